Source: an optimization exercise on an open RTL-to-GDS flow (aim: small area, a short achievable clock period and few clock cycles). Production flows keep margins and buffers that such runs may drop.
Where RTL was checked, it was by simulation tests only, not by an equivalence proof against the original.
The runs stand in the order in which they began. Some may have run side by side, so a run need not build on the results above it, and the first need not be the original design.
Some runs may be left out. An edit can pass the tests and still lose a function that they never use.
For runs 2 to 4, only the layout was checked, not whether the RTL still works.
Power figures rest on the tool's default switching activity, not on a simulated workload.

File: flow/design.v
module multiplier ( input  wire clk, start, is_signed,
                    input  wire [31:0] a, b, 
                    output wire [63:0] s,
                    output wire done
                   );
reg  is_signed_reg;
reg  [31:0] a_reg;
reg  enable;					
reg  [ 4:0] count ;
reg  [66:0] accumulator ;  
wire IsZero, IsDouble, IsNegative ;
wire [33:0] a_0, a_1, a_2 ;  
wire [33:0] Sum ;
always@(posedge clk)
   if( start )
	 begin
	  a_reg         <=  a;
	  enable        <=  1;
	  is_signed_reg <= is_signed;
	  if( is_signed )
	   count <= 15;  
	  else
	   count <= 16;  
	 end 
	else if ( count != 5'b0 )
	 begin
	  count  <= (count  - 1);  
	  enable <= (count != 0); 
	 end
	else
	  enable <= 0;
always@(posedge clk)
   if( start )        
    accumulator <= { 32'b0, 2'b0,  b, 1'b0};
   else if ( enable ) 
    accumulator <= { Sum[33:0], accumulator[34:2]};  
 assign a_0[33:0] = (IsDouble)? {{(is_signed_reg)? a_reg[31] : 1'b0}, a_reg[31:0], 1'b0} : { {2{(is_signed_reg)? a_reg[31] : 1'b0}}, a_reg[31:0]};
 assign a_1[33:0] = a_0 ^ {34{IsNegative}};
 assign a_2[33:0] = a_1 & {34{~IsZero   }};
 assign   s[63:0] = is_signed_reg? accumulator[66:3] : accumulator[64:1] ;
 assign   done     = ~enable & (count == 5'b0);
 FullAdder    module0( a_2[33:0], { {2{accumulator[66]} }, accumulator[66:35]}, (IsNegative)&(~IsZero), Sum);
 BoothEncoder module1( accumulator[2:0], IsZero, IsDouble, IsNegative);
endmodule 
module BoothEncoder( input wire [2:0] in, output wire IsZero, IsDouble, IsNegative);
  assign IsZero     = (in == 3'b000)|(in == 3'b111);
  assign IsDouble   = (in == 3'b011)|(in == 3'b100);  
  assign IsNegative =  in[2]; 
endmodule
module FullAdder   ( input wire [33:0] In1,In2, input wire Cin, output wire [33:0] Sum);  
  assign Sum[33:0] = In1[33:0] + In2[33:0] + { 33'b0 , Cin } ;						
endmodule
File: flow/run.sh
#!/bin/bash
# synth_recipe.tcl (not shown) runs the flow's synth.tcl, then flattens the netlist and writes it again
# the make line also repeats each setting of config.mk as NAME=value (left out here)
make -C /OpenROAD-flow-scripts/flow DESIGN_CONFIG=/design/flow/config.mk WORK_HOME=/design/flow/orfs CLKGATE_MAP_FILE= SYNTH_SCRIPT=/design/flow/synth_recipe.tcl finish
File: flow/config.mk
export PLATFORM = sky130hd
export DESIGN_NAME = multiplier
export DESIGN_NICKNAME = multiplier
export VERILOG_FILES = /design/flow/design.v
export SDC_FILE = /design/flow/constraint.sdc
export NUM_CORES = 4
export LEC_CHECK = 0
export CAP_MARGIN = 20
export CORE_MARGIN = 2
export CORE_UTILIZATION = 40
export SLEW_MARGIN = 20
File: flow/constraint.sdc
create_clock -name core_clock -period 6.0 [get_ports {clk}]
set_input_delay 1.2000 -clock core_clock [delete_from_list [all_inputs] [get_ports {clk}]]
set_output_delay 1.2000 -clock core_clock [all_outputs]
set_load 0.01 [all_outputs]
==> impl_metrics.csv, run 1 <==
group,metric,value,unit
setup_path,cp_num_buf_inv,1,
routing,vias_per_cell,5.621,
setup_path,crit_arrival,4.65,ns
floorplan,die-area,18920,sq um
cts,insertion_delay,0.36,ns
layout,final_cell_mix,"clkdlybuf4s50_1, edfxtp_1, o21ai_0, mux2_2, nor2_1",
run,maxCapViolations,0,
grt,grtUsageMet1,26.92,%
place,post-place-ws,1.718,ns
setup_path,worstPathMaxFanout,16,
layout,final_common_cell,"clkdlybuf4s50_1",
cts,numCtsBuffers,9,
logic_synthesis,ys_seq_elements,106,
routing,drc,0,
layout,n_antenna_cell,0,
layout,largest_reg_flops,67,
timing,worst_pin_slew,0.9413,ns
place,port_buffers,131,
grt,gr-total-overflow,0,
outcome,outcome,"no timing/DRC/antenna violations",
logic_synthesis,synthesis.area,7136,sq um
timing,rsz0062_at_grt,"no",
layout,syn_to_final_growth,25.32,%
logic_synthesis,ys_types,62,
timing,drv_slew,0,
timing,finalSetupTns,0,ns
timing,holdWs,0.5009,ns
logic_synthesis,seq_area_frac_synth,39.56,%
grt,use_met2,34.16,%
routing,drtIter0Drc,394,
routing,drtPass1Iterations,6,
logic_synthesis,ys_warn_count,1,
routing,finalWirelength,19090,microns
logic_synthesis,yosysTopAreaCellShare,29.46,%
timing,max_freq,0.2294,GHz
floorplan,dieWidth,137.6,microns
cts,cts_tree,"yes",
layout,final_nets,938,
setup_path,path_common_cell,"and3_1",
logic_synthesis,syn_area_per_cell,9.842,sq um
routing,wl_per_cell,17.92,microns
cts,clk_pin_slew,0.07,ns
setup_path,start_kind,"flop",
floorplan,rows,48,
setup_path,path_delay_family,"simple AND/OR/NAND/NOR gates",
floorplan,initial_core_util,41.11,%
pwr,power_density,384.7,nW/um^2
floorplan,ios,132,
pwr,p_leak,3.590,nW
setup_path,crit_slowest_cell,"and3_1",
cts,cts-root-buf,"clkbuf_16",
hold_path,hold_class,"reg2reg",
setup_path,r2r_slack,1.64,ns
grt,top_usage_layer,"met2",
logic_synthesis,ys_dominant_reg_cell,"edfxtp_1",
cts,ctsResizeCount,0,
grt,antenna_found_initial,0,
pwr,ir_worst_vdd,0.1815,mV
logic_synthesis,async_flop_share,0,%
logic_synthesis,synthCells,725,
logic_synthesis,synth_top_area_cell,"edfxtp_1",
routing,vias,5986,
place,dp_hpwl,13370,microns
place,gp_congestion,0.8872,
cts,htree_num_levels,3,
floorplan,coreArea,17360,sq um
logic_synthesis,synth_edf_count,70,
grt,grt_pass1_wl,30490,microns
timing,min_period,4.359,ns
setup_path,r2r_start,"accumulator[1]",
timing,finalClockSkew,0.005172,ns
setup_path,end_kind,"flop",
timing,setup_viol,0,
grt,grtUsageTotal,20.53,%
cts,holdBufCountCts,0,
cts,cts.sinks,106,
hold_path,worstHoldStart,"accumulator[62]",
setup_path,worst-setup-path-type,"reg2reg",
cts,clockBufferDepth,2,
timing,maxSlewHeadroom,37.24,%
layout,layout-drive-gt1-share,12.14,%
setup_path,worstPathRequired,6.29,ns
floorplan,die_h,137.6,microns
timing,finalHoldViolCount,0,
pwr,design_power_total,3.441,mW
grt,grt_max_degree,53,
grt,grt_use_met3,3.937,%
setup_path,crit_path_start,"accumulator[1]",
timing,fin_crit_sh,72.64,%
setup_path,max_stage_delay,0.72,ns
setup_path,crit_chain,"and3_1 > buf_4 > a221oi_1 > fa_1 > nand2b_1 > a211oi_2 > o21ai_1 > and3_1 > o311a_1 > nor3_1 > mux2_1 > a21oi_1",
grt,grt_pass1_vias,6022,
routing,ant_nets,0,
cts,cts_setup_buffers,0,
timing,layout_setup_ws,1.641,ns
logic_synthesis,ys_top_cells_by_area,"edfxtp_1, dfxtp_1, mux2_2",
worst min-delay path: cells and delay by family (launching register included):
family | cells | cell delay, ns
and+or+nand+nor | 1 | 0.06
DFF | 1 | 0.35
AOI/OAI and AO/OA | 1 | 0.05
cells by family (layout without fill, tap and decap cells):
| logic type | after synthesis | count (layout) | share of synthesized area, % |
|---|---|---|---|
| XOR/XNOR | 62 | 62 | 7.610 |
| AND/OR/NAND/NOR | 148 | 148 | 9.662 |
| AO/OA/AOI/OAI | 233 | 233 | 21.41 |
| buffers and inverters | 65 | 180 | 3.612 |
| flip-flops | 106 | 106 | 39.56 |
| multiplexers | 75 | 75 | 11.63 |
| adder cells (fa/ha/maj) | 36 | 36 | 6.523 |
path summary, 6_finish.rpt:
check / to / cells past startpoint
hold / removal: accumulator[62] / 2
setup / recovery: accumulator[63] / 12
setup reg to reg: accumulator[63] / 12
hold reg to reg: accumulator[62] / 2
stage by stage:
| stage | cell area [sq um] | utilization [%] | cells |
|---|---|---|---|
| 2_1_floorplan | 7136 | - | 725 |
| 3_3_place_gp | 8640 | 49.78 | 1049 |
| 3_5_place_dp | 8640 | 49.78 | 1049 |
| 4_1_cts | 8942 | 51.52 | 1065 |
| 5_1_grt | 8942 | 51.52 | 1065 |
| 6_report | 8942 | 51.52 | 1065 |
cells in the mapped netlist (3+ instances only):
library cell / instances
buf_1: 4
a22o_1: 31
o21ai_0: 63
a22oi_1: 31
dfxtp_1: 36
o211ai_1: 4
a21oi_1: 49
o21bai_1: 6
xnor2_1: 17
xor2_1: 45
nor3_1: 9
nand3_1: 5
a221oi_1: 3
ha_1: 34
nand2_1: 48
nor2_1: 54
o21ai_1: 7
nand4_1: 11
and3_1: 3
a211oi_1: 4
a21o_1: 13
clkbuf_1: 34
mux2i_1: 12
inv_1: 22
edfxtp_1: 70
mux2_2: 62
layer usage:
layer / part of all wire [%] / routed length [microns]
met1: 45 / 8657
met2: 46 / 8775
met3: 6.9 / 1311
met4: 1.8 / 342
met5: 0 / 0
where the power goes:
part	internal (mW)	switching [mW]
registers	0.940	0.173
logic	0.834	0.876
clock network	0.328	0.289
total	2.10	1.34
layout make-up:
type / count / area, sq um
repair buffers: 141 / 1384
flip-flops and latches: 106 / 2823
inverters: 23 / 86.33
multi-input cells: 554 / 4065
well taps: 225 / 281.5
fillers: 1551 / 8414
clock inverters: 7 / 77.57
clock buffers: 9 / 225.2
Testbench counts, summed over its fixed seeds: cycles 27,997.
--- run 2: outline of the changes from run 1 ---
flow/design.v: 52 -> 1675 lines; modules unchanged: 0
  multiplier: edited, 44 -> 1675 lines, shown in part
  removed: BoothEncoder, FullAdder
==> module multiplier, changes in run 2, first 53 of 1718 lines <==
@@ -1,44 +1,1675 @@
 module multiplier ( input  wire clk, start, is_signed,
-                    input  wire [31:0] a, b, 
-                    output wire [63:0] s,
-                    output wire done
+                    input  wire [31:0] a, b,
+                    output reg  [63:0] s,
+                    output reg  done
                    );
-reg  is_signed_reg;
-reg  [31:0] a_reg;
-reg  enable;					
-reg  [ 4:0] count ;
-reg  [66:0] accumulator ;  
-wire IsZero, IsDouble, IsNegative ;
-wire [33:0] a_0, a_1, a_2 ;  
-wire [33:0] Sum ;
-always@(posedge clk)
-   if( start )
-	 begin
-	  a_reg         <=  a;
-	  enable        <=  1;
-	  is_signed_reg <= is_signed;
-	  if( is_signed )
-	   count <= 15;  
-	  else
-	   count <= 16;  
-	 end 
-	else if ( count != 5'b0 )
-	 begin
-	  count  <= (count  - 1);  
-	  enable <= (count != 0); 
-	 end
-	else
-	  enable <= 0;
-always@(posedge clk)
-   if( start )        
-    accumulator <= { 32'b0, 2'b0,  b, 1'b0};
-   else if ( enable ) 
-    accumulator <= { Sum[33:0], accumulator[34:2]};  
- assign a_0[33:0] = (IsDouble)? {{(is_signed_reg)? a_reg[31] : 1'b0}, a_reg[31:0], 1'b0} : { {2{(is_signed_reg)? a_reg[31] : 1'b0}}, a_reg[31:0]};
- assign a_1[33:0] = a_0 ^ {34{IsNegative}};
- assign a_2[33:0] = a_1 & {34{~IsZero   }};
- assign   s[63:0] = is_signed_reg? accumulator[66:3] : accumulator[64:1] ;
- assign   done     = ~enable & (count == 5'b0);
- FullAdder    module0( a_2[33:0], { {2{accumulator[66]} }, accumulator[66:35]}, (IsNegative)&(~IsZero), Sum);
- BoothEncoder module1( accumulator[2:0], IsZero, IsDouble, IsNegative);
-endmodule 
+  wire a32 = is_signed & a[31];
+  wire one0 = b[0];
+  wire two1 = b[1] & ~b[0];
+  wire neg2 = b[1];
+  wire pp3 = ((one0 & a[0])) ^ neg2;
==> run 2 against run 1 <==
Against the previous run: now fails the layout checks on setup timing; die area increased to 4.9 times the previous value; utilization increased by 5.7 points; setup slack got worse by 2.8 ns; cell area increased to 5.8 times the previous value; routed wire length increased to 8.9 times the previous value; non-clock buffer count increased by 1255; fmax decreased by 39%.
==> impl_metrics.csv, run 2 <==
group,metric,value,unit
floorplan,ios,132,
logic_synthesis,ys_types,77,
floorplan,rows,110,
logic_synthesis,synthesis.area,36360,sq um
grt,grt_pass1_wl,250800,microns
logic_synthesis,synth_top_area_cell,"fa_1",
place,place_area,46270,sq um
setup_path,worstPathMaxFanout,19,
place,placedCellCount,6961,
layout,final_common_cell,"buf_4",
timing,holdWs,1.457,ns
layout,design_area,51550,sq um
timing,fin_crit_sh,120.1,%
place,port_buffers,130,
floorplan,dieWidth,305.5,microns
floorplan,die_h,305.5,microns
routing,drtPass1Iterations,8,
cts,cts_tree,"yes",
grt,grt_max_degree,65,
layout,largest_reg_flops,64,
timing,drv_slew,0,
setup_path,worstPathRequired,6.09,ns
setup_path,worst-setup-path-type,"in2reg",
cts,numCtsBuffers,9,
timing,max_freq,0.1388,GHz
layout,largest-register,"s",
grt,grtUsageTotal,34.95,%
logic_synthesis,async_flop_share,0,%
cts,cts.sinks,64,
outcome,check.faults,"setup timing",
cts,clk_pin_slew,0.06,ns
routing,drtIter0Drc,5617,
place,post-place-ws,-2.262,ns
floorplan,initial_core_util,40.40,%
routing,finalWirelength,170100,microns
cts,htree_num_levels,3,
logic_synthesis,ys_seq_elements,64,
cts,clockBufferDepth,2,
logic_synthesis,synth_edf_count,64,
layout,regArea,1922,sq um
hold_path,hold_class,"in2reg",
floorplan,die-area,93330,sq um
grt,antenna_found_initial,4,
place,dp_hpwl,135500,microns
routing,wl_per_cell,23.93,microns
timing,finalHoldViolCount,0,
logic_synthesis,synthCells,5183,
timing,layout_setup_ws,-1.204,ns
cts,cts-root-buf,"clkbuf_16",
layout,layout-drive-gt1-share,35.17,%
setup_path,crit_path_start,"b[13]",
cts,holdBufCountCts,0,
logic_synthesis,seq_area_frac_synth,5.285,%
timing,rsz0062_at_grt,"yes",
routing,vias_per_cell,6.080,
logic_synthesis,ys_warn_count,1,
place,gp_congestion,0.9866,
routing,drc,0,
logic_synthesis,yosysTopAreaCellShare,26.32,%
logic_synthesis,ys_dominant_reg_cell,"edfxtp_1",
layout,final_cell_mix,"buf_4, nand2_1, a21oi_1, inv_1, fa_1",
hold_path,worstHoldStart,"b[1]",
setup_path,crit_arrival,7.30,ns
layout,multi_input_area,33290,sq um
layout,finalNonFillerCells,7111,
grt,grt_pass1_vias,39780,
grt,gr-total-overflow,0,
setup_path,start_kind,"input port",
timing,setup_viol,44,
logic_synthesis,yosys.cell_count.top_type,"nand2_1",
logic_synthesis,ys_top_cells_by_area,"fa_1, a21oi_1, nand2_1",
timing,min_period,7.204,ns
logic_synthesis,yosys-top-cells-count,"nand2_1, inv_1, a21oi_1",
run,maxCapViolations,0,
layout,final_nets,6565,
outcome,outcome,"complete, but fails checks",
timing,maxSlewHeadroom,38.79,%
routing,ant_nets,0,
floorplan,coreArea,90010,sq um
layout,nFillCells,8260,
logic_synthesis,syn_area_per_cell,7.015,sq um
layout,syn_to_final_growth,41.77,%
timing,worst_pin_slew,0.9182,ns
setup_path,end_kind,"flop",
routing,vias,43240,
==> run 2: cell count changes in the layout (fill, tap and decap cells not counted), sizes merged, moves of 69 or more <==
cell / delta
a22oi: +234
a221oi: +118
fa: +476
a211oi: +92
nor2: +294
o21ai: +315
nor2b: +69
o22ai: +167
inv: +545
maj3: +110
buf: +1308
nand2: +621
a21oi: +507
==> run 2: area by class of cell <==
class | instances | area share, %
Clock inverter | 5 | 0.1408
Multi-Input combinational cell | 3881 | 64.59
Clock buffer | 10 | 0.4442
Antenna cell | 4 | 0.01942
Inverter | 575 | 4.236
Tap cell | 1176 | 2.854
Timing Repair Buffer | 1396 | 23.99
Sequential cell | 64 | 3.728
==> run 2: critical path: stages <==
cell,delay [ns]
buf_8,0.14
buf_4,0.21
buf_4,0.34
nor2_1,0.11
a221oi_2,0.29
fa_1,0.48
inv_1,0.12
fa_2,0.22
inv_2,0.04
fa_2,0.52
inv_2,0.04
fa_2,0.57
inv_2,0.04
fa_2,0.59
ha_4,0.23
ha_4,0.26
a2111oi_4,0.35
o21ai_1,0.13
o22a_1,0.27
a41o_1,0.24
a211oi_4,0.23
a21oi_4,0.13
o21ai_4,0.24
nor4b_4,0.22
a211oi_1,0.07
==> run 2: repair_timing <==
item | 4_1_cts | 5_1_grt
setup buffers | 81 | 58
gates resized for setup | 693 | 349
gates cloned | 5 | 3
pin swaps | 240 | 177
setup endpoints to repair | 51 | 50
endpoints found under the hold margin | 0 | 0
==> run 2: routing by layer <==
layer | up-vias | share of wire [%] | GRT usage, %
met1 | 20940 | 42 | 50.96
met2 | 2729 | 42 | 51.09
met4 | 2 | 4.4 | 12.05
met5 | - | 0.0076 | 0
met3 | 345 | 12 | 7.065
li1 | 19220 | - | -
==> run 2: path summary, 6_finish.rpt <==
check	slack (ns)	end	depth (start not counted)
hold / removal	1.46	s[0]	3
setup / recovery	-1.20	s[57]	25
==> run 2: logic make-up after synthesis <==
| kind of cell | synth area share, % |
|---|---|
| AO/OA/AOI/OAI | 31.95 |
| XOR/XNOR | 2.963 |
| adder cells (fa/ha/maj) | 32.55 |
| buffers and inverters | 12.83 |
| flip-flops | 5.285 |
| multiplexers | 0.02753 |
| other | 0.01031 |
| AND/OR/NAND/NOR | 14.39 |
==> run 2: per-stage QoR <==
| stage | util (%) | setup TNS (ns) |
|---|---|---|
| 2_1_floorplan | - | -28.09 |
| 3_3_place_gp | 51.40 | -83.62 |
| 3_5_place_dp | 51.40 | -86.49 |
| 4_1_cts | 55.23 | -33.73 |
| 5_1_grt | 57.27 | -41.20 |
| 6_report | 57.27 | -35.00 |
Power of run 2 is left out: the tool's default activity adds up to more than one toggle a clock period on the data nets, which glitch-free logic cannot reach.
--- run 3: outline of the changes from run 2 ---
flow/design.v: 1675 -> 2198 lines; modules unchanged: 0
  multiplier: edited, 1675 -> 2187 lines, shown in part
  FA: new, 4 lines
  PP: new, 3 lines
  HA: new, 4 lines
==> module multiplier as of run 3, first 57 of 2187 lines <==
module multiplier ( input  wire clk, start, is_signed,
                    input  wire [31:0] a, b,
                    output reg  [63:0] s,
                    output reg  done
                   );
  wire a32 = is_signed & a[31];
  wire one0 = b[0];
  wire two1 = b[1] & ~b[0];
  wire neg2 = b[1];
  wire pp3 = ((one0 & a[0])) ^ neg2;
  wire pp4;
  PP pm4 (one0, two1, neg2, a[1], a[0], pp4);
  wire pp5;
  PP pm5 (one0, two1, neg2, a[2], a[1], pp5);
  wire pp6;
  PP pm6 (one0, two1, neg2, a[3], a[2], pp6);
  wire pp7;
  PP pm7 (one0, two1, neg2, a[4], a[3], pp7);
  wire pp8;
  PP pm8 (one0, two1, neg2, a[5], a[4], pp8);
  wire pp9;
  PP pm9 (one0, two1, neg2, a[6], a[5], pp9);
  wire pp10;
  PP pm10 (one0, two1, neg2, a[7], a[6], pp10);
  wire pp11;
  PP pm11 (one0, two1, neg2, a[8], a[7], pp11);
  wire pp12;
  PP pm12 (one0, two1, neg2, a[9], a[8], pp12);
  wire pp13;
  PP pm13 (one0, two1, neg2, a[10], a[9], pp13);
  wire pp14;
  PP pm14 (one0, two1, neg2, a[11], a[10], pp14);
  wire pp15;
  PP pm15 (one0, two1, neg2, a[12], a[11], pp15);
  wire pp16;
  PP pm16 (one0, two1, neg2, a[13], a[12], pp16);
  wire pp17;
  PP pm17 (one0, two1, neg2, a[14], a[13], pp17);
  wire pp18;
  PP pm18 (one0, two1, neg2, a[15], a[14], pp18);
  wire pp19;
  PP pm19 (one0, two1, neg2, a[16], a[15], pp19);
  wire pp20;
  PP pm20 (one0, two1, neg2, a[17], a[16], pp20);
  wire pp21;
  PP pm21 (one0, two1, neg2, a[18], a[17], pp21);
  wire pp22;
  PP pm22 (one0, two1, neg2, a[19], a[18], pp22);
  wire pp23;
  PP pm23 (one0, two1, neg2, a[20], a[19], pp23);
  wire pp24;
  PP pm24 (one0, two1, neg2, a[21], a[20], pp24);
  wire pp25;
  PP pm25 (one0, two1, neg2, a[22], a[21], pp25);
  wire pp26;
  PP pm26 (one0, two1, neg2, a[23], a[22], pp26);
  wire pp27;
==> module FA as of run 3 <==
module FA (input wire x, y, z, output wire s, c);
  assign s = x ^ y ^ z;
  assign c = (x & y) | (x & z) | (y & z);
endmodule
==> module PP as of run 3 <==
module PP (input wire one, two, neg, x, y, output wire p);
  assign p = ((one & x) | (two & y)) ^ neg;
endmodule
==> module HA as of run 3 <==
module HA (input wire x, y, output wire s, c);
  assign s = x ^ y;
  assign c = x & y;
endmodule
--- a/flow/config.mk
+++ b/flow/config.mk
@@ -10,2 +10,3 @@
 export CORE_UTILIZATION = 40
 export SLEW_MARGIN = 20
+export SYNTH_HIERARCHICAL = 1
==> run 3 against run 2 <==
Against the previous run: global-route usage is 4.6 points lower; setup slack worse by 0.11 ns; hold slack better by 0.10 ns; largest cell class unchanged; fmax is 1.5% lower; the layout still fails its checks (setup timing); sequential share of layout area is 1.0 points higher; synthesized cell count is 53% lower; clock-buffer cell count is 1 higher; first-iteration DRC count is 64% lower; critical path depth stayed put; non-clock buffer count is 490 lower.
==> impl_metrics.csv, run 3 <==
group,metric,value,unit
outcome,outcome,"complete, but fails checks",
outcome,check.faults,"setup timing",
routing,finalWirelength,109500,microns
routing,ant_nets,0,
layout,final_cell_mix,"buf_4, a22oi_2, xnor2_1, fa_1, fa_2",
floorplan,coreArea,68830,sq um
timing,setup_viol,48,
logic_synthesis,ys_dominant_reg_cell,"edfxtp_1",
logic_synthesis,synth_edf_count,64,
routing,vias,24640,
cts,htree_num_levels,3,
logic_synthesis,yosys-top-cells-count,"xnor2_1, a22oi_2, fa_1",
hold_path,hold_class,"in2reg",
layout,layout-drive-gt1-share,55.10,%
logic_synthesis,syn_area_per_cell,11.53,sq um
grt,grt_pass1_wl,163900,microns
grt,grtUsageTotal,30.37,%
routing,drtPass1Iterations,5,
timing,worst_pin_slew,0.8701,ns
floorplan,ios,132,
setup_path,worstPathMaxFanout,5,
layout,final_nets,3926,
layout,largest_reg_flops,64,
floorplan,initial_core_util,40.56,%
setup_path,worstPathRequired,6.07,ns
layout,finalNonFillerCells,4223,
logic_synthesis,synth_top_area_cell,"fa_1",
grt,grt_max_degree,65,
timing,maxSlewHeadroom,41.99,%
place,placedCellCount,4139,
setup_path,end_kind,"flop",
timing,layout_setup_ws,-1.313,ns
timing,max_freq,0.1367,GHz
timing,fin_crit_sh,121.9,%
routing,drtIter0Drc,2022,
layout,syn_to_final_growth,45.69,%
cts,clk_pin_slew,0.05,ns
logic_synthesis,ys_seq_elements,64,
run,maxCapViolations,0,
cts,cts-root-buf,"clkbuf_16",
grt,gr-total-overflow,0,
logic_synthesis,ys_warn_count,7,
hold_path,min_to,"s[1]",
routing,vias_per_cell,5.834,
timing,rsz0062_at_grt,"yes",
floorplan,rows,96,
setup_path,start_kind,"input port",
layout,final_core_util,59.09,%
floorplan,die-area,71920,sq um
routing,wl_per_cell,25.92,microns
logic_synthesis,yosys.cell_count.top_type,"xnor2_1",
logic_synthesis,ys_top_cells_by_area,"fa_1, a22oi_2, xnor2_1",
setup_path,crit_arrival,7.38,ns
layout,final_common_cell,"buf_4",
setup_path,worst-setup-path-type,"in2reg",
timing,finalHoldViolCount,0,
place,gp_congestion,0.9887,
grt,grt_pass1_vias,26030,
layout,n_antenna_cell,0,
cts,cts.sinks,64,
logic_synthesis,seq_area_frac_synth,6.884,%
layout,design_area,40670,sq um
layout,largest-register,"s",
logic_synthesis,yosysTopAreaCellShare,34.35,%
place,port_buffers,130,
hold_path,whs_path_depth,2,
floorplan,die_h,268.2,microns
logic_synthesis,ys_types,67,
routing,drc,0,
place,place_area,37500,sq um
place,dp_hpwl,88780,microns
cts,cts_tree,"yes",
timing,drv_slew,0,
floorplan,dieWidth,268.2,microns
logic_synthesis,synthesis.area,27920,sq um
logic_synthesis,async_flop_share,0,%
cts,numCtsBuffers,9,
cts,clockBufferDepth,2,
timing,min_period,7.313,ns
hold_path,worstHoldStart,"start",
logic_synthesis,synthCells,2422,
grt,antenna_found_initial,1,
==> run 3: worst max-delay path: stages <==
cell,delay (ns)
clkbuf_4,0.22
buf_6,0.19
nand2_2,0.08
o21ai_4,0.08
buf_12,0.14
buf_16,0.13
a22oi_2,0.18
xnor2_2,0.15
fa_1,0.48
fa_2,0.41
fa_2,0.42
fa_2,0.37
fa_1,0.52
fa_2,0.43
fa_2,0.50
ha_4,0.19
a21oi_4,0.17
buf_6,0.12
o21a_1,0.15
nand2_1,0.09
or4b_4,0.50
nand2_4,0.10
o211ai_1,0.16
a21boi_1,0.23
xnor2_1,0.14
==> run 3: how the worst max path moves through the flow <==
stage,cells past startpoint,to,from
CTS,23,s[52],b[4]
detailed placement,23,s[63],b[16]
global route,25,s[52],b[8]
global placement,23,s[63],b[16]
finish,25,s[52],b[17]
floorplan,21,s[60],b[9]
==> run 3: layout make-up <==
cell class | count | area (sq um)
Inverter | 34 | 127.6
Sequential cell | 64 | 1922
Clock buffer | 11 | 232.7
Tap cell | 931 | 1165
Multi-Input combinational cell | 2272 | 28510
Clock inverter | 5 | 71.32
Fill cell | 5606 | 28160
Timing Repair Buffer | 906 | 8637
==> run 3: cell families (layout without fill, tap and decap cells) <==
group	count (synthesis)	in the layout	share of synthesized area, %
XOR/XNOR	603	603	18.92
AND/OR/NAND/NOR	317	317	5.585
multiplexers	2	2	0.07172
flip-flops	64	64	6.884
buffers and inverters	86	956	1.201
other	1	1	0.01343
AO/OA/AOI/OAI	777	777	28.81
adder cells (fa/ha/maj)	572	572	38.52
==> run 3: layer usage <==
metal	vias up	global-route usage, %	wire length [microns]
li1	10580	-	-
met1	12700	41.59	45920
met2	1108	48.43	50140
met3	244	5.058	8294
met4	2	10.98	5096
met5	-	0	12
==> run 3: Yosys stat by module, one instance, submodules excluded <==
module      flip-flops and latches  cells  cell area [sq um]  times used
HA                               0      1              12.51          30
PP                               0      2              21.27         512
multiplier                      64    889               7061           1
FA                               0      1              20.02         479
==> run 3: metrics by stage <==
step	worst slack [ns]	setup TNS, ns	hold WS (ns)
finish	-1.313	-43.69	1.561
global route	-1.443	-51.17	1.621
CTS	-1.445	-50.87	1.593
detailed placement	-2.369	-97.31	1.950
global placement	-2.333	-95.19	1.941
floorplan	-1.467	-43.46	1.313
==> run 3: timing repair <==
action                                  4_1_cts  5_1_grt
endpoints found under the setup margin       54       53
hold buffers                                  0        0
cloned                                        2        2
setup buffers                                40       29
pin swaps                                   114      205
gates resized for setup                     207      263
Power of run 3 is left out for the same reason.
## Run 4: large edit since run 3, in outline
flow/design.v: 2198 -> 3097 lines; modules unchanged: 3
  multiplier: edited, 2187 -> 3052 lines, shown in part
  ENC: new, 4 lines
  PGN: new, 4 lines
  FX: new, 6 lines
  X2: new, 3 lines
  MAJ: new, 3 lines
  NODE: new, 3 lines
  NODEP: new, 4 lines
  NODEI: new, 3 lines
  NODEIP: new, 4 lines
==> module multiplier, changes in run 4, first 55 of 4994 lines <==
@@ -5,2179 +5,3044 @@
                    );
   wire a32 = is_signed & a[31];
-  wire one0 = b[0];
-  wire two1 = b[1] & ~b[0];
-  wire neg2 = b[1];
-  wire pp3 = ((one0 & a[0])) ^ neg2;
-  wire pp4;
-  PP pm4 (one0, two1, neg2, a[1], a[0], pp4);
-  wire pp5;
-  PP pm5 (one0, two1, neg2, a[2], a[1], pp5);
+  wire one1 = b[0];
+  wire two2 = b[1] & ~b[0];
+  wire one3 = b[0];
+  wire two4 = b[1] & ~b[0];
+  wire pp5 = (one1 & a[0]) ^ b[1];
   wire pp6;
-  PP pm6 (one0, two1, neg2, a[3], a[2], pp6);
-  wire pp7;
-  PP pm7 (one0, two1, neg2, a[4], a[3], pp7);
+  PP u7 (one1, two2, b[1], a[1], a[0], pp6);
   wire pp8;
-  PP pm8 (one0, two1, neg2, a[5], a[4], pp8);
-  wire pp9;
-  PP pm9 (one0, two1, neg2, a[6], a[5], pp9);
+  PP u9 (one1, two2, b[1], a[2], a[1], pp8);
   wire pp10;
-  PP pm10 (one0, two1, neg2, a[7], a[6], pp10);
-  wire pp11;
-  PP pm11 (one0, two1, neg2, a[8], a[7], pp11);
+  PP u11 (one1, two2, b[1], a[3], a[2], pp10);
   wire pp12;
-  PP pm12 (one0, two1, neg2, a[9], a[8], pp12);
-  wire pp13;
-  PP pm13 (one0, two1, neg2, a[10], a[9], pp13);
+  PP u13 (one1, two2, b[1], a[4], a[3], pp12);
   wire pp14;
-  PP pm14 (one0, two1, neg2, a[11], a[10], pp14);
-  wire pp15;
-  PP pm15 (one0, two1, neg2, a[12], a[11], pp15);
+  PP u15 (one1, two2, b[1], a[5], a[4], pp14);
   wire pp16;
-  PP pm16 (one0, two1, neg2, a[13], a[12], pp16);
-  wire pp17;
-  PP pm17 (one0, two1, neg2, a[14], a[13], pp17);
+  PP u17 (one1, two2, b[1], a[6], a[5], pp16);
   wire pp18;
-  PP pm18 (one0, two1, neg2, a[15], a[14], pp18);
-  wire pp19;
-  PP pm19 (one0, two1, neg2, a[16], a[15], pp19);
+  PP u19 (one1, two2, b[1], a[7], a[6], pp18);
   wire pp20;
-  PP pm20 (one0, two1, neg2, a[17], a[16], pp20);
-  wire pp21;
-  PP pm21 (one0, two1, neg2, a[18], a[17], pp21);
==> module ENC as of run 4 <==
module ENC (input wire b2, b1, b0, output wire one, two);
  assign one = b1 ^ b0;
  assign two = (b2 & ~b1 & ~b0) | (~b2 & b1 & b0);
endmodule
==> module PGN as of run 4 <==
module PGN (input wire x, y, output wire pn, gn);
  assign pn = ~(x ^ y);
  assign gn = ~(x & y);
endmodule
==> module FX as of run 4 <==
module FX (input wire x, y, z, output wire s, c);
  wire t;
  X2 x1 (x, y, t);
  X2 x2 (t, z, s);
  MAJ m (x, y, z, c);
endmodule
==> module X2 as of run 4 <==
module X2 (input wire x, y, output wire s);
  assign s = x ^ y;
endmodule
==> module MAJ as of run 4 <==
module MAJ (input wire x, y, z, output wire c);
  assign c = (x & y) | (x & z) | (y & z);
endmodule
==> module NODE as of run 4 <==
module NODE (input wire gh, ph, gl, output wire gn);
  assign gn = ~(gh | (ph & gl));
endmodule
==> module NODEP as of run 4 <==
module NODEP (input wire gh, ph, gl, pl, output wire gn, pn);
  assign gn = ~(gh | (ph & gl));
  assign pn = ~(ph & pl);
endmodule
==> module NODEI as of run 4 <==
module NODEI (input wire ghn, phn, gln, output wire g);
  assign g = ~(ghn & (phn | gln));
endmodule
==> module NODEIP as of run 4 <==
module NODEIP (input wire ghn, phn, gln, pln, output wire g, p);
  assign g = ~(ghn & (phn | gln));
  assign p = ~(phn | pln);
endmodule
--- a/flow/config.mk
+++ b/flow/config.mk
@@ -9,4 +9,5 @@
 export CORE_MARGIN = 2
 export CORE_UTILIZATION = 40
+export GPL_TIMING_DRIVEN = 0
 export SLEW_MARGIN = 20
 export SYNTH_HIERARCHICAL = 1
==> run 4 against run 3 <==
Against the previous run: the layout still fails its checks (setup timing); via count rose by 32%; sequential cell count stayed put; clock-buffer cell count down 2; highest routed layer is now met4.
==> impl_metrics.csv, run 4 <==
group,metric,value,unit
floorplan,coreArea,84880,sq um
timing,worst_pin_slew,0.8314,ns
cts,htree_num_levels,3,
layout,syn_to_final_growth,41.96,%
grt,grt_pass1_vias,31450,
layout,n_antenna_cell,0,
floorplan,initial_core_util,40.29,%
setup_path,crit_arrival,6.47,ns
routing,drtPass1Iterations,5,
timing,max_freq,0.1565,GHz
layout,final_cell_mix,"xor2_1, a22oi_2, maj3_2, buf_4, xnor2_1",
layout,largest_reg_flops,64,
setup_path,worstPathRequired,6.08,ns
routing,vias_per_cell,5.914,
floorplan,die_h,296.4,microns
timing,maxSlewHeadroom,44.57,%
setup_path,worstPathMaxFanout,33,
outcome,check.faults,"setup timing",
grt,grt_pass1_wl,198000,microns
timing,layout_setup_ws,-0.3880,ns
timing,finalHoldViolCount,0,
logic_synthesis,synthCells,3636,
place,place_area,38570,sq um
layout,final_nets,4521,
cts,clk_pin_slew,0.06,ns
timing,holdWs,1.160,ns
floorplan,ios,132,
setup_path,worst-setup-path-type,"in2reg",
cts,cts-root-buf,"clkbuf_16",
logic_synthesis,syn_area_per_cell,9.405,sq um
grt,gr-total-overflow,0,
setup_path,end_kind,"flop",
routing,wl_per_cell,25.29,microns
timing,rsz0062_at_grt,"yes",
grt,grtUsageTotal,29.66,%
floorplan,die-area,87840,sq um
timing,setup_viol,39,
routing,ant_nets,0,
layout,design_area,48540,sq um
timing,fin_crit_sh,106.5,%
layout,layout-drive-gt1-share,57.50,%
outcome,outcome,"complete, but fails checks",
cts,cts_tree,"yes",
grt,grt_max_degree,57,
routing,finalWirelength,139300,microns
layout,largest-register,"s",
routing,drc,0,
hold_path,hold_class,"in2reg",
floorplan,dieWidth,296.4,microns
logic_synthesis,ys_warn_count,7,
timing,min_period,6.388,ns
setup_path,start_kind,"input port",
layout,final_common_cell,"xor2_1",
run,maxCapViolations,0,
routing,vias,32580,
floorplan,rows,107,
place,gp_congestion,0.9442,
routing,drtIter0Drc,2770,
logic_synthesis,synthesis.area,34200,sq um
cts,clockBufferDepth,2,
cts,numCtsBuffers,9,
layout,nFillCells,7140,
place,dp_hpwl,88740,microns
grt,antenna_found_initial,0,
timing,drv_slew,0,
cts,cts.sinks,64,
place,port_buffers,130,
==> run 4: layer usage <==
| metal | global-route usage (%) | up-vias | wire length (microns) |
|---|---|---|---|
| li1 | - | 14310 | - |
| met1 | 38.37 | 16110 | 55950 |
| met2 | 48.86 | 1655 | 64100 |
| met3 | 4.588 | 500 | 11520 |
| met4 | 12.61 | 0 | 7735 |
| met5 | 0 | - | 0 |
==> run 4: worst paths after layout <==
check / startpoint / endpoint / depth (start not counted) / slack, ns
min: start / s[62] / 1 / 1.16
max: a[11] / s[49] / 23 / -0.39
==> run 4: cell type report <==
| class | count | area [sq um] | share of cell area (%) |
|---|---|---|---|
| Clock inverter | 7 | 118.9 | 0.2449 |
| Multi-Input combinational cell | 3406 | 36050 | 74.27 |
| Tap cell | 1144 | 1431 | 2.949 |
| Clock buffer | 9 | 225.2 | 0.4640 |
| Inverter | 158 | 670.6 | 1.382 |
| Timing Repair Buffer | 713 | 8038 | 16.56 |
| Sequential cell | 64 | 1922 | 3.959 |
| Buffer | 8 | 82.58 | 0.1701 |
==> run 4: stage by stage <==
stage	instances	worst slack, ns	TNS, ns	util, %
after global routing	5509	-0.4786	-13.67	57.19
final	5509	-0.3880	-9.694	57.19
after detailed placement	4949	-1.944	-78.43	45.45
after floorplan	3636	-0.04490	-0.5974	-
after CTS	5361	-0.07293	-0.6910	53.39
after global placement	4910	-4.850	-255.36	44.07
==> run 4: critical path: stages <==
cell and delay [ns]:
buf_4 0.64, a22oi_2 0.18, xnor2_1 0.37, xor2_1 0.36
xor2_1 0.30, maj3_2 0.32, xor2_1 0.18, xor2_1 0.30
xor2_1 0.20, xor2_1 0.26, xor2_1 0.20, xor2_1 0.17
ha_1 0.28, ha_4 0.29, inv_4 0.06, nor2_4 0.22
nand2_4 0.12, o21ai_4 0.21, a21oi_2 0.07, buf_4 0.15
o21ai_2 0.12, a21oi_2 0.08, xor2_2 0.18
==> run 4: what timing repair did <==
item | 4_1_cts | 5_1_grt
cloned | 26 | 3
hold buffers | 0 | 0
gates resized for setup | 512 | 356
pin swaps | 225 | 237
endpoints found under the setup margin | 50 | 47
buffers inserted | 371 | 146
Power of run 4 is left out for the same reason.
==> inputs of run 5 (changes only) <==
--- a/flow/design.v
+++ b/flow/design.v
@@ -1175,15 +1175,15 @@
   wire cf1199 = ~pp1182;
   wire h1200, h1201;
-  HA u1202 (b[3], pp77, h1200, h1201);
+  HX u1202 (b[3], pp77, h1200, h1201);
   wire h1203, h1204;
-  HA u1205 (pp10, pp78, h1203, h1204);
+  HX u1205 (pp10, pp78, h1203, h1204);
   wire f1206, f1207;
   FX u1208 (b[5], pp12, pp149, f1206, f1207);
   wire h1209, h1210;
-  HA u1211 (pp80, h1204, h1209, h1210);
+  HX u1211 (pp80, h1204, h1209, h1210);
   wire f1212, f1213;
   FX u1214 (pp14, pp150, pp82, f1212, f1213);
   wire h1215, h1216;
-  HA u1217 (f1207, f1212, h1215, h1216);
+  HX u1217 (f1207, f1212, h1215, h1216);
   wire f1218, f1219;
   FX u1220 (b[7], pp152, pp16, f1218, f1219);
@@ -1191,5 +1191,5 @@
   FX u1223 (pp221, pp84, f1213, f1221, f1222);
   wire h1224, h1225;
-  HA u1226 (f1218, f1221, h1224, h1225);
+  HX u1226 (f1218, f1221, h1224, h1225);
   wire f1227, f1228;
   FX u1229 (pp154, pp18, pp222, f1227, f1228);
@@ -1197,5 +1197,5 @@
   FX u1232 (pp86, f1219, f1227, f1230, f1231);
   wire h1233, h1234;
-  HA u1235 (f1222, f1230, h1233, h1234);
+  HX u1235 (f1222, f1230, h1233, h1234);
   wire f1236, f1237;
   FX u1238 (b[9], pp156, pp20, f1236, f1237);
@@ -1205,5 +1205,5 @@
   FX u1244 (f1228, f1236, f1239, f1242, f1243);
   wire h1245, h1246;
-  HA u1247 (f1231, f1242, h1245, h1246);
+  HX u1247 (f1231, f1242, h1245, h1246);
   wire f1248, f1249;
   FX u1250 (pp158, pp22, pp226, f1248, f1249);
@@ -1213,5 +1213,5 @@
   FX u1256 (f1240, f1248, f1251, f1254, f1255);
   wire h1257, h1258;
-  HA u1259 (f1243, f1254, h1257, h1258);
+  HX u1259 (f1243, f1254, h1257, h1258);
   wire f1260, f1261;
   FX u1262 (b[11], pp160, pp228, f1260, f1261);
@@ -1223,5 +1223,5 @@
   FX u1271 (f1263, f1252, f1266, f1269, f1270);
   wire h1272, h1273;
-  HA u1274 (f1255, f1269, h1272, h1273);
+  HX u1274 (f1255, h1258, h1272, h1273);
   wire f1275, f1276;
   FX u1277 (pp162, pp230, pp26, f1275, f1276);
@@ -1233,5 +1233,5 @@
   FX u1286 (f1278, f1267, f1281, f1284, f1285);
   wire h1287, h1288;
-  HA u1289 (f1270, f1284, h1287, h1288);
+  HX u1289 (f1270, f1284, h1287, h1288);
   wire f1290, f1291;
   FX u1292 (b[13], pp164, pp232, f1290, f1291);
@@ -1245,5 +1245,5 @@
   FX u1304 (f1296, f1282, f1299, f1302, f1303);
   wire h1305, h1306;
-  HA u1307 (f1285, f1302, h1305, h1306);
+  HX u1307 (f1285, f1302, h1305, h1306);
   wire f1308, f1309;
   FX u1310 (pp166, pp234, pp30, f1308, f1309);
@@ -1257,5 +1257,5 @@
   FX u1322 (f1300, f1314, f1317, f1320, f1321);
   wire h1323, h1324;
-  HA u1325 (f1303, f1320, h1323, h1324);
+  HX u1325 (f1303, f1320, h1323, h1324);
   wire f1326, f1327;
   FX u1328 (b[15], pp100, pp168, f1326, f1327);
@@ -1271,5 +1271,5 @@
   FX u1343 (f1335, f1338, f1318, f1341, f1342);
   wire h1344, h1345;
-  HA u1346 (f1321, f1341, h1344, h1345);
+  HX u1346 (f1321, f1341, h1344, h1345);
   wire f1347, f1348;
   FX u1349 (pp102, pp170, pp238, f1347, f1348);
@@ -1285,5 +1285,5 @@
   FX u1364 (f1356, f1359, f1339, f1362, f1363);
   wire h1365, h1366;
-  HA u1367 (f1342, f1362, h1365, h1366);
+  HX u1367 (f1342, f1362, h1365, h1366);
   wire f1368, f1369;
   FX u1370 (b[17], pp104, pp172, f1368, f1369);
@@ -1301,5 +1301,5 @@
   FX u1388 (f1380, f1360, f1383, f1386, f1387);
   wire h1389, h1390;
-  HA u1391 (f1363, f1386, h1389, h1390);
+  HX u1391 (f1363, f1386, h1389, h1390);
   wire f1392, f1393;
   FX u1394 (pp106, pp174, pp242, f1392, f1393);
@@ -1317,5 +1317,5 @@
   FX u1412 (f1404, f1384, f1407, f1410, f1411);
   wire h1413, h1414;
-  HA u1415 (f1387, f1410, h1413, h1414);
+  HX u1415 (f1387, f1410, h1413, h1414);
   wire f1416, f1417;
   FX u1418 (b[19], pp108, pp176, f1416, f1417);
@@ -1335,5 +1335,5 @@
   FX u1439 (f1431, f1408, f1434, f1437, f1438);
   wire h1440, h1441;
-  HA u1442 (f1411, f1437, h1440, h1441);
+  HX u1442 (f1411, f1437, h1440, h1441);
   wire f1443, f1444;
   FX u1445 (pp110, pp178, pp246, f1443, f1444);
@@ -1353,5 +1353,5 @@
   FX u1466 (f1458, f1435, f1461, f1464, f1465);
   wire h1467, h1468;
-  HA u1469 (f1438, f1464, h1467, h1468);
+  HX u1469 (f1438, f1464, h1467, h1468);
   wire f1470, f1471;
   FX u1472 (b[21], pp112, pp180, f1470, f1471);
@@ -1373,5 +1373,5 @@
   FX u1496 (f1459, f1462, f1491, f1494, f1495);
   wire h1497, h1498;
-  HA u1499 (f1465, f1494, h1497, h1498);
+  HX u1499 (f1465, f1494, h1497, h1498);
   wire f1500, f1501;
   FX u1502 (pp114, pp182, pp250, f1500, f1501);
@@ -1393,5 +1393,5 @@
   FX u1526 (f1489, f1521, f1492, f1524, f1525);
   wire h1527, h1528;
-  HA u1529 (f1495, f1524, h1527, h1528);
+  HX u1529 (f1495, f1524, h1527, h1528);
   wire f1530, f1531;
   FX u1532 (b[23], pp116, pp184, f1530, f1531);
@@ -1415,5 +1415,5 @@
   FX u1559 (f1551, f1554, f1522, f1557, f1558);
   wire h1560, h1561;
-  HA u1562 (f1557, f1525, h1560, h1561);
+  HX u1562 (f1557, f1525, h1560, h1561);
   wire f1563, f1564;
   FX u1565 (pp118, pp186, pp254, f1563, f1564);
@@ -1437,5 +1437,5 @@
   FX u1592 (f1584, f1587, f1555, f1590, f1591);
   wire h1593, h1594;
-  HA u1595 (f1558, f1590, h1593, h1594);
+  HX u1595 (f1558, f1590, h1593, h1594);
   wire f1596, f1597;
   FX u1598 (b[25], pp120, pp188, f1596, f1597);
@@ -1461,5 +1461,5 @@
   FX u1628 (f1620, f1623, f1588, f1626, f1627);
   wire h1629, h1630;
-  HA u1631 (f1591, f1626, h1629, h1630);
+  HX u1631 (f1591, f1626, h1629, h1630);
   wire f1632, f1633;
   FX u1634 (pp122, pp190, pp258, f1632, f1633);
@@ -1485,5 +1485,5 @@
   FX u1664 (f1656, f1659, f1624, f1662, f1663);
   wire h1665, h1666;
-  HA u1667 (f1627, f1662, h1665, h1666);
+  HX u1667 (f1627, f1662, h1665, h1666);
   wire f1668, f1669;
   FX u1670 (b[27], pp124, pp192, f1668, f1669);
@@ -1511,5 +1511,5 @@
   FX u1703 (f1695, f1660, f1698, f1701, f1702);
   wire h1704, h1705;
-  HA u1706 (f1663, f1701, h1704, h1705);
+  HX u1706 (f1663, f1701, h1704, h1705);
   wire f1707, f1708;
   FX u1709 (pp126, pp194, pp262, f1707, f1708);
@@ -1537,5 +1537,5 @@
   FX u1742 (f1734, f1699, f1737, f1740, f1741);
   wire h1743, h1744;
-  HA u1745 (f1702, f1740, h1743, h1744);
+  HX u1745 (f1702, f1740, h1743, h1744);
   wire f1746, f1747;
   FX u1748 (b[29], pp1013, pp128, f1746, f1747);
@@ -1565,5 +1565,5 @@
   FX u1784 (f1776, f1738, f1779, f1782, f1783);
   wire h1785, h1786;
-  HA u1787 (f1741, f1782, h1785, h1786);
+  HX u1787 (f1741, f1782, h1785, h1786);
   wire f1788, f1789;
   FX u1790 (pp1014, pp130, pp198, f1788, f1789);
@@ -1593,5 +1593,5 @@
   FX u1826 (f1818, f1780, f1821, f1824, f1825);
   wire h1827, h1828;
-  HA u1829 (f1783, f1824, h1827, h1828);
+  HX u1829 (f1783, f1824, h1827, h1828);
   wire f1830, f1831;
   FX u1832 (b[31], pp1016, pp1085, f1830, f1831);
@@ -1623,5 +1623,5 @@
   FX u1871 (f1863, f1866, f1822, f1869, f1870);
   wire h1872, h1873;
-  HA u1874 (f1825, f1869, h1872, h1873);
+  HX u1874 (f1825, f1869, h1872, h1873);
   wire f1875, f1876;
   FX u1877 (pp1018, pp1086, pp134, f1875, f1876);
@@ -1653,5 +1653,5 @@
   FX u1916 (f1908, f1911, f1867, f1914, f1915);
   wire h1917, h1918;
-  HA u1919 (f1914, f1870, h1917, h1918);
+  HX u1919 (f1914, f1870, h1917, h1918);
   wire f1920, f1921;
   FX u1922 (pp1152, pp1020, pp1088, f1920, f1921);
@@ -2212,5 +2212,5 @@
   PGN u2754 (h1246, h1257, g2752, g2753);
   wire g2755, g2756;
-  PGN u2757 (h1258, h1272, g2755, g2756);
+  PGN u2757 (f1269, h1272, g2755, g2756);
   wire g2758, g2759;
   PGN u2760 (h1273, h1287, g2758, g2759);
@@ -3063,6 +3063,19 @@
 endmodule
 module PGN (input wire x, y, output wire pn, gn);
-  assign pn = ~(x ^ y);
-  assign gn = ~(x & y);
+  XN2 p (x, y, pn);
+  ND2 g (x, y, gn);
+endmodule
+module XN2 (input wire x, y, output wire s);
+  assign s = ~(x ^ y);
+endmodule
+module ND2 (input wire x, y, output wire s);
+  assign s = ~(x & y);
+endmodule
+module HX (input wire x, y, output wire s, c);
+  X2 u1 (x, y, s);
+  AN2 u2 (x, y, c);
+endmodule
+module AN2 (input wire x, y, output wire s);
+  assign s = x & y;
 endmodule
 module FX (input wire x, y, z, output wire s, c);
--- a/flow/config.mk
+++ b/flow/config.mk
@@ -10,4 +10,5 @@
 export CORE_UTILIZATION = 40
 export GPL_TIMING_DRIVEN = 0
+export SETUP_SLACK_MARGIN = 0.7
 export SLEW_MARGIN = 20
 export SYNTH_HIERARCHICAL = 1
==> run 5 against run 4 <==
Against the previous run: the layout still fails its checks (setup timing); sequential cell count did not move; final cell count rose by 1.5%; critical path depth rose by 4; setup slack improved by 0.085 ns; routed wire length rose by 4.3%; synthesized cell count fell by 0.91%; first-iteration DRC count fell by 4.2%; via count rose by 1.9%; critical path type unchanged; largest cell class unchanged; fmax rose by 1.4%; global-route usage rose by 1.3 points.
==> impl_metrics.csv, run 5 <==
group,metric,value,unit
hold_path,hold_class,"in2reg",
timing,min_period,6.303,ns
layout,syn_to_final_growth,49.87,%
routing,vias,33190,
grt,gr-total-overflow,0,
cts,numCtsBuffers,9,
layout,final_common_cell,"xor2_1",
setup_path,worst-setup-path-type,"in2reg",
timing,rsz0062_at_grt,"yes",
layout,final_cell_mix,"xor2_1, buf_4, a22oi_2, maj3_2, xnor2_1",
floorplan,rows,106,
place,port_buffers,130,
layout,final_nets,4521,
routing,drtIter0Drc,2655,
floorplan,dieWidth,294.7,microns
logic_synthesis,synthesis.area,33800,sq um
cts,clockBufferDepth,2,
cts,clk_pin_slew,0.06,ns
run,maxCapViolations,0,
layout,finalNonFillerCells,5593,
grt,grt_pass1_vias,32300,
timing,layout_setup_ws,-0.3026,ns
setup_path,worstPathRequired,6.15,ns
cts,cts.sinks,64,
setup_path,worstPathMaxFanout,6,
grt,antenna_found_initial,3,
place,placedCellCount,4895,
cts,cts_tree,"yes",
routing,ant_nets,0,
timing,setup_viol,35,
floorplan,die-area,86830,sq um
cts,cts-root-buf,"clkbuf_16",
setup_path,crit_slowest_cell,"maj3_2",
routing,drc,0,
timing,finalHoldViolCount,0,
grt,grtUsageTotal,30.97,%
timing,maxSlewHeadroom,43.69,%
setup_path,path_delay_family,"XOR/XNOR gates",
setup_path,start_kind,"input port",
floorplan,initial_core_util,40.39,%
place,dp_hpwl,87390,microns
timing,max_freq,0.1587,GHz
setup_path,crit_arrival,6.45,ns
outcome,outcome,"complete, but fails checks",
timing,drv_slew,0,
timing,worst_pin_slew,0.8447,ns
floorplan,ios,132,
setup_path,max_stage_delay,0.37,ns
floorplan,die_h,294.7,microns
floorplan,coreArea,83690,sq um
place,gp_congestion,0.9569,
layout,layout-drive-gt1-share,60.57,%
setup_path,cp_num_buf_inv,8,
grt,grt_max_degree,48,
layout,largest_reg_flops,64,
routing,wl_per_cell,25.98,microns
setup_path,end_kind,"flop",
cts,htree_num_levels,3,
timing,fin_crit_sh,105.0,%
timing,holdWs,1.241,ns
outcome,check.faults,"setup timing",
routing,drtPass1Iterations,5,
grt,grt_pass1_wl,203800,microns
routing,vias_per_cell,5.935,
layout,largest-register,"s",
timing,finalSetupTns,-6.526,ns
routing,finalWirelength,145300,microns
logic_synthesis,syn_area_per_cell,9.380,sq um
logic_synthesis,synthCells,3603,
logic_synthesis,ys_warn_count,7,
==> run 5: what timing repair did <==
action,4_1_cts,5_1_grt
gates cloned,30,3
endpoints found under the setup margin,56,55
hold buffers,0,0
pin swaps,274,271
setup buffers,508,140
resized for setup,529,421
endpoints found under the hold margin,0,0
==> run 5: layer usage <==
metal  part of all wire, %  GRT usage, %  vias up
li1                      -             -    14470
met2                    46         52.03     1754
met5                 0.021             0        -
met1                    39         38.77    16340
met3                   8.1         4.570      624
met4                   6.3         14.73        4
==> run 5: worst paths after layout <==
check	start	endpoint	slack, ns	cells after the start
worst max-delay path	b[9]	s[45]	-0.30	27
worst min-delay path	start	s[61]	1.24	1
==> run 5: area by class of cell <==
type | instances | area, sq um
sequential | 64 | 1922
antenna | 1 | 2.502
timing repair buffer | 839 | 9580
clock inverter | 7 | 102.6
inverter | 33 | 123.9
tap | 1134 | 1419
multi-input combinational | 3498 | 37190
fill | 6526 | 33040
buffer | 8 | 81.33
clock buffer | 9 | 225.2
==> run 5: through the flow <==
stage | cell area [sq um] | setup WS [ns] | utilization, %
2_1_floorplan | 34900 | 0.1192 | -
3_3_place_gp | 37620 | -5.143 | 44.95
3_5_place_dp | 38310 | -2.155 | 45.78
4_1_cts | 46990 | 0.003789 | 56.15
5_1_grt | 50650 | -0.4250 | 60.52
6_report | 50650 | -0.3026 | 60.52
Testbench counts for the RTL of run 5, summed over its fixed seeds: cycles 1,600.
Power of run 5 is left out for the same reason.
==> inputs of run 6 (changes only) <==
==> flow/design.v (replaced) <==
module multiplier ( input  wire clk, start, is_signed,
                    input  wire [31:0] a, b,
                    output wire [63:0] s,
                    output reg  done
                   );
  reg  [32:0] ar;       
  reg  [65:0] r;        
  reg         bp;       
  reg         corr;     
  reg  [1:0] step;
  wire [33:0] h = r[65:32];
  wire [31:0] l = r[31:0];
  wire last = (step == 2'd3);
  wire cl = corr & last;
  wire hs1 = ~h[33];
  wire one2 = l[0] ^ bp;
  wire two3 = (l[1] & ~l[0] & ~bp) | (~l[1] & l[0] & bp);
  wire pp4 = (one2 & ar[0]) ^ l[1];
  wire pp5;
  PP u6 (one2, two3, l[1], ar[1], ar[0], pp5);
  wire pp7;
  PP u8 (one2, two3, l[1], ar[2], ar[1], pp7);
  wire pp9;
  PP u10 (one2, two3, l[1], ar[3], ar[2], pp9);
  wire pp11;
  PP u12 (one2, two3, l[1], ar[4], ar[3], pp11);
  wire pp13;
  PP u14 (one2, two3, l[1], ar[5], ar[4], pp13);
  wire pp15;
  PP u16 (one2, two3, l[1], ar[6], ar[5], pp15);
  wire pp17;
  PP u18 (one2, two3, l[1], ar[7], ar[6], pp17);
  wire pp19;
  PP u20 (one2, two3, l[1], ar[8], ar[7], pp19);
  wire pp21;
  PP u22 (one2, two3, l[1], ar[9], ar[8], pp21);
  wire pp23;
  PP u24 (one2, two3, l[1], ar[10], ar[9], pp23);
  wire pp25;
  PP u26 (one2, two3, l[1], ar[11], ar[10], pp25);
  wire pp27;
  PP u28 (one2, two3, l[1], ar[12], ar[11], pp27);
  wire pp29;
  PP u30 (one2, two3, l[1], ar[13], ar[12], pp29);
  wire pp31;
  PP u32 (one2, two3, l[1], ar[14], ar[13], pp31);
  wire pp33;
  PP u34 (one2, two3, l[1], ar[15], ar[14], pp33);
  wire pp35;
  PP u36 (one2, two3, l[1], ar[16], ar[15], pp35);
  wire pp37;
  PP u38 (one2, two3, l[1], ar[17], ar[16], pp37);
  wire pp39;
  PP u40 (one2, two3, l[1], ar[18], ar[17], pp39);
  wire pp41;
  PP u42 (one2, two3, l[1], ar[19], ar[18], pp41);
  wire pp43;
  PP u44 (one2, two3, l[1], ar[20], ar[19], pp43);
  wire pp45;
  PP u46 (one2, two3, l[1], ar[21], ar[20], pp45);
  wire pp47;
  PP u48 (one2, two3, l[1], ar[22], ar[21], pp47);
  wire pp49;
  PP u50 (one2, two3, l[1], ar[23], ar[22], pp49);
  wire pp51;
  PP u52 (one2, two3, l[1], ar[24], ar[23], pp51);
  wire pp53;
  PP u54 (one2, two3, l[1], ar[25], ar[24], pp53);
  wire pp55;
  PP u56 (one2, two3, l[1], ar[26], ar[25], pp55);
  wire pp57;
  PP u58 (one2, two3, l[1], ar[27], ar[26], pp57);
  wire pp59;
  PP u60 (one2, two3, l[1], ar[28], ar[27], pp59);
  wire pp61;
  PP u62 (one2, two3, l[1], ar[29], ar[28], pp61);
  wire pp63;
  PP u64 (one2, two3, l[1], ar[30], ar[29], pp63);
  wire pp65;
  PP u66 (one2, two3, l[1], ar[31], ar[30], pp65);
  wire pp67;
  PP u68 (one2, two3, l[1], ar[32], ar[31], pp67);
  wire pp69 = ~(((one2 | two3) & ar[32]) ^ l[1]);
  wire one70 = l[2] ^ l[1];
  wire two71 = (l[3] & ~l[2] & ~l[1]) | (~l[3] & l[2] & l[1]);
  wire pp72 = (one70 & ar[0]) ^ l[3];
  wire pp73;
  PP u74 (one70, two71, l[3], ar[1], ar[0], pp73);
  wire pp75;
  PP u76 (one70, two71, l[3], ar[2], ar[1], pp75);
  wire pp77;
  PP u78 (one70, two71, l[3], ar[3], ar[2], pp77);
  wire pp79;
  PP u80 (one70, two71, l[3], ar[4], ar[3], pp79);
  wire pp81;
  PP u82 (one70, two71, l[3], ar[5], ar[4], pp81);
  wire pp83;
  PP u84 (one70, two71, l[3], ar[6], ar[5], pp83);
  wire pp85;
  PP u86 (one70, two71, l[3], ar[7], ar[6], pp85);
  wire pp87;
  PP u88 (one70, two71, l[3], ar[8], ar[7], pp87);
  wire pp89;
  PP u90 (one70, two71, l[3], ar[9], ar[8], pp89);
  wire pp91;
  PP u92 (one70, two71, l[3], ar[10], ar[9], pp91);
  wire pp93;
  PP u94 (one70, two71, l[3], ar[11], ar[10], pp93);
  wire pp95;
  PP u96 (one70, two71, l[3], ar[12], ar[11], pp95);
  wire pp97;
  PP u98 (one70, two71, l[3], ar[13], ar[12], pp97);
  wire pp99;
  PP u100 (one70, two71, l[3], ar[14], ar[13], pp99);
  wire pp101;
  PP u102 (one70, two71, l[3], ar[15], ar[14], pp101);
  wire pp103;
  PP u104 (one70, two71, l[3], ar[16], ar[15], pp103);
  wire pp105;
  PP u106 (one70, two71, l[3], ar[17], ar[16], pp105);
  wire pp107;
  PP u108 (one70, two71, l[3], ar[18], ar[17], pp107);
  wire pp109;
  PP u110 (one70, two71, l[3], ar[19], ar[18], pp109);
  wire pp111;
  PP u112 (one70, two71, l[3], ar[20], ar[19], pp111);
  wire pp113;
  PP u114 (one70, two71, l[3], ar[21], ar[20], pp113);
  wire pp115;
  PP u116 (one70, two71, l[3], ar[22], ar[21], pp115);
  wire pp117;
  PP u118 (one70, two71, l[3], ar[23], ar[22], pp117);
  wire pp119;
  PP u120 (one70, two71, l[3], ar[24], ar[23], pp119);
  wire pp121;
  PP u122 (one70, two71, l[3], ar[25], ar[24], pp121);
  wire pp123;
  PP u124 (one70, two71, l[3], ar[26], ar[25], pp123);
  wire pp125;
  PP u126 (one70, two71, l[3], ar[27], ar[26], pp125);
  wire pp127;
  PP u128 (one70, two71, l[3], ar[28], ar[27], pp127);
  wire pp129;
  PP u130 (one70, two71, l[3], ar[29], ar[28], pp129);
  wire pp131;
  PP u132 (one70, two71, l[3], ar[30], ar[29], pp131);
  wire pp133;
  PP u134 (one70, two71, l[3], ar[31], ar[30], pp133);
  wire pp135;
  PP u136 (one70, two71, l[3], ar[32], ar[31], pp135);
  wire pp137 = ~(((one70 | two71) & ar[32]) ^ l[3]);
  wire one138 = l[4] ^ l[3];
  wire two139 = (l[5] & ~l[4] & ~l[3]) | (~l[5] & l[4] & l[3]);
  wire pp140 = (one138 & ar[0]) ^ l[5];
  wire pp141;
  PP u142 (one138, two139, l[5], ar[1], ar[0], pp141);
  wire pp143;
  PP u144 (one138, two139, l[5], ar[2], ar[1], pp143);
  wire pp145;
  PP u146 (one138, two139, l[5], ar[3], ar[2], pp145);
  wire pp147;
  PP u148 (one138, two139, l[5], ar[4], ar[3], pp147);
  wire pp149;
  PP u150 (one138, two139, l[5], ar[5], ar[4], pp149);
  wire pp151;
  PP u152 (one138, two139, l[5], ar[6], ar[5], pp151);
  wire pp153;
  PP u154 (one138, two139, l[5], ar[7], ar[6], pp153);
  wire pp155;
  PP u156 (one138, two139, l[5], ar[8], ar[7], pp155);
  wire pp157;
  PP u158 (one138, two139, l[5], ar[9], ar[8], pp157);
  wire pp159;
  PP u160 (one138, two139, l[5], ar[10], ar[9], pp159);
  wire pp161;
  PP u162 (one138, two139, l[5], ar[11], ar[10], pp161);
  wire pp163;
  PP u164 (one138, two139, l[5], ar[12], ar[11], pp163);
  wire pp165;
  PP u166 (one138, two139, l[5], ar[13], ar[12], pp165);
  wire pp167;
  PP u168 (one138, two139, l[5], ar[14], ar[13], pp167);
  wire pp169;
  PP u170 (one138, two139, l[5], ar[15], ar[14], pp169);
  wire pp171;
  PP u172 (one138, two139, l[5], ar[16], ar[15], pp171);
  wire pp173;
  PP u174 (one138, two139, l[5], ar[17], ar[16], pp173);
  wire pp175;
  PP u176 (one138, two139, l[5], ar[18], ar[17], pp175);
  wire pp177;
  PP u178 (one138, two139, l[5], ar[19], ar[18], pp177);
  wire pp179;
  PP u180 (one138, two139, l[5], ar[20], ar[19], pp179);
  wire pp181;
  PP u182 (one138, two139, l[5], ar[21], ar[20], pp181);
  wire pp183;
  PP u184 (one138, two139, l[5], ar[22], ar[21], pp183);
  wire pp185;
  PP u186 (one138, two139, l[5], ar[23], ar[22], pp185);
  wire pp187;
  PP u188 (one138, two139, l[5], ar[24], ar[23], pp187);
  wire pp189;
  PP u190 (one138, two139, l[5], ar[25], ar[24], pp189);
  wire pp191;
  PP u192 (one138, two139, l[5], ar[26], ar[25], pp191);
  wire pp193;
  PP u194 (one138, two139, l[5], ar[27], ar[26], pp193);
  wire pp195;
  PP u196 (one138, two139, l[5], ar[28], ar[27], pp195);
  wire pp197;
  PP u198 (one138, two139, l[5], ar[29], ar[28], pp197);
  wire pp199;
  PP u200 (one138, two139, l[5], ar[30], ar[29], pp199);
  wire pp201;
  PP u202 (one138, two139, l[5], ar[31], ar[30], pp201);
  wire pp203;
  PP u204 (one138, two139, l[5], ar[32], ar[31], pp203);
  wire pp205 = ~(((one138 | two139) & ar[32]) ^ l[5]);
  wire one206 = l[6] ^ l[5];
  wire two207 = (l[7] & ~l[6] & ~l[5]) | (~l[7] & l[6] & l[5]);
  wire pp208 = (one206 & ar[0]) ^ l[7];
  wire pp209;
  PP u210 (one206, two207, l[7], ar[1], ar[0], pp209);
  wire pp211;
  PP u212 (one206, two207, l[7], ar[2], ar[1], pp211);
  wire pp213;
  PP u214 (one206, two207, l[7], ar[3], ar[2], pp213);
  wire pp215;
  PP u216 (one206, two207, l[7], ar[4], ar[3], pp215);
  wire pp217;
  PP u218 (one206, two207, l[7], ar[5], ar[4], pp217);
  wire pp219;
  PP u220 (one206, two207, l[7], ar[6], ar[5], pp219);
  wire pp221;
  PP u222 (one206, two207, l[7], ar[7], ar[6], pp221);
  wire pp223;
  PP u224 (one206, two207, l[7], ar[8], ar[7], pp223);
  wire pp225;
  PP u226 (one206, two207, l[7], ar[9], ar[8], pp225);
  wire pp227;
  PP u228 (one206, two207, l[7], ar[10], ar[9], pp227);
  wire pp229;
  PP u230 (one206, two207, l[7], ar[11], ar[10], pp229);
  wire pp231;
  PP u232 (one206, two207, l[7], ar[12], ar[11], pp231);
  wire pp233;
  PP u234 (one206, two207, l[7], ar[13], ar[12], pp233);
  wire pp235;
  PP u236 (one206, two207, l[7], ar[14], ar[13], pp235);
  wire pp237;
  PP u238 (one206, two207, l[7], ar[15], ar[14], pp237);
  wire pp239;
  PP u240 (one206, two207, l[7], ar[16], ar[15], pp239);
  wire pp241;
  PP u242 (one206, two207, l[7], ar[17], ar[16], pp241);
  wire pp243;
  PP u244 (one206, two207, l[7], ar[18], ar[17], pp243);
  wire pp245;
  PP u246 (one206, two207, l[7], ar[19], ar[18], pp245);
  wire pp247;
  PP u248 (one206, two207, l[7], ar[20], ar[19], pp247);
  wire pp249;
  PP u250 (one206, two207, l[7], ar[21], ar[20], pp249);
  wire pp251;
  PP u252 (one206, two207, l[7], ar[22], ar[21], pp251);
  wire pp253;
  PP u254 (one206, two207, l[7], ar[23], ar[22], pp253);
  wire pp255;
  PP u256 (one206, two207, l[7], ar[24], ar[23], pp255);
  wire pp257;
  PP u258 (one206, two207, l[7], ar[25], ar[24], pp257);
  wire pp259;
  PP u260 (one206, two207, l[7], ar[26], ar[25], pp259);
  wire pp261;
  PP u262 (one206, two207, l[7], ar[27], ar[26], pp261);
  wire pp263;
  PP u264 (one206, two207, l[7], ar[28], ar[27], pp263);
  wire pp265;
  PP u266 (one206, two207, l[7], ar[29], ar[28], pp265);
  wire pp267;
  PP u268 (one206, two207, l[7], ar[30], ar[29], pp267);
  wire pp269;
  PP u270 (one206, two207, l[7], ar[31], ar[30], pp269);
  wire pp271;
  PP u272 (one206, two207, l[7], ar[32], ar[31], pp271);
  wire pp273 = ~(((one206 | two207) & ar[32]) ^ l[7]);
  wire pc274 = cl & ar[0];
  wire pc275 = cl & ar[1];
  wire pc276 = cl & ar[2];
  wire pc277 = cl & ar[3];
  wire pc278 = cl & ar[4];
  wire pc279 = cl & ar[5];
  wire pc280 = cl & ar[6];
  wire pc281 = cl & ar[7];
  wire pc282 = cl & ar[8];
  wire pc283 = cl & ar[9];
  wire pc284 = cl & ar[10];
  wire pc285 = cl & ar[11];
  wire pc286 = cl & ar[12];
  wire pc287 = cl & ar[13];
  wire pc288 = cl & ar[14];
  wire pc289 = cl & ar[15];
  wire pc290 = cl & ar[16];
  wire pc291 = cl & ar[17];
  wire pc292 = cl & ar[18];
  wire pc293 = cl & ar[19];
  wire pc294 = cl & ar[20];
  wire pc295 = cl & ar[21];
  wire pc296 = cl & ar[22];
  wire pc297 = cl & ar[23];
  wire pc298 = cl & ar[24];
  wire pc299 = cl & ar[25];
  wire pc300 = cl & ar[26];
  wire pc301 = cl & ar[27];
  wire pc302 = cl & ar[28];
  wire pc303 = cl & ar[29];
  wire pc304 = cl & ar[30];
  wire pc305 = cl & ar[31];
  wire cf306 = ~pc300;
  wire cf307 = ~pc302;
  wire cf308 = ~pc304;
  wire h309, h310;
  HA u311 (h[0], l[1], h309, h310);
  wire h312, h313;
  HA u314 (h[1], h310, h312, h313);
  wire f315, f316;
  FA u317 (pp7, h[2], l[3], f315, f316);
  wire h318, h319;
  HA u320 (pp72, h313, h318, h319);
  wire f321, f322;
  FA u323 (pp9, h[3], pp73, f321, f322);
  wire h324, h325;
  HA u326 (h319, f316, h324, h325);
  wire f327, f328;
  FA u329 (pp11, h[4], l[5], f327, f328);
  wire f330, f331;
  FA u332 (f322, pp140, pp75, f330, f331);
  wire h333, h334;
  HA u335 (f327, h325, h333, h334);
  wire f336, f337;
  FA u338 (pp141, h[5], pp13, f336, f337);
  wire f339, f340;
  FA u341 (f336, pp77, f328, f339, f340);
  wire h342, h343;
  HA u344 (f331, h334, h342, h343);
  wire f345, f346;
  FA u347 (pp143, h[6], l[7], f345, f346);
  wire f348, f349;
  FA u350 (pp79, pp15, pp208, f348, f349);
  wire f351, f352;
  FA u353 (f348, f337, f345, f351, f352);
  wire h354, h355;
  HA u356 (f340, f351, h354, h355);
  wire f357, f358;
  FA u359 (pp17, h[7], pp145, f357, f358);
  wire f360, f361;
  FA u362 (f346, pp209, pp81, f360, f361);
  wire f363, f364;
  FA u365 (f360, f349, f357, f363, f364);
  wire h366, h367;
  HA u368 (f352, h355, h366, h367);
  wire f369, f370;
  FA u371 (pp147, h[8], pc274, f369, f370);
  wire f372, f373;
  FA u374 (pp83, pp19, pp211, f372, f373);
  wire f375, f376;
  FA u377 (f372, f358, f369, f375, f376);
  wire f378, f379;
  FA u380 (f364, f361, f375, f378, f379);
  wire f381, f382;
  FA u383 (pp149, h[9], pc275, f381, f382);
  wire f384, f385;
  FA u386 (pp85, pp21, pp213, f384, f385);
  wire f387, f388;
  FA u389 (f381, f370, f373, f387, f388);
  wire f390, f391;
  FA u392 (f387, f384, f376, f390, f391);
  wire f393, f394;
  FA u395 (pp151, h[10], pc276, f393, f394);
  wire f396, f397;
  FA u398 (pp87, pp215, pp23, f396, f397);
  wire f399, f400;
  FA u401 (f393, f382, f385, f399, f400);
  wire f402, f403;
  FA u404 (f399, f396, f388, f402, f403);
  wire f405, f406;
  FA u407 (pp153, h[11], pc277, f405, f406);
  wire f408, f409;
  FA u410 (pp89, pp217, pp25, f408, f409);
  wire f411, f412;
  FA u413 (f405, f394, f397, f411, f412);
  wire f414, f415;
  FA u416 (f411, f408, f400, f414, f415);
  wire f417, f418;
  FA u419 (pp155, h[12], pc278, f417, f418);
  wire f420, f421;
  FA u422 (pp91, pp219, pp27, f420, f421);
  wire f423, f424;
  FA u425 (f417, f406, f409, f423, f424);
  wire f426, f427;
  FA u428 (f423, f420, f412, f426, f427);
  wire f429, f430;
  FA u431 (pp157, h[13], pc279, f429, f430);
  wire f432, f433;
  FA u434 (pp93, pp221, pp29, f432, f433);
  wire f435, f436;
  FA u437 (f429, f418, f421, f435, f436);
  wire f438, f439;
  FA u440 (f435, f432, f424, f438, f439);
  wire f441, f442;
  FA u443 (pp159, h[14], pc280, f441, f442);
  wire f444, f445;
  FA u446 (pp95, pp223, pp31, f444, f445);
  wire f447, f448;
  FA u449 (f441, f430, f433, f447, f448);
  wire f450, f451;
  FA u452 (f447, f444, f436, f450, f451);
  wire f453, f454;
  FA u455 (pp161, h[15], pc281, f453, f454);
  wire f456, f457;
  FA u458 (pp97, pp225, pp33, f456, f457);
  wire f459, f460;
  FA u461 (f453, f442, f445, f459, f460);
  wire f462, f463;
  FA u464 (f459, f456, f448, f462, f463);
  wire f465, f466;
  FA u467 (pp163, h[16], pc282, f465, f466);
  wire f468, f469;
  FA u470 (pp99, pp227, pp35, f468, f469);
  wire f471, f472;
  FA u473 (f465, f454, f457, f471, f472);
  wire f474, f475;
  FA u476 (f471, f468, f460, f474, f475);
  wire f477, f478;
  FA u479 (pp101, h[17], pc283, f477, f478);
  wire f480, f481;
  FA u482 (pp37, pp165, pp229, f480, f481);
  wire f483, f484;
  FA u485 (f477, f466, f469, f483, f484);
  wire f486, f487;
  FA u488 (f483, f480, f472, f486, f487);
  wire f489, f490;
  FA u491 (pp103, h[18], pc284, f489, f490);
  wire f492, f493;
  FA u494 (pp39, pp167, pp231, f492, f493);
  wire f495, f496;
  FA u497 (f489, f478, f481, f495, f496);
  wire f498, f499;
  FA u500 (f495, f492, f484, f498, f499);
  wire f501, f502;
  FA u503 (pp105, h[19], pc285, f501, f502);
  wire f504, f505;
  FA u506 (pp41, pp169, pp233, f504, f505);
  wire f507, f508;
  FA u509 (f501, f490, f493, f507, f508);
  wire f510, f511;
  FA u512 (f507, f504, f496, f510, f511);
  wire f513, f514;
  FA u515 (pp107, h[20], pc286, f513, f514);
  wire f516, f517;
  FA u518 (pp43, pp171, pp235, f516, f517);
  wire f519, f520;
  FA u521 (f513, f502, f505, f519, f520);
  wire f522, f523;
  FA u524 (f519, f516, f508, f522, f523);
  wire f525, f526;
  FA u527 (pp109, h[21], pc287, f525, f526);
  wire f528, f529;
  FA u530 (pp45, pp173, pp237, f528, f529);
  wire f531, f532;
  FA u533 (f525, f514, f517, f531, f532);
  wire f534, f535;
  FA u536 (f531, f528, f520, f534, f535);
  wire f537, f538;
  FA u539 (pp111, h[22], pc288, f537, f538);
  wire f540, f541;
  FA u542 (pp47, pp175, pp239, f540, f541);
  wire f543, f544;
  FA u545 (f537, f526, f529, f543, f544);
  wire f546, f547;
  FA u548 (f543, f540, f532, f546, f547);
  wire f549, f550;
  FA u551 (pp113, h[23], pc289, f549, f550);
  wire f552, f553;
  FA u554 (pp49, pp177, pp241, f552, f553);
  wire f555, f556;
  FA u557 (f549, f538, f541, f555, f556);
  wire f558, f559;
  FA u560 (f555, f552, f544, f558, f559);
  wire f561, f562;
  FA u563 (pp115, h[24], pc290, f561, f562);
  wire f564, f565;
  FA u566 (pp51, pp179, pp243, f564, f565);
  wire f567, f568;
  FA u569 (f561, f550, f553, f567, f568);
  wire f570, f571;
  FA u572 (f567, f564, f556, f570, f571);
  wire f573, f574;
  FA u575 (pp117, h[25], pc291, f573, f574);
  wire f576, f577;
  FA u578 (pp53, pp181, pp245, f576, f577);
  wire f579, f580;
  FA u581 (f573, f562, f565, f579, f580);
  wire f582, f583;
  FA u584 (f579, f576, f568, f582, f583);
  wire f585, f586;
  FA u587 (pp119, h[26], pc292, f585, f586);
  wire f588, f589;
  FA u590 (pp55, pp183, pp247, f588, f589);
  wire f591, f592;
  FA u593 (f585, f574, f577, f591, f592);
  wire f594, f595;
  FA u596 (f591, f588, f580, f594, f595);
  wire f597, f598;
  FA u599 (pp121, h[27], pc293, f597, f598);
  wire f600, f601;
  FA u602 (pp57, pp185, pp249, f600, f601);
  wire f603, f604;
  FA u605 (f597, f586, f589, f603, f604);
  wire f606, f607;
  FA u608 (f603, f600, f592, f606, f607);
  wire f609, f610;
  FA u611 (pp123, h[28], pc294, f609, f610);
  wire f612, f613;
  FA u614 (pp59, pp187, pp251, f612, f613);
  wire f615, f616;
  FA u617 (f609, f598, f601, f615, f616);
  wire f618, f619;
  FA u620 (f615, f612, f604, f618, f619);
  wire f621, f622;
  FA u623 (pp125, h[29], pc295, f621, f622);
  wire f624, f625;
  FA u626 (pp61, pp189, pp253, f624, f625);
  wire f627, f628;
  FA u629 (f621, f610, f613, f627, f628);
  wire f630, f631;
  FA u632 (f627, f624, f616, f630, f631);
  wire f633, f634;
  FA u635 (pp127, h[30], pc296, f633, f634);
  wire f636, f637;
  FA u638 (pp63, pp191, pp255, f636, f637);
  wire f639, f640;
  FA u641 (f633, f622, f625, f639, f640);
  wire f642, f643;
  FA u644 (f639, f636, f628, f642, f643);
  wire f645, f646;
  FA u647 (pp129, h[31], pc297, f645, f646);
  wire f648, f649;
  FA u650 (pp65, pp193, pp257, f648, f649);
  wire f651, f652;
  FA u653 (f645, f634, f637, f651, f652);
  wire f654, f655;
  FA u656 (f651, f648, f640, f654, f655);
  wire f657, f658;
  FA u659 (pp131, h[32], pc298, f657, f658);
  wire f660, f661;
  FA u662 (pp67, pp195, pp259, f660, f661);
  wire f663, f664;
  FA u665 (f657, f646, f649, f663, f664);
  wire f666, f667;
  FA u668 (f663, f660, f652, f666, f667);
  wire f669, f670;
  FA u671 (pp133, hs1, pc299, f669, f670);
  wire f672, f673;
  FA u674 (pp69, pp197, pp261, f672, f673);
  wire f675, f676;
  FA u677 (f669, f658, f661, f675, f676);
  wire f678, f679;
  FA u680 (f675, f672, f664, f678, f679);
  wire f681, f682;
  FA u683 (pp199, cf306, pp135, f681, f682);
  wire f684, f685;
  FA u686 (f673, pp263, f670, f684, f685);
  wire f687, f688;
  FA u689 (f676, f681, f684, f687, f688);
  wire f690, f691;
  FA u692 (pp137, pc300, pc301, f690, f691);
  wire f693, f694;
  FA u695 (f682, pp201, pp265, f693, f694);
  wire f696, f697;
  FA u698 (f693, f690, f685, f696, f697);
  wire f699, f700;
  FA u701 (pp267, cf307, pp203, f699, f700);
  wire f702, f703;
  FA u704 (f694, f691, f699, f702, f703);
  wire f705, f706;
  FA u707 (pp205, pc302, pc303, f705, f706);
  wire f708, f709;
  FA u710 (f705, pp269, f700, f708, f709);
  wire f711, f712;
  FA u713 (f706, cf308, pp271, f711, f712);
  wire f714, f715;
  FA u716 (pp273, pc304, pc305, f714, f715);
  wire g717, g718;
  PGN u719 (pp4, h309, g717, g718);
  wire g720, g721;
  PGN u722 (pp5, h312, g720, g721);
  wire g723, g724;
  PGN u725 (f315, h318, g723, g724);
  wire g726, g727;
  PGN u728 (f321, h324, g726, g727);
  wire g729, g730;
  PGN u731 (f330, h333, g729, g730);
  wire g732, g733;
  PGN u734 (f339, h342, g732, g733);
  wire g735, g736;
  PGN u737 (h343, h354, g735, g736);
  wire g738, g739;
  PGN u740 (f363, h366, g738, g739);
  wire g741, g742;
  PGN u743 (h367, f378, g741, g742);
  wire g744, g745;
  PGN u746 (f379, f390, g744, g745);
  wire g747, g748;
  PGN u749 (f391, f402, g747, g748);
  wire g750, g751;
  PGN u752 (f403, f414, g750, g751);
  wire g753, g754;
  PGN u755 (f415, f426, g753, g754);
  wire g756, g757;
  PGN u758 (f427, f438, g756, g757);
  wire g759, g760;
  PGN u761 (f439, f450, g759, g760);
  wire g762, g763;
  PGN u764 (f451, f462, g762, g763);
  wire g765, g766;
  PGN u767 (f463, f474, g765, g766);
  wire g768, g769;
  PGN u770 (f475, f486, g768, g769);
  wire g771, g772;
  PGN u773 (f487, f498, g771, g772);
  wire g774, g775;
  PGN u776 (f499, f510, g774, g775);
  wire g777, g778;
  PGN u779 (f511, f522, g777, g778);
  wire g780, g781;
  PGN u782 (f523, f534, g780, g781);
  wire g783, g784;
  PGN u785 (f535, f546, g783, g784);
  wire g786, g787;
  PGN u788 (f547, f558, g786, g787);
  wire g789, g790;
  PGN u791 (f559, f570, g789, g790);
  wire g792, g793;
  PGN u794 (f571, f582, g792, g793);
  wire g795, g796;
  PGN u797 (f583, f594, g795, g796);
  wire g798, g799;
  PGN u800 (f595, f606, g798, g799);
  wire g801, g802;
  PGN u803 (f607, f618, g801, g802);
  wire g804, g805;
  PGN u806 (f619, f630, g804, g805);
  wire g807, g808;
  PGN u809 (f631, f642, g807, g808);
  wire g810, g811;
  PGN u812 (f643, f654, g810, g811);
  wire g813, g814;
  PGN u815 (f655, f666, g813, g814);
  wire g816, g817;
  PGN u818 (f667, f678, g816, g817);
  wire g819, g820;
  PGN u821 (f679, f687, g819, g820);
  wire g822, g823;
  PGN u824 (f688, f696, g822, g823);
  wire g825, g826;
  PGN u827 (f697, f702, g825, g826);
  wire g828, g829;
  PGN u830 (f703, f708, g828, g829);
  wire g831, g832;
  PGN u833 (f709, f711, g831, g832);
  wire g834, g835;
  PGN u836 (f712, f714, g834, g835);
  wire g837, g838;
  PGN u839 (1'b1, f715, g837, g838);
  wire n840 = ~1'b1;
  wire k841;
  NODEI u842 (g721, g720, g718, k841);
  wire k843, k844;
  NODEIP u845 (g724, g723, g721, g720, k843, k844);
  wire k846, k847;
  NODEIP u848 (g727, g726, g724, g723, k846, k847);
  wire k849, k850;
  NODEIP u851 (g730, g729, g727, g726, k849, k850);
  wire k852, k853;
  NODEIP u854 (g733, g732, g730, g729, k852, k853);
  wire k855, k856;
  NODEIP u857 (g736, g735, g733, g732, k855, k856);
  wire k858, k859;
  NODEIP u860 (g739, g738, g736, g735, k858, k859);
  wire k861, k862;
  NODEIP u863 (g742, g741, g739, g738, k861, k862);
  wire k864, k865;
  NODEIP u866 (g745, g744, g742, g741, k864, k865);
  wire k867, k868;
  NODEIP u869 (g748, g747, g745, g744, k867, k868);
  wire k870, k871;
  NODEIP u872 (g751, g750, g748, g747, k870, k871);
  wire k873, k874;
  NODEIP u875 (g754, g753, g751, g750, k873, k874);
  wire k876, k877;
  NODEIP u878 (g757, g756, g754, g753, k876, k877);
  wire k879, k880;
  NODEIP u881 (g760, g759, g757, g756, k879, k880);
  wire k882, k883;
  NODEIP u884 (g763, g762, g760, g759, k882, k883);
  wire k885, k886;
  NODEIP u887 (g766, g765, g763, g762, k885, k886);
  wire k888, k889;
  NODEIP u890 (g769, g768, g766, g765, k888, k889);
  wire k891, k892;
  NODEIP u893 (g772, g771, g769, g768, k891, k892);
  wire k894, k895;
  NODEIP u896 (g775, g774, g772, g771, k894, k895);
  wire k897, k898;
  NODEIP u899 (g778, g777, g775, g774, k897, k898);
  wire k900, k901;
  NODEIP u902 (g781, g780, g778, g777, k900, k901);
  wire k903, k904;
  NODEIP u905 (g784, g783, g781, g780, k903, k904);
  wire k906, k907;
  NODEIP u908 (g787, g786, g784, g783, k906, k907);
  wire k909, k910;
  NODEIP u911 (g790, g789, g787, g786, k909, k910);
  wire k912, k913;
  NODEIP u914 (g793, g792, g790, g789, k912, k913);
  wire k915, k916;
  NODEIP u917 (g796, g795, g793, g792, k915, k916);
  wire k918, k919;
  NODEIP u920 (g799, g798, g796, g795, k918, k919);
  wire k921, k922;
  NODEIP u923 (g802, g801, g799, g798, k921, k922);
  wire k924, k925;
  NODEIP u926 (g805, g804, g802, g801, k924, k925);
  wire k927, k928;
  NODEIP u929 (g808, g807, g805, g804, k927, k928);
  wire k930, k931;
  NODEIP u932 (g811, g810, g808, g807, k930, k931);
  wire k933, k934;
  NODEIP u935 (g814, g813, g811, g810, k933, k934);
  wire k936, k937;
  NODEIP u938 (g817, g816, g814, g813, k936, k937);
  wire k939, k940;
  NODEIP u941 (g820, g819, g817, g816, k939, k940);
  wire k942, k943;
  NODEIP u944 (g823, g822, g820, g819, k942, k943);
  wire k945, k946;
  NODEIP u947 (g826, g825, g823, g822, k945, k946);
  wire k948, k949;
  NODEIP u950 (g829, g828, g826, g825, k948, k949);
  wire k951, k952;
  NODEIP u953 (g832, g831, g829, g828, k951, k952);
  wire k954, k955;
  NODEIP u956 (g835, g834, g832, g831, k954, k955);
  wire k957, k958;
  NODEIP u959 (g838, g837, g835, g834, k957, k958);
  wire n960 = ~n840;
  wire n961 = ~g838;
  wire q962 = n960 & n961;
  wire n963 = ~g837;
  wire q964 = n960 & n963;
  wire n965 = ~g718;
  wire k966;
  NODE u967 (k843, k844, n965, k966);
  wire k968;
  NODE u969 (k846, k847, k841, k968);
  wire k970, k971;
  NODEP u972 (k849, k850, k843, k844, k970, k971);
  wire k973, k974;
  NODEP u975 (k852, k853, k846, k847, k973, k974);
  wire k976, k977;
  NODEP u978 (k855, k856, k849, k850, k976, k977);
  wire k979, k980;
  NODEP u981 (k858, k859, k852, k853, k979, k980);
  wire k982, k983;
  NODEP u984 (k861, k862, k855, k856, k982, k983);
  wire k985, k986;
  NODEP u987 (k864, k865, k858, k859, k985, k986);
  wire k988, k989;
  NODEP u990 (k867, k868, k861, k862, k988, k989);
  wire k991, k992;
  NODEP u993 (k870, k871, k864, k865, k991, k992);
  wire k994, k995;
  NODEP u996 (k873, k874, k867, k868, k994, k995);
  wire k997, k998;
  NODEP u999 (k876, k877, k870, k871, k997, k998);
  wire k1000, k1001;
  NODEP u1002 (k879, k880, k873, k874, k1000, k1001);
  wire k1003, k1004;
  NODEP u1005 (k882, k883, k876, k877, k1003, k1004);
  wire k1006, k1007;
  NODEP u1008 (k885, k886, k879, k880, k1006, k1007);
  wire k1009, k1010;
  NODEP u1011 (k888, k889, k882, k883, k1009, k1010);
  wire k1012, k1013;
  NODEP u1014 (k891, k892, k885, k886, k1012, k1013);
  wire k1015, k1016;
  NODEP u1017 (k894, k895, k888, k889, k1015, k1016);
  wire k1018, k1019;
  NODEP u1020 (k897, k898, k891, k892, k1018, k1019);
  wire k1021, k1022;
  NODEP u1023 (k900, k901, k894, k895, k1021, k1022);
  wire k1024, k1025;
  NODEP u1026 (k903, k904, k897, k898, k1024, k1025);
  wire k1027, k1028;
  NODEP u1029 (k906, k907, k900, k901, k1027, k1028);
  wire k1030, k1031;
  NODEP u1032 (k909, k910, k903, k904, k1030, k1031);
  wire k1033, k1034;
  NODEP u1035 (k912, k913, k906, k907, k1033, k1034);
  wire k1036, k1037;
  NODEP u1038 (k915, k916, k909, k910, k1036, k1037);
  wire k1039, k1040;
  NODEP u1041 (k918, k919, k912, k913, k1039, k1040);
  wire k1042, k1043;
  NODEP u1044 (k921, k922, k915, k916, k1042, k1043);
  wire k1045, k1046;
  NODEP u1047 (k924, k925, k918, k919, k1045, k1046);
  wire k1048, k1049;
  NODEP u1050 (k927, k928, k921, k922, k1048, k1049);
  wire k1051, k1052;
  NODEP u1053 (k930, k931, k924, k925, k1051, k1052);
  wire k1054, k1055;
  NODEP u1056 (k933, k934, k927, k928, k1054, k1055);
  wire k1057, k1058;
  NODEP u1059 (k936, k937, k930, k931, k1057, k1058);
  wire k1060, k1061;
  NODEP u1062 (k939, k940, k933, k934, k1060, k1061);
  wire k1063, k1064;
  NODEP u1065 (k942, k943, k936, k937, k1063, k1064);
  wire k1066, k1067;
  NODEP u1068 (k945, k946, k939, k940, k1066, k1067);
  wire k1069, k1070;
  NODEP u1071 (k948, k949, k942, k943, k1069, k1070);
  wire k1072, k1073;
  NODEP u1074 (k951, k952, k945, k946, k1072, k1073);
  wire k1075, k1076;
  NODEP u1077 (k954, k955, k948, k949, k1075, k1076);
  wire k1078, k1079;
  NODEP u1080 (k957, k958, k951, k952, k1078, k1079);
  wire k1081, k1082;
  NODEP u1083 (q962, q964, k954, k955, k1081, k1082);
  wire k1084;
  NODEI u1085 (k970, k971, g718, k1084);
  wire n1086 = ~k841;
  wire k1087;
  NODEI u1088 (k973, k974, n1086, k1087);
  wire k1089;
  NODEI u1090 (k976, k977, k966, k1089);
  wire k1091;
  NODEI u1092 (k979, k980, k968, k1091);
  wire k1093, k1094;
  NODEIP u1095 (k982, k983, k970, k971, k1093, k1094);
  wire k1096, k1097;
  NODEIP u1098 (k985, k986, k973, k974, k1096, k1097);
  wire k1099, k1100;
  NODEIP u1101 (k988, k989, k976, k977, k1099, k1100);
  wire k1102, k1103;
  NODEIP u1104 (k991, k992, k979, k980, k1102, k1103);
  wire k1105, k1106;
  NODEIP u1107 (k994, k995, k982, k983, k1105, k1106);
  wire k1108, k1109;
  NODEIP u1110 (k997, k998, k985, k986, k1108, k1109);
  wire k1111, k1112;
  NODEIP u1113 (k1000, k1001, k988, k989, k1111, k1112);
  wire k1114, k1115;
  NODEIP u1116 (k1003, k1004, k991, k992, k1114, k1115);
  wire k1117, k1118;
  NODEIP u1119 (k1006, k1007, k994, k995, k1117, k1118);
  wire k1120, k1121;
  NODEIP u1122 (k1009, k1010, k997, k998, k1120, k1121);
  wire k1123, k1124;
  NODEIP u1125 (k1012, k1013, k1000, k1001, k1123, k1124);
  wire k1126, k1127;
  NODEIP u1128 (k1015, k1016, k1003, k1004, k1126, k1127);
  wire k1129, k1130;
  NODEIP u1131 (k1018, k1019, k1006, k1007, k1129, k1130);
  wire k1132, k1133;
  NODEIP u1134 (k1021, k1022, k1009, k1010, k1132, k1133);
  wire k1135, k1136;
  NODEIP u1137 (k1024, k1025, k1012, k1013, k1135, k1136);
  wire k1138, k1139;
  NODEIP u1140 (k1027, k1028, k1015, k1016, k1138, k1139);
  wire k1141, k1142;
  NODEIP u1143 (k1030, k1031, k1018, k1019, k1141, k1142);
  wire k1144, k1145;
  NODEIP u1146 (k1033, k1034, k1021, k1022, k1144, k1145);
  wire k1147, k1148;
  NODEIP u1149 (k1036, k1037, k1024, k1025, k1147, k1148);
  wire k1150, k1151;
  NODEIP u1152 (k1039, k1040, k1027, k1028, k1150, k1151);
  wire k1153, k1154;
  NODEIP u1155 (k1042, k1043, k1030, k1031, k1153, k1154);
  wire k1156, k1157;
  NODEIP u1158 (k1045, k1046, k1033, k1034, k1156, k1157);
  wire k1159, k1160;
  NODEIP u1161 (k1048, k1049, k1036, k1037, k1159, k1160);
  wire k1162, k1163;
  NODEIP u1164 (k1051, k1052, k1039, k1040, k1162, k1163);
  wire k1165, k1166;
  NODEIP u1167 (k1054, k1055, k1042, k1043, k1165, k1166);
  wire k1168, k1169;
  NODEIP u1170 (k1057, k1058, k1045, k1046, k1168, k1169);
  wire k1171, k1172;
  NODEIP u1173 (k1060, k1061, k1048, k1049, k1171, k1172);
  wire k1174, k1175;
  NODEIP u1176 (k1063, k1064, k1051, k1052, k1174, k1175);
  wire k1177, k1178;
  NODEIP u1179 (k1066, k1067, k1054, k1055, k1177, k1178);
  wire k1180, k1181;
  NODEIP u1182 (k1069, k1070, k1057, k1058, k1180, k1181);
  wire k1183, k1184;
  NODEIP u1185 (k1072, k1073, k1060, k1061, k1183, k1184);
  wire k1186, k1187;
  NODEIP u1188 (k1075, k1076, k1063, k1064, k1186, k1187);
  wire k1189, k1190;
  NODEIP u1191 (k1078, k1079, k1066, k1067, k1189, k1190);
  wire k1192, k1193;
  NODEIP u1194 (k1081, k1082, k1069, k1070, k1192, k1193);
  wire k1195;
  NODE u1196 (k1093, k1094, n965, k1195);
  wire k1197;
  NODE u1198 (k1096, k1097, k841, k1197);
  wire n1199 = ~k966;
  wire k1200;
  NODE u1201 (k1099, k1100, n1199, k1200);
  wire n1202 = ~k968;
  wire k1203;
  NODE u1204 (k1102, k1103, n1202, k1203);
  wire k1205;
  NODE u1206 (k1105, k1106, k1084, k1205);
  wire k1207;
  NODE u1208 (k1108, k1109, k1087, k1207);
  wire k1209;
  NODE u1210 (k1111, k1112, k1089, k1209);
  wire k1211;
  NODE u1212 (k1114, k1115, k1091, k1211);
  wire k1213, k1214;
  NODEP u1215 (k1117, k1118, k1093, k1094, k1213, k1214);
  wire k1216, k1217;
  NODEP u1218 (k1120, k1121, k1096, k1097, k1216, k1217);
  wire k1219, k1220;
  NODEP u1221 (k1123, k1124, k1099, k1100, k1219, k1220);
  wire k1222, k1223;
  NODEP u1224 (k1126, k1127, k1102, k1103, k1222, k1223);
  wire k1225, k1226;
  NODEP u1227 (k1129, k1130, k1105, k1106, k1225, k1226);
  wire k1228, k1229;
  NODEP u1230 (k1132, k1133, k1108, k1109, k1228, k1229);
  wire k1231, k1232;
  NODEP u1233 (k1135, k1136, k1111, k1112, k1231, k1232);
  wire k1234, k1235;
  NODEP u1236 (k1138, k1139, k1114, k1115, k1234, k1235);
  wire k1237, k1238;
  NODEP u1239 (k1141, k1142, k1117, k1118, k1237, k1238);
  wire k1240, k1241;
  NODEP u1242 (k1144, k1145, k1120, k1121, k1240, k1241);
  wire k1243, k1244;
  NODEP u1245 (k1147, k1148, k1123, k1124, k1243, k1244);
  wire k1246, k1247;
  NODEP u1248 (k1150, k1151, k1126, k1127, k1246, k1247);
  wire k1249, k1250;
  NODEP u1251 (k1153, k1154, k1129, k1130, k1249, k1250);
  wire k1252, k1253;
  NODEP u1254 (k1156, k1157, k1132, k1133, k1252, k1253);
  wire k1255, k1256;
  NODEP u1257 (k1159, k1160, k1135, k1136, k1255, k1256);
  wire k1258, k1259;
  NODEP u1260 (k1162, k1163, k1138, k1139, k1258, k1259);
  wire k1261, k1262;
  NODEP u1263 (k1165, k1166, k1141, k1142, k1261, k1262);
  wire k1264, k1265;
  NODEP u1266 (k1168, k1169, k1144, k1145, k1264, k1265);
  wire k1267, k1268;
  NODEP u1269 (k1171, k1172, k1147, k1148, k1267, k1268);
  wire k1270, k1271;
  NODEP u1272 (k1174, k1175, k1150, k1151, k1270, k1271);
  wire k1273, k1274;
  NODEP u1275 (k1177, k1178, k1153, k1154, k1273, k1274);
  wire k1276, k1277;
  NODEP u1278 (k1180, k1181, k1156, k1157, k1276, k1277);
  wire k1279, k1280;
  NODEP u1281 (k1183, k1184, k1159, k1160, k1279, k1280);
  wire k1282, k1283;
  NODEP u1284 (k1186, k1187, k1162, k1163, k1282, k1283);
  wire k1285, k1286;
  NODEP u1287 (k1189, k1190, k1165, k1166, k1285, k1286);
  wire k1288, k1289;
  NODEP u1290 (k1192, k1193, k1168, k1169, k1288, k1289);
  wire k1291;
  NODEI u1292 (k1213, k1214, g718, k1291);
  wire k1293;
  NODEI u1294 (k1216, k1217, n1086, k1293);
  wire k1295;
  NODEI u1296 (k1219, k1220, k966, k1295);
  wire k1297;
  NODEI u1298 (k1222, k1223, k968, k1297);
  wire n1299 = ~k1084;
  wire k1300;
  NODEI u1301 (k1225, k1226, n1299, k1300);
  wire n1302 = ~k1087;
  wire k1303;
  NODEI u1304 (k1228, k1229, n1302, k1303);
  wire n1305 = ~k1089;
  wire k1306;
  NODEI u1307 (k1231, k1232, n1305, k1306);
  wire n1308 = ~k1091;
  wire k1309;
  NODEI u1310 (k1234, k1235, n1308, k1309);
  wire k1311;
  NODEI u1312 (k1237, k1238, k1195, k1311);
  wire k1313;
  NODEI u1314 (k1240, k1241, k1197, k1313);
  wire k1315;
  NODEI u1316 (k1243, k1244, k1200, k1315);
  wire k1317;
  NODEI u1318 (k1246, k1247, k1203, k1317);
  wire k1319;
  NODEI u1320 (k1249, k1250, k1205, k1319);
  wire k1321;
  NODEI u1322 (k1252, k1253, k1207, k1321);
  wire k1323;
  NODEI u1324 (k1255, k1256, k1209, k1323);
  wire k1325;
  NODEI u1326 (k1258, k1259, k1211, k1325);
  wire k1327, k1328;
  NODEIP u1329 (k1261, k1262, k1213, k1214, k1327, k1328);
  wire k1330, k1331;
  NODEIP u1332 (k1264, k1265, k1216, k1217, k1330, k1331);
  wire k1333, k1334;
  NODEIP u1335 (k1267, k1268, k1219, k1220, k1333, k1334);
  wire k1336, k1337;
  NODEIP u1338 (k1270, k1271, k1222, k1223, k1336, k1337);
  wire k1339, k1340;
  NODEIP u1341 (k1273, k1274, k1225, k1226, k1339, k1340);
  wire k1342, k1343;
  NODEIP u1344 (k1276, k1277, k1228, k1229, k1342, k1343);
  wire k1345, k1346;
  NODEIP u1347 (k1279, k1280, k1231, k1232, k1345, k1346);
  wire k1348, k1349;
  NODEIP u1350 (k1282, k1283, k1234, k1235, k1348, k1349);
  wire k1351, k1352;
  NODEIP u1353 (k1285, k1286, k1237, k1238, k1351, k1352);
  wire k1354, k1355;
  NODEIP u1356 (k1288, k1289, k1240, k1241, k1354, k1355);
  wire k1357;
  NODE u1358 (k1327, k1328, n965, k1357);
  wire k1359;
  NODE u1360 (k1330, k1331, k841, k1359);
  wire k1361;
  NODE u1362 (k1333, k1334, n1199, k1361);
  wire k1363;
  NODE u1364 (k1336, k1337, n1202, k1363);
  wire k1365;
  NODE u1366 (k1339, k1340, k1084, k1365);
  wire k1367;
  NODE u1368 (k1342, k1343, k1087, k1367);
  wire k1369;
  NODE u1370 (k1345, k1346, k1089, k1369);
  wire k1371;
  NODE u1372 (k1348, k1349, k1091, k1371);
  wire n1373 = ~k1195;
  wire k1374;
  NODE u1375 (k1351, k1352, n1373, k1374);
  wire n1376 = ~k1197;
  wire k1377;
  NODE u1378 (k1354, k1355, n1376, k1377);
  wire r1379 = ~g717;
  wire r1380 = g720 ^ g718;
  wire r1381 = ~(g723 ^ k841);
  wire r1382 = g726 ^ k966;
  wire r1383 = g729 ^ k968;
  wire r1384 = ~(g732 ^ k1084);
  wire r1385 = ~(g735 ^ k1087);
  wire r1386 = ~(g738 ^ k1089);
  wire r1387 = ~(g741 ^ k1091);
  wire r1388 = g744 ^ k1195;
  wire r1389 = g747 ^ k1197;
  wire r1390 = g750 ^ k1200;
  wire r1391 = g753 ^ k1203;
  wire r1392 = g756 ^ k1205;
  wire r1393 = g759 ^ k1207;
  wire r1394 = g762 ^ k1209;
  wire r1395 = g765 ^ k1211;
  wire r1396 = ~(g768 ^ k1291);
  wire r1397 = ~(g771 ^ k1293);
  wire r1398 = ~(g774 ^ k1295);
  wire r1399 = ~(g777 ^ k1297);
  wire r1400 = ~(g780 ^ k1300);
  wire r1401 = ~(g783 ^ k1303);
  wire r1402 = ~(g786 ^ k1306);
  wire r1403 = ~(g789 ^ k1309);
  wire r1404 = ~(g792 ^ k1311);
  wire r1405 = ~(g795 ^ k1313);
  wire r1406 = ~(g798 ^ k1315);
  wire r1407 = ~(g801 ^ k1317);
  wire r1408 = ~(g804 ^ k1319);
  wire r1409 = ~(g807 ^ k1321);
  wire r1410 = ~(g810 ^ k1323);
  wire r1411 = ~(g813 ^ k1325);
  wire r1412 = g816 ^ k1357;
  wire r1413 = g819 ^ k1359;
  wire r1414 = g822 ^ k1361;
  wire r1415 = g825 ^ k1363;
  wire r1416 = g828 ^ k1365;
  wire r1417 = g831 ^ k1367;
  wire r1418 = g834 ^ k1369;
  wire r1419 = g837 ^ k1371;
  wire r1420 = ~(1'b1 ^ k1374);
  wire [41:0] v = {r1420, r1419, r1418, r1417, r1416, r1415, r1414, r1413, r1412, r1411, r1410, r1409, r1408, r1407, r1406, r1405, r1404, r1403, r1402, r1401, r1400, r1399, r1398, r1397, r1396, r1395, r1394, r1393, r1392, r1391, r1390, r1389, r1388, r1387, r1386, r1385, r1384, r1383, r1382, r1381, r1380, r1379};
  assign s = r[63:0];
  always @(posedge clk)
    if (start) begin
      ar   <= {is_signed & a[31], a};
      r    <= {34'd0, b};
      bp   <= 1'b0;
      corr <= b[31] & ~is_signed;
      step <= 2'd0;
      done <= 1'b0;
    end else if (!done) begin
      r    <= {v, l[31:8]};
      bp   <= l[7];
      step <= step + 2'd1;
      done <= last;
    end
endmodule
module PP (input wire one, two, neg, x, y, output wire p);
  assign p = ((one & x) | (two & y)) ^ neg;
endmodule
module FA (input wire x, y, z, output wire s, c);
  assign s = x ^ y ^ z;
  assign c = (x & y) | (x & z) | (y & z);
endmodule
module FX (input wire x, y, z, output wire s, c);
  wire t;
  X2 x1 (x, y, t);
  X2 x2 (t, z, s);
  MAJ m (x, y, z, c);
endmodule
module X2 (input wire x, y, output wire s);
  assign s = x ^ y;
endmodule
module MAJ (input wire x, y, z, output wire c);
  assign c = (x & y) | (x & z) | (y & z);
endmodule
module HA (input wire x, y, output wire s, c);
  assign s = x ^ y;
  assign c = x & y;
endmodule
module PGN (input wire x, y, output wire pn, gn);
  assign pn = ~(x ^ y);
  assign gn = ~(x & y);
endmodule
module NODE (input wire gh, ph, gl, output wire gn);
  assign gn = ~(gh | (ph & gl));
endmodule
module NODEP (input wire gh, ph, gl, pl, output wire gn, pn);
  assign gn = ~(gh | (ph & gl));
  assign pn = ~(ph & pl);
endmodule
module NODEI (input wire ghn, phn, gln, output wire g);
  assign g = ~(ghn & (phn | gln));
endmodule
module NODEIP (input wire ghn, phn, gln, pln, output wire g, p);
  assign g = ~(ghn & (phn | gln));
  assign p = ~(phn | pln);
endmodule
--- a/flow/config.mk
+++ b/flow/config.mk
@@ -9,6 +9,5 @@
 export CORE_MARGIN = 2
 export CORE_UTILIZATION = 40
-export GPL_TIMING_DRIVEN = 0
-export SETUP_SLACK_MARGIN = 0.7
+export SETUP_SLACK_MARGIN = 2.0
 export SLEW_MARGIN = 20
 export SYNTH_HIERARCHICAL = 1
==> run 6 against run 5 <==
Against the previous run: the run now finishes clean; clock-buffer cell count did not move; cell area shrank 66%; via count is 70% lower; final cell count shrank 67%; sequential cell count grew 40; utilization down 6.8 points; sequential share of layout area is 12 points higher; die area down 60%; critical path depth down 7; setup slack improved by 1.5 ns; synthesized cell count fell by 65%; non-clock buffer count is 630 lower; critical path type is now reg2reg; critical endpoint is now r[50]; highest routed layer is now met4.
==> impl_metrics.csv, run 6 <==
group,metric,value,unit
outcome,outcome,"no timing/DRC/antenna violations",
floorplan,dieWidth,185.5,microns
grt,antenna_found_initial,0,
cts,htree_num_levels,3,
logic_synthesis,yosys.cell_count.top_type,"xnor2_1",
cts,clockBufferDepth,2,
floorplan,coreArea,32450,sq um
grt,grt_pass1_vias,10490,
place,gp_congestion,0.9498,
logic_synthesis,synth_top_area_cell,"fa_1",
timing,fin_crit_sh,80.84,%
layout,n_antenna_cell,0,
grt,grtUsageTotal,24.48,%
place,port_buffers,131,
place,dp_hpwl,30410,microns
logic_synthesis,synthCells,1247,
routing,ant_nets,0,
logic_synthesis,ys_dominant_reg_cell,"edfxtp_1",
floorplan,rows,66,
timing,setup_viol,0,
floorplan,ios,132,
timing,maxSlewHeadroom,44.30,%
routing,drtPass1Iterations,6,
cts,insertion_delay,0.39,ns
setup_path,worstPathRequired,6.32,ns
layout,finalNonFillerCells,1866,
logic_synthesis,ys_seq_elements,104,
timing,finalHoldViolCount,0,
setup_path,worst-setup-path-type,"reg2reg",
routing,vias_per_cell,5.401,
routing,vias,10080,
layout,layout-drive-gt1-share,45.86,%
layout,final_common_cell,"clkdlybuf4s50_1",
grt,grt_pass1_wl,62670,microns
logic_synthesis,synth_edf_count,66,
place,post-place-ws,0.7211,ns
grt,gr-total-overflow,0,
timing,layout_setup_ws,1.150,ns
grt,grt_max_degree,86,
cts,cts.sinks,104,
cts,holdBufCountCts,0,
cts,numCtsBuffers,9,
layout,largest-register,"r",
routing,finalWirelength,41730,microns
logic_synthesis,seq_area_frac_synth,20.81,%
logic_synthesis,ys_top_cells_by_area,"fa_1, edfxtp_1, a22oi_2",
logic_synthesis,yosysTopAreaCellShare,19.44,%
setup_path,start_kind,"flop",
timing,worst_pin_slew,0.8355,ns
timing,max_freq,0.2062,GHz
logic_synthesis,synthesis.area,13180,sq um
setup_path,crit_arrival,5.17,ns
layout,largest_reg_flops,66,
setup_path,end_kind,"flop",
layout,final_nets,1664,
cts,cts_tree,"yes",
cts,clk_pin_slew,0.08,ns
logic_synthesis,async_flop_share,0,%
timing,min_period,4.850,ns
setup_path,worstPathMaxFanout,6,
logic_synthesis,ys_types,32,
timing,drv_slew,0,
floorplan,die-area,34420,sq um
hold_path,hold_class,"reg2reg",
routing,drc,0,
routing,wl_per_cell,22.36,microns
layout,final_cell_mix,"clkdlybuf4s50_1, a22oi_2, xnor2_1, fa_1, o21ai_2",
timing,finalClockSkew,0.01544,ns
floorplan,initial_core_util,40.61,%
routing,drtIter0Drc,525,
layout,syn_to_final_growth,32.39,%
floorplan,die_h,185.5,microns
logic_synthesis,syn_area_per_cell,10.57,sq um
logic_synthesis,ys_warn_count,7,
logic_synthesis,yosys-top-cells-count,"xnor2_1, a22oi_2, fa_1",
place,placedCellCount,1790,
cts,cts-root-buf,"clkbuf_16",
timing,rsz0062_at_grt,"yes",
run,maxCapViolations,0,
run 6: Yosys stat by module, one instance, submodules excluded:
module,flip-flops and latches,area [sq um],cells,times used
NODEI,0,5.005,1,21
NODE,0,8.758,1,19
HA,0,12.51,1,8
FA,0,20.02,1,128
NODEIP,0,12.51,2,81
PGN,0,20.02,3,41
multiplier,104,4912,406,1
NODEP,0,12.51,2,62
PP,0,21.27,2,128
run 6: routing by layer:
| metal | vias up | part of all wire [%] | GRT usage [%] |
|---|---|---|---|
| met5 | - | 0 | 0 |
| met4 | 0 | 2.4 | 5.683 |
| met3 | 55 | 4.7 | 4.735 |
| met2 | 266 | 49 | 41.33 |
| met1 | 5096 | 44 | 32.45 |
| li1 | 4661 | - | - |
run 6: final cells by class:
cell class	instances	area (sq um)
fill	2875	15010
multi-input combinational	992	11160
sequential	104	2744
timing repair buffer	217	2290
tap	442	553.0
inverter	95	406.6
clock buffer	9	225.2
clock inverter	7	70.07
run 6: worst paths after layout:
kind | endpoint | slack (ns) | cells after the start | from
setup / recovery | r[50] | 1.15 | 20 | r[1]
hold reg to reg | step[1] | 0.51 | 2 | step[1]
hold / removal | step[1] | 0.51 | 2 | step[1]
setup reg to reg | r[50] | 1.15 | 20 | r[1]
run 6: metrics by stage:
step | hold WS, ns | cell area (sq um) | setup TNS (ns) | util (%)
global placement | 0.4787 | 15290 | 0 | 47.12
detailed placement | 0.5034 | 15290 | 0 | 47.12
finish | 0.5138 | 17450 | 0 | 53.76
CTS | 0.5229 | 16460 | 0 | 50.73
global route | 0.5548 | 17450 | 0 | 53.76
floorplan | 0.4637 | 13550 | -64.74 | -
run 6: logic make-up (layout without fill, tap and decap cells):
logic type	count (synthesis)	count (layout)	synth area share (%)
compound gates	329	329	24.44
simple gates	245	245	7.766
fa+ha+maj	178	178	24.19
xor+xnor	177	177	11.93
buf+inv	151	328	5.896
flops	104	104	20.81
mux	62	62	4.937
other cells	1	1	0.02845
run 6: timing repair:
action,4_1_cts,5_1_grt
pin swaps,38,56
gates resized for setup,118,144
hold endpoints to repair,0,0
buffers inserted,35,20
gates cloned,1,3
setup endpoints to repair,37,36
run 6: worst max-delay path, cell delays in order, from the launching register on:
cell	delay [ns]
edfxtp_1	0.47
buf_6	0.18
buf_12	0.12
xor2_4	0.18
buf_6	0.16
buf_12	0.15
a22oi_2	0.20
xnor2_2	0.12
fa_2	0.60
fa_2	0.44
fa_2	0.57
ha_4	0.22
inv_6	0.09
nor2_4	0.07
a21oi_4	0.23
o21ai_4	0.10
a21oi_2	0.25
o21ai_2	0.12
xnor2_2	0.26
mux2i_1	0.11
nor2_1	0.13
Testbench counts for the RTL of run 6, summed over its fixed seeds: cycles 8,000.
Power of run 6 is left out for the same reason.
==> inputs of run 7 (changes only) <==
==> flow/design.v (replaced) <==
module multiplier ( input  wire clk, start, is_signed,
                    input  wire [31:0] a, b,
                    output wire [63:0] s,
                    output reg  done
                   );
  reg  [32:0] ar;             
  wire [32:0] ar_d;
  reg  [34:0] sr, cr;         
  reg  [31:0] l;              
  reg         ci;             
  reg  [7:0] plx, ply;      
  reg  [3:0] e1, e2, en;     
  reg         corr;           
  reg  [2:0] st;
  reg         cl;             
  reg         f0;             
  reg  [31:0] hr;             
  wire fin = (st == 3'd4);
  wire sq1 = sr[0] & ~f0;
  wire cq2 = cr[0] & ~f0;
  wire sq3 = sr[1] & ~f0;
  wire cq4 = cr[1] & ~f0;
  wire sq5 = sr[2] & ~f0;
  wire cq6 = cr[2] & ~f0;
  wire sq7 = sr[3] & ~f0;
  wire cq8 = cr[3] & ~f0;
  wire sq9 = sr[4] & ~f0;
  wire cq10 = cr[4] & ~f0;
  wire sq11 = sr[5] & ~f0;
  wire cq12 = cr[5] & ~f0;
  wire sq13 = sr[6] & ~f0;
  wire cq14 = cr[6] & ~f0;
  wire sq15 = sr[7] & ~f0;
  wire cq16 = cr[7] & ~f0;
  wire sq17 = sr[8] & ~f0;
  wire cq18 = cr[8] & ~f0;
  wire sq19 = sr[9] & ~f0;
  wire cq20 = cr[9] & ~f0;
  wire sq21 = sr[10] & ~f0;
  wire cq22 = cr[10] & ~f0;
  wire sq23 = sr[11] & ~f0;
  wire cq24 = cr[11] & ~f0;
  wire sq25 = sr[12] & ~f0;
  wire cq26 = cr[12] & ~f0;
  wire sq27 = sr[13] & ~f0;
  wire cq28 = cr[13] & ~f0;
  wire sq29 = sr[14] & ~f0;
  wire cq30 = cr[14] & ~f0;
  wire sq31 = sr[15] & ~f0;
  wire cq32 = cr[15] & ~f0;
  wire sq33 = sr[16] & ~f0;
  wire cq34 = cr[16] & ~f0;
  wire sq35 = sr[17] & ~f0;
  wire cq36 = cr[17] & ~f0;
  wire sq37 = sr[18] & ~f0;
  wire cq38 = cr[18] & ~f0;
  wire sq39 = sr[19] & ~f0;
  wire cq40 = cr[19] & ~f0;
  wire sq41 = sr[20] & ~f0;
  wire cq42 = cr[20] & ~f0;
  wire sq43 = sr[21] & ~f0;
  wire cq44 = cr[21] & ~f0;
  wire sq45 = sr[22] & ~f0;
  wire cq46 = cr[22] & ~f0;
  wire sq47 = sr[23] & ~f0;
  wire cq48 = cr[23] & ~f0;
  wire sq49 = sr[24] & ~f0;
  wire cq50 = cr[24] & ~f0;
  wire sq51 = sr[25] & ~f0;
  wire cq52 = cr[25] & ~f0;
  wire sq53 = sr[26] & ~f0;
  wire cq54 = cr[26] & ~f0;
  wire sq55 = sr[27] & ~f0;
  wire cq56 = cr[27] & ~f0;
  wire sq57 = sr[28] & ~f0;
  wire cq58 = cr[28] & ~f0;
  wire sq59 = sr[29] & ~f0;
  wire cq60 = cr[29] & ~f0;
  wire sq61 = sr[30] & ~f0;
  wire cq62 = cr[30] & ~f0;
  wire sq63 = sr[31] & ~f0;
  wire cq64 = cr[31] & ~f0;
  wire sq65 = sr[32] & ~f0;
  wire cq66 = cr[32] & ~f0;
  wire sq67 = sr[33] & ~f0;
  wire cq68 = cr[33] & ~f0;
  wire sq69 = sr[34] & ~f0;
  wire cq70 = cr[34] & ~f0;
  wire pp71 = (e1[0] & ar[0]) ^ en[0];
  wire pp72;
  PP u73 (e1[0], e2[0], en[0], ar[1], ar[0], pp72);
  wire pp74;
  PP u75 (e1[0], e2[0], en[0], ar[2], ar[1], pp74);
  wire pp76;
  PP u77 (e1[0], e2[0], en[0], ar[3], ar[2], pp76);
  wire pp78;
  PP u79 (e1[0], e2[0], en[0], ar[4], ar[3], pp78);
  wire pp80;
  PP u81 (e1[0], e2[0], en[0], ar[5], ar[4], pp80);
  wire pp82;
  PP u83 (e1[0], e2[0], en[0], ar[6], ar[5], pp82);
  wire pp84;
  PP u85 (e1[0], e2[0], en[0], ar[7], ar[6], pp84);
  wire pp86;
  PP u87 (e1[0], e2[0], en[0], ar[8], ar[7], pp86);
  wire pp88;
  PP u89 (e1[0], e2[0], en[0], ar[9], ar[8], pp88);
  wire pp90;
  PP u91 (e1[0], e2[0], en[0], ar[10], ar[9], pp90);
  wire pp92;
  PP u93 (e1[0], e2[0], en[0], ar[11], ar[10], pp92);
  wire pp94;
  PP u95 (e1[0], e2[0], en[0], ar[12], ar[11], pp94);
  wire pp96;
  PP u97 (e1[0], e2[0], en[0], ar[13], ar[12], pp96);
  wire pp98;
  PP u99 (e1[0], e2[0], en[0], ar[14], ar[13], pp98);
  wire pp100;
  PP u101 (e1[0], e2[0], en[0], ar[15], ar[14], pp100);
  wire pp102;
  PP u103 (e1[0], e2[0], en[0], ar[16], ar[15], pp102);
  wire pp104;
  PP u105 (e1[0], e2[0], en[0], ar[17], ar[16], pp104);
  wire pp106;
  PP u107 (e1[0], e2[0], en[0], ar[18], ar[17], pp106);
  wire pp108;
  PP u109 (e1[0], e2[0], en[0], ar[19], ar[18], pp108);
  wire pp110;
  PP u111 (e1[0], e2[0], en[0], ar[20], ar[19], pp110);
  wire pp112;
  PP u113 (e1[0], e2[0], en[0], ar[21], ar[20], pp112);
  wire pp114;
  PP u115 (e1[0], e2[0], en[0], ar[22], ar[21], pp114);
  wire pp116;
  PP u117 (e1[0], e2[0], en[0], ar[23], ar[22], pp116);
  wire pp118;
  PP u119 (e1[0], e2[0], en[0], ar[24], ar[23], pp118);
  wire pp120;
  PP u121 (e1[0], e2[0], en[0], ar[25], ar[24], pp120);
  wire pp122;
  PP u123 (e1[0], e2[0], en[0], ar[26], ar[25], pp122);
  wire pp124;
  PP u125 (e1[0], e2[0], en[0], ar[27], ar[26], pp124);
  wire pp126;
  PP u127 (e1[0], e2[0], en[0], ar[28], ar[27], pp126);
  wire pp128;
  PP u129 (e1[0], e2[0], en[0], ar[29], ar[28], pp128);
  wire pp130;
  PP u131 (e1[0], e2[0], en[0], ar[30], ar[29], pp130);
  wire pp132;
  PP u133 (e1[0], e2[0], en[0], ar[31], ar[30], pp132);
  wire pp134;
  PP u135 (e1[0], e2[0], en[0], ar[32], ar[31], pp134);
  wire sg136 = ~(((e1[0] | e2[0]) & ar[32]) ^ en[0]);
  wire pp137 = (e1[1] & ar[0]) ^ en[1];
  wire pp138;
  PP u139 (e1[1], e2[1], en[1], ar[1], ar[0], pp138);
  wire pp140;
  PP u141 (e1[1], e2[1], en[1], ar[2], ar[1], pp140);
  wire pp142;
  PP u143 (e1[1], e2[1], en[1], ar[3], ar[2], pp142);
  wire pp144;
  PP u145 (e1[1], e2[1], en[1], ar[4], ar[3], pp144);
  wire pp146;
  PP u147 (e1[1], e2[1], en[1], ar[5], ar[4], pp146);
  wire pp148;
  PP u149 (e1[1], e2[1], en[1], ar[6], ar[5], pp148);
  wire pp150;
  PP u151 (e1[1], e2[1], en[1], ar[7], ar[6], pp150);
  wire pp152;
  PP u153 (e1[1], e2[1], en[1], ar[8], ar[7], pp152);
  wire pp154;
  PP u155 (e1[1], e2[1], en[1], ar[9], ar[8], pp154);
  wire pp156;
  PP u157 (e1[1], e2[1], en[1], ar[10], ar[9], pp156);
  wire pp158;
  PP u159 (e1[1], e2[1], en[1], ar[11], ar[10], pp158);
  wire pp160;
  PP u161 (e1[1], e2[1], en[1], ar[12], ar[11], pp160);
  wire pp162;
  PP u163 (e1[1], e2[1], en[1], ar[13], ar[12], pp162);
  wire pp164;
  PP u165 (e1[1], e2[1], en[1], ar[14], ar[13], pp164);
  wire pp166;
  PP u167 (e1[1], e2[1], en[1], ar[15], ar[14], pp166);
  wire pp168;
  PP u169 (e1[1], e2[1], en[1], ar[16], ar[15], pp168);
  wire pp170;
  PP u171 (e1[1], e2[1], en[1], ar[17], ar[16], pp170);
  wire pp172;
  PP u173 (e1[1], e2[1], en[1], ar[18], ar[17], pp172);
  wire pp174;
  PP u175 (e1[1], e2[1], en[1], ar[19], ar[18], pp174);
  wire pp176;
  PP u177 (e1[1], e2[1], en[1], ar[20], ar[19], pp176);
  wire pp178;
  PP u179 (e1[1], e2[1], en[1], ar[21], ar[20], pp178);
  wire pp180;
  PP u181 (e1[1], e2[1], en[1], ar[22], ar[21], pp180);
  wire pp182;
  PP u183 (e1[1], e2[1], en[1], ar[23], ar[22], pp182);
  wire pp184;
  PP u185 (e1[1], e2[1], en[1], ar[24], ar[23], pp184);
  wire pp186;
  PP u187 (e1[1], e2[1], en[1], ar[25], ar[24], pp186);
  wire pp188;
  PP u189 (e1[1], e2[1], en[1], ar[26], ar[25], pp188);
  wire pp190;
  PP u191 (e1[1], e2[1], en[1], ar[27], ar[26], pp190);
  wire pp192;
  PP u193 (e1[1], e2[1], en[1], ar[28], ar[27], pp192);
  wire pp194;
  PP u195 (e1[1], e2[1], en[1], ar[29], ar[28], pp194);
  wire pp196;
  PP u197 (e1[1], e2[1], en[1], ar[30], ar[29], pp196);
  wire pp198;
  PP u199 (e1[1], e2[1], en[1], ar[31], ar[30], pp198);
  wire pp200;
  PP u201 (e1[1], e2[1], en[1], ar[32], ar[31], pp200);
  wire sg202 = ~(((e1[1] | e2[1]) & ar[32]) ^ en[1]);
  wire pp203 = (e1[2] & ar[0]) ^ en[2];
  wire pp204;
  PP u205 (e1[2], e2[2], en[2], ar[1], ar[0], pp204);
  wire pp206;
  PP u207 (e1[2], e2[2], en[2], ar[2], ar[1], pp206);
  wire pp208;
  PP u209 (e1[2], e2[2], en[2], ar[3], ar[2], pp208);
  wire pp210;
  PP u211 (e1[2], e2[2], en[2], ar[4], ar[3], pp210);
  wire pp212;
  PP u213 (e1[2], e2[2], en[2], ar[5], ar[4], pp212);
  wire pp214;
  PP u215 (e1[2], e2[2], en[2], ar[6], ar[5], pp214);
  wire pp216;
  PP u217 (e1[2], e2[2], en[2], ar[7], ar[6], pp216);
  wire pp218;
  PP u219 (e1[2], e2[2], en[2], ar[8], ar[7], pp218);
  wire pp220;
  PP u221 (e1[2], e2[2], en[2], ar[9], ar[8], pp220);
  wire pp222;
  PP u223 (e1[2], e2[2], en[2], ar[10], ar[9], pp222);
  wire pp224;
  PP u225 (e1[2], e2[2], en[2], ar[11], ar[10], pp224);
  wire pp226;
  PP u227 (e1[2], e2[2], en[2], ar[12], ar[11], pp226);
  wire pp228;
  PP u229 (e1[2], e2[2], en[2], ar[13], ar[12], pp228);
  wire pp230;
  PP u231 (e1[2], e2[2], en[2], ar[14], ar[13], pp230);
  wire pp232;
  PP u233 (e1[2], e2[2], en[2], ar[15], ar[14], pp232);
  wire pp234;
  PP u235 (e1[2], e2[2], en[2], ar[16], ar[15], pp234);
  wire pp236;
  PP u237 (e1[2], e2[2], en[2], ar[17], ar[16], pp236);
  wire pp238;
  PP u239 (e1[2], e2[2], en[2], ar[18], ar[17], pp238);
  wire pp240;
  PP u241 (e1[2], e2[2], en[2], ar[19], ar[18], pp240);
  wire pp242;
  PP u243 (e1[2], e2[2], en[2], ar[20], ar[19], pp242);
  wire pp244;
  PP u245 (e1[2], e2[2], en[2], ar[21], ar[20], pp244);
  wire pp246;
  PP u247 (e1[2], e2[2], en[2], ar[22], ar[21], pp246);
  wire pp248;
  PP u249 (e1[2], e2[2], en[2], ar[23], ar[22], pp248);
  wire pp250;
  PP u251 (e1[2], e2[2], en[2], ar[24], ar[23], pp250);
  wire pp252;
  PP u253 (e1[2], e2[2], en[2], ar[25], ar[24], pp252);
  wire pp254;
  PP u255 (e1[2], e2[2], en[2], ar[26], ar[25], pp254);
  wire pp256;
  PP u257 (e1[2], e2[2], en[2], ar[27], ar[26], pp256);
  wire pp258;
  PP u259 (e1[2], e2[2], en[2], ar[28], ar[27], pp258);
  wire pp260;
  PP u261 (e1[2], e2[2], en[2], ar[29], ar[28], pp260);
  wire pp262;
  PP u263 (e1[2], e2[2], en[2], ar[30], ar[29], pp262);
  wire pp264;
  PP u265 (e1[2], e2[2], en[2], ar[31], ar[30], pp264);
  wire pp266;
  PP u267 (e1[2], e2[2], en[2], ar[32], ar[31], pp266);
  wire sg268 = ~(((e1[2] | e2[2]) & ar[32]) ^ en[2]);
  wire pp269 = (e1[3] & ar[0]) ^ en[3];
  wire pp270;
  PP u271 (e1[3], e2[3], en[3], ar[1], ar[0], pp270);
  wire pp272;
  PP u273 (e1[3], e2[3], en[3], ar[2], ar[1], pp272);
  wire pp274;
  PP u275 (e1[3], e2[3], en[3], ar[3], ar[2], pp274);
  wire pp276;
  PP u277 (e1[3], e2[3], en[3], ar[4], ar[3], pp276);
  wire pp278;
  PP u279 (e1[3], e2[3], en[3], ar[5], ar[4], pp278);
  wire pp280;
  PP u281 (e1[3], e2[3], en[3], ar[6], ar[5], pp280);
  wire pp282;
  PP u283 (e1[3], e2[3], en[3], ar[7], ar[6], pp282);
  wire pp284;
  PP u285 (e1[3], e2[3], en[3], ar[8], ar[7], pp284);
  wire pp286;
  PP u287 (e1[3], e2[3], en[3], ar[9], ar[8], pp286);
  wire pp288;
  PP u289 (e1[3], e2[3], en[3], ar[10], ar[9], pp288);
  wire pp290;
  PP u291 (e1[3], e2[3], en[3], ar[11], ar[10], pp290);
  wire pp292;
  PP u293 (e1[3], e2[3], en[3], ar[12], ar[11], pp292);
  wire pp294;
  PP u295 (e1[3], e2[3], en[3], ar[13], ar[12], pp294);
  wire pp296;
  PP u297 (e1[3], e2[3], en[3], ar[14], ar[13], pp296);
  wire pp298;
  PP u299 (e1[3], e2[3], en[3], ar[15], ar[14], pp298);
  wire pp300;
  PP u301 (e1[3], e2[3], en[3], ar[16], ar[15], pp300);
  wire pp302;
  PP u303 (e1[3], e2[3], en[3], ar[17], ar[16], pp302);
  wire pp304;
  PP u305 (e1[3], e2[3], en[3], ar[18], ar[17], pp304);
  wire pp306;
  PP u307 (e1[3], e2[3], en[3], ar[19], ar[18], pp306);
  wire pp308;
  PP u309 (e1[3], e2[3], en[3], ar[20], ar[19], pp308);
  wire pp310;
  PP u311 (e1[3], e2[3], en[3], ar[21], ar[20], pp310);
  wire pp312;
  PP u313 (e1[3], e2[3], en[3], ar[22], ar[21], pp312);
  wire pp314;
  PP u315 (e1[3], e2[3], en[3], ar[23], ar[22], pp314);
  wire pp316;
  PP u317 (e1[3], e2[3], en[3], ar[24], ar[23], pp316);
  wire pp318;
  PP u319 (e1[3], e2[3], en[3], ar[25], ar[24], pp318);
  wire pp320;
  PP u321 (e1[3], e2[3], en[3], ar[26], ar[25], pp320);
  wire pp322;
  PP u323 (e1[3], e2[3], en[3], ar[27], ar[26], pp322);
  wire pp324;
  PP u325 (e1[3], e2[3], en[3], ar[28], ar[27], pp324);
  wire pp326;
  PP u327 (e1[3], e2[3], en[3], ar[29], ar[28], pp326);
  wire pp328;
  PP u329 (e1[3], e2[3], en[3], ar[30], ar[29], pp328);
  wire pp330;
  PP u331 (e1[3], e2[3], en[3], ar[31], ar[30], pp330);
  wire pp332;
  PP u333 (e1[3], e2[3], en[3], ar[32], ar[31], pp332);
  wire sg334 = ~(((e1[3] | e2[3]) & ar[32]) ^ en[3]);
  wire pc335 = cl & ar[0];
  wire pc336 = cl & ar[1];
  wire pc337 = cl & ar[2];
  wire pc338 = cl & ar[3];
  wire pc339 = cl & ar[4];
  wire pc340 = cl & ar[5];
  wire pc341 = cl & ar[6];
  wire pc342 = cl & ar[7];
  wire pc343 = cl & ar[8];
  wire pc344 = cl & ar[9];
  wire pc345 = cl & ar[10];
  wire pc346 = cl & ar[11];
  wire pc347 = cl & ar[12];
  wire pc348 = cl & ar[13];
  wire pc349 = cl & ar[14];
  wire pc350 = cl & ar[15];
  wire pc351 = cl & ar[16];
  wire pc352 = cl & ar[17];
  wire pc353 = cl & ar[18];
  wire pc354 = cl & ar[19];
  wire pc355 = cl & ar[20];
  wire pc356 = cl & ar[21];
  wire pc357 = cl & ar[22];
  wire pc358 = cl & ar[23];
  wire pc359 = cl & ar[24];
  wire pc360 = cl & ar[25];
  wire pc361 = cl & ar[26];
  wire pc362 = cl & ar[27];
  wire pc363 = cl & ar[28];
  wire pc364 = cl & ar[29];
  wire pc365 = cl & ar[30];
  wire pc366 = cl & ar[31];
  wire cf367 = ~cq70;
  wire cf368 = ~pp266;
  wire cf369 = ~pp332;
  wire _w1, _w2;
  FX u370 (en[0], cq2, sq1, _w1, _w2);
  wire _w3, _w4;
  FX u371 (cq4, sq3, pp72, _w3, _w4);
  wire _w5, _w6;
  FX u372 (en[1], cq6, sq5, _w5, _w6);
  wire _w7, _w8;
  FX u373 (pp137, pp74, _w5, _w7, _w8);
  wire _w9, _w10;
  FX u374 (cq8, sq7, pp138, _w9, _w10);
  wire _w11, _w12;
  FX u375 (pp76, _w6, _w9, _w11, _w12);
  wire _w13, _w14;
  FX u376 (en[2], cq10, sq9, _w13, _w14);
  wire _w15, _w16;
  FX u377 (pp140, pp203, pp78, _w15, _w16);
  wire _w17, _w18;
  FX u378 (_w13, _w10, _w15, _w17, _w18);
  wire _w19, _w20;
  FX u379 (cq12, sq11, pp142, _w19, _w20);
  wire _w21, _w22;
  FX u380 (pp204, pp80, _w14, _w21, _w22);
  wire _w23, _w24;
  FX u381 (_w19, _w16, _w21, _w23, _w24);
  wire _w25, _w26;
  FX u382 (en[3], cq14, sq13, _w25, _w26);
  wire _w27, _w28;
  FX u383 (pp144, pp206, pp269, _w27, _w28);
  wire _w29, _w30;
  FX u384 (pp82, _w25, _w20, _w29, _w30);
  wire _w31, _w32;
  FX u385 (_w27, _w22, _w29, _w31, _w32);
  wire _w33, _w34;
  FX u386 (cq16, sq15, pp146, _w33, _w34);
  wire _w35, _w36;
  FX u387 (pp208, pp270, pp84, _w35, _w36);
  wire _w37, _w38;
  FX u388 (_w26, _w33, _w28, _w37, _w38);
  wire _w39, _w40;
  FX u389 (_w35, _w30, _w37, _w39, _w40);
  wire _w41, _w42;
  FX u390 (cq18, sq17, pp148, _w41, _w42);
  wire _w43, _w44;
  FX u391 (pp210, pp272, pp86, _w43, _w44);
  wire _w45, _w46;
  FX u392 (pc335, _w41, _w34, _w45, _w46);
  wire _w47, _w48;
  FX u393 (_w36, _w43, _w38, _w47, _w48);
  wire _w49, _w50;
  HX u394 (_w45, _w47, _w49, _w50);
  wire _w51, _w52;
  FX u395 (cq20, sq19, pp150, _w51, _w52);
  wire _w53, _w54;
  FX u396 (pp212, pp274, pp88, _w53, _w54);
  wire _w55, _w56;
  FX u397 (pc336, _w51, _w42, _w55, _w56);
  wire _w57, _w58;
  FX u398 (_w44, _w53, _w46, _w57, _w58);
  wire _w59, _w60;
  FX u399 (_w55, _w57, _w48, _w59, _w60);
  wire _w61, _w62;
  FX u400 (cq22, sq21, pp152, _w61, _w62);
  wire _w63, _w64;
  FX u401 (pp214, pp276, pp90, _w63, _w64);
  wire _w65, _w66;
  FX u402 (pc337, _w61, _w52, _w65, _w66);
  wire _w67, _w68;
  FX u403 (_w54, _w63, _w56, _w67, _w68);
  wire _w69, _w70;
  FX u404 (_w65, _w67, _w58, _w69, _w70);
  wire _w71, _w72;
  FX u405 (cq24, sq23, pp154, _w71, _w72);
  wire _w73, _w74;
  FX u406 (pp216, pp278, pp92, _w73, _w74);
  wire _w75, _w76;
  FX u407 (pc338, _w71, _w62, _w75, _w76);
  wire _w77, _w78;
  FX u408 (_w64, _w73, _w66, _w77, _w78);
  wire _w79, _w80;
  FX u409 (_w75, _w77, _w68, _w79, _w80);
  wire _w81, _w82;
  FX u410 (cq26, sq25, pp156, _w81, _w82);
  wire _w83, _w84;
  FX u411 (pp218, pp280, pp94, _w83, _w84);
  wire _w85, _w86;
  FX u412 (pc339, _w81, _w72, _w85, _w86);
  wire _w87, _w88;
  FX u413 (_w74, _w83, _w76, _w87, _w88);
  wire _w89, _w90;
  FX u414 (_w85, _w87, _w78, _w89, _w90);
  wire _w91, _w92;
  FX u415 (cq28, sq27, pp158, _w91, _w92);
  wire _w93, _w94;
  FX u416 (pp220, pp282, pp96, _w93, _w94);
  wire _w95, _w96;
  FX u417 (pc340, _w91, _w82, _w95, _w96);
  wire _w97, _w98;
  FX u418 (_w84, _w93, _w86, _w97, _w98);
  wire _w99, _w100;
  FX u419 (_w95, _w97, _w88, _w99, _w100);
  wire _w101, _w102;
  FX u420 (cq30, sq29, pp160, _w101, _w102);
  wire _w103, _w104;
  FX u421 (pp222, pp284, pp98, _w103, _w104);
  wire _w105, _w106;
  FX u422 (pc341, _w101, _w92, _w105, _w106);
  wire _w107, _w108;
  FX u423 (_w94, _w103, _w96, _w107, _w108);
  wire _w109, _w110;
  FX u424 (_w105, _w107, _w98, _w109, _w110);
  wire _w111, _w112;
  FX u425 (cq32, sq31, pp100, _w111, _w112);
  wire _w113, _w114;
  FX u426 (pp162, pp224, pp286, _w113, _w114);
  wire _w115, _w116;
  FX u427 (pc342, _w111, _w102, _w115, _w116);
  wire _w117, _w118;
  FX u428 (_w104, _w113, _w106, _w117, _w118);
  wire _w119, _w120;
  FX u429 (_w115, _w117, _w108, _w119, _w120);
  wire _w121, _w122;
  FX u430 (cq34, sq33, pp102, _w121, _w122);
  wire _w123, _w124;
  FX u431 (pp164, pp226, pp288, _w123, _w124);
  wire _w125, _w126;
  FX u432 (pc343, _w121, _w112, _w125, _w126);
  wire _w127, _w128;
  FX u433 (_w114, _w123, _w116, _w127, _w128);
  wire _w129, _w130;
  FX u434 (_w125, _w127, _w118, _w129, _w130);
  wire _w131, _w132;
  FX u435 (cq36, sq35, pp104, _w131, _w132);
  wire _w133, _w134;
  FX u436 (pp166, pp228, pp290, _w133, _w134);
  wire _w135, _w136;
  FX u437 (pc344, _w131, _w122, _w135, _w136);
  wire _w137, _w138;
  FX u438 (_w124, _w133, _w126, _w137, _w138);
  wire _w139, _w140;
  FX u439 (_w135, _w137, _w128, _w139, _w140);
  wire _w141, _w142;
  FX u440 (cq38, sq37, pp106, _w141, _w142);
  wire _w143, _w144;
  FX u441 (pp168, pp230, pp292, _w143, _w144);
  wire _w145, _w146;
  FX u442 (pc345, _w141, _w132, _w145, _w146);
  wire _w147, _w148;
  FX u443 (_w134, _w143, _w136, _w147, _w148);
  wire _w149, _w150;
  FX u444 (_w145, _w147, _w138, _w149, _w150);
  wire _w151, _w152;
  FX u445 (cq40, sq39, pp108, _w151, _w152);
  wire _w153, _w154;
  FX u446 (pp170, pp232, pp294, _w153, _w154);
  wire _w155, _w156;
  FX u447 (pc346, _w151, _w142, _w155, _w156);
  wire _w157, _w158;
  FX u448 (_w144, _w153, _w146, _w157, _w158);
  wire _w159, _w160;
  FX u449 (_w155, _w157, _w148, _w159, _w160);
  wire _w161, _w162;
  FX u450 (cq42, sq41, pp110, _w161, _w162);
  wire _w163, _w164;
  FX u451 (pp172, pp234, pp296, _w163, _w164);
  wire _w165, _w166;
  FX u452 (pc347, _w161, _w152, _w165, _w166);
  wire _w167, _w168;
  FX u453 (_w154, _w163, _w156, _w167, _w168);
  wire _w169, _w170;
  FX u454 (_w165, _w167, _w158, _w169, _w170);
  wire _w171, _w172;
  FX u455 (cq44, sq43, pp112, _w171, _w172);
  wire _w173, _w174;
  FX u456 (pp174, pp236, pp298, _w173, _w174);
  wire _w175, _w176;
  FX u457 (pc348, _w171, _w162, _w175, _w176);
  wire _w177, _w178;
  FX u458 (_w164, _w173, _w166, _w177, _w178);
  wire _w179, _w180;
  FX u459 (_w175, _w177, _w168, _w179, _w180);
  wire _w181, _w182;
  FX u460 (cq46, sq45, pp114, _w181, _w182);
  wire _w183, _w184;
  FX u461 (pp176, pp238, pp300, _w183, _w184);
  wire _w185, _w186;
  FX u462 (pc349, _w181, _w172, _w185, _w186);
  wire _w187, _w188;
  FX u463 (_w174, _w183, _w176, _w187, _w188);
  wire _w189, _w190;
  FX u464 (_w185, _w187, _w178, _w189, _w190);
  wire _w191, _w192;
  FX u465 (cq48, sq47, pp116, _w191, _w192);
  wire _w193, _w194;
  FX u466 (pp178, pp240, pp302, _w193, _w194);
  wire _w195, _w196;
  FX u467 (pc350, _w191, _w182, _w195, _w196);
  wire _w197, _w198;
  FX u468 (_w184, _w193, _w186, _w197, _w198);
  wire _w199, _w200;
  FX u469 (_w195, _w197, _w188, _w199, _w200);
  wire _w201, _w202;
  FX u470 (cq50, sq49, pp118, _w201, _w202);
  wire _w203, _w204;
  FX u471 (pp180, pp242, pp304, _w203, _w204);
  wire _w205, _w206;
  FX u472 (pc351, _w201, _w192, _w205, _w206);
  wire _w207, _w208;
  FX u473 (_w194, _w203, _w196, _w207, _w208);
  wire _w209, _w210;
  FX u474 (_w205, _w207, _w198, _w209, _w210);
  wire _w211, _w212;
  FX u475 (cq52, sq51, pp120, _w211, _w212);
  wire _w213, _w214;
  FX u476 (pp182, pp244, pp306, _w213, _w214);
  wire _w215, _w216;
  FX u477 (pc352, _w211, _w202, _w215, _w216);
  wire _w217, _w218;
  FX u478 (_w204, _w213, _w206, _w217, _w218);
  wire _w219, _w220;
  FX u479 (_w215, _w217, _w208, _w219, _w220);
  wire _w221, _w222;
  FX u480 (cq54, sq53, pp122, _w221, _w222);
  wire _w223, _w224;
  FX u481 (pp184, pp246, pp308, _w223, _w224);
  wire _w225, _w226;
  FX u482 (pc353, _w221, _w212, _w225, _w226);
  wire _w227, _w228;
  FX u483 (_w214, _w223, _w216, _w227, _w228);
  wire _w229, _w230;
  FX u484 (_w225, _w227, _w218, _w229, _w230);
  wire _w231, _w232;
  FX u485 (cq56, sq55, pp124, _w231, _w232);
  wire _w233, _w234;
  FX u486 (pp186, pp248, pp310, _w233, _w234);
  wire _w235, _w236;
  FX u487 (pc354, _w231, _w222, _w235, _w236);
  wire _w237, _w238;
  FX u488 (_w224, _w233, _w226, _w237, _w238);
  wire _w239, _w240;
  FX u489 (_w235, _w237, _w228, _w239, _w240);
  wire _w241, _w242;
  FX u490 (cq58, sq57, pp126, _w241, _w242);
  wire _w243, _w244;
  FX u491 (pp188, pp250, pp312, _w243, _w244);
  wire _w245, _w246;
  FX u492 (pc355, _w241, _w232, _w245, _w246);
  wire _w247, _w248;
  FX u493 (_w234, _w243, _w236, _w247, _w248);
  wire _w249, _w250;
  FX u494 (_w245, _w247, _w238, _w249, _w250);
  wire _w251, _w252;
  FX u495 (cq60, sq59, pp128, _w251, _w252);
  wire _w253, _w254;
  FX u496 (pp190, pp252, pp314, _w253, _w254);
  wire _w255, _w256;
  FX u497 (pc356, _w251, _w242, _w255, _w256);
  wire _w257, _w258;
  FX u498 (_w244, _w253, _w246, _w257, _w258);
  wire _w259, _w260;
  FX u499 (_w255, _w257, _w248, _w259, _w260);
  wire _w261, _w262;
  FX u500 (cq62, sq61, pp130, _w261, _w262);
  wire _w263, _w264;
  FX u501 (pp192, pp254, pp316, _w263, _w264);
  wire _w265, _w266;
  FX u502 (pc357, _w261, _w252, _w265, _w266);
  wire _w267, _w268;
  FX u503 (_w254, _w263, _w256, _w267, _w268);
  wire _w269, _w270;
  FX u504 (_w265, _w267, _w258, _w269, _w270);
  wire _w271, _w272;
  FX u505 (cq64, sq63, pp132, _w271, _w272);
  wire _w273, _w274;
  FX u506 (pp194, pp256, pp318, _w273, _w274);
  wire _w275, _w276;
  FX u507 (pc358, _w271, _w262, _w275, _w276);
  wire _w277, _w278;
  FX u508 (_w264, _w273, _w266, _w277, _w278);
  wire _w279, _w280;
  FX u509 (_w275, _w277, _w268, _w279, _w280);
  wire _w281, _w282;
  FX u510 (cq66, sq65, pp134, _w281, _w282);
  wire _w283, _w284;
  FX u511 (pp196, pp258, pp320, _w283, _w284);
  wire _w285, _w286;
  FX u512 (pc359, _w281, _w272, _w285, _w286);
  wire _w287, _w288;
  FX u513 (_w274, _w283, _w276, _w287, _w288);
  wire _w289, _w290;
  FX u514 (_w285, _w287, _w278, _w289, _w290);
  wire _w291, _w292;
  FX u515 (f0, cq68, sq67, _w291, _w292);
  wire _w293, _w294;
  FX u516 (pp198, pp260, pp322, _w293, _w294);
  wire _w295, _w296;
  FX u517 (sg136, pc360, _w291, _w295, _w296);
  wire _w297, _w298;
  FX u518 (_w282, _w284, _w293, _w297, _w298);
  wire _w299, _w300;
  FX u519 (_w295, _w286, _w297, _w299, _w300);
  wire _w301, _w302;
  HX u520 (_w288, _w299, _w301, _w302);
  wire _w303, _w304;
  FX u521 (cf367, sq69, pp200, _w303, _w304);
  wire _w305, _w306;
  FX u522 (pp262, pp324, pc361, _w305, _w306);
  wire _w307, _w308;
  FX u523 (_w292, _w303, _w294, _w307, _w308);
  wire _w309, _w310;
  FX u524 (_w305, _w296, _w307, _w309, _w310);
  wire _w311, _w312;
  FX u525 (_w298, _w309, _w300, _w311, _w312);
  wire _w313, _w314;
  FX u526 (cq70, pp264, pp326, _w313, _w314);
  wire _w315, _w316;
  FX u527 (sg202, pc362, _w304, _w315, _w316);
  wire _w317, _w318;
  FX u528 (_w306, _w313, _w315, _w317, _w318);
  wire _w319, _w320;
  FX u529 (_w308, _w317, _w310, _w319, _w320);
  wire _w321, _w322;
  FX u530 (cf368, pp328, pc363, _w321, _w322);
  wire _w323, _w324;
  FX u531 (_w314, _w321, _w316, _w323, _w324);
  wire _w325, _w326;
  HX u532 (_w318, _w323, _w325, _w326);
  wire _w327, _w328;
  FX u533 (pp266, pp330, sg268, _w327, _w328);
  wire _w329, _w330;
  FX u534 (pc364, _w322, _w327, _w329, _w330);
  wire _w331, _w332;
  HX u535 (_w329, _w324, _w331, _w332);
  wire _w333, _w334;
  FX u536 (cf369, pc365, _w328, _w333, _w334);
  wire _w335, _w336;
  HX u537 (_w333, _w330, _w335, _w336);
  wire _w337, _w338;
  FX u538 (pp332, sg334, pc366, _w337, _w338);
  wire _w339, _w340;
  HX u539 (_w337, _w334, _w339, _w340);
  wire _w341, _w342;
  HX u540 (1'b1, _w338, _w341, _w342);
  wire [42:0] tx = {1'b0, _w342, _w340, _w336, _w332, _w326, _w320, _w312, _w302, _w290, _w280, _w270, _w260, _w250, _w240, _w230, _w220, _w210, _w200, _w190, _w180, _w170, _w160, _w150, _w140, _w130, _w120, _w110, _w100, _w90, _w80, _w70, _w60, _w50, _w40, _w32, _w24, _w18, _w12, _w8, _w4, _w2, pp71};
  wire [42:0] ty = {1'b0, 1'b0, _w341, _w339, _w335, _w331, _w325, _w319, _w311, _w301, _w289, _w279, _w269, _w259, _w249, _w239, _w229, _w219, _w209, _w199, _w189, _w179, _w169, _w159, _w149, _w139, _w129, _w119, _w109, _w99, _w89, _w79, _w69, _w59, _w49, _w39, _w31, _w23, _w17, _w11, _w7, _w3, _w1};
  wire [8:0] lo = f0 ? 9'd0 : plx + ply + ci;
  wire g541, g542;
  PGN u543 (fx[0], fy[0], g541, g542);
  wire g544, g545;
  PGN u546 (fx[1], fy[1], g544, g545);
  wire g547, g548;
  PGN u549 (fx[2], fy[2], g547, g548);
  wire g550, g551;
  PGN u552 (fx[3], fy[3], g550, g551);
  wire g553, g554;
  PGN u555 (fx[4], fy[4], g553, g554);
  wire g556, g557;
  PGN u558 (fx[5], fy[5], g556, g557);
  wire g559, g560;
  PGN u561 (fx[6], fy[6], g559, g560);
  wire g562, g563;
  PGN u564 (fx[7], fy[7], g562, g563);
  wire g565, g566;
  PGN u567 (fx[8], fy[8], g565, g566);
  wire g568, g569;
  PGN u570 (fx[9], fy[9], g568, g569);
  wire g571, g572;
  PGN u573 (fx[10], fy[10], g571, g572);
  wire g574, g575;
  PGN u576 (fx[11], fy[11], g574, g575);
  wire g577, g578;
  PGN u579 (fx[12], fy[12], g577, g578);
  wire g580, g581;
  PGN u582 (fx[13], fy[13], g580, g581);
  wire g583, g584;
  PGN u585 (fx[14], fy[14], g583, g584);
  wire g586, g587;
  PGN u588 (fx[15], fy[15], g586, g587);
  wire g589, g590;
  PGN u591 (fx[16], fy[16], g589, g590);
  wire g592, g593;
  PGN u594 (fx[17], fy[17], g592, g593);
  wire g595, g596;
  PGN u597 (fx[18], fy[18], g595, g596);
  wire g598, g599;
  PGN u600 (fx[19], fy[19], g598, g599);
  wire g601, g602;
  PGN u603 (fx[20], fy[20], g601, g602);
  wire g604, g605;
  PGN u606 (fx[21], fy[21], g604, g605);
  wire g607, g608;
  PGN u609 (fx[22], fy[22], g607, g608);
  wire g610, g611;
  PGN u612 (fx[23], fy[23], g610, g611);
  wire g613, g614;
  PGN u615 (fx[24], fy[24], g613, g614);
  wire g616, g617;
  PGN u618 (fx[25], fy[25], g616, g617);
  wire g619, g620;
  PGN u621 (fx[26], fy[26], g619, g620);
  wire g622, g623;
  PGN u624 (fx[27], fy[27], g622, g623);
  wire g625, g626;
  PGN u627 (fx[28], fy[28], g625, g626);
  wire g628, g629;
  PGN u630 (fx[29], fy[29], g628, g629);
  wire g631, g632;
  PGN u633 (fx[30], fy[30], g631, g632);
  wire g634, g635;
  PGN u636 (fx[31], fy[31], g634, g635);
  wire g637, g638;
  PGN u639 (fx[32], fy[32], g637, g638);
  wire g640, g641;
  PGN u642 (fx[33], fy[33], g640, g641);
  wire g643, g644;
  PGN u645 (fx[34], fy[34], g643, g644);
  wire g646, g647;
  PGN u648 (fx[35], fy[35], g646, g647);
  wire g649, g650;
  PGN u651 (fx[36], fy[36], g649, g650);
  wire g652, g653;
  PGN u654 (fx[37], fy[37], g652, g653);
  wire g655, g656;
  PGN u657 (fx[38], fy[38], g655, g656);
  wire g658, g659;
  PGN u660 (fx[39], fy[39], g658, g659);
  wire n661 = ~ci;
  wire k662;
  NODEI u663 (g542, g541, n661, k662);
  wire k664, k665;
  NODEIP u666 (g545, g544, g542, g541, k664, k665);
  wire k667, k668;
  NODEIP u669 (g548, g547, g545, g544, k667, k668);
  wire k670, k671;
  NODEIP u672 (g551, g550, g548, g547, k670, k671);
  wire k673, k674;
  NODEIP u675 (g554, g553, g551, g550, k673, k674);
  wire k676, k677;
  NODEIP u678 (g557, g556, g554, g553, k676, k677);
  wire k679, k680;
  NODEIP u681 (g560, g559, g557, g556, k679, k680);
  wire k682, k683;
  NODEIP u684 (g563, g562, g560, g559, k682, k683);
  wire k685, k686;
  NODEIP u687 (g566, g565, g563, g562, k685, k686);
  wire k688, k689;
  NODEIP u690 (g569, g568, g566, g565, k688, k689);
  wire k691, k692;
  NODEIP u693 (g572, g571, g569, g568, k691, k692);
  wire k694, k695;
  NODEIP u696 (g575, g574, g572, g571, k694, k695);
  wire k697, k698;
  NODEIP u699 (g578, g577, g575, g574, k697, k698);
  wire k700, k701;
  NODEIP u702 (g581, g580, g578, g577, k700, k701);
  wire k703, k704;
  NODEIP u705 (g584, g583, g581, g580, k703, k704);
  wire k706, k707;
  NODEIP u708 (g587, g586, g584, g583, k706, k707);
  wire k709, k710;
  NODEIP u711 (g590, g589, g587, g586, k709, k710);
  wire k712, k713;
  NODEIP u714 (g593, g592, g590, g589, k712, k713);
  wire k715, k716;
  NODEIP u717 (g596, g595, g593, g592, k715, k716);
  wire k718, k719;
  NODEIP u720 (g599, g598, g596, g595, k718, k719);
  wire k721, k722;
  NODEIP u723 (g602, g601, g599, g598, k721, k722);
  wire k724, k725;
  NODEIP u726 (g605, g604, g602, g601, k724, k725);
  wire k727, k728;
  NODEIP u729 (g608, g607, g605, g604, k727, k728);
  wire k730, k731;
  NODEIP u732 (g611, g610, g608, g607, k730, k731);
  wire k733, k734;
  NODEIP u735 (g614, g613, g611, g610, k733, k734);
  wire k736, k737;
  NODEIP u738 (g617, g616, g614, g613, k736, k737);
  wire k739, k740;
  NODEIP u741 (g620, g619, g617, g616, k739, k740);
  wire k742, k743;
  NODEIP u744 (g623, g622, g620, g619, k742, k743);
  wire k745, k746;
  NODEIP u747 (g626, g625, g623, g622, k745, k746);
  wire k748, k749;
  NODEIP u750 (g629, g628, g626, g625, k748, k749);
  wire k751, k752;
  NODEIP u753 (g632, g631, g629, g628, k751, k752);
  wire k754, k755;
  NODEIP u756 (g635, g634, g632, g631, k754, k755);
  wire k757, k758;
  NODEIP u759 (g638, g637, g635, g634, k757, k758);
  wire k760, k761;
  NODEIP u762 (g641, g640, g638, g637, k760, k761);
  wire k763, k764;
  NODEIP u765 (g644, g643, g641, g640, k763, k764);
  wire k766, k767;
  NODEIP u768 (g647, g646, g644, g643, k766, k767);
  wire k769, k770;
  NODEIP u771 (g650, g649, g647, g646, k769, k770);
  wire k772, k773;
  NODEIP u774 (g653, g652, g650, g649, k772, k773);
  wire k775, k776;
  NODEIP u777 (g656, g655, g653, g652, k775, k776);
  wire k778, k779;
  NODEIP u780 (g659, g658, g656, g655, k778, k779);
  wire k781;
  NODE u782 (k664, k665, ci, k781);
  wire k783;
  NODE u784 (k667, k668, k662, k783);
  wire k785, k786;
  NODEP u787 (k670, k671, k664, k665, k785, k786);
  wire k788, k789;
  NODEP u790 (k673, k674, k667, k668, k788, k789);
  wire k791, k792;
  NODEP u793 (k676, k677, k670, k671, k791, k792);
  wire k794, k795;
  NODEP u796 (k679, k680, k673, k674, k794, k795);
  wire k797, k798;
  NODEP u799 (k682, k683, k676, k677, k797, k798);
  wire k800, k801;
  NODEP u802 (k685, k686, k679, k680, k800, k801);
  wire k803, k804;
  NODEP u805 (k688, k689, k682, k683, k803, k804);
  wire k806, k807;
  NODEP u808 (k691, k692, k685, k686, k806, k807);
  wire k809, k810;
  NODEP u811 (k694, k695, k688, k689, k809, k810);
  wire k812, k813;
  NODEP u814 (k697, k698, k691, k692, k812, k813);
  wire k815, k816;
  NODEP u817 (k700, k701, k694, k695, k815, k816);
  wire k818, k819;
  NODEP u820 (k703, k704, k697, k698, k818, k819);
  wire k821, k822;
  NODEP u823 (k706, k707, k700, k701, k821, k822);
  wire k824, k825;
  NODEP u826 (k709, k710, k703, k704, k824, k825);
  wire k827, k828;
  NODEP u829 (k712, k713, k706, k707, k827, k828);
  wire k830, k831;
  NODEP u832 (k715, k716, k709, k710, k830, k831);
  wire k833, k834;
  NODEP u835 (k718, k719, k712, k713, k833, k834);
  wire k836, k837;
  NODEP u838 (k721, k722, k715, k716, k836, k837);
  wire k839, k840;
  NODEP u841 (k724, k725, k718, k719, k839, k840);
  wire k842, k843;
  NODEP u844 (k727, k728, k721, k722, k842, k843);
  wire k845, k846;
  NODEP u847 (k730, k731, k724, k725, k845, k846);
  wire k848, k849;
  NODEP u850 (k733, k734, k727, k728, k848, k849);
  wire k851, k852;
  NODEP u853 (k736, k737, k730, k731, k851, k852);
  wire k854, k855;
  NODEP u856 (k739, k740, k733, k734, k854, k855);
  wire k857, k858;
  NODEP u859 (k742, k743, k736, k737, k857, k858);
  wire k860, k861;
  NODEP u862 (k745, k746, k739, k740, k860, k861);
  wire k863, k864;
  NODEP u865 (k748, k749, k742, k743, k863, k864);
  wire k866, k867;
  NODEP u868 (k751, k752, k745, k746, k866, k867);
  wire k869, k870;
  NODEP u871 (k754, k755, k748, k749, k869, k870);
  wire k872, k873;
  NODEP u874 (k757, k758, k751, k752, k872, k873);
  wire k875, k876;
  NODEP u877 (k760, k761, k754, k755, k875, k876);
  wire k878, k879;
  NODEP u880 (k763, k764, k757, k758, k878, k879);
  wire k881, k882;
  NODEP u883 (k766, k767, k760, k761, k881, k882);
  wire k884, k885;
  NODEP u886 (k769, k770, k763, k764, k884, k885);
  wire k887, k888;
  NODEP u889 (k772, k773, k766, k767, k887, k888);
  wire k890, k891;
  NODEP u892 (k775, k776, k769, k770, k890, k891);
  wire k893, k894;
  NODEP u895 (k778, k779, k772, k773, k893, k894);
  wire k896;
  NODEI u897 (k785, k786, n661, k896);
  wire n898 = ~k662;
  wire k899;
  NODEI u900 (k788, k789, n898, k899);
  wire k901;
  NODEI u902 (k791, k792, k781, k901);
  wire k903;
  NODEI u904 (k794, k795, k783, k903);
  wire k905, k906;
  NODEIP u907 (k797, k798, k785, k786, k905, k906);
  wire k908, k909;
  NODEIP u910 (k800, k801, k788, k789, k908, k909);
  wire k911, k912;
  NODEIP u913 (k803, k804, k791, k792, k911, k912);
  wire k914, k915;
  NODEIP u916 (k806, k807, k794, k795, k914, k915);
  wire k917, k918;
  NODEIP u919 (k809, k810, k797, k798, k917, k918);
  wire k920, k921;
  NODEIP u922 (k812, k813, k800, k801, k920, k921);
  wire k923, k924;
  NODEIP u925 (k815, k816, k803, k804, k923, k924);
  wire k926, k927;
  NODEIP u928 (k818, k819, k806, k807, k926, k927);
  wire k929, k930;
  NODEIP u931 (k821, k822, k809, k810, k929, k930);
  wire k932, k933;
  NODEIP u934 (k824, k825, k812, k813, k932, k933);
  wire k935, k936;
  NODEIP u937 (k827, k828, k815, k816, k935, k936);
  wire k938, k939;
  NODEIP u940 (k830, k831, k818, k819, k938, k939);
  wire k941, k942;
  NODEIP u943 (k833, k834, k821, k822, k941, k942);
  wire k944, k945;
  NODEIP u946 (k836, k837, k824, k825, k944, k945);
  wire k947, k948;
  NODEIP u949 (k839, k840, k827, k828, k947, k948);
  wire k950, k951;
  NODEIP u952 (k842, k843, k830, k831, k950, k951);
  wire k953, k954;
  NODEIP u955 (k845, k846, k833, k834, k953, k954);
  wire k956, k957;
  NODEIP u958 (k848, k849, k836, k837, k956, k957);
  wire k959, k960;
  NODEIP u961 (k851, k852, k839, k840, k959, k960);
  wire k962, k963;
  NODEIP u964 (k854, k855, k842, k843, k962, k963);
  wire k965, k966;
  NODEIP u967 (k857, k858, k845, k846, k965, k966);
  wire k968, k969;
  NODEIP u970 (k860, k861, k848, k849, k968, k969);
  wire k971, k972;
  NODEIP u973 (k863, k864, k851, k852, k971, k972);
  wire k974, k975;
  NODEIP u976 (k866, k867, k854, k855, k974, k975);
  wire k977, k978;
  NODEIP u979 (k869, k870, k857, k858, k977, k978);
  wire k980, k981;
  NODEIP u982 (k872, k873, k860, k861, k980, k981);
  wire k983, k984;
  NODEIP u985 (k875, k876, k863, k864, k983, k984);
  wire k986, k987;
  NODEIP u988 (k878, k879, k866, k867, k986, k987);
  wire k989, k990;
  NODEIP u991 (k881, k882, k869, k870, k989, k990);
  wire k992, k993;
  NODEIP u994 (k884, k885, k872, k873, k992, k993);
  wire k995, k996;
  NODEIP u997 (k887, k888, k875, k876, k995, k996);
  wire k998, k999;
  NODEIP u1000 (k890, k891, k878, k879, k998, k999);
  wire k1001, k1002;
  NODEIP u1003 (k893, k894, k881, k882, k1001, k1002);
  wire k1004;
  NODE u1005 (k905, k906, ci, k1004);
  wire k1006;
  NODE u1007 (k908, k909, k662, k1006);
  wire n1008 = ~k781;
  wire k1009;
  NODE u1010 (k911, k912, n1008, k1009);
  wire n1011 = ~k783;
  wire k1012;
  NODE u1013 (k914, k915, n1011, k1012);
  wire k1014;
  NODE u1015 (k917, k918, k896, k1014);
  wire k1016;
  NODE u1017 (k920, k921, k899, k1016);
  wire k1018;
  NODE u1019 (k923, k924, k901, k1018);
  wire k1020;
  NODE u1021 (k926, k927, k903, k1020);
  wire k1022, k1023;
  NODEP u1024 (k929, k930, k905, k906, k1022, k1023);
  wire k1025, k1026;
  NODEP u1027 (k932, k933, k908, k909, k1025, k1026);
  wire k1028, k1029;
  NODEP u1030 (k935, k936, k911, k912, k1028, k1029);
  wire k1031, k1032;
  NODEP u1033 (k938, k939, k914, k915, k1031, k1032);
  wire k1034, k1035;
  NODEP u1036 (k941, k942, k917, k918, k1034, k1035);
  wire k1037, k1038;
  NODEP u1039 (k944, k945, k920, k921, k1037, k1038);
  wire k1040, k1041;
  NODEP u1042 (k947, k948, k923, k924, k1040, k1041);
  wire k1043, k1044;
  NODEP u1045 (k950, k951, k926, k927, k1043, k1044);
  wire k1046, k1047;
  NODEP u1048 (k953, k954, k929, k930, k1046, k1047);
  wire k1049, k1050;
  NODEP u1051 (k956, k957, k932, k933, k1049, k1050);
  wire k1052, k1053;
  NODEP u1054 (k959, k960, k935, k936, k1052, k1053);
  wire k1055, k1056;
  NODEP u1057 (k962, k963, k938, k939, k1055, k1056);
  wire k1058, k1059;
  NODEP u1060 (k965, k966, k941, k942, k1058, k1059);
  wire k1061, k1062;
  NODEP u1063 (k968, k969, k944, k945, k1061, k1062);
  wire k1064, k1065;
  NODEP u1066 (k971, k972, k947, k948, k1064, k1065);
  wire k1067, k1068;
  NODEP u1069 (k974, k975, k950, k951, k1067, k1068);
  wire k1070, k1071;
  NODEP u1072 (k977, k978, k953, k954, k1070, k1071);
  wire k1073, k1074;
  NODEP u1075 (k980, k981, k956, k957, k1073, k1074);
  wire k1076, k1077;
  NODEP u1078 (k983, k984, k959, k960, k1076, k1077);
  wire k1079, k1080;
  NODEP u1081 (k986, k987, k962, k963, k1079, k1080);
  wire k1082, k1083;
  NODEP u1084 (k989, k990, k965, k966, k1082, k1083);
  wire k1085, k1086;
  NODEP u1087 (k992, k993, k968, k969, k1085, k1086);
  wire k1088, k1089;
  NODEP u1090 (k995, k996, k971, k972, k1088, k1089);
  wire k1091, k1092;
  NODEP u1093 (k998, k999, k974, k975, k1091, k1092);
  wire k1094, k1095;
  NODEP u1096 (k1001, k1002, k977, k978, k1094, k1095);
  wire k1097;
  NODEI u1098 (k1022, k1023, n661, k1097);
  wire k1099;
  NODEI u1100 (k1025, k1026, n898, k1099);
  wire k1101;
  NODEI u1102 (k1028, k1029, k781, k1101);
  wire k1103;
  NODEI u1104 (k1031, k1032, k783, k1103);
  wire n1105 = ~k896;
  wire k1106;
  NODEI u1107 (k1034, k1035, n1105, k1106);
  wire n1108 = ~k899;
  wire k1109;
  NODEI u1110 (k1037, k1038, n1108, k1109);
  wire n1111 = ~k901;
  wire k1112;
  NODEI u1113 (k1040, k1041, n1111, k1112);
  wire n1114 = ~k903;
  wire k1115;
  NODEI u1116 (k1043, k1044, n1114, k1115);
  wire k1117;
  NODEI u1118 (k1046, k1047, k1004, k1117);
  wire k1119;
  NODEI u1120 (k1049, k1050, k1006, k1119);
  wire k1121;
  NODEI u1122 (k1052, k1053, k1009, k1121);
  wire k1123;
  NODEI u1124 (k1055, k1056, k1012, k1123);
  wire k1125;
  NODEI u1126 (k1058, k1059, k1014, k1125);
  wire k1127;
  NODEI u1128 (k1061, k1062, k1016, k1127);
  wire k1129;
  NODEI u1130 (k1064, k1065, k1018, k1129);
  wire k1131;
  NODEI u1132 (k1067, k1068, k1020, k1131);
  wire k1133, k1134;
  NODEIP u1135 (k1070, k1071, k1022, k1023, k1133, k1134);
  wire k1136, k1137;
  NODEIP u1138 (k1073, k1074, k1025, k1026, k1136, k1137);
  wire k1139, k1140;
  NODEIP u1141 (k1076, k1077, k1028, k1029, k1139, k1140);
  wire k1142, k1143;
  NODEIP u1144 (k1079, k1080, k1031, k1032, k1142, k1143);
  wire k1145, k1146;
  NODEIP u1147 (k1082, k1083, k1034, k1035, k1145, k1146);
  wire k1148, k1149;
  NODEIP u1150 (k1085, k1086, k1037, k1038, k1148, k1149);
  wire k1151, k1152;
  NODEIP u1153 (k1088, k1089, k1040, k1041, k1151, k1152);
  wire k1154, k1155;
  NODEIP u1156 (k1091, k1092, k1043, k1044, k1154, k1155);
  wire k1157, k1158;
  NODEIP u1159 (k1094, k1095, k1046, k1047, k1157, k1158);
  wire k1160;
  NODE u1161 (k1133, k1134, ci, k1160);
  wire k1162;
  NODE u1163 (k1136, k1137, k662, k1162);
  wire k1164;
  NODE u1165 (k1139, k1140, n1008, k1164);
  wire k1166;
  NODE u1167 (k1142, k1143, n1011, k1166);
  wire k1168;
  NODE u1169 (k1145, k1146, k896, k1168);
  wire k1170;
  NODE u1171 (k1148, k1149, k899, k1170);
  wire k1172;
  NODE u1173 (k1151, k1152, k901, k1172);
  wire k1174;
  NODE u1175 (k1154, k1155, k903, k1174);
  wire n1176 = ~k1004;
  wire k1177;
  NODE u1178 (k1157, k1158, n1176, k1177);
  wire r1179 = ~(g541 ^ ci);
  wire r1180 = ~(g544 ^ k662);
  wire r1181 = g547 ^ k781;
  wire r1182 = g550 ^ k783;
  wire r1183 = ~(g553 ^ k896);
  wire r1184 = ~(g556 ^ k899);
  wire r1185 = ~(g559 ^ k901);
  wire r1186 = ~(g562 ^ k903);
  wire r1187 = g565 ^ k1004;
  wire r1188 = g568 ^ k1006;
  wire r1189 = g571 ^ k1009;
  wire r1190 = g574 ^ k1012;
  wire r1191 = g577 ^ k1014;
  wire r1192 = g580 ^ k1016;
  wire r1193 = g583 ^ k1018;
  wire r1194 = g586 ^ k1020;
  wire r1195 = ~(g589 ^ k1097);
  wire r1196 = ~(g592 ^ k1099);
  wire r1197 = ~(g595 ^ k1101);
  wire r1198 = ~(g598 ^ k1103);
  wire r1199 = ~(g601 ^ k1106);
  wire r1200 = ~(g604 ^ k1109);
  wire r1201 = ~(g607 ^ k1112);
  wire r1202 = ~(g610 ^ k1115);
  wire r1203 = ~(g613 ^ k1117);
  wire r1204 = ~(g616 ^ k1119);
  wire r1205 = ~(g619 ^ k1121);
  wire r1206 = ~(g622 ^ k1123);
  wire r1207 = ~(g625 ^ k1125);
  wire r1208 = ~(g628 ^ k1127);
  wire r1209 = ~(g631 ^ k1129);
  wire r1210 = ~(g634 ^ k1131);
  wire r1211 = g637 ^ k1160;
  wire r1212 = g640 ^ k1162;
  wire r1213 = g643 ^ k1164;
  wire r1214 = g646 ^ k1166;
  wire r1215 = g649 ^ k1168;
  wire r1216 = g652 ^ k1170;
  wire r1217 = g655 ^ k1172;
  wire r1218 = g658 ^ k1174;
  wire [39:0] fx = {sr[31:0], plx};
  wire [39:0] fy = {cr[31:0], ply};
  wire [39:0] fsum = {r1218, r1217, r1216, r1215, r1214, r1213, r1212, r1211, r1210, r1209, r1208, r1207, r1206, r1205, r1204, r1203, r1202, r1201, r1200, r1199, r1198, r1197, r1196, r1195, r1194, r1193, r1192, r1191, r1190, r1189, r1188, r1187, r1186, r1185, r1184, r1183, r1182, r1181, r1180, r1179};
  wire [8:0] bw = {b[7:0], 1'b0};
  wire [8:0] lw = l[15:7];
  wire [3:0] b1, b2, bn, l1, l2, ln;
  genvar g;
  generate
    for (g = 0; g < 4; g = g + 1) begin : enc
      ENC eb (bw[2*g+2], bw[2*g+1], bw[2*g], b1[g], b2[g], bn[g]);
      ENC el (lw[2*g+2], lw[2*g+1], lw[2*g], l1[g], l2[g], ln[g]);
    end
  endgenerate
  assign s = {hr, l};
  always @(posedge clk) begin
    sr  <= tx[42:8];
    cr  <= ty[42:8];
    plx <= tx[7:0];
    ply <= ty[7:0];
    ci  <= lo[8];
    f0  <= start;
  end
  always @(posedge clk)
    if (fin && !done)
      hr <= fsum[39:8];
  always @(posedge clk)
    if (start) begin
      l    <= b;
      corr <= b[31] & ~is_signed;
      cl   <= 1'b0;
      st   <= 3'd0;
      done <= 1'b0;
    end else if (!done) begin
      st <= st + 3'd1;
      cl <= corr & (st == 3'd2);
      if (fin) begin
        l    <= {fsum[7:0], l[31:8]};
        done <= 1'b1;
      end else begin
        l   <= {lo[7:0], l[31:8]};
      end
    end
  wire [32:0] a_in = {is_signed & a[31], a};
  generate
    for (g = 0; g < 33; g = g + 1) begin : hold_a
      MX ma (start, a_in[g], ar[g], ar_d[g]);
    end
  endgenerate
  always @(posedge clk) ar <= ar_d;
  always @(posedge clk)
    if (start) begin
      e1 <= b1;
      e2 <= b2;
      en <= bn;
    end else begin
      e1 <= l1;
      e2 <= l2;
      en <= ln;
    end
endmodule
module ENC (input wire b2, b1, b0, output wire one, two, neg);
  assign one = b1 ^ b0;
  assign two = (b2 & ~b1 & ~b0) | (~b2 & b1 & b0);
  assign neg = b2 & ~(b1 & b0);
endmodule
module MX (input wire s, a, b, output wire y);
  assign y = s ? a : b;
endmodule
module PP (input wire one, two, neg, x, y, output wire p);
  assign p = ((one & x) | (two & y)) ^ neg;
endmodule
module FA (input wire x, y, z, output wire s, c);
  assign s = x ^ y ^ z;
  assign c = (x & y) | (x & z) | (y & z);
endmodule
module FX (input wire x, y, z, output wire s, c);
  wire t;
  X2 x1 (x, y, t);
  X2 x2 (t, z, s);
  MAJ m (x, y, z, c);
endmodule
module X2 (input wire x, y, output wire s);
  assign s = x ^ y;
endmodule
module MAJ (input wire x, y, z, output wire c);
  assign c = (x & y) | (x & z) | (y & z);
endmodule
module HA (input wire x, y, output wire s, c);
  assign s = x ^ y;
  assign c = x & y;
endmodule
module HX (input wire x, y, output wire s, c);
  X2 u1 (x, y, s);
  AN2 u2 (x, y, c);
endmodule
module AN2 (input wire x, y, output wire s);
  assign s = x & y;
endmodule
module PGN (input wire x, y, output wire pn, gn);
  XN2 p (x, y, pn);
  ND2 g (x, y, gn);
endmodule
module XN2 (input wire x, y, output wire s);
  assign s = ~(x ^ y);
endmodule
module ND2 (input wire x, y, output wire s);
  assign s = ~(x & y);
endmodule
module NODE (input wire gh, ph, gl, output wire gn);
  assign gn = ~(gh | (ph & gl));
endmodule
module NODEP (input wire gh, ph, gl, pl, output wire gn, pn);
  assign gn = ~(gh | (ph & gl));
  assign pn = ~(ph & pl);
endmodule
module NODEI (input wire ghn, phn, gln, output wire g);
  assign g = ~(ghn & (phn | gln));
endmodule
module NODEIP (input wire ghn, phn, gln, pln, output wire g, p);
  assign g = ~(ghn & (phn | gln));
  assign p = ~(phn | pln);
endmodule
==> flow/flow/run.sh (new file) <==
#!/bin/bash
# The standard layout, with faster port buffers (buf_2 instead of the
# default delay-cell buffer) so register-to-port paths are not limited by them.
set -euo pipefail
bash standard.sh "BUFFER_PORTS_ARGS=-buffer_cell sky130_fd_sc_hd__buf_2" finish > standard_flow.log 2>&1
==> flow/standard.sh (new file) <==
#!/bin/bash
# synth_recipe.tcl (not shown) runs the flow's synth.tcl, then flattens the netlist and writes it again
# the make line also repeats each setting of config.mk as NAME=value (left out here)
make -C /OpenROAD-flow-scripts/flow DESIGN_CONFIG=/design/flow/config.mk WORK_HOME=/design/flow/orfs CLKGATE_MAP_FILE= SYNTH_SCRIPT=/design/flow/synth_recipe.tcl "${@:-finish}"
--- a/flow/config.mk
+++ b/flow/config.mk
@@ -9,5 +9,5 @@
 export CORE_MARGIN = 2
 export CORE_UTILIZATION = 40
-export SETUP_SLACK_MARGIN = 2.0
+export SETUP_SLACK_MARGIN = 4.2
 export SLEW_MARGIN = 20
 export SYNTH_HIERARCHICAL = 1
removed: flow/run.sh
==> run 7 against run 6 <==
Against the previous run: still clean; final cell count is 49% higher; cell area grew 50%; fmax increased by 96%; routed wire length is 60% higher; synthesized area grew 35%; clock skew increased by 0.0027 ns; sequential cell count increased by 96.
==> impl_metrics.csv, run 7 <==
group,metric,value,unit
outcome,outcome,"no timing/DRC/antenna violations",
floorplan,dieWidth,214.8,microns
cts,cts_tree,"yes",
timing,fin_crit_sh,41.17,%
timing,finalSetupTns,0,ns
cts,htree_num_levels,4,
setup_path,crit_arrival,2.85,ns
hold_path,hold_class,"reg2reg",
setup_path,worstPathRequired,6.38,ns
floorplan,die-area,46120,sq um
setup_path,worstPathMaxFanout,7,
timing,max_freq,0.4049,GHz
place,placedCellCount,2458,
logic_synthesis,synthCells,1740,
routing,vias,15200,
layout,largest-register,"sr",
floorplan,ios,132,
timing,setup_viol,0,
floorplan,initial_core_util,40.36,%
setup_path,worst-setup-path-type,"reg2reg",
layout,syn_to_final_growth,47.22,%
routing,drtIter0Drc,1039,
layout,n_antenna_cell,0,
cts,holdBufCountCts,0,
logic_synthesis,synthesis.area,17770,sq um
grt,grt_pass1_wl,92000,microns
grt,antenna_found_initial,0,
layout,layout-drive-gt1-share,65.71,%
cts,clk_pin_slew,0.09,ns
cts,clockBufferDepth,2,
routing,ant_nets,0,
routing,wl_per_cell,23.98,microns
routing,drtPass1Iterations,5,
routing,vias_per_cell,5.469,
routing,finalWirelength,66630,microns
place,gp_congestion,0.8799,
layout,final_nets,2261,
setup_path,end_kind,"flop",
layout,final_common_cell,"xor2_1",
cts,cts-root-buf,"clkbuf_16",
layout,finalNonFillerCells,2779,
logic_synthesis,ys_warn_count,7,
cts,numCtsBuffers,17,
cts,insertion_delay,0.49,ns
layout,multi_input_area,16070,sq um
place,dp_hpwl,37090,microns
grt,gr-total-overflow,0,
floorplan,die_h,214.8,microns
setup_path,start_kind,"flop",
layout,nFillCells,3488,
grt,grt_pass1_vias,15090,
floorplan,rows,77,
grt,grt_max_degree,33,
cts,cts.sinks,200,
grt,grtUsageTotal,26.49,%
logic_synthesis,syn_area_per_cell,10.21,sq um
floorplan,coreArea,44030,sq um
run,maxCapViolations,0,
timing,finalClockSkew,0.01819,ns
timing,drv_slew,0,
place,port_buffers,131,
layout,regArea,4892,sq um
layout,largest_reg_flops,34,
timing,finalHoldViolCount,0,
timing,min_period,2.470,ns
routing,drc,0,
layout,final_cell_mix,"xor2_1, buf_4, maj3_2, a22oi_2, buf_2",
timing,rsz0062_at_grt,"yes",
## run 7: changes by cell type in the layout (fill, tap and decap cells not counted), sizes merged, moves of 41 or more
| cell | change |
|---|---|
| fa | -126 |
| maj3 | +164 |
| nor2b | +75 |
| xnor2 | +41 |
| inv | -81 |
| dfxtp | +97 |
| buf | +332 |
| xor2 | +337 |
| clkdlybuf4s50 | -130 |
| mux2 | +47 |
## run 7: cell type report
| class | count | share of cell area [%] |
|---|---|---|
| well taps | 592 | 2.832 |
| flip-flops and latches | 200 | 18.70 |
| multi-input cells | 1521 | 61.44 |
| clock inverters | 13 | 0.5836 |
| repair buffers | 421 | 14.49 |
| inverters | 13 | 0.2583 |
| clock buffers | 19 | 1.693 |
## run 7: repair_timing
item,CTS,global route
buffers inserted,168,112
resized for setup,472,183
pin swaps,251,281
endpoints found under the setup margin,318,180
cloned,6,3
## run 7: per-stage QoR
stage	hold slack, ns	setup WS [ns]	util, %	instance area (sq um)
after floorplan	0.4862	3.667	-	18340
after global placement	0.5130	2.892	44.41	19550
after detailed placement	0.5297	2.866	44.41	19550
after CTS	0.5569	3.641	55.15	24280
after global routing	0.5963	3.443	59.41	26160
final	0.5942	3.530	59.41	26160
## run 7: path summary, 6_finish.rpt
kind,from,end,slack [ns],cells after the start
max,e1[0],sr[22],3.53,7
min,l[25],l[17],0.59,1
max reg2reg,e1[0],sr[22],3.53,7
min reg2reg,l[25],l[17],0.59,1
## run 7: routing by layer
layer	wire length (microns)	global-route usage, %	vias to the layer above
li1	-	-	6964
met1	27290	32.87	7579
met2	32160	44.05	477
met3	3458	4.006	179
met4	3723	14.79	0
met5	0	0	-
## run 7: worst max-delay path: stages, from the launching register on
cell       delay [ns]
dfxtp_4          0.49
clkbuf_16        0.21
a22oi_2          0.09
xnor2_2          0.19
maj3_2           0.35
maj3_2           0.36
maj3_2           0.35
maj3_2           0.31
Testbench counts for the RTL of run 7, summed over its fixed seeds: cycles 9,600.
Power of run 7 is not shown: the default activity estimate is doubtful for this run.
==> inputs of run 8 (changes only) <==
==> flow/flow/run.sh (replaced) <==
#!/bin/bash
# The standard layout, with faster port buffers (buf_2 instead of the
# default delay-cell buffer) and power recovery (downsizing of gates with
# slack) after global routing.
set -euo pipefail
bash standard.sh "BUFFER_PORTS_ARGS=-buffer_cell sky130_fd_sc_hd__buf_2" RECOVER_POWER=100 finish > standard_flow.log 2>&1
==> run 8 against run 7 <==
Against the previous run: now fails the layout checks on capacitance limit, slew limit; utilization decreased by 2.4 points; final cell count increased by 0.11%; critical path depth decreased by 4; register-to-register slack got worse by 1.1 ns; sequential share of layout area increased by 0.74 points; clock-buffer cell count unchanged; highest routed layer unchanged; critical path type is now in2reg.
==> impl_metrics.csv, run 8 <==
group,metric,value,unit
routing,ant_nets,0,
grt,gr-total-overflow,0,
setup_path,end_kind,"flop",
floorplan,rows,77,
layout,layout-drive-gt1-share,54.64,%
routing,drtPass1Iterations,5,
place,place_area,19550,sq um
logic_synthesis,ys_warn_count,7,
timing,finalHoldViolCount,0,
setup_path,worstPathRequired,6.10,ns
routing,drc,0,
place,port_buffers,131,
setup_path,worstSetupEndpoint,"l[27]",
place,dp_hpwl,37090,microns
setup_path,start_kind,"input port",
setup_path,crit_chain,"clkbuf_1 > inv_8 > nand2_1",
timing,maxSlewHeadroom,-55.75,%
setup_path,r2r_slack,2.42,ns
timing,drv_slew,56,
place,post-place-ws,2.866,ns
timing,worst_pin_slew,2.336,ns
floorplan,die-area,46120,sq um
timing,setup_viol,0,
timing,finalClockSkew,0.01821,ns
cts,clk_pin_slew,0.08,ns
setup_path,ff2ff_path_depth,7,
run,maxCapViolations,2,
layout,largest-register,"sr",
floorplan,ios,132,
cts,cts.sinks,200,
floorplan,coreArea,44030,sq um
layout,nFillCells,3736,
grt,grt_pass1_wl,92000,microns
cts,cts_tree,"yes",
cts,cts-root-buf,"clkbuf_16",
layout,design_area,25080,sq um
timing,min_period,3.963,ns
setup_path,r2r-end,"sr[2]",
setup_path,worst-setup-path-type,"in2reg",
place,gp_congestion,0.8799,
layout,final_cell_mix,"xor2_1, buf_4, maj3_2, a22oi_2, xnor2_2",
setup_path,worstPathMaxFanout,32,
timing,finalSetupTns,0,ns
cts,htree_num_levels,4,
cts,holdBufCountCts,0,
cts,insertion_delay,0.49,ns
logic_synthesis,synthCells,1740,
grt,grtUsageTotal,26.49,%
routing,vias,15140,
grt,antenna_found_initial,1,
logic_synthesis,syn_area_per_cell,10.21,sq um
cts,numCtsBuffers,17,
setup_path,crit_path_start,"start",
routing,vias_per_cell,5.442,
floorplan,die_h,214.8,microns
timing,rsz0062_at_grt,"yes",
routing,finalWirelength,66630,microns
hold_path,hold_class,"reg2reg",
floorplan,dieWidth,214.8,microns
layout,final_nets,2261,
floorplan,initial_core_util,40.36,%
layout,final_common_cell,"xor2_1",
grt,grt_max_degree,33,
setup_path,path_delay_family,"buffers and inverters",
setup_path,crit_slowest_cell,"clkbuf_1",
routing,wl_per_cell,23.95,microns
cts,clockBufferDepth,2,
logic_synthesis,synthesis.area,17770,sq um
outcome,outcome,"complete, but fails checks",
layout,largest_reg_flops,34,
setup_path,cp_num_buf_inv,2,
timing,max_freq,0.2524,GHz
timing,fin_crit_sh,66.05,%
timing,layout_setup_ws,2.037,ns
setup_path,crit_arrival,4.06,ns
setup_path,path_depth,3,
outcome,check.faults,"capacitance limit, slew limit",
grt,grt_pass1_vias,15090,
routing,drtIter0Drc,1070,
layout,syn_to_final_growth,41.15,%
setup_path,r2r_start,"e1[0]",
setup_path,max_stage_delay,1.58,ns
-- run 8: layout make-up --
type | instances | area [sq um] | area share, %
Sequential cell | 200 | 4877 | 19.45
Inverter | 13 | 67.56 | 0.2694
Clock buffer | 19 | 442.9 | 1.766
Multi-Input combinational cell | 1521 | 15440 | 61.55
Timing Repair Buffer | 421 | 3354 | 13.37
Tap cell | 592 | 740.7 | 2.953
Antenna cell | 3 | 7.507 | 0.02993
Clock inverter | 13 | 152.6 | 0.6086
-- run 8: per-layer routing --
metal / global-route usage [%] / vias up / share of wire, %
li1: - / 6965 / -
met5: 0 / - / 0
met1: 32.87 / 7495 / 40
met4: 14.79 / 0 / 6.3
met3: 4.006 / 186 / 5.9
met2: 44.05 / 493 / 48
-- run 8: metrics by stage --
step	std cells	hold slack (ns)	utilization, %
finish	2782	0.5741	56.96
global route	2780	0.5873	56.95
CTS	2664	0.5569	55.15
detailed placement	2458	0.5297	44.41
global placement	2458	0.5130	44.41
floorplan	1751	0.4862	-
-- run 8: how the worst min path moves through the flow --
stage	endpoint	depth (start not counted)	slack [ns]	startpoint
3_5_place_dp	cl	2	0.53	corr
6_report	l[17]	1	0.57	l[25]
4_1_cts	cl	2	0.56	corr
3_3_place_gp	cl	2	0.51	corr
2_1_floorplan	cl	2	0.49	corr
5_1_grt	l[17]	1	0.59	l[25]
-- run 8: repair_timing --
action / CTS / global route
hold endpoints to repair: 0 / 0
buffers inserted: 168 / 112
gates cloned: 6 / 3
endpoints found under the setup margin: 318 / 180
pin swaps: 251 / 281
resized for setup: 472 / 183
Power of run 8 is not shown: the default activity estimate is doubtful for this run.
==> inputs of run 9 (changes only) <==
==> flow/flow/run.sh (replaced) <==
#!/bin/bash
# The standard layout, with faster port buffers (buf_2 instead of the
# default delay-cell buffer) so register-to-port paths are not limited by them.
set -euo pipefail
bash standard.sh "BUFFER_PORTS_ARGS=-buffer_cell sky130_fd_sc_hd__buf_2" finish > standard_flow.log 2>&1
--- a/flow/config.mk
+++ b/flow/config.mk
@@ -9,5 +9,5 @@
 export CORE_MARGIN = 2
 export CORE_UTILIZATION = 40
-export SETUP_SLACK_MARGIN = 4.2
+export SETUP_SLACK_MARGIN = 3.6
 export SLEW_MARGIN = 20
 export SYNTH_HIERARCHICAL = 1
==> run 9 against run 8 <==
Against the previous run: now clean on timing, DRC and antenna; synthesized cell count unchanged; fmax up 60%; die area unchanged; clock skew down 0.0053 ns; sequential share of layout area up 2.1 points.
==> impl_metrics.csv, run 9 <==
group,metric,value,unit
outcome,outcome,"no timing/DRC/antenna violations",
layout,final_cell_mix,"xor2_1, maj3_2, buf_2, a22oi_2",
cts,clk_pin_slew,0.09,ns
logic_synthesis,ys_warn_count,7,
grt,grt_pass1_vias,13750,
setup_path,worst-setup-path-type,"reg2reg",
setup_path,start_kind,"flop",
timing,layout_setup_ws,3.517,ns
layout,n_antenna_cell,0,
setup_path,ff2ff_path_depth,8,
layout,final_common_cell,"xor2_1",
floorplan,dieWidth,214.8,microns
setup_path,r2r_start,"e1[1]",
grt,grtUsageTotal,23.83,%
layout,nFillCells,4061,
floorplan,initial_core_util,40.36,%
run,maxCapViolations,0,
grt,antenna_found_initial,0,
cts,htree_num_levels,4,
routing,drtIter0Drc,923,
floorplan,ios,132,
timing,finalClockSkew,0.01287,ns
timing,max_freq,0.4027,GHz
floorplan,rows,77,
setup_path,crit_chain,"buf_6 > a22oi_2 > xnor2_2 > maj3_2 > xor2_1 > xor2_1 > maj3_2 > maj3_2",
place,gp_congestion,0.8827,
timing,maxSlewHeadroom,53.85,%
routing,finalWirelength,58100,microns
place,port_buffers,131,
timing,worst_pin_slew,0.6873,ns
cts,holdBufCountCts,0,
layout,largest-register,"sr",
routing,wl_per_cell,22.24,microns
setup_path,worstSetupEndpoint,"sr[27]",
grt,grt_max_degree,41,
hold_path,hold_class,"reg2reg",
floorplan,die_h,214.8,microns
routing,vias_per_cell,5.339,
cts,clockBufferDepth,2,
routing,vias,13950,
cts,cts_tree,"yes",
place,dp_hpwl,37280,microns
setup_path,r2r-end,"sr[27]",
timing,min_period,2.483,ns
timing,setup_viol,0,
setup_path,worstPathMaxFanout,5,
cts,numCtsBuffers,17,
layout,syn_to_final_growth,24.41,%
layout,largest_reg_flops,34,
setup_path,crit_arrival,2.86,ns
layout,layout-drive-gt1-share,48.79,%
setup_path,max_stage_delay,0.50,ns
grt,grt_pass1_wl,83670,microns
timing,drv_slew,0,
setup_path,worstPathRequired,6.37,ns
setup_path,r2r_slack,3.52,ns
layout,final_nets,2095,
timing,rsz0062_at_grt,"yes",
cts,insertion_delay,0.48,ns
routing,ant_nets,0,
layout,final_core_util,50.21,%
floorplan,die-area,46120,sq um
setup_path,path_common_cell,"maj3_2",
cts,cts-root-buf,"clkbuf_16",
cts,cts.sinks,200,
hold_path,worstHoldStart,"cl",
routing,drc,0,
place,post-place-ws,3.009,ns
routing,drtPass1Iterations,6,
logic_synthesis,synthesis.area,17770,sq um
grt,gr-total-overflow,0,
setup_path,end_kind,"flop",
timing,finalHoldViolCount,0,
timing,finalSetupTns,0,ns
logic_synthesis,syn_area_per_cell,10.21,sq um
floorplan,coreArea,44030,sq um
setup_path,crit_slowest_cell,"dfxtp_4",
setup_path,crit_path_start,"e1[1]",
timing,fin_crit_sh,41.39,%
logic_synthesis,synthCells,1740,
==> run 9: cell type report <==
class / count / area (sq um) / share of cell area [%]
Sequential cell: 200 / 4757 / 21.52
Tap cell: 592 / 740.7 / 3.351
Timing Repair Buffer: 256 / 2111 / 9.548
Clock inverter: 13 / 171.4 / 0.7754
Inverter: 13 / 48.80 / 0.2207
Multi-Input combinational cell: 1520 / 13820 / 62.53
Clock buffer: 19 / 454.2 / 2.055
==> run 9: how the worst min path moves through the flow <==
stage                     endpoint  cells after the start
final                           cl                      2
after global routing            cl                      2
after CTS                       cl                      2
after detailed placement        cl                      2
after global placement          cl                      2
after floorplan                 cl                      2
==> run 9: what timing repair did <==
action,in CTS,in global routing
setup endpoints to repair,84,68
buffers inserted,45,69
pin swaps,1,212
resized for setup,55,113
endpoints found under the hold margin,0,0
cloned,0,5
==> run 9: worst max-delay path: cells and delay by family (launching register included) <==
family / cells / cell delay, ns
compound gates: 1 / 0.10
flops: 1 / 0.50
fa+ha+maj: 3 / 1.00
buf+inv: 1 / 0.19
xor+xnor: 3 / 0.56
==> run 9: through the flow <==
step                instance area [sq um]  std cells  hold slack (ns)
floorplan                           17870       1751           0.4862
global placement                    19230       2461           0.4727
finish                              22110       2613           0.5204
global route                        22110       2613           0.5554
detailed placement                  19260       2462           0.5032
CTS                                 20720       2539           0.5238
==> run 9: layer usage <==
| layer | GRT usage [%] | share of wire (%) |
|---|---|---|
| met5 | 0 | 0 |
| met4 | 9.005 | 2.9 |
| met3 | 3.298 | 4.0 |
| met2 | 39.90 | 49 |
| met1 | 31.13 | 44 |
Power of run 9 is not shown: the default activity estimate is doubtful for this run.
==> inputs of run 10 (changes only) <==
--- a/flow/config.mk
+++ b/flow/config.mk
@@ -8,5 +8,6 @@
 export CAP_MARGIN = 20
 export CORE_MARGIN = 2
-export CORE_UTILIZATION = 40
+export CORE_UTILIZATION = 60
+export PLACE_DENSITY = 0.75
 export SETUP_SLACK_MARGIN = 3.6
 export SLEW_MARGIN = 20
==> run 10 against run 9 <==
Against the previous run: still clean; via count rose by 3.7%; sequential share of layout area rose by 0.42 points; clock-buffer cell count fell by 1; cell area fell by 1.8%; first-iteration DRC count rose by 20%; register-to-register slack got worse by 0.05 ns; critical path type unchanged.
==> impl_metrics.csv, run 10 <==
group,metric,value,unit
outcome,outcome,"no timing/DRC/antenna violations",
grt,top_usage_layer,"met2",
timing,holdWs,0.5527,ns
layout,layout-drive-gt1-share,49.18,%
cts,clk_pin_slew,0.08,ns
cts,insertion_delay,0.46,ns
hold_path,hold_class,"reg2reg",
grt,grt_pass1_wl,79890,microns
layout,largest_reg_flops,34,
setup_path,crit_chain,"buf_12 > buf_4 > a22oi_2 > xnor2_2 > xor2_1 > xor2_1 > xor2_1 > xor2_2 > xor2_1 > xor2_1",
grt,grt_pass1_vias,13910,
floorplan,rows,63,
setup_path,crit_arrival,2.90,ns
layout,largest-register,"sr",
layout,syn_to_final_growth,22.18,%
layout,n_antenna_cell,0,
grt,grt_max_degree,54,
setup_path,max_stage_delay,0.37,ns
setup_path,crit_slowest_cell,"dfxtp_4",
place,gp_congestion,0.9304,
setup_path,path_common_cell,"xor2_1",
timing,maxSlewHeadroom,30.18,%
cts,htree_num_levels,4,
layout,final_cell_mix,"xor2_1, maj3_2, buf_2, a22oi_2, nand2_1",
grt,grtUsageMet1,44.70,%
timing,finalClockSkew,0.01988,ns
cts,cts.sinks,200,
cts,cts_tree,"yes",
floorplan,initial_core_util,60.43,%
timing,finalSetupTns,0,ns
setup_path,worstPathMaxFanout,12,
setup_path,start_kind,"flop",
routing,drtIter0Drc,1109,
logic_synthesis,synthesis.area,17770,sq um
timing,max_freq,0.3955,GHz
grt,gr-total-overflow,0,
layout,final_nets,2081,
logic_synthesis,syn_area_per_cell,10.21,sq um
routing,ant_nets,0,
place,dp_hpwl,34210,microns
routing,drtPass1Iterations,5,
cts,clockBufferDepth,2,
timing,setup_viol,0,
grt,grt_use_met3,4.414,%
routing,wl_per_cell,23.37,microns
routing,vias_per_cell,6.035,
run,maxCapViolations,0,
layout,finalNonFillerCells,2397,
floorplan,dieWidth,176.1,microns
timing,worst_pin_slew,1.045,ns
routing,drc,0,
setup_path,worst-setup-path-type,"reg2reg",
logic_synthesis,ys_warn_count,7,
timing,fin_crit_sh,42.14,%
place,port_buffers,131,
floorplan,die_h,176.1,microns
timing,min_period,2.529,ns
grt,antenna_found_initial,1,
grt,use_met2,54.43,%
timing,finalHoldViolCount,0,
grt,grtUsageTotal,33.68,%
cts,cts-root-buf,"clkbuf_16",
timing,rsz0062_at_grt,"yes",
setup_path,end_kind,"flop",
routing,finalWirelength,56010,microns
floorplan,ios,132,
floorplan,coreArea,29400,sq um
logic_synthesis,synthCells,1740,
floorplan,die-area,31010,sq um
routing,vias,14470,
cts,numCtsBuffers,17,
layout,final_common_cell,"xor2_1",
setup_path,worstPathRequired,6.38,ns
timing,drv_slew,0,
place,placedCellCount,2258,
-- run 10: final timing paths --
kind,from,to,slack (ns),cells past startpoint
setup / recovery,e1[2],cr[5],3.47,10
hold / removal,corr,cl,0.55,2
setup reg to reg,e1[2],cr[5],3.47,10
hold reg to reg,corr,cl,0.55,2
-- run 10: worst max-delay path: cells and delay by family, from the launching register on --
family | cells | cell delay, ns
compound gates | 1 | 0.19
flops | 1 | 0.37
buf+inv | 2 | 0.31
xor+xnor | 7 | 1.57
-- run 10: what timing repair did --
action / 4_1_cts / 5_1_grt
buffers inserted: 37 / 67
pin swaps: 0 / 159
resized for setup: 47 / 143
hold buffers: 0 / 0
setup endpoints to repair: 140 / 87
gates cloned: 1 / 2
-- run 10: layout make-up --
type | instances | area [sq um]
Multi-Input combinational cell | 1520 | 13920
Clock buffer | 18 | 429.2
Timing Repair Buffer | 242 | 1934
Sequential cell | 200 | 4763
Fill cell | 2064 | 7692
Inverter | 13 | 48.80
Clock inverter | 14 | 130.1
Tap cell | 390 | 488.0
-- run 10: per-stage QoR --
| stage | setup WS (ns) | cell area [sq um] | utilization (%) |
|---|---|---|---|
| 6_report | 3.471 | 21710 | 73.84 |
| 5_1_grt | 3.401 | 21710 | 73.84 |
| 4_1_cts | 3.569 | 20200 | 68.72 |
| 3_5_place_dp | 2.950 | 18970 | 64.53 |
| 3_3_place_gp | 2.976 | 18970 | 64.53 |
| 2_1_floorplan | 3.484 | 17870 | - |
-- run 10: layer usage --
| metal | part of all wire (%) | routed length, microns | vias up |
|---|---|---|---|
| li1 | - | - | 6597 |
| met1 | 41 | 23230 | 7207 |
| met2 | 48 | 26810 | 552 |
| met5 | 0 | 0 | - |
| met3 | 6.4 | 3604 | 109 |
| met4 | 4.2 | 2369 | 0 |
Power of run 10 is not shown: the default activity estimate is doubtful for this run.
==> run 11: too many edits to list; what changed since run 10 <==
flow/design.v: 1349 -> 3207 lines; modules unchanged: 16
  multiplier: edited, 1287 -> 3148 lines, shown in part
  removed: MX
==> module multiplier as of run 11, first 59 of 3148 lines <==
module multiplier ( input  wire clk, start, is_signed,
                    input  wire [31:0] a, b,
                    output reg  [63:0] s,
                    output reg  done
                   );
  wire a32 = is_signed & a[31];
  wire as1;
  AN2 u2 (is_signed, a[31], as1);
  wire one3 = b[0];
  wire two4 = b[1] & ~b[0];
  wire one5 = b[0];
  wire two6 = b[1] & ~b[0];
  wire one7 = b[0];
  wire two8 = b[1] & ~b[0];
  wire one9 = b[0];
  wire two10 = b[1] & ~b[0];
  wire pp11 = (one3 & a[0]) ^ b[1];
  wire pp12;
  PP u13 (one3, two4, b[1], a[1], a[0], pp12);
  wire pp14;
  PP u15 (one3, two4, b[1], a[2], a[1], pp14);
  wire pp16;
  PP u17 (one3, two4, b[1], a[3], a[2], pp16);
  wire pp18;
  PP u19 (one3, two4, b[1], a[4], a[3], pp18);
  wire pp20;
  PP u21 (one3, two4, b[1], a[5], a[4], pp20);
  wire pp22;
  PP u23 (one3, two4, b[1], a[6], a[5], pp22);
  wire pp24;
  PP u25 (one3, two4, b[1], a[7], a[6], pp24);
  wire pp26;
  PP u27 (one3, two4, b[1], a[8], a[7], pp26);
  wire pp28;
  PP u29 (one5, two6, b[1], a[9], a[8], pp28);
  wire pp30;
  PP u31 (one5, two6, b[1], a[10], a[9], pp30);
  wire pp32;
  PP u33 (one5, two6, b[1], a[11], a[10], pp32);
  wire pp34;
  PP u35 (one5, two6, b[1], a[12], a[11], pp34);
  wire pp36;
  PP u37 (one5, two6, b[1], a[13], a[12], pp36);
  wire pp38;
  PP u39 (one5, two6, b[1], a[14], a[13], pp38);
  wire pp40;
  PP u41 (one5, two6, b[1], a[15], a[14], pp40);
  wire pp42;
  PP u43 (one5, two6, b[1], a[16], a[15], pp42);
  wire pp44;
  PP u45 (one7, two8, b[1], a[17], a[16], pp44);
  wire pp46;
  PP u47 (one7, two8, b[1], a[18], a[17], pp46);
  wire pp48;
  PP u49 (one7, two8, b[1], a[19], a[18], pp48);
  wire pp50;
  PP u51 (one7, two8, b[1], a[20], a[19], pp50);
  wire pp52;
  PP u53 (one7, two8, b[1], a[21], a[20], pp52);
removed: flow/flow/run.sh
removed: flow/standard.sh
==> flow/run.sh (new file) <==
#!/bin/bash
# synth_recipe.tcl (not shown) runs the flow's synth.tcl, then flattens the netlist and writes it again
# the make line also repeats each setting of config.mk as NAME=value (left out here)
make -C /OpenROAD-flow-scripts/flow DESIGN_CONFIG=/design/flow/config.mk WORK_HOME=/design/flow/orfs CLKGATE_MAP_FILE= SYNTH_SCRIPT=/design/flow/synth_recipe.tcl finish
--- a/flow/config.mk
+++ b/flow/config.mk
@@ -9,6 +9,7 @@
 export CORE_MARGIN = 2
 export CORE_UTILIZATION = 60
+export GPL_TIMING_DRIVEN = 0
 export PLACE_DENSITY = 0.75
-export SETUP_SLACK_MARGIN = 3.6
+export SETUP_SLACK_MARGIN = 0.8
 export SLEW_MARGIN = 20
 export SYNTH_HIERARCHICAL = 1
==> run 11 against run 10 <==
Against the previous run: the layout now fails its checks (setup timing); routed wire length increased to 2.7 times the previous value; fmax decreased by 66%; critical endpoint is now s[41]; clock-buffer cell count decreased by 8; critical path type is now in2reg.
==> impl_metrics.csv, run 11 <==
group,metric,value,unit
outcome,outcome,"complete, but fails checks",
outcome,check.faults,"setup timing",
run,maxCapViolations,0,
cts,clockBufferDepth,2,
cts,holdBufCountCts,0,
grt,antenna_found_initial,3,
cts,htree_num_levels,3,
cts,cts_tree,"yes",
timing,drv_slew,0,
setup_path,start_kind,"input port",
timing,fin_crit_sh,122.3,%
routing,finalWirelength,149800,microns
floorplan,coreArea,58690,sq um
setup_path,worstPathMaxFanout,17,
cts,clk_pin_slew,0.06,ns
routing,vias_per_cell,7.013,
setup_path,end_kind,"flop",
hold_path,whs_path_depth,1,
setup_path,crit_arrival,7.48,ns
place,port_buffers,130,
grt,grt_pass1_vias,32100,
hold_path,hold_class,"in2reg",
layout,largest_reg_flops,64,
cts,cts-root-buf,"clkbuf_16",
place,gp_congestion,0.9934,
floorplan,die_h,246.9,microns
layout,syn_to_final_growth,33.86,%
cts,cts.sinks,64,
logic_synthesis,syn_area_per_cell,9.326,sq um
timing,maxSlewHeadroom,27.32,%
routing,drtIter0Drc,4098,
timing,max_freq,0.1363,GHz
timing,rsz0062_at_grt,"yes",
layout,layout-drive-gt1-share,56.15,%
timing,holdWs,1.475,ns
place,dp_hpwl,87550,microns
timing,min_period,7.336,ns
cts,numCtsBuffers,9,
routing,wl_per_cell,29.29,microns
routing,drtPass1Iterations,6,
routing,drc,0,
logic_synthesis,synthCells,3795,
floorplan,die-area,60950,sq um
grt,grt_pass1_wl,183100,microns
layout,largest-register,"s",
setup_path,worstPathRequired,6.14,ns
timing,setup_viol,45,
timing,finalHoldViolCount,0,
logic_synthesis,ys_warn_count,7,
grt,gr-total-overflow,0,
layout,nFillCells,3134,
logic_synthesis,synthesis.area,35390,sq um
hold_path,worstHoldStart,"start",
timing,worst_pin_slew,1.088,ns
timing,finalSetupTns,-41.81,ns
floorplan,initial_core_util,60.31,%
grt,grtUsageTotal,38.07,%
floorplan,dieWidth,246.9,microns
floorplan,ios,132,
routing,vias,35870,
floorplan,rows,89,
routing,ant_nets,0,
timing,layout_setup_ws,-1.336,ns
setup_path,worst-setup-path-type,"in2reg",
layout,final_common_cell,"xor2_1",
grt,grt_max_degree,65,
hold_path,min_to,"s[43]",
layout,final_cell_mix,"xor2_1, a22oi_2, maj3_2, xnor2_1, buf_4",
layout,final_nets,4463,
-- run 11: per-stage QoR --
stage	util (%)	instance area, sq um	instances	worst slack, ns
2_1_floorplan	-	35750	3795	0.1465
3_3_place_gp	64.79	38020	4698	-4.261
3_5_place_dp	65.45	38410	4728	-2.264
4_1_cts	73.21	42960	4931	0.1015
5_1_grt	80.73	47370	5113	-1.430
6_report	80.73	47380	5114	-1.336
-- run 11: worst max-delay path by stage --
stage	endpoint	from	slack, ns
floorplan	s[40]	b[1]	0.15
detailed placement	s[41]	b[27]	-2.26
global route	s[39]	a[0]	-1.43
global placement	s[41]	b[1]	-4.26
finish	s[41]	a[0]	-1.34
CTS	s[43]	b[1]	0.10
-- run 11: layer usage --
layer | global-route usage (%) | wire length [microns] | up-vias
met5 | 0 | 67 | -
met4 | 16.30 | 14710 | 6
met3 | 5.709 | 17150 | 1229
met2 | 62.04 | 64490 | 2992
met1 | 49.76 | 53340 | 17080
li1 | - | - | 14560
-- run 11: worst max-delay path, stage by stage --
cell	delay [ns]
buf_8	0.23
buf_6	0.21
buf_6	0.23
nand2_1	0.14
xnor2_1	0.33
xor2_1	0.31
xor2_1	0.43
buf_4	0.22
xor2_2	0.11
maj3_2	0.37
maj3_2	0.36
xor2_2	0.16
xor2_1	0.25
xor2_1	0.71
xor2_2	0.50
buf_4	0.25
xnor2_4	0.13
buf_6	0.15
nor2_4	0.06
a21oi_4	0.17
o21ai_2	0.10
a21oi_2	0.24
o21ai_2	0.09
a21oi_2	0.22
xor2_2	0.26
-- run 11: cell type report --
type / count / area, sq um / area share (%)
diodes: 1 / 2.502 / 0.005282
clock buffers: 10 / 229.0 / 0.4833
well taps: 773 / 967.2 / 2.041
repair buffers: 529 / 5573 / 11.76
multi-input cells: 3692 / 38390 / 81.04
flip-flops and latches: 64 / 1922 / 4.057
inverters: 33 / 123.9 / 0.2615
clock inverters: 6 / 107.6 / 0.2271
plain buffers: 6 / 60.06 / 0.1268
-- run 11: what timing repair did --
action	CTS	global route
cloned	5	8
gates resized for setup	569	461
endpoints found under the setup margin	57	53
setup buffers	182	174
pin swaps	149	251
Testbench counts for the RTL of run 11, summed over its fixed seeds: cycles 1,600.
Power of run 11 is left out: the tool's default activity adds up to more than one toggle a clock period on the data nets, which glitch-free logic cannot reach.
==> inputs of run 12 (changes only) <==
==> flow/design.v (replaced) <==
module multiplier ( input  wire clk, start, is_signed,
                    input  wire [31:0] a, b,
                    output wire [63:0] s,
                    output reg  done
                   );
  reg  [32:0] ar;             
  wire [32:0] ar_d;
  reg  [33:0] sr, cr;         
  reg  [31:0] l;              
  reg         ci;             
  reg  [7:0] plx, ply;      
  reg  [3:0] e1, e2, en;     
  reg         corr;           
  reg  [2:0] st;
  reg         cl;             
  reg         f0;             
  reg  [31:0] hr;             
  wire fin = (st == 3'd4);
  wire sq1 = sr[0] & ~f0;
  wire cq2 = cr[0] & ~f0;
  wire sq3 = sr[1] & ~f0;
  wire cq4 = cr[1] & ~f0;
  wire sq5 = sr[2] & ~f0;
  wire cq6 = cr[2] & ~f0;
  wire sq7 = sr[3] & ~f0;
  wire cq8 = cr[3] & ~f0;
  wire sq9 = sr[4] & ~f0;
  wire cq10 = cr[4] & ~f0;
  wire sq11 = sr[5] & ~f0;
  wire cq12 = cr[5] & ~f0;
  wire sq13 = sr[6] & ~f0;
  wire cq14 = cr[6] & ~f0;
  wire sq15 = sr[7] & ~f0;
  wire cq16 = cr[7] & ~f0;
  wire sq17 = sr[8] & ~f0;
  wire cq18 = cr[8] & ~f0;
  wire sq19 = sr[9] & ~f0;
  wire cq20 = cr[9] & ~f0;
  wire sq21 = sr[10] & ~f0;
  wire cq22 = cr[10] & ~f0;
  wire sq23 = sr[11] & ~f0;
  wire cq24 = cr[11] & ~f0;
  wire sq25 = sr[12] & ~f0;
  wire cq26 = cr[12] & ~f0;
  wire sq27 = sr[13] & ~f0;
  wire cq28 = cr[13] & ~f0;
  wire sq29 = sr[14] & ~f0;
  wire cq30 = cr[14] & ~f0;
  wire sq31 = sr[15] & ~f0;
  wire cq32 = cr[15] & ~f0;
  wire sq33 = sr[16] & ~f0;
  wire cq34 = cr[16] & ~f0;
  wire sq35 = sr[17] & ~f0;
  wire cq36 = cr[17] & ~f0;
  wire sq37 = sr[18] & ~f0;
  wire cq38 = cr[18] & ~f0;
  wire sq39 = sr[19] & ~f0;
  wire cq40 = cr[19] & ~f0;
  wire sq41 = sr[20] & ~f0;
  wire cq42 = cr[20] & ~f0;
  wire sq43 = sr[21] & ~f0;
  wire cq44 = cr[21] & ~f0;
  wire sq45 = sr[22] & ~f0;
  wire cq46 = cr[22] & ~f0;
  wire sq47 = sr[23] & ~f0;
  wire cq48 = cr[23] & ~f0;
  wire sq49 = sr[24] & ~f0;
  wire cq50 = cr[24] & ~f0;
  wire sq51 = sr[25] & ~f0;
  wire cq52 = cr[25] & ~f0;
  wire sq53 = sr[26] & ~f0;
  wire cq54 = cr[26] & ~f0;
  wire sq55 = sr[27] & ~f0;
  wire cq56 = cr[27] & ~f0;
  wire sq57 = sr[28] & ~f0;
  wire cq58 = cr[28] & ~f0;
  wire sq59 = sr[29] & ~f0;
  wire cq60 = cr[29] & ~f0;
  wire sq61 = sr[30] & ~f0;
  wire cq62 = cr[30] & ~f0;
  wire sq63 = sr[31] & ~f0;
  wire cq64 = cr[31] & ~f0;
  wire sq65 = sr[32] & ~f0;
  wire cq66 = cr[32] & ~f0;
  wire sq67 = sr[33] & ~f0;
  wire cq68 = cr[33] & ~f0;
  wire pp69 = (e1[0] & ar[0]) ^ en[0];
  wire pp70;
  PP u71 (e1[0], e2[0], en[0], ar[1], ar[0], pp70);
  wire pp72;
  PP u73 (e1[0], e2[0], en[0], ar[2], ar[1], pp72);
  wire pp74;
  PP u75 (e1[0], e2[0], en[0], ar[3], ar[2], pp74);
  wire pp76;
  PP u77 (e1[0], e2[0], en[0], ar[4], ar[3], pp76);
  wire pp78;
  PP u79 (e1[0], e2[0], en[0], ar[5], ar[4], pp78);
  wire pp80;
  PP u81 (e1[0], e2[0], en[0], ar[6], ar[5], pp80);
  wire pp82;
  PP u83 (e1[0], e2[0], en[0], ar[7], ar[6], pp82);
  wire pp84;
  PP u85 (e1[0], e2[0], en[0], ar[8], ar[7], pp84);
  wire pp86;
  PP u87 (e1[0], e2[0], en[0], ar[9], ar[8], pp86);
  wire pp88;
  PP u89 (e1[0], e2[0], en[0], ar[10], ar[9], pp88);
  wire pp90;
  PP u91 (e1[0], e2[0], en[0], ar[11], ar[10], pp90);
  wire pp92;
  PP u93 (e1[0], e2[0], en[0], ar[12], ar[11], pp92);
  wire pp94;
  PP u95 (e1[0], e2[0], en[0], ar[13], ar[12], pp94);
  wire pp96;
  PP u97 (e1[0], e2[0], en[0], ar[14], ar[13], pp96);
  wire pp98;
  PP u99 (e1[0], e2[0], en[0], ar[15], ar[14], pp98);
  wire pp100;
  PP u101 (e1[0], e2[0], en[0], ar[16], ar[15], pp100);
  wire pp102;
  PP u103 (e1[0], e2[0], en[0], ar[17], ar[16], pp102);
  wire pp104;
  PP u105 (e1[0], e2[0], en[0], ar[18], ar[17], pp104);
  wire pp106;
  PP u107 (e1[0], e2[0], en[0], ar[19], ar[18], pp106);
  wire pp108;
  PP u109 (e1[0], e2[0], en[0], ar[20], ar[19], pp108);
  wire pp110;
  PP u111 (e1[0], e2[0], en[0], ar[21], ar[20], pp110);
  wire pp112;
  PP u113 (e1[0], e2[0], en[0], ar[22], ar[21], pp112);
  wire pp114;
  PP u115 (e1[0], e2[0], en[0], ar[23], ar[22], pp114);
  wire pp116;
  PP u117 (e1[0], e2[0], en[0], ar[24], ar[23], pp116);
  wire pp118;
  PP u119 (e1[0], e2[0], en[0], ar[25], ar[24], pp118);
  wire pp120;
  PP u121 (e1[0], e2[0], en[0], ar[26], ar[25], pp120);
  wire pp122;
  PP u123 (e1[0], e2[0], en[0], ar[27], ar[26], pp122);
  wire pp124;
  PP u125 (e1[0], e2[0], en[0], ar[28], ar[27], pp124);
  wire pp126;
  PP u127 (e1[0], e2[0], en[0], ar[29], ar[28], pp126);
  wire pp128;
  PP u129 (e1[0], e2[0], en[0], ar[30], ar[29], pp128);
  wire pp130;
  PP u131 (e1[0], e2[0], en[0], ar[31], ar[30], pp130);
  wire pp132;
  PP u133 (e1[0], e2[0], en[0], ar[32], ar[31], pp132);
  wire sg134 = ~(((e1[0] | e2[0]) & ar[32]) ^ en[0]);
  wire pp135 = (e1[1] & ar[0]) ^ en[1];
  wire pp136;
  PP u137 (e1[1], e2[1], en[1], ar[1], ar[0], pp136);
  wire pp138;
  PP u139 (e1[1], e2[1], en[1], ar[2], ar[1], pp138);
  wire pp140;
  PP u141 (e1[1], e2[1], en[1], ar[3], ar[2], pp140);
  wire pp142;
  PP u143 (e1[1], e2[1], en[1], ar[4], ar[3], pp142);
  wire pp144;
  PP u145 (e1[1], e2[1], en[1], ar[5], ar[4], pp144);
  wire pp146;
  PP u147 (e1[1], e2[1], en[1], ar[6], ar[5], pp146);
  wire pp148;
  PP u149 (e1[1], e2[1], en[1], ar[7], ar[6], pp148);
  wire pp150;
  PP u151 (e1[1], e2[1], en[1], ar[8], ar[7], pp150);
  wire pp152;
  PP u153 (e1[1], e2[1], en[1], ar[9], ar[8], pp152);
  wire pp154;
  PP u155 (e1[1], e2[1], en[1], ar[10], ar[9], pp154);
  wire pp156;
  PP u157 (e1[1], e2[1], en[1], ar[11], ar[10], pp156);
  wire pp158;
  PP u159 (e1[1], e2[1], en[1], ar[12], ar[11], pp158);
  wire pp160;
  PP u161 (e1[1], e2[1], en[1], ar[13], ar[12], pp160);
  wire pp162;
  PP u163 (e1[1], e2[1], en[1], ar[14], ar[13], pp162);
  wire pp164;
  PP u165 (e1[1], e2[1], en[1], ar[15], ar[14], pp164);
  wire pp166;
  PP u167 (e1[1], e2[1], en[1], ar[16], ar[15], pp166);
  wire pp168;
  PP u169 (e1[1], e2[1], en[1], ar[17], ar[16], pp168);
  wire pp170;
  PP u171 (e1[1], e2[1], en[1], ar[18], ar[17], pp170);
  wire pp172;
  PP u173 (e1[1], e2[1], en[1], ar[19], ar[18], pp172);
  wire pp174;
  PP u175 (e1[1], e2[1], en[1], ar[20], ar[19], pp174);
  wire pp176;
  PP u177 (e1[1], e2[1], en[1], ar[21], ar[20], pp176);
  wire pp178;
  PP u179 (e1[1], e2[1], en[1], ar[22], ar[21], pp178);
  wire pp180;
  PP u181 (e1[1], e2[1], en[1], ar[23], ar[22], pp180);
  wire pp182;
  PP u183 (e1[1], e2[1], en[1], ar[24], ar[23], pp182);
  wire pp184;
  PP u185 (e1[1], e2[1], en[1], ar[25], ar[24], pp184);
  wire pp186;
  PP u187 (e1[1], e2[1], en[1], ar[26], ar[25], pp186);
  wire pp188;
  PP u189 (e1[1], e2[1], en[1], ar[27], ar[26], pp188);
  wire pp190;
  PP u191 (e1[1], e2[1], en[1], ar[28], ar[27], pp190);
  wire pp192;
  PP u193 (e1[1], e2[1], en[1], ar[29], ar[28], pp192);
  wire pp194;
  PP u195 (e1[1], e2[1], en[1], ar[30], ar[29], pp194);
  wire pp196;
  PP u197 (e1[1], e2[1], en[1], ar[31], ar[30], pp196);
  wire pp198;
  PP u199 (e1[1], e2[1], en[1], ar[32], ar[31], pp198);
  wire sg200 = ~(((e1[1] | e2[1]) & ar[32]) ^ en[1]);
  wire pp201 = (e1[2] & ar[0]) ^ en[2];
  wire pp202;
  PP u203 (e1[2], e2[2], en[2], ar[1], ar[0], pp202);
  wire pp204;
  PP u205 (e1[2], e2[2], en[2], ar[2], ar[1], pp204);
  wire pp206;
  PP u207 (e1[2], e2[2], en[2], ar[3], ar[2], pp206);
  wire pp208;
  PP u209 (e1[2], e2[2], en[2], ar[4], ar[3], pp208);
  wire pp210;
  PP u211 (e1[2], e2[2], en[2], ar[5], ar[4], pp210);
  wire pp212;
  PP u213 (e1[2], e2[2], en[2], ar[6], ar[5], pp212);
  wire pp214;
  PP u215 (e1[2], e2[2], en[2], ar[7], ar[6], pp214);
  wire pp216;
  PP u217 (e1[2], e2[2], en[2], ar[8], ar[7], pp216);
  wire pp218;
  PP u219 (e1[2], e2[2], en[2], ar[9], ar[8], pp218);
  wire pp220;
  PP u221 (e1[2], e2[2], en[2], ar[10], ar[9], pp220);
  wire pp222;
  PP u223 (e1[2], e2[2], en[2], ar[11], ar[10], pp222);
  wire pp224;
  PP u225 (e1[2], e2[2], en[2], ar[12], ar[11], pp224);
  wire pp226;
  PP u227 (e1[2], e2[2], en[2], ar[13], ar[12], pp226);
  wire pp228;
  PP u229 (e1[2], e2[2], en[2], ar[14], ar[13], pp228);
  wire pp230;
  PP u231 (e1[2], e2[2], en[2], ar[15], ar[14], pp230);
  wire pp232;
  PP u233 (e1[2], e2[2], en[2], ar[16], ar[15], pp232);
  wire pp234;
  PP u235 (e1[2], e2[2], en[2], ar[17], ar[16], pp234);
  wire pp236;
  PP u237 (e1[2], e2[2], en[2], ar[18], ar[17], pp236);
  wire pp238;
  PP u239 (e1[2], e2[2], en[2], ar[19], ar[18], pp238);
  wire pp240;
  PP u241 (e1[2], e2[2], en[2], ar[20], ar[19], pp240);
  wire pp242;
  PP u243 (e1[2], e2[2], en[2], ar[21], ar[20], pp242);
  wire pp244;
  PP u245 (e1[2], e2[2], en[2], ar[22], ar[21], pp244);
  wire pp246;
  PP u247 (e1[2], e2[2], en[2], ar[23], ar[22], pp246);
  wire pp248;
  PP u249 (e1[2], e2[2], en[2], ar[24], ar[23], pp248);
  wire pp250;
  PP u251 (e1[2], e2[2], en[2], ar[25], ar[24], pp250);
  wire pp252;
  PP u253 (e1[2], e2[2], en[2], ar[26], ar[25], pp252);
  wire pp254;
  PP u255 (e1[2], e2[2], en[2], ar[27], ar[26], pp254);
  wire pp256;
  PP u257 (e1[2], e2[2], en[2], ar[28], ar[27], pp256);
  wire pp258;
  PP u259 (e1[2], e2[2], en[2], ar[29], ar[28], pp258);
  wire pp260;
  PP u261 (e1[2], e2[2], en[2], ar[30], ar[29], pp260);
  wire pp262;
  PP u263 (e1[2], e2[2], en[2], ar[31], ar[30], pp262);
  wire pp264;
  PP u265 (e1[2], e2[2], en[2], ar[32], ar[31], pp264);
  wire sg266 = ~(((e1[2] | e2[2]) & ar[32]) ^ en[2]);
  wire pp267 = (e1[3] & ar[0]) ^ en[3];
  wire pp268;
  PP u269 (e1[3], e2[3], en[3], ar[1], ar[0], pp268);
  wire pp270;
  PP u271 (e1[3], e2[3], en[3], ar[2], ar[1], pp270);
  wire pp272;
  PP u273 (e1[3], e2[3], en[3], ar[3], ar[2], pp272);
  wire pp274;
  PP u275 (e1[3], e2[3], en[3], ar[4], ar[3], pp274);
  wire pp276;
  PP u277 (e1[3], e2[3], en[3], ar[5], ar[4], pp276);
  wire pp278;
  PP u279 (e1[3], e2[3], en[3], ar[6], ar[5], pp278);
  wire pp280;
  PP u281 (e1[3], e2[3], en[3], ar[7], ar[6], pp280);
  wire pp282;
  PP u283 (e1[3], e2[3], en[3], ar[8], ar[7], pp282);
  wire pp284;
  PP u285 (e1[3], e2[3], en[3], ar[9], ar[8], pp284);
  wire pp286;
  PP u287 (e1[3], e2[3], en[3], ar[10], ar[9], pp286);
  wire pp288;
  PP u289 (e1[3], e2[3], en[3], ar[11], ar[10], pp288);
  wire pp290;
  PP u291 (e1[3], e2[3], en[3], ar[12], ar[11], pp290);
  wire pp292;
  PP u293 (e1[3], e2[3], en[3], ar[13], ar[12], pp292);
  wire pp294;
  PP u295 (e1[3], e2[3], en[3], ar[14], ar[13], pp294);
  wire pp296;
  PP u297 (e1[3], e2[3], en[3], ar[15], ar[14], pp296);
  wire pp298;
  PP u299 (e1[3], e2[3], en[3], ar[16], ar[15], pp298);
  wire pp300;
  PP u301 (e1[3], e2[3], en[3], ar[17], ar[16], pp300);
  wire pp302;
  PP u303 (e1[3], e2[3], en[3], ar[18], ar[17], pp302);
  wire pp304;
  PP u305 (e1[3], e2[3], en[3], ar[19], ar[18], pp304);
  wire pp306;
  PP u307 (e1[3], e2[3], en[3], ar[20], ar[19], pp306);
  wire pp308;
  PP u309 (e1[3], e2[3], en[3], ar[21], ar[20], pp308);
  wire pp310;
  PP u311 (e1[3], e2[3], en[3], ar[22], ar[21], pp310);
  wire pp312;
  PP u313 (e1[3], e2[3], en[3], ar[23], ar[22], pp312);
  wire pp314;
  PP u315 (e1[3], e2[3], en[3], ar[24], ar[23], pp314);
  wire pp316;
  PP u317 (e1[3], e2[3], en[3], ar[25], ar[24], pp316);
  wire pp318;
  PP u319 (e1[3], e2[3], en[3], ar[26], ar[25], pp318);
  wire pp320;
  PP u321 (e1[3], e2[3], en[3], ar[27], ar[26], pp320);
  wire pp322;
  PP u323 (e1[3], e2[3], en[3], ar[28], ar[27], pp322);
  wire pp324;
  PP u325 (e1[3], e2[3], en[3], ar[29], ar[28], pp324);
  wire pp326;
  PP u327 (e1[3], e2[3], en[3], ar[30], ar[29], pp326);
  wire pp328;
  PP u329 (e1[3], e2[3], en[3], ar[31], ar[30], pp328);
  wire pp330;
  PP u331 (e1[3], e2[3], en[3], ar[32], ar[31], pp330);
  wire sg332 = ~(((e1[3] | e2[3]) & ar[32]) ^ en[3]);
  wire pc333 = cl & ar[0];
  wire pc334 = cl & ar[1];
  wire pc335 = cl & ar[2];
  wire pc336 = cl & ar[3];
  wire pc337 = cl & ar[4];
  wire pc338 = cl & ar[5];
  wire pc339 = cl & ar[6];
  wire pc340 = cl & ar[7];
  wire pc341 = cl & ar[8];
  wire pc342 = cl & ar[9];
  wire pc343 = cl & ar[10];
  wire pc344 = cl & ar[11];
  wire pc345 = cl & ar[12];
  wire pc346 = cl & ar[13];
  wire pc347 = cl & ar[14];
  wire pc348 = cl & ar[15];
  wire pc349 = cl & ar[16];
  wire pc350 = cl & ar[17];
  wire pc351 = cl & ar[18];
  wire pc352 = cl & ar[19];
  wire pc353 = cl & ar[20];
  wire pc354 = cl & ar[21];
  wire pc355 = cl & ar[22];
  wire pc356 = cl & ar[23];
  wire pc357 = cl & ar[24];
  wire pc358 = cl & ar[25];
  wire pc359 = cl & ar[26];
  wire pc360 = cl & ar[27];
  wire pc361 = cl & ar[28];
  wire pc362 = cl & ar[29];
  wire pc363 = cl & ar[30];
  wire pc364 = cl & ar[31];
  wire cf365 = ~pp198;
  wire cf366 = ~pp264;
  wire cf367 = ~pp330;
  wire _w1, _w2;
  FX u368 (en[0], cq2, sq1, _w1, _w2);
  wire _w3, _w4;
  FX u369 (cq4, sq3, pp70, _w3, _w4);
  wire _w5, _w6;
  FX u370 (en[1], cq6, sq5, _w5, _w6);
  wire _w7, _w8;
  FX u371 (pp135, pp72, _w5, _w7, _w8);
  wire _w9, _w10;
  FX u372 (cq8, sq7, pp136, _w9, _w10);
  wire _w11, _w12;
  FX u373 (pp74, _w6, _w9, _w11, _w12);
  wire _w13, _w14;
  FX u374 (en[2], cq10, sq9, _w13, _w14);
  wire _w15, _w16;
  FX u375 (pp138, pp201, pp76, _w15, _w16);
  wire _w17, _w18;
  FX u376 (_w13, _w10, _w15, _w17, _w18);
  wire _w19, _w20;
  FX u377 (cq12, sq11, pp140, _w19, _w20);
  wire _w21, _w22;
  FX u378 (pp202, pp78, _w14, _w21, _w22);
  wire _w23, _w24;
  FX u379 (_w19, _w16, _w21, _w23, _w24);
  wire _w25, _w26;
  FX u380 (en[3], cq14, sq13, _w25, _w26);
  wire _w27, _w28;
  FX u381 (pp142, pp204, pp267, _w27, _w28);
  wire _w29, _w30;
  FX u382 (pp80, _w25, _w20, _w29, _w30);
  wire _w31, _w32;
  FX u383 (_w27, _w22, _w29, _w31, _w32);
  wire _w33, _w34;
  FX u384 (cq16, sq15, pp144, _w33, _w34);
  wire _w35, _w36;
  FX u385 (pp206, pp268, pp82, _w35, _w36);
  wire _w37, _w38;
  FX u386 (_w26, _w33, _w28, _w37, _w38);
  wire _w39, _w40;
  FX u387 (_w35, _w30, _w37, _w39, _w40);
  wire _w41, _w42;
  FX u388 (cq18, sq17, pp146, _w41, _w42);
  wire _w43, _w44;
  FX u389 (pp208, pp270, pp84, _w43, _w44);
  wire _w45, _w46;
  FX u390 (pc333, _w41, _w34, _w45, _w46);
  wire _w47, _w48;
  FX u391 (_w36, _w43, _w38, _w47, _w48);
  wire _w49, _w50;
  HX u392 (_w45, _w47, _w49, _w50);
  wire _w51, _w52;
  FX u393 (cq20, sq19, pp148, _w51, _w52);
  wire _w53, _w54;
  FX u394 (pp210, pp272, pp86, _w53, _w54);
  wire _w55, _w56;
  FX u395 (pc334, _w51, _w42, _w55, _w56);
  wire _w57, _w58;
  FX u396 (_w44, _w53, _w46, _w57, _w58);
  wire _w59, _w60;
  FX u397 (_w55, _w57, _w48, _w59, _w60);
  wire _w61, _w62;
  FX u398 (cq22, sq21, pp150, _w61, _w62);
  wire _w63, _w64;
  FX u399 (pp212, pp274, pp88, _w63, _w64);
  wire _w65, _w66;
  FX u400 (pc335, _w61, _w52, _w65, _w66);
  wire _w67, _w68;
  FX u401 (_w54, _w63, _w56, _w67, _w68);
  wire _w69, _w70;
  FX u402 (_w65, _w67, _w58, _w69, _w70);
  wire _w71, _w72;
  FX u403 (cq24, sq23, pp152, _w71, _w72);
  wire _w73, _w74;
  FX u404 (pp214, pp276, pp90, _w73, _w74);
  wire _w75, _w76;
  FX u405 (pc336, _w71, _w62, _w75, _w76);
  wire _w77, _w78;
  FX u406 (_w64, _w73, _w66, _w77, _w78);
  wire _w79, _w80;
  FX u407 (_w75, _w77, _w68, _w79, _w80);
  wire _w81, _w82;
  FX u408 (cq26, sq25, pp154, _w81, _w82);
  wire _w83, _w84;
  FX u409 (pp216, pp278, pp92, _w83, _w84);
  wire _w85, _w86;
  FX u410 (pc337, _w81, _w72, _w85, _w86);
  wire _w87, _w88;
  FX u411 (_w74, _w83, _w76, _w87, _w88);
  wire _w89, _w90;
  FX u412 (_w85, _w87, _w78, _w89, _w90);
  wire _w91, _w92;
  FX u413 (cq28, sq27, pp156, _w91, _w92);
  wire _w93, _w94;
  FX u414 (pp218, pp280, pp94, _w93, _w94);
  wire _w95, _w96;
  FX u415 (pc338, _w91, _w82, _w95, _w96);
  wire _w97, _w98;
  FX u416 (_w84, _w93, _w86, _w97, _w98);
  wire _w99, _w100;
  FX u417 (_w95, _w97, _w88, _w99, _w100);
  wire _w101, _w102;
  FX u418 (cq30, sq29, pp158, _w101, _w102);
  wire _w103, _w104;
  FX u419 (pp220, pp282, pp96, _w103, _w104);
  wire _w105, _w106;
  FX u420 (pc339, _w101, _w92, _w105, _w106);
  wire _w107, _w108;
  FX u421 (_w94, _w103, _w96, _w107, _w108);
  wire _w109, _w110;
  FX u422 (_w105, _w107, _w98, _w109, _w110);
  wire _w111, _w112;
  FX u423 (cq32, sq31, pp160, _w111, _w112);
  wire _w113, _w114;
  FX u424 (pp222, pp284, pp98, _w113, _w114);
  wire _w115, _w116;
  FX u425 (pc340, _w111, _w102, _w115, _w116);
  wire _w117, _w118;
  FX u426 (_w104, _w113, _w106, _w117, _w118);
  wire _w119, _w120;
  FX u427 (_w115, _w117, _w108, _w119, _w120);
  wire _w121, _w122;
  FX u428 (cq34, sq33, pp100, _w121, _w122);
  wire _w123, _w124;
  FX u429 (pp162, pp224, pp286, _w123, _w124);
  wire _w125, _w126;
  FX u430 (pc341, _w121, _w112, _w125, _w126);
  wire _w127, _w128;
  FX u431 (_w114, _w123, _w116, _w127, _w128);
  wire _w129, _w130;
  FX u432 (_w125, _w127, _w118, _w129, _w130);
  wire _w131, _w132;
  FX u433 (cq36, sq35, pp102, _w131, _w132);
  wire _w133, _w134;
  FX u434 (pp164, pp226, pp288, _w133, _w134);
  wire _w135, _w136;
  FX u435 (pc342, _w131, _w122, _w135, _w136);
  wire _w137, _w138;
  FX u436 (_w124, _w133, _w126, _w137, _w138);
  wire _w139, _w140;
  FX u437 (_w135, _w137, _w128, _w139, _w140);
  wire _w141, _w142;
  FX u438 (cq38, sq37, pp104, _w141, _w142);
  wire _w143, _w144;
  FX u439 (pp166, pp228, pp290, _w143, _w144);
  wire _w145, _w146;
  FX u440 (pc343, _w141, _w132, _w145, _w146);
  wire _w147, _w148;
  FX u441 (_w134, _w143, _w136, _w147, _w148);
  wire _w149, _w150;
  FX u442 (_w145, _w147, _w138, _w149, _w150);
  wire _w151, _w152;
  FX u443 (cq40, sq39, pp106, _w151, _w152);
  wire _w153, _w154;
  FX u444 (pp168, pp230, pp292, _w153, _w154);
  wire _w155, _w156;
  FX u445 (pc344, _w151, _w142, _w155, _w156);
  wire _w157, _w158;
  FX u446 (_w144, _w153, _w146, _w157, _w158);
  wire _w159, _w160;
  FX u447 (_w155, _w157, _w148, _w159, _w160);
  wire _w161, _w162;
  FX u448 (cq42, sq41, pp108, _w161, _w162);
  wire _w163, _w164;
  FX u449 (pp170, pp232, pp294, _w163, _w164);
  wire _w165, _w166;
  FX u450 (pc345, _w161, _w152, _w165, _w166);
  wire _w167, _w168;
  FX u451 (_w154, _w163, _w156, _w167, _w168);
  wire _w169, _w170;
  FX u452 (_w165, _w167, _w158, _w169, _w170);
  wire _w171, _w172;
  FX u453 (cq44, sq43, pp110, _w171, _w172);
  wire _w173, _w174;
  FX u454 (pp172, pp234, pp296, _w173, _w174);
  wire _w175, _w176;
  FX u455 (pc346, _w171, _w162, _w175, _w176);
  wire _w177, _w178;
  FX u456 (_w164, _w173, _w166, _w177, _w178);
  wire _w179, _w180;
  FX u457 (_w175, _w177, _w168, _w179, _w180);
  wire _w181, _w182;
  FX u458 (cq46, sq45, pp112, _w181, _w182);
  wire _w183, _w184;
  FX u459 (pp174, pp236, pp298, _w183, _w184);
  wire _w185, _w186;
  FX u460 (pc347, _w181, _w172, _w185, _w186);
  wire _w187, _w188;
  FX u461 (_w174, _w183, _w176, _w187, _w188);
  wire _w189, _w190;
  FX u462 (_w185, _w187, _w178, _w189, _w190);
  wire _w191, _w192;
  FX u463 (cq48, sq47, pp114, _w191, _w192);
  wire _w193, _w194;
  FX u464 (pp176, pp238, pp300, _w193, _w194);
  wire _w195, _w196;
  FX u465 (pc348, _w191, _w182, _w195, _w196);
  wire _w197, _w198;
  FX u466 (_w184, _w193, _w186, _w197, _w198);
  wire _w199, _w200;
  FX u467 (_w195, _w197, _w188, _w199, _w200);
  wire _w201, _w202;
  FX u468 (cq50, sq49, pp116, _w201, _w202);
  wire _w203, _w204;
  FX u469 (pp178, pp240, pp302, _w203, _w204);
  wire _w205, _w206;
  FX u470 (pc349, _w201, _w192, _w205, _w206);
  wire _w207, _w208;
  FX u471 (_w194, _w203, _w196, _w207, _w208);
  wire _w209, _w210;
  FX u472 (_w205, _w207, _w198, _w209, _w210);
  wire _w211, _w212;
  FX u473 (cq52, sq51, pp118, _w211, _w212);
  wire _w213, _w214;
  FX u474 (pp180, pp242, pp304, _w213, _w214);
  wire _w215, _w216;
  FX u475 (pc350, _w211, _w202, _w215, _w216);
  wire _w217, _w218;
  FX u476 (_w204, _w213, _w206, _w217, _w218);
  wire _w219, _w220;
  FX u477 (_w215, _w217, _w208, _w219, _w220);
  wire _w221, _w222;
  FX u478 (cq54, sq53, pp120, _w221, _w222);
  wire _w223, _w224;
  FX u479 (pp182, pp244, pp306, _w223, _w224);
  wire _w225, _w226;
  FX u480 (pc351, _w221, _w212, _w225, _w226);
  wire _w227, _w228;
  FX u481 (_w214, _w223, _w216, _w227, _w228);
  wire _w229, _w230;
  FX u482 (_w225, _w227, _w218, _w229, _w230);
  wire _w231, _w232;
  FX u483 (cq56, sq55, pp122, _w231, _w232);
  wire _w233, _w234;
  FX u484 (pp184, pp246, pp308, _w233, _w234);
  wire _w235, _w236;
  FX u485 (pc352, _w231, _w222, _w235, _w236);
  wire _w237, _w238;
  FX u486 (_w224, _w233, _w226, _w237, _w238);
  wire _w239, _w240;
  FX u487 (_w235, _w237, _w228, _w239, _w240);
  wire _w241, _w242;
  FX u488 (cq58, sq57, pp124, _w241, _w242);
  wire _w243, _w244;
  FX u489 (pp186, pp248, pp310, _w243, _w244);
  wire _w245, _w246;
  FX u490 (pc353, _w241, _w232, _w245, _w246);
  wire _w247, _w248;
  FX u491 (_w234, _w243, _w236, _w247, _w248);
  wire _w249, _w250;
  FX u492 (_w245, _w247, _w238, _w249, _w250);
  wire _w251, _w252;
  FX u493 (cq60, sq59, pp126, _w251, _w252);
  wire _w253, _w254;
  FX u494 (pp188, pp250, pp312, _w253, _w254);
  wire _w255, _w256;
  FX u495 (pc354, _w251, _w242, _w255, _w256);
  wire _w257, _w258;
  FX u496 (_w244, _w253, _w246, _w257, _w258);
  wire _w259, _w260;
  FX u497 (_w255, _w257, _w248, _w259, _w260);
  wire _w261, _w262;
  FX u498 (cq62, sq61, pp128, _w261, _w262);
  wire _w263, _w264;
  FX u499 (pp190, pp252, pp314, _w263, _w264);
  wire _w265, _w266;
  FX u500 (pc355, _w261, _w252, _w265, _w266);
  wire _w267, _w268;
  FX u501 (_w254, _w263, _w256, _w267, _w268);
  wire _w269, _w270;
  FX u502 (_w265, _w267, _w258, _w269, _w270);
  wire _w271, _w272;
  FX u503 (cq64, sq63, pp130, _w271, _w272);
  wire _w273, _w274;
  FX u504 (pp192, pp254, pp316, _w273, _w274);
  wire _w275, _w276;
  FX u505 (pc356, _w271, _w262, _w275, _w276);
  wire _w277, _w278;
  FX u506 (_w264, _w273, _w266, _w277, _w278);
  wire _w279, _w280;
  FX u507 (_w275, _w277, _w268, _w279, _w280);
  wire _w281, _w282;
  FX u508 (cq66, sq65, pp132, _w281, _w282);
  wire _w283, _w284;
  FX u509 (pp194, pp256, pp318, _w283, _w284);
  wire _w285, _w286;
  FX u510 (pc357, _w281, _w272, _w285, _w286);
  wire _w287, _w288;
  FX u511 (_w274, _w283, _w276, _w287, _w288);
  wire _w289, _w290;
  FX u512 (_w285, _w287, _w278, _w289, _w290);
  wire _w291, _w292;
  FX u513 (f0, cq68, sq67, _w291, _w292);
  wire _w293, _w294;
  FX u514 (pp196, pp258, pp320, _w293, _w294);
  wire _w295, _w296;
  FX u515 (sg134, pc358, _w291, _w295, _w296);
  wire _w297, _w298;
  FX u516 (_w282, _w284, _w293, _w297, _w298);
  wire _w299, _w300;
  FX u517 (_w295, _w286, _w297, _w299, _w300);
  wire _w301, _w302;
  HX u518 (_w288, _w299, _w301, _w302);
  wire _w303, _w304;
  FX u519 (cf365, pp260, pp322, _w303, _w304);
  wire _w305, _w306;
  FX u520 (pc359, _w292, _w294, _w305, _w306);
  wire _w307, _w308;
  FX u521 (_w303, _w296, _w305, _w307, _w308);
  wire _w309, _w310;
  FX u522 (_w298, _w307, _w300, _w309, _w310);
  wire _w311, _w312;
  FX u523 (pp198, pp262, pp324, _w311, _w312);
  wire _w313, _w314;
  FX u524 (sg200, pc360, _w304, _w313, _w314);
  wire _w315, _w316;
  FX u525 (_w311, _w313, _w306, _w315, _w316);
  wire _w317, _w318;
  HX u526 (_w315, _w308, _w317, _w318);
  wire _w319, _w320;
  FX u527 (cf366, pp326, pc361, _w319, _w320);
  wire _w321, _w322;
  FX u528 (_w312, _w319, _w314, _w321, _w322);
  wire _w323, _w324;
  HX u529 (_w321, _w316, _w323, _w324);
  wire _w325, _w326;
  FX u530 (pp264, pp328, sg266, _w325, _w326);
  wire _w327, _w328;
  FX u531 (pc362, _w320, _w325, _w327, _w328);
  wire _w329, _w330;
  HX u532 (_w327, _w322, _w329, _w330);
  wire _w331, _w332;
  FX u533 (cf367, pc363, _w326, _w331, _w332);
  wire _w333, _w334;
  HX u534 (_w331, _w328, _w333, _w334);
  wire _w335, _w336;
  FX u535 (pp330, sg332, pc364, _w335, _w336);
  wire _w337, _w338;
  HX u536 (_w335, _w332, _w337, _w338);
  wire _w339, _w340;
  HX u537 (1'b1, _w336, _w339, _w340);
  wire [41:0] tx = {_w340, _w338, _w334, _w330, _w324, _w318, _w310, _w302, _w290, _w280, _w270, _w260, _w250, _w240, _w230, _w220, _w210, _w200, _w190, _w180, _w170, _w160, _w150, _w140, _w130, _w120, _w110, _w100, _w90, _w80, _w70, _w60, _w50, _w40, _w32, _w24, _w18, _w12, _w8, _w4, _w2, pp69};
  wire [41:0] ty = {1'b0, _w339, _w337, _w333, _w329, _w323, _w317, _w309, _w301, _w289, _w279, _w269, _w259, _w249, _w239, _w229, _w219, _w209, _w199, _w189, _w179, _w169, _w159, _w149, _w139, _w129, _w119, _w109, _w99, _w89, _w79, _w69, _w59, _w49, _w39, _w31, _w23, _w17, _w11, _w7, _w3, _w1};
  wire [8:0] lo = f0 ? 9'd0 : plx + ply + ci;
  wire g538, g539;
  PGN u540 (fx[0], fy[0], g538, g539);
  wire g541, g542;
  PGN u543 (fx[1], fy[1], g541, g542);
  wire g544, g545;
  PGN u546 (fx[2], fy[2], g544, g545);
  wire g547, g548;
  PGN u549 (fx[3], fy[3], g547, g548);
  wire g550, g551;
  PGN u552 (fx[4], fy[4], g550, g551);
  wire g553, g554;
  PGN u555 (fx[5], fy[5], g553, g554);
  wire g556, g557;
  PGN u558 (fx[6], fy[6], g556, g557);
  wire g559, g560;
  PGN u561 (fx[7], fy[7], g559, g560);
  wire g562, g563;
  PGN u564 (fx[8], fy[8], g562, g563);
  wire g565, g566;
  PGN u567 (fx[9], fy[9], g565, g566);
  wire g568, g569;
  PGN u570 (fx[10], fy[10], g568, g569);
  wire g571, g572;
  PGN u573 (fx[11], fy[11], g571, g572);
  wire g574, g575;
  PGN u576 (fx[12], fy[12], g574, g575);
  wire g577, g578;
  PGN u579 (fx[13], fy[13], g577, g578);
  wire g580, g581;
  PGN u582 (fx[14], fy[14], g580, g581);
  wire g583, g584;
  PGN u585 (fx[15], fy[15], g583, g584);
  wire g586, g587;
  PGN u588 (fx[16], fy[16], g586, g587);
  wire g589, g590;
  PGN u591 (fx[17], fy[17], g589, g590);
  wire g592, g593;
  PGN u594 (fx[18], fy[18], g592, g593);
  wire g595, g596;
  PGN u597 (fx[19], fy[19], g595, g596);
  wire g598, g599;
  PGN u600 (fx[20], fy[20], g598, g599);
  wire g601, g602;
  PGN u603 (fx[21], fy[21], g601, g602);
  wire g604, g605;
  PGN u606 (fx[22], fy[22], g604, g605);
  wire g607, g608;
  PGN u609 (fx[23], fy[23], g607, g608);
  wire g610, g611;
  PGN u612 (fx[24], fy[24], g610, g611);
  wire g613, g614;
  PGN u615 (fx[25], fy[25], g613, g614);
  wire g616, g617;
  PGN u618 (fx[26], fy[26], g616, g617);
  wire g619, g620;
  PGN u621 (fx[27], fy[27], g619, g620);
  wire g622, g623;
  PGN u624 (fx[28], fy[28], g622, g623);
  wire g625, g626;
  PGN u627 (fx[29], fy[29], g625, g626);
  wire g628, g629;
  PGN u630 (fx[30], fy[30], g628, g629);
  wire g631, g632;
  PGN u633 (fx[31], fy[31], g631, g632);
  wire g634, g635;
  PGN u636 (fx[32], fy[32], g634, g635);
  wire g637, g638;
  PGN u639 (fx[33], fy[33], g637, g638);
  wire g640, g641;
  PGN u642 (fx[34], fy[34], g640, g641);
  wire g643, g644;
  PGN u645 (fx[35], fy[35], g643, g644);
  wire g646, g647;
  PGN u648 (fx[36], fy[36], g646, g647);
  wire g649, g650;
  PGN u651 (fx[37], fy[37], g649, g650);
  wire g652, g653;
  PGN u654 (fx[38], fy[38], g652, g653);
  wire g655, g656;
  PGN u657 (fx[39], fy[39], g655, g656);
  wire n658 = ~ci;
  wire k659;
  NODEI u660 (g539, g538, n658, k659);
  wire k661, k662;
  NODEIP u663 (g545, g544, g542, g541, k661, k662);
  wire k664, k665;
  NODEIP u666 (g551, g550, g548, g547, k664, k665);
  wire k667, k668;
  NODEIP u669 (g557, g556, g554, g553, k667, k668);
  wire k670, k671;
  NODEIP u672 (g563, g562, g560, g559, k670, k671);
  wire k673, k674;
  NODEIP u675 (g569, g568, g566, g565, k673, k674);
  wire k676, k677;
  NODEIP u678 (g575, g574, g572, g571, k676, k677);
  wire k679, k680;
  NODEIP u681 (g581, g580, g578, g577, k679, k680);
  wire k682, k683;
  NODEIP u684 (g587, g586, g584, g583, k682, k683);
  wire k685, k686;
  NODEIP u687 (g593, g592, g590, g589, k685, k686);
  wire k688, k689;
  NODEIP u690 (g599, g598, g596, g595, k688, k689);
  wire k691, k692;
  NODEIP u693 (g605, g604, g602, g601, k691, k692);
  wire k694, k695;
  NODEIP u696 (g611, g610, g608, g607, k694, k695);
  wire k697, k698;
  NODEIP u699 (g617, g616, g614, g613, k697, k698);
  wire k700, k701;
  NODEIP u702 (g623, g622, g620, g619, k700, k701);
  wire k703, k704;
  NODEIP u705 (g629, g628, g626, g625, k703, k704);
  wire k706, k707;
  NODEIP u708 (g635, g634, g632, g631, k706, k707);
  wire k709, k710;
  NODEIP u711 (g641, g640, g638, g637, k709, k710);
  wire k712, k713;
  NODEIP u714 (g647, g646, g644, g643, k712, k713);
  wire k715, k716;
  NODEIP u717 (g653, g652, g650, g649, k715, k716);
  wire n718 = ~k659;
  wire k719;
  NODEI u720 (g542, g541, n718, k719);
  wire k721;
  NODE u722 (k661, k662, k659, k721);
  wire n723 = ~k664;
  wire n724 = ~k665;
  wire k725, k726;
  NODEIP u727 (g554, g553, n723, n724, k725, k726);
  wire k728, k729;
  NODEP u730 (k667, k668, k664, k665, k728, k729);
  wire n731 = ~k670;
  wire n732 = ~k671;
  wire k733, k734;
  NODEIP u735 (g566, g565, n731, n732, k733, k734);
  wire k736, k737;
  NODEP u738 (k673, k674, k670, k671, k736, k737);
  wire n739 = ~k676;
  wire n740 = ~k677;
  wire k741, k742;
  NODEIP u743 (g578, g577, n739, n740, k741, k742);
  wire k744, k745;
  NODEP u746 (k679, k680, k676, k677, k744, k745);
  wire n747 = ~k682;
  wire n748 = ~k683;
  wire k749, k750;
  NODEIP u751 (g590, g589, n747, n748, k749, k750);
  wire k752, k753;
  NODEP u754 (k685, k686, k682, k683, k752, k753);
  wire n755 = ~k688;
  wire n756 = ~k689;
  wire k757, k758;
  NODEIP u759 (g602, g601, n755, n756, k757, k758);
  wire k760, k761;
  NODEP u762 (k691, k692, k688, k689, k760, k761);
  wire n763 = ~k694;
  wire n764 = ~k695;
  wire k765, k766;
  NODEIP u767 (g614, g613, n763, n764, k765, k766);
  wire k768, k769;
  NODEP u770 (k697, k698, k694, k695, k768, k769);
  wire n771 = ~k700;
  wire n772 = ~k701;
  wire k773, k774;
  NODEIP u775 (g626, g625, n771, n772, k773, k774);
  wire k776, k777;
  NODEP u778 (k703, k704, k700, k701, k776, k777);
  wire n779 = ~k706;
  wire n780 = ~k707;
  wire k781, k782;
  NODEIP u783 (g638, g637, n779, n780, k781, k782);
  wire k784, k785;
  NODEP u786 (k709, k710, k706, k707, k784, k785);
  wire n787 = ~k712;
  wire n788 = ~k713;
  wire k789, k790;
  NODEIP u791 (g650, g649, n787, n788, k789, k790);
  wire k792, k793;
  NODEP u794 (k715, k716, k712, k713, k792, k793);
  wire k795;
  NODEI u796 (g548, g547, k721, k795);
  wire n797 = ~k721;
  wire k798;
  NODE u799 (k664, k665, n797, k798);
  wire k800;
  NODE u801 (k725, k726, n797, k800);
  wire k802;
  NODEI u803 (k728, k729, k721, k802);
  wire k804, k805;
  NODEIP u806 (g572, g571, k736, k737, k804, k805);
  wire n807 = ~k736;
  wire n808 = ~k737;
  wire k809, k810;
  NODEP u811 (k676, k677, n807, n808, k809, k810);
  wire k812, k813;
  NODEP u814 (k741, k742, n807, n808, k812, k813);
  wire k815, k816;
  NODEIP u817 (k744, k745, k736, k737, k815, k816);
  wire k818, k819;
  NODEIP u820 (g596, g595, k752, k753, k818, k819);
  wire n821 = ~k752;
  wire n822 = ~k753;
  wire k823, k824;
  NODEP u825 (k688, k689, n821, n822, k823, k824);
  wire k826, k827;
  NODEP u828 (k757, k758, n821, n822, k826, k827);
  wire k829, k830;
  NODEIP u831 (k760, k761, k752, k753, k829, k830);
  wire k832, k833;
  NODEIP u834 (g620, g619, k768, k769, k832, k833);
  wire n835 = ~k768;
  wire n836 = ~k769;
  wire k837, k838;
  NODEP u839 (k700, k701, n835, n836, k837, k838);
  wire k840, k841;
  NODEP u842 (k773, k774, n835, n836, k840, k841);
  wire k843, k844;
  NODEIP u845 (k776, k777, k768, k769, k843, k844);
  wire k846, k847;
  NODEIP u848 (g644, g643, k784, k785, k846, k847);
  wire n849 = ~k784;
  wire n850 = ~k785;
  wire k851, k852;
  NODEP u853 (k712, k713, n849, n850, k851, k852);
  wire k854, k855;
  NODEP u856 (k789, k790, n849, n850, k854, k855);
  wire k857, k858;
  NODEIP u859 (k792, k793, k784, k785, k857, k858);
  wire n860 = ~k802;
  wire k861;
  NODEI u862 (g560, g559, n860, k861);
  wire k863;
  NODE u864 (k670, k671, k802, k863);
  wire k865;
  NODE u866 (k733, k734, k802, k865);
  wire k867;
  NODEI u868 (k736, k737, n860, k867);
  wire k869;
  NODE u870 (k804, k805, k802, k869);
  wire k871;
  NODEI u872 (k809, k810, n860, k871);
  wire k873;
  NODEI u874 (k812, k813, n860, k873);
  wire k875;
  NODE u876 (k815, k816, k802, k875);
  wire n877 = ~k829;
  wire n878 = ~k830;
  wire k879, k880;
  NODEIP u881 (g608, g607, n877, n878, k879, k880);
  wire k882, k883;
  NODEP u884 (k694, k695, k829, k830, k882, k883);
  wire k885, k886;
  NODEP u887 (k765, k766, k829, k830, k885, k886);
  wire k888, k889;
  NODEIP u890 (k768, k769, n877, n878, k888, k889);
  wire k891, k892;
  NODEP u893 (k832, k833, k829, k830, k891, k892);
  wire k894, k895;
  NODEIP u896 (k837, k838, n877, n878, k894, k895);
  wire k897, k898;
  NODEIP u899 (k840, k841, n877, n878, k897, k898);
  wire k900, k901;
  NODEP u902 (k843, k844, k829, k830, k900, k901);
  wire n903 = ~k857;
  wire n904 = ~k858;
  wire k905, k906;
  NODEIP u907 (g656, g655, n903, n904, k905, k906);
  wire k908;
  NODEI u909 (g584, g583, k875, k908);
  wire n910 = ~k875;
  wire k911;
  NODE u912 (k682, k683, n910, k911);
  wire k913;
  NODE u914 (k749, k750, n910, k913);
  wire k915;
  NODEI u916 (k752, k753, k875, k915);
  wire k917;
  NODE u918 (k818, k819, n910, k917);
  wire k919;
  NODEI u920 (k823, k824, k875, k919);
  wire k921;
  NODEI u922 (k826, k827, k875, k921);
  wire k923;
  NODE u924 (k829, k830, n910, k923);
  wire k925;
  NODE u926 (k879, k880, n910, k925);
  wire k927;
  NODEI u928 (k882, k883, k875, k927);
  wire k929;
  NODEI u930 (k885, k886, k875, k929);
  wire k931;
  NODE u932 (k888, k889, n910, k931);
  wire k933;
  NODEI u934 (k891, k892, k875, k933);
  wire k935;
  NODE u936 (k894, k895, n910, k935);
  wire k937;
  NODE u938 (k897, k898, n910, k937);
  wire k939;
  NODEI u940 (k900, k901, k875, k939);
  wire n941 = ~k939;
  wire k942;
  NODEI u943 (g632, g631, n941, k942);
  wire k944;
  NODE u945 (k706, k707, k939, k944);
  wire k946;
  NODE u947 (k781, k782, k939, k946);
  wire k948;
  NODEI u949 (k784, k785, n941, k948);
  wire k950;
  NODE u951 (k846, k847, k939, k950);
  wire k952;
  NODEI u953 (k851, k852, n941, k952);
  wire k954;
  NODEI u955 (k854, k855, n941, k954);
  wire k956;
  NODE u957 (k857, k858, k939, k956);
  wire k958;
  NODE u959 (k905, k906, k939, k958);
  wire r960 = ~(g538 ^ ci);
  wire r961 = ~(g541 ^ k659);
  wire r962 = ~(g544 ^ k719);
  wire r963 = g547 ^ k721;
  wire r964 = ~(g550 ^ k795);
  wire r965 = g553 ^ k798;
  wire r966 = g556 ^ k800;
  wire r967 = ~(g559 ^ k802);
  wire r968 = ~(g562 ^ k861);
  wire r969 = g565 ^ k863;
  wire r970 = g568 ^ k865;
  wire r971 = ~(g571 ^ k867);
  wire r972 = g574 ^ k869;
  wire r973 = ~(g577 ^ k871);
  wire r974 = ~(g580 ^ k873);
  wire r975 = g583 ^ k875;
  wire r976 = ~(g586 ^ k908);
  wire r977 = g589 ^ k911;
  wire r978 = g592 ^ k913;
  wire r979 = ~(g595 ^ k915);
  wire r980 = g598 ^ k917;
  wire r981 = ~(g601 ^ k919);
  wire r982 = ~(g604 ^ k921);
  wire r983 = g607 ^ k923;
  wire r984 = g610 ^ k925;
  wire r985 = ~(g613 ^ k927);
  wire r986 = ~(g616 ^ k929);
  wire r987 = g619 ^ k931;
  wire r988 = ~(g622 ^ k933);
  wire r989 = g625 ^ k935;
  wire r990 = g628 ^ k937;
  wire r991 = ~(g631 ^ k939);
  wire r992 = ~(g634 ^ k942);
  wire r993 = g637 ^ k944;
  wire r994 = g640 ^ k946;
  wire r995 = ~(g643 ^ k948);
  wire r996 = g646 ^ k950;
  wire r997 = ~(g649 ^ k952);
  wire r998 = ~(g652 ^ k954);
  wire r999 = g655 ^ k956;
  wire [39:0] fx = {sr[31:0], plx};
  wire [39:0] fy = {cr[31:0], ply};
  wire [39:0] fsum = {r999, r998, r997, r996, r995, r994, r993, r992, r991, r990, r989, r988, r987, r986, r985, r984, r983, r982, r981, r980, r979, r978, r977, r976, r975, r974, r973, r972, r971, r970, r969, r968, r967, r966, r965, r964, r963, r962, r961, r960};
  wire [8:0] bw = {b[7:0], 1'b0};
  wire [8:0] lw = l[15:7];
  wire [3:0] b1, b2, bn, l1, l2, ln;
  genvar g;
  generate
    for (g = 0; g < 4; g = g + 1) begin : enc
      ENC eb (bw[2*g+2], bw[2*g+1], bw[2*g], b1[g], b2[g], bn[g]);
      ENC el (lw[2*g+2], lw[2*g+1], lw[2*g], l1[g], l2[g], ln[g]);
    end
  endgenerate
  assign s = {hr, l};
  always @(posedge clk) begin
    sr  <= tx[41:8];
    cr  <= ty[41:8];
    plx <= tx[7:0];
    ply <= ty[7:0];
    ci  <= lo[8];
    f0  <= start;
  end
  always @(posedge clk)
    if (fin && !done)
      hr <= fsum[39:8];
  always @(posedge clk)
    if (start) begin
      l    <= b;
      corr <= b[31] & ~is_signed;
      cl   <= 1'b0;
      st   <= 3'd0;
      done <= 1'b0;
    end else if (!done) begin
      st <= st + 3'd1;
      cl <= corr & (st == 3'd2);
      if (fin) begin
        l    <= {fsum[7:0], l[31:8]};
        done <= 1'b1;
      end else begin
        l   <= {lo[7:0], l[31:8]};
      end
    end
  wire [32:0] a_in = {is_signed & a[31], a};
  generate
    for (g = 0; g < 33; g = g + 1) begin : hold_a
      MX ma (start, a_in[g], ar[g], ar_d[g]);
    end
  endgenerate
  always @(posedge clk) ar <= ar_d;
  always @(posedge clk)
    if (start) begin
      e1 <= b1;
      e2 <= b2;
      en <= bn;
    end else begin
      e1 <= l1;
      e2 <= l2;
      en <= ln;
    end
endmodule
module ENC (input wire b2, b1, b0, output wire one, two, neg);
  assign one = b1 ^ b0;
  assign two = (b2 & ~b1 & ~b0) | (~b2 & b1 & b0);
  assign neg = b2 & ~(b1 & b0);
endmodule
module MX (input wire s, a, b, output wire y);
  assign y = s ? a : b;
endmodule
module PP (input wire one, two, neg, x, y, output wire p);
  assign p = ((one & x) | (two & y)) ^ neg;
endmodule
module FA (input wire x, y, z, output wire s, c);
  assign s = x ^ y ^ z;
  assign c = (x & y) | (x & z) | (y & z);
endmodule
module FX (input wire x, y, z, output wire s, c);
  wire t;
  X2 x1 (x, y, t);
  X2 x2 (t, z, s);
  MAJ m (x, y, z, c);
endmodule
module X2 (input wire x, y, output wire s);
  assign s = x ^ y;
endmodule
module MAJ (input wire x, y, z, output wire c);
  assign c = (x & y) | (x & z) | (y & z);
endmodule
module HA (input wire x, y, output wire s, c);
  assign s = x ^ y;
  assign c = x & y;
endmodule
module HX (input wire x, y, output wire s, c);
  X2 u1 (x, y, s);
  AN2 u2 (x, y, c);
endmodule
module AN2 (input wire x, y, output wire s);
  assign s = x & y;
endmodule
module PGN (input wire x, y, output wire pn, gn);
  XN2 p (x, y, pn);
  ND2 g (x, y, gn);
endmodule
module XN2 (input wire x, y, output wire s);
  assign s = ~(x ^ y);
endmodule
module ND2 (input wire x, y, output wire s);
  assign s = ~(x & y);
endmodule
module NODE (input wire gh, ph, gl, output wire gn);
  assign gn = ~(gh | (ph & gl));
endmodule
module NODEP (input wire gh, ph, gl, pl, output wire gn, pn);
  assign gn = ~(gh | (ph & gl));
  assign pn = ~(ph & pl);
endmodule
module NODEI (input wire ghn, phn, gln, output wire g);
  assign g = ~(ghn & (phn | gln));
endmodule
module NODEIP (input wire ghn, phn, gln, pln, output wire g, p);
  assign g = ~(ghn & (phn | gln));
  assign p = ~(phn | pln);
endmodule
==> flow/flow/run.sh (new file) <==
#!/bin/bash
# The standard layout, with faster port buffers (buf_2 instead of the
# default delay-cell buffer) so register-to-port paths are not limited by them.
set -euo pipefail
bash standard.sh "BUFFER_PORTS_ARGS=-buffer_cell sky130_fd_sc_hd__buf_2" finish > standard_flow.log 2>&1
==> flow/standard.sh (new file) <==
#!/bin/bash
# synth_recipe.tcl (not shown) runs the flow's synth.tcl, then flattens the netlist and writes it again
# the make line also repeats each setting of config.mk as NAME=value (left out here)
make -C /OpenROAD-flow-scripts/flow DESIGN_CONFIG=/design/flow/config.mk WORK_HOME=/design/flow/orfs CLKGATE_MAP_FILE= SYNTH_SCRIPT=/design/flow/synth_recipe.tcl "${@:-finish}"
--- a/flow/config.mk
+++ b/flow/config.mk
@@ -8,8 +8,6 @@
 export CAP_MARGIN = 20
 export CORE_MARGIN = 2
-export CORE_UTILIZATION = 60
-export GPL_TIMING_DRIVEN = 0
-export PLACE_DENSITY = 0.75
-export SETUP_SLACK_MARGIN = 0.8
+export CORE_UTILIZATION = 40
+export SETUP_SLACK_MARGIN = 3.6
 export SLEW_MARGIN = 20
 export SYNTH_HIERARCHICAL = 1
removed: flow/run.sh
==> run 12 against run 11 <==
Against the previous run: the run now finishes clean; clock-buffer cell count increased by 8; hold slack got worse by 0.93 ns; synthesized cell count decreased by 58%; via count decreased by 64%; final cell count decreased by 52%.
==> impl_metrics.csv, run 12 <==
group,metric,value,unit
setup_path,path_common_cell,"xor2_1",
place,place_area,18260,sq um
layout,largest_reg_flops,34,
setup_path,r2r_start,"ar[22]",
timing,drv_slew,0,
timing,min_period,2.524,ns
grt,antenna_found_initial,1,
hold_path,hold_class,"reg2reg",
layout,multi_input_area,12720,sq um
layout,final_cell_mix,"xor2_1, maj3_2, xnor2_1, buf_2, a22oi_2",
setup_path,worstSetupEndpoint,"cr[19]",
logic_synthesis,synthesis.area,16890,sq um
grt,grt_pass1_wl,74720,microns
setup_path,worstPathMaxFanout,10,
routing,finalWirelength,48180,microns
timing,fin_crit_sh,42.06,%
grt,grtUsageTotal,22.07,%
floorplan,coreArea,41850,sq um
routing,ant_nets,0,
timing,worst_pin_slew,0.5696,ns
floorplan,rows,75,
outcome,outcome,"no timing/DRC/antenna violations",
cts,cts.sinks,200,
routing,drc,0,
setup_path,crit_chain,"a22oi_2 > xnor2_1 > xor2_1 > xor2_1 > xor2_1 > xor2_1 > xor2_1 > xor2_1",
run,maxCapViolations,0,
setup_path,path_delay_family,"XOR/XNOR gates",
floorplan,dieWidth,209.5,microns
setup_path,r2r_slack,3.48,ns
layout,largest-register,"sr",
setup_path,worst-setup-path-type,"reg2reg",
timing,setup_viol,0,
routing,vias,12790,
routing,vias_per_cell,5.212,
cts,cts-root-buf,"clkbuf_16",
cts,htree_num_levels,4,
cts,numCtsBuffers,17,
logic_synthesis,ys_warn_count,7,
timing,finalHoldViolCount,0,
setup_path,worstPathRequired,6.36,ns
cts,cts_tree,"yes",
layout,final_nets,1988,
setup_path,start_kind,"flop",
setup_path,r2r-end,"cr[19]",
grt,grt_pass1_vias,13130,
setup_path,path_depth,8,
place,port_buffers,131,
setup_path,ff2ff_path_depth,8,
timing,finalClockSkew,0.009549,ns
layout,regArea,4775,sq um
setup_path,max_stage_delay,0.55,ns
layout,nFillCells,3835,
floorplan,initial_core_util,40.36,%
setup_path,cp_num_buf_inv,0,
setup_path,end_kind,"flop",
logic_synthesis,syn_area_per_cell,10.48,sq um
floorplan,die-area,43890,sq um
place,gp_congestion,0.8115,
setup_path,crit_arrival,2.88,ns
setup_path,crit_slowest_cell,"dfxtp_2",
timing,maxSlewHeadroom,61.75,%
cts,clockBufferDepth,2,
setup_path,crit_path_start,"ar[22]",
timing,finalSetupTns,0,ns
routing,wl_per_cell,19.63,microns
layout,layout-drive-gt1-share,47.81,%
layout,final_common_cell,"xor2_1",
cts,insertion_delay,0.48,ns
logic_synthesis,synthCells,1612,
routing,drtPass1Iterations,5,
timing,rsz0062_at_grt,"yes",
cts,clk_pin_slew,0.08,ns
layout,design_area,21170,sq um
layout,syn_to_final_growth,25.31,%
cts,holdBufCountCts,0,
floorplan,ios,132,
grt,gr-total-overflow,0,
grt,grt_max_degree,43,
routing,drtIter0Drc,635,
place,dp_hpwl,30910,microns
floorplan,die_h,209.5,microns
timing,max_freq,0.3962,GHz
==> run 12: worst min-delay path by stage <==
stage / end / start / cells past startpoint / slack (ns)
after floorplan: cl / corr / 2 / 0.49
after global placement: st[0] / st[0] / 2 / 0.53
after detailed placement: st[0] / st[0] / 2 / 0.54
after CTS: cl / corr / 2 / 0.56
after global routing: st[0] / st[0] / 2 / 0.59
final: cl / corr / 2 / 0.54
==> run 12: worst register-to-register path: stages (launching register included) <==
cell	delay, ns
dfxtp_2	0.55
a22oi_2	0.10
xnor2_1	0.27
xor2_1	0.22
xor2_1	0.29
xor2_1	0.21
xor2_1	0.23
xor2_1	0.20
xor2_1	0.31
==> run 12: metrics by stage <==
stage / worst slack [ns] / util (%) / cells / hold WS, ns
5_1_grt: 3.339 / 50.57 / 2454 / 0.5860
3_3_place_gp: 2.977 / 43.63 / 2273 / 0.5285
4_1_cts: 3.476 / 48.68 / 2412 / 0.5591
6_report: 3.476 / 50.57 / 2454 / 0.5419
3_5_place_dp: 2.906 / 43.63 / 2273 / 0.5412
2_1_floorplan: 3.484 / - / 1617 / 0.4862
==> run 12: timing repair <==
action | CTS | global route
buffers inserted | 107 | 40
cloned | 0 | 1
gates resized for setup | 90 | 74
setup endpoints to repair | 157 | 76
pin swaps | 84 | 89
==> run 12: final cells by class <==
| type | count | share of cell area [%] |
|---|---|---|
| Timing Repair Buffer | 283 | 10.67 |
| Clock inverter | 14 | 0.6384 |
| Clock buffer | 18 | 2.128 |
| Tap cell | 539 | 3.186 |
| Sequential cell | 200 | 22.56 |
| Multi-Input combinational cell | 1359 | 60.08 |
| Inverter | 40 | 0.7271 |
| Antenna cell | 1 | 0.01182 |
==> run 12: metal layers <==
layer / up-vias / track usage, % / share of wire [%]
li1: 6180 / - / -
met1: 6320 / 29.22 / 45
met2: 237 / 37.72 / 49
met3: 53 / 3.023 / 4.0
met4: 0 / 6.065 / 1.9
met5: - / 0 / 0
Testbench counts for the RTL of run 12, summed over its fixed seeds: cycles 9,600.
Power of run 12 is not shown: the default activity estimate is doubtful for this run.
==> inputs of run 13 (changes only) <==
--- a/flow/config.mk
+++ b/flow/config.mk
@@ -9,5 +9,5 @@
 export CORE_MARGIN = 2
 export CORE_UTILIZATION = 40
-export SETUP_SLACK_MARGIN = 3.6
+export SETUP_SLACK_MARGIN = 3.8
 export SLEW_MARGIN = 20
 export SYNTH_HIERARCHICAL = 1
==> run 13 against run 12 <==
Against the previous run: routed wire length is 9.6% higher; final cell count is 4.8% higher; die area stayed put; sequential cell count stayed put; register-to-register slack worse by 0.02 ns; cell area is 8.6% higher; fmax is 0.97% lower; setup slack worse by 0.025 ns; non-clock buffer count is 120 higher; first-iteration DRC count is 45% higher; sequential share of layout area is 1.6 points lower; critical path depth is 2 higher.
==> impl_metrics.csv, run 13 <==
group,metric,value,unit
outcome,outcome,"no timing/DRC/antenna violations",
cts,htree_num_levels,4,
setup_path,crit_chain,"buf_8 > buf_12 > a22oi_2 > xnor2_2 > xor2_1 > xor2_1 > xor2_1 > xor2_1 > xor2_1 > xor2_1",
routing,vias,13630,
grt,antenna_found_initial,0,
cts,insertion_delay,0.47,ns
grt,grt_pass1_vias,13610,
setup_path,start_kind,"flop",
layout,design_area,22980,sq um
setup_path,worstPathRequired,6.37,ns
layout,syn_to_final_growth,36.03,%
hold_path,hold_class,"reg2reg",
cts,cts-root-buf,"clkbuf_16",
floorplan,initial_core_util,40.36,%
setup_path,path_common_cell,"xor2_1",
logic_synthesis,syn_area_per_cell,10.48,sq um
floorplan,dieWidth,209.5,microns
timing,setup_viol,0,
timing,finalHoldViolCount,0,
layout,largest-register,"sr",
setup_path,cp_num_buf_inv,2,
logic_synthesis,synthCells,1612,
floorplan,coreArea,41850,sq um
timing,finalClockSkew,0.01794,ns
logic_synthesis,ys_warn_count,7,
grt,gr-total-overflow,0,
routing,drc,0,
cts,clockBufferDepth,2,
setup_path,end_kind,"flop",
cts,numCtsBuffers,17,
timing,drv_slew,0,
routing,wl_per_cell,20.53,microns
timing,worst_pin_slew,0.5130,ns
layout,final_nets,2108,
grt,grt_max_degree,47,
place,dp_hpwl,30790,microns
layout,layout-drive-gt1-share,55.41,%
timing,finalSetupTns,0,ns
layout,final_common_cell,"xor2_1",
routing,ant_nets,0,
floorplan,die_h,209.5,microns
place,gp_congestion,0.8142,
routing,vias_per_cell,5.298,
floorplan,rows,75,
place,port_buffers,131,
run,maxCapViolations,0,
grt,grt_pass1_wl,77680,microns
layout,largest_reg_flops,34,
timing,maxSlewHeadroom,65.55,%
setup_path,crit_arrival,2.92,ns
logic_synthesis,synthesis.area,16890,sq um
grt,grtUsageTotal,23.04,%
routing,drtIter0Drc,922,
routing,finalWirelength,52830,microns
routing,drtPass1Iterations,5,
layout,final_cell_mix,"xor2_1, buf_4, maj3_2, buf_2, a22oi_2",
setup_path,path_delay_family,"XOR/XNOR gates",
cts,cts_tree,"yes",
setup_path,worst-setup-path-type,"reg2reg",
timing,rsz0062_at_grt,"yes",
timing,max_freq,0.3924,GHz
floorplan,ios,132,
floorplan,die-area,43890,sq um
setup_path,crit_slowest_cell,"dfxtp_4",
setup_path,max_stage_delay,0.40,ns
layout,n_antenna_cell,0,
place,place_area,18510,sq um
timing,fin_crit_sh,42.47,%
setup_path,worstPathMaxFanout,5,
cts,clk_pin_slew,0.09,ns
timing,min_period,2.548,ns
cts,cts.sinks,200,
run 13: tightest hold or removal path: stages (launching register included):
cell	delay, ns
dfxtp_1	0.37
xor2_1	0.08
nor2_1	0.08
run 13: cell type report:
type	count	area, sq um
clock inverter	15	198.9
multi-input combinational	1359	13330
tap	539	674.4
sequential	200	4811
clock buffer	17	425.4
inverter	40	162.7
fill	3553	18880
timing repair buffer	403	3376
run 13: layer usage:
metal,part of all wire (%),global-route usage (%)
met1,44,30.67
met5,0,0
met4,2.0,5.967
met3,4.8,2.529
met2,49,39.84
run 13: worst paths after layout:
kind / start / endpoint / slack (ns) / depth (start not counted)
worst max-delay path: e1[2] / cr[18] / 3.45 / 10
worst min-delay path: st[0] / st[0] / 0.57 / 2
worst max register to register: e1[2] / cr[18] / 3.45 / 10
worst min register to register: st[0] / st[0] / 0.57 / 2
run 13: repair_timing:
action	CTS	global route
buffers inserted	181	81
endpoints found under the hold margin	0	0
pin swaps	176	183
gates resized for setup	175	101
endpoints found under the setup margin	214	186
gates cloned	1	5
hold buffers	0	0
run 13: per-stage QoR:
step | hold WS [ns] | instances | util [%] | worst slack (ns)
floorplan | 0.4862 | 1617 | - | 3.631
global placement | 0.5354 | 2273 | 44.23 | 2.532
detailed placement | 0.5548 | 2273 | 44.23 | 2.500
CTS | 0.5706 | 2487 | 51.73 | 3.535
global route | 0.5895 | 2573 | 54.90 | 3.311
finish | 0.5676 | 2573 | 54.90 | 3.452
Power of run 13 is not shown: the default activity estimate is doubtful for this run.
==> inputs of run 14 (changes only) <==
--- a/flow/config.mk
+++ b/flow/config.mk
@@ -8,6 +8,6 @@
 export CAP_MARGIN = 20
 export CORE_MARGIN = 2
-export CORE_UTILIZATION = 40
-export SETUP_SLACK_MARGIN = 3.8
+export CORE_UTILIZATION = 50
+export SETUP_SLACK_MARGIN = 3.5
 export SLEW_MARGIN = 20
 export SYNTH_HIERARCHICAL = 1
==> run 14 against run 13 <==
Against the previous run: still clean on timing, DRC and antenna; sequential share of layout area up 2.4 points; register-to-register slack better by 0.04 ns; synthesized cell count unchanged; routed wire length decreased by 14%; global-route usage grew 2.7 points; critical endpoint is now cr[21]; largest cell class unchanged; highest routed layer unchanged.
==> impl_metrics.csv, run 14 <==
group,metric,value,unit
setup_path,worstPathMaxFanout,8,
timing,max_freq,0.3990,GHz
routing,vias,12340,
setup_path,crit_path_start,"e1[1]",
setup_path,ff2ff_path_depth,9,
grt,grt_max_degree,55,
timing,min_period,2.506,ns
floorplan,dieWidth,187.8,microns
place,placedCellCount,2184,
run,maxCapViolations,0,
hold_path,whs_path_depth,2,
timing,holdWs,0.5412,ns
floorplan,die_h,187.8,microns
setup_path,r2r_slack,3.49,ns
floorplan,rows,67,
floorplan,die-area,35270,sq um
layout,largest-register,"sr",
hold_path,hold_class,"reg2reg",
routing,finalWirelength,45550,microns
routing,vias_per_cell,5.374,
timing,finalHoldViolCount,0,
setup_path,worst-setup-path-type,"reg2reg",
cts,clockBufferDepth,2,
setup_path,crit_chain,"buf_4 > a22oi_2 > xnor2_2 > xor2_1 > xor2_1 > xor2_1 > xor2_1 > xor2_1 > xor2_1",
grt,antenna_found_initial,1,
setup_path,r2r_start,"e1[1]",
layout,final_nets,1922,
setup_path,r2r-end,"cr[21]",
setup_path,path_depth,9,
layout,largest_reg_flops,34,
timing,finalSetupTns,0,ns
routing,drtPass1Iterations,5,
setup_path,end_kind,"flop",
setup_path,path_common_cell,"xor2_1",
floorplan,coreArea,33360,sq um
cts,numCtsBuffers,17,
timing,worst_pin_slew,0.5942,ns
place,post-place-ws,2.869,ns
grt,grt_pass1_wl,70320,microns
logic_synthesis,syn_area_per_cell,10.48,sq um
layout,finalNonFillerCells,2297,
logic_synthesis,synthesis.area,16890,sq um
setup_path,crit_arrival,2.86,ns
cts,cts_tree,"yes",
cts,cts-root-buf,"clkbuf_16",
timing,drv_slew,0,
timing,finalClockSkew,0.01415,ns
cts,holdBufCountCts,0,
cts,clk_pin_slew,0.08,ns
timing,fin_crit_sh,41.77,%
floorplan,initial_core_util,50.63,%
setup_path,path_delay_family,"XOR/XNOR gates",
floorplan,ios,132,
cts,htree_num_levels,4,
cts,insertion_delay,0.46,ns
layout,layout-drive-gt1-share,44.86,%
routing,ant_nets,0,
routing,drtIter0Drc,624,
cts,cts.sinks,200,
timing,rsz0062_at_grt,"yes",
layout,final_cell_mix,"xor2_1, maj3_2, xnor2_1, buf_2, a22oi_2",
layout,final_common_cell,"xor2_1",
routing,wl_per_cell,19.83,microns
setup_path,start_kind,"flop",
timing,maxSlewHeadroom,60.29,%
layout,syn_to_final_growth,20.95,%
setup_path,worstSetupEndpoint,"cr[21]",
routing,drc,0,
outcome,outcome,"no timing/DRC/antenna violations",
grt,grtUsageTotal,25.76,%
setup_path,worstPathRequired,6.35,ns
setup_path,cp_num_buf_inv,1,
grt,grt_pass1_vias,12470,
grt,gr-total-overflow,0,
logic_synthesis,ys_warn_count,7,
logic_synthesis,synthCells,1612,
setup_path,crit_slowest_cell,"dfxtp_4",
timing,layout_setup_ws,3.494,ns
place,dp_hpwl,30310,microns
place,gp_congestion,0.8210,
place,port_buffers,131,
setup_path,max_stage_delay,0.42,ns
timing,setup_viol,0,
run 14: cell types whose count changed in the layout (fill, tap and decap cells not counted), moves of 6 or more:
cell and change:
nor2_2 -6, nor2_1 +9, dfxtp_4 -7, dfxtp_2 -17, xnor2_4 -8, buf_6 -24, dfxtp_1 +24, xnor2_1 +53
buf_4 -147, xnor2_2 -45, buf_12 -8
run 14: per-layer routing:
metal / up-vias / routed length [microns] / global-route usage, %
li1: 6028 / - / -
met1: 6035 / 20880 / 33.89
met2: 225 / 22050 / 43.72
met3: 55 / 1805 / 4.211
met4: 0 / 815 / 7.087
met5: - / 0 / 0
run 14: worst min-delay path by stage:
stage | from | endpoint
floorplan | corr | cl
global placement | corr | cl
detailed placement | corr | cl
CTS | corr | cl
global route | corr | cl
finish | corr | cl
run 14: tightest hold or removal path, cell delays in order, from the launching register on:
cell      delay [ns]
edfxtp_1        0.33
a32oi_1         0.09
nor2_1          0.09
run 14: cell type report:
cell class	count	area [sq um]
clock inverters	13	187.7
clock buffers	19	432.9
repair buffers	217	1699
flip-flops and latches	200	4763
fillers	2929	12930
diodes	1	2.502
well taps	448	560.5
inverters	40	153.9
multi-input cells	1359	12630
run 14: timing repair:
action / CTS / global route
setup endpoints to repair: 124 / 58
endpoints found under the hold margin: 0 / 0
resized for setup: 47 / 87
pin swaps: 1 / 43
gates cloned: 0 / 0
setup buffers: 40 / 40
run 14: metrics by stage:
step / area, sq um / util, %
after floorplan: 16960 / -
after global placement: 18150 / 54.41
after detailed placement: 18150 / 54.41
after CTS: 19480 / 58.38
after global routing: 20430 / 61.23
final: 20430 / 61.23
Power of run 14 is not shown: the default activity estimate is doubtful for this run.
==> inputs of run 15 (changes only) <==
--- a/flow/config.mk
+++ b/flow/config.mk
@@ -8,6 +8,6 @@
 export CAP_MARGIN = 20
 export CORE_MARGIN = 2
-export CORE_UTILIZATION = 50
-export SETUP_SLACK_MARGIN = 3.5
+export CORE_UTILIZATION = 40
+export SETUP_SLACK_MARGIN = 3.7
 export SLEW_MARGIN = 20
 export SYNTH_HIERARCHICAL = 1
==> run 15 against run 14 <==
Against the previous run: still clean; cell area rose by 8.8%; routed wire length is 12% higher; register-to-register slack worse by 0.08 ns; synthesized area unchanged; sequential cell count stayed put; die area increased by 24%; via count is 6.6% higher; global-route usage is 2.5 points lower; synthesized cell count is the same; final cell count rose by 9.2%; largest cell class unchanged.
==> impl_metrics.csv, run 15 <==
group,metric,value,unit
floorplan,initial_core_util,40.36,%
grt,grt_pass1_vias,13150,
floorplan,die_h,209.5,microns
logic_synthesis,synthesis.area,16890,sq um
floorplan,rows,75,
logic_synthesis,synthCells,1612,
cts,numCtsBuffers,17,
timing,worst_pin_slew,0.5610,ns
timing,finalHoldViolCount,0,
setup_path,worstPathRequired,6.36,ns
grt,antenna_found_initial,0,
cts,htree_num_levels,4,
routing,ant_nets,0,
routing,vias_per_cell,5.243,
cts,cts_tree,"yes",
layout,design_area,22220,sq um
timing,fin_crit_sh,43.14,%
timing,finalSetupTns,0,ns
timing,drv_slew,0,
cts,holdBufCountCts,0,
layout,layout-drive-gt1-share,52.59,%
timing,rsz0062_at_grt,"yes",
place,gp_congestion,0.8036,
grt,grt_max_degree,47,
outcome,outcome,"no timing/DRC/antenna violations",
routing,wl_per_cell,20.38,microns
setup_path,max_stage_delay,0.43,ns
timing,setup_viol,0,
setup_path,worst-setup-path-type,"reg2reg",
routing,drc,0,
layout,final_common_cell,"xor2_1",
logic_synthesis,ys_warn_count,7,
layout,n_antenna_cell,0,
layout,largest-register,"sr",
cts,clk_pin_slew,0.08,ns
timing,holdWs,0.5042,ns
logic_synthesis,syn_area_per_cell,10.48,sq um
routing,drtIter0Drc,628,
setup_path,path_common_cell,"maj3_2",
layout,final_cell_mix,"xor2_1, maj3_2, buf_4, buf_2, a22oi_2",
setup_path,end_kind,"flop",
hold_path,hold_class,"reg2reg",
setup_path,start_kind,"flop",
timing,max_freq,0.3863,GHz
layout,largest_reg_flops,34,
routing,vias,13150,
floorplan,die-area,43890,sq um
routing,drtPass1Iterations,5,
layout,final_nets,2044,
timing,maxSlewHeadroom,62.60,%
layout,syn_to_final_growth,31.56,%
hold_path,whs_path_depth,2,
place,place_area,18460,sq um
floorplan,ios,132,
floorplan,dieWidth,209.5,microns
grt,gr-total-overflow,0,
cts,insertion_delay,0.48,ns
place,port_buffers,131,
place,dp_hpwl,30560,microns
setup_path,crit_slowest_cell,"dfxtp_4",
floorplan,coreArea,41850,sq um
cts,cts.sinks,200,
setup_path,crit_chain,"buf_12 > buf_16 > buf_12 > a22oi_2 > xnor2_2 > maj3_2 > maj3_2 > maj3_2 > maj3_2",
cts,cts-root-buf,"clkbuf_16",
timing,min_period,2.588,ns
setup_path,worstPathMaxFanout,8,
setup_path,crit_arrival,2.95,ns
routing,finalWirelength,51140,microns
timing,finalClockSkew,0.01348,ns
setup_path,ff2ff_path_depth,9,
grt,grt_pass1_wl,76940,microns
run,maxCapViolations,0,
grt,grtUsageTotal,23.22,%
cts,clockBufferDepth,2,
-- run 15: layout make-up --
type,count,area (sq um)
clock buffer,17,425.4
inverter,40,156.4
multi-input combinational,1359,13040
tap,539,674.4
clock inverter,15,172.7
sequential,200,4797
timing repair buffer,339,2957
fill,3664,19630
-- run 15: layer usage --
layer / GRT usage, % / part of all wire, % / vias to the layer above
met2: 38.49 / 48 / 275
met4: 8.242 / 3.0 / 0
li1: - / - / 6298
met1: 29.96 / 44 / 6505
met3: 4.863 / 4.9 / 76
met5: 0 / 0 / -
-- run 15: worst paths after layout --
path / from / endpoint / slack, ns
max: e1[1] / sr[8] / 3.41
min: cl / cl / 0.50
max reg2reg: e1[1] / sr[8] / 3.41
min reg2reg: cl / cl / 0.50
-- run 15: repair_timing --
item,in CTS,in global routing
resized for setup,141,94
buffers inserted,128,67
hold endpoints to repair,0,0
gates cloned,8,0
pin swaps,152,159
setup endpoints to repair,127,120
-- run 15: worst max-delay path, delay by kind of cell, from the launching register on --
family                   cells  cell delay [ns]
buffers and inverters        3             0.40
flip-flops                   1             0.43
AO/OA/AOI/OAI                1             0.21
adder cells (fa/ha/maj)      4             1.30
XOR/XNOR                     1             0.10
-- run 15: through the flow --
step                setup slack (ns)  utilization, %  std cells
floorplan                      3.638               -       1617
global placement               3.015           44.10       2274
detailed placement             2.979           44.10       2274
CTS                            3.525           50.85       2442
global route                   3.341           53.09       2509
finish                         3.412           53.09       2509
Power of run 15 is not shown: the default activity estimate is doubtful for this run.
==> inputs of run 16 (changes only) <==
--- a/flow/config.mk
+++ b/flow/config.mk
@@ -8,6 +8,6 @@
 export CAP_MARGIN = 20
 export CORE_MARGIN = 2
-export CORE_UTILIZATION = 40
-export SETUP_SLACK_MARGIN = 3.7
+export CORE_UTILIZATION = 50
+export SETUP_SLACK_MARGIN = 3.3
 export SLEW_MARGIN = 20
 export SYNTH_HIERARCHICAL = 1
==> run 16 against run 15 <==
Against the previous run: cell area down 13%; utilization up 4.6 points; synthesized area unchanged; first-iteration DRC count down 12%; hold slack better by 0.067 ns; still clean; critical path depth down 1; via count down 8.4%; largest cell class unchanged; critical path type unchanged; final cell count down 11%.
==> impl_metrics.csv, run 16 <==
group,metric,value,unit
setup_path,crit_arrival,2.96,ns
timing,finalSetupTns,0,ns
layout,final_nets,1865,
grt,grtUsageTotal,24.48,%
cts,clockBufferDepth,2,
routing,highest_layer,"met4",
cts,clk_pin_slew,0.09,ns
setup_path,path_common_cell,"xor2_1",
layout,final_common_cell,"xor2_1",
run,maxCapViolations,0,
setup_path,worst-setup-path-type,"reg2reg",
routing,vias_per_cell,5.379,
logic_synthesis,synthesis.area,16890,sq um
grt,grt_pass1_vias,12110,
layout,n_antenna_cell,0,
place,port_buffers,131,
grt,grt_pass1_wl,67250,microns
cts,numCtsBuffers,17,
layout,final_cell_mix,"xor2_1, xnor2_1, maj3_2, buf_2, a22oi_2",
outcome,outcome,"no timing/DRC/antenna violations",
setup_path,max_stage_delay,0.35,ns
place,dp_hpwl,29880,microns
routing,finalWirelength,42900,microns
setup_path,r2r_slack,3.40,ns
routing,ant_nets,0,
routing,drtPass1Iterations,4,
timing,layout_setup_ws,3.402,ns
floorplan,die-area,35270,sq um
place,post-place-ws,2.605,ns
routing,drtIter0Drc,553,
timing,worst_pin_slew,0.6755,ns
timing,finalHoldViolCount,0,
layout,largest_reg_flops,34,
cts,cts_tree,"yes",
routing,dr_wl_met3,1527,microns
cts,htree_num_levels,4,
timing,rsz0062_at_grt,"yes",
layout,layout-drive-gt1-share,38.97,%
setup_path,start_kind,"flop",
timing,min_period,2.598,ns
timing,fin_crit_sh,43.30,%
routing,wl_met1,20270,microns
grt,gr-total-overflow,0,
setup_path,crit_chain,"buf_6 > a22oi_2 > xnor2_1 > maj3_2 > maj3_2 > xor2_1 > xor2_1 > xor2_1",
layout,largest-register,"sr",
cts,cts-root-buf,"clkbuf_16",
timing,drv_slew,0,
routing,vias,12040,
floorplan,die_h,187.8,microns
routing,drc,0,
floorplan,dieWidth,187.8,microns
logic_synthesis,synthCells,1612,
floorplan,coreArea,33360,sq um
setup_path,ff2ff_path_depth,8,
grt,antenna_found_initial,0,
routing,wl_met2,20190,microns
floorplan,ios,132,
logic_synthesis,ys_warn_count,7,
layout,syn_to_final_growth,13.87,%
routing,wl_per_cell,19.16,microns
timing,max_freq,0.3849,GHz
setup_path,end_kind,"flop",
cts,cts.sinks,200,
setup_path,worstPathRequired,6.37,ns
cts,insertion_delay,0.47,ns
cts,holdBufCountCts,0,
floorplan,initial_core_util,50.63,%
logic_synthesis,syn_area_per_cell,10.48,sq um
grt,grt_max_degree,46,
timing,maxSlewHeadroom,54.97,%
hold_path,whs_path_depth,2,
timing,finalClockSkew,0.01492,ns
setup_path,crit_slowest_cell,"maj3_2",
setup_path,worstPathMaxFanout,33,
floorplan,rows,67,
hold_path,hold_class,"reg2reg",
place,gp_congestion,0.8108,
timing,setup_viol,0,
==> run 16: layout make-up <==
class | count | area (sq um)
clock buffer | 20 | 489.2
clock inverter | 12 | 143.9
timing repair buffer | 160 | 1059
fill | 3006 | 14130
sequential | 200 | 4717
multi-input combinational | 1359 | 12110
tap | 448 | 560.5
inverter | 40 | 150.1
==> run 16: metrics by stage <==
| step | cells | util [%] | cell area (sq um) | hold WS (ns) |
|---|---|---|---|---|
| floorplan | 1617 | - | 16930 | 0.4862 |
| global route | 2239 | 57.65 | 19230 | 0.5991 |
| finish | 2239 | 57.65 | 19230 | 0.5709 |
| detailed placement | 2192 | 54.49 | 18180 | 0.5119 |
| global placement | 2192 | 54.49 | 18180 | 0.5059 |
| CTS | 2226 | 56.73 | 18930 | 0.5321 |
==> run 16: final timing paths <==
kind | startpoint | endpoint
worst min-delay path | st[1] | st[1]
worst min register to register | st[1] | st[1]
worst max-delay path | e2[0] | cr[21]
worst max register to register | e2[0] | cr[21]
==> run 16: critical path, delay by kind of cell (launching register included) <==
kind	cells	cell delay, ns
buffers and inverters	1	0.34
XOR/XNOR	4	0.95
adder cells (fa/ha/maj)	2	0.70
flip-flops	1	0.33
AO/OA/AOI/OAI	1	0.11
==> run 16: repair_timing <==
action,4_1_cts,5_1_grt
pin swaps,0,2
setup buffers,2,12
gates cloned,0,1
resized for setup,21,44
setup endpoints to repair,81,58
==> run 16: metal layers <==
layer | global-route usage, % | vias up
met5 | 0 | -
met4 | 7.299 | 0
met3 | 3.462 | 46
met2 | 40.47 | 191
met1 | 33.21 | 5876
li1 | - | 5931
Power of run 16 is not shown: the default activity estimate is doubtful for this run.
==> inputs of run 17 (changes only) <==
--- a/flow/config.mk
+++ b/flow/config.mk
@@ -8,6 +8,6 @@
 export CAP_MARGIN = 20
 export CORE_MARGIN = 2
-export CORE_UTILIZATION = 50
-export SETUP_SLACK_MARGIN = 3.3
+export CORE_UTILIZATION = 60
+export SETUP_SLACK_MARGIN = 3.4
 export SLEW_MARGIN = 20
 export SYNTH_HIERARCHICAL = 1
==> run 17 against run 16 <==
Against the previous run: largest cell class unchanged; highest routed layer unchanged; critical endpoint is now cr[23]; via count increased by 2.7%; global-route usage increased by 4.8 points; still clean on timing, DRC and antenna; first-iteration DRC count increased by 36%; register-to-register slack got worse by 0.05 ns.
==> impl_metrics.csv, run 17 <==
group,metric,value,unit
layout,largest-register,"sr",
timing,max_freq,0.3781,GHz
layout,final_common_cell,"xor2_1",
hold_path,hold_class,"reg2reg",
setup_path,end_kind,"flop",
floorplan,dieWidth,171.8,microns
layout,layout-drive-gt1-share,40.54,%
cts,htree_num_levels,4,
hold_path,whs_path_depth,2,
setup_path,worstPathRequired,6.33,ns
setup_path,ff2ff_path_depth,8,
cts,clockBufferDepth,2,
setup_path,r2r_start,"e1[0]",
place,gp_congestion,0.8832,
grt,grt_max_degree,67,
floorplan,initial_core_util,60.80,%
logic_synthesis,synthesis.area,16890,sq um
cts,numCtsBuffers,17,
timing,finalHoldViolCount,0,
grt,grt_pass1_wl,67030,microns
routing,vias,12380,
logic_synthesis,syn_area_per_cell,10.48,sq um
timing,setup_viol,0,
place,port_buffers,131,
timing,maxSlewHeadroom,48.39,%
layout,syn_to_final_growth,15.37,%
logic_synthesis,synthCells,1612,
hold_path,min_to,"cl",
cts,holdBufCountCts,0,
floorplan,die_h,171.8,microns
place,dp_hpwl,28590,microns
timing,finalClockSkew,0.02040,ns
grt,gr-total-overflow,0,
setup_path,worst-setup-path-type,"reg2reg",
hold_path,worstHoldStart,"corr",
cts,clk_pin_slew,0.08,ns
timing,fin_crit_sh,44.07,%
setup_path,worstPathMaxFanout,34,
grt,grt_pass1_vias,12330,
setup_path,start_kind,"flop",
cts,cts-root-buf,"clkbuf_16",
timing,min_period,2.644,ns
routing,ant_nets,0,
timing,finalSetupTns,0,ns
routing,wl_per_cell,19.34,microns
cts,insertion_delay,0.45,ns
routing,drtPass1Iterations,5,
routing,vias_per_cell,5.620,
layout,final_cell_mix,"xor2_1, xnor2_1, maj3_2, buf_2, a22oi_2",
floorplan,die-area,29510,sq um
timing,rsz0062_at_grt,"yes",
grt,grtUsageTotal,29.25,%
floorplan,coreArea,27780,sq um
routing,finalWirelength,42590,microns
timing,worst_pin_slew,0.7714,ns
floorplan,rows,61,
routing,drtIter0Drc,750,
setup_path,r2r_slack,3.36,ns
outcome,outcome,"no timing/DRC/antenna violations",
layout,final_nets,1897,
setup_path,r2r-end,"cr[23]",
grt,antenna_found_initial,0,
routing,drc,0,
floorplan,ios,132,
cts,cts_tree,"yes",
logic_synthesis,ys_warn_count,7,
timing,drv_slew,0,
run,maxCapViolations,0,
setup_path,crit_arrival,2.98,ns
layout,largest_reg_flops,34,
cts,cts.sinks,200,
-- run 17: per-layer routing --
metal  vias to the layer above  wire (microns)  GRT usage, %
met5                         -               0             0
met2                       244           21260         51.75
met4                         0             676         6.796
li1                       6008               -             -
met1                      6083           19280         38.16
met3                        40            1372         3.313
-- run 17: per-stage QoR --
stage / setup WS [ns] / hold WS (ns) / cell area, sq um / std cells / util (%)
global placement: 2.564 / 0.5082 / 18070 / 2118 / 65.03
CTS: 3.366 / 0.5462 / 19090 / 2167 / 68.70
finish: 3.356 / 0.5418 / 19490 / 2202 / 70.15
global route: 3.294 / 0.5542 / 19480 / 2201 / 70.14
floorplan: 3.396 / 0.4862 / 16930 / 1617 / -
detailed placement: 2.509 / 0.5229 / 18090 / 2119 / 65.11
-- run 17: critical path, cell delays in order, from the launching register on --
cell	delay, ns
dfxtp_2	0.36
buf_12	0.27
a22oi_2	0.14
xnor2_1	0.18
maj3_2	0.37
maj3_2	0.35
xor2_1	0.26
xor2_1	0.26
xor2_1	0.33
-- run 17: final cells by class --
| cell class | count | area (sq um) |
|---|---|---|
| multi-input combinational | 1359 | 12150 |
| fill | 2227 | 8294 |
| sequential | 200 | 4727 |
| timing repair buffer | 192 | 1390 |
| tap | 378 | 473.0 |
| clock buffer | 18 | 439.2 |
| inverter | 40 | 153.9 |
| clock inverter | 14 | 151.4 |
| antenna | 1 | 2.502 |
-- run 17: worst max path at each step --
stage,from,endpoint,slack (ns),cells after the start
final,e1[0],cr[23],3.36,8
after global routing,e1[2],cr[9],3.29,9
after CTS,cr[8],hr[30],3.37,9
after detailed placement,plx[0],hr[30],2.51,9
after global placement,plx[0],hr[30],2.56,9
after floorplan,e1[2],sr[27],3.40,7
-- run 17: timing repair --
item	CTS	global route
hold endpoints to repair	0	0
buffers inserted	15	34
endpoints found under the setup margin	85	68
gates resized for setup	45	28
cloned	1	0
pin swaps	3	9
Power of run 17 is not shown: the default activity estimate is doubtful for this run.
==> inputs of run 18 (changes only) <==
--- a/flow/config.mk
+++ b/flow/config.mk
@@ -8,6 +8,6 @@
 export CAP_MARGIN = 20
 export CORE_MARGIN = 2
-export CORE_UTILIZATION = 60
-export SETUP_SLACK_MARGIN = 3.4
+export CORE_UTILIZATION = 50
+export SETUP_SLACK_MARGIN = 3.0
 export SLEW_MARGIN = 20
 export SYNTH_HIERARCHICAL = 1
==> run 18 against run 17 <==
Against the previous run: utilization shrank 14 points; register-to-register slack lost 0.15 ns; die area grew 20%; critical endpoint is now cr[26]; fmax shrank 5.3%; clock skew shrank 0.0099 ns; highest routed layer unchanged; largest cell class unchanged.
==> impl_metrics.csv, run 18 <==
group,metric,value,unit
timing,fin_crit_sh,46.54,%
cts,cts-root-buf,"clkbuf_16",
timing,maxSlewHeadroom,47.46,%
logic_synthesis,synthesis.area,16890,sq um
grt,grt_max_degree,54,
floorplan,dieWidth,187.8,microns
timing,setup_viol,0,
layout,largest_reg_flops,34,
floorplan,die-area,35270,sq um
cts,cts_setup_buffers,0,
setup_path,worst-setup-path-type,"reg2reg",
timing,worst_pin_slew,0.7881,ns
setup_path,path_common_cell,"xor2_1",
grt,grt_pass1_vias,11870,
place,gp_congestion,0.7937,
routing,drc,0,
setup_path,max_stage_delay,0.51,ns
layout,nFillCells,3066,
logic_synthesis,syn_area_per_cell,10.48,sq um
routing,vias_per_cell,5.374,
layout,syn_to_final_growth,11.53,%
routing,drtIter0Drc,499,
timing,rsz0062_at_grt,"no",
logic_synthesis,ys_warn_count,7,
floorplan,rows,67,
layout,final_nets,1851,
setup_path,crit_chain,"buf_4 > a22oi_2 > xnor2_1 > inv_1 > xor2_1 > xor2_1 > xor2_1 > xor2_1 > xor2_1 > xor2_1",
routing,wl_per_cell,18.38,microns
logic_synthesis,synthCells,1612,
cts,htree_num_levels,4,
floorplan,ios,132,
cts,numCtsBuffers,17,
cts,cts_tree,"yes",
timing,min_period,2.793,ns
floorplan,initial_core_util,50.63,%
floorplan,die_h,187.8,microns
timing,drv_slew,0,
place,port_buffers,131,
layout,final_cell_mix,"xor2_1, xnor2_1, maj3_2, buf_2, a22oi_2",
cts,cts.sinks,200,
cts,holdBufCountCts,0,
floorplan,coreArea,33360,sq um
setup_path,end_kind,"flop",
setup_path,cp_num_buf_inv,2,
timing,finalSetupTns,0,ns
routing,ant_nets,0,
layout,layout-drive-gt1-share,36.52,%
setup_path,crit_path_start,"e2[1]",
setup_path,worstPathRequired,6.39,ns
setup_path,start_kind,"flop",
place,dp_hpwl,29460,microns
grt,gr-total-overflow,0,
setup_path,crit_slowest_cell,"buf_4",
run,maxCapViolations,0,
setup_path,worstPathMaxFanout,33,
setup_path,path_delay_family,"XOR/XNOR gates",
cts,insertion_delay,0.46,ns
routing,finalWirelength,40910,microns
hold_path,worstHoldStart,"corr",
outcome,outcome,"no timing/DRC/antenna violations",
setup_path,r2r_start,"e2[1]",
layout,final_common_cell,"xor2_1",
cts,clk_pin_slew,0.08,ns
grt,antenna_found_initial,1,
hold_path,hold_class,"reg2reg",
routing,vias,11960,
setup_path,crit_arrival,3.18,ns
routing,drtPass1Iterations,5,
timing,finalHoldViolCount,0,
layout,largest-register,"sr",
grt,grt_pass1_wl,65410,microns
cts,clockBufferDepth,2,
timing,max_freq,0.3581,GHz
timing,finalClockSkew,0.01048,ns
grt,grtUsageTotal,23.59,%
[run 18: final cells by class]
cell class,count,area [sq um],area share (%)
Antenna cell,1,2.502,0.01328
Clock buffer,20,489.2,2.597
Clock inverter,12,126.4,0.6708
Inverter,40,150.1,0.7970
Multi-Input combinational cell,1359,12050,63.97
Sequential cell,200,4681,24.85
Tap cell,448,560.5,2.976
Timing Repair Buffer,146,778.2,4.131
[run 18: worst paths after layout]
path,endpoint,slack [ns],cells past startpoint
max reg2reg,cr[26],3.21,10
max,cr[26],3.21,10
min,cl,0.55,2
min reg2reg,cl,0.55,2
[run 18: routing by layer]
| metal | up-vias | routed length, microns | share of wire, % | track usage, % |
|---|---|---|---|---|
| li1 | 5896 | - | - | - |
| met4 | 0 | 789 | 1.9 | 6.996 |
| met2 | 176 | 19280 | 47 | 39.52 |
| met5 | - | 0 | 0 | 0 |
| met1 | 5846 | 19670 | 48 | 31.50 |
| met3 | 44 | 1167 | 2.9 | 3.462 |
[run 18: timing repair]
item                       in CTS  in global routing
cloned                          0                  0
gates resized for setup         5                  4
pin swaps                       0                  0
setup endpoints to repair      23                 21
[run 18: through the flow]
step	hold WS [ns]	area (sq um)	setup WS, ns	cells	util [%]
4_1_cts	0.5569	18820	3.080	2225	56.40
3_5_place_dp	0.5339	18190	2.630	2193	54.51
2_1_floorplan	0.4862	16920	3.017	1617	-
5_1_grt	0.5764	18840	3.043	2226	56.46
6_report	0.5540	18840	3.207	2226	56.46
3_3_place_gp	0.5302	18190	2.727	2193	54.51
[run 18: worst min-delay path: cells and delay by family, from the launching register on]
family	cells	cell delay, ns
AOI/OAI and AO/OA	1	0.10
DFF	1	0.33
and+or+nand+nor	1	0.09
Power of run 18 is not shown: the default activity estimate is doubtful for this run.
==> inputs of run 19 (changes only) <==
--- a/flow/config.mk
+++ b/flow/config.mk
@@ -9,5 +9,5 @@
 export CORE_MARGIN = 2
 export CORE_UTILIZATION = 50
-export SETUP_SLACK_MARGIN = 3.0
+export SETUP_SLACK_MARGIN = 2.7
 export SLEW_MARGIN = 20
 export SYNTH_HIERARCHICAL = 1
==> run 19 against run 18 <==
Against the previous run: highest routed layer unchanged; fmax is 10% lower; hold slack worse by 0.021 ns; synthesized cell count stayed put; global-route usage is 0.32 points higher; die area stayed put; first-iteration DRC count is 11% lower; via count is 0.33% lower; non-clock buffer count is 1 lower; clock-buffer cell count is 3 lower.
==> impl_metrics.csv, run 19 <==
group,metric,value,unit
outcome,outcome,"no timing/DRC/antenna violations",
place,gp_congestion,0.7972,
timing,min_period,3.110,ns
timing,finalClockSkew,0.01346,ns
timing,drv_slew,0,
layout,layout-drive-gt1-share,36.43,%
cts,cts-root-buf,"clkbuf_16",
layout,nFillCells,3096,
setup_path,cp_num_buf_inv,2,
setup_path,worstPathRequired,6.21,ns
cts,holdBufCountCts,0,
setup_path,worst-setup-path-type,"reg2reg",
setup_path,crit_arrival,3.32,ns
routing,ant_nets,0,
layout,multi_input_area,12040,sq um
floorplan,rows,67,
hold_path,hold_class,"reg2reg",
setup_path,start_kind,"flop",
floorplan,die-area,35270,sq um
routing,drtPass1Iterations,4,
logic_synthesis,synthCells,1612,
logic_synthesis,synthesis.area,16890,sq um
cts,numCtsBuffers,17,
logic_synthesis,syn_area_per_cell,10.48,sq um
layout,final_common_cell,"xor2_1",
grt,grt_pass1_wl,66320,microns
layout,syn_to_final_growth,11.46,%
setup_path,crit_slowest_cell,"o21ai_1",
setup_path,end_kind,"flop",
timing,max_freq,0.3215,GHz
layout,final_nets,1850,
place,port_buffers,131,
timing,fin_crit_sh,51.84,%
timing,maxSlewHeadroom,24.64,%
routing,finalWirelength,41260,microns
routing,wl_per_cell,18.55,microns
layout,regArea,4673,sq um
run,maxCapViolations,0,
floorplan,ios,132,
routing,drtIter0Drc,445,
layout,largest-register,"sr",
floorplan,initial_core_util,50.63,%
setup_path,crit_chain,"xnor2_1 > o21ai_1 > a21oi_2 > o21ai_1 > a21oi_2 > buf_4 > o21ai_2 > inv_1 > o21ai_1 > xnor2_1",
routing,drc,0,
floorplan,dieWidth,187.8,microns
logic_synthesis,ys_warn_count,7,
floorplan,die_h,187.8,microns
layout,largest_reg_flops,34,
timing,worst_pin_slew,1.130,ns
grt,antenna_found_initial,0,
place,dp_hpwl,29590,microns
floorplan,coreArea,33360,sq um
setup_path,path_delay_family,"compound AO/OA/AOI/OAI gates",
timing,finalSetupTns,0,ns
routing,vias,11920,
grt,grtUsageTotal,23.91,%
cts,cts_setup_buffers,0,
setup_path,worstPathMaxFanout,10,
routing,vias_per_cell,5.361,
cts,clk_pin_slew,0.09,ns
cts,clockBufferDepth,2,
cts,cts_tree,"yes",
grt,grt_max_degree,48,
timing,setup_viol,0,
layout,n_antenna_cell,0,
grt,grt_pass1_vias,12060,
setup_path,max_stage_delay,0.55,ns
cts,ctsResizeCount,1,
cts,cts.sinks,200,
layout,final_cell_mix,"xor2_1, xnor2_1, maj3_2, buf_2, a22oi_2",
cts,insertion_delay,0.47,ns
timing,finalHoldViolCount,0,
timing,rsz0062_at_grt,"no",
grt,gr-total-overflow,0,
cts,htree_num_levels,4,
setup_path,path_common_cell,"o21ai_1",
## run 19: metal layers
| layer | part of all wire (%) | wire [microns] | vias up | track usage (%) |
|---|---|---|---|---|
| li1 | - | - | 5895 | - |
| met1 | 48 | 19780 | 5821 | 32.10 |
| met2 | 47 | 19470 | 169 | 40.03 |
| met3 | 3.1 | 1269 | 38 | 3.762 |
| met4 | 1.8 | 744 | 0 | 6.269 |
| met5 | 0 | 0 | - | 0 |
## run 19: path summary, 6_finish.rpt
kind	start	endpoint	slack, ns	depth (start not counted)
max reg2reg	plx[0]	hr[24]	2.89	10
max	plx[0]	hr[24]	2.89	10
min	corr	cl	0.53	2
min reg2reg	corr	cl	0.53	2
## run 19: metrics by stage
| stage | hold slack [ns] | util, % | worst slack, ns | area [sq um] | instances |
|---|---|---|---|---|---|
| 2_1_floorplan | 0.4862 | - | 2.879 | 16910 | 1617 |
| 3_3_place_gp | 0.5075 | 54.49 | 2.716 | 18180 | 2192 |
| 3_5_place_dp | 0.5063 | 54.49 | 2.627 | 18180 | 2192 |
| 4_1_cts | 0.5329 | 56.41 | 2.908 | 18820 | 2224 |
| 5_1_grt | 0.5669 | 56.43 | 2.730 | 18830 | 2224 |
| 6_report | 0.5333 | 56.43 | 2.890 | 18830 | 2224 |
## run 19: area by class of cell
type	instances	area share (%)
clock buffers	17	2.260
clock inverters	15	1.123
inverters	40	0.7975
multi-input cells	1359	63.95
flip-flops and latches	200	24.82
well taps	448	2.977
repair buffers	145	4.074
## run 19: worst min-delay path, delay by kind of cell, from the launching register on
kind,cells,cell delay [ns]
AOI/OAI and AO/OA,1,0.09
DFF,1,0.33
and+or+nand+nor,1,0.08
Power of run 19 is not shown: the default activity estimate is doubtful for this run.
==> inputs of run 20 (changes only) <==
--- a/flow/design.v
+++ b/flow/design.v
@@ -87,265 +87,265 @@
   wire pp69 = (e1[0] & ar[0]) ^ en[0];
   wire pp70;
-  PP u71 (e1[0], e2[0], en[0], ar[1], ar[0], pp70);
+  PPS u71 (e1[0], e2[0], en[0], ar[1], ar[0], pp70);
   wire pp72;
-  PP u73 (e1[0], e2[0], en[0], ar[2], ar[1], pp72);
+  PPS u73 (e1[0], e2[0], en[0], ar[2], ar[1], pp72);
   wire pp74;
-  PP u75 (e1[0], e2[0], en[0], ar[3], ar[2], pp74);
+  PPS u75 (e1[0], e2[0], en[0], ar[3], ar[2], pp74);
   wire pp76;
-  PP u77 (e1[0], e2[0], en[0], ar[4], ar[3], pp76);
+  PPS u77 (e1[0], e2[0], en[0], ar[4], ar[3], pp76);
   wire pp78;
-  PP u79 (e1[0], e2[0], en[0], ar[5], ar[4], pp78);
+  PPS u79 (e1[0], e2[0], en[0], ar[5], ar[4], pp78);
   wire pp80;
-  PP u81 (e1[0], e2[0], en[0], ar[6], ar[5], pp80);
+  PPS u81 (e1[0], e2[0], en[0], ar[6], ar[5], pp80);
   wire pp82;
-  PP u83 (e1[0], e2[0], en[0], ar[7], ar[6], pp82);
+  PPS u83 (e1[0], e2[0], en[0], ar[7], ar[6], pp82);
   wire pp84;
-  PP u85 (e1[0], e2[0], en[0], ar[8], ar[7], pp84);
+  PPS u85 (e1[0], e2[0], en[0], ar[8], ar[7], pp84);
   wire pp86;
-  PP u87 (e1[0], e2[0], en[0], ar[9], ar[8], pp86);
+  PPS u87 (e1[0], e2[0], en[0], ar[9], ar[8], pp86);
   wire pp88;
-  PP u89 (e1[0], e2[0], en[0], ar[10], ar[9], pp88);
+  PPS u89 (e1[0], e2[0], en[0], ar[10], ar[9], pp88);
   wire pp90;
-  PP u91 (e1[0], e2[0], en[0], ar[11], ar[10], pp90);
+  PPS u91 (e1[0], e2[0], en[0], ar[11], ar[10], pp90);
   wire pp92;
-  PP u93 (e1[0], e2[0], en[0], ar[12], ar[11], pp92);
+  PPS u93 (e1[0], e2[0], en[0], ar[12], ar[11], pp92);
   wire pp94;
-  PP u95 (e1[0], e2[0], en[0], ar[13], ar[12], pp94);
+  PPS u95 (e1[0], e2[0], en[0], ar[13], ar[12], pp94);
   wire pp96;
-  PP u97 (e1[0], e2[0], en[0], ar[14], ar[13], pp96);
+  PPS u97 (e1[0], e2[0], en[0], ar[14], ar[13], pp96);
   wire pp98;
-  PP u99 (e1[0], e2[0], en[0], ar[15], ar[14], pp98);
+  PPS u99 (e1[0], e2[0], en[0], ar[15], ar[14], pp98);
   wire pp100;
-  PP u101 (e1[0], e2[0], en[0], ar[16], ar[15], pp100);
+  PPS u101 (e1[0], e2[0], en[0], ar[16], ar[15], pp100);
   wire pp102;
-  PP u103 (e1[0], e2[0], en[0], ar[17], ar[16], pp102);
+  PPS u103 (e1[0], e2[0], en[0], ar[17], ar[16], pp102);
   wire pp104;
-  PP u105 (e1[0], e2[0], en[0], ar[18], ar[17], pp104);
+  PPS u105 (e1[0], e2[0], en[0], ar[18], ar[17], pp104);
   wire pp106;
-  PP u107 (e1[0], e2[0], en[0], ar[19], ar[18], pp106);
+  PPS u107 (e1[0], e2[0], en[0], ar[19], ar[18], pp106);
   wire pp108;
-  PP u109 (e1[0], e2[0], en[0], ar[20], ar[19], pp108);
+  PPS u109 (e1[0], e2[0], en[0], ar[20], ar[19], pp108);
   wire pp110;
-  PP u111 (e1[0], e2[0], en[0], ar[21], ar[20], pp110);
+  PPS u111 (e1[0], e2[0], en[0], ar[21], ar[20], pp110);
   wire pp112;
-  PP u113 (e1[0], e2[0], en[0], ar[22], ar[21], pp112);
+  PPS u113 (e1[0], e2[0], en[0], ar[22], ar[21], pp112);
   wire pp114;
-  PP u115 (e1[0], e2[0], en[0], ar[23], ar[22], pp114);
+  PPS u115 (e1[0], e2[0], en[0], ar[23], ar[22], pp114);
   wire pp116;
-  PP u117 (e1[0], e2[0], en[0], ar[24], ar[23], pp116);
+  PPS u117 (e1[0], e2[0], en[0], ar[24], ar[23], pp116);
   wire pp118;
-  PP u119 (e1[0], e2[0], en[0], ar[25], ar[24], pp118);
+  PPS u119 (e1[0], e2[0], en[0], ar[25], ar[24], pp118);
   wire pp120;
-  PP u121 (e1[0], e2[0], en[0], ar[26], ar[25], pp120);
+  PPS u121 (e1[0], e2[0], en[0], ar[26], ar[25], pp120);
   wire pp122;
-  PP u123 (e1[0], e2[0], en[0], ar[27], ar[26], pp122);
+  PPS u123 (e1[0], e2[0], en[0], ar[27], ar[26], pp122);
   wire pp124;
-  PP u125 (e1[0], e2[0], en[0], ar[28], ar[27], pp124);
+  PPS u125 (e1[0], e2[0], en[0], ar[28], ar[27], pp124);
   wire pp126;
-  PP u127 (e1[0], e2[0], en[0], ar[29], ar[28], pp126);
+  PPS u127 (e1[0], e2[0], en[0], ar[29], ar[28], pp126);
   wire pp128;
-  PP u129 (e1[0], e2[0], en[0], ar[30], ar[29], pp128);
+  PPS u129 (e1[0], e2[0], en[0], ar[30], ar[29], pp128);
   wire pp130;
-  PP u131 (e1[0], e2[0], en[0], ar[31], ar[30], pp130);
+  PPS u131 (e1[0], e2[0], en[0], ar[31], ar[30], pp130);
   wire pp132;
-  PP u133 (e1[0], e2[0], en[0], ar[32], ar[31], pp132);
+  PPS u133 (e1[0], e2[0], en[0], ar[32], ar[31], pp132);
   wire sg134 = ~(((e1[0] | e2[0]) & ar[32]) ^ en[0]);
   wire pp135 = (e1[1] & ar[0]) ^ en[1];
   wire pp136;
-  PP u137 (e1[1], e2[1], en[1], ar[1], ar[0], pp136);
+  PPS u137 (e1[1], e2[1], en[1], ar[1], ar[0], pp136);
   wire pp138;
-  PP u139 (e1[1], e2[1], en[1], ar[2], ar[1], pp138);
+  PPS u139 (e1[1], e2[1], en[1], ar[2], ar[1], pp138);
   wire pp140;
-  PP u141 (e1[1], e2[1], en[1], ar[3], ar[2], pp140);
+  PPS u141 (e1[1], e2[1], en[1], ar[3], ar[2], pp140);
   wire pp142;
-  PP u143 (e1[1], e2[1], en[1], ar[4], ar[3], pp142);
+  PPS u143 (e1[1], e2[1], en[1], ar[4], ar[3], pp142);
   wire pp144;
-  PP u145 (e1[1], e2[1], en[1], ar[5], ar[4], pp144);
+  PPS u145 (e1[1], e2[1], en[1], ar[5], ar[4], pp144);
   wire pp146;
-  PP u147 (e1[1], e2[1], en[1], ar[6], ar[5], pp146);
+  PPS u147 (e1[1], e2[1], en[1], ar[6], ar[5], pp146);
   wire pp148;
-  PP u149 (e1[1], e2[1], en[1], ar[7], ar[6], pp148);
+  PPS u149 (e1[1], e2[1], en[1], ar[7], ar[6], pp148);
   wire pp150;
-  PP u151 (e1[1], e2[1], en[1], ar[8], ar[7], pp150);
+  PPS u151 (e1[1], e2[1], en[1], ar[8], ar[7], pp150);
   wire pp152;
-  PP u153 (e1[1], e2[1], en[1], ar[9], ar[8], pp152);
+  PPS u153 (e1[1], e2[1], en[1], ar[9], ar[8], pp152);
   wire pp154;
-  PP u155 (e1[1], e2[1], en[1], ar[10], ar[9], pp154);
+  PPS u155 (e1[1], e2[1], en[1], ar[10], ar[9], pp154);
   wire pp156;
-  PP u157 (e1[1], e2[1], en[1], ar[11], ar[10], pp156);
+  PPS u157 (e1[1], e2[1], en[1], ar[11], ar[10], pp156);
   wire pp158;
-  PP u159 (e1[1], e2[1], en[1], ar[12], ar[11], pp158);
+  PPS u159 (e1[1], e2[1], en[1], ar[12], ar[11], pp158);
   wire pp160;
-  PP u161 (e1[1], e2[1], en[1], ar[13], ar[12], pp160);
+  PPS u161 (e1[1], e2[1], en[1], ar[13], ar[12], pp160);
   wire pp162;
-  PP u163 (e1[1], e2[1], en[1], ar[14], ar[13], pp162);
+  PPS u163 (e1[1], e2[1], en[1], ar[14], ar[13], pp162);
   wire pp164;
-  PP u165 (e1[1], e2[1], en[1], ar[15], ar[14], pp164);
+  PPS u165 (e1[1], e2[1], en[1], ar[15], ar[14], pp164);
   wire pp166;
-  PP u167 (e1[1], e2[1], en[1], ar[16], ar[15], pp166);
+  PPS u167 (e1[1], e2[1], en[1], ar[16], ar[15], pp166);
   wire pp168;
-  PP u169 (e1[1], e2[1], en[1], ar[17], ar[16], pp168);
+  PPS u169 (e1[1], e2[1], en[1], ar[17], ar[16], pp168);
   wire pp170;
-  PP u171 (e1[1], e2[1], en[1], ar[18], ar[17], pp170);
+  PPS u171 (e1[1], e2[1], en[1], ar[18], ar[17], pp170);
   wire pp172;
-  PP u173 (e1[1], e2[1], en[1], ar[19], ar[18], pp172);
+  PPS u173 (e1[1], e2[1], en[1], ar[19], ar[18], pp172);
   wire pp174;
-  PP u175 (e1[1], e2[1], en[1], ar[20], ar[19], pp174);
+  PPS u175 (e1[1], e2[1], en[1], ar[20], ar[19], pp174);
   wire pp176;
-  PP u177 (e1[1], e2[1], en[1], ar[21], ar[20], pp176);
+  PPS u177 (e1[1], e2[1], en[1], ar[21], ar[20], pp176);
   wire pp178;
-  PP u179 (e1[1], e2[1], en[1], ar[22], ar[21], pp178);
+  PPS u179 (e1[1], e2[1], en[1], ar[22], ar[21], pp178);
   wire pp180;
-  PP u181 (e1[1], e2[1], en[1], ar[23], ar[22], pp180);
+  PPS u181 (e1[1], e2[1], en[1], ar[23], ar[22], pp180);
   wire pp182;
-  PP u183 (e1[1], e2[1], en[1], ar[24], ar[23], pp182);
+  PPS u183 (e1[1], e2[1], en[1], ar[24], ar[23], pp182);
   wire pp184;
-  PP u185 (e1[1], e2[1], en[1], ar[25], ar[24], pp184);
+  PPS u185 (e1[1], e2[1], en[1], ar[25], ar[24], pp184);
   wire pp186;
-  PP u187 (e1[1], e2[1], en[1], ar[26], ar[25], pp186);
+  PPS u187 (e1[1], e2[1], en[1], ar[26], ar[25], pp186);
   wire pp188;
-  PP u189 (e1[1], e2[1], en[1], ar[27], ar[26], pp188);
+  PPS u189 (e1[1], e2[1], en[1], ar[27], ar[26], pp188);
   wire pp190;
-  PP u191 (e1[1], e2[1], en[1], ar[28], ar[27], pp190);
+  PPS u191 (e1[1], e2[1], en[1], ar[28], ar[27], pp190);
   wire pp192;
-  PP u193 (e1[1], e2[1], en[1], ar[29], ar[28], pp192);
+  PPS u193 (e1[1], e2[1], en[1], ar[29], ar[28], pp192);
   wire pp194;
-  PP u195 (e1[1], e2[1], en[1], ar[30], ar[29], pp194);
+  PPS u195 (e1[1], e2[1], en[1], ar[30], ar[29], pp194);
   wire pp196;
-  PP u197 (e1[1], e2[1], en[1], ar[31], ar[30], pp196);
+  PPS u197 (e1[1], e2[1], en[1], ar[31], ar[30], pp196);
   wire pp198;
-  PP u199 (e1[1], e2[1], en[1], ar[32], ar[31], pp198);
+  PPS u199 (e1[1], e2[1], en[1], ar[32], ar[31], pp198);
   wire sg200 = ~(((e1[1] | e2[1]) & ar[32]) ^ en[1]);
   wire pp201 = (e1[2] & ar[0]) ^ en[2];
   wire pp202;
-  PP u203 (e1[2], e2[2], en[2], ar[1], ar[0], pp202);
+  PPS u203 (e1[2], e2[2], en[2], ar[1], ar[0], pp202);
   wire pp204;
-  PP u205 (e1[2], e2[2], en[2], ar[2], ar[1], pp204);
+  PPS u205 (e1[2], e2[2], en[2], ar[2], ar[1], pp204);
   wire pp206;
-  PP u207 (e1[2], e2[2], en[2], ar[3], ar[2], pp206);
+  PPS u207 (e1[2], e2[2], en[2], ar[3], ar[2], pp206);
   wire pp208;
-  PP u209 (e1[2], e2[2], en[2], ar[4], ar[3], pp208);
+  PPS u209 (e1[2], e2[2], en[2], ar[4], ar[3], pp208);
   wire pp210;
-  PP u211 (e1[2], e2[2], en[2], ar[5], ar[4], pp210);
+  PPS u211 (e1[2], e2[2], en[2], ar[5], ar[4], pp210);
   wire pp212;
-  PP u213 (e1[2], e2[2], en[2], ar[6], ar[5], pp212);
+  PPS u213 (e1[2], e2[2], en[2], ar[6], ar[5], pp212);
   wire pp214;
-  PP u215 (e1[2], e2[2], en[2], ar[7], ar[6], pp214);
+  PPS u215 (e1[2], e2[2], en[2], ar[7], ar[6], pp214);
   wire pp216;
-  PP u217 (e1[2], e2[2], en[2], ar[8], ar[7], pp216);
+  PPS u217 (e1[2], e2[2], en[2], ar[8], ar[7], pp216);
   wire pp218;
-  PP u219 (e1[2], e2[2], en[2], ar[9], ar[8], pp218);
+  PPS u219 (e1[2], e2[2], en[2], ar[9], ar[8], pp218);
   wire pp220;
-  PP u221 (e1[2], e2[2], en[2], ar[10], ar[9], pp220);
+  PPS u221 (e1[2], e2[2], en[2], ar[10], ar[9], pp220);
   wire pp222;
-  PP u223 (e1[2], e2[2], en[2], ar[11], ar[10], pp222);
+  PPS u223 (e1[2], e2[2], en[2], ar[11], ar[10], pp222);
   wire pp224;
-  PP u225 (e1[2], e2[2], en[2], ar[12], ar[11], pp224);
+  PPS u225 (e1[2], e2[2], en[2], ar[12], ar[11], pp224);
   wire pp226;
-  PP u227 (e1[2], e2[2], en[2], ar[13], ar[12], pp226);
+  PPS u227 (e1[2], e2[2], en[2], ar[13], ar[12], pp226);
   wire pp228;
-  PP u229 (e1[2], e2[2], en[2], ar[14], ar[13], pp228);
+  PPS u229 (e1[2], e2[2], en[2], ar[14], ar[13], pp228);
   wire pp230;
-  PP u231 (e1[2], e2[2], en[2], ar[15], ar[14], pp230);
+  PPS u231 (e1[2], e2[2], en[2], ar[15], ar[14], pp230);
   wire pp232;
-  PP u233 (e1[2], e2[2], en[2], ar[16], ar[15], pp232);
+  PPS u233 (e1[2], e2[2], en[2], ar[16], ar[15], pp232);
   wire pp234;
-  PP u235 (e1[2], e2[2], en[2], ar[17], ar[16], pp234);
+  PPS u235 (e1[2], e2[2], en[2], ar[17], ar[16], pp234);
   wire pp236;
-  PP u237 (e1[2], e2[2], en[2], ar[18], ar[17], pp236);
+  PPS u237 (e1[2], e2[2], en[2], ar[18], ar[17], pp236);
   wire pp238;
-  PP u239 (e1[2], e2[2], en[2], ar[19], ar[18], pp238);
+  PPS u239 (e1[2], e2[2], en[2], ar[19], ar[18], pp238);
   wire pp240;
-  PP u241 (e1[2], e2[2], en[2], ar[20], ar[19], pp240);
+  PPS u241 (e1[2], e2[2], en[2], ar[20], ar[19], pp240);
   wire pp242;
-  PP u243 (e1[2], e2[2], en[2], ar[21], ar[20], pp242);
+  PPS u243 (e1[2], e2[2], en[2], ar[21], ar[20], pp242);
   wire pp244;
-  PP u245 (e1[2], e2[2], en[2], ar[22], ar[21], pp244);
+  PPS u245 (e1[2], e2[2], en[2], ar[22], ar[21], pp244);
   wire pp246;
-  PP u247 (e1[2], e2[2], en[2], ar[23], ar[22], pp246);
+  PPS u247 (e1[2], e2[2], en[2], ar[23], ar[22], pp246);
   wire pp248;
-  PP u249 (e1[2], e2[2], en[2], ar[24], ar[23], pp248);
+  PPS u249 (e1[2], e2[2], en[2], ar[24], ar[23], pp248);
   wire pp250;
-  PP u251 (e1[2], e2[2], en[2], ar[25], ar[24], pp250);
+  PPS u251 (e1[2], e2[2], en[2], ar[25], ar[24], pp250);
   wire pp252;
-  PP u253 (e1[2], e2[2], en[2], ar[26], ar[25], pp252);
+  PPS u253 (e1[2], e2[2], en[2], ar[26], ar[25], pp252);
   wire pp254;
-  PP u255 (e1[2], e2[2], en[2], ar[27], ar[26], pp254);
+  PPS u255 (e1[2], e2[2], en[2], ar[27], ar[26], pp254);
   wire pp256;
-  PP u257 (e1[2], e2[2], en[2], ar[28], ar[27], pp256);
+  PPS u257 (e1[2], e2[2], en[2], ar[28], ar[27], pp256);
   wire pp258;
-  PP u259 (e1[2], e2[2], en[2], ar[29], ar[28], pp258);
+  PPS u259 (e1[2], e2[2], en[2], ar[29], ar[28], pp258);
   wire pp260;
-  PP u261 (e1[2], e2[2], en[2], ar[30], ar[29], pp260);
+  PPS u261 (e1[2], e2[2], en[2], ar[30], ar[29], pp260);
   wire pp262;
-  PP u263 (e1[2], e2[2], en[2], ar[31], ar[30], pp262);
+  PPS u263 (e1[2], e2[2], en[2], ar[31], ar[30], pp262);
   wire pp264;
-  PP u265 (e1[2], e2[2], en[2], ar[32], ar[31], pp264);
+  PPS u265 (e1[2], e2[2], en[2], ar[32], ar[31], pp264);
   wire sg266 = ~(((e1[2] | e2[2]) & ar[32]) ^ en[2]);
   wire pp267 = (e1[3] & ar[0]) ^ en[3];
   wire pp268;
-  PP u269 (e1[3], e2[3], en[3], ar[1], ar[0], pp268);
+  PPS u269 (e1[3], e2[3], en[3], ar[1], ar[0], pp268);
   wire pp270;
-  PP u271 (e1[3], e2[3], en[3], ar[2], ar[1], pp270);
+  PPS u271 (e1[3], e2[3], en[3], ar[2], ar[1], pp270);
   wire pp272;
-  PP u273 (e1[3], e2[3], en[3], ar[3], ar[2], pp272);
+  PPS u273 (e1[3], e2[3], en[3], ar[3], ar[2], pp272);
   wire pp274;
-  PP u275 (e1[3], e2[3], en[3], ar[4], ar[3], pp274);
+  PPS u275 (e1[3], e2[3], en[3], ar[4], ar[3], pp274);
   wire pp276;
-  PP u277 (e1[3], e2[3], en[3], ar[5], ar[4], pp276);
+  PPS u277 (e1[3], e2[3], en[3], ar[5], ar[4], pp276);
   wire pp278;
-  PP u279 (e1[3], e2[3], en[3], ar[6], ar[5], pp278);
+  PPS u279 (e1[3], e2[3], en[3], ar[6], ar[5], pp278);
   wire pp280;
-  PP u281 (e1[3], e2[3], en[3], ar[7], ar[6], pp280);
+  PPS u281 (e1[3], e2[3], en[3], ar[7], ar[6], pp280);
   wire pp282;
-  PP u283 (e1[3], e2[3], en[3], ar[8], ar[7], pp282);
+  PPS u283 (e1[3], e2[3], en[3], ar[8], ar[7], pp282);
   wire pp284;
-  PP u285 (e1[3], e2[3], en[3], ar[9], ar[8], pp284);
+  PPS u285 (e1[3], e2[3], en[3], ar[9], ar[8], pp284);
   wire pp286;
-  PP u287 (e1[3], e2[3], en[3], ar[10], ar[9], pp286);
+  PPS u287 (e1[3], e2[3], en[3], ar[10], ar[9], pp286);
   wire pp288;
-  PP u289 (e1[3], e2[3], en[3], ar[11], ar[10], pp288);
+  PPS u289 (e1[3], e2[3], en[3], ar[11], ar[10], pp288);
   wire pp290;
-  PP u291 (e1[3], e2[3], en[3], ar[12], ar[11], pp290);
+  PPS u291 (e1[3], e2[3], en[3], ar[12], ar[11], pp290);
   wire pp292;
-  PP u293 (e1[3], e2[3], en[3], ar[13], ar[12], pp292);
+  PPS u293 (e1[3], e2[3], en[3], ar[13], ar[12], pp292);
   wire pp294;
-  PP u295 (e1[3], e2[3], en[3], ar[14], ar[13], pp294);
+  PPS u295 (e1[3], e2[3], en[3], ar[14], ar[13], pp294);
   wire pp296;
-  PP u297 (e1[3], e2[3], en[3], ar[15], ar[14], pp296);
+  PPS u297 (e1[3], e2[3], en[3], ar[15], ar[14], pp296);
   wire pp298;
-  PP u299 (e1[3], e2[3], en[3], ar[16], ar[15], pp298);
+  PPS u299 (e1[3], e2[3], en[3], ar[16], ar[15], pp298);
   wire pp300;
-  PP u301 (e1[3], e2[3], en[3], ar[17], ar[16], pp300);
+  PPS u301 (e1[3], e2[3], en[3], ar[17], ar[16], pp300);
   wire pp302;
-  PP u303 (e1[3], e2[3], en[3], ar[18], ar[17], pp302);
+  PPS u303 (e1[3], e2[3], en[3], ar[18], ar[17], pp302);
   wire pp304;
-  PP u305 (e1[3], e2[3], en[3], ar[19], ar[18], pp304);
+  PPS u305 (e1[3], e2[3], en[3], ar[19], ar[18], pp304);
   wire pp306;
-  PP u307 (e1[3], e2[3], en[3], ar[20], ar[19], pp306);
+  PPS u307 (e1[3], e2[3], en[3], ar[20], ar[19], pp306);
   wire pp308;
-  PP u309 (e1[3], e2[3], en[3], ar[21], ar[20], pp308);
+  PPS u309 (e1[3], e2[3], en[3], ar[21], ar[20], pp308);
   wire pp310;
-  PP u311 (e1[3], e2[3], en[3], ar[22], ar[21], pp310);
+  PPS u311 (e1[3], e2[3], en[3], ar[22], ar[21], pp310);
   wire pp312;
-  PP u313 (e1[3], e2[3], en[3], ar[23], ar[22], pp312);
+  PPS u313 (e1[3], e2[3], en[3], ar[23], ar[22], pp312);
   wire pp314;
-  PP u315 (e1[3], e2[3], en[3], ar[24], ar[23], pp314);
+  PPS u315 (e1[3], e2[3], en[3], ar[24], ar[23], pp314);
   wire pp316;
-  PP u317 (e1[3], e2[3], en[3], ar[25], ar[24], pp316);
+  PPS u317 (e1[3], e2[3], en[3], ar[25], ar[24], pp316);
   wire pp318;
-  PP u319 (e1[3], e2[3], en[3], ar[26], ar[25], pp318);
+  PPS u319 (e1[3], e2[3], en[3], ar[26], ar[25], pp318);
   wire pp320;
-  PP u321 (e1[3], e2[3], en[3], ar[27], ar[26], pp320);
+  PPS u321 (e1[3], e2[3], en[3], ar[27], ar[26], pp320);
   wire pp322;
-  PP u323 (e1[3], e2[3], en[3], ar[28], ar[27], pp322);
+  PPS u323 (e1[3], e2[3], en[3], ar[28], ar[27], pp322);
   wire pp324;
-  PP u325 (e1[3], e2[3], en[3], ar[29], ar[28], pp324);
+  PPS u325 (e1[3], e2[3], en[3], ar[29], ar[28], pp324);
   wire pp326;
-  PP u327 (e1[3], e2[3], en[3], ar[30], ar[29], pp326);
+  PPS u327 (e1[3], e2[3], en[3], ar[30], ar[29], pp326);
   wire pp328;
-  PP u329 (e1[3], e2[3], en[3], ar[31], ar[30], pp328);
+  PPS u329 (e1[3], e2[3], en[3], ar[31], ar[30], pp328);
   wire pp330;
-  PP u331 (e1[3], e2[3], en[3], ar[32], ar[31], pp330);
+  PPS u331 (e1[3], e2[3], en[3], ar[32], ar[31], pp330);
   wire sg332 = ~(((e1[3] | e2[3]) & ar[32]) ^ en[3]);
   wire pc333 = cl & ar[0];
@@ -1130,10 +1130,6 @@
     end
   wire [32:0] a_in = {is_signed & a[31], a};
-  generate
-    for (g = 0; g < 33; g = g + 1) begin : hold_a
-      MX ma (start, a_in[g], ar[g], ar_d[g]);
-    end
-  endgenerate
-  always @(posedge clk) ar <= ar_d;
+  always @(posedge clk)
+    if (start) ar <= a_in;
   always @(posedge clk)
     if (start) begin
@@ -1155,4 +1151,8 @@
   assign y = s ? a : b;
 endmodule
+module PPS (input wire one, two, neg, x, y, output wire p);
+  wire n = (one & x) | (two & y);
+  X2 u (n, neg, p);
+endmodule
 module PP (input wire one, two, neg, x, y, output wire p);
   assign p = ((one & x) | (two & y)) ^ neg;
--- a/flow/config.mk
+++ b/flow/config.mk
@@ -9,5 +9,5 @@
 export CORE_MARGIN = 2
 export CORE_UTILIZATION = 50
-export SETUP_SLACK_MARGIN = 2.7
+export SETUP_SLACK_MARGIN = 3.3
 export SLEW_MARGIN = 20
 export SYNTH_HIERARCHICAL = 1
==> run 20 against run 19 <==
Against the previous run: die area decreased by 3.7%; register-to-register slack improved by 0.49 ns; sequential cell count unchanged; utilization increased by 1.4 points; non-clock buffer count increased by 40.
==> impl_metrics.csv, run 20 <==
group,metric,value,unit
cts,holdBufCountCts,0,
place,port_buffers,131,
cts,cts.sinks,200,
timing,drv_slew,0,
timing,finalSetupTns,0,ns
layout,design_area,18660,sq um
setup_path,r2r_slack,3.38,ns
layout,final_cell_mix,"xor2_1, maj3_2, buf_2, a22o_1, edfxtp_1",
routing,ant_nets,0,
layout,final_common_cell,"xor2_1",
setup_path,worst-setup-path-type,"reg2reg",
timing,worst_pin_slew,0.5929,ns
timing,rsz0062_at_grt,"yes",
logic_synthesis,ys_warn_count,7,
grt,grt_pass1_wl,65180,microns
timing,finalHoldViolCount,0,
routing,finalWirelength,42010,microns
setup_path,r2r_start,"ar[26]",
routing,dr_wl_met3,1281,microns
routing,wl_per_cell,18.85,microns
timing,setup_viol,0,
routing,drtIter0Drc,706,
floorplan,initial_core_util,50.31,%
logic_synthesis,syn_area_per_cell,10.29,sq um
floorplan,dieWidth,184.3,microns
hold_path,min_to,"cl",
floorplan,die-area,33950,sq um
cts,htree_num_levels,4,
routing,wl_met1,19280,microns
cts,numCtsBuffers,17,
cts,insertion_delay,0.47,ns
hold_path,worstHoldStart,"corr",
cts,cts_tree,"yes",
routing,vias,11980,
setup_path,start_kind,"flop",
place,place_area,17530,sq um
layout,finalNonFillerCells,2228,
logic_synthesis,synthesis.area,16250,sq um
layout,final_nets,1857,
timing,maxSlewHeadroom,60.47,%
layout,largest-register,"sr",
timing,min_period,2.618,ns
cts,clk_pin_slew,0.08,ns
timing,max_freq,0.3820,GHz
setup_path,r2r-end,"sr[22]",
place,placedCellCount,2155,
setup_path,end_kind,"flop",
logic_synthesis,synthCells,1579,
floorplan,rows,66,
floorplan,ios,132,
grt,grtUsageTotal,24.86,%
layout,layout-drive-gt1-share,29.73,%
grt,gr-total-overflow,0,
cts,clockBufferDepth,2,
setup_path,ff2ff_path_depth,7,
floorplan,coreArea,32290,sq um
routing,drtPass1Iterations,4,
place,dp_hpwl,29090,microns
floorplan,die_h,184.3,microns
grt,antenna_found_initial,3,
routing,drc,0,
setup_path,worstPathMaxFanout,4,
place,gp_congestion,0.8303,
hold_path,hold_class,"reg2reg",
cts,cts-root-buf,"clkbuf_16",
grt,grt_pass1_vias,11930,
layout,largest_reg_flops,34,
timing,finalClockSkew,0.01676,ns
layout,syn_to_final_growth,14.87,%
routing,wl_met2,20650,microns
setup_path,worstPathRequired,6.33,ns
grt,grt_max_degree,44,
routing,vias_per_cell,5.375,
timing,fin_crit_sh,43.64,%
run,maxCapViolations,0,
setup_path,crit_arrival,2.95,ns
outcome,outcome,"no timing/DRC/antenna violations",
hold_path,whs_path_depth,2,
routing,highest_layer,"met4",
run 20: cell count changes in the layout (fill, tap and decap cells not counted), sizes merged:
cell    change
a22o      +128
a22oi     -128
buf        +36
clkbuf      +5
dfxtp      -33
diode       +3
edfxtp     +33
inv         -1
mux2       -33
xnor2     -128
xor2      +128
run 20: per-stage QoR:
step                hold slack [ns]  setup slack [ns]  utilization (%)
finish                       0.5480             3.382            57.80
floorplan                    0.4862             3.300                -
global route                 0.5792             3.255            57.80
detailed placement           0.5419             2.557            54.30
CTS                          0.5616             3.300            56.73
global placement             0.5256             2.664            54.30
run 20: critical path: stages, from the launching register on:
cell and delay, ns:
edfxtp_1 0.54, buf_4 0.21, a22o_1 0.21, xor2_1 0.16, maj3_2 0.35, maj3_2 0.33
maj3_2 0.33, maj3_2 0.35
run 20: area by class of cell:
type	instances	area, sq um
repair buffers	185	1237
clock inverters	14	135.1
multi-input cells	1326	11140
clock buffers	18	429.2
diodes	3	7.507
flip-flops and latches	200	5009
well taps	442	553.0
inverters	40	150.1
fillers	2944	13630
run 20: worst max-delay path by stage:
stage / from / end / slack (ns) / cells past startpoint
final: ar[26] / sr[22] / 3.38 / 7
after global routing: ar[26] / cr[23] / 3.25 / 9
after CTS: e2[2] / cr[21] / 3.30 / 9
after detailed placement: plx[0] / hr[29] / 2.56 / 9
after global placement: plx[0] / hr[29] / 2.66 / 9
after floorplan: start / l[0] / 3.30 / 4
run 20: per-layer routing:
metal | vias up | global-route usage (%)
met2 | 217 | 42.85
met3 | 44 | 2.865
met1 | 5838 | 32.43
li1 | 5876 | -
met5 | - | 0
met4 | 0 | 8.128
run 20: timing repair:
item                                   4_1_cts  5_1_grt
cloned                                       0        1
resized for setup                           22       25
pin swaps                                    1        8
setup endpoints to repair                   73       33
buffers inserted                            12       25
endpoints found under the hold margin        0        0
Testbench counts for the RTL of run 20, summed over its fixed seeds: cycles 9,600.
Power of run 20 is not shown: the default activity estimate is doubtful for this run.
==> inputs of run 21 (changes only) <==
--- a/flow/config.mk
+++ b/flow/config.mk
@@ -9,5 +9,5 @@
 export CORE_MARGIN = 2
 export CORE_UTILIZATION = 50
-export SETUP_SLACK_MARGIN = 3.3
+export SETUP_SLACK_MARGIN = 3.5
 export SLEW_MARGIN = 20
 export SYNTH_HIERARCHICAL = 1
==> run 21 against run 20 <==
Against the previous run: still clean; final cell count is 3.5% higher; cell area is 5.2% higher; synthesized area stayed put; global-route usage is 0.35 points higher; routed wire length is 2.6% higher; first-iteration DRC count is 17% lower; hold slack worse by 0.016 ns; highest routed layer unchanged.
==> impl_metrics.csv, run 21 <==
group,metric,value,unit
setup_path,start_kind,"flop",
layout,final_core_util,60.81,%
cts,cts-root-buf,"clkbuf_16",
hold_path,hold_class,"reg2reg",
timing,finalHoldViolCount,0,
setup_path,r2r_start,"ar[24]",
setup_path,crit_arrival,2.96,ns
outcome,outcome,"no timing/DRC/antenna violations",
grt,grtUsageTotal,25.21,%
layout,final_cell_mix,"xor2_1, maj3_2, buf_2, a22o_1, buf_4",
layout,largest-register,"sr",
timing,drv_slew,0,
setup_path,max_stage_delay,0.53,ns
setup_path,worst-setup-path-type,"reg2reg",
setup_path,path_common_cell,"maj3_2",
cts,clk_pin_slew,0.08,ns
timing,min_period,2.618,ns
cts,numCtsBuffers,17,
grt,grt_pass1_vias,12040,
timing,rsz0062_at_grt,"yes",
logic_synthesis,syn_area_per_cell,10.29,sq um
layout,nFillCells,2834,
layout,syn_to_final_growth,20.86,%
grt,gr-total-overflow,0,
layout,final_common_cell,"xor2_1",
grt,grt_pass1_wl,65520,microns
layout,largest_reg_flops,34,
timing,max_freq,0.3819,GHz
layout,layout-drive-gt1-share,34.98,%
timing,finalClockSkew,0.01302,ns
routing,drc,0,
routing,wl_per_cell,18.68,microns
floorplan,die_h,184.3,microns
setup_path,crit_slowest_cell,"edfxtp_1",
place,gp_congestion,0.8180,
cts,clockBufferDepth,2,
cts,insertion_delay,0.47,ns
setup_path,crit_chain,"buf_4 > a22o_1 > xor2_2 > maj3_2 > maj3_2 > maj3_2 > maj3_2",
cts,holdBufCountCts,0,
hold_path,worstHoldStart,"corr",
grt,antenna_found_initial,1,
routing,drtIter0Drc,588,
routing,ant_nets,0,
routing,drtPass1Iterations,5,
routing,finalWirelength,43100,microns
floorplan,rows,66,
logic_synthesis,ys_warn_count,7,
timing,setup_viol,0,
grt,grt_max_degree,81,
cts,cts.sinks,200,
run,maxCapViolations,0,
timing,worst_pin_slew,0.6411,ns
layout,final_nets,1938,
logic_synthesis,synthesis.area,16250,sq um
setup_path,ff2ff_path_depth,7,
floorplan,initial_core_util,50.31,%
floorplan,coreArea,32290,sq um
setup_path,crit_path_start,"ar[24]",
routing,vias,12360,
setup_path,end_kind,"flop",
place,dp_hpwl,28690,microns
setup_path,worstPathMaxFanout,7,
timing,finalSetupTns,0,ns
floorplan,ios,132,
cts,cts_tree,"yes",
hold_path,whs_path_depth,2,
floorplan,dieWidth,184.3,microns
timing,maxSlewHeadroom,57.26,%
setup_path,worstPathRequired,6.34,ns
floorplan,die-area,33950,sq um
timing,fin_crit_sh,43.64,%
logic_synthesis,synthCells,1579,
place,port_buffers,131,
cts,htree_num_levels,4,
routing,vias_per_cell,5.357,
timing,holdWs,0.5320,ns
==> run 21: final cells by class <==
class / count / area [sq um] / share of cell area [%]
multi-input cells: 1326 / 11420 / 58.16
diodes: 1 / 2.502 / 0.01275
flip-flops and latches: 200 / 5027 / 25.61
clock inverters: 14 / 125.1 / 0.6373
inverters: 40 / 153.9 / 0.7838
clock buffers: 18 / 450.4 / 2.294
well taps: 442 / 553.0 / 2.817
repair buffers: 266 / 1903 / 9.693
==> run 21: repair_timing <==
item	4_1_cts	5_1_grt
pin swaps	9	46
setup buffers	47	80
setup endpoints to repair	124	103
hold endpoints to repair	0	0
resized for setup	33	47
==> run 21: final timing paths <==
check	slack, ns	end
worst max-delay path	3.38	sr[20]
worst min-delay path	0.53	cl
worst max register to register	3.38	sr[20]
worst min register to register	0.53	cl
==> run 21: routing by layer <==
layer	vias up	track usage [%]	wire [microns]
li1	6018	-	-
met1	6078	32.23	19280
met2	225	44.27	21420
met3	38	4.070	1750
met4	0	6.336	648
met5	-	0	0
==> run 21: worst max-delay path, delay by kind of cell (launching register included) <==
family	cells	cell delay [ns]
flip-flops	1	0.53
buffers and inverters	1	0.20
AO/OA/AOI/OAI	1	0.23
adder cells (fa/ha/maj)	4	1.36
XOR/XNOR	1	0.17
==> run 21: through the flow <==
stage               instances  instance area, sq um  setup WS [ns]
global route             2307                 19630          3.268
CTS                      2226                 18640          3.486
global placement         2147                 17490          2.456
detailed placement       2147                 17490          2.407
finish                   2307                 19630          3.382
floorplan                1584                 16290          3.507
Power of run 21 is not shown: the default activity estimate is doubtful for this run.
==> inputs of run 22 (changes only) <==
==> flow/flow/run.sh (replaced) <==
#!/bin/bash
# The standard layout, with faster port buffers (buf_1 instead of the
# default delay-cell buffer) so register-to-port paths are not limited by them.
set -euo pipefail
bash standard.sh "BUFFER_PORTS_ARGS=-buffer_cell sky130_fd_sc_hd__buf_1" finish > standard_flow.log 2>&1
--- a/flow/config.mk
+++ b/flow/config.mk
@@ -9,5 +9,5 @@
 export CORE_MARGIN = 2
 export CORE_UTILIZATION = 50
-export SETUP_SLACK_MARGIN = 3.5
+export SETUP_SLACK_MARGIN = 3.3
 export SLEW_MARGIN = 20
 export SYNTH_HIERARCHICAL = 1
==> run 22 against run 21 <==
Against the previous run: fmax decreased by 0.16%; clock-buffer cell count up 1; first-iteration DRC count is 7.5% higher; final cell count shrank 3.0%; synthesized area stayed put; die area is the same; critical path depth is the same; highest routed layer unchanged.
==> impl_metrics.csv, run 22 <==
group,metric,value,unit
setup_path,r2r_slack,3.38,ns
place,dp_hpwl,29060,microns
layout,largest-register,"sr",
cts,holdBufCountCts,0,
timing,drv_slew,0,
floorplan,initial_core_util,50.31,%
timing,fin_crit_sh,43.71,%
setup_path,crit_chain,"buf_4 > a22o_1 > xor2_1 > maj3_2 > maj3_2 > maj3_2 > maj3_2",
grt,grt_pass1_vias,11820,
timing,maxSlewHeadroom,28.49,%
routing,vias,11960,
timing,finalHoldViolCount,0,
timing,holdWs,0.5370,ns
grt,grtUsageTotal,24.53,%
floorplan,rows,66,
routing,drc,0,
setup_path,worst-setup-path-type,"reg2reg",
setup_path,path_common_cell,"maj3_2",
setup_path,crit_arrival,2.97,ns
floorplan,die_h,184.3,microns
setup_path,start_kind,"flop",
cts,numCtsBuffers,17,
cts,htree_num_levels,4,
setup_path,max_stage_delay,0.51,ns
floorplan,ios,132,
routing,wl_per_cell,18.76,microns
hold_path,hold_class,"reg2reg",
timing,finalClockSkew,0.01394,ns
floorplan,coreArea,32290,sq um
outcome,outcome,"no timing/DRC/antenna violations",
setup_path,end_kind,"flop",
routing,drtIter0Drc,632,
timing,setup_viol,0,
cts,clk_pin_slew,0.08,ns
setup_path,worstPathMaxFanout,6,
layout,layout-drive-gt1-share,23.31,%
routing,drtPass1Iterations,5,
setup_path,crit_slowest_cell,"edfxtp_1",
layout,multi_input_area,11180,sq um
routing,ant_nets,0,
layout,final_cell_mix,"xor2_1, maj3_2, buf_1, a22o_1, edfxtp_1",
cts,cts_tree,"yes",
logic_synthesis,synthesis.area,16250,sq um
cts,cts.sinks,200,
layout,final_nets,1867,
logic_synthesis,ys_warn_count,7,
logic_synthesis,synthCells,1579,
cts,clockBufferDepth,2,
grt,antenna_found_initial,3,
timing,worst_pin_slew,1.073,ns
place,port_buffers,131,
timing,rsz0062_at_grt,"yes",
setup_path,worstPathRequired,6.35,ns
timing,max_freq,0.3813,GHz
timing,finalSetupTns,0,ns
logic_synthesis,syn_area_per_cell,10.29,sq um
run,maxCapViolations,0,
grt,gr-total-overflow,0,
layout,final_common_cell,"xor2_1",
floorplan,die-area,33950,sq um
routing,finalWirelength,41990,microns
layout,syn_to_final_growth,15.20,%
cts,insertion_delay,0.47,ns
floorplan,dieWidth,184.3,microns
layout,nFillCells,2889,
cts,cts-root-buf,"clkbuf_16",
place,gp_congestion,0.7959,
layout,regArea,5017,sq um
timing,min_period,2.623,ns
grt,grt_max_degree,80,
routing,vias_per_cell,5.343,
grt,grt_pass1_wl,64420,microns
layout,largest_reg_flops,34,
run 22: changes by cell type in the layout (fill, tap and decap cells not counted), moves of 4 or more:
cell       before  now
xor2_2         34   10
xor2_1        454  478
buf_8           9    2
xnor2_1        60   64
clkbuf_16      18   22
buf_1           0  130
buf_4         109   45
xnor2_2         4    0
buf_2         130    0
run 22: worst paths after layout:
path	startpoint	end	cells past startpoint
setup / recovery	ar[27]	sr[23]	7
hold / removal	corr	cl	2
setup reg to reg	ar[27]	sr[23]	7
hold reg to reg	corr	cl	2
run 22: final cells by class:
cell class                 count  share of cell area, %
antenna                        3                0.04011
inverter                      40                 0.8022
sequential                   200                  26.81
clock buffer                  19                  2.480
tap                          442                  2.955
clock inverter                13                 0.9360
multi-input combinational   1326                  59.71
timing repair buffer         195                  6.264
run 22: layer usage:
| metal | wire length, microns | share of wire (%) | track usage (%) | vias to the layer above |
|---|---|---|---|---|
| li1 | - | - | - | 5901 |
| met4 | 641 | 1.5 | 7.520 | 0 |
| met5 | 0 | 0 | 0 | - |
| met2 | 20980 | 50 | 42.57 | 212 |
| met1 | 19070 | 45 | 31.87 | 5806 |
| met3 | 1297 | 3.1 | 3.023 | 38 |
run 22: worst max-delay path: cells and delay by family, from the launching register on:
| kind | cells | cell delay (ns) |
|---|---|---|
| adder cells (fa/ha/maj) | 4 | 1.39 |
| buffers and inverters | 1 | 0.22 |
| XOR/XNOR | 1 | 0.16 |
| flip-flops | 1 | 0.51 |
| AO/OA/AOI/OAI | 1 | 0.21 |
run 22: stage by stage:
stage | instance area (sq um) | utilization (%) | cells | setup slack (ns)
2_1_floorplan | 16270 | - | 1584 | 3.300
3_3_place_gp | 17370 | 53.80 | 2155 | 2.601
3_5_place_dp | 17370 | 53.80 | 2155 | 2.528
4_1_cts | 18170 | 56.27 | 2193 | 3.301
5_1_grt | 18720 | 57.96 | 2238 | 3.252
6_report | 18720 | 57.96 | 2238 | 3.377
run 22: timing repair:
| item | CTS | global route |
|---|---|---|
| resized for setup | 27 | 31 |
| endpoints found under the hold margin | 0 | 0 |
| setup endpoints to repair | 71 | 43 |
| cloned | 0 | 3 |
| pin swaps | 1 | 15 |
| setup buffers | 6 | 39 |
Power of run 22 is not shown: the default activity estimate is doubtful for this run.
==> inputs of run 23 (changes only) <==
==> flow/flow/run.sh (replaced) <==
#!/bin/bash
# The standard layout, with faster port buffers (buf_2 instead of the
# default delay-cell buffer) so register-to-port paths are not limited by them.
set -euo pipefail
bash standard.sh "BUFFER_PORTS_ARGS=-buffer_cell sky130_fd_sc_hd__buf_2" finish > standard_flow.log 2>&1
--- a/flow/config.mk
+++ b/flow/config.mk
@@ -8,5 +8,5 @@
 export CAP_MARGIN = 20
 export CORE_MARGIN = 2
-export CORE_UTILIZATION = 50
+export CORE_UTILIZATION = 45
 export SETUP_SLACK_MARGIN = 3.3
 export SLEW_MARGIN = 20
==> run 23 against run 22 <==
Against the previous run: die area increased by 11%; clock skew is 0.0050 ns higher; still clean; hold slack lost 0.031 ns; register-to-register slack hardly changed; fmax is 0.12% higher; non-clock buffer count fell by 13; critical path depth increased by 1; routed wire length down 0.19%; cell area down 0.47%; clock-buffer cell count did not move.
==> impl_metrics.csv, run 23 <==
group,metric,value,unit
outcome,outcome,"no timing/DRC/antenna violations",
floorplan,die-area,37640,sq um
setup_path,ff2ff_path_depth,8,
cts,clk_pin_slew,0.09,ns
layout,final_cell_mix,"xor2_1, maj3_2, buf_2, a22o_1, edfxtp_1",
cts,clockBufferDepth,2,
floorplan,ios,132,
layout,finalNonFillerCells,2241,
cts,cts.sinks,200,
timing,finalClockSkew,0.01893,ns
setup_path,r2r_start,"ar[26]",
setup_path,crit_arrival,2.99,ns
setup_path,start_kind,"flop",
routing,vias_per_cell,5.329,
floorplan,coreArea,35570,sq um
routing,drtIter0Drc,608,
layout,syn_to_final_growth,14.66,%
logic_synthesis,syn_area_per_cell,10.29,sq um
run,maxCapViolations,0,
layout,largest_reg_flops,34,
hold_path,min_to,"cl",
layout,n_antenna_cell,0,
timing,max_freq,0.3818,GHz
routing,wl_per_cell,18.70,microns
grt,grt_pass1_vias,12020,
setup_path,crit_chain,"buf_4 > a22o_1 > xor2_1 > maj3_2 > xor2_1 > xor2_1 > maj3_2 > maj3_2",
layout,final_core_util,52.37,%
hold_path,worstHoldStart,"cl",
floorplan,rows,69,
floorplan,die_h,194.0,microns
place,dp_hpwl,29780,microns
timing,maxSlewHeadroom,49.93,%
logic_synthesis,synthesis.area,16250,sq um
grt,grt_pass1_wl,66300,microns
layout,final_common_cell,"xor2_1",
cts,holdBufCountCts,0,
setup_path,max_stage_delay,0.54,ns
routing,finalWirelength,41910,microns
routing,drtPass1Iterations,5,
layout,layout-drive-gt1-share,29.49,%
hold_path,whs_path_depth,2,
cts,htree_num_levels,4,
timing,drv_slew,0,
timing,fin_crit_sh,43.66,%
cts,cts_tree,"yes",
place,placedCellCount,2176,
setup_path,worst-setup-path-type,"reg2reg",
setup_path,r2r_slack,3.38,ns
timing,worst_pin_slew,0.7510,ns
grt,gr-total-overflow,0,
cts,insertion_delay,0.47,ns
setup_path,worstPathRequired,6.37,ns
cts,numCtsBuffers,17,
floorplan,initial_core_util,45.67,%
routing,drc,0,
timing,finalHoldViolCount,0,
hold_path,hold_class,"reg2reg",
timing,setup_viol,0,
setup_path,r2r-end,"sr[27]",
cts,cts-root-buf,"clkbuf_16",
timing,min_period,2.619,ns
setup_path,crit_slowest_cell,"edfxtp_1",
grt,antenna_found_initial,0,
layout,final_nets,1854,
routing,ant_nets,0,
place,port_buffers,131,
place,gp_congestion,0.7992,
grt,grtUsageTotal,22.13,%
grt,grt_max_degree,55,
layout,largest-register,"sr",
timing,finalSetupTns,0,ns
setup_path,worstPathMaxFanout,7,
logic_synthesis,synthCells,1579,
floorplan,dieWidth,194.0,microns
routing,vias,11940,
timing,rsz0062_at_grt,"yes",
logic_synthesis,ys_warn_count,7,
setup_path,end_kind,"flop",
-- run 23: critical path, delay by kind of cell (launching register included) --
kind	cells	cell delay, ns
compound gates	1	0.21
xor+xnor	3	0.53
fa+ha+maj	3	1.03
buf+inv	1	0.22
flops	1	0.54
-- run 23: stage by stage --
step	area (sq um)	hold WS [ns]	worst slack, ns
after detailed placement	17570	0.4742	2.743
after CTS	18260	0.4962	3.209
after global placement	17570	0.4728	2.916
after floorplan	16270	0.4862	3.300
after global routing	18630	0.5296	3.264
final	18630	0.5059	3.381
-- run 23: how the worst max path moves through the flow --
stage / from / to / slack, ns
floorplan: start / l[0] / 3.30
global placement: plx[0] / hr[30] / 2.92
detailed placement: plx[0] / hr[29] / 2.74
CTS: plx[0] / hr[29] / 3.21
global route: cr[11] / hr[29] / 3.26
finish: ar[26] / sr[27] / 3.38
-- run 23: cell type report --
| class | count | area, sq um |
|---|---|---|
| Fill cell | 3316 | 16940 |
| Inverter | 40 | 153.9 |
| Clock inverter | 13 | 160.2 |
| Multi-Input combinational cell | 1326 | 11150 |
| Timing Repair Buffer | 182 | 1151 |
| Clock buffer | 19 | 432.9 |
| Tap cell | 461 | 576.8 |
| Sequential cell | 200 | 5004 |
-- run 23: routing by layer --
layer  part of all wire, %  vias up  GRT usage, %
met2                    49      220         36.93
met1                    47     5826         30.11
met3                   3.3       24         3.392
met4                  0.86        0         5.191
met5                     0        -             0
li1                      -     5873             -
-- run 23: timing repair --
item / in CTS / in global routing
setup endpoints to repair: 69 / 57
setup buffers: 4 / 29
pin swaps: 0 / 5
resized for setup: 18 / 30
Power of run 23 is not shown: the default activity estimate is doubtful for this run.
==> inputs of run 24 (changes only) <==
--- a/flow/design.v
+++ b/flow/design.v
@@ -385,33 +385,33 @@
   wire cf367 = ~pp330;
   wire _w1, _w2;
-  FX u368 (en[0], cq2, sq1, _w1, _w2);
+  FA u368 (sq1, en[0], cq2, _w1, _w2);
   wire _w3, _w4;
-  FX u369 (cq4, sq3, pp70, _w3, _w4);
+  FA u369 (pp70, cq4, sq3, _w3, _w4);
   wire _w5, _w6;
-  FX u370 (en[1], cq6, sq5, _w5, _w6);
+  FA u370 (sq5, en[1], cq6, _w5, _w6);
   wire _w7, _w8;
-  FX u371 (pp135, pp72, _w5, _w7, _w8);
+  FA u371 (_w5, pp135, pp72, _w7, _w8);
   wire _w9, _w10;
-  FX u372 (cq8, sq7, pp136, _w9, _w10);
+  FA u372 (pp136, cq8, sq7, _w9, _w10);
   wire _w11, _w12;
-  FX u373 (pp74, _w6, _w9, _w11, _w12);
+  FA u373 (_w9, pp74, _w6, _w11, _w12);
   wire _w13, _w14;
-  FX u374 (en[2], cq10, sq9, _w13, _w14);
+  FA u374 (sq9, en[2], cq10, _w13, _w14);
   wire _w15, _w16;
-  FX u375 (pp138, pp201, pp76, _w15, _w16);
+  FA u375 (pp76, pp138, pp201, _w15, _w16);
   wire _w17, _w18;
-  FX u376 (_w13, _w10, _w15, _w17, _w18);
+  FA u376 (_w15, _w10, _w13, _w17, _w18);
   wire _w19, _w20;
-  FX u377 (cq12, sq11, pp140, _w19, _w20);
+  FA u377 (pp140, cq12, sq11, _w19, _w20);
   wire _w21, _w22;
-  FX u378 (pp202, pp78, _w14, _w21, _w22);
+  FA u378 (_w14, pp202, pp78, _w21, _w22);
   wire _w23, _w24;
-  FX u379 (_w19, _w16, _w21, _w23, _w24);
+  FX u379 (_w16, _w19, _w21, _w23, _w24);
   wire _w25, _w26;
-  FX u380 (en[3], cq14, sq13, _w25, _w26);
+  FA u380 (sq13, en[3], cq14, _w25, _w26);
   wire _w27, _w28;
-  FX u381 (pp142, pp204, pp267, _w27, _w28);
+  FA u381 (pp267, pp142, pp204, _w27, _w28);
   wire _w29, _w30;
-  FX u382 (pp80, _w25, _w20, _w29, _w30);
+  FA u382 (_w25, pp80, _w20, _w29, _w30);
   wire _w31, _w32;
   FX u383 (_w27, _w22, _w29, _w31, _w32);
@@ -419,15 +419,15 @@
   FX u384 (cq16, sq15, pp144, _w33, _w34);
   wire _w35, _w36;
-  FX u385 (pp206, pp268, pp82, _w35, _w36);
+  FA u385 (pp82, pp206, pp268, _w35, _w36);
   wire _w37, _w38;
-  FX u386 (_w26, _w33, _w28, _w37, _w38);
+  FX u386 (_w33, _w26, _w28, _w37, _w38);
   wire _w39, _w40;
-  FX u387 (_w35, _w30, _w37, _w39, _w40);
+  FX u387 (_w35, _w37, _w30, _w39, _w40);
   wire _w41, _w42;
   FX u388 (cq18, sq17, pp146, _w41, _w42);
   wire _w43, _w44;
-  FX u389 (pp208, pp270, pp84, _w43, _w44);
+  FA u389 (pp84, pp208, pp270, _w43, _w44);
   wire _w45, _w46;
-  FX u390 (pc333, _w41, _w34, _w45, _w46);
+  FA u390 (_w34, pc333, _w41, _w45, _w46);
   wire _w47, _w48;
   FX u391 (_w36, _w43, _w38, _w47, _w48);
@@ -437,7 +437,7 @@
   FX u393 (cq20, sq19, pp148, _w51, _w52);
   wire _w53, _w54;
-  FX u394 (pp210, pp272, pp86, _w53, _w54);
+  FA u394 (pp86, pp210, pp272, _w53, _w54);
   wire _w55, _w56;
-  FX u395 (pc334, _w51, _w42, _w55, _w56);
+  FA u395 (_w42, pc334, _w51, _w55, _w56);
   wire _w57, _w58;
   FX u396 (_w44, _w53, _w46, _w57, _w58);
@@ -447,7 +447,7 @@
   FX u398 (cq22, sq21, pp150, _w61, _w62);
   wire _w63, _w64;
-  FX u399 (pp212, pp274, pp88, _w63, _w64);
+  FA u399 (pp88, pp212, pp274, _w63, _w64);
   wire _w65, _w66;
-  FX u400 (pc335, _w61, _w52, _w65, _w66);
+  FA u400 (_w52, pc335, _w61, _w65, _w66);
   wire _w67, _w68;
   FX u401 (_w54, _w63, _w56, _w67, _w68);
@@ -457,7 +457,7 @@
   FX u403 (cq24, sq23, pp152, _w71, _w72);
   wire _w73, _w74;
-  FX u404 (pp214, pp276, pp90, _w73, _w74);
+  FA u404 (pp90, pp214, pp276, _w73, _w74);
   wire _w75, _w76;
-  FX u405 (pc336, _w71, _w62, _w75, _w76);
+  FA u405 (_w62, pc336, _w71, _w75, _w76);
   wire _w77, _w78;
   FX u406 (_w64, _w73, _w66, _w77, _w78);
@@ -467,7 +467,7 @@
   FX u408 (cq26, sq25, pp154, _w81, _w82);
   wire _w83, _w84;
-  FX u409 (pp216, pp278, pp92, _w83, _w84);
+  FA u409 (pp92, pp216, pp278, _w83, _w84);
   wire _w85, _w86;
-  FX u410 (pc337, _w81, _w72, _w85, _w86);
+  FA u410 (_w72, pc337, _w81, _w85, _w86);
   wire _w87, _w88;
   FX u411 (_w74, _w83, _w76, _w87, _w88);
@@ -477,7 +477,7 @@
   FX u413 (cq28, sq27, pp156, _w91, _w92);
   wire _w93, _w94;
-  FX u414 (pp218, pp280, pp94, _w93, _w94);
+  FA u414 (pp94, pp218, pp280, _w93, _w94);
   wire _w95, _w96;
-  FX u415 (pc338, _w91, _w82, _w95, _w96);
+  FA u415 (_w82, pc338, _w91, _w95, _w96);
   wire _w97, _w98;
   FX u416 (_w84, _w93, _w86, _w97, _w98);
@@ -487,7 +487,7 @@
   FX u418 (cq30, sq29, pp158, _w101, _w102);
   wire _w103, _w104;
-  FX u419 (pp220, pp282, pp96, _w103, _w104);
+  FA u419 (pp96, pp220, pp282, _w103, _w104);
   wire _w105, _w106;
-  FX u420 (pc339, _w101, _w92, _w105, _w106);
+  FA u420 (_w92, pc339, _w101, _w105, _w106);
   wire _w107, _w108;
   FX u421 (_w94, _w103, _w96, _w107, _w108);
@@ -497,7 +497,7 @@
   FX u423 (cq32, sq31, pp160, _w111, _w112);
   wire _w113, _w114;
-  FX u424 (pp222, pp284, pp98, _w113, _w114);
+  FA u424 (pp98, pp222, pp284, _w113, _w114);
   wire _w115, _w116;
-  FX u425 (pc340, _w111, _w102, _w115, _w116);
+  FA u425 (_w102, pc340, _w111, _w115, _w116);
   wire _w117, _w118;
   FX u426 (_w104, _w113, _w106, _w117, _w118);
@@ -507,7 +507,7 @@
   FX u428 (cq34, sq33, pp100, _w121, _w122);
   wire _w123, _w124;
-  FX u429 (pp162, pp224, pp286, _w123, _w124);
+  FA u429 (pp286, pp162, pp224, _w123, _w124);
   wire _w125, _w126;
-  FX u430 (pc341, _w121, _w112, _w125, _w126);
+  FA u430 (_w112, pc341, _w121, _w125, _w126);
   wire _w127, _w128;
   FX u431 (_w114, _w123, _w116, _w127, _w128);
@@ -517,7 +517,7 @@
   FX u433 (cq36, sq35, pp102, _w131, _w132);
   wire _w133, _w134;
-  FX u434 (pp164, pp226, pp288, _w133, _w134);
+  FA u434 (pp288, pp164, pp226, _w133, _w134);
   wire _w135, _w136;
-  FX u435 (pc342, _w131, _w122, _w135, _w136);
+  FA u435 (_w122, pc342, _w131, _w135, _w136);
   wire _w137, _w138;
   FX u436 (_w124, _w133, _w126, _w137, _w138);
@@ -527,7 +527,7 @@
   FX u438 (cq38, sq37, pp104, _w141, _w142);
   wire _w143, _w144;
-  FX u439 (pp166, pp228, pp290, _w143, _w144);
+  FA u439 (pp290, pp166, pp228, _w143, _w144);
   wire _w145, _w146;
-  FX u440 (pc343, _w141, _w132, _w145, _w146);
+  FA u440 (_w132, pc343, _w141, _w145, _w146);
   wire _w147, _w148;
   FX u441 (_w134, _w143, _w136, _w147, _w148);
@@ -537,7 +537,7 @@
   FX u443 (cq40, sq39, pp106, _w151, _w152);
   wire _w153, _w154;
-  FX u444 (pp168, pp230, pp292, _w153, _w154);
+  FA u444 (pp292, pp168, pp230, _w153, _w154);
   wire _w155, _w156;
-  FX u445 (pc344, _w151, _w142, _w155, _w156);
+  FA u445 (_w142, pc344, _w151, _w155, _w156);
   wire _w157, _w158;
   FX u446 (_w144, _w153, _w146, _w157, _w158);
@@ -547,7 +547,7 @@
   FX u448 (cq42, sq41, pp108, _w161, _w162);
   wire _w163, _w164;
-  FX u449 (pp170, pp232, pp294, _w163, _w164);
+  FA u449 (pp294, pp170, pp232, _w163, _w164);
   wire _w165, _w166;
-  FX u450 (pc345, _w161, _w152, _w165, _w166);
+  FA u450 (_w152, pc345, _w161, _w165, _w166);
   wire _w167, _w168;
   FX u451 (_w154, _w163, _w156, _w167, _w168);
@@ -557,7 +557,7 @@
   FX u453 (cq44, sq43, pp110, _w171, _w172);
   wire _w173, _w174;
-  FX u454 (pp172, pp234, pp296, _w173, _w174);
+  FA u454 (pp296, pp172, pp234, _w173, _w174);
   wire _w175, _w176;
-  FX u455 (pc346, _w171, _w162, _w175, _w176);
+  FA u455 (_w162, pc346, _w171, _w175, _w176);
   wire _w177, _w178;
   FX u456 (_w164, _w173, _w166, _w177, _w178);
@@ -567,7 +567,7 @@
   FX u458 (cq46, sq45, pp112, _w181, _w182);
   wire _w183, _w184;
-  FX u459 (pp174, pp236, pp298, _w183, _w184);
+  FA u459 (pp298, pp174, pp236, _w183, _w184);
   wire _w185, _w186;
-  FX u460 (pc347, _w181, _w172, _w185, _w186);
+  FA u460 (_w172, pc347, _w181, _w185, _w186);
   wire _w187, _w188;
   FX u461 (_w174, _w183, _w176, _w187, _w188);
@@ -577,7 +577,7 @@
   FX u463 (cq48, sq47, pp114, _w191, _w192);
   wire _w193, _w194;
-  FX u464 (pp176, pp238, pp300, _w193, _w194);
+  FA u464 (pp300, pp176, pp238, _w193, _w194);
   wire _w195, _w196;
-  FX u465 (pc348, _w191, _w182, _w195, _w196);
+  FA u465 (_w182, pc348, _w191, _w195, _w196);
   wire _w197, _w198;
   FX u466 (_w184, _w193, _w186, _w197, _w198);
@@ -587,7 +587,7 @@
   FX u468 (cq50, sq49, pp116, _w201, _w202);
   wire _w203, _w204;
-  FX u469 (pp178, pp240, pp302, _w203, _w204);
+  FA u469 (pp302, pp178, pp240, _w203, _w204);
   wire _w205, _w206;
-  FX u470 (pc349, _w201, _w192, _w205, _w206);
+  FA u470 (_w192, pc349, _w201, _w205, _w206);
   wire _w207, _w208;
   FX u471 (_w194, _w203, _w196, _w207, _w208);
@@ -597,7 +597,7 @@
   FX u473 (cq52, sq51, pp118, _w211, _w212);
   wire _w213, _w214;
-  FX u474 (pp180, pp242, pp304, _w213, _w214);
+  FA u474 (pp304, pp180, pp242, _w213, _w214);
   wire _w215, _w216;
-  FX u475 (pc350, _w211, _w202, _w215, _w216);
+  FA u475 (_w202, pc350, _w211, _w215, _w216);
   wire _w217, _w218;
   FX u476 (_w204, _w213, _w206, _w217, _w218);
@@ -607,7 +607,7 @@
   FX u478 (cq54, sq53, pp120, _w221, _w222);
   wire _w223, _w224;
-  FX u479 (pp182, pp244, pp306, _w223, _w224);
+  FA u479 (pp306, pp182, pp244, _w223, _w224);
   wire _w225, _w226;
-  FX u480 (pc351, _w221, _w212, _w225, _w226);
+  FA u480 (_w212, pc351, _w221, _w225, _w226);
   wire _w227, _w228;
   FX u481 (_w214, _w223, _w216, _w227, _w228);
@@ -617,7 +617,7 @@
   FX u483 (cq56, sq55, pp122, _w231, _w232);
   wire _w233, _w234;
-  FX u484 (pp184, pp246, pp308, _w233, _w234);
+  FA u484 (pp308, pp184, pp246, _w233, _w234);
   wire _w235, _w236;
-  FX u485 (pc352, _w231, _w222, _w235, _w236);
+  FA u485 (_w222, pc352, _w231, _w235, _w236);
   wire _w237, _w238;
   FX u486 (_w224, _w233, _w226, _w237, _w238);
@@ -627,7 +627,7 @@
   FX u488 (cq58, sq57, pp124, _w241, _w242);
   wire _w243, _w244;
-  FX u489 (pp186, pp248, pp310, _w243, _w244);
+  FA u489 (pp310, pp186, pp248, _w243, _w244);
   wire _w245, _w246;
-  FX u490 (pc353, _w241, _w232, _w245, _w246);
+  FA u490 (_w232, pc353, _w241, _w245, _w246);
   wire _w247, _w248;
   FX u491 (_w234, _w243, _w236, _w247, _w248);
@@ -637,7 +637,7 @@
   FX u493 (cq60, sq59, pp126, _w251, _w252);
   wire _w253, _w254;
-  FX u494 (pp188, pp250, pp312, _w253, _w254);
+  FA u494 (pp312, pp188, pp250, _w253, _w254);
   wire _w255, _w256;
-  FX u495 (pc354, _w251, _w242, _w255, _w256);
+  FA u495 (_w242, pc354, _w251, _w255, _w256);
   wire _w257, _w258;
   FX u496 (_w244, _w253, _w246, _w257, _w258);
@@ -647,7 +647,7 @@
   FX u498 (cq62, sq61, pp128, _w261, _w262);
   wire _w263, _w264;
-  FX u499 (pp190, pp252, pp314, _w263, _w264);
+  FA u499 (pp314, pp190, pp252, _w263, _w264);
   wire _w265, _w266;
-  FX u500 (pc355, _w261, _w252, _w265, _w266);
+  FA u500 (_w252, pc355, _w261, _w265, _w266);
   wire _w267, _w268;
   FX u501 (_w254, _w263, _w256, _w267, _w268);
@@ -657,7 +657,7 @@
   FX u503 (cq64, sq63, pp130, _w271, _w272);
   wire _w273, _w274;
-  FX u504 (pp192, pp254, pp316, _w273, _w274);
+  FA u504 (pp316, pp192, pp254, _w273, _w274);
   wire _w275, _w276;
-  FX u505 (pc356, _w271, _w262, _w275, _w276);
+  FA u505 (_w262, pc356, _w271, _w275, _w276);
   wire _w277, _w278;
   FX u506 (_w264, _w273, _w266, _w277, _w278);
@@ -669,7 +669,7 @@
   FX u509 (pp194, pp256, pp318, _w283, _w284);
   wire _w285, _w286;
-  FX u510 (pc357, _w281, _w272, _w285, _w286);
+  FA u510 (_w272, pc357, _w281, _w285, _w286);
   wire _w287, _w288;
-  FX u511 (_w274, _w283, _w276, _w287, _w288);
+  FX u511 (_w283, _w274, _w276, _w287, _w288);
   wire _w289, _w290;
   FX u512 (_w285, _w287, _w278, _w289, _w290);
@@ -683,9 +683,9 @@
   FX u516 (_w282, _w284, _w293, _w297, _w298);
   wire _w299, _w300;
-  FX u517 (_w295, _w286, _w297, _w299, _w300);
+  FX u517 (_w295, _w297, _w286, _w299, _w300);
   wire _w301, _w302;
   HX u518 (_w288, _w299, _w301, _w302);
   wire _w303, _w304;
-  FX u519 (cf365, pp260, pp322, _w303, _w304);
+  FA u519 (pp322, cf365, pp260, _w303, _w304);
   wire _w305, _w306;
   FX u520 (pc359, _w292, _w294, _w305, _w306);
@@ -695,13 +695,13 @@
   FX u522 (_w298, _w307, _w300, _w309, _w310);
   wire _w311, _w312;
-  FX u523 (pp198, pp262, pp324, _w311, _w312);
+  FA u523 (pp324, pp198, pp262, _w311, _w312);
   wire _w313, _w314;
   FX u524 (sg200, pc360, _w304, _w313, _w314);
   wire _w315, _w316;
-  FX u525 (_w311, _w313, _w306, _w315, _w316);
+  FA u525 (_w306, _w311, _w313, _w315, _w316);
   wire _w317, _w318;
-  HX u526 (_w315, _w308, _w317, _w318);
+  HX u526 (_w308, _w315, _w317, _w318);
   wire _w319, _w320;
-  FX u527 (cf366, pp326, pc361, _w319, _w320);
+  FA u527 (pc361, cf366, pp326, _w319, _w320);
   wire _w321, _w322;
   FX u528 (_w312, _w319, _w314, _w321, _w322);
@@ -709,15 +709,15 @@
   HX u529 (_w321, _w316, _w323, _w324);
   wire _w325, _w326;
-  FX u530 (pp264, pp328, sg266, _w325, _w326);
+  FA u530 (sg266, pp264, pp328, _w325, _w326);
   wire _w327, _w328;
-  FX u531 (pc362, _w320, _w325, _w327, _w328);
+  FA u531 (_w325, pc362, _w320, _w327, _w328);
   wire _w329, _w330;
-  HX u532 (_w327, _w322, _w329, _w330);
+  HX u532 (_w322, _w327, _w329, _w330);
   wire _w331, _w332;
-  FX u533 (cf367, pc363, _w326, _w331, _w332);
+  FA u533 (_w326, cf367, pc363, _w331, _w332);
   wire _w333, _w334;
   HX u534 (_w331, _w328, _w333, _w334);
   wire _w335, _w336;
-  FX u535 (pp330, sg332, pc364, _w335, _w336);
+  FA u535 (pc364, pp330, sg332, _w335, _w336);
   wire _w337, _w338;
   HX u536 (_w335, _w332, _w337, _w338);
==> run 24 against run 23 <==
Against the previous run: clock skew down 0.0040 ns; synthesized area down 3.9%; die area decreased by 3.8%; synthesized cell count shrank 9.1%; critical path depth decreased by 1; via count down 6.7%; non-clock buffer count rose by 4; cell area shrank 3.2%; routed wire length down 2.1%.
==> impl_metrics.csv, run 24 <==
group,metric,value,unit
setup_path,worst-setup-path-type,"reg2reg",
timing,min_period,2.652,ns
timing,finalSetupTns,0,ns
layout,syn_to_final_growth,15.48,%
timing,worst_pin_slew,0.8184,ns
setup_path,r2r_slack,3.35,ns
cts,insertion_delay,0.46,ns
routing,vias_per_cell,5.318,
layout,final_common_cell,"xor2_1",
floorplan,coreArea,34370,sq um
floorplan,rows,68,
layout,n_antenna_cell,0,
layout,largest-register,"sr",
cts,clockBufferDepth,2,
cts,cts_tree,"yes",
timing,drv_slew,0,
timing,finalClockSkew,0.01494,ns
routing,drtIter0Drc,598,
place,port_buffers,131,
layout,final_cell_mix,"xor2_1, buf_2, a22o_1, edfxtp_1",
floorplan,die-area,36210,sq um
timing,fin_crit_sh,44.19,%
layout,final_nets,1786,
routing,finalWirelength,41030,microns
run,maxCapViolations,0,
setup_path,end_kind,"flop",
routing,drtPass1Iterations,5,
grt,grt_pass1_wl,64040,microns
floorplan,dieWidth,190.3,microns
grt,grtUsageTotal,23.09,%
routing,wl_per_cell,19.58,microns
logic_synthesis,synthCells,1435,
place,dp_hpwl,28490,microns
cts,numCtsBuffers,17,
routing,ant_nets,0,
floorplan,ios,132,
grt,antenna_found_initial,0,
routing,vias,11140,
grt,grt_max_degree,62,
setup_path,crit_arrival,2.99,ns
place,gp_congestion,0.8414,
outcome,outcome,"no timing/DRC/antenna violations",
cts,clk_pin_slew,0.08,ns
setup_path,worstPathMaxFanout,9,
timing,finalHoldViolCount,0,
timing,setup_viol,0,
cts,cts.sinks,200,
timing,rsz0062_at_grt,"yes",
floorplan,die_h,190.3,microns
routing,drc,0,
layout,largest_reg_flops,34,
cts,cts-root-buf,"clkbuf_16",
cts,htree_num_levels,4,
timing,maxSlewHeadroom,45.44,%
logic_synthesis,syn_area_per_cell,10.88,sq um
grt,gr-total-overflow,0,
layout,nFillCells,3077,
logic_synthesis,ys_warn_count,7,
layout,layout-drive-gt1-share,27.93,%
setup_path,start_kind,"flop",
grt,grt_pass1_vias,11470,
floorplan,initial_core_util,45.43,%
hold_path,hold_class,"reg2reg",
setup_path,worstPathRequired,6.34,ns
timing,max_freq,0.3771,GHz
logic_synthesis,synthesis.area,15610,sq um
==> run 24: cell types whose count changed in the layout (fill, tap and decap cells not counted), sizes merged <==
cell,change
fa,+72
inv,-2
clkinv,-3
bufinv,-1
xor2,-144
maj3,-72
clkbuf,+5
buf,+5
==> run 24: path summary, 6_finish.rpt <==
path | startpoint | endpoint | cells after the start
worst max-delay path | ar[26] | cr[27] | 7
worst min register to register | corr | cl | 2
worst min-delay path | corr | cl | 2
worst max register to register | ar[26] | cr[27] | 7
==> run 24: cell type report <==
| cell class | count | area, sq um | area share [%] |
|---|---|---|---|
| Clock buffer | 25 | 518.0 | 2.873 |
| Clock inverter | 7 | 57.56 | 0.3192 |
| Inverter | 40 | 153.9 | 0.8535 |
| Multi-Input combinational cell | 1182 | 10490 | 58.19 |
| Sequential cell | 200 | 5022 | 27.85 |
| Tap cell | 455 | 569.3 | 3.157 |
| Timing Repair Buffer | 186 | 1219 | 6.758 |
==> run 24: routing by layer <==
metal	vias to the layer above	global-route usage [%]	wire length, microns
met5	-	0	0
met4	0	5.307	486
met3	32	3.662	1861
met2	254	38.94	20100
met1	5504	31.15	18580
li1	5352	-	-
==> run 24: timing repair <==
item                       in CTS  in global routing
hold buffers                    0                  0
setup endpoints to repair      85                 49
buffers inserted                5                 35
pin swaps                       0                  2
resized for setup              26                 16
==> run 24: critical path, cell delays in order, from the launching register on <==
cell and delay, ns:
edfxtp_1 0.57, buf_4 0.22, a22o_1 0.18, xor2_1 0.16, maj3_2 0.38, maj3_2 0.34, fa_1 0.50, xor2_1 0.18
==> run 24: stage by stage <==
stage	cell area (sq um)	hold WS [ns]	setup WS, ns	util, %	instances
floorplan	15640	0.4862	3.300	-	1440
global placement	16910	0.5049	2.862	49.21	2023
detailed placement	16910	0.5220	2.764	49.21	2023
CTS	17650	0.5397	3.300	51.35	2060
global route	18030	0.5657	3.244	52.46	2095
finish	18030	0.5288	3.348	52.46	2095
Testbench counts for the RTL of run 24, summed over its fixed seeds: cycles 9,600.
Power of run 24 is not shown: the default activity estimate is doubtful for this run.
==> inputs of run 25 (changes only) <==
--- a/flow/design.v
+++ b/flow/design.v
@@ -405,13 +405,13 @@
   FA u377 (pp140, cq12, sq11, _w19, _w20);
   wire _w21, _w22;
-  FA u378 (_w14, pp202, pp78, _w21, _w22);
+  FX u378 (pp202, pp78, _w14, _w21, _w22);
   wire _w23, _w24;
-  FX u379 (_w16, _w19, _w21, _w23, _w24);
+  FA u379 (_w19, _w16, _w21, _w23, _w24);
   wire _w25, _w26;
   FA u380 (sq13, en[3], cq14, _w25, _w26);
   wire _w27, _w28;
-  FA u381 (pp267, pp142, pp204, _w27, _w28);
+  FX u381 (pp142, pp204, pp267, _w27, _w28);
   wire _w29, _w30;
-  FA u382 (_w25, pp80, _w20, _w29, _w30);
+  FX u382 (pp80, _w20, _w25, _w29, _w30);
   wire _w31, _w32;
   FX u383 (_w27, _w22, _w29, _w31, _w32);
@@ -421,5 +421,5 @@
   FA u385 (pp82, pp206, pp268, _w35, _w36);
   wire _w37, _w38;
-  FX u386 (_w33, _w26, _w28, _w37, _w38);
+  FX u386 (_w33, _w28, _w26, _w37, _w38);
   wire _w39, _w40;
   FX u387 (_w35, _w37, _w30, _w39, _w40);
@@ -429,5 +429,5 @@
   FA u389 (pp84, pp208, pp270, _w43, _w44);
   wire _w45, _w46;
-  FA u390 (_w34, pc333, _w41, _w45, _w46);
+  FX u390 (pc333, _w41, _w34, _w45, _w46);
   wire _w47, _w48;
   FX u391 (_w36, _w43, _w38, _w47, _w48);
@@ -437,9 +437,9 @@
   FX u393 (cq20, sq19, pp148, _w51, _w52);
   wire _w53, _w54;
-  FA u394 (pp86, pp210, pp272, _w53, _w54);
+  FX u394 (pp210, pp272, pp86, _w53, _w54);
   wire _w55, _w56;
-  FA u395 (_w42, pc334, _w51, _w55, _w56);
+  FX u395 (pc334, _w51, _w42, _w55, _w56);
   wire _w57, _w58;
-  FX u396 (_w44, _w53, _w46, _w57, _w58);
+  FX u396 (_w53, _w44, _w46, _w57, _w58);
   wire _w59, _w60;
   FX u397 (_w55, _w57, _w48, _w59, _w60);
@@ -449,9 +449,9 @@
   FA u399 (pp88, pp212, pp274, _w63, _w64);
   wire _w65, _w66;
-  FA u400 (_w52, pc335, _w61, _w65, _w66);
+  FX u400 (pc335, _w61, _w52, _w65, _w66);
   wire _w67, _w68;
-  FX u401 (_w54, _w63, _w56, _w67, _w68);
+  FX u401 (_w54, _w56, _w63, _w67, _w68);
   wire _w69, _w70;
-  FX u402 (_w65, _w67, _w58, _w69, _w70);
+  FX u402 (_w65, _w58, _w67, _w69, _w70);
   wire _w71, _w72;
   FX u403 (cq24, sq23, pp152, _w71, _w72);
@@ -459,9 +459,9 @@
   FA u404 (pp90, pp214, pp276, _w73, _w74);
   wire _w75, _w76;
-  FA u405 (_w62, pc336, _w71, _w75, _w76);
+  FX u405 (pc336, _w71, _w62, _w75, _w76);
   wire _w77, _w78;
-  FX u406 (_w64, _w73, _w66, _w77, _w78);
+  FX u406 (_w64, _w66, _w73, _w77, _w78);
   wire _w79, _w80;
-  FX u407 (_w75, _w77, _w68, _w79, _w80);
+  FX u407 (_w75, _w68, _w77, _w79, _w80);
   wire _w81, _w82;
   FX u408 (cq26, sq25, pp154, _w81, _w82);
@@ -469,9 +469,9 @@
   FA u409 (pp92, pp216, pp278, _w83, _w84);
   wire _w85, _w86;
-  FA u410 (_w72, pc337, _w81, _w85, _w86);
+  FX u410 (pc337, _w81, _w72, _w85, _w86);
   wire _w87, _w88;
-  FX u411 (_w74, _w83, _w76, _w87, _w88);
+  FX u411 (_w74, _w76, _w83, _w87, _w88);
   wire _w89, _w90;
-  FX u412 (_w85, _w87, _w78, _w89, _w90);
+  FX u412 (_w85, _w78, _w87, _w89, _w90);
   wire _w91, _w92;
   FX u413 (cq28, sq27, pp156, _w91, _w92);
@@ -479,9 +479,9 @@
   FA u414 (pp94, pp218, pp280, _w93, _w94);
   wire _w95, _w96;
-  FA u415 (_w82, pc338, _w91, _w95, _w96);
+  FX u415 (pc338, _w91, _w82, _w95, _w96);
   wire _w97, _w98;
-  FX u416 (_w84, _w93, _w86, _w97, _w98);
+  FX u416 (_w84, _w86, _w93, _w97, _w98);
   wire _w99, _w100;
-  FX u417 (_w95, _w97, _w88, _w99, _w100);
+  FX u417 (_w95, _w88, _w97, _w99, _w100);
   wire _w101, _w102;
   FX u418 (cq30, sq29, pp158, _w101, _w102);
@@ -489,9 +489,9 @@
   FA u419 (pp96, pp220, pp282, _w103, _w104);
   wire _w105, _w106;
-  FA u420 (_w92, pc339, _w101, _w105, _w106);
+  FX u420 (pc339, _w101, _w92, _w105, _w106);
   wire _w107, _w108;
-  FX u421 (_w94, _w103, _w96, _w107, _w108);
+  FX u421 (_w94, _w96, _w103, _w107, _w108);
   wire _w109, _w110;
-  FX u422 (_w105, _w107, _w98, _w109, _w110);
+  FX u422 (_w105, _w98, _w107, _w109, _w110);
   wire _w111, _w112;
   FX u423 (cq32, sq31, pp160, _w111, _w112);
@@ -499,9 +499,9 @@
   FA u424 (pp98, pp222, pp284, _w113, _w114);
   wire _w115, _w116;
-  FA u425 (_w102, pc340, _w111, _w115, _w116);
+  FX u425 (pc340, _w111, _w102, _w115, _w116);
   wire _w117, _w118;
-  FX u426 (_w104, _w113, _w106, _w117, _w118);
+  FX u426 (_w104, _w106, _w113, _w117, _w118);
   wire _w119, _w120;
-  FX u427 (_w115, _w117, _w108, _w119, _w120);
+  FX u427 (_w115, _w108, _w117, _w119, _w120);
   wire _w121, _w122;
   FX u428 (cq34, sq33, pp100, _w121, _w122);
@@ -509,9 +509,9 @@
   FA u429 (pp286, pp162, pp224, _w123, _w124);
   wire _w125, _w126;
-  FA u430 (_w112, pc341, _w121, _w125, _w126);
+  FX u430 (pc341, _w121, _w112, _w125, _w126);
   wire _w127, _w128;
-  FX u431 (_w114, _w123, _w116, _w127, _w128);
+  FX u431 (_w114, _w116, _w123, _w127, _w128);
   wire _w129, _w130;
-  FX u432 (_w125, _w127, _w118, _w129, _w130);
+  FX u432 (_w125, _w118, _w127, _w129, _w130);
   wire _w131, _w132;
   FX u433 (cq36, sq35, pp102, _w131, _w132);
@@ -519,9 +519,9 @@
   FA u434 (pp288, pp164, pp226, _w133, _w134);
   wire _w135, _w136;
-  FA u435 (_w122, pc342, _w131, _w135, _w136);
+  FX u435 (pc342, _w131, _w122, _w135, _w136);
   wire _w137, _w138;
-  FX u436 (_w124, _w133, _w126, _w137, _w138);
+  FX u436 (_w124, _w126, _w133, _w137, _w138);
   wire _w139, _w140;
-  FX u437 (_w135, _w137, _w128, _w139, _w140);
+  FX u437 (_w135, _w128, _w137, _w139, _w140);
   wire _w141, _w142;
   FX u438 (cq38, sq37, pp104, _w141, _w142);
@@ -529,9 +529,9 @@
   FA u439 (pp290, pp166, pp228, _w143, _w144);
   wire _w145, _w146;
-  FA u440 (_w132, pc343, _w141, _w145, _w146);
+  FX u440 (pc343, _w141, _w132, _w145, _w146);
   wire _w147, _w148;
-  FX u441 (_w134, _w143, _w136, _w147, _w148);
+  FX u441 (_w134, _w136, _w143, _w147, _w148);
   wire _w149, _w150;
-  FX u442 (_w145, _w147, _w138, _w149, _w150);
+  FX u442 (_w145, _w138, _w147, _w149, _w150);
   wire _w151, _w152;
   FX u443 (cq40, sq39, pp106, _w151, _w152);
@@ -539,9 +539,9 @@
   FA u444 (pp292, pp168, pp230, _w153, _w154);
   wire _w155, _w156;
-  FA u445 (_w142, pc344, _w151, _w155, _w156);
+  FX u445 (pc344, _w151, _w142, _w155, _w156);
   wire _w157, _w158;
-  FX u446 (_w144, _w153, _w146, _w157, _w158);
+  FX u446 (_w144, _w146, _w153, _w157, _w158);
   wire _w159, _w160;
-  FX u447 (_w155, _w157, _w148, _w159, _w160);
+  FX u447 (_w155, _w148, _w157, _w159, _w160);
   wire _w161, _w162;
   FX u448 (cq42, sq41, pp108, _w161, _w162);
@@ -549,9 +549,9 @@
   FA u449 (pp294, pp170, pp232, _w163, _w164);
   wire _w165, _w166;
-  FA u450 (_w152, pc345, _w161, _w165, _w166);
+  FX u450 (pc345, _w161, _w152, _w165, _w166);
   wire _w167, _w168;
-  FX u451 (_w154, _w163, _w156, _w167, _w168);
+  FX u451 (_w154, _w156, _w163, _w167, _w168);
   wire _w169, _w170;
-  FX u452 (_w165, _w167, _w158, _w169, _w170);
+  FX u452 (_w165, _w158, _w167, _w169, _w170);
   wire _w171, _w172;
   FX u453 (cq44, sq43, pp110, _w171, _w172);
@@ -559,9 +559,9 @@
   FA u454 (pp296, pp172, pp234, _w173, _w174);
   wire _w175, _w176;
-  FA u455 (_w162, pc346, _w171, _w175, _w176);
+  FX u455 (pc346, _w171, _w162, _w175, _w176);
   wire _w177, _w178;
-  FX u456 (_w164, _w173, _w166, _w177, _w178);
+  FX u456 (_w164, _w166, _w173, _w177, _w178);
   wire _w179, _w180;
-  FX u457 (_w175, _w177, _w168, _w179, _w180);
+  FX u457 (_w175, _w168, _w177, _w179, _w180);
   wire _w181, _w182;
   FX u458 (cq46, sq45, pp112, _w181, _w182);
@@ -569,9 +569,9 @@
   FA u459 (pp298, pp174, pp236, _w183, _w184);
   wire _w185, _w186;
-  FA u460 (_w172, pc347, _w181, _w185, _w186);
+  FX u460 (pc347, _w181, _w172, _w185, _w186);
   wire _w187, _w188;
-  FX u461 (_w174, _w183, _w176, _w187, _w188);
+  FX u461 (_w174, _w176, _w183, _w187, _w188);
   wire _w189, _w190;
-  FX u462 (_w185, _w187, _w178, _w189, _w190);
+  FX u462 (_w185, _w178, _w187, _w189, _w190);
   wire _w191, _w192;
   FX u463 (cq48, sq47, pp114, _w191, _w192);
@@ -579,9 +579,9 @@
   FA u464 (pp300, pp176, pp238, _w193, _w194);
   wire _w195, _w196;
-  FA u465 (_w182, pc348, _w191, _w195, _w196);
+  FX u465 (pc348, _w191, _w182, _w195, _w196);
   wire _w197, _w198;
-  FX u466 (_w184, _w193, _w186, _w197, _w198);
+  FX u466 (_w184, _w186, _w193, _w197, _w198);
   wire _w199, _w200;
-  FX u467 (_w195, _w197, _w188, _w199, _w200);
+  FX u467 (_w195, _w188, _w197, _w199, _w200);
   wire _w201, _w202;
   FX u468 (cq50, sq49, pp116, _w201, _w202);
@@ -589,9 +589,9 @@
   FA u469 (pp302, pp178, pp240, _w203, _w204);
   wire _w205, _w206;
-  FA u470 (_w192, pc349, _w201, _w205, _w206);
+  FX u470 (pc349, _w201, _w192, _w205, _w206);
   wire _w207, _w208;
-  FX u471 (_w194, _w203, _w196, _w207, _w208);
+  FX u471 (_w194, _w196, _w203, _w207, _w208);
   wire _w209, _w210;
-  FX u472 (_w205, _w207, _w198, _w209, _w210);
+  FX u472 (_w205, _w198, _w207, _w209, _w210);
   wire _w211, _w212;
   FX u473 (cq52, sq51, pp118, _w211, _w212);
@@ -599,9 +599,9 @@
   FA u474 (pp304, pp180, pp242, _w213, _w214);
   wire _w215, _w216;
-  FA u475 (_w202, pc350, _w211, _w215, _w216);
+  FX u475 (pc350, _w211, _w202, _w215, _w216);
   wire _w217, _w218;
-  FX u476 (_w204, _w213, _w206, _w217, _w218);
+  FX u476 (_w204, _w206, _w213, _w217, _w218);
   wire _w219, _w220;
-  FX u477 (_w215, _w217, _w208, _w219, _w220);
+  FX u477 (_w215, _w208, _w217, _w219, _w220);
   wire _w221, _w222;
   FX u478 (cq54, sq53, pp120, _w221, _w222);
@@ -609,9 +609,9 @@
   FA u479 (pp306, pp182, pp244, _w223, _w224);
   wire _w225, _w226;
-  FA u480 (_w212, pc351, _w221, _w225, _w226);
+  FX u480 (pc351, _w221, _w212, _w225, _w226);
   wire _w227, _w228;
-  FX u481 (_w214, _w223, _w216, _w227, _w228);
+  FX u481 (_w214, _w216, _w223, _w227, _w228);
   wire _w229, _w230;
-  FX u482 (_w225, _w227, _w218, _w229, _w230);
+  FX u482 (_w225, _w218, _w227, _w229, _w230);
   wire _w231, _w232;
   FX u483 (cq56, sq55, pp122, _w231, _w232);
@@ -619,9 +619,9 @@
   FA u484 (pp308, pp184, pp246, _w233, _w234);
   wire _w235, _w236;
-  FA u485 (_w222, pc352, _w231, _w235, _w236);
+  FX u485 (pc352, _w231, _w222, _w235, _w236);
   wire _w237, _w238;
-  FX u486 (_w224, _w233, _w226, _w237, _w238);
+  FX u486 (_w224, _w226, _w233, _w237, _w238);
   wire _w239, _w240;
-  FX u487 (_w235, _w237, _w228, _w239, _w240);
+  FX u487 (_w235, _w228, _w237, _w239, _w240);
   wire _w241, _w242;
   FX u488 (cq58, sq57, pp124, _w241, _w242);
@@ -629,9 +629,9 @@
   FA u489 (pp310, pp186, pp248, _w243, _w244);
   wire _w245, _w246;
-  FA u490 (_w232, pc353, _w241, _w245, _w246);
+  FX u490 (pc353, _w241, _w232, _w245, _w246);
   wire _w247, _w248;
-  FX u491 (_w234, _w243, _w236, _w247, _w248);
+  FX u491 (_w234, _w236, _w243, _w247, _w248);
   wire _w249, _w250;
-  FX u492 (_w245, _w247, _w238, _w249, _w250);
+  FX u492 (_w245, _w238, _w247, _w249, _w250);
   wire _w251, _w252;
   FX u493 (cq60, sq59, pp126, _w251, _w252);
@@ -639,9 +639,9 @@
   FA u494 (pp312, pp188, pp250, _w253, _w254);
   wire _w255, _w256;
-  FA u495 (_w242, pc354, _w251, _w255, _w256);
+  FX u495 (pc354, _w251, _w242, _w255, _w256);
   wire _w257, _w258;
-  FX u496 (_w244, _w253, _w246, _w257, _w258);
+  FX u496 (_w244, _w246, _w253, _w257, _w258);
   wire _w259, _w260;
-  FX u497 (_w255, _w257, _w248, _w259, _w260);
+  FX u497 (_w255, _w248, _w257, _w259, _w260);
   wire _w261, _w262;
   FX u498 (cq62, sq61, pp128, _w261, _w262);
@@ -649,9 +649,9 @@
   FA u499 (pp314, pp190, pp252, _w263, _w264);
   wire _w265, _w266;
-  FA u500 (_w252, pc355, _w261, _w265, _w266);
+  FX u500 (pc355, _w261, _w252, _w265, _w266);
   wire _w267, _w268;
-  FX u501 (_w254, _w263, _w256, _w267, _w268);
+  FX u501 (_w254, _w256, _w263, _w267, _w268);
   wire _w269, _w270;
-  FX u502 (_w265, _w267, _w258, _w269, _w270);
+  FX u502 (_w265, _w258, _w267, _w269, _w270);
   wire _w271, _w272;
   FX u503 (cq64, sq63, pp130, _w271, _w272);
@@ -661,7 +661,7 @@
   FA u505 (_w262, pc356, _w271, _w275, _w276);
   wire _w277, _w278;
-  FX u506 (_w264, _w273, _w266, _w277, _w278);
+  FX u506 (_w264, _w266, _w273, _w277, _w278);
   wire _w279, _w280;
-  FX u507 (_w275, _w277, _w268, _w279, _w280);
+  FX u507 (_w275, _w268, _w277, _w279, _w280);
   wire _w281, _w282;
   FX u508 (cq66, sq65, pp132, _w281, _w282);
@@ -669,9 +669,9 @@
   FX u509 (pp194, pp256, pp318, _w283, _w284);
   wire _w285, _w286;
-  FA u510 (_w272, pc357, _w281, _w285, _w286);
+  FX u510 (pc357, _w281, _w272, _w285, _w286);
   wire _w287, _w288;
   FX u511 (_w283, _w274, _w276, _w287, _w288);
   wire _w289, _w290;
-  FX u512 (_w285, _w287, _w278, _w289, _w290);
+  FX u512 (_w285, _w278, _w287, _w289, _w290);
   wire _w291, _w292;
   FX u513 (f0, cq68, sq67, _w291, _w292);
@@ -683,7 +683,7 @@
   FX u516 (_w282, _w284, _w293, _w297, _w298);
   wire _w299, _w300;
-  FX u517 (_w295, _w297, _w286, _w299, _w300);
+  FX u517 (_w295, _w286, _w297, _w299, _w300);
   wire _w301, _w302;
-  HX u518 (_w288, _w299, _w301, _w302);
+  HX u518 (_w299, _w288, _w301, _w302);
   wire _w303, _w304;
   FA u519 (pp322, cf365, pp260, _w303, _w304);
@@ -691,5 +691,5 @@
   FX u520 (pc359, _w292, _w294, _w305, _w306);
   wire _w307, _w308;
-  FX u521 (_w303, _w296, _w305, _w307, _w308);
+  FX u521 (_w296, _w305, _w303, _w307, _w308);
   wire _w309, _w310;
   FX u522 (_w298, _w307, _w300, _w309, _w310);
@@ -699,5 +699,5 @@
   FX u524 (sg200, pc360, _w304, _w313, _w314);
   wire _w315, _w316;
-  FA u525 (_w306, _w311, _w313, _w315, _w316);
+  FX u525 (_w306, _w311, _w313, _w315, _w316);
   wire _w317, _w318;
   HX u526 (_w308, _w315, _w317, _w318);
@@ -707,15 +707,15 @@
   FX u528 (_w312, _w319, _w314, _w321, _w322);
   wire _w323, _w324;
-  HX u529 (_w321, _w316, _w323, _w324);
+  HX u529 (_w316, _w321, _w323, _w324);
   wire _w325, _w326;
   FA u530 (sg266, pp264, pp328, _w325, _w326);
   wire _w327, _w328;
-  FA u531 (_w325, pc362, _w320, _w327, _w328);
+  FX u531 (pc362, _w320, _w325, _w327, _w328);
   wire _w329, _w330;
-  HX u532 (_w322, _w327, _w329, _w330);
+  HX u532 (_w327, _w322, _w329, _w330);
   wire _w331, _w332;
   FA u533 (_w326, cf367, pc363, _w331, _w332);
   wire _w333, _w334;
-  HX u534 (_w331, _w328, _w333, _w334);
+  HX u534 (_w328, _w331, _w333, _w334);
   wire _w335, _w336;
   FA u535 (pc364, pp330, sg332, _w335, _w336);
==> run 25 against run 24 <==
Against the previous run: critical path type unchanged; first-iteration DRC count up 4.5%; cell area up 0.49%; critical path depth unchanged; sequential cell count unchanged; sequential share of layout area down 0.22 points; via count up 2.0%; global-route usage down 0.74 points; die area up 1.6%; critical endpoint is now sr[20].
==> impl_metrics.csv, run 25 <==
group,metric,value,unit
setup_path,start_kind,"flop",
logic_synthesis,ys_warn_count,7,
setup_path,crit_path_start,"ar[24]",
layout,design_area,18120,sq um
timing,finalHoldViolCount,0,
setup_path,crit_arrival,2.97,ns
setup_path,max_stage_delay,0.58,ns
timing,layout_setup_ws,3.432,ns
grt,grt_pass1_wl,62830,microns
timing,maxSlewHeadroom,60.78,%
layout,final_common_cell,"xor2_1",
cts,clk_pin_slew,0.08,ns
place,dp_hpwl,28040,microns
routing,finalWirelength,39840,microns
logic_synthesis,synthCells,1493,
cts,holdBufCountCts,0,
timing,finalClockSkew,0.01288,ns
setup_path,worst-setup-path-type,"reg2reg",
routing,wl_met2,18860,microns
layout,syn_to_final_growth,14.19,%
cts,cts.sinks,200,
hold_path,worstHoldStart,"corr",
setup_path,worstPathMaxFanout,9,
timing,min_period,2.568,ns
grt,grt_pass1_vias,11370,
routing,drtPass1Iterations,5,
setup_path,path_delay_family,"adder cells",
timing,worst_pin_slew,0.5883,ns
routing,vias_per_cell,5.302,
layout,final_nets,1804,
outcome,outcome,"no timing/DRC/antenna violations",
setup_path,cp_num_buf_inv,0,
layout,largest_reg_flops,34,
timing,max_freq,0.3895,GHz
grt,gr-total-overflow,0,
layout,final_cell_mix,"xor2_1, buf_2, a22o_1, maj3_2, edfxtp_1",
logic_synthesis,synthesis.area,15870,sq um
floorplan,ios,132,
floorplan,rows,68,
setup_path,end_kind,"flop",
timing,setup_viol,0,
place,place_area,17170,sq um
floorplan,coreArea,34630,sq um
timing,rsz0062_at_grt,"no",
setup_path,r2r_start,"ar[24]",
grt,antenna_found_initial,2,
routing,dr_wl_met3,1562,microns
cts,cts-root-buf,"clkbuf_16",
routing,wl_per_cell,18.58,microns
routing,highest_layer,"met4",
cts,cts_tree,"yes",
place,port_buffers,131,
routing,drtIter0Drc,625,
floorplan,die_h,191.8,microns
logic_synthesis,syn_area_per_cell,10.63,sq um
routing,drc,0,
floorplan,initial_core_util,45.83,%
timing,finalSetupTns,0,ns
layout,largest-register,"sr",
place,gp_congestion,0.7866,
cts,insertion_delay,0.47,ns
layout,final_core_util,52.33,%
cts,clockBufferDepth,2,
floorplan,die-area,36780,sq um
routing,ant_nets,0,
timing,drv_slew,0,
run,maxCapViolations,0,
floorplan,dieWidth,191.8,microns
setup_path,crit_chain,"a22o_1 > xor2_1 > maj3_2 > maj3_2 > xor2_1 > xor2_1 > maj3_2",
setup_path,crit_slowest_cell,"edfxtp_1",
layout,layout-drive-gt1-share,27.98,%
place,post-place-ws,2.572,ns
timing,fin_crit_sh,42.79,%
grt,grtUsageTotal,22.36,%
cts,numCtsBuffers,17,
routing,vias,11370,
routing,wl_met1,18590,microns
setup_path,worstPathRequired,6.40,ns
grt,grt_max_degree,45,
cts,htree_num_levels,4,
hold_path,hold_class,"reg2reg",
-- run 25: layer usage --
metal | vias to the layer above | GRT usage (%)
met3 | 46 | 3.179
met2 | 240 | 36.39
li1 | 5570 | -
met4 | 0 | 7.692
met5 | - | 0
met1 | 5512 | 30.38
-- run 25: final cells by class --
type | instances | area (sq um)
Clock buffer | 17 | 425.4
Antenna cell | 2 | 5.005
Sequential cell | 200 | 5007
Inverter | 40 | 153.9
Tap cell | 455 | 569.3
Fill cell | 3247 | 16510
Clock inverter | 15 | 155.1
Multi-Input combinational cell | 1240 | 10730
Timing Repair Buffer | 175 | 1077
-- run 25: final timing paths --
kind                            endpoint  slack, ns  cells after the start
worst max-delay path              sr[20]       3.43                      7
worst min-delay path                  cl       0.54                      2
worst max register to register    sr[20]       3.43                      7
worst min register to register        cl       0.54                      2
-- run 25: per-stage QoR --
step	hold WS [ns]	std cells
after global placement	0.5066	2081
after floorplan	0.4862	1498
after CTS	0.5472	2117
final	0.5415	2144
after detailed placement	0.5273	2081
after global routing	0.5583	2144
-- run 25: worst min-delay path, stage by stage, from the launching register on --
cell and delay, ns:
edfxtp_1 0.33, a32oi_1 0.09, nor2_1 0.09
-- run 25: repair_timing --
| item | CTS | global route |
|---|---|---|
| gates resized for setup | 13 | 17 |
| pin swaps | 1 | 2 |
| endpoints found under the setup margin | 78 | 40 |
| setup buffers | 4 | 25 |
| cloned | 0 | 0 |
Testbench counts for the RTL of run 25, summed over its fixed seeds: cycles 9,600.
Power of run 25 is not shown: the default activity estimate is doubtful for this run.
==> inputs of run 26 (changes only) <==
--- a/flow/design.v
+++ b/flow/design.v
@@ -391,9 +391,9 @@
   FA u370 (sq5, en[1], cq6, _w5, _w6);
   wire _w7, _w8;
-  FA u371 (_w5, pp135, pp72, _w7, _w8);
+  FX u371 (pp135, pp72, _w5, _w7, _w8);
   wire _w9, _w10;
   FA u372 (pp136, cq8, sq7, _w9, _w10);
   wire _w11, _w12;
-  FA u373 (_w9, pp74, _w6, _w11, _w12);
+  FX u373 (pp74, _w6, _w9, _w11, _w12);
   wire _w13, _w14;
   FA u374 (sq9, en[2], cq10, _w13, _w14);
@@ -401,5 +401,5 @@
   FA u375 (pp76, pp138, pp201, _w15, _w16);
   wire _w17, _w18;
-  FA u376 (_w15, _w10, _w13, _w17, _w18);
+  FX u376 (_w10, _w13, _w15, _w17, _w18);
   wire _w19, _w20;
   FA u377 (pp140, cq12, sq11, _w19, _w20);
@@ -407,13 +407,13 @@
   FX u378 (pp202, pp78, _w14, _w21, _w22);
   wire _w23, _w24;
-  FA u379 (_w19, _w16, _w21, _w23, _w24);
+  FX u379 (_w16, _w21, _w19, _w23, _w24);
   wire _w25, _w26;
-  FA u380 (sq13, en[3], cq14, _w25, _w26);
+  FX u380 (en[3], cq14, sq13, _w25, _w26);
   wire _w27, _w28;
   FX u381 (pp142, pp204, pp267, _w27, _w28);
   wire _w29, _w30;
-  FX u382 (pp80, _w20, _w25, _w29, _w30);
+  FX u382 (pp80, _w25, _w20, _w29, _w30);
   wire _w31, _w32;
-  FX u383 (_w27, _w22, _w29, _w31, _w32);
+  FX u383 (_w27, _w29, _w22, _w31, _w32);
   wire _w33, _w34;
   FX u384 (cq16, sq15, pp144, _w33, _w34);
@@ -421,7 +421,7 @@
   FA u385 (pp82, pp206, pp268, _w35, _w36);
   wire _w37, _w38;
-  FX u386 (_w33, _w28, _w26, _w37, _w38);
+  FX u386 (_w26, _w33, _w28, _w37, _w38);
   wire _w39, _w40;
-  FX u387 (_w35, _w37, _w30, _w39, _w40);
+  FX u387 (_w37, _w35, _w30, _w39, _w40);
   wire _w41, _w42;
   FX u388 (cq18, sq17, pp146, _w41, _w42);
@@ -431,5 +431,5 @@
   FX u390 (pc333, _w41, _w34, _w45, _w46);
   wire _w47, _w48;
-  FX u391 (_w36, _w43, _w38, _w47, _w48);
+  FX u391 (_w36, _w38, _w43, _w47, _w48);
   wire _w49, _w50;
   HX u392 (_w45, _w47, _w49, _w50);
@@ -457,11 +457,11 @@
   FX u403 (cq24, sq23, pp152, _w71, _w72);
   wire _w73, _w74;
-  FA u404 (pp90, pp214, pp276, _w73, _w74);
+  FX u404 (pp214, pp276, pp90, _w73, _w74);
   wire _w75, _w76;
   FX u405 (pc336, _w71, _w62, _w75, _w76);
   wire _w77, _w78;
-  FX u406 (_w64, _w66, _w73, _w77, _w78);
+  FX u406 (_w73, _w64, _w66, _w77, _w78);
   wire _w79, _w80;
-  FX u407 (_w75, _w68, _w77, _w79, _w80);
+  FX u407 (_w75, _w77, _w68, _w79, _w80);
   wire _w81, _w82;
   FX u408 (cq26, sq25, pp154, _w81, _w82);
@@ -477,11 +477,11 @@
   FX u413 (cq28, sq27, pp156, _w91, _w92);
   wire _w93, _w94;
-  FA u414 (pp94, pp218, pp280, _w93, _w94);
+  FX u414 (pp218, pp280, pp94, _w93, _w94);
   wire _w95, _w96;
   FX u415 (pc338, _w91, _w82, _w95, _w96);
   wire _w97, _w98;
-  FX u416 (_w84, _w86, _w93, _w97, _w98);
+  FX u416 (_w93, _w84, _w86, _w97, _w98);
   wire _w99, _w100;
-  FX u417 (_w95, _w88, _w97, _w99, _w100);
+  FX u417 (_w95, _w97, _w88, _w99, _w100);
   wire _w101, _w102;
   FX u418 (cq30, sq29, pp158, _w101, _w102);
@@ -497,11 +497,11 @@
   FX u423 (cq32, sq31, pp160, _w111, _w112);
   wire _w113, _w114;
-  FA u424 (pp98, pp222, pp284, _w113, _w114);
+  FX u424 (pp222, pp284, pp98, _w113, _w114);
   wire _w115, _w116;
   FX u425 (pc340, _w111, _w102, _w115, _w116);
   wire _w117, _w118;
-  FX u426 (_w104, _w106, _w113, _w117, _w118);
+  FX u426 (_w113, _w104, _w106, _w117, _w118);
   wire _w119, _w120;
-  FX u427 (_w115, _w108, _w117, _w119, _w120);
+  FX u427 (_w115, _w117, _w108, _w119, _w120);
   wire _w121, _w122;
   FX u428 (cq34, sq33, pp100, _w121, _w122);
@@ -517,11 +517,11 @@
   FX u433 (cq36, sq35, pp102, _w131, _w132);
   wire _w133, _w134;
-  FA u434 (pp288, pp164, pp226, _w133, _w134);
+  FX u434 (pp164, pp226, pp288, _w133, _w134);
   wire _w135, _w136;
   FX u435 (pc342, _w131, _w122, _w135, _w136);
   wire _w137, _w138;
-  FX u436 (_w124, _w126, _w133, _w137, _w138);
+  FX u436 (_w133, _w124, _w126, _w137, _w138);
   wire _w139, _w140;
-  FX u437 (_w135, _w128, _w137, _w139, _w140);
+  FX u437 (_w135, _w137, _w128, _w139, _w140);
   wire _w141, _w142;
   FX u438 (cq38, sq37, pp104, _w141, _w142);
@@ -537,11 +537,11 @@
   FX u443 (cq40, sq39, pp106, _w151, _w152);
   wire _w153, _w154;
-  FA u444 (pp292, pp168, pp230, _w153, _w154);
+  FX u444 (pp168, pp230, pp292, _w153, _w154);
   wire _w155, _w156;
   FX u445 (pc344, _w151, _w142, _w155, _w156);
   wire _w157, _w158;
-  FX u446 (_w144, _w146, _w153, _w157, _w158);
+  FX u446 (_w153, _w144, _w146, _w157, _w158);
   wire _w159, _w160;
-  FX u447 (_w155, _w148, _w157, _w159, _w160);
+  FX u447 (_w155, _w157, _w148, _w159, _w160);
   wire _w161, _w162;
   FX u448 (cq42, sq41, pp108, _w161, _w162);
@@ -557,11 +557,11 @@
   FX u453 (cq44, sq43, pp110, _w171, _w172);
   wire _w173, _w174;
-  FA u454 (pp296, pp172, pp234, _w173, _w174);
+  FX u454 (pp172, pp234, pp296, _w173, _w174);
   wire _w175, _w176;
   FX u455 (pc346, _w171, _w162, _w175, _w176);
   wire _w177, _w178;
-  FX u456 (_w164, _w166, _w173, _w177, _w178);
+  FX u456 (_w173, _w164, _w166, _w177, _w178);
   wire _w179, _w180;
-  FX u457 (_w175, _w168, _w177, _w179, _w180);
+  FX u457 (_w175, _w177, _w168, _w179, _w180);
   wire _w181, _w182;
   FX u458 (cq46, sq45, pp112, _w181, _w182);
@@ -577,11 +577,11 @@
   FX u463 (cq48, sq47, pp114, _w191, _w192);
   wire _w193, _w194;
-  FA u464 (pp300, pp176, pp238, _w193, _w194);
+  FX u464 (pp176, pp238, pp300, _w193, _w194);
   wire _w195, _w196;
   FX u465 (pc348, _w191, _w182, _w195, _w196);
   wire _w197, _w198;
-  FX u466 (_w184, _w186, _w193, _w197, _w198);
+  FX u466 (_w193, _w184, _w186, _w197, _w198);
   wire _w199, _w200;
-  FX u467 (_w195, _w188, _w197, _w199, _w200);
+  FX u467 (_w195, _w197, _w188, _w199, _w200);
   wire _w201, _w202;
   FX u468 (cq50, sq49, pp116, _w201, _w202);
@@ -597,11 +597,11 @@
   FX u473 (cq52, sq51, pp118, _w211, _w212);
   wire _w213, _w214;
-  FA u474 (pp304, pp180, pp242, _w213, _w214);
+  FX u474 (pp180, pp242, pp304, _w213, _w214);
   wire _w215, _w216;
   FX u475 (pc350, _w211, _w202, _w215, _w216);
   wire _w217, _w218;
-  FX u476 (_w204, _w206, _w213, _w217, _w218);
+  FX u476 (_w213, _w204, _w206, _w217, _w218);
   wire _w219, _w220;
-  FX u477 (_w215, _w208, _w217, _w219, _w220);
+  FX u477 (_w215, _w217, _w208, _w219, _w220);
   wire _w221, _w222;
   FX u478 (cq54, sq53, pp120, _w221, _w222);
@@ -617,11 +617,11 @@
   FX u483 (cq56, sq55, pp122, _w231, _w232);
   wire _w233, _w234;
-  FA u484 (pp308, pp184, pp246, _w233, _w234);
+  FX u484 (pp184, pp246, pp308, _w233, _w234);
   wire _w235, _w236;
   FX u485 (pc352, _w231, _w222, _w235, _w236);
   wire _w237, _w238;
-  FX u486 (_w224, _w226, _w233, _w237, _w238);
+  FX u486 (_w233, _w224, _w226, _w237, _w238);
   wire _w239, _w240;
-  FX u487 (_w235, _w228, _w237, _w239, _w240);
+  FX u487 (_w235, _w237, _w228, _w239, _w240);
   wire _w241, _w242;
   FX u488 (cq58, sq57, pp124, _w241, _w242);
@@ -637,11 +637,11 @@
   FX u493 (cq60, sq59, pp126, _w251, _w252);
   wire _w253, _w254;
-  FA u494 (pp312, pp188, pp250, _w253, _w254);
+  FX u494 (pp188, pp250, pp312, _w253, _w254);
   wire _w255, _w256;
   FX u495 (pc354, _w251, _w242, _w255, _w256);
   wire _w257, _w258;
-  FX u496 (_w244, _w246, _w253, _w257, _w258);
+  FX u496 (_w253, _w244, _w246, _w257, _w258);
   wire _w259, _w260;
-  FX u497 (_w255, _w248, _w257, _w259, _w260);
+  FX u497 (_w255, _w257, _w248, _w259, _w260);
   wire _w261, _w262;
   FX u498 (cq62, sq61, pp128, _w261, _w262);
@@ -657,11 +657,11 @@
   FX u503 (cq64, sq63, pp130, _w271, _w272);
   wire _w273, _w274;
-  FA u504 (pp316, pp192, pp254, _w273, _w274);
+  FX u504 (pp192, pp254, pp316, _w273, _w274);
   wire _w275, _w276;
-  FA u505 (_w262, pc356, _w271, _w275, _w276);
+  FX u505 (pc356, _w271, _w262, _w275, _w276);
   wire _w277, _w278;
-  FX u506 (_w264, _w266, _w273, _w277, _w278);
+  FX u506 (_w273, _w264, _w266, _w277, _w278);
   wire _w279, _w280;
-  FX u507 (_w275, _w268, _w277, _w279, _w280);
+  FX u507 (_w275, _w277, _w268, _w279, _w280);
   wire _w281, _w282;
   FX u508 (cq66, sq65, pp132, _w281, _w282);
@@ -671,7 +671,7 @@
   FX u510 (pc357, _w281, _w272, _w285, _w286);
   wire _w287, _w288;
-  FX u511 (_w283, _w274, _w276, _w287, _w288);
+  FX u511 (_w274, _w283, _w276, _w287, _w288);
   wire _w289, _w290;
-  FX u512 (_w285, _w278, _w287, _w289, _w290);
+  FX u512 (_w285, _w287, _w278, _w289, _w290);
   wire _w291, _w292;
   FX u513 (f0, cq68, sq67, _w291, _w292);
@@ -685,11 +685,11 @@
   FX u517 (_w295, _w286, _w297, _w299, _w300);
   wire _w301, _w302;
-  HX u518 (_w299, _w288, _w301, _w302);
+  HX u518 (_w288, _w299, _w301, _w302);
   wire _w303, _w304;
-  FA u519 (pp322, cf365, pp260, _w303, _w304);
+  FX u519 (cf365, pp260, pp322, _w303, _w304);
   wire _w305, _w306;
   FX u520 (pc359, _w292, _w294, _w305, _w306);
   wire _w307, _w308;
-  FX u521 (_w296, _w305, _w303, _w307, _w308);
+  FX u521 (_w303, _w296, _w305, _w307, _w308);
   wire _w309, _w310;
   FX u522 (_w298, _w307, _w300, _w309, _w310);
@@ -699,5 +699,5 @@
   FX u524 (sg200, pc360, _w304, _w313, _w314);
   wire _w315, _w316;
-  FX u525 (_w306, _w311, _w313, _w315, _w316);
+  FX u525 (_w313, _w306, _w311, _w315, _w316);
   wire _w317, _w318;
   HX u526 (_w308, _w315, _w317, _w318);
@@ -705,7 +705,7 @@
   FA u527 (pc361, cf366, pp326, _w319, _w320);
   wire _w321, _w322;
-  FX u528 (_w312, _w319, _w314, _w321, _w322);
+  FX u528 (_w312, _w314, _w319, _w321, _w322);
   wire _w323, _w324;
-  HX u529 (_w316, _w321, _w323, _w324);
+  HX u529 (_w321, _w316, _w323, _w324);
   wire _w325, _w326;
   FA u530 (sg266, pp264, pp328, _w325, _w326);
@@ -715,7 +715,7 @@
   HX u532 (_w327, _w322, _w329, _w330);
   wire _w331, _w332;
-  FA u533 (_w326, cf367, pc363, _w331, _w332);
+  FX u533 (cf367, pc363, _w326, _w331, _w332);
   wire _w333, _w334;
-  HX u534 (_w328, _w331, _w333, _w334);
+  HX u534 (_w331, _w328, _w333, _w334);
   wire _w335, _w336;
   FA u535 (pc364, pp330, sg332, _w335, _w336);
==> run 26 against run 25 <==
Against the previous run: final cell count grew 1.8%; via count is 3.4% higher; critical path type unchanged; non-clock buffer count down 4; sequential cell count stayed put; highest routed layer unchanged.
==> impl_metrics.csv, run 26 <==
group,metric,value,unit
setup_path,worstPathMaxFanout,26,
floorplan,coreArea,35310,sq um
timing,drv_slew,0,
layout,final_cell_mix,"xor2_1, maj3_2, buf_2, a22o_1, edfxtp_1",
layout,n_antenna_cell,0,
setup_path,start_kind,"flop",
routing,wl_met1,20480,microns
setup_path,crit_slowest_cell,"dfxtp_4",
floorplan,ios,132,
timing,maxSlewHeadroom,49.01,%
layout,finalNonFillerCells,2182,
timing,finalHoldViolCount,0,
setup_path,max_stage_delay,0.57,ns
cts,numCtsBuffers,17,
layout,layout-drive-gt1-share,28.53,%
grt,antenna_found_initial,0,
setup_path,crit_chain,"buf_4 > nor2b_1 > xor2_1 > xor2_1 > maj3_2 > maj3_2 > maj3_2",
routing,drc,0,
setup_path,end_kind,"flop",
cts,clockBufferDepth,2,
routing,wl_per_cell,19.72,microns
floorplan,die_h,192.8,microns
routing,dr_wl_met3,1466,microns
cts,clk_pin_slew,0.08,ns
cts,htree_num_levels,4,
timing,rsz0062_at_grt,"no",
logic_synthesis,synthesis.area,16040,sq um
setup_path,ff2ff_path_depth,7,
grt,grt_pass1_wl,64470,microns
cts,holdBufCountCts,0,
setup_path,r2r_slack,3.38,ns
run,maxCapViolations,0,
logic_synthesis,synthCells,1531,
routing,vias_per_cell,5.387,
routing,highest_layer,"met4",
grt,grtUsageTotal,22.70,%
place,dp_hpwl,29090,microns
place,port_buffers,131,
floorplan,initial_core_util,45.41,%
cts,insertion_delay,0.46,ns
routing,finalWirelength,43020,microns
timing,worst_pin_slew,0.7649,ns
setup_path,path_common_cell,"maj3_2",
floorplan,die-area,37160,sq um
cts,cts.sinks,200,
layout,final_nets,1819,
timing,finalClockSkew,0.01351,ns
timing,max_freq,0.3815,GHz
timing,fin_crit_sh,43.68,%
routing,drtPass1Iterations,5,
routing,wl_met2,20510,microns
hold_path,whs_path_depth,2,
layout,largest-register,"sr",
timing,setup_viol,0,
layout,nFillCells,3197,
layout,multi_input_area,10900,sq um
setup_path,r2r_start,"f0",
logic_synthesis,syn_area_per_cell,10.47,sq um
setup_path,crit_arrival,2.97,ns
timing,finalSetupTns,0,ns
cts,cts_tree,"yes",
place,gp_congestion,0.7911,
hold_path,min_to,"cl",
layout,regArea,5021,sq um
floorplan,rows,69,
grt,gr-total-overflow,0,
hold_path,worstHoldStart,"corr",
logic_synthesis,ys_warn_count,7,
grt,grt_max_degree,57,
routing,ant_nets,0,
routing,vias,11760,
grt,grt_pass1_vias,11690,
cts,cts-root-buf,"clkbuf_16",
floorplan,dieWidth,192.8,microns
routing,drtIter0Drc,649,
timing,min_period,2.621,ns
outcome,outcome,"no timing/DRC/antenna violations",
layout,largest_reg_flops,34,
hold_path,hold_class,"reg2reg",
setup_path,r2r-end,"sr[27]",
setup_path,worst-setup-path-type,"reg2reg",
setup_path,worstPathRequired,6.35,ns
place,placedCellCount,2122,
layout,syn_to_final_growth,14.29,%
layout,final_common_cell,"xor2_1",
[run 26: timing repair]
action | in CTS | in global routing
resized for setup | 13 | 17
endpoints found under the setup margin | 83 | 50
setup buffers | 1 | 27
[run 26: area by class of cell]
cell class | instances | area share (%)
clock buffers | 17 | 2.321
clock inverters | 15 | 0.8944
inverters | 40 | 0.8398
multi-input cells | 1278 | 59.47
flip-flops and latches | 200 | 27.40
well taps | 461 | 3.147
repair buffers | 171 | 5.933
[run 26: how the worst max path moves through the flow]
stage | startpoint | endpoint | depth (start not counted)
final | f0 | sr[27] | 7
after detailed placement | plx[0] | hr[29] | 10
after global placement | plx[0] | hr[30] | 10
after floorplan | start | l[0] | 4
after global routing | ar[17] | cr[11] | 8
after CTS | en[1] | cr[10] | 7
[run 26: worst max-delay path: cells and delay by family (launching register included)]
kind | cells | cell delay (ns)
xor gates and xnor gates | 2 | 0.38
adders and majority gates | 3 | 1.02
buffers and inverters | 1 | 0.38
DFF | 1 | 0.57
and+or+nand+nor | 1 | 0.14
[run 26: per-layer routing]
metal	vias to the layer above	GRT usage, %
met2	209	38.25
met5	-	0
met4	0	5.167
met1	5835	30.74
met3	33	3.201
li1	5678	-
[run 26: metrics by stage]
step	setup slack, ns	hold slack [ns]	utilization [%]	area [sq um]
after floorplan	3.300	0.4862	-	16060
after global placement	2.844	0.5030	49.06	17320
after detailed placement	2.751	0.5334	49.06	17320
after CTS	3.305	0.5531	50.92	17980
after global routing	3.304	0.5916	51.90	18330
final	3.379	0.5550	51.90	18330
Testbench counts for the RTL of run 26, summed over its fixed seeds: cycles 9,600.
Power of run 26 is not shown: the default activity estimate is doubtful for this run.
==> inputs of run 27 (changes only) <==
==> flow/design.v: back to that of run 25 <==
--- a/flow/config.mk
+++ b/flow/config.mk
@@ -9,5 +9,5 @@
 export CORE_MARGIN = 2
 export CORE_UTILIZATION = 45
-export SETUP_SLACK_MARGIN = 3.3
+export SETUP_SLACK_MARGIN = 3.5
 export SLEW_MARGIN = 20
 export SYNTH_HIERARCHICAL = 1
==> run 27 against run 26 <==
Against the previous run: utilization up 3.6 points; hold slack worse by 0.017 ns; setup slack better by 0.10 ns; still clean; critical endpoint is now sr[9].
==> impl_metrics.csv, run 27 <==
group,metric,value,unit
timing,layout_setup_ws,3.480,ns
floorplan,dieWidth,191.8,microns
setup_path,worst-setup-path-type,"reg2reg",
cts,holdBufCountCts,0,
setup_path,worstPathRequired,6.36,ns
floorplan,die-area,36780,sq um
timing,setup_viol,0,
layout,syn_to_final_growth,21.22,%
routing,drtPass1Iterations,5,
grt,antenna_found_initial,2,
hold_path,min_to,"cl",
layout,final_nets,1894,
timing,min_period,2.520,ns
floorplan,rows,68,
timing,finalSetupTns,0,ns
cts,cts-root-buf,"clkbuf_16",
floorplan,ios,132,
layout,regArea,5037,sq um
routing,vias,11900,
timing,drv_slew,0,
routing,finalWirelength,43780,microns
hold_path,hold_class,"reg2reg",
place,gp_congestion,0.8237,
routing,vias_per_cell,5.326,
grt,grt_pass1_wl,66250,microns
setup_path,start_kind,"flop",
layout,multi_input_area,11020,sq um
grt,gr-total-overflow,0,
routing,ant_nets,0,
timing,finalClockSkew,0.01366,ns
grt,grt_pass1_vias,12050,
routing,drtIter0Drc,687,
floorplan,initial_core_util,45.83,%
run,maxCapViolations,0,
cts,clockBufferDepth,2,
grt,grt_max_degree,81,
setup_path,ff2ff_path_depth,8,
outcome,outcome,"no timing/DRC/antenna violations",
setup_path,crit_arrival,2.88,ns
layout,layout-drive-gt1-share,34.67,%
layout,largest_reg_flops,34,
hold_path,worstHoldStart,"corr",
timing,rsz0062_at_grt,"yes",
place,port_buffers,131,
setup_path,crit_chain,"buf_4 > a22o_1 > xor2_1 > maj3_2 > maj3_2 > xor2_1 > xor2_1 > maj3_2",
layout,final_cell_mix,"xor2_1, buf_2, a22o_1, maj3_2, buf_4",
cts,cts_tree,"yes",
floorplan,die_h,191.8,microns
layout,largest-register,"sr",
setup_path,end_kind,"flop",
logic_synthesis,synthesis.area,15870,sq um
place,post-place-ws,2.447,ns
layout,nFillCells,3031,
routing,drc,0,
timing,finalHoldViolCount,0,
timing,fin_crit_sh,42.00,%
setup_path,r2r_start,"e1[1]",
logic_synthesis,synthCells,1493,
setup_path,worstPathMaxFanout,9,
cts,numCtsBuffers,17,
setup_path,r2r_slack,3.48,ns
routing,wl_per_cell,19.60,microns
cts,insertion_delay,0.47,ns
setup_path,crit_slowest_cell,"dfxtp_4",
cts,cts.sinks,200,
timing,max_freq,0.3968,GHz
setup_path,r2r-end,"sr[9]",
cts,htree_num_levels,4,
cts,clk_pin_slew,0.08,ns
timing,worst_pin_slew,0.6263,ns
logic_synthesis,ys_warn_count,7,
grt,grtUsageTotal,23.56,%
layout,final_common_cell,"xor2_1",
place,dp_hpwl,28360,microns
hold_path,whs_path_depth,2,
timing,maxSlewHeadroom,58.25,%
setup_path,max_stage_delay,0.41,ns
logic_synthesis,syn_area_per_cell,10.63,sq um
floorplan,coreArea,34630,sq um
-- run 27: through the flow --
step | area, sq um | util, % | std cells | hold WS [ns]
detailed placement | 17120 | 49.45 | 2073 | 0.5119
global route | 19240 | 55.55 | 2234 | 0.5974
floorplan | 15920 | - | 1498 | 0.4862
global placement | 17120 | 49.45 | 2073 | 0.5133
CTS | 18330 | 52.93 | 2163 | 0.5434
finish | 19240 | 55.55 | 2234 | 0.5385
-- run 27: worst max-delay path, delay by kind of cell, from the launching register on --
family          cells  cell delay (ns)
buf+inv             1             0.20
fa+ha+maj           3             1.01
flops               1             0.41
xor+xnor            3             0.55
compound gates      1             0.24
-- run 27: area by class of cell --
class	count	area share, %
Multi-Input combinational cell	1240	57.30
Sequential cell	200	26.19
Timing Repair Buffer	265	9.783
Tap cell	455	2.960
Clock buffer	18	2.231
Inverter	40	0.8001
Clock inverter	14	0.7090
Antenna cell	2	0.02602
-- run 27: how the worst max path moves through the flow --
stage / from / to / slack [ns] / cells past startpoint
2_1_floorplan: e1[1] / cr[29] / 3.49 / 7
4_1_cts: ar[31] / sr[27] / 3.50 / 7
5_1_grt: ar[31] / sr[27] / 3.42 / 8
3_5_place_dp: start / l[3] / 2.45 / 3
3_3_place_gp: start / l[3] / 2.47 / 3
6_report: e1[1] / sr[9] / 3.48 / 8
-- run 27: what timing repair did --
| item | CTS | global route |
|---|---|---|
| setup buffers | 58 | 69 |
| resized for setup | 27 | 59 |
| pin swaps | 2 | 71 |
| endpoints found under the setup margin | 124 | 107 |
-- run 27: per-layer routing --
metal  global-route usage (%)  share of wire, %  vias to the layer above
met3                    3.508               4.3                       56
met1                    31.17                45                     5871
met2                    39.57                49                      247
met4                    7.456               2.0                        0
li1                         -                 -                     5724
met5                        0                 0                        -
Testbench counts for the RTL of run 27, summed over its fixed seeds: cycles 9,600.
Power of run 27 is not shown: the default activity estimate is doubtful for this run.

[what the ideal ports hide]
No port has a modelled driver above. Below, the same layouts with a new extraction and two added sets of constraints. Step 1 sets driving cells, clkbuf_16 on the clock port and buf_2 on the other inputs (assumed; they add their load-dependent delay and slew). Step 2 times the ports against the registers' clock, not the clock port: input delays grow and output delays shrink by t, the midpoint of the rising clock arrivals with the driver on. a / b / c = no drivers / after step 1 / after step 2; a / b = the first two.
run | shift t [ns] | setup WS [ns] | clock arrival spread, ns | slew at the worst register clock pin (ns)
run 1 | 0.402 | 1.641 / 1.641 / 1.641 | 0.006 / 0.006 | 0.08 / 0.08
run 2 | 0.415 | -1.204 / -1.229 / -1.645 | 0.013 / 0.013 | 0.06 / 0.06
run 3 | 0.387 | -1.313 / -1.284 / -1.671 | 0.011 / 0.011 | 0.06 / 0.06
run 4 | 0.403 | -0.388 / -0.424 / -0.827 | 0.011 / 0.011 | 0.06 / 0.06
run 5 | 0.397 | -0.303 / -0.374 / -0.770 | 0.007 / 0.007 | 0.06 / 0.06
run 6 | 0.438 | 1.150 / 1.150 / 1.150 | 0.016 / 0.015 | 0.09 / 0.09
run 7 | 0.536 | 3.530 / 3.530 / 3.447 | 0.018 / 0.018 | 0.09 / 0.09
run 8 | 0.536 | 2.037 / 1.851 / 1.315 | 0.018 / 0.019 | 0.09 / 0.09
run 9 | 0.533 | 3.517 / 3.517 / 3.181 | 0.013 / 0.014 | 0.09 / 0.09
run 10 | 0.502 | 3.471 / 3.471 / 3.145 | 0.020 / 0.020 | 0.09 / 0.09
run 11 | 0.368 | -1.336 / -1.450 / -1.819 | 0.011 / 0.011 | 0.06 / 0.06
run 12 | 0.525 | 3.476 / 3.476 / 3.177 | 0.010 / 0.010 | 0.08 / 0.08
run 13 | 0.513 | 3.452 / 3.452 / 3.397 | 0.019 / 0.018 | 0.09 / 0.09
run 14 | 0.509 | 3.494 / 3.489 / 3.167 | 0.014 / 0.014 | 0.08 / 0.08
run 15 | 0.528 | 3.412 / 3.412 / 3.334 | 0.013 / 0.014 | 0.08 / 0.08
run 16 | 0.516 | 3.402 / 3.402 / 3.005 | 0.015 / 0.015 | 0.09 / 0.09
run 17 | 0.493 | 3.356 / 3.356 / 3.100 | 0.022 / 0.021 | 0.09 / 0.09
run 18 | 0.510 | 3.207 / 3.207 / 2.870 | 0.011 / 0.011 | 0.08 / 0.08
run 19 | 0.514 | 2.890 / 2.890 / 2.890 | 0.013 / 0.013 | 0.09 / 0.09
run 20 | 0.512 | 3.382 / 3.382 / 2.984 | 0.017 / 0.017 | 0.09 / 0.09
run 21 | 0.516 | 3.382 / 3.382 / 3.133 | 0.013 / 0.014 | 0.08 / 0.08
run 22 | 0.522 | 3.377 / 3.377 / 3.144 | 0.014 / 0.014 | 0.08 / 0.08
run 23 | 0.518 | 3.381 / 3.381 / 3.133 | 0.019 / 0.019 | 0.09 / 0.09
run 24 | 0.506 | 3.348 / 3.348 / 3.046 | 0.015 / 0.015 | 0.08 / 0.08
run 25 | 0.515 | 3.432 / 3.432 / 3.125 | 0.013 / 0.014 | 0.09 / 0.09
run 26 | 0.506 | 3.379 / 3.379 / 3.098 | 0.014 / 0.015 | 0.08 / 0.08
run 27 | 0.517 | 3.480 / 3.480 / 3.159 | 0.014 / 0.014 | 0.08 / 0.08
For run 8, which loses most, drivers alone change the setup slack by -0.186 ns; drivers and shift together by -0.722 ns.
